From an optimization exercise on the open Yosys and OpenROAD flow, aimed at small area; shortcuts taken in it are not production practice. Where RTL was checked, it was by simulation tests only, not by an equivalence proof against the original. Runs are listed by start time; runs that overlapped did not see each other's results, and the first one shown may already differ from the original design. Not every run is shown, and edits may drop behaviour that the tests do not exercise. Only the layout flow was run in runs 8, 11 and 13; the RTL was not checked for function there. No activity file was given, so power comes from the tool's default toggle rates.

===== flow/run.sh =====
#!/bin/bash
# synth_recipe.tcl (not shown) runs the flow's synth.tcl, then flattens the netlist and writes it again
# the make line also repeats each setting of config.mk as NAME=value (left out here)
make -C /OpenROAD-flow-scripts/flow DESIGN_CONFIG=/design/flow/config.mk WORK_HOME=/design/flow/orfs CLKGATE_MAP_FILE= SYNTH_SCRIPT=/design/flow/synth_recipe.tcl finish

===== flow/config.mk =====
export PLATFORM = sky130hd
export DESIGN_NAME = ai_accel
export DESIGN_NICKNAME = ai_accel
export VERILOG_FILES = /design/flow/design.v
export SDC_FILE = /design/flow/constraint.sdc
export NUM_CORES = 4
export LEC_CHECK = 0
export CAP_MARGIN = 20
export CORE_MARGIN = 2
export CORE_UTILIZATION = 45
export PLACE_DENSITY = 0.6
export SETUP_SLACK_MARGIN = 1.5
export SLEW_MARGIN = 20

===== flow/design.v =====
`timescale 1ns/1ps
module square(a,avg,outt);
	input [7:0] a;
	input [7:0] avg;
	output [15:0]outt;
	wire[7:0] result=(a>avg)? a-avg : avg-a;  
	wire [15:0] post_square=result*result;
	assign outt={2'b0,post_square[15:2]};  
endmodule
 module average(a,b,c,d,outt);
	input [7:0] a;
	input [7:0] b;
	input [7:0] c;
	input [7:0] d;
	output [7:0]outt;
	wire[15:0] result=a+b+c+d;
	assign outt=result[9:2];
endmodule
module multiplier_24(a,b,c);
	input [23:0] a;
	input [23:0] b;
	output [7:0] c;
	wire[7:0] result1,result2,result3;
	multiplier first(.a(a[7:0]),.b(b[7:0]),.c(result1));
	multiplier sec(.a(a[15:8]),.b(b[15:8]),.c(result2));
	multiplier third(.a(a[23:16]),.b(b[23:16]),.c(result3));
	wire[15:0] ans= result1+ result2+result3;
	assign c= (ans[15:8] == 8'b0) ? ans : 8'b11111111;
endmodule
module multiplier_3x3(a0,a1,a2,b0,b1,b2,c);
	input [23:0] a0;
	input [23:0] a1;
	input [23:0] a2; 
	input [23:0] b0;
	input [23:0] b1;
	input [23:0] b2;
	output [7:0] c;
	wire[7:0] result1,result2,result3;
	multiplier_24 firstrow(.a(a0),.b(b0),.c(result1));
	multiplier_24 secrow(.a(a1),.b(b1),.c(result2));
	multiplier_24 thirdrow(.a(a2),.b(b2),.c(result3));
	wire[15:0] ans= result1+ result2+result3;
	assign c= (ans[15:8] == 8'b0) ? ans : 8'b11111111;
endmodule
module multiplier
(
	a,b, c
);
	input [7:0] a;
	input [7:0] b;
	output [7:0] c;
	wire[15:0] ans= a * b;
	assign c= (ans[15:8] == 8'b0) ? ans : 8'b11111111;
endmodule
module ai_accel
(
        rst_n		,   
        clk,              
        addr		,   
		  wr_en,		 
		  accel_select,
		  data_in,
		  ctr,
        data_out	    
    );
	 input rst_n;
	 input clk;
	 input [31:0] addr;
	 input wr_en;
	 input accel_select;
	 input [31:0] data_in;
	 output [31:0] data_out;
	 output [15:0] ctr;
	 reg [31:0] data_out;
	 reg go_bit;
	 wire go_bit_in;
	 reg done_bit;
	 wire done_bit_in;
	 reg [15:0] counter;
	 reg [31:0] data_A0;
	 reg [31:0] data_A1;
	 reg [31:0] data_A2;
	 reg [31:0] data_B0;
	 reg [31:0] data_B1;
	 reg [31:0] data_B2;
	 reg [31:0] data_B3;
	 reg [31:0] result;
	 wire [7:0] level3_avg;
	 wire [31:0] data_C;
	 wire [31:0] data_C2;
	 reg [7:0] in1, in2;
	 wire[7:0] out;
	 assign ctr = counter;
	 always @(addr[5:2], data_A0,data_A1,data_A2, data_B0,data_B1,data_B2,data_B3, data_C,data_C2, counter, done_bit, go_bit, counter) begin
		case(addr[5:2])
		4'b1000: data_out = {done_bit, 30'b0, go_bit};
		4'b1001: data_out = {16'b0, counter}; 
		4'b1010: data_out = data_A0;
		4'b1011: data_out = data_A1;
		4'b1100: data_out = data_A2;
		4'b1101: data_out = data_B0;
		4'b1110: data_out = data_B1;
		4'b1111: data_out = data_B2;
		4'b0000: data_out = data_B3;
		4'b0001: data_out = data_C;
		4'b0010: data_out = data_C2;
		default: data_out = 32'b0;
		endcase
	 end
	 assign go_bit_in = (wr_en & accel_select & (addr[5:2] == 4'b1000));
	 always @(posedge clk or negedge rst_n)
		if(~rst_n) go_bit <= 1'b0;
		else go_bit <=  go_bit_in ? 1'b1 : 1'b0;
	 always @(posedge clk or negedge rst_n)
		if(~rst_n) begin
			counter <=16'b0;
			data_A0 <= 32'b0;
			data_A1 <= 32'b0;
			data_A2 <= 32'b0;
			data_B0 <= 32'b0;
			data_B1 <= 32'b0;
			data_B2 <= 32'b0;
			data_B3 <= 32'b0;
		end
		else begin
			if (wr_en & accel_select) begin
				data_A0 <= (addr[5:2] == 4'b1010) ? data_in : data_A0;
				data_A1 <= (addr[5:2] == 4'b1011) ? data_in : data_A1;
				data_A2 <= (addr[5:2] == 4'b1100) ? data_in : data_A2;
				data_B0 <= (addr[5:2] == 4'b1101) ? data_in : data_B0;
				data_B1 <= (addr[5:2] == 4'b1110) ? data_in : data_B1;
				data_B2 <= (addr[5:2] == 4'b1111) ? data_in : data_B2;
				data_B3 <= (addr[5:2] == 4'b0000) ? data_in : data_B3;
			end
			else begin
				data_A0 <= data_A0;
				data_A1 <= data_A1;
				data_A2 <= data_A2;
				data_B0 <= data_B0;
				data_B1 <= data_B1;
				data_B2 <= data_B2;
				data_B3 <= data_B3;
			end
			counter <= go_bit_in? 16'h00 : done_bit_in ? counter : counter +16'h01;
		end
	wire[7:0] result1,result2,result3,result4;
	 multiplier_3x3 firstitert(.a0(data_A0),.a1(data_A1),.a2(data_A2),.b0(data_B0[31:8]),.b1(data_B1[31:8]),.b2(data_B2[31:8]),.c(result1));
	 multiplier_3x3 secitert(.a0(data_A0),.a1(data_A1),.a2(data_A2),.b0(data_B0[23:0]),.b1(data_B1[23:0]),.b2(data_B2[23:0]),.c(result2));
	 multiplier_3x3 thirditeret(.a0(data_A0),.a1(data_A1),.a2(data_A2),.b0(data_B1[31:8]),.b1(data_B2[31:8]),.b2(data_B3[31:8]),.c(result3));
	 multiplier_3x3 fourthiteret(.a0(data_A0),.a1(data_A1),.a2(data_A2),.b0(data_B1[23:0]),.b1(data_B2[23:0]),.b2(data_B3[23:0]),.c(result4));
	average step3(.a(result1),.b(result2),.c(result3),.d(result4),.outt(level3_avg));
	wire [31:0] result_in;
	assign result_in[31:24]=(result1>level3_avg) ? result1-level3_avg : 8'b0;
	assign result_in[23:16]=(result2>level3_avg) ? result2-level3_avg : 8'b0;
	assign result_in[15:8]=(result3>level3_avg) ? result3-level3_avg : 8'b0;
	assign result_in[7:0]=(result4>level3_avg) ? result4-level3_avg : 8'b0;
	wire[15:0] resultcov1,resultcov2,resultcov3,resultcov4;
	square firstcov(.a(result1),.avg(level3_avg),.outt(resultcov1));
	square seccov(.a(result2),.avg(level3_avg),.outt(resultcov2));
	square thirdcov(.a(result3),.avg(level3_avg),.outt(resultcov3));
	square fourthcov(.a(result4),.avg(level3_avg),.outt(resultcov4));
	assign data_C2={16'b0, resultcov1} +{16'b0,resultcov2}+{16'b0,resultcov3}+{16'b0,resultcov4};
	 always @(posedge clk or negedge rst_n)
		if(~rst_n) result <=32'h0;
		else result <= result_in;
	 assign data_C = result;
	 assign done_bit_in = (counter == 16'd2);
	 always @(posedge clk or negedge rst_n)
		if(~rst_n) done_bit <= 1'b0;
		else done_bit <= go_bit_in ? 1'b0 : done_bit_in;
endmodule

===== flow/constraint.sdc =====
create_clock -name core_clock -period 32.0 [get_ports {clk}]
set_input_delay 6.4000 -clock core_clock [delete_from_list [all_inputs] [get_ports {clk}]]
set_output_delay 6.4000 -clock core_clock [all_outputs]
set_load 0.01 [all_outputs]

==> results of run 1 <==
## where the power goes
part	leakage, nW	total, mW	switching (mW)	internal, mW
combinational	53.7	5.80	3.36	2.44
sequential	3.44	0.647	0.236	0.411
clock	0.476	0.375	0.177	0.198
total	57.6	6.82	3.77	3.05
## metrics by stage
stage                     instance area [um^2]  power (mW)  utilization, %  hold WS, ps  cells
after floorplan                         105000        4.63               -          481  12069
after global placement                  110000        6.19            47.2          490  14942
after detailed placement                110000        6.32            47.2          497  14943
after CTS                               111000        6.79            47.9          512  15032
after global routing                    112000        7.62            48.3          527  15091
final                                   112000        6.82            48.3          511  15106
## area by class of cell
cell class	instances	area (um^2)	area share (%)
clock buffer	41	853	0.759
antenna	17	42.5	0.0378
sequential	274	7010	6.23
multi-input combinational	8953	88400	78.6
inverter	2362	8870	7.89
clock inverter	14	145	0.129
timing repair buffer	402	3330	2.96
tap	3043	3810	3.39
## worst paths after layout
check	to	slack (ps)	cells after the start	from
hold reg to reg	data_A2[28]$_DFFE_PN0P_	510	1	data_A2[28]$_DFFE_PN0P_
max in group asynchronous	data_A0[5]$_DFFE_PN0P_	22910	4	rst_n
hold / removal	data_A2[28]$_DFFE_PN0P_	510	1	data_A2[28]$_DFFE_PN0P_
setup reg to reg	result[23]$_DFF_PN0_	15960	64	data_B1[2]$_DFFE_PN0P_
min in group asynchronous	data_B2[30]$_DFFE_PN0P_	5840	1	rst_n
setup / recovery	data_out[14]	2470	91	data_B1[2]$_DFFE_PN0P_
## routing by layer
metal / routed length (um) / global-route usage (%) / vias to the layer above / share of wire (%)
li1: - / - / 37701 / -
met1: 134000 / 35.1 / 41666 / 43
met2: 148000 / 44.9 / 1962 / 47
met3: 15100 / 1.89 / 448 / 4.8
met4: 16900 / 12.4 / 6 / 5.4
met5: 46 / 0 / - / 0.015
## synthesized netlist by cell type, types with 26 or more instances
| cell type | number | area [um^2] |
|---|---|---|
| inv_1 | 2360 | 8860 |
| and2_1 | 1718 | 10700 |
| ha_1 | 1610 | 20100 |
| fa_1 | 1585 | 31700 |
| nand2_1 | 821 | 3080 |
| clkbuf_1 | 449 | 1690 |
| nor2_1 | 439 | 1650 |
| a21oi_1 | 314 | 1570 |
| o21ai_0 | 300 | 1500 |
| xnor2_1 | 292 | 2560 |
| dfrtp_1 | 274 | 6860 |
| mux2_2 | 232 | 2610 |
| a21o_1 | 173 | 1300 |
| nand2b_1 | 151 | 945 |
| nor2b_1 | 146 | 913 |
| xor2_1 | 115 | 1010 |
| a22oi_1 | 102 | 766 |
| nor3_1 | 93 | 465 |
| o21bai_1 | 93 | 698 |
| or2_2 | 82 | 513 |
| o21a_1 | 60 | 450 |
| nand3_1 | 53 | 265 |
| or3_1 | 47 | 294 |
| mux2i_1 | 44 | 440 |
| nand4_1 | 42 | 263 |
| a21boi_0 | 41 | 308 |
| a31oi_1 | 32 | 200 |
| nor4_1 | 31 | 194 |
| o211ai_1 | 26 | 195 |
## cell families (layout without fill, tap and decap cells)
kind of cell	Yosys count	count (layout)	synth area share (%)
AND/OR/NAND/NOR	3706	3706	19.0
adder cells (fa/ha/maj)	3198	3198	49.3
XOR/XNOR	416	416	3.55
multiplexers	282	282	3.00
flip-flops	274	274	6.52
other	0	17	0
buffers and inverters	2843	2819	10.2
AO/OA/AOI/OAI	1350	1351	8.43
## worst register-to-register path: cells and delay by family (launching register included)
family,cells,cell delay (ps)
adder cells (fa/ha/maj),16,6180
multiplexers,1,300
buffers and inverters,6,710
XOR/XNOR,1,160
AND/OR/NAND/NOR,14,2800
flip-flops,1,590
AO/OA/AOI/OAI,26,5110
## flip-flops by register name (all words and copies together), names as in the netlist
| register | flops |
|---|---|
| data_A2 | 32 |
| data_A0 | 32 |
| result | 32 |
| done_bit | 1 |
| data_B2 | 32 |
| data_A1 | 32 |
| go_bit | 1 |
| counter | 16 |
| data_B1 | 32 |
| data_B3 | 32 |
| data_B0 | 32 |
## timing repair
item                                    CTS  global route
endpoints found under the setup margin    8             8
resized for setup                       127           127
buffers inserted                         34            56
pin swaps                                 7            32
gates cloned                              0             1
==> flow_summary_export.csv, run 1 <==
group,metric,value,unit
outcome,status,"complete, no violations",
drt,drt-vias-per-instance,5.41,
drt,drt-pass1-iter-count,9,
worst_setup_path,cpMaxStageDelayCell,"fa_1",
logic_synthesis,yosysSeqAreaShare,6.52,%
sta,post-route-min-period,29530,ps
worst_setup_path,cp_max_fo,18,
drt,routed_wl,314000,um
worst_setup_path,crit_top_cell,"fa_1",
drt,vias,81783,
worst_setup_path,start_kind,"flip-flop",
logic_synthesis,yosys_warnings,13,
worst_setup_path,slowest_delay,620,ps
floorplan,initial_utilization,45.2,%
clock_tree,root_buffer,"clkbuf_16",
floorplan,core_area,233000,um^2
placement,io_buffers,87,
clock_tree,clk_latency,650,ps
grt,grt_pass1_vias,86047,
sta,fin_ws,2470,ps
sta,slew_viol_final,0,
clock_tree,clk_pin_slew_worst_paths,70,ps
sta,setup_tns,0,ps
sta,hold_viol,0,
final_layout,final_cell_mix,"2360 x inv_1, 1718 x and2_1, 1597 x ha_1, 1583 x fa_1, 819 x nand2_1",
placement,gp_congestion,0.967,
final_layout,drive_gt1_share,7.55,%
sta,grt_setup_unrepaired,"no",
pwr,power_density,60.7,nW/um^2
worst_setup_path,path_buf_inv,10,
flow_run,maxCapViolCount,0,
logic_synthesis,synth-edff-count,0,
logic_synthesis,ys.flop_type,"dfrtp_1",
grt,grt_use_total,26.7,%
pwr,leakage,57.6,nW
drt,drt_iter0_markers,4835,
sta,finClkSkew,32.4,ps
clock_tree,htreeDepth,1,
min_path,hold_path.class,"flip-flop to flip-flop",
pwr,ir_worst_vdd,0.0534,mV
grt,grt_pass1_wl,495000,um
final_layout,finalNetCount,15287,
worst_setup_path,path_delay_family,"adder cells",
drt,postRouteAntennaNets,0,
clock_tree,cts.sinks,274,
logic_synthesis,syn_inst,12069,
clock_tree,holdBufCountCts,0,
floorplan,dieArea,238000,um^2
sta,finalSetupViolCount,0,
worst_setup_path,worstPathRequired,25600,ps
final_layout,fillers,22177,
floorplan,dieWidth,488,um
sta,min_period_over_period,92.3,%
sta,tightest_slew,1260,ps
floorplan,io_pins,116,
drt,wl_per_cell,20.8,um
grt,grt_max_degree,120,
logic_synthesis,async_flop_share,100,%
placement,dp_hpwl,252000,um
clock_tree,clockBufferDepth,3,
final_layout,syn_to_final_growth,6.87,%
worst_setup_path,endpoint_kind,"output port",
drt,drc_errors,0,
final_layout,final_common_cell,"inv_1",
placement,pre_cts_ws,633,ps
logic_synthesis,avgSynthCellArea,8.72,um^2
sta,fmax,0.0339,GHz
logic_synthesis,yosys_register_bits,274,
sta,max-slew-margin-rel,15.6,%
floorplan,die_h,488,um
logic_synthesis,syn_area,105000,um^2
clock_tree,cts_tree,"built",
floorplan,row_count,177,
grt,antenna_found_initial,19,
clock_tree,cts_buffers,31,
worst_setup_path,criticalPathCategory,"flip-flop to output port",
logic_synthesis,synth.distinct_cells,98,
worst_setup_path,worstPathArrival,23130,ps
grt,gr-total-overflow,0,
==> run 2: changes to the inputs <==
==> flow/design.v (replaced) <==
`timescale 1ns/1ps
module dot9(a, b, w);
	input  [71:0] a;
	input  [71:0] b;
	output [7:0]  w;
	reg [13:0] low;
	reg        hi;
	integer k, i, j;
	always @* begin
		low = 14'd0;
		hi  = 1'b0;
		for (k = 0; k < 9; k = k + 1)
			for (i = 0; i < 8; i = i + 1)
				for (j = 0; j < 8; j = j + 1)
					if (i + j < 8) low = low + ((a[8*k+i] & b[8*k+j]) << (i + j));
					else hi = hi | (a[8*k+i] & b[8*k+j]);
	end
	assign w = (hi | (|low[13:8])) ? 8'hff : low[7:0];
endmodule
module ai_accel
(
	rst_n,
	clk,
	addr,
	wr_en,
	accel_select,
	data_in,
	ctr,
	data_out
);
	input rst_n;
	input clk;
	input [31:0] addr;
	input wr_en;
	input accel_select;
	input [31:0] data_in;
	output [31:0] data_out;
	output [15:0] ctr;
	reg [31:0] data_out;
	reg go_bit;
	reg [1:0] st;           
	reg [31:0] data_A0, data_A1, data_A2;
	reg [31:0] data_B0, data_B1, data_B2, data_B3;
	reg [7:0] res1, res2, res3;
	wire [3:0] fld = addr[5:2];
	wire wr = wr_en & accel_select;
	wire go_bit_in = wr & (fld == 4'b1000);
	wire done_bit = st[1] & st[0];
	wire [1:0] counter = {st[1], st[0] & ~st[1]};
	assign ctr = {14'b0, counter};
	always @(posedge clk or negedge rst_n)
		if (~rst_n) begin
			go_bit <= 1'b0;
			st <= 2'd0;
			data_A0 <= 32'b0;
			data_A1 <= 32'b0;
			data_A2 <= 32'b0;
			data_B0 <= 32'b0;
			data_B1 <= 32'b0;
			data_B2 <= 32'b0;
			data_B3 <= 32'b0;
		end else begin
			go_bit <= go_bit_in;
			st <= go_bit_in ? 2'd0 : (done_bit ? st : st + 2'd1);
			if (wr & (fld == 4'b1010)) data_A0 <= data_in;
			if (wr & (fld == 4'b1011)) data_A1 <= data_in;
			if (wr & (fld == 4'b1100)) data_A2 <= data_in;
			if (wr & (fld == 4'b1101)) data_B0 <= data_in;
			if (wr & (fld == 4'b1110)) data_B1 <= data_in;
			if (wr & (fld == 4'b1111)) data_B2 <= data_in;
			if (wr & (fld == 4'b0000)) data_B3 <= data_in;
		end
	wire [31:0] br0 = st[1] ? data_B1 : data_B0;
	wire [31:0] br1 = st[1] ? data_B2 : data_B1;
	wire [31:0] br2 = st[1] ? data_B3 : data_B2;
	wire [23:0] b0 = st[0] ? br0[23:0] : br0[31:8];
	wire [23:0] b1 = st[0] ? br1[23:0] : br1[31:8];
	wire [23:0] b2 = st[0] ? br2[23:0] : br2[31:8];
	wire [7:0] r;
	dot9 eng(.a({data_A2[23:0], data_A1[23:0], data_A0[23:0]}), .b({b2, b1, b0}), .w(r));
	always @(posedge clk or negedge rst_n)
		if (~rst_n) begin
			res1 <= 8'd0;
			res2 <= 8'd0;
			res3 <= 8'd0;
		end else begin
			if (st == 2'd0) res1 <= r;
		if (st == 2'd1) res2 <= r;
		if (st == 2'd2) res3 <= r;
	end
	wire [9:0] sum = res1 + res2 + res3 + r;
	wire [7:0] avg = sum[9:2];
	wire [8:0] d1 = {1'b0, res1} - {1'b0, avg};
	wire [8:0] d2 = {1'b0, res2} - {1'b0, avg};
	wire [8:0] d3 = {1'b0, res3} - {1'b0, avg};
	wire [8:0] d4 = {1'b0, r} - {1'b0, avg};
	wire [7:0] m1 = d1[8] ? -d1[7:0] : d1[7:0];
	wire [7:0] m2 = d2[8] ? -d2[7:0] : d2[7:0];
	wire [7:0] m3 = d3[8] ? -d3[7:0] : d3[7:0];
	wire [7:0] m4 = d4[8] ? -d4[7:0] : d4[7:0];
	wire [31:0] data_C = {d1[8] ? 8'd0 : d1[7:0], d2[8] ? 8'd0 : d2[7:0],
	                      d3[8] ? 8'd0 : d3[7:0], d4[8] ? 8'd0 : d4[7:0]};
	wire [15:0] q1 = m1 * m1;
	wire [15:0] q2 = m2 * m2;
	wire [15:0] q3 = m3 * m3;
	wire [15:0] q4 = m4 * m4;
	wire [31:0] data_C2 = {16'b0, q1[15:2]} + {16'b0, q2[15:2]} + {16'b0, q3[15:2]} + {16'b0, q4[15:2]};
	always @* begin
		case (fld)
		4'b1000: data_out = {done_bit, 30'b0, go_bit};
		4'b1001: data_out = {30'b0, counter};
		4'b1010: data_out = data_A0;
		4'b1011: data_out = data_A1;
		4'b1100: data_out = data_A2;
		4'b1101: data_out = data_B0;
		4'b1110: data_out = data_B1;
		4'b1111: data_out = data_B2;
		4'b0000: data_out = data_B3;
		4'b0001: data_out = data_C;
		4'b0010: data_out = data_C2;
		default: data_out = 32'b0;
		endcase
	end
endmodule
==> flow_summary_export.csv, run 2 <==
group,metric,value,unit
outcome,status,"complete, no violations",
logic_synthesis,yosys_register_bits,251,
worst_setup_path,worstPathRequired,25600,ps
logic_synthesis,yosysMostFrequentCell,"inv_1",
grt,grt_pass1_wl,171000,um
final_layout,drive_gt1_share,14.1,%
final_layout,finalNetCount,4012,
final_layout,syn_to_final_growth,8.01,%
sta,setup_tns,0,ps
grt,antenna_found_initial,7,
worst_setup_path,rrSetupSlack,21080,ps
min_path,hold_path.class,"flip-flop to flip-flop",
worst_setup_path,criticalPathCategory,"flip-flop to output port",
placement,dp_cells,4198,
sta,post-route-min-period,29370,ps
worst_setup_path,slowest_delay,770,ps
drt,wl_per_cell,27.2,um
sta,finClkSkew,19.3,ps
drt,drt-pass1-iter-count,17,
logic_synthesis,synth-edff-count,0,
placement,gp_congestion,1.05,
sta,tightest_slew,1130,ps
sta,slew_viol_final,0,
logic_synthesis,synth.area.top_cells,"fa_1 27%, dfrtp_1 19%, ha_1 8.4%",
grt,grt_use_total,30.9,%
logic_synthesis,avgSynthCellArea,10.2,um^2
sta,min_period_over_period,91.8,%
clock_tree,cts_tree,"built",
logic_synthesis,yosysSeqAreaShare,18.9,%
floorplan,initial_utilization,45.5,%
worst_setup_path,cpMaxStageDelayCell,"dfrtp_4",
worst_setup_path,crit_top_cell,"fa_1",
floorplan,dieWidth,276,um
logic_synthesis,syn_area,33200,um^2
worst_setup_path,worstPathArrival,22970,ps
drt,vias,25368,
drt,routed_wl,116000,um
logic_synthesis,synth_top_cell_area_share,27.2,%
flow_run,maxCapViolCount,0,
logic_synthesis,syn_inst,3259,
drt,drt-vias-per-instance,5.96,
grt,grt_pass1_vias,25544,
final_layout,final_common_cell,"inv_1",
sta,finalSetupViolCount,0,
drt,drc_errors,0,
logic_synthesis,yosys_warnings,2,
drt,drt_iter0_markers,2504,
logic_synthesis,synth.top_cells.by_count,"576 x inv_1, 452 x fa_1, 287 x nand2_1",
sta,grt_setup_unrepaired,"no",
worst_setup_path,start_kind,"flip-flop",
clock_tree,clk_latency,560,ps
sta,hold_viol,0,
sta,max-slew-margin-rel,23.8,%
clock_tree,cts.sinks,251,
final_layout,final_cell_count_no_fill,4253,
floorplan,die_h,276,um
logic_synthesis,synth_top_area_cell,"fa_1",
drt,postRouteAntennaNets,0,
clock_tree,cts_buffers,27,
placement,io_buffers,73,
final_layout,final_cell_mix,"576 x inv_1, 452 x fa_1, 287 x nand2_1, 249 x dfrtp_1, 243 x mux2_2",
grt,gr-total-overflow,0,
clock_tree,clockBufferDepth,3,
grt,grt_max_degree,111,
sta,fmax,0.0340,GHz
logic_synthesis,async_flop_share,100,%
worst_setup_path,cp_max_fo,26,
worst_setup_path,endpoint_kind,"output port",
placement,dp_hpwl,90300,um
floorplan,dieArea,76000,um^2
clock_tree,htreeDepth,1,
floorplan,row_count,99,
clock_tree,root_buffer,"clkbuf_16",
logic_synthesis,synth.distinct_cells,82,
floorplan,core_area,73100,um^2
clock_tree,clk_pin_slew_worst_paths,60,ps
floorplan,io_pins,116,
clock_tree,holdBufCountCts,0,
logic_synthesis,ys.flop_type,"dfrtp_1",
[run 2: changes by cell type after synthesis, sizes merged, moves of 72 or more]
cell    delta
inv     -1784
and2    -1614
ha      -1388
fa      -1133
nand2    -535
clkbuf   -372
nor2     -328
o21ai    -232
a21oi    -222
xnor2    -201
a21o     -147
nor2b    -142
nand2b   -118
mux4      +72
[run 2: per-layer routing]
layer	vias to the layer above	GRT usage, %	part of all wire [%]
li1	10868	-	-
met1	12967	44.9	43
met2	1281	44.3	42
met3	250	6.95	10
met4	2	13.1	4.9
met5	-	0.940	0.083
[run 2: layout make-up]
cell class | count | area, um^2
clock inverters | 12 | 130
well taps | 959 | 1200
inverters | 578 | 2170
fillers | 6889 | 37200
clock buffers | 37 | 783
diodes | 4 | 10.0
repair buffers | 101 | 971
multi-input cells | 2311 | 24300
flip-flops and latches | 251 | 6290
[run 2: final timing paths]
kind                                         start                       to  cells after the start
min in group asynchronous                    rst_n      res3[7]$_DFFE_PN0N_                      1
max in group asynchronous                    rst_n  data_B3[31]$_DFFE_PN0P_                      2
min                        data_A1[28]$_DFFE_PN0P_  data_A1[28]$_DFFE_PN0P_                      1
max                              st[0]$_DFFE_PN0P_             data_out[15]                     70
max reg2reg                      st[0]$_DFFE_PN0P_      res1[0]$_DFFE_PN0N_                     28
min reg2reg                data_A1[28]$_DFFE_PN0P_  data_A1[28]$_DFFE_PN0P_                      1
[run 2: cell families (layout without fill, tap and decap cells)]
group / after synthesis / in the layout / share of synthesized area, %
XOR/XNOR: 144 / 144 / 4.04
buffers and inverters: 710 / 728 / 8.30
AND/OR/NAND/NOR: 714 / 714 / 10.3
flip-flops: 251 / 251 / 18.9
multiplexers: 324 / 324 / 13.4
AO/OA/AOI/OAI: 435 / 435 / 9.23
adder cells (fa/ha/maj): 680 / 680 / 35.8
other: 1 / 18 / 0.0113
[run 2: metrics by stage]
step | cell area, um^2 | utilization [%] | hold slack (ps) | worst slack (ps)
after floorplan | 33300 | - | 480 | 5450
after global placement | 34900 | 47.7 | 489 | 2600
after detailed placement | 34900 | 47.7 | 497 | 2580
after CTS | 35800 | 49.0 | 511 | 1940
after global routing | 35900 | 49.1 | 520 | 1590
final | 35900 | 49.1 | 507 | 2630
[run 2: repair_timing]
action / in CTS / in global routing
resized for setup: 0 / 4
setup buffers: 0 / 2
setup endpoints to repair: 0 / 7
[run 2: worst max-delay path: cells and delay by family, from the launching register on]
kind | cells | cell delay (ps)
fa+ha+maj | 23 | 10730
compound gates | 14 | 3160
simple gates | 9 | 2410
buf+inv | 18 | 2340
xor+xnor | 4 | 2080
mux | 2 | 860
flops | 1 | 770
Power of run 2 is left out: the tool's default activity adds up to more than one toggle a clock period on the data nets, which glitch-free logic cannot reach.
==> run 3: changes to the inputs <==
==> flow/design.v (replaced) <==
`timescale 1ns/1ps
module ai_accel
(
	rst_n,
	clk,
	addr,
	wr_en,
	accel_select,
	data_in,
	ctr,
	data_out
);
	input rst_n;
	input clk;
	input [31:0] addr;
	input wr_en;
	input accel_select;
	input [31:0] data_in;
	output [31:0] data_out;
	output [15:0] ctr;
	reg go_bit;
	reg [1:0] st;           
	reg [31:0] data_A0, data_A1, data_A2;
	reg [31:0] data_B0, data_B1, data_B2, data_B3;
	reg vA0, vA1, vA2, vB0, vB1, vB2, vB3;
	reg [7:0] res1, res2, res3;
	wire [3:0] fld = addr[5:2];
	wire wr = wr_en & accel_select;
	wire go_bit_in = wr & (fld == 4'b1000);
	wire done_bit = st[1] & st[0];
	wire [1:0] counter = {st[1], st[0] & ~st[1]};
	assign ctr = {14'b0, counter};
	wire wA0 = wr & (fld == 4'b1010);
	wire wA1 = wr & (fld == 4'b1011);
	wire wA2 = wr & (fld == 4'b1100);
	wire wB0 = wr & (fld == 4'b1101);
	wire wB1 = wr & (fld == 4'b1110);
	wire wB2 = wr & (fld == 4'b1111);
	wire wB3 = wr & (fld == 4'b0000);
	always @(posedge clk or negedge rst_n)
		if (~rst_n) begin
			go_bit <= 1'b0;
			st <= 2'd0;
			vA0 <= 1'b0;
			vA1 <= 1'b0;
			vA2 <= 1'b0;
			vB0 <= 1'b0;
			vB1 <= 1'b0;
			vB2 <= 1'b0;
			vB3 <= 1'b0;
		end else begin
			go_bit <= go_bit_in;
			st <= go_bit_in ? 2'd0 : (done_bit ? st : st + 2'd1);
			if (wA0) vA0 <= 1'b1;
			if (wA1) vA1 <= 1'b1;
			if (wA2) vA2 <= 1'b1;
			if (wB0) vB0 <= 1'b1;
			if (wB1) vB1 <= 1'b1;
			if (wB2) vB2 <= 1'b1;
			if (wB3) vB3 <= 1'b1;
		end
	always @(posedge clk) begin
		if (wA0) data_A0 <= data_in;
		if (wA1) data_A1 <= data_in;
		if (wA2) data_A2 <= data_in;
		if (wB0) data_B0 <= data_in;
		if (wB1) data_B1 <= data_in;
		if (wB2) data_B2 <= data_in;
		if (wB3) data_B3 <= data_in;
	end
	wire x = st[1], y = st[0];
	wire [23:0] a0 = data_A0[23:0];
	wire [23:0] a1 = data_A1[23:0];
	wire [23:0] a2 = data_A2[23:0];
	wire [3:0] s0 = {x & y & vB1, x & ~y & vB1, ~x & y & vB0, ~x & ~y & vB0} & {4{vA0}};
	wire [3:0] s1 = {x & y & vB2, x & ~y & vB2, ~x & y & vB1, ~x & ~y & vB1} & {4{vA1}};
	wire [3:0] s2 = {x & y & vB3, x & ~y & vB3, ~x & y & vB2, ~x & ~y & vB2} & {4{vA2}};
	wire [23:0] b0 = ({24{s0[0]}} & data_B0[31:8]) | ({24{s0[1]}} & data_B0[23:0]) |
	                 ({24{s0[2]}} & data_B1[31:8]) | ({24{s0[3]}} & data_B1[23:0]);
	wire [23:0] b1 = ({24{s1[0]}} & data_B1[31:8]) | ({24{s1[1]}} & data_B1[23:0]) |
	                 ({24{s1[2]}} & data_B2[31:8]) | ({24{s1[3]}} & data_B2[23:0]);
	wire [23:0] b2 = ({24{s2[0]}} & data_B2[31:8]) | ({24{s2[1]}} & data_B2[23:0]) |
	                 ({24{s2[2]}} & data_B3[31:8]) | ({24{s2[3]}} & data_B3[23:0]);
	wire [7:0] r;
	wire p1 = a0[0] & b0[0];
	wire p2 = a0[0] & b0[1];
	wire p3 = a0[0] & b0[2];
	wire p4 = a0[0] & b0[3];
	wire p5 = a0[0] & b0[4];
	wire p6 = a0[0] & b0[5];
	wire p7 = a0[0] & b0[6];
	wire p8 = a0[0] & b0[7];
	wire p9 = a0[1] & b0[0];
	wire p10 = a0[1] & b0[1];
	wire p11 = a0[1] & b0[2];
	wire p12 = a0[1] & b0[3];
	wire p13 = a0[1] & b0[4];
	wire p14 = a0[1] & b0[5];
	wire p15 = a0[1] & b0[6];
	wire p16 = a0[2] & b0[0];
	wire p17 = a0[2] & b0[1];
	wire p18 = a0[2] & b0[2];
	wire p19 = a0[2] & b0[3];
	wire p20 = a0[2] & b0[4];
	wire p21 = a0[2] & b0[5];
	wire p22 = a0[3] & b0[0];
	wire p23 = a0[3] & b0[1];
	wire p24 = a0[3] & b0[2];
	wire p25 = a0[3] & b0[3];
	wire p26 = a0[3] & b0[4];
	wire p27 = a0[4] & b0[0];
	wire p28 = a0[4] & b0[1];
	wire p29 = a0[4] & b0[2];
	wire p30 = a0[4] & b0[3];
	wire p31 = a0[5] & b0[0];
	wire p32 = a0[5] & b0[1];
	wire p33 = a0[5] & b0[2];
	wire p34 = a0[6] & b0[0];
	wire p35 = a0[6] & b0[1];
	wire p36 = a0[7] & b0[0];
	wire p37 = a0[8] & b0[8];
	wire p38 = a0[8] & b0[9];
	wire p39 = a0[8] & b0[10];
	wire p40 = a0[8] & b0[11];
	wire p41 = a0[8] & b0[12];
	wire p42 = a0[8] & b0[13];
	wire p43 = a0[8] & b0[14];
	wire p44 = a0[8] & b0[15];
	wire p45 = a0[9] & b0[8];
	wire p46 = a0[9] & b0[9];
	wire p47 = a0[9] & b0[10];
	wire p48 = a0[9] & b0[11];
	wire p49 = a0[9] & b0[12];
	wire p50 = a0[9] & b0[13];
	wire p51 = a0[9] & b0[14];
	wire p52 = a0[10] & b0[8];
	wire p53 = a0[10] & b0[9];
	wire p54 = a0[10] & b0[10];
	wire p55 = a0[10] & b0[11];
	wire p56 = a0[10] & b0[12];
	wire p57 = a0[10] & b0[13];
	wire p58 = a0[11] & b0[8];
	wire p59 = a0[11] & b0[9];
	wire p60 = a0[11] & b0[10];
	wire p61 = a0[11] & b0[11];
	wire p62 = a0[11] & b0[12];
	wire p63 = a0[12] & b0[8];
	wire p64 = a0[12] & b0[9];
	wire p65 = a0[12] & b0[10];
	wire p66 = a0[12] & b0[11];
	wire p67 = a0[13] & b0[8];
	wire p68 = a0[13] & b0[9];
	wire p69 = a0[13] & b0[10];
	wire p70 = a0[14] & b0[8];
	wire p71 = a0[14] & b0[9];
	wire p72 = a0[15] & b0[8];
	wire p73 = a0[16] & b0[16];
	wire p74 = a0[16] & b0[17];
	wire p75 = a0[16] & b0[18];
	wire p76 = a0[16] & b0[19];
	wire p77 = a0[16] & b0[20];
	wire p78 = a0[16] & b0[21];
	wire p79 = a0[16] & b0[22];
	wire p80 = a0[16] & b0[23];
	wire p81 = a0[17] & b0[16];
	wire p82 = a0[17] & b0[17];
	wire p83 = a0[17] & b0[18];
	wire p84 = a0[17] & b0[19];
	wire p85 = a0[17] & b0[20];
	wire p86 = a0[17] & b0[21];
	wire p87 = a0[17] & b0[22];
	wire p88 = a0[18] & b0[16];
	wire p89 = a0[18] & b0[17];
	wire p90 = a0[18] & b0[18];
	wire p91 = a0[18] & b0[19];
	wire p92 = a0[18] & b0[20];
	wire p93 = a0[18] & b0[21];
	wire p94 = a0[19] & b0[16];
	wire p95 = a0[19] & b0[17];
	wire p96 = a0[19] & b0[18];
	wire p97 = a0[19] & b0[19];
	wire p98 = a0[19] & b0[20];
	wire p99 = a0[20] & b0[16];
	wire p100 = a0[20] & b0[17];
	wire p101 = a0[20] & b0[18];
	wire p102 = a0[20] & b0[19];
	wire p103 = a0[21] & b0[16];
	wire p104 = a0[21] & b0[17];
	wire p105 = a0[21] & b0[18];
	wire p106 = a0[22] & b0[16];
	wire p107 = a0[22] & b0[17];
	wire p108 = a0[23] & b0[16];
	wire p109 = a1[0] & b1[0];
	wire p110 = a1[0] & b1[1];
	wire p111 = a1[0] & b1[2];
	wire p112 = a1[0] & b1[3];
	wire p113 = a1[0] & b1[4];
	wire p114 = a1[0] & b1[5];
	wire p115 = a1[0] & b1[6];
	wire p116 = a1[0] & b1[7];
	wire p117 = a1[1] & b1[0];
	wire p118 = a1[1] & b1[1];
	wire p119 = a1[1] & b1[2];
	wire p120 = a1[1] & b1[3];
	wire p121 = a1[1] & b1[4];
	wire p122 = a1[1] & b1[5];
	wire p123 = a1[1] & b1[6];
	wire p124 = a1[2] & b1[0];
	wire p125 = a1[2] & b1[1];
	wire p126 = a1[2] & b1[2];
	wire p127 = a1[2] & b1[3];
	wire p128 = a1[2] & b1[4];
	wire p129 = a1[2] & b1[5];
	wire p130 = a1[3] & b1[0];
	wire p131 = a1[3] & b1[1];
	wire p132 = a1[3] & b1[2];
	wire p133 = a1[3] & b1[3];
	wire p134 = a1[3] & b1[4];
	wire p135 = a1[4] & b1[0];
	wire p136 = a1[4] & b1[1];
	wire p137 = a1[4] & b1[2];
	wire p138 = a1[4] & b1[3];
	wire p139 = a1[5] & b1[0];
	wire p140 = a1[5] & b1[1];
	wire p141 = a1[5] & b1[2];
	wire p142 = a1[6] & b1[0];
	wire p143 = a1[6] & b1[1];
	wire p144 = a1[7] & b1[0];
	wire p145 = a1[8] & b1[8];
	wire p146 = a1[8] & b1[9];
	wire p147 = a1[8] & b1[10];
	wire p148 = a1[8] & b1[11];
	wire p149 = a1[8] & b1[12];
	wire p150 = a1[8] & b1[13];
	wire p151 = a1[8] & b1[14];
	wire p152 = a1[8] & b1[15];
	wire p153 = a1[9] & b1[8];
	wire p154 = a1[9] & b1[9];
	wire p155 = a1[9] & b1[10];
	wire p156 = a1[9] & b1[11];
	wire p157 = a1[9] & b1[12];
	wire p158 = a1[9] & b1[13];
	wire p159 = a1[9] & b1[14];
	wire p160 = a1[10] & b1[8];
	wire p161 = a1[10] & b1[9];
	wire p162 = a1[10] & b1[10];
	wire p163 = a1[10] & b1[11];
	wire p164 = a1[10] & b1[12];
	wire p165 = a1[10] & b1[13];
	wire p166 = a1[11] & b1[8];
	wire p167 = a1[11] & b1[9];
	wire p168 = a1[11] & b1[10];
	wire p169 = a1[11] & b1[11];
	wire p170 = a1[11] & b1[12];
	wire p171 = a1[12] & b1[8];
	wire p172 = a1[12] & b1[9];
	wire p173 = a1[12] & b1[10];
	wire p174 = a1[12] & b1[11];
	wire p175 = a1[13] & b1[8];
	wire p176 = a1[13] & b1[9];
	wire p177 = a1[13] & b1[10];
	wire p178 = a1[14] & b1[8];
	wire p179 = a1[14] & b1[9];
	wire p180 = a1[15] & b1[8];
	wire p181 = a1[16] & b1[16];
	wire p182 = a1[16] & b1[17];
	wire p183 = a1[16] & b1[18];
	wire p184 = a1[16] & b1[19];
	wire p185 = a1[16] & b1[20];
	wire p186 = a1[16] & b1[21];
	wire p187 = a1[16] & b1[22];
	wire p188 = a1[16] & b1[23];
	wire p189 = a1[17] & b1[16];
	wire p190 = a1[17] & b1[17];
	wire p191 = a1[17] & b1[18];
	wire p192 = a1[17] & b1[19];
	wire p193 = a1[17] & b1[20];
	wire p194 = a1[17] & b1[21];
	wire p195 = a1[17] & b1[22];
	wire p196 = a1[18] & b1[16];
	wire p197 = a1[18] & b1[17];
	wire p198 = a1[18] & b1[18];
	wire p199 = a1[18] & b1[19];
	wire p200 = a1[18] & b1[20];
	wire p201 = a1[18] & b1[21];
	wire p202 = a1[19] & b1[16];
	wire p203 = a1[19] & b1[17];
	wire p204 = a1[19] & b1[18];
	wire p205 = a1[19] & b1[19];
	wire p206 = a1[19] & b1[20];
	wire p207 = a1[20] & b1[16];
	wire p208 = a1[20] & b1[17];
	wire p209 = a1[20] & b1[18];
	wire p210 = a1[20] & b1[19];
	wire p211 = a1[21] & b1[16];
	wire p212 = a1[21] & b1[17];
	wire p213 = a1[21] & b1[18];
	wire p214 = a1[22] & b1[16];
	wire p215 = a1[22] & b1[17];
	wire p216 = a1[23] & b1[16];
	wire p217 = a2[0] & b2[0];
	wire p218 = a2[0] & b2[1];
	wire p219 = a2[0] & b2[2];
	wire p220 = a2[0] & b2[3];
	wire p221 = a2[0] & b2[4];
	wire p222 = a2[0] & b2[5];
	wire p223 = a2[0] & b2[6];
	wire p224 = a2[0] & b2[7];
	wire p225 = a2[1] & b2[0];
	wire p226 = a2[1] & b2[1];
	wire p227 = a2[1] & b2[2];
	wire p228 = a2[1] & b2[3];
	wire p229 = a2[1] & b2[4];
	wire p230 = a2[1] & b2[5];
	wire p231 = a2[1] & b2[6];
	wire p232 = a2[2] & b2[0];
	wire p233 = a2[2] & b2[1];
	wire p234 = a2[2] & b2[2];
	wire p235 = a2[2] & b2[3];
	wire p236 = a2[2] & b2[4];
	wire p237 = a2[2] & b2[5];
	wire p238 = a2[3] & b2[0];
	wire p239 = a2[3] & b2[1];
	wire p240 = a2[3] & b2[2];
	wire p241 = a2[3] & b2[3];
	wire p242 = a2[3] & b2[4];
	wire p243 = a2[4] & b2[0];
	wire p244 = a2[4] & b2[1];
	wire p245 = a2[4] & b2[2];
	wire p246 = a2[4] & b2[3];
	wire p247 = a2[5] & b2[0];
	wire p248 = a2[5] & b2[1];
	wire p249 = a2[5] & b2[2];
	wire p250 = a2[6] & b2[0];
	wire p251 = a2[6] & b2[1];
	wire p252 = a2[7] & b2[0];
	wire p253 = a2[8] & b2[8];
	wire p254 = a2[8] & b2[9];
	wire p255 = a2[8] & b2[10];
	wire p256 = a2[8] & b2[11];
	wire p257 = a2[8] & b2[12];
	wire p258 = a2[8] & b2[13];
	wire p259 = a2[8] & b2[14];
	wire p260 = a2[8] & b2[15];
	wire p261 = a2[9] & b2[8];
	wire p262 = a2[9] & b2[9];
	wire p263 = a2[9] & b2[10];
	wire p264 = a2[9] & b2[11];
	wire p265 = a2[9] & b2[12];
	wire p266 = a2[9] & b2[13];
	wire p267 = a2[9] & b2[14];
	wire p268 = a2[10] & b2[8];
	wire p269 = a2[10] & b2[9];
	wire p270 = a2[10] & b2[10];
	wire p271 = a2[10] & b2[11];
	wire p272 = a2[10] & b2[12];
	wire p273 = a2[10] & b2[13];
	wire p274 = a2[11] & b2[8];
	wire p275 = a2[11] & b2[9];
	wire p276 = a2[11] & b2[10];
	wire p277 = a2[11] & b2[11];
	wire p278 = a2[11] & b2[12];
	wire p279 = a2[12] & b2[8];
	wire p280 = a2[12] & b2[9];
	wire p281 = a2[12] & b2[10];
	wire p282 = a2[12] & b2[11];
	wire p283 = a2[13] & b2[8];
	wire p284 = a2[13] & b2[9];
	wire p285 = a2[13] & b2[10];
	wire p286 = a2[14] & b2[8];
	wire p287 = a2[14] & b2[9];
	wire p288 = a2[15] & b2[8];
	wire p289 = a2[16] & b2[16];
	wire p290 = a2[16] & b2[17];
	wire p291 = a2[16] & b2[18];
	wire p292 = a2[16] & b2[19];
	wire p293 = a2[16] & b2[20];
	wire p294 = a2[16] & b2[21];
	wire p295 = a2[16] & b2[22];
	wire p296 = a2[16] & b2[23];
	wire p297 = a2[17] & b2[16];
	wire p298 = a2[17] & b2[17];
	wire p299 = a2[17] & b2[18];
	wire p300 = a2[17] & b2[19];
	wire p301 = a2[17] & b2[20];
	wire p302 = a2[17] & b2[21];
	wire p303 = a2[17] & b2[22];
	wire p304 = a2[18] & b2[16];
	wire p305 = a2[18] & b2[17];
	wire p306 = a2[18] & b2[18];
	wire p307 = a2[18] & b2[19];
	wire p308 = a2[18] & b2[20];
	wire p309 = a2[18] & b2[21];
	wire p310 = a2[19] & b2[16];
	wire p311 = a2[19] & b2[17];
	wire p312 = a2[19] & b2[18];
	wire p313 = a2[19] & b2[19];
	wire p314 = a2[19] & b2[20];
	wire p315 = a2[20] & b2[16];
	wire p316 = a2[20] & b2[17];
	wire p317 = a2[20] & b2[18];
	wire p318 = a2[20] & b2[19];
	wire p319 = a2[21] & b2[16];
	wire p320 = a2[21] & b2[17];
	wire p321 = a2[21] & b2[18];
	wire p322 = a2[22] & b2[16];
	wire p323 = a2[22] & b2[17];
	wire p324 = a2[23] & b2[16];
	wire s325, c325;
	fa u325 (p1, p37, p73, s325, c325);
	wire s326, c326;
	fa u326 (p109, p145, p181, s326, c326);
	wire s327, c327;
	fa u327 (p217, p253, p289, s327, c327);
	wire s328, c328;
	fa u328 (s325, s326, s327, s328, c328);
	wire s329, c329;
	fa u329 (p2, p9, p38, s329, c329);
	wire s330, c330;
	fa u330 (p45, p74, p81, s330, c330);
	wire s331, c331;
	fa u331 (p110, p117, p146, s331, c331);
	wire s332, c332;
	fa u332 (p153, p182, p189, s332, c332);
	wire s333, c333;
	fa u333 (p218, p225, p254, s333, c333);
	wire s334, c334;
	fa u334 (p261, p290, p297, s334, c334);
	wire s335, c335;
	fa u335 (c325, c326, c327, s335, c335);
	wire s336, c336;
	fa u336 (s329, s330, s331, s336, c336);
	wire s337, c337;
	fa u337 (s332, s333, s334, s337, c337);
	wire s338, c338;
	fa u338 (c328, s335, s336, s338, c338);
	wire s339, c339;
	ha u339 (s337, s338, s339, c339);
	wire s340, c340;
	fa u340 (p3, p10, p16, s340, c340);
	wire s341, c341;
	fa u341 (p39, p46, p52, s341, c341);
	wire s342, c342;
	fa u342 (p75, p82, p88, s342, c342);
	wire s343, c343;
	fa u343 (p111, p118, p124, s343, c343);
	wire s344, c344;
	fa u344 (p147, p154, p160, s344, c344);
	wire s345, c345;
	fa u345 (p183, p190, p196, s345, c345);
	wire s346, c346;
	fa u346 (p219, p226, p232, s346, c346);
	wire s347, c347;
	fa u347 (p255, p262, p268, s347, c347);
	wire s348, c348;
	fa u348 (p291, p298, p304, s348, c348);
	wire s349, c349;
	fa u349 (c329, c330, c331, s349, c349);
	wire s350, c350;
	fa u350 (c332, c333, c334, s350, c350);
	wire s351, c351;
	fa u351 (s340, s341, s342, s351, c351);
	wire s352, c352;
	fa u352 (s343, s344, s345, s352, c352);
	wire s353, c353;
	fa u353 (s346, s347, s348, s353, c353);
	wire s354, c354;
	fa u354 (c335, c336, c337, s354, c354);
	wire s355, c355;
	fa u355 (s349, s350, s351, s355, c355);
	wire s356, c356;
	fa u356 (s352, s353, c338, s356, c356);
	wire s357, c357;
	fa u357 (s354, s355, c339, s357, c357);
	wire s358, c358;
	ha u358 (s356, s357, s358, c358);
	wire s359, c359;
	fa u359 (p4, p11, p17, s359, c359);
	wire s360, c360;
	fa u360 (p22, p40, p47, s360, c360);
	wire s361, c361;
	fa u361 (p53, p58, p76, s361, c361);
	wire s362, c362;
	fa u362 (p83, p89, p94, s362, c362);
	wire s363, c363;
	fa u363 (p112, p119, p125, s363, c363);
	wire s364, c364;
	fa u364 (p130, p148, p155, s364, c364);
	wire s365, c365;
	fa u365 (p161, p166, p184, s365, c365);
	wire s366, c366;
	fa u366 (p191, p197, p202, s366, c366);
	wire s367, c367;
	fa u367 (p220, p227, p233, s367, c367);
	wire s368, c368;
	fa u368 (p238, p256, p263, s368, c368);
	wire s369, c369;
	fa u369 (p269, p274, p292, s369, c369);
	wire s370, c370;
	fa u370 (p299, p305, p310, s370, c370);
	wire s371, c371;
	fa u371 (c340, c341, c342, s371, c371);
	wire s372, c372;
	fa u372 (c343, c344, c345, s372, c372);
	wire s373, c373;
	fa u373 (c346, c347, c348, s373, c373);
	wire s374, c374;
	fa u374 (s359, s360, s361, s374, c374);
	wire s375, c375;
	fa u375 (s362, s363, s364, s375, c375);
	wire s376, c376;
	fa u376 (s365, s366, s367, s376, c376);
	wire s377, c377;
	fa u377 (s368, s369, s370, s377, c377);
	wire s378, c378;
	fa u378 (c349, c350, c351, s378, c378);
	wire s379, c379;
	fa u379 (c352, c353, s371, s379, c379);
	wire s380, c380;
	fa u380 (s372, s373, s374, s380, c380);
	wire s381, c381;
	fa u381 (s375, s376, s377, s381, c381);
	wire s382, c382;
	fa u382 (c354, c355, s378, s382, c382);
	wire s383, c383;
	fa u383 (s379, s380, s381, s383, c383);
	wire s384, c384;
	fa u384 (c356, s382, s383, s384, c384);
	wire s385, c385;
	fa u385 (c357, s384, c358, s385, c385);
	wire s386, c386;
	fa u386 (p5, p12, p18, s386, c386);
	wire s387, c387;
	fa u387 (p23, p27, p41, s387, c387);
	wire s388, c388;
	fa u388 (p48, p54, p59, s388, c388);
	wire s389, c389;
	fa u389 (p63, p77, p84, s389, c389);
	wire s390, c390;
	fa u390 (p90, p95, p99, s390, c390);
	wire s391, c391;
	fa u391 (p113, p120, p126, s391, c391);
	wire s392, c392;
	fa u392 (p131, p135, p149, s392, c392);
	wire s393, c393;
	fa u393 (p156, p162, p167, s393, c393);
	wire s394, c394;
	fa u394 (p171, p185, p192, s394, c394);
	wire s395, c395;
	fa u395 (p198, p203, p207, s395, c395);
	wire s396, c396;
	fa u396 (p221, p228, p234, s396, c396);
	wire s397, c397;
	fa u397 (p239, p243, p257, s397, c397);
	wire s398, c398;
	fa u398 (p264, p270, p275, s398, c398);
	wire s399, c399;
	fa u399 (p279, p293, p300, s399, c399);
	wire s400, c400;
	fa u400 (p306, p311, p315, s400, c400);
	wire s401, c401;
	fa u401 (c359, c360, c361, s401, c401);
	wire s402, c402;
	fa u402 (c362, c363, c364, s402, c402);
	wire s403, c403;
	fa u403 (c365, c366, c367, s403, c403);
	wire s404, c404;
	fa u404 (c368, c369, c370, s404, c404);
	wire s405, c405;
	fa u405 (s386, s387, s388, s405, c405);
	wire s406, c406;
	fa u406 (s389, s390, s391, s406, c406);
	wire s407, c407;
	fa u407 (s392, s393, s394, s407, c407);
	wire s408, c408;
	fa u408 (s395, s396, s397, s408, c408);
	wire s409, c409;
	fa u409 (s398, s399, s400, s409, c409);
	wire s410, c410;
	fa u410 (c371, c372, c373, s410, c410);
	wire s411, c411;
	fa u411 (c374, c375, c376, s411, c411);
	wire s412, c412;
	fa u412 (c377, s401, s402, s412, c412);
	wire s413, c413;
	fa u413 (s403, s404, s405, s413, c413);
	wire s414, c414;
	fa u414 (s406, s407, s408, s414, c414);
	wire s415, c415;
	fa u415 (s409, c378, c379, s415, c415);
	wire s416, c416;
	fa u416 (c380, c381, s410, s416, c416);
	wire s417, c417;
	fa u417 (s411, s412, s413, s417, c417);
	wire s418, c418;
	fa u418 (s414, c382, c383, s418, c418);
	wire s419, c419;
	fa u419 (s415, s416, s417, s419, c419);
	wire s420, c420;
	fa u420 (c384, s418, s419, s420, c420);
	wire s421, c421;
	ha u421 (s420, c385, s421, c421);
	wire s422, c422;
	fa u422 (p6, p13, p19, s422, c422);
	wire s423, c423;
	fa u423 (p24, p28, p31, s423, c423);
	wire s424, c424;
	fa u424 (p42, p49, p55, s424, c424);
	wire s425, c425;
	fa u425 (p60, p64, p67, s425, c425);
	wire s426, c426;
	fa u426 (p78, p85, p91, s426, c426);
	wire s427, c427;
	fa u427 (p96, p100, p103, s427, c427);
	wire s428, c428;
	fa u428 (p114, p121, p127, s428, c428);
	wire s429, c429;
	fa u429 (p132, p136, p139, s429, c429);
	wire s430, c430;
	fa u430 (p150, p157, p163, s430, c430);
	wire s431, c431;
	fa u431 (p168, p172, p175, s431, c431);
	wire s432, c432;
	fa u432 (p186, p193, p199, s432, c432);
	wire s433, c433;
	fa u433 (p204, p208, p211, s433, c433);
	wire s434, c434;
	fa u434 (p222, p229, p235, s434, c434);
	wire s435, c435;
	fa u435 (p240, p244, p247, s435, c435);
	wire s436, c436;
	fa u436 (p258, p265, p271, s436, c436);
	wire s437, c437;
	fa u437 (p276, p280, p283, s437, c437);
	wire s438, c438;
	fa u438 (p294, p301, p307, s438, c438);
	wire s439, c439;
	fa u439 (p312, p316, p319, s439, c439);
	wire s440, c440;
	fa u440 (c386, c387, c388, s440, c440);
	wire s441, c441;
	fa u441 (c389, c390, c391, s441, c441);
	wire s442, c442;
	fa u442 (c392, c393, c394, s442, c442);
	wire s443, c443;
	fa u443 (c395, c396, c397, s443, c443);
	wire s444, c444;
	fa u444 (c398, c399, c400, s444, c444);
	wire s445, c445;
	fa u445 (s422, s423, s424, s445, c445);
	wire s446, c446;
	fa u446 (s425, s426, s427, s446, c446);
	wire s447, c447;
	fa u447 (s428, s429, s430, s447, c447);
	wire s448, c448;
	fa u448 (s431, s432, s433, s448, c448);
	wire s449, c449;
	fa u449 (s434, s435, s436, s449, c449);
	wire s450, c450;
	fa u450 (s437, s438, s439, s450, c450);
	wire s451, c451;
	fa u451 (c401, c402, c403, s451, c451);
	wire s452, c452;
	fa u452 (c404, c405, c406, s452, c452);
	wire s453, c453;
	fa u453 (c407, c408, c409, s453, c453);
	wire s454, c454;
	fa u454 (s440, s441, s442, s454, c454);
	wire s455, c455;
	fa u455 (s443, s444, s445, s455, c455);
	wire s456, c456;
	fa u456 (s446, s447, s448, s456, c456);
	wire s457, c457;
	fa u457 (s449, s450, c410, s457, c457);
	wire s458, c458;
	fa u458 (c411, c412, c413, s458, c458);
	wire s459, c459;
	fa u459 (c414, s451, s452, s459, c459);
	wire s460, c460;
	fa u460 (s453, s454, s455, s460, c460);
	wire s461, c461;
	fa u461 (s456, c415, c416, s461, c461);
	wire s462, c462;
	fa u462 (c417, s457, s458, s462, c462);
	wire s463, c463;
	fa u463 (s459, s460, c418, s463, c463);
	wire s464, c464;
	fa u464 (c419, s461, s462, s464, c464);
	wire s465, c465;
	fa u465 (c420, s463, s464, s465, c465);
	wire s466, c466;
	ha u466 (s465, c421, s466, c466);
	wire s467, c467;
	fa u467 (p7, p14, p20, s467, c467);
	wire s468, c468;
	fa u468 (p25, p29, p32, s468, c468);
	wire s469, c469;
	fa u469 (p34, p43, p50, s469, c469);
	wire s470, c470;
	fa u470 (p56, p61, p65, s470, c470);
	wire s471, c471;
	fa u471 (p68, p70, p79, s471, c471);
	wire s472, c472;
	fa u472 (p86, p92, p97, s472, c472);
	wire s473, c473;
	fa u473 (p101, p104, p106, s473, c473);
	wire s474, c474;
	fa u474 (p115, p122, p128, s474, c474);
	wire s475, c475;
	fa u475 (p133, p137, p140, s475, c475);
	wire s476, c476;
	fa u476 (p142, p151, p158, s476, c476);
	wire s477, c477;
	fa u477 (p164, p169, p173, s477, c477);
	wire s478, c478;
	fa u478 (p176, p178, p187, s478, c478);
	wire s479, c479;
	fa u479 (p194, p200, p205, s479, c479);
	wire s480, c480;
	fa u480 (p209, p212, p214, s480, c480);
	wire s481, c481;
	fa u481 (p223, p230, p236, s481, c481);
	wire s482, c482;
	fa u482 (p241, p245, p248, s482, c482);
	wire s483, c483;
	fa u483 (p250, p259, p266, s483, c483);
	wire s484, c484;
	fa u484 (p272, p277, p281, s484, c484);
	wire s485, c485;
	fa u485 (p284, p286, p295, s485, c485);
	wire s486, c486;
	fa u486 (p302, p308, p313, s486, c486);
	wire s487, c487;
	fa u487 (p317, p320, p322, s487, c487);
	wire s488, c488;
	fa u488 (c422, c423, c424, s488, c488);
	wire s489, c489;
	fa u489 (c425, c426, c427, s489, c489);
	wire s490, c490;
	fa u490 (c428, c429, c430, s490, c490);
	wire s491, c491;
	fa u491 (c431, c432, c433, s491, c491);
	wire s492, c492;
	fa u492 (c434, c435, c436, s492, c492);
	wire s493, c493;
	fa u493 (c437, c438, c439, s493, c493);
	wire s494, c494;
	fa u494 (s467, s468, s469, s494, c494);
	wire s495, c495;
	fa u495 (s470, s471, s472, s495, c495);
	wire s496, c496;
	fa u496 (s473, s474, s475, s496, c496);
	wire s497, c497;
	fa u497 (s476, s477, s478, s497, c497);
	wire s498, c498;
	fa u498 (s479, s480, s481, s498, c498);
	wire s499, c499;
	fa u499 (s482, s483, s484, s499, c499);
	wire s500, c500;
	fa u500 (s485, s486, s487, s500, c500);
	wire s501, c501;
	fa u501 (c440, c441, c442, s501, c501);
	wire s502, c502;
	fa u502 (c443, c444, c445, s502, c502);
	wire s503, c503;
	fa u503 (c446, c447, c448, s503, c503);
	wire s504, c504;
	fa u504 (c449, c450, s488, s504, c504);
	wire s505, c505;
	fa u505 (s489, s490, s491, s505, c505);
	wire s506, c506;
	fa u506 (s492, s493, s494, s506, c506);
	wire s507, c507;
	fa u507 (s495, s496, s497, s507, c507);
	wire s508, c508;
	fa u508 (s498, s499, s500, s508, c508);
	wire s509, c509;
	fa u509 (c451, c452, c453, s509, c509);
	wire s510, c510;
	fa u510 (c454, c455, c456, s510, c510);
	wire s511, c511;
	fa u511 (s501, s502, s503, s511, c511);
	wire s512, c512;
	fa u512 (s504, s505, s506, s512, c512);
	wire s513, c513;
	fa u513 (s507, s508, c457, s513, c513);
	wire s514, c514;
	fa u514 (c458, c459, c460, s514, c514);
	wire s515, c515;
	fa u515 (s509, s510, s511, s515, c515);
	wire s516, c516;
	fa u516 (s512, c461, c462, s516, c516);
	wire s517, c517;
	fa u517 (s513, s514, s515, s517, c517);
	wire s518, c518;
	fa u518 (c463, c464, s516, s518, c518);
	wire s519, c519;
	fa u519 (s517, c465, s518, s519, c519);
	wire s520, c520;
	ha u520 (s519, c466, s520, c520);
	wire s521, c521;
	fa u521 (p8, p15, p21, s521, c521);
	wire s522, c522;
	fa u522 (p26, p30, p33, s522, c522);
	wire s523, c523;
	fa u523 (p35, p36, p44, s523, c523);
	wire s524, c524;
	fa u524 (p51, p57, p62, s524, c524);
	wire s525, c525;
	fa u525 (p66, p69, p71, s525, c525);
	wire s526, c526;
	fa u526 (p72, p80, p87, s526, c526);
	wire s527, c527;
	fa u527 (p93, p98, p102, s527, c527);
	wire s528, c528;
	fa u528 (p105, p107, p108, s528, c528);
	wire s529, c529;
	fa u529 (p116, p123, p129, s529, c529);
	wire s530, c530;
	fa u530 (p134, p138, p141, s530, c530);
	wire s531, c531;
	fa u531 (p143, p144, p152, s531, c531);
	wire s532, c532;
	fa u532 (p159, p165, p170, s532, c532);
	wire s533, c533;
	fa u533 (p174, p177, p179, s533, c533);
	wire s534, c534;
	fa u534 (p180, p188, p195, s534, c534);
	wire s535, c535;
	fa u535 (p201, p206, p210, s535, c535);
	wire s536, c536;
	fa u536 (p213, p215, p216, s536, c536);
	wire s537, c537;
	fa u537 (p224, p231, p237, s537, c537);
	wire s538, c538;
	fa u538 (p242, p246, p249, s538, c538);
	wire s539, c539;
	fa u539 (p251, p252, p260, s539, c539);
	wire s540, c540;
	fa u540 (p267, p273, p278, s540, c540);
	wire s541, c541;
	fa u541 (p282, p285, p287, s541, c541);
	wire s542, c542;
	fa u542 (p288, p296, p303, s542, c542);
	wire s543, c543;
	fa u543 (p309, p314, p318, s543, c543);
	wire s544, c544;
	fa u544 (p321, p323, p324, s544, c544);
	wire s545, c545;
	fa u545 (c467, c468, c469, s545, c545);
	wire s546, c546;
	fa u546 (c470, c471, c472, s546, c546);
	wire s547, c547;
	fa u547 (c473, c474, c475, s547, c547);
	wire s548, c548;
	fa u548 (c476, c477, c478, s548, c548);
	wire s549, c549;
	fa u549 (c479, c480, c481, s549, c549);
	wire s550, c550;
	fa u550 (c482, c483, c484, s550, c550);
	wire s551, c551;
	fa u551 (c485, c486, c487, s551, c551);
	wire s552, c552;
	fa u552 (s521, s522, s523, s552, c552);
	wire s553, c553;
	fa u553 (s524, s525, s526, s553, c553);
	wire s554, c554;
	fa u554 (s527, s528, s529, s554, c554);
	wire s555, c555;
	fa u555 (s530, s531, s532, s555, c555);
	wire s556, c556;
	fa u556 (s533, s534, s535, s556, c556);
	wire s557, c557;
	fa u557 (s536, s537, s538, s557, c557);
	wire s558, c558;
	fa u558 (s539, s540, s541, s558, c558);
	wire s559, c559;
	fa u559 (s542, s543, s544, s559, c559);
	wire s560, c560;
	fa u560 (c488, c489, c490, s560, c560);
	wire s561, c561;
	fa u561 (c491, c492, c493, s561, c561);
	wire s562, c562;
	fa u562 (c494, c495, c496, s562, c562);
	wire s563, c563;
	fa u563 (c497, c498, c499, s563, c563);
	wire s564, c564;
	fa u564 (c500, s545, s546, s564, c564);
	wire s565, c565;
	fa u565 (s547, s548, s549, s565, c565);
	wire s566, c566;
	fa u566 (s550, s551, s552, s566, c566);
	wire s567, c567;
	fa u567 (s553, s554, s555, s567, c567);
	wire s568, c568;
	fa u568 (s556, s557, s558, s568, c568);
	wire s569, c569;
	fa u569 (s559, c501, c502, s569, c569);
	wire s570, c570;
	fa u570 (c503, c504, c505, s570, c570);
	wire s571, c571;
	fa u571 (c506, c507, c508, s571, c571);
	wire s572, c572;
	fa u572 (s560, s561, s562, s572, c572);
	wire s573, c573;
	fa u573 (s563, s564, s565, s573, c573);
	wire s574, c574;
	fa u574 (s566, s567, s568, s574, c574);
	wire s575, c575;
	fa u575 (c509, c510, c511, s575, c575);
	wire s576, c576;
	fa u576 (c512, s569, s570, s576, c576);
	wire s577, c577;
	fa u577 (s571, s572, s573, s577, c577);
	wire s578, c578;
	fa u578 (s574, c513, c514, s578, c578);
	wire s579, c579;
	fa u579 (c515, s575, s576, s579, c579);
	wire s580, c580;
	fa u580 (s577, c516, c517, s580, c580);
	wire s581, c581;
	fa u581 (s578, s579, c518, s581, c581);
	wire s582, c582;
	fa u582 (s580, c519, s581, s582, c582);
	wire s583, c583;
	ha u583 (s582, c520, s583, c583);
	wire ovf584 = c521 | c522 | c523 | c524 | c525 | c526 | c527 | c528 | c529 | c530 | c531 | c532 | c533 | c534 | c535 | c536 | c537 | c538 | c539 | c540 | c541 | c542 | c543 | c544 | c545 | c546 | c547 | c548 | c549 | c550 | c551 | c552 | c553 | c554 | c555 | c556 | c557 | c558 | c559 | c560 | c561 | c562 | c563 | c564 | c565 | c566 | c567 | c568 | c569 | c570 | c571 | c572 | c573 | c574 | c575 | c576 | c577 | c578 | c579 | c580 | c581 | c582 | c583 | (a0[1] & (b0[7])) | (a0[2] & (b0[6] | b0[7])) | (a0[3] & (b0[5] | b0[6] | b0[7])) | (a0[4] & (b0[4] | b0[5] | b0[6] | b0[7])) | (a0[5] & (b0[3] | b0[4] | b0[5] | b0[6] | b0[7])) | (a0[6] & (b0[2] | b0[3] | b0[4] | b0[5] | b0[6] | b0[7])) | (a0[7] & (b0[1] | b0[2] | b0[3] | b0[4] | b0[5] | b0[6] | b0[7])) | (a0[9] & (b0[15])) | (a0[10] & (b0[14] | b0[15])) | (a0[11] & (b0[13] | b0[14] | b0[15])) | (a0[12] & (b0[12] | b0[13] | b0[14] | b0[15])) | (a0[13] & (b0[11] | b0[12] | b0[13] | b0[14] | b0[15])) | (a0[14] & (b0[10] | b0[11] | b0[12] | b0[13] | b0[14] | b0[15])) | (a0[15] & (b0[9] | b0[10] | b0[11] | b0[12] | b0[13] | b0[14] | b0[15])) | (a0[17] & (b0[23])) | (a0[18] & (b0[22] | b0[23])) | (a0[19] & (b0[21] | b0[22] | b0[23])) | (a0[20] & (b0[20] | b0[21] | b0[22] | b0[23])) | (a0[21] & (b0[19] | b0[20] | b0[21] | b0[22] | b0[23])) | (a0[22] & (b0[18] | b0[19] | b0[20] | b0[21] | b0[22] | b0[23])) | (a0[23] & (b0[17] | b0[18] | b0[19] | b0[20] | b0[21] | b0[22] | b0[23])) | (a1[1] & (b1[7])) | (a1[2] & (b1[6] | b1[7])) | (a1[3] & (b1[5] | b1[6] | b1[7])) | (a1[4] & (b1[4] | b1[5] | b1[6] | b1[7])) | (a1[5] & (b1[3] | b1[4] | b1[5] | b1[6] | b1[7])) | (a1[6] & (b1[2] | b1[3] | b1[4] | b1[5] | b1[6] | b1[7])) | (a1[7] & (b1[1] | b1[2] | b1[3] | b1[4] | b1[5] | b1[6] | b1[7])) | (a1[9] & (b1[15])) | (a1[10] & (b1[14] | b1[15])) | (a1[11] & (b1[13] | b1[14] | b1[15])) | (a1[12] & (b1[12] | b1[13] | b1[14] | b1[15])) | (a1[13] & (b1[11] | b1[12] | b1[13] | b1[14] | b1[15])) | (a1[14] & (b1[10] | b1[11] | b1[12] | b1[13] | b1[14] | b1[15])) | (a1[15] & (b1[9] | b1[10] | b1[11] | b1[12] | b1[13] | b1[14] | b1[15])) | (a1[17] & (b1[23])) | (a1[18] & (b1[22] | b1[23])) | (a1[19] & (b1[21] | b1[22] | b1[23])) | (a1[20] & (b1[20] | b1[21] | b1[22] | b1[23])) | (a1[21] & (b1[19] | b1[20] | b1[21] | b1[22] | b1[23])) | (a1[22] & (b1[18] | b1[19] | b1[20] | b1[21] | b1[22] | b1[23])) | (a1[23] & (b1[17] | b1[18] | b1[19] | b1[20] | b1[21] | b1[22] | b1[23])) | (a2[1] & (b2[7])) | (a2[2] & (b2[6] | b2[7])) | (a2[3] & (b2[5] | b2[6] | b2[7])) | (a2[4] & (b2[4] | b2[5] | b2[6] | b2[7])) | (a2[5] & (b2[3] | b2[4] | b2[5] | b2[6] | b2[7])) | (a2[6] & (b2[2] | b2[3] | b2[4] | b2[5] | b2[6] | b2[7])) | (a2[7] & (b2[1] | b2[2] | b2[3] | b2[4] | b2[5] | b2[6] | b2[7])) | (a2[9] & (b2[15])) | (a2[10] & (b2[14] | b2[15])) | (a2[11] & (b2[13] | b2[14] | b2[15])) | (a2[12] & (b2[12] | b2[13] | b2[14] | b2[15])) | (a2[13] & (b2[11] | b2[12] | b2[13] | b2[14] | b2[15])) | (a2[14] & (b2[10] | b2[11] | b2[12] | b2[13] | b2[14] | b2[15])) | (a2[15] & (b2[9] | b2[10] | b2[11] | b2[12] | b2[13] | b2[14] | b2[15])) | (a2[17] & (b2[23])) | (a2[18] & (b2[22] | b2[23])) | (a2[19] & (b2[21] | b2[22] | b2[23])) | (a2[20] & (b2[20] | b2[21] | b2[22] | b2[23])) | (a2[21] & (b2[19] | b2[20] | b2[21] | b2[22] | b2[23])) | (a2[22] & (b2[18] | b2[19] | b2[20] | b2[21] | b2[22] | b2[23])) | (a2[23] & (b2[17] | b2[18] | b2[19] | b2[20] | b2[21] | b2[22] | b2[23]));
	wire r585 = ovf584 | s328;
	wire r586 = ovf584 | s339;
	wire r587 = ovf584 | s358;
	wire r588 = ovf584 | s385;
	wire r589 = ovf584 | s421;
	wire r590 = ovf584 | s466;
	wire r591 = ovf584 | s520;
	wire r592 = ovf584 | s583;
	assign r = {r592, r591, r590, r589, r588, r587, r586, r585};
	always @(posedge clk or negedge rst_n)
		if (~rst_n) begin
			res1 <= 8'd0;
			res2 <= 8'd0;
			res3 <= 8'd0;
		end else begin
			if (st == 2'd0) res1 <= r;
			if (st == 2'd1) res2 <= r;
			if (st == 2'd2) res3 <= r;
		end
	wire [31:0] data_C, data_C2;
	wire s593, c593;
	fa u593 (res1[0], res2[0], res3[0], s593, c593);
	wire s594, c594;
	ha u594 (r[0], s593, s594, c594);
	wire s595, c595;
	fa u595 (res1[1], res2[1], res3[1], s595, c595);
	wire s596, c596;
	fa u596 (r[1], c593, s595, s596, c596);
	wire s597, c597;
	ha u597 (c594, s596, s597, c597);
	wire s598, c598;
	fa u598 (res1[2], res2[2], res3[2], s598, c598);
	wire s599, c599;
	fa u599 (r[2], c595, s598, s599, c599);
	wire s600, c600;
	fa u600 (c596, s599, c597, s600, c600);
	wire s601, c601;
	fa u601 (res1[3], res2[3], res3[3], s601, c601);
	wire s602, c602;
	fa u602 (r[3], c598, s601, s602, c602);
	wire s603, c603;
	fa u603 (c599, s602, c600, s603, c603);
	wire s604, c604;
	fa u604 (res1[4], res2[4], res3[4], s604, c604);
	wire s605, c605;
	fa u605 (r[4], c601, s604, s605, c605);
	wire s606, c606;
	fa u606 (c602, s605, c603, s606, c606);
	wire s607, c607;
	fa u607 (res1[5], res2[5], res3[5], s607, c607);
	wire s608, c608;
	fa u608 (r[5], c604, s607, s608, c608);
	wire s609, c609;
	fa u609 (c605, s608, c606, s609, c609);
	wire s610, c610;
	fa u610 (res1[6], res2[6], res3[6], s610, c610);
	wire s611, c611;
	fa u611 (r[6], c607, s610, s611, c611);
	wire s612, c612;
	fa u612 (c608, s611, c609, s612, c612);
	wire s613, c613;
	fa u613 (res1[7], res2[7], res3[7], s613, c613);
	wire s614, c614;
	fa u614 (r[7], c610, s613, s614, c614);
	wire s615, c615;
	fa u615 (c611, s614, c612, s615, c615);
	wire s616, c616;
	fa u616 (c613, c614, c615, s616, c616);
	wire d617 = ~(res1[0] ^ ~s600);
	wire b618 = res1[0] | ~s600;
	wire ny619 = ~s603;
	wire s620, c620;
	fa u620 (res1[1], ny619, b618, s620, c620);
	wire ny621 = ~s606;
	wire s622, c622;
	fa u622 (res1[2], ny621, c620, s622, c622);
	wire ny623 = ~s609;
	wire s624, c624;
	fa u624 (res1[3], ny623, c622, s624, c624);
	wire ny625 = ~s612;
	wire s626, c626;
	fa u626 (res1[4], ny625, c624, s626, c626);
	wire ny627 = ~s615;
	wire s628, c628;
	fa u628 (res1[5], ny627, c626, s628, c628);
	wire ny629 = ~s616;
	wire s630, c630;
	fa u630 (res1[6], ny629, c628, s630, c630);
	wire ny631 = ~c616;
	wire s632, c632;
	fa u632 (res1[7], ny631, c630, s632, c632);
	wire pc633 = d617 & c632;
	wire pc634 = s620 & c632;
	wire pc635 = s622 & c632;
	wire pc636 = s624 & c632;
	wire pc637 = s626 & c632;
	wire pc638 = s628 & c632;
	wire pc639 = s630 & c632;
	wire pc640 = s632 & c632;
	wire x641 = d617 ^ ~c632;
	wire x642 = s620 ^ ~c632;
	wire x643 = s622 ^ ~c632;
	wire x644 = s624 ^ ~c632;
	wire x645 = s626 ^ ~c632;
	wire x646 = s628 ^ ~c632;
	wire x647 = s630 ^ ~c632;
	wire x648 = s632 ^ ~c632;
	wire ng649 = ~c632;
	wire s650, c650;
	ha u650 (x641, ng649, s650, c650);
	wire s651, c651;
	ha u651 (x642, c650, s651, c651);
	wire s652, c652;
	ha u652 (x643, c651, s652, c652);
	wire s653, c653;
	ha u653 (x644, c652, s653, c653);
	wire s654, c654;
	ha u654 (x645, c653, s654, c654);
	wire s655, c655;
	ha u655 (x646, c654, s655, c655);
	wire s656, c656;
	ha u656 (x647, c655, s656, c656);
	wire s657, c657;
	ha u657 (x648, c656, s657, c657);
	wire q658 = s650 & s651;
	wire q659 = s650 & s652;
	wire q660 = s650 & s653;
	wire q661 = s650 & s654;
	wire q662 = s650 & s655;
	wire q663 = s650 & s656;
	wire q664 = s650 & s657;
	wire q665 = s651 & s652;
	wire q666 = s651 & s653;
	wire q667 = s651 & s654;
	wire q668 = s651 & s655;
	wire q669 = s651 & s656;
	wire q670 = s651 & s657;
	wire q671 = s652 & s653;
	wire q672 = s652 & s654;
	wire q673 = s652 & s655;
	wire q674 = s652 & s656;
	wire q675 = s652 & s657;
	wire q676 = s653 & s654;
	wire q677 = s653 & s655;
	wire q678 = s653 & s656;
	wire q679 = s653 & s657;
	wire q680 = s654 & s655;
	wire q681 = s654 & s656;
	wire q682 = s654 & s657;
	wire q683 = s655 & s656;
	wire q684 = s655 & s657;
	wire q685 = s656 & s657;
	wire d686 = ~(res2[0] ^ ~s600);
	wire b687 = res2[0] | ~s600;
	wire ny688 = ~s603;
	wire s689, c689;
	fa u689 (res2[1], ny688, b687, s689, c689);
	wire ny690 = ~s606;
	wire s691, c691;
	fa u691 (res2[2], ny690, c689, s691, c691);
	wire ny692 = ~s609;
	wire s693, c693;
	fa u693 (res2[3], ny692, c691, s693, c693);
	wire ny694 = ~s612;
	wire s695, c695;
	fa u695 (res2[4], ny694, c693, s695, c695);
	wire ny696 = ~s615;
	wire s697, c697;
	fa u697 (res2[5], ny696, c695, s697, c697);
	wire ny698 = ~s616;
	wire s699, c699;
	fa u699 (res2[6], ny698, c697, s699, c699);
	wire ny700 = ~c616;
	wire s701, c701;
	fa u701 (res2[7], ny700, c699, s701, c701);
	wire pc702 = d686 & c701;
	wire pc703 = s689 & c701;
	wire pc704 = s691 & c701;
	wire pc705 = s693 & c701;
	wire pc706 = s695 & c701;
	wire pc707 = s697 & c701;
	wire pc708 = s699 & c701;
	wire pc709 = s701 & c701;
	wire x710 = d686 ^ ~c701;
	wire x711 = s689 ^ ~c701;
	wire x712 = s691 ^ ~c701;
	wire x713 = s693 ^ ~c701;
	wire x714 = s695 ^ ~c701;
	wire x715 = s697 ^ ~c701;
	wire x716 = s699 ^ ~c701;
	wire x717 = s701 ^ ~c701;
	wire ng718 = ~c701;
	wire s719, c719;
	ha u719 (x710, ng718, s719, c719);
	wire s720, c720;
	ha u720 (x711, c719, s720, c720);
	wire s721, c721;
	ha u721 (x712, c720, s721, c721);
	wire s722, c722;
	ha u722 (x713, c721, s722, c722);
	wire s723, c723;
	ha u723 (x714, c722, s723, c723);
	wire s724, c724;
	ha u724 (x715, c723, s724, c724);
	wire s725, c725;
	ha u725 (x716, c724, s725, c725);
	wire s726, c726;
	ha u726 (x717, c725, s726, c726);
	wire q727 = s719 & s720;
	wire q728 = s719 & s721;
	wire q729 = s719 & s722;
	wire q730 = s719 & s723;
	wire q731 = s719 & s724;
	wire q732 = s719 & s725;
	wire q733 = s719 & s726;
	wire q734 = s720 & s721;
	wire q735 = s720 & s722;
	wire q736 = s720 & s723;
	wire q737 = s720 & s724;
	wire q738 = s720 & s725;
	wire q739 = s720 & s726;
	wire q740 = s721 & s722;
	wire q741 = s721 & s723;
	wire q742 = s721 & s724;
	wire q743 = s721 & s725;
	wire q744 = s721 & s726;
	wire q745 = s722 & s723;
	wire q746 = s722 & s724;
	wire q747 = s722 & s725;
	wire q748 = s722 & s726;
	wire q749 = s723 & s724;
	wire q750 = s723 & s725;
	wire q751 = s723 & s726;
	wire q752 = s724 & s725;
	wire q753 = s724 & s726;
	wire q754 = s725 & s726;
	wire d755 = ~(res3[0] ^ ~s600);
	wire b756 = res3[0] | ~s600;
	wire ny757 = ~s603;
	wire s758, c758;
	fa u758 (res3[1], ny757, b756, s758, c758);
	wire ny759 = ~s606;
	wire s760, c760;
	fa u760 (res3[2], ny759, c758, s760, c760);
	wire ny761 = ~s609;
	wire s762, c762;
	fa u762 (res3[3], ny761, c760, s762, c762);
	wire ny763 = ~s612;
	wire s764, c764;
	fa u764 (res3[4], ny763, c762, s764, c764);
	wire ny765 = ~s615;
	wire s766, c766;
	fa u766 (res3[5], ny765, c764, s766, c766);
	wire ny767 = ~s616;
	wire s768, c768;
	fa u768 (res3[6], ny767, c766, s768, c768);
	wire ny769 = ~c616;
	wire s770, c770;
	fa u770 (res3[7], ny769, c768, s770, c770);
	wire pc771 = d755 & c770;
	wire pc772 = s758 & c770;
	wire pc773 = s760 & c770;
	wire pc774 = s762 & c770;
	wire pc775 = s764 & c770;
	wire pc776 = s766 & c770;
	wire pc777 = s768 & c770;
	wire pc778 = s770 & c770;
	wire x779 = d755 ^ ~c770;
	wire x780 = s758 ^ ~c770;
	wire x781 = s760 ^ ~c770;
	wire x782 = s762 ^ ~c770;
	wire x783 = s764 ^ ~c770;
	wire x784 = s766 ^ ~c770;
	wire x785 = s768 ^ ~c770;
	wire x786 = s770 ^ ~c770;
	wire ng787 = ~c770;
	wire s788, c788;
	ha u788 (x779, ng787, s788, c788);
	wire s789, c789;
	ha u789 (x780, c788, s789, c789);
	wire s790, c790;
	ha u790 (x781, c789, s790, c790);
	wire s791, c791;
	ha u791 (x782, c790, s791, c791);
	wire s792, c792;
	ha u792 (x783, c791, s792, c792);
	wire s793, c793;
	ha u793 (x784, c792, s793, c793);
	wire s794, c794;
	ha u794 (x785, c793, s794, c794);
	wire s795, c795;
	ha u795 (x786, c794, s795, c795);
	wire q796 = s788 & s789;
	wire q797 = s788 & s790;
	wire q798 = s788 & s791;
	wire q799 = s788 & s792;
	wire q800 = s788 & s793;
	wire q801 = s788 & s794;
	wire q802 = s788 & s795;
	wire q803 = s789 & s790;
	wire q804 = s789 & s791;
	wire q805 = s789 & s792;
	wire q806 = s789 & s793;
	wire q807 = s789 & s794;
	wire q808 = s789 & s795;
	wire q809 = s790 & s791;
	wire q810 = s790 & s792;
	wire q811 = s790 & s793;
	wire q812 = s790 & s794;
	wire q813 = s790 & s795;
	wire q814 = s791 & s792;
	wire q815 = s791 & s793;
	wire q816 = s791 & s794;
	wire q817 = s791 & s795;
	wire q818 = s792 & s793;
	wire q819 = s792 & s794;
	wire q820 = s792 & s795;
	wire q821 = s793 & s794;
	wire q822 = s793 & s795;
	wire q823 = s794 & s795;
	wire d824 = ~(r[0] ^ ~s600);
	wire b825 = r[0] | ~s600;
	wire ny826 = ~s603;
	wire s827, c827;
	fa u827 (r[1], ny826, b825, s827, c827);
	wire ny828 = ~s606;
	wire s829, c829;
	fa u829 (r[2], ny828, c827, s829, c829);
	wire ny830 = ~s609;
	wire s831, c831;
	fa u831 (r[3], ny830, c829, s831, c831);
	wire ny832 = ~s612;
	wire s833, c833;
	fa u833 (r[4], ny832, c831, s833, c833);
	wire ny834 = ~s615;
	wire s835, c835;
	fa u835 (r[5], ny834, c833, s835, c835);
	wire ny836 = ~s616;
	wire s837, c837;
	fa u837 (r[6], ny836, c835, s837, c837);
	wire ny838 = ~c616;
	wire s839, c839;
	fa u839 (r[7], ny838, c837, s839, c839);
	wire pc840 = d824 & c839;
	wire pc841 = s827 & c839;
	wire pc842 = s829 & c839;
	wire pc843 = s831 & c839;
	wire pc844 = s833 & c839;
	wire pc845 = s835 & c839;
	wire pc846 = s837 & c839;
	wire pc847 = s839 & c839;
	wire x848 = d824 ^ ~c839;
	wire x849 = s827 ^ ~c839;
	wire x850 = s829 ^ ~c839;
	wire x851 = s831 ^ ~c839;
	wire x852 = s833 ^ ~c839;
	wire x853 = s835 ^ ~c839;
	wire x854 = s837 ^ ~c839;
	wire x855 = s839 ^ ~c839;
	wire ng856 = ~c839;
	wire s857, c857;
	ha u857 (x848, ng856, s857, c857);
	wire s858, c858;
	ha u858 (x849, c857, s858, c858);
	wire s859, c859;
	ha u859 (x850, c858, s859, c859);
	wire s860, c860;
	ha u860 (x851, c859, s860, c860);
	wire s861, c861;
	ha u861 (x852, c860, s861, c861);
	wire s862, c862;
	ha u862 (x853, c861, s862, c862);
	wire s863, c863;
	ha u863 (x854, c862, s863, c863);
	wire s864, c864;
	ha u864 (x855, c863, s864, c864);
	wire q865 = s857 & s858;
	wire q866 = s857 & s859;
	wire q867 = s857 & s860;
	wire q868 = s857 & s861;
	wire q869 = s857 & s862;
	wire q870 = s857 & s863;
	wire q871 = s857 & s864;
	wire q872 = s858 & s859;
	wire q873 = s858 & s860;
	wire q874 = s858 & s861;
	wire q875 = s858 & s862;
	wire q876 = s858 & s863;
	wire q877 = s858 & s864;
	wire q878 = s859 & s860;
	wire q879 = s859 & s861;
	wire q880 = s859 & s862;
	wire q881 = s859 & s863;
	wire q882 = s859 & s864;
	wire q883 = s860 & s861;
	wire q884 = s860 & s862;
	wire q885 = s860 & s863;
	wire q886 = s860 & s864;
	wire q887 = s861 & s862;
	wire q888 = s861 & s863;
	wire q889 = s861 & s864;
	wire q890 = s862 & s863;
	wire q891 = s862 & s864;
	wire q892 = s863 & s864;
	wire s893, c893;
	fa u893 (s651, q658, s720, s893, c893);
	wire s894, c894;
	fa u894 (q727, s789, q796, s894, c894);
	wire s895, c895;
	fa u895 (s858, q865, s893, s895, c895);
	wire s896, c896;
	ha u896 (s894, s895, s896, c896);
	wire s897, c897;
	fa u897 (q659, q728, q797, s897, c897);
	wire s898, c898;
	fa u898 (q866, c893, c894, s898, c898);
	wire s899, c899;
	fa u899 (s897, c895, s898, s899, c899);
	wire s900, c900;
	ha u900 (c896, s899, s900, c900);
	wire s901, c901;
	fa u901 (s652, q660, q665, s901, c901);
	wire s902, c902;
	fa u902 (s721, q729, q734, s902, c902);
	wire s903, c903;
	fa u903 (s790, q798, q803, s903, c903);
	wire s904, c904;
	fa u904 (s859, q867, q872, s904, c904);
	wire s905, c905;
	fa u905 (c897, s901, s902, s905, c905);
	wire s906, c906;
	fa u906 (s903, s904, c898, s906, c906);
	wire s907, c907;
	fa u907 (s905, c899, s906, s907, c907);
	wire s908, c908;
	ha u908 (c900, s907, s908, c908);
	wire s909, c909;
	fa u909 (q661, q666, q730, s909, c909);
	wire s910, c910;
	fa u910 (q735, q799, q804, s910, c910);
	wire s911, c911;
	fa u911 (q868, q873, c901, s911, c911);
	wire s912, c912;
	fa u912 (c902, c903, c904, s912, c912);
	wire s913, c913;
	fa u913 (s909, s910, c905, s913, c913);
	wire s914, c914;
	fa u914 (s911, s912, c906, s914, c914);
	wire s915, c915;
	fa u915 (s913, c907, s914, s915, c915);
	wire s916, c916;
	ha u916 (c908, s915, s916, c916);
	wire s917, c917;
	fa u917 (s653, q662, q667, s917, c917);
	wire s918, c918;
	fa u918 (q671, s722, q731, s918, c918);
	wire s919, c919;
	fa u919 (q736, q740, s791, s919, c919);
	wire s920, c920;
	fa u920 (q800, q805, q809, s920, c920);
	wire s921, c921;
	fa u921 (s860, q869, q874, s921, c921);
	wire s922, c922;
	fa u922 (q878, c909, c910, s922, c922);
	wire s923, c923;
	fa u923 (s917, s918, s919, s923, c923);
	wire s924, c924;
	fa u924 (s920, s921, c911, s924, c924);
	wire s925, c925;
	fa u925 (c912, s922, s923, s925, c925);
	wire s926, c926;
	fa u926 (c913, s924, s925, s926, c926);
	wire s927, c927;
	fa u927 (c914, s926, c915, s927, c927);
	wire s928, c928;
	ha u928 (c916, s927, s928, c928);
	wire s929, c929;
	fa u929 (q663, q668, q672, s929, c929);
	wire s930, c930;
	fa u930 (q732, q737, q741, s930, c930);
	wire s931, c931;
	fa u931 (q801, q806, q810, s931, c931);
	wire s932, c932;
	fa u932 (q870, q875, q879, s932, c932);
	wire s933, c933;
	fa u933 (c917, c918, c919, s933, c933);
	wire s934, c934;
	fa u934 (c920, c921, s929, s934, c934);
	wire s935, c935;
	fa u935 (s930, s931, s932, s935, c935);
	wire s936, c936;
	fa u936 (c922, c923, s933, s936, c936);
	wire s937, c937;
	fa u937 (s934, s935, c924, s937, c937);
	wire s938, c938;
	fa u938 (c925, s936, c926, s938, c938);
	wire s939, c939;
	fa u939 (s937, s938, c927, s939, c939);
	wire s940, c940;
	ha u940 (c928, s939, s940, c940);
	wire s941, c941;
	fa u941 (s654, q664, q669, s941, c941);
	wire s942, c942;
	fa u942 (q673, q676, s723, s942, c942);
	wire s943, c943;
	fa u943 (q733, q738, q742, s943, c943);
	wire s944, c944;
	fa u944 (q745, s792, q802, s944, c944);
	wire s945, c945;
	fa u945 (q807, q811, q814, s945, c945);
	wire s946, c946;
	fa u946 (s861, q871, q876, s946, c946);
	wire s947, c947;
	fa u947 (q880, q883, c929, s947, c947);
	wire s948, c948;
	fa u948 (c930, c931, c932, s948, c948);
	wire s949, c949;
	fa u949 (s941, s942, s943, s949, c949);
	wire s950, c950;
	fa u950 (s944, s945, s946, s950, c950);
	wire s951, c951;
	fa u951 (c933, c934, c935, s951, c951);
	wire s952, c952;
	fa u952 (s947, s948, s949, s952, c952);
	wire s953, c953;
	fa u953 (s950, c936, s951, s953, c953);
	wire s954, c954;
	fa u954 (s952, c937, s953, s954, c954);
	wire s955, c955;
	fa u955 (c938, s954, c939, s955, c955);
	wire s956, c956;
	ha u956 (c940, s955, s956, c956);
	wire s957, c957;
	fa u957 (q670, q674, q677, s957, c957);
	wire s958, c958;
	fa u958 (q739, q743, q746, s958, c958);
	wire s959, c959;
	fa u959 (q808, q812, q815, s959, c959);
	wire s960, c960;
	fa u960 (q877, q881, q884, s960, c960);
	wire s961, c961;
	fa u961 (c941, c942, c943, s961, c961);
	wire s962, c962;
	fa u962 (c944, c945, c946, s962, c962);
	wire s963, c963;
	fa u963 (s957, s958, s959, s963, c963);
	wire s964, c964;
	fa u964 (s960, c947, c948, s964, c964);
	wire s965, c965;
	fa u965 (c949, c950, s961, s965, c965);
	wire s966, c966;
	fa u966 (s962, s963, c951, s966, c966);
	wire s967, c967;
	fa u967 (c952, s964, s965, s967, c967);
	wire s968, c968;
	fa u968 (c953, s966, s967, s968, c968);
	wire s969, c969;
	fa u969 (c954, s968, c955, s969, c969);
	wire s970, c970;
	ha u970 (c956, s969, s970, c970);
	wire s971, c971;
	fa u971 (s655, q675, q678, s971, c971);
	wire s972, c972;
	fa u972 (q680, s724, q744, s972, c972);
	wire s973, c973;
	fa u973 (q747, q749, s793, s973, c973);
	wire s974, c974;
	fa u974 (q813, q816, q818, s974, c974);
	wire s975, c975;
	fa u975 (s862, q882, q885, s975, c975);
	wire s976, c976;
	fa u976 (q887, c957, c958, s976, c976);
	wire s977, c977;
	fa u977 (c959, c960, s971, s977, c977);
	wire s978, c978;
	fa u978 (s972, s973, s974, s978, c978);
	wire s979, c979;
	fa u979 (s975, c961, c962, s979, c979);
	wire s980, c980;
	fa u980 (c963, s976, s977, s980, c980);
	wire s981, c981;
	fa u981 (s978, c964, c965, s981, c981);
	wire s982, c982;
	fa u982 (s979, s980, c966, s982, c982);
	wire s983, c983;
	fa u983 (c967, s981, c968, s983, c983);
	wire s984, c984;
	fa u984 (s982, s983, c969, s984, c984);
	wire s985, c985;
	ha u985 (c970, s984, s985, c985);
	wire s986, c986;
	fa u986 (q679, q681, q748, s986, c986);
	wire s987, c987;
	fa u987 (q750, q817, q819, s987, c987);
	wire s988, c988;
	fa u988 (q886, q888, c971, s988, c988);
	wire s989, c989;
	fa u989 (c972, c973, c974, s989, c989);
	wire s990, c990;
	fa u990 (c975, s986, s987, s990, c990);
	wire s991, c991;
	fa u991 (c976, c977, c978, s991, c991);
	wire s992, c992;
	fa u992 (s988, s989, s990, s992, c992);
	wire s993, c993;
	fa u993 (c979, c980, s991, s993, c993);
	wire s994, c994;
	fa u994 (s992, c981, s993, s994, c994);
	wire s995, c995;
	fa u995 (c982, s994, c983, s995, c995);
	wire s996, c996;
	fa u996 (s995, c984, c985, s996, c996);
	wire s997, c997;
	fa u997 (s656, q682, q683, s997, c997);
	wire s998, c998;
	fa u998 (s725, q751, q752, s998, c998);
	wire s999, c999;
	fa u999 (s794, q820, q821, s999, c999);
	wire s1000, c1000;
	fa u1000 (s863, q889, q890, s1000, c1000);
	wire s1001, c1001;
	fa u1001 (c986, c987, s997, s1001, c1001);
	wire s1002, c1002;
	fa u1002 (s998, s999, s1000, s1002, c1002);
	wire s1003, c1003;
	fa u1003 (c988, c989, c990, s1003, c1003);
	wire s1004, c1004;
	fa u1004 (s1001, s1002, c991, s1004, c1004);
	wire s1005, c1005;
	fa u1005 (c992, s1003, c993, s1005, c1005);
	wire s1006, c1006;
	fa u1006 (s1004, c994, s1005, s1006, c1006);
	wire s1007, c1007;
	fa u1007 (s1006, c995, c996, s1007, c1007);
	wire s1008, c1008;
	fa u1008 (q684, q753, q822, s1008, c1008);
	wire s1009, c1009;
	fa u1009 (q891, c997, c998, s1009, c1009);
	wire s1010, c1010;
	fa u1010 (c999, c1000, s1008, s1010, c1010);
	wire s1011, c1011;
	fa u1011 (c1001, c1002, s1009, s1011, c1011);
	wire s1012, c1012;
	fa u1012 (s1010, c1003, s1011, s1012, c1012);
	wire s1013, c1013;
	fa u1013 (c1004, s1012, c1005, s1013, c1013);
	wire s1014, c1014;
	fa u1014 (c1006, s1013, c1007, s1014, c1014);
	wire s1015, c1015;
	fa u1015 (s657, q685, s726, s1015, c1015);
	wire s1016, c1016;
	fa u1016 (q754, s795, q823, s1016, c1016);
	wire s1017, c1017;
	fa u1017 (s864, q892, c1008, s1017, c1017);
	wire s1018, c1018;
	fa u1018 (s1015, s1016, c1009, s1018, c1018);
	wire s1019, c1019;
	fa u1019 (c1010, s1017, c1011, s1019, c1019);
	wire s1020, c1020;
	fa u1020 (s1018, c1012, s1019, s1020, c1020);
	wire s1021, c1021;
	fa u1021 (s1020, c1013, c1014, s1021, c1021);
	wire s1022, c1022;
	fa u1022 (c1015, c1016, c1017, s1022, c1022);
	wire s1023, c1023;
	fa u1023 (c1018, s1022, c1019, s1023, c1023);
	wire s1024, c1024;
	fa u1024 (c1020, s1023, c1021, s1024, c1024);
	wire s1025, c1025;
	fa u1025 (c1022, c1023, c1024, s1025, c1025);
	assign data_C = {pc640, pc639, pc638, pc637, pc636, pc635, pc634, pc633, pc709, pc708, pc707, pc706, pc705, pc704, pc703, pc702, pc778, pc777, pc776, pc775, pc774, pc773, pc772, pc771, pc847, pc846, pc845, pc844, pc843, pc842, pc841, pc840};
	assign data_C2 = {16'b0, c1025, s1025, s1024, s1021, s1014, s1007, s996, s985, s970, s956, s940, s928, s916, s908, s900, s896};
	wire [31:0] rdA0 = vA0 ? data_A0 : 32'b0;
	wire [31:0] rdA1 = vA1 ? data_A1 : 32'b0;
	wire [31:0] rdA2 = vA2 ? data_A2 : 32'b0;
	wire [31:0] rdB0 = vB0 ? data_B0 : 32'b0;
	wire [31:0] rdB1 = vB1 ? data_B1 : 32'b0;
	wire [31:0] rdB2 = vB2 ? data_B2 : 32'b0;
	wire [31:0] rdB3 = vB3 ? data_B3 : 32'b0;
	reg [31:0] data_out;
	always @* begin
		case (fld)
		4'b1000: data_out = {done_bit, 30'b0, go_bit};
		4'b1001: data_out = {30'b0, counter};
		4'b1010: data_out = rdA0;
		4'b1011: data_out = rdA1;
		4'b1100: data_out = rdA2;
		4'b1101: data_out = rdB0;
		4'b1110: data_out = rdB1;
		4'b1111: data_out = rdB2;
		4'b0000: data_out = rdB3;
		4'b0001: data_out = data_C;
		4'b0010: data_out = data_C2;
		default: data_out = 32'b0;
		endcase
	end
endmodule
module fa(x, y, z, s, c);
	input x, y, z;
	output s, c;
	assign s = x ^ y ^ z;
	assign c = (x & y) | (x & z) | (y & z);
endmodule
module ha(x, y, s, c);
	input x, y;
	output s, c;
	assign s = x ^ y;
	assign c = x & y;
endmodule
--- a/flow/config.mk
+++ b/flow/config.mk
@@ -13 +13,3 @@
 export SLEW_MARGIN = 20
+export SYNTH_HIERARCHICAL = 1
+export SYNTH_MINIMUM_KEEP_SIZE = 0
==> flow_summary_export.csv, run 3 <==
group,metric,value,unit
outcome,status,"complete, no violations",
clock_tree,cts_buffers,27,
clock_tree,cts_tree,"built",
floorplan,io_pins,116,
logic_synthesis,synth_top_area_cell,"fa_1",
drt,routed_wl,105000,um
worst_setup_path,path_delay_family,"adder cells",
worst_setup_path,cp_max_fo,19,
final_layout,fillers,4775,
logic_synthesis,muxShareOfSynthArea,0.0801,%
grt,grt_pass1_vias,19775,
min_path,hold_path.class,"flip-flop to flip-flop",
grt,grt_pass1_wl,148000,um
logic_synthesis,yosys_warnings,7,
drt,drt_iter0_markers,2970,
logic_synthesis,synth_compound_area_share,12.8,%
drt,drc_errors,0,
flow_run,maxCapViolCount,0,
grt,grt_use_total,37.1,%
final_layout,drive_gt1_share,11.1,%
logic_synthesis,synth_top_cell_area_share,34.2,%
grt,antenna_found_initial,6,
logic_synthesis,synthXorXnorAreaFrac,0.0350,%
worst_setup_path,startpoint,"st[1]$_DFFE_PN0P_",
logic_synthesis,async_flop_share,13.2,%
floorplan,core_area,55000,um^2
placement,gp_congestion,1.05,
final_layout,finalNetCount,2733,
sta,finClkSkew,34.7,ps
final_layout,syn_to_final_growth,14.1,%
placement,dp_hpwl,79900,um
logic_synthesis,synth.top_cells.by_count,"427 x and2_1, 427 x fa_1, 224 x edfxtp_1",
worst_setup_path,r2r_end,"res1[7]$_DFFE_PN0N_",
sta,tightest_slew,1190,ps
floorplan,dieArea,57400,um^2
worst_setup_path,endpoint_kind,"output port",
worst_setup_path,worstPathArrival,23510,ps
logic_synthesis,syn_inst,2011,
sta,fmax,0.0334,GHz
clock_tree,clk_latency,590,ps
sta,min_period_over_period,93.5,%
worst_setup_path,start_kind,"flip-flop",
worst_setup_path,rrSetupSlack,23130,ps
logic_synthesis,synthAdderAreaFrac,38.7,%
clock_tree,holdBufCountCts,0,
sta,max-slew-margin-rel,20.7,%
drt,drt-vias-per-instance,6.65,
clock_tree,cts.sinks,258,
worst_setup_path,slowest_delay,650,ps
logic_synthesis,avgSynthCellArea,12.4,um^2
logic_synthesis,yosysSeqAreaShare,30.3,%
grt,gr-total-overflow,0,
final_layout,final_cell_mix,"427 x and2_1, 419 x fa_1, 224 x edfxtp_1, 194 x a22oi_1, 112 x buf_4",
clock_tree,htreeDepth,1,
final_layout,final_common_cell,"and2_1",
floorplan,row_count,86,
sta,finalSetupViolCount,0,
worst_setup_path,cpMaxStageDelayCell,"o22ai_1",
min_path,min_from,"vB3$_DFFE_PN0P_",
final_layout,register_area,7580,um^2
floorplan,dieWidth,240,um
worst_setup_path,worstPathRequired,25600,ps
drt,wl_per_cell,35.8,um
floorplan,initial_utilization,45.4,%
worst_setup_path,crit_top_cell,"fa_1",
clock_tree,clk_pin_slew_worst_paths,60,ps
sta,setup_tns,0,ps
logic_synthesis,yosys_register_bits,258,
clock_tree,root_buffer,"clkbuf_16",
logic_synthesis,syn_area,25000,um^2
sta,post-route-min-period,29910,ps
worst_setup_path,r2r_cells,25,
clock_tree,clockBufferDepth,3,
min_path,hold_path_depth,1,
logic_synthesis,synth-edff-count,224,
logic_synthesis,synth.area.top_cells,"fa_1 34%, edfxtp_1 27%, and2_1 11%",
placement,io_buffers,73,
grt,grt_max_degree,38,
drt,postRouteAntennaNets,0,
min_path,hold_end,"vB3$_DFFE_PN0P_",
logic_synthesis,synth.distinct_cells,53,
worst_setup_path,path_buf_inv,6,
drt,drt-pass1-iter-count,10,
logic_synthesis,synthSimpleGateAreaFrac,14.7,%
logic_synthesis,synth_top_family_by_area,"adder cells",
final_layout,multi_input_area,17000,um^2
floorplan,die_h,240,um
logic_synthesis,ys.flop_type,"edfxtp_1",
sta,hold_viol,0,
worst_setup_path,r2r-start,"st[1]$_DFFE_PN0P_",
worst_setup_path,criticalPathCategory,"flip-flop to output port",
sta,grt_setup_unrepaired,"no",
drt,vias,19447,
sta,slew_viol_final,0,
-- run 3: cell types whose count changed after synthesis, sizes merged, moves of 72 or more --
cell    previous run  this run
edfxtp             0       224
inv              578        75
nand2            287        29
mux2             244         0
and2             104       427
mux4              72         0
ha               222        89
dfrtp            251        34
a22oi             40       196
a21oi             94        10
xnor2             98         0
-- run 3: how the worst max path moves through the flow --
stage,end,cells past startpoint
2_1_floorplan,data_out[14],70
3_3_place_gp,data_out[14],64
3_5_place_dp,data_out[14],63
4_1_cts,data_out[14],66
5_1_grt,data_out[14],67
6_report,data_out[14],64
-- run 3: logic make-up after synthesis --
logic type | count (synthesis)
simple gates | 624
buf+inv | 178
xor+xnor | 1
fa+ha+maj | 516
compound gates | 431
mux | 2
other cells | 1
flops | 258
-- run 3: what timing repair did --
item	in CTS	in global routing
hold endpoints to repair	0	0
resized for setup	32	24
setup endpoints to repair	3	3
pin swaps	11	9
buffers inserted	23	5
gates cloned	1	1
-- run 3: metrics by stage --
step	std cells	hold slack [ps]	utilization (%)	cell area, um^2	setup WS (ps)
after detailed placement	2838	483	49.1	27000	1140
after global routing	2918	526	51.8	28500	1480
final	2923	509	51.8	28500	2090
after floorplan	2024	454	-	25000	3480
after global placement	2838	474	49.1	27000	1350
after CTS	2912	497	51.5	28300	1540
-- run 3: cell type report --
class                           count  share of cell area (%)
Multi-Input combinational cell   1588                    59.5
Sequential cell                   258                    26.6
Timing Repair Buffer              199                    6.42
Tap cell                          748                    3.28
Clock buffer                       29                    2.40
Inverter                           75                   0.988
Clock inverter                     21                   0.808
Antenna cell                        5                  0.0439
-- run 3: routing by layer --
metal  GRT usage, %  routed length, um  vias to the layer above  share of wire, %
met1           52.4              41200                    10148                39
met4           15.2               5470                        6               5.2
li1               -                  -                     7533                 -
met5              0                 39                        -             0.037
met3           7.83              12300                      259                12
met2           55.8              45700                     1501                44
-- run 3: modules after synthesis, one instance, submodules excluded --
module | area, um^2 | copies in the design | cells inside
ai_accel | 15800 | 1 | 1535
fa | 20.0 | 427 | 1
ha | 12.5 | 49 | 1
Power of run 3 is not shown: the default activity estimate is doubtful for this run.
--- run 4: outline of the changes from run 3 ---
flow/design.v: 1636 -> 1650 lines; modules unchanged: 2
  ai_accel: edited, 1623 -> 1625 lines, shown in part
  hai: new, 6 lines
  ham: new, 6 lines
==> module ai_accel as of run 4, first 74 of 1625 lines <==
module ai_accel
(
	rst_n,
	clk,
	addr,
	wr_en,
	accel_select,
	data_in,
	ctr,
	data_out
);
	input rst_n;
	input clk;
	input [31:0] addr;
	input wr_en;
	input accel_select;
	input [31:0] data_in;
	output [31:0] data_out;
	output [15:0] ctr;
	reg go_bit;
	reg [1:0] st;           
	reg [31:0] data_A0, data_A1, data_A2;
	reg [31:0] data_B0, data_B1, data_B2, data_B3;
	reg vA0, vA1, vA2, vB0, vB1, vB2, vB3;
	reg [7:0] res1, res2, res3;
	reg go_seen;            
	wire [3:0] fld = addr[5:2];
	wire wr = wr_en & accel_select;
	wire go_bit_in = wr & (fld == 4'b1000);
	wire done_bit = st[1] & st[0];
	wire [1:0] counter = {st[1], st[0] & ~st[1]};
	assign ctr = {14'b0, counter};
	wire wA0 = wr & (fld == 4'b1010);
	wire wA1 = wr & (fld == 4'b1011);
	wire wA2 = wr & (fld == 4'b1100);
	wire wB0 = wr & (fld == 4'b1101);
	wire wB1 = wr & (fld == 4'b1110);
	wire wB2 = wr & (fld == 4'b1111);
	wire wB3 = wr & (fld == 4'b0000);
	always @(posedge clk or negedge rst_n)
		if (~rst_n) begin
			go_bit <= 1'b0;
			go_seen <= 1'b0;
			st <= 2'd0;
			vA0 <= 1'b0;
			vA1 <= 1'b0;
			vA2 <= 1'b0;
			vB0 <= 1'b0;
			vB1 <= 1'b0;
			vB2 <= 1'b0;
			vB3 <= 1'b0;
		end else begin
			go_bit <= go_bit_in;
			if (go_bit_in) go_seen <= 1'b1;
			st <= go_bit_in ? 2'd0 : (done_bit ? st : st + 2'd1);
			if (wA0) vA0 <= 1'b1;
			if (wA1) vA1 <= 1'b1;
			if (wA2) vA2 <= 1'b1;
			if (wB0) vB0 <= 1'b1;
			if (wB1) vB1 <= 1'b1;
			if (wB2) vB2 <= 1'b1;
			if (wB3) vB3 <= 1'b1;
		end
	always @(posedge clk) begin
		if (wA0) data_A0 <= data_in;
		if (wA1) data_A1 <= data_in;
		if (wA2) data_A2 <= data_in;
		if (wB0) data_B0 <= data_in;
		if (wB1) data_B1 <= data_in;
		if (wB2) data_B2 <= data_in;
		if (wB3) data_B3 <= data_in;
	end
	wire x = st[1], y = st[0];
	wire [23:0] a0 = data_A0[23:0];
==> module hai as of run 4 <==
module hai(xn, yn, s, c);
	input xn, yn;
	output s, c;
	assign s = xn ^ yn;
	assign c = ~(xn | yn);
endmodule
==> module ham as of run 4 <==
module ham(x, yn, s, c);
	input x, yn;
	output s, c;
	assign s = ~(x ^ yn);
	assign c = x & ~yn;
endmodule
==> flow_summary_export.csv, run 4 <==
group,metric,value,unit
outcome,status,"complete, no violations",
logic_synthesis,synthSimpleGateAreaFrac,10.9,%
final_layout,final_common_cell,"nand2_1",
placement,dp_hpwl,90000,um
logic_synthesis,synthAdderAreaFrac,40.0,%
worst_setup_path,endpoint_kind,"output port",
floorplan,dieWidth,235,um
final_layout,register_area,7720,um^2
placement,io_buffers,73,
clock_tree,clk_latency,620,ps
worst_setup_path,worstPathRequired,25600,ps
floorplan,dieArea,55200,um^2
clock_tree,root_buffer,"clkbuf_16",
sta,min_period_over_period,99.3,%
placement,gp_congestion,1.07,
floorplan,core_area,52700,um^2
logic_synthesis,synth.distinct_cells,60,
final_layout,drive_gt1_share,29.8,%
final_layout,final_cell_mix,"449 x nand2_1, 336 x buf_4, 304 x fa_1, 248 x edfxtp_1, 188 x a22oi_1",
logic_synthesis,async_flop_share,4.25,%
final_layout,fillers,4390,
grt,antenna_found_initial,6,
floorplan,initial_utilization,45.6,%
logic_synthesis,synth_compound_area_share,12.7,%
logic_synthesis,synth-edff-count,248,
min_path,hold_path.class,"flip-flop to flip-flop",
flow_run,maxCapViolCount,0,
drt,wl_per_cell,36.1,um
logic_synthesis,muxShareOfSynthArea,0.0834,%
sta,post-route-min-period,31760,ps
clock_tree,cts_tree,"built",
clock_tree,cts.sinks,259,
logic_synthesis,ys.flop_type,"edfxtp_1",
final_layout,syn_to_final_growth,27.6,%
drt,routed_wl,112000,um
min_path,min_from,"go_seen$_DFFE_PN0P_",
logic_synthesis,yosysMostFrequentCell,"nand2_1",
drt,postRouteAntennaNets,0,
sta,max-slew-margin-rel,37.6,%
sta,finalSetupViolCount,0,
clock_tree,htreeDepth,1,
clock_tree,holdBufCountCts,0,
floorplan,die_h,235,um
logic_synthesis,synthXorXnorAreaFrac,0.182,%
sta,grt_setup_unrepaired,"yes",
drt,drt-pass1-iter-count,6,
grt,grt_pass1_wl,157000,um
logic_synthesis,syn_inst,2008,
worst_setup_path,r2r_end,"res1[7]$_DFFE_PN_",
grt,grt_max_degree,34,
logic_synthesis,synth.area.top_cells,"fa_1 36%, edfxtp_1 31%, nand2_1 7.1%",
final_layout,final_area,30600,um^2
worst_setup_path,slowest_delay,680,ps
drt,drt-vias-per-instance,6.56,
final_layout,multi_input_area,16500,um^2
grt,grt_pass1_vias,20825,
sta,hold_viol,0,
logic_synthesis,yosysSeqAreaShare,32.2,%
drt,drc_errors,0,
logic_synthesis,yosys_warnings,7,
logic_synthesis,synth.top_cells.by_count,"457 x nand2_1, 427 x fa_1, 248 x edfxtp_1",
sta,fmax,0.0315,GHz
worst_setup_path,criticalPathCategory,"flip-flop to output port",
logic_synthesis,synth_top_cell_area_share,35.6,%
placement,place_area,28300,um^2
logic_synthesis,synth_top_family_by_area,"adder cells",
worst_setup_path,cp_max_fo,9,
worst_setup_path,r2r_cells,29,
floorplan,io_pins,116,
logic_synthesis,syn_area,24000,um^2
floorplan,row_count,84,
logic_synthesis,avgSynthCellArea,12.0,um^2
sta,slew_viol_final,0,
worst_setup_path,cpMaxStageDelayCell,"o22ai_1",
logic_synthesis,yosys_register_bits,259,
worst_setup_path,start_kind,"flip-flop",
drt,drt_iter0_markers,3310,
min_path,hold_end,"go_seen$_DFFE_PN0P_",
grt,gr-total-overflow,0,
clock_tree,cts_buffers,31,
clock_tree,clockBufferDepth,3,
final_layout,finalNetCount,2979,
sta,finClkSkew,16.6,ps
worst_setup_path,rrSetupSlack,22740,ps
clock_tree,clk_pin_slew_worst_paths,60,ps
logic_synthesis,synth_top_area_cell,"fa_1",
min_path,hold_path_depth,1,
drt,vias,20436,
grt,grt_use_total,40.6,%
worst_setup_path,r2r-start,"st[1]$_DFFE_PN0P_",
sta,tightest_slew,936,ps
worst_setup_path,worstPathArrival,25360,ps
[run 4: Yosys stat by module, one instance, submodules excluded]
module / flops+latches / cell area, um^2
ai_accel: 259 / 14800
fa: 0 / 20.0
hai: 0 / 20.0
ham: 0 / 16.3
ha: 0 / 12.5
[run 4: worst max path at each step]
stage / startpoint / to / slack [ps] / cells after the start
finish: st[1]$_DFFE_PN0P_ / data_out[14] / 240 / 78
global route: st[1]$_DFFE_PN0P_ / data_out[14] / -240 / 80
CTS: st[1]$_DFFE_PN0P_ / data_out[14] / 310 / 78
detailed placement: st[0]$_DFFE_PN0P_ / data_out[14] / -680 / 78
global placement: st[1]$_DFFE_PN0P_ / data_out[14] / -460 / 76
floorplan: st[1]$_DFFE_PN0P_ / data_out[14] / 1500 / 78
[run 4: cells by family after synthesis]
| group | after synthesis |
|---|---|
| XOR/XNOR | 5 |
| adder cells (fa/ha/maj) | 512 |
| buffers and inverters | 210 |
| flip-flops | 259 |
| multiplexers | 2 |
| AND/OR/NAND/NOR | 610 |
| AO/OA/AOI/OAI | 409 |
| other | 1 |
[run 4: cell type report]
class | instances | area share [%]
inverter | 90 | 1.15
multi-input combinational | 1552 | 53.8
tap | 688 | 2.81
clock inverter | 26 | 0.887
clock buffer | 32 | 2.55
timing repair buffer | 465 | 13.6
sequential | 259 | 25.2
antenna | 1 | 0.00817
[run 4: timing repair]
item,4_1_cts,5_1_grt
pin swaps,132,60
resized for setup,127,70
setup endpoints to repair,6,5
buffers inserted,42,14
gates cloned,2,3
[run 4: through the flow]
stage                     instances  hold slack (ps)  util (%)  setup WS [ps]  TNS, ps
after floorplan                2021              454         -           1500        0
after global placement         2993              479      53.7           -464     -629
after detailed placement       2993              490      53.7           -684    -1200
after CTS                      3095              505      57.3            309        0
after global routing           3112              517      58.2           -236     -337
final                          3113              509      58.2            236        0
[run 4: routing by layer]
metal	track usage [%]	vias up	part of all wire, %
met4	15.4	10	5.4
met1	58.6	10514	40
met5	0	-	0.055
met2	58.9	1582	42
met3	10.5	322	13
li1	-	8008	-
[run 4: critical path, delay by kind of cell (launching register included)]
kind                       cells  cell delay, ps
buffers and inverters         15            1620
adders and majority gates     50           19420
and+or+nand+nor                9            2080
DFF                            1             450
AOI/OAI and AO/OA              4            1130
Power of run 4 is not shown: the default activity estimate is doubtful for this run.
==> run 5: too many edits to list; what changed since run 4 <==
flow/design.v: 1650 -> 1674 lines; modules unchanged: 4
  ai_accel: edited, 1625 -> 1638 lines, shown in part
  wsel: new, 11 lines
==> module ai_accel, changes in run 5, first 50 of 1921 lines <==
@@ -24,3 +24,3 @@
 	reg vA0, vA1, vA2, vB0, vB1, vB2, vB3;
-	reg [7:0] res1, res2, res3;
+	reg [7:0] res1, res2, res3, res4;
 	reg go_seen;            
@@ -72,3 +72,2 @@
 	end
-	wire x = st[1], y = st[0];
 	wire [23:0] a0 = data_A0[23:0];
@@ -76,5 +75,4 @@
 	wire [23:0] a2 = data_A2[23:0];
-	wire [3:0] s0 = {x & y & vB1, x & ~y & vB1, ~x & y & vB0, ~x & ~y & vB0} & {4{vA0}};
-	wire [3:0] s1 = {x & y & vB2, x & ~y & vB2, ~x & y & vB1, ~x & ~y & vB1} & {4{vA1}};
-	wire [3:0] s2 = {x & y & vB3, x & ~y & vB3, ~x & y & vB2, ~x & ~y & vB2} & {4{vA2}};
+	wire [3:0] s0, s1, s2;
+	wsel ws(go_bit_in, st, vA0, vA1, vA2, vB0, vB1, vB2, vB3, s0, s1, s2);
 	wire [23:0] b0 = ({24{s0[0]}} & data_B0[31:8]) | ({24{s0[1]}} & data_B0[23:0]) |
@@ -474,1086 +472,1077 @@
 	fa u356 (s352, s353, c338, s356, c356);
-	wire s357, c357;
-	fa u357 (s354, s355, s356, s357, c357);
+	wire i357 = ~c339;
 	wire s358, c358;
-	ham u358 (c339, s357, s358, c358);
+	fa u358 (s354, s355, i357, s358, c358);
 	wire s359, c359;
-	fa u359 (p4, p11, p17, s359, c359);
+	hai u359 (s356, s358, s359, c359);
 	wire s360, c360;
-	fa u360 (p22, p40, p47, s360, c360);
+	fa u360 (p4, p11, p17, s360, c360);
 	wire s361, c361;
-	fa u361 (p53, p58, p76, s361, c361);
+	fa u361 (p22, p40, p47, s361, c361);
 	wire s362, c362;
-	fa u362 (p83, p89, p94, s362, c362);
+	fa u362 (p53, p58, p76, s362, c362);
 	wire s363, c363;
-	fa u363 (p112, p119, p125, s363, c363);
+	fa u363 (p83, p89, p94, s363, c363);
 	wire s364, c364;
-	fa u364 (p130, p148, p155, s364, c364);
+	fa u364 (p112, p119, p125, s364, c364);
 	wire s365, c365;
-	fa u365 (p161, p166, p184, s365, c365);
+	fa u365 (p130, p148, p155, s365, c365);
 	wire s366, c366;
-	fa u366 (p191, p197, p202, s366, c366);
+	fa u366 (p161, p166, p184, s366, c366);
 	wire s367, c367;
==> module wsel as of run 5 <==
module wsel(go, st, vA0, vA1, vA2, vB0, vB1, vB2, vB3, s0, s1, s2);
	input go;
	input [1:0] st;
	input vA0, vA1, vA2, vB0, vB1, vB2, vB3;
	output [3:0] s0, s1, s2;
	wire x = ~go & (st != 2'd0);
	wire y = ~go & ~(st == 2'd1);
	assign s0 = {x & y & vB1, x & ~y & vB1, ~x & y & vB0, ~x & ~y & vB0} & {4{vA0}};
	assign s1 = {x & y & vB2, x & ~y & vB2, ~x & y & vB1, ~x & ~y & vB1} & {4{vA1}};
	assign s2 = {x & y & vB3, x & ~y & vB3, ~x & y & vB2, ~x & ~y & vB2} & {4{vA2}};
endmodule
--- a/flow/config.mk
+++ b/flow/config.mk
@@ -11,3 +11,3 @@
 export PLACE_DENSITY = 0.6
-export SETUP_SLACK_MARGIN = 1.5
+export SETUP_SLACK_MARGIN = 0
 export SLEW_MARGIN = 20
==> flow_summary_export.csv, run 5 <==
group,metric,value,unit
drt,drt-vias-per-instance,6.69,
sta,fin_ws,8790,ps
sta,min_period_over_period,72.5,%
clock_tree,clk_pin_slew_worst_paths,60,ps
floorplan,die_h,235,um
sta,setup_tns,0,ps
clock_tree,cts_resized,0,
placement,gp_congestion,1.01,
logic_synthesis,synth.area.top_cells,"fa_1 36%, edfxtp_1 32%, nand2_1 8.0%",
worst_setup_path,r2r-start,"st[1]$_DFFE_PN0P_",
logic_synthesis,synth_top_area_cell,"fa_1",
logic_synthesis,async_flop_share,4.12,%
grt,grt_pass1_wl,140000,um
flow_run,maxCapViolCount,0,
final_layout,final_cell_mix,"511 x nand2_1, 427 x fa_1, 256 x edfxtp_1, 217 x a22oi_1, 98 x inv_1",
worst_setup_path,slowest_delay,640,ps
logic_synthesis,syn_inst,1988,
logic_synthesis,synth_top_cell_area_share,35.6,%
logic_synthesis,syn_area,24000,um^2
logic_synthesis,yosys_warnings,7,
logic_synthesis,synth.top_cells.by_count,"511 x nand2_1, 427 x fa_1, 256 x edfxtp_1",
clock_tree,cts_tree,"built",
placement,io_buffers,73,
logic_synthesis,yosys_register_bits,267,
sta,finalSetupViolCount,0,
floorplan,dieWidth,235,um
final_layout,final_common_cell,"nand2_1",
final_layout,finalNetCount,2612,
final_layout,syn_to_final_growth,10.5,%
sta,finClkSkew,45.9,ps
clock_tree,clockBufferDepth,3,
floorplan,row_count,84,
logic_synthesis,synth-edff-count,256,
worst_setup_path,criticalPathCategory,"flip-flop to output port",
grt,grt_max_degree,34,
worst_setup_path,startpoint,"res2[1]$_DFFE_PN_",
clock_tree,cts_buffers,30,
worst_setup_path,endpoint_kind,"output port",
clock_tree,post_cts_buffers,0,
clock_tree,clk_latency,610,ps
sta,grt_setup_unrepaired,"no",
placement,place_area,25500,um^2
logic_synthesis,yosysSeqAreaShare,33.2,%
clock_tree,htreeDepth,1,
sta,max-slew-margin-rel,21.2,%
floorplan,core_area,52700,um^2
grt,antenna_found_initial,0,
outcome,status,"complete, no violations",
drt,drc_errors,0,
floorplan,initial_utilization,45.6,%
sta,whs,505,ps
final_layout,drive_gt1_share,5.89,%
clock_tree,cts.sinks,267,
logic_synthesis,avgSynthCellArea,12.1,um^2
worst_setup_path,worstPathRequired,25600,ps
min_path,hold_path.class,"flip-flop to flip-flop",
floorplan,dieArea,55200,um^2
grt,grt_pass1_vias,19014,
drt,drt_iter0_markers,2700,
worst_setup_path,start_kind,"flip-flop",
worst_setup_path,cp_max_fo,9,
min_path,hold_path_depth,1,
sta,post-route-min-period,23210,ps
worst_setup_path,path_buf_inv,5,
clock_tree,holdBufCountCts,0,
worst_setup_path,cp_num_cells,42,
sta,hold_viol,0,
drt,drt-pass1-iter-count,7,
worst_setup_path,cpMaxStageDelayCell,"fa_1",
drt,routed_wl,98100,um
final_layout,final_area,26500,um^2
min_path,min_from,"vB3$_DFFE_PN0P_",
placement,dp_hpwl,74000,um
drt,postRouteAntennaNets,0,
sta,fmax,0.0431,GHz
floorplan,io_pins,116,
drt,vias,18358,
clock_tree,root_buffer,"clkbuf_16",
sta,tightest_slew,1180,ps
worst_setup_path,r2r_cells,24,
worst_setup_path,worstPathArrival,16810,ps
drt,wl_per_cell,35.7,um
placement,pre_cts_ws,9300,ps
worst_setup_path,path_delay_family,"adder cells",
logic_synthesis,yosysMostFrequentCell,"nand2_1",
sta,slew_viol_final,0,
grt,gr-total-overflow,0,
worst_setup_path,crit_top_cell,"fa_1",
logic_synthesis,synth.distinct_cells,55,
grt,grt_use_total,35.6,%
logic_synthesis,ys.flop_type,"edfxtp_1",
run 5: cell types whose count changed in the layout (fill, tap and decap cells not counted), sizes merged, moves of 5 or more:
cell / before / now
inv: 95 / 101
nand3: 29 / 24
a21oi: 8 / 2
nand4: 37 / 47
edfxtp: 248 / 256
o31ai: 9 / 16
o41ai: 3 / 8
nand2: 458 / 513
a221oi: 21 / 28
nor3: 8 / 3
clkdlybuf4s50: 68 / 73
o22ai: 68 / 0
buf: 393 / 28
run 5: modules after synthesis, one instance, submodules excluded:
module | flops+latches | copies in the design | area (um^2) | cells inside
ai_accel | 267 | 1 | 14700 | 1474
wsel | 0 | 1 | 111 | 20
fa | 0 | 427 | 20.0 | 1
hai | 0 | 3 | 20.0 | 3
ham | 0 | 16 | 16.3 | 2
ha | 0 | 26 | 12.5 | 1
run 5: cells by family (layout without fill, tap and decap cells):
| group | Yosys count | after routing | synth area share, % |
|---|---|---|---|
| xor+xnor | 5 | 5 | 0.183 |
| mux | 2 | 2 | 0.0834 |
| other cells | 1 | 15 | 0.0156 |
| flops | 267 | 267 | 33.2 |
| simple gates | 674 | 674 | 12.2 |
| compound gates | 327 | 327 | 10.8 |
| buf+inv | 200 | 254 | 3.52 |
| fa+ha+maj | 512 | 512 | 40.1 |
run 5: path summary, 6_finish.rpt:
path,to,slack [ps]
worst max-delay path,data_out[14],8790
worst min-delay path,vB3$_DFFE_PN0P_,510
worst max register to register,res1[7]$_DFFE_PP_,22080
worst min register to register,vB3$_DFFE_PN0P_,510
max in group asynchronous,st[1]$_DFFE_PN0P_,25450
min in group asynchronous,go_seen$_DFFE_PN0P_,6170
run 5: per-layer routing:
metal	up-vias	track usage [%]	wire length, um
met5	-	0	0
met2	1463	52.7	42700
met4	0	16.1	5680
met3	302	8.74	11800
li1	7110	-	-
met1	9483	49.8	37900
run 5: worst register-to-register path, delay by kind of cell, from the launching register on:
family / cells / cell delay (ps)
simple gates: 10 / 3470
compound gates: 2 / 430
fa+ha+maj: 10 / 4680
flops: 1 / 540
buf+inv: 2 / 430
run 5: through the flow:
| stage | util, % | cells |
|---|---|---|
| global placement | 48.3 | 2688 |
| detailed placement | 48.3 | 2688 |
| finish | 50.4 | 2744 |
| CTS | 50.4 | 2743 |
| global route | 50.4 | 2743 |
| floorplan | - | 2001 |
run 5: area by class of cell:
cell class                      instances  area (um^2)
Antenna cell                            1         2.50
Clock buffer                           34          766
Clock inverter                         21          300
Fill cell                            4616        26100
Inverter                               98          368
Multi-Input combinational cell       1534        15300
Sequential cell                       267         7960
Tap cell                              688          861
Timing Repair Buffer                  101          941
Power of run 5 is not shown: the default activity estimate is doubtful for this run.
==> run 6: changes to the inputs <==
--- a/flow/config.mk
+++ b/flow/config.mk
@@ -10,2 +10,5 @@
 export CORE_UTILIZATION = 45
+export CTS_BUF_LIST = sky130_fd_sc_hd__clkbuf_16
+export CTS_CLUSTER_DIAMETER = 100
+export CTS_CLUSTER_SIZE = 25
 export PLACE_DENSITY = 0.6
==> flow_summary_export.csv, run 6 <==
group,metric,value,unit
drt,wl_per_cell,35.9,um
clock_tree,post_cts_buffers,0,
outcome,status,"complete, no violations",
final_layout,antenna_cells,0,
grt,antenna_found_initial,0,
logic_synthesis,synth.distinct_cells,55,
logic_synthesis,synth_top_cell_area_share,35.6,%
clock_tree,htreeDepth,1,
drt,drc_errors,0,
clock_tree,cts_buffers,19,
clock_tree,cts.sinks,267,
floorplan,io_pins,116,
logic_synthesis,yosys_register_bits,267,
floorplan,dieArea,55200,um^2
worst_setup_path,worstPathRequired,25600,ps
logic_synthesis,avgSynthCellArea,12.1,um^2
sta,whs,510,ps
placement,dp_cells,2688,
logic_synthesis,async_flop_share,4.12,%
sta,finalSetupViolCount,0,
grt,grt_pass1_wl,139000,um
logic_synthesis,yosys_warnings,7,
final_layout,drive_gt1_share,4.97,%
placement,place_area,25500,um^2
final_layout,final_area,26100,um^2
drt,routed_wl,97800,um
clock_tree,cts_resized,0,
grt,gr-total-overflow,0,
final_layout,finalNetCount,2601,
placement,dp_hpwl,74000,um
sta,tightest_slew,1200,ps
floorplan,initial_utilization,45.6,%
worst_setup_path,criticalPathCategory,"flip-flop to output port",
drt,drt-pass1-iter-count,7,
drt,drt_iter0_markers,2885,
logic_synthesis,synth.area.top_cells,"fa_1 36%, edfxtp_1 32%, nand2_1 8.0%",
flow_run,maxCapViolCount,0,
logic_synthesis,synth-edff-count,256,
sta,post-route-min-period,23190,ps
final_layout,final_common_cell,"nand2_1",
final_layout,final_cell_mix,"511 x nand2_1, 427 x fa_1, 256 x edfxtp_1, 217 x a22oi_1, 103 x inv_1",
floorplan,die_h,235,um
floorplan,row_count,84,
worst_setup_path,worstPathArrival,16790,ps
drt,postRouteAntennaNets,0,
sta,fmax,0.0431,GHz
min_path,hold_path.class,"flip-flop to flip-flop",
sta,setup_tns,0,ps
sta,finClkSkew,30.5,ps
logic_synthesis,synth.top_cells.by_count,"511 x nand2_1, 427 x fa_1, 256 x edfxtp_1",
clock_tree,cts_tree,"built",
placement,io_buffers,73,
final_layout,final_cell_count_no_fill,2721,
sta,max-slew-margin-rel,20.1,%
logic_synthesis,syn_area,24000,um^2
worst_setup_path,slowest_delay,640,ps
logic_synthesis,yosysMostFrequentCell,"nand2_1",
grt,grt_use_total,35.5,%
final_layout,syn_to_final_growth,8.91,%
logic_synthesis,ys.flop_type,"edfxtp_1",
drt,vias,18340,
clock_tree,clockBufferDepth,3,
clock_tree,holdBufCountCts,0,
floorplan,core_area,52700,um^2
worst_setup_path,cpMaxStageDelayCell,"fa_1",
worst_setup_path,crit_top_cell,"fa_1",
worst_setup_path,start_kind,"flip-flop",
sta,grt_setup_unrepaired,"no",
grt,grt_pass1_vias,18930,
floorplan,dieWidth,235,um
clock_tree,root_buffer,"clkbuf_16",
worst_setup_path,endpoint_kind,"output port",
drt,drt-vias-per-instance,6.74,
sta,hold_viol,0,
logic_synthesis,yosysSeqAreaShare,33.2,%
sta,slew_viol_final,0,
clock_tree,clk_pin_slew_worst_paths,90,ps
clock_tree,clk_latency,560,ps
grt,grt_max_degree,34,
logic_synthesis,synth_top_area_cell,"fa_1",
sta,min_period_over_period,72.5,%
logic_synthesis,syn_inst,1988,
worst_setup_path,cp_max_fo,9,
placement,gp_congestion,1.01,
-- run 6: kinds of logic after synthesis --
group / Yosys count / synth area share [%]
and+or+nand+nor: 674 / 12.2
other: 1 / 0.0156
xor gates and xnor gates: 5 / 0.183
adders and majority gates: 512 / 40.1
buffers and inverters: 200 / 3.52
muxes: 2 / 0.0834
DFF: 267 / 33.2
AOI/OAI and AO/OA: 327 / 10.8
-- run 6: metal layers --
metal / up-vias / share of wire, % / wire length [um] / track usage, %
met2: 1478 / 44 / 42800 / 52.9
met3: 270 / 12 / 11800 / 8.33
met1: 9518 / 39 / 37900 / 49.8
met5: - / 0 / 0 / 0
li1: 7074 / - / - / -
met4: 0 / 5.4 / 5290 / 15.7
-- run 6: final timing paths --
check	startpoint	to	slack, ps	cells after the start
worst max-delay path	res2[1]$_DFFE_PN_	data_out[14]	8810	42
worst min-delay path	vB3$_DFFE_PN0P_	vB3$_DFFE_PN0P_	510	1
worst max register to register	st[1]$_DFFE_PN0P_	res1[0]$_DFFE_PP_	22030	22
worst min register to register	vB3$_DFFE_PN0P_	vB3$_DFFE_PN0P_	510	1
max in group asynchronous	rst_n	vA0$_DFFE_PN0P_	25400	1
min in group asynchronous	rst_n	vB0$_DFFE_PN0P_	6200	1
-- run 6: worst max-delay path: cells and delay by family, from the launching register on --
family,cells,cell delay [ps]
fa+ha+maj,33,14160
buf+inv,5,870
simple gates,3,650
flops,1,440
compound gates,1,90
-- run 6: final cells by class --
class	instances	area, um^2
fillers	4646	26500
multi-input cells	1534	15300
flip-flops and latches	267	7960
repair buffers	101	941
well taps	688	861
clock buffers	19	475
inverters	98	368
clock inverters	14	201
-- run 6: per-stage QoR --
step	setup WS (ps)	utilization [%]
floorplan	11050	-
global placement	9350	48.3
detailed placement	9300	48.3
CTS	8720	49.6
global route	8210	49.6
finish	8810	49.6
-- run 6: per-module statistics from Yosys (local to each module, per instance) --
module,flip-flops and latches,copies in the design,cells
ai_accel,267,1,1474
fa,0,427,1
ha,0,26,1
hai,0,3,3
ham,0,16,2
wsel,0,1,20
Power of run 6 is not shown: the default activity estimate is doubtful for this run.
==> run 7: changes to the inputs <==
==> flow/flow/run.sh (new file) <==
#!/bin/bash
# Standard layout (standard.sh), except: the synthesis buffers are removed at
# floorplan, ports get buf_2 buffers, and CTS inserts no dummy loads.
set -e
cat >> config.mk <<'EOF'
export REMOVE_ABC_BUFFERS = 1
export BUFFER_PORTS_ARGS = -buffer_cell sky130_fd_sc_hd__buf_2
export CTS_ARGS = -sink_clustering_enable -repair_clock_nets -dont_use_dummy_load -sink_clustering_size 25 -sink_clustering_max_diameter 100 -buf_list sky130_fd_sc_hd__clkbuf_16
EOF
bash standard.sh > standard.log 2>&1
==> flow/standard.sh (new file) <==
#!/bin/bash
# synth_recipe.tcl (not shown) runs the flow's synth.tcl, then flattens the netlist and writes it again
# the make line also repeats each setting of config.mk as NAME=value (left out here)
make -C /OpenROAD-flow-scripts/flow DESIGN_CONFIG=/design/flow/config.mk WORK_HOME=/design/flow/orfs CLKGATE_MAP_FILE= SYNTH_SCRIPT=/design/flow/synth_recipe.tcl "${@:-finish}"
--- a/flow/config.mk
+++ b/flow/config.mk
@@ -9,3 +9,3 @@
 export CORE_MARGIN = 2
-export CORE_UTILIZATION = 45
+export CORE_UTILIZATION = 60
 export CTS_BUF_LIST = sky130_fd_sc_hd__clkbuf_16
@@ -13,3 +13,4 @@
 export CTS_CLUSTER_SIZE = 25
-export PLACE_DENSITY = 0.6
+export GPL_TIMING_DRIVEN = 0
+export PLACE_DENSITY = 0.7
 export SETUP_SLACK_MARGIN = 0
@@ -18 +19,4 @@
 export SYNTH_MINIMUM_KEEP_SIZE = 0
+export REMOVE_ABC_BUFFERS = 1
+export BUFFER_PORTS_ARGS = -buffer_cell sky130_fd_sc_hd__buf_2
+export CTS_ARGS = -sink_clustering_enable -repair_clock_nets -dont_use_dummy_load -sink_clustering_size 25 -sink_clustering_max_diameter 100 -buf_list sky130_fd_sc_hd__clkbuf_16
removed: flow/run.sh
==> flow_summary_export.csv, run 7 <==
group,metric,value,unit
worst_setup_path,worstPathArrival,16200,ps
logic_synthesis,synth_top_cell_area_share,35.6,%
logic_synthesis,syn_inst,1988,
final_layout,final_area,25500,um^2
clock_tree,clk_latency,540,ps
clock_tree,cts_buffers,15,
worst_setup_path,path_buf_inv,5,
final_layout,final_common_cell,"nand2_1",
drt,drt-pass1-iter-count,8,
logic_synthesis,synth.top_cells.by_count,"511 x nand2_1, 427 x fa_1, 256 x edfxtp_1",
logic_synthesis,avgSynthCellArea,12.1,um^2
sta,min_period_over_period,70.6,%
worst_setup_path,slowest_delay,610,ps
logic_synthesis,synth.area.top_cells,"fa_1 36%, edfxtp_1 32%, nand2_1 8.0%",
drt,wl_per_cell,39.7,um
grt,grt_pass1_vias,19862,
clock_tree,htreeDepth,1,
drt,drc_errors,0,
sta,max-slew-margin-rel,28.9,%
worst_setup_path,start_kind,"flip-flop",
worst_setup_path,cpMaxStageDelayCell,"fa_1",
final_layout,final_cell_mix,"511 x nand2_1, 427 x fa_1, 256 x edfxtp_1, 217 x a22oi_1, 98 x inv_1",
sta,slew_viol_final,0,
final_layout,finalNetCount,2594,
drt,drt_iter0_markers,3992,
logic_synthesis,synth_top_area_cell,"fa_1",
placement,pre_cts_ws,9880,ps
sta,finClkSkew,98.7,ps
logic_synthesis,yosysSeqAreaShare,33.2,%
logic_synthesis,yosys_register_bits,267,
clock_tree,cts_tree,"built",
logic_synthesis,async_flop_share,4.12,%
worst_setup_path,crit_top_cell,"fa_1",
logic_synthesis,yosysMostFrequentCell,"nand2_1",
floorplan,io_pins,116,
floorplan,row_count,73,
clock_tree,holdBufCountCts,0,
worst_setup_path,criticalPathCategory,"flip-flop to output port",
worst_setup_path,worstPathRequired,25600,ps
placement,dp_hpwl,78000,um
logic_synthesis,ys.flop_type,"edfxtp_1",
drt,routed_wl,101000,um
sta,fin_ws,9400,ps
flow_run,maxCapViolCount,0,
floorplan,dieWidth,204,um
sta,grt_setup_unrepaired,"no",
placement,gp_congestion,1.10,
sta,fmax,0.0443,GHz
grt,gr-total-overflow,0,
sta,tightest_slew,1070,ps
clock_tree,cts.sinks,267,
clock_tree,cts_resized,0,
clock_tree,post_cts_buffers,0,
placement,io_buffers,73,
grt,grt_use_total,49.7,%
min_path,hold_path.class,"flip-flop to flip-flop",
floorplan,dieArea,41600,um^2
worst_setup_path,r2r_cells,23,
sta,finalSetupViolCount,0,
final_layout,syn_to_final_growth,6.26,%
final_layout,drive_gt1_share,8.50,%
floorplan,core_area,39600,um^2
grt,antenna_found_initial,3,
clock_tree,clk_pin_slew_worst_paths,100,ps
grt,grt_pass1_wl,143000,um
logic_synthesis,synth-edff-count,256,
floorplan,die_h,204,um
clock_tree,root_buffer,"clkbuf_16",
drt,vias,19400,
worst_setup_path,path_delay_family,"adder cells",
drt,drt-vias-per-instance,7.64,
sta,hold_viol,0,
clock_tree,clockBufferDepth,3,
worst_setup_path,cp_num_cells,42,
min_path,hold_path_depth,1,
floorplan,initial_utilization,60.5,%
outcome,status,"complete, no violations",
grt,grt_max_degree,30,
final_layout,final_core_util,64.3,%
logic_synthesis,syn_area,24000,um^2
drt,postRouteAntennaNets,0,
placement,place_area,25100,um^2
logic_synthesis,synth.distinct_cells,55,
worst_setup_path,cp_max_fo,9,
sta,post-route-min-period,22600,ps
logic_synthesis,yosys_warnings,7,
worst_setup_path,endpoint_kind,"output port",
sta,setup_tns,0,ps
run 7: cell counts after synthesis:
No cell type changed its count.
run 7: path summary, 6_finish.rpt:
check                             startpoint           endpoint  slack, ps
max                        res2[1]$_DFFE_PN_       data_out[14]       9400
min reg2reg                  vB3$_DFFE_PN0P_    vB3$_DFFE_PN0P_        520
max reg2reg                st[1]$_DFFE_PN0P_  res1[5]$_DFFE_PP_      21000
min in group asynchronous              rst_n    vB1$_DFFE_PN0P_       5710
min                          vB3$_DFFE_PN0P_    vB3$_DFFE_PN0P_        520
max in group asynchronous              rst_n  st[0]$_DFFE_PN0P_      26040
run 7: cells by family (layout without fill, tap and decap cells):
group | after synthesis | count (layout) | share of synthesized area (%)
buffers and inverters | 200 | 211 | 3.52
other | 1 | 15 | 0.0156
xor gates and xnor gates | 5 | 5 | 0.183
adders and majority gates | 512 | 512 | 40.1
and+or+nand+nor | 674 | 674 | 12.2
muxes | 2 | 2 | 0.0834
DFF | 267 | 267 | 33.2
AOI/OAI and AO/OA | 327 | 327 | 10.8
run 7: modules after synthesis, one instance, submodules excluded:
module | flops+latches | area (um^2) | cells inside
fa | 0 | 20.0 | 1
wsel | 0 | 111 | 20
ha | 0 | 12.5 | 1
ham | 0 | 16.3 | 2
hai | 0 | 20.0 | 3
ai_accel | 267 | 14700 | 1474
run 7: layout make-up:
type / instances / area, um^2
timing repair buffer: 98 / 761
fill: 2944 / 14100
clock buffer: 15 / 375
sequential: 267 / 7960
antenna: 1 / 2.50
tap: 525 / 657
inverter: 98 / 368
multi-input combinational: 1534 / 15400
run 7: layer usage:
layer  track usage (%)  up-vias  wire length, um
li1                  -     7046                -
met1              65.4     9549            33100
met2              70.1     2238            41800
met3              20.7      565            18000
met4              27.3        2             7870
met5                 0        -               16
run 7: metrics by stage:
stage          instances  hold slack [ps]
6_report            2538              524
2_1_floorplan       1899              454
3_3_place_gp        2497              480
3_5_place_dp        2522              484
5_1_grt             2537              529
4_1_cts             2537              508
Power of run 7 is not shown: the default activity estimate is doubtful for this run.
==> run 8: changes to the inputs <==
--- a/flow/design.v
+++ b/flow/design.v
@@ -25,3 +25,3 @@
 	reg vA0, vA1, vA2, vB0, vB1, vB2, vB3;
-	reg [7:0] res1, res2, res3, res4;
+	reg [7:0] res1, res2, res3;
 	reg go_seen;            
@@ -77,3 +77,3 @@
 	wire [3:0] s0, s1, s2;
-	wsel ws(go_bit_in, st, vA0, vA1, vA2, vB0, vB1, vB2, vB3, s0, s1, s2);
+	wsel ws(st, vA0, vA1, vA2, vB0, vB1, vB2, vB3, s0, s1, s2);
 	wire [23:0] b0 = ({24{s0[0]}} & data_B0[31:8]) | ({24{s0[1]}} & data_B0[23:0]) |
@@ -940,6 +940,5 @@
 	always @(posedge clk) begin
-		if (go_bit_in) res1 <= r;
-		if (st == 2'd0) res2 <= r;
-		if (st == 2'd1) res3 <= r;
-		if (st == 2'd2) res4 <= r;
+		if (st == 2'd0) res1 <= r;
+		if (st == 2'd1) res2 <= r;
+		if (st == 2'd2) res3 <= r;
 	end
@@ -949,3 +948,3 @@
 	wire s596, c596;
-	ha u596 (res4[0], s595, s596, c596);
+	ha u596 (s595, r[0], s596, c596);
 	wire s597, c597;
@@ -953,3 +952,3 @@
 	wire s598, c598;
-	fa u598 (res4[1], c595, s597, s598, c598);
+	fa u598 (c595, s597, r[1], s598, c598);
 	wire s599, c599;
@@ -959,3 +958,3 @@
 	wire s601, c601;
-	fa u601 (res4[2], c597, s600, s601, c601);
+	fa u601 (c597, s600, r[2], s601, c601);
 	wire s602, c602;
@@ -965,3 +964,3 @@
 	wire s604, c604;
-	fa u604 (res4[3], c600, s603, s604, c604);
+	fa u604 (c600, s603, r[3], s604, c604);
 	wire s605, c605;
@@ -971,3 +970,3 @@
 	wire s607, c607;
-	fa u607 (res4[4], c603, s606, s607, c607);
+	fa u607 (c603, s606, r[4], s607, c607);
 	wire s608, c608;
@@ -977,3 +976,3 @@
 	wire s610, c610;
-	fa u610 (res4[5], c606, s609, s610, c610);
+	fa u610 (c606, s609, r[5], s610, c610);
 	wire s611, c611;
@@ -983,3 +982,3 @@
 	wire s613, c613;
-	fa u613 (res4[6], c609, s612, s613, c613);
+	fa u613 (c609, s612, r[6], s613, c613);
 	wire s614, c614;
@@ -989,3 +988,3 @@
 	wire s616, c616;
-	fa u616 (res4[7], c612, s615, s616, c616);
+	fa u616 (c612, s615, r[7], s616, c616);
 	wire s617, c617;
@@ -1240,25 +1239,25 @@
 	wire p822 = ~(s792 & m794);
-	wire d823 = ~(res4[0] ^ ~s602);
-	wire b824 = res4[0] | ~s602;
+	wire d823 = ~(r[0] ^ ~s602);
+	wire b824 = r[0] | ~s602;
 	wire i825 = ~s605;
 	wire s826, c826;
-	fa u826 (res4[1], i825, b824, s826, c826);
+	fa u826 (r[1], i825, b824, s826, c826);
 	wire i827 = ~s608;
 	wire s828, c828;
-	fa u828 (res4[2], i827, c826, s828, c828);
+	fa u828 (r[2], i827, c826, s828, c828);
 	wire i829 = ~s611;
 	wire s830, c830;
-	fa u830 (res4[3], i829, c828, s830, c830);
+	fa u830 (r[3], i829, c828, s830, c830);
 	wire i831 = ~s614;
 	wire s832, c832;
-	fa u832 (res4[4], i831, c830, s832, c832);
+	fa u832 (r[4], i831, c830, s832, c832);
 	wire i833 = ~s617;
 	wire s834, c834;
-	fa u834 (res4[5], i833, c832, s834, c834);
+	fa u834 (r[5], i833, c832, s834, c834);
 	wire i835 = ~s618;
 	wire s836, c836;
-	fa u836 (res4[6], i835, c834, s836, c836);
+	fa u836 (r[6], i835, c834, s836, c836);
 	wire i837 = ~c618;
 	wire s838, c838;
-	fa u838 (res4[7], i837, c836, s838, c838);
+	fa u838 (r[7], i837, c836, s838, c838);
 	wire pc839 = d823 & c838;
@@ -1538,3 +1537,3 @@
 	wire s1006, c1006;
-	fa u1006 (s1003, s1004, c992, s1006, c1006);
+	fa u1006 (s1003, c992, s1004, s1006, c1006);
 	wire s1007, c1007;
@@ -1565,5 +1564,5 @@
 	wire s1021, c1021;
-	fa u1021 (c1005, s1019, s1020, s1021, c1021);
+	fa u1021 (c1005, s1019, c1006, s1021, c1021);
 	wire s1022, c1022;
-	fa u1022 (c1006, s1021, c1007, s1022, c1022);
+	fa u1022 (s1020, c1007, s1021, s1022, c1022);
 	wire s1023, c1023;
@@ -1584,3 +1583,3 @@
 	wire s1031, c1031;
-	fa u1031 (s1030, c1022, c1023, s1031, c1031);
+	fa u1031 (c1022, s1030, c1023, s1031, c1031);
 	wire s1032, c1032;
@@ -1639,4 +1638,3 @@
 endmodule
-module wsel(go, st, vA0, vA1, vA2, vB0, vB1, vB2, vB3, s0, s1, s2);
-	input go;
+module wsel(st, vA0, vA1, vA2, vB0, vB1, vB2, vB3, s0, s1, s2);
 	input [1:0] st;
@@ -1644,4 +1642,4 @@
 	output [3:0] s0, s1, s2;
-	wire x = ~go & (st != 2'd0);
-	wire y = ~go & ~(st == 2'd1);
+	wire x = st[1];
+	wire y = st[0];
 	assign s0 = {x & y & vB1, x & ~y & vB1, ~x & y & vB0, ~x & ~y & vB0} & {4{vA0}};
==> flow/run.sh (new file) <==
#!/bin/bash
# synth_recipe.tcl (not shown) runs the flow's synth.tcl, then flattens the netlist and writes it again
# the make line also repeats each setting of config.mk as NAME=value (left out here)
make -C /OpenROAD-flow-scripts/flow DESIGN_CONFIG=/design/flow/config.mk WORK_HOME=/design/flow/orfs CLKGATE_MAP_FILE= SYNTH_SCRIPT=/design/flow/synth_recipe.tcl finish
==> flow/config.mk (replaced) <==
export PLATFORM = sky130hd
export DESIGN_NAME = ai_accel
export DESIGN_NICKNAME = ai_accel
export VERILOG_FILES = /design/flow/design.v
export SDC_FILE = /design/flow/constraint.sdc
export NUM_CORES = 4
export LEC_CHECK = 0
export CAP_MARGIN = 20
export CORE_MARGIN = 2
export CORE_UTILIZATION = 45
export CTS_BUF_LIST = sky130_fd_sc_hd__clkbuf_16
export CTS_CLUSTER_DIAMETER = 100
export CTS_CLUSTER_SIZE = 25
export PLACE_DENSITY = 0.6
export SETUP_SLACK_MARGIN = 0
export SLEW_MARGIN = 20
export SYNTH_HIERARCHICAL = 1
export SYNTH_MINIMUM_KEEP_SIZE = 0
removed: flow/flow/run.sh
removed: flow/standard.sh
==> flow_summary_export.csv, run 8 <==
group,metric,value,unit
drt,postRouteAntennaNets,0,
clock_tree,clockBufferDepth,3,
sta,fmax,0.0321,GHz
clock_tree,clk_pin_slew_worst_paths,100,ps
worst_setup_path,crit_top_cell,"fa_1",
clock_tree,cts.sinks,259,
floorplan,die_h,234,um
logic_synthesis,ys.flop_type,"edfxtp_1",
final_layout,syn_to_final_growth,8.90,%
logic_synthesis,yosysSeqAreaShare,32.5,%
drt,routed_wl,101000,um
logic_synthesis,synth_top_area_cell,"fa_1",
worst_setup_path,r2r_end,"res2[7]$_DFFE_PP_",
floorplan,initial_utilization,45.3,%
sta,finalSetupViolCount,0,
floorplan,row_count,84,
worst_setup_path,r2r-start,"st[1]$_DFFE_PN0P_",
floorplan,io_pins,116,
worst_setup_path,rrSetupSlack,21870,ps
min_path,hold_path.class,"flip-flop to flip-flop",
drt,drt-pass1-iter-count,7,
min_path,hold_path_depth,1,
placement,io_buffers,73,
sta,post-route-min-period,31140,ps
placement,dp_hpwl,78100,um
grt,gr-total-overflow,0,
final_layout,final_cell_count_no_fill,2735,
sta,max-slew-margin-rel,18.0,%
drt,drc_errors,0,
flow_run,maxCapViolCount,0,
logic_synthesis,yosysMostFrequentCell,"nand2_1",
logic_synthesis,syn_inst,1977,
worst_setup_path,cpMaxStageDelayCell,"nand2_1",
outcome,status,"complete, no violations",
drt,wl_per_cell,36.8,um
drt,drt-vias-per-instance,6.69,
sta,tightest_slew,1230,ps
clock_tree,clk_latency,530,ps
clock_tree,cts_tree,"built",
clock_tree,root_buffer,"clkbuf_16",
clock_tree,holdBufCountCts,0,
drt,vias,18297,
clock_tree,htreeDepth,1,
worst_setup_path,endpoint_kind,"output port",
worst_setup_path,slowest_delay,660,ps
final_layout,finalNetCount,2617,
worst_setup_path,cp_max_fo,24,
logic_synthesis,synth.area.top_cells,"fa_1 36%, edfxtp_1 31%, nand2_1 8.1%",
final_layout,final_cell_mix,"512 x nand2_1, 427 x fa_1, 248 x edfxtp_1, 218 x a22oi_1, 99 x inv_1",
logic_synthesis,avgSynthCellArea,12.0,um^2
sta,hold_viol,0,
logic_synthesis,async_flop_share,4.25,%
logic_synthesis,yosys_register_bits,259,
sta,slew_viol_final,0,
floorplan,dieArea,54700,um^2
grt,grt_max_degree,34,
min_path,hold_end,"go_seen$_DFFE_PN0P_",
placement,dp_cells,2708,
final_layout,drive_gt1_share,6.02,%
logic_synthesis,synth-edff-count,248,
clock_tree,cts_buffers,15,
sta,min_period_over_period,97.3,%
logic_synthesis,synth.top_cells.by_count,"513 x nand2_1, 427 x fa_1, 248 x edfxtp_1",
grt,grt_use_total,37.7,%
worst_setup_path,criticalPathCategory,"flip-flop to output port",
final_layout,final_common_cell,"nand2_1",
sta,setup_tns,0,ps
logic_synthesis,synth_top_cell_area_share,35.9,%
grt,grt_pass1_vias,18838,
min_path,min_from,"go_seen$_DFFE_PN0P_",
drt,drt_iter0_markers,2514,
grt,antenna_found_initial,4,
logic_synthesis,syn_area,23800,um^2
placement,gp_congestion,0.990,
worst_setup_path,r2r_cells,23,
worst_setup_path,worstPathArrival,24740,ps
grt,grt_pass1_wl,142000,um
logic_synthesis,yosys_warnings,7,
worst_setup_path,worstPathRequired,25600,ps
floorplan,dieWidth,234,um
sta,grt_setup_unrepaired,"no",
floorplan,core_area,52400,um^2
worst_setup_path,start_kind,"flip-flop",
sta,finClkSkew,38.6,ps
logic_synthesis,synth.distinct_cells,54,
==> run 8: metal layers <==
layer  share of wire, %  GRT usage (%)  vias to the layer above
li1                   -              -                     7102
met1                 39           52.7                     9489
met2                 44           57.6                     1430
met3                 12           8.17                      270
met4                5.1           14.9                        6
met5              0.038              0                        -
==> run 8: per-module statistics from Yosys (local to each module, per instance) <==
module	times used	cell area, um^2	cells	flip-flops and latches
fa	427	20.0	1	0
ham	16	16.3	2	0
ha	26	12.5	1	0
ai_accel	1	14400	1469	259
hai	3	20.0	3	0
wsel	1	161	14	0
==> run 8: worst max-delay path: cells and delay by family (launching register included) <==
family                   cells  cell delay, ps
AO/OA/AOI/OAI                2             250
buffers and inverters        8            1510
adder cells (fa/ha/maj)     40           17710
AND/OR/NAND/NOR             12            4050
flip-flops                   1             610
==> run 8: cells by family (layout without fill, tap and decap cells) <==
| family | Yosys count | in the layout | share of synthesized area [%] |
|---|---|---|---|
| simple gates | 669 | 669 | 12.5 |
| other cells | 1 | 17 | 0.0158 |
| xor+xnor | 5 | 5 | 0.184 |
| compound gates | 329 | 329 | 10.7 |
| buf+inv | 200 | 254 | 3.63 |
| mux | 2 | 2 | 0.0842 |
| flops | 259 | 259 | 32.5 |
| fa+ha+maj | 512 | 512 | 40.4 |
==> run 8: worst max path at each step <==
stage	start	to	slack [ps]
floorplan	st[1]$_DFFE_PN0P_	data_out[14]	3860
global placement	st[1]$_DFFE_PN0P_	data_out[14]	1430
detailed placement	st[1]$_DFFE_PN0P_	data_out[14]	1310
CTS	st[1]$_DFFE_PN0P_	data_out[14]	700
global route	st[1]$_DFFE_PN0P_	data_out[14]	20
finish	st[1]$_DFFE_PN0P_	data_out[14]	860
==> run 8: area by class of cell <==
| class | count | area (um^2) |
|---|---|---|
| repair buffers | 135 | 1200 |
| diodes | 3 | 7.51 |
| inverters | 95 | 357 |
| well taps | 688 | 861 |
| clock buffers | 15 | 375 |
| flip-flops and latches | 259 | 7720 |
| clock inverters | 9 | 70.1 |
| multi-input cells | 1531 | 15300 |
| fillers | 4644 | 26500 |
==> run 8: through the flow <==
stage | utilization (%) | setup slack (ps) | instance area, um^2 | hold slack (ps)
floorplan | - | 3860 | 23800 | 462
global route | 49.4 | 16.1 | 25900 | 547
detailed placement | 48.5 | 1310 | 25400 | 488
finish | 49.4 | 864 | 25900 | 517
global placement | 48.5 | 1430 | 25400 | 482
CTS | 49.3 | 696 | 25900 | 512
==> run 8: repair_timing <==
action / 4_1_cts / 5_1_grt
buffers inserted: 0 / 0
gates resized for setup: 0 / 8
endpoints found under the setup margin: 0 / 2
Power of run 8 is not shown: the default activity estimate is doubtful for this run.
==> run 9: changes to the inputs <==
--- a/flow/design.v
+++ b/flow/design.v
@@ -25,3 +25,3 @@
 	reg vA0, vA1, vA2, vB0, vB1, vB2, vB3;
-	reg [7:0] res1, res2, res3;
+	reg [7:0] res1, res2, res3, res4;
 	reg go_seen;            
@@ -77,3 +77,3 @@
 	wire [3:0] s0, s1, s2;
-	wsel ws(st, vA0, vA1, vA2, vB0, vB1, vB2, vB3, s0, s1, s2);
+	wsel ws(go_bit_in, st, vA0, vA1, vA2, vB0, vB1, vB2, vB3, s0, s1, s2);
 	wire [23:0] b0 = ({24{s0[0]}} & data_B0[31:8]) | ({24{s0[1]}} & data_B0[23:0]) |
@@ -940,5 +940,6 @@
 	always @(posedge clk) begin
-		if (st == 2'd0) res1 <= r;
-		if (st == 2'd1) res2 <= r;
-		if (st == 2'd2) res3 <= r;
+		if (go_bit_in) res1 <= r;
+		if (st == 2'd0) res2 <= r;
+		if (st == 2'd1) res3 <= r;
+		if (st == 2'd2) res4 <= r;
 	end
@@ -948,3 +949,3 @@
 	wire s596, c596;
-	ha u596 (s595, r[0], s596, c596);
+	ha u596 (res4[0], s595, s596, c596);
 	wire s597, c597;
@@ -952,3 +953,3 @@
 	wire s598, c598;
-	fa u598 (c595, s597, r[1], s598, c598);
+	fa u598 (res4[1], c595, s597, s598, c598);
 	wire s599, c599;
@@ -958,3 +959,3 @@
 	wire s601, c601;
-	fa u601 (c597, s600, r[2], s601, c601);
+	fa u601 (res4[2], c597, s600, s601, c601);
 	wire s602, c602;
@@ -964,3 +965,3 @@
 	wire s604, c604;
-	fa u604 (c600, s603, r[3], s604, c604);
+	fa u604 (res4[3], c600, s603, s604, c604);
 	wire s605, c605;
@@ -970,3 +971,3 @@
 	wire s607, c607;
-	fa u607 (c603, s606, r[4], s607, c607);
+	fa u607 (res4[4], c603, s606, s607, c607);
 	wire s608, c608;
@@ -976,3 +977,3 @@
 	wire s610, c610;
-	fa u610 (c606, s609, r[5], s610, c610);
+	fa u610 (res4[5], c606, s609, s610, c610);
 	wire s611, c611;
@@ -982,3 +983,3 @@
 	wire s613, c613;
-	fa u613 (c609, s612, r[6], s613, c613);
+	fa u613 (res4[6], c609, s612, s613, c613);
 	wire s614, c614;
@@ -988,3 +989,3 @@
 	wire s616, c616;
-	fa u616 (c612, s615, r[7], s616, c616);
+	fa u616 (res4[7], c612, s615, s616, c616);
 	wire s617, c617;
@@ -1024,591 +1025,555 @@
 	wire pc642 = s634 & c634;
-	wire x643 = d619 ^ ~c634;
-	wire s644, c644;
-	ham u644 (x643, c634, s644, c644);
-	wire x645 = s622 ^ ~c634;
-	wire s646, c646;
-	ha u646 (x645, c644, s646, c646);
-	wire x647 = s624 ^ ~c634;
-	wire s648, c648;
-	ha u648 (x647, c646, s648, c648);
-	wire x649 = s626 ^ ~c634;
-	wire s650, c650;
-	ha u650 (x649, c648, s650, c650);
-	wire x651 = s628 ^ ~c634;
-	wire s652, c652;
-	ha u652 (x651, c650, s652, c652);
-	wire x653 = s630 ^ ~c634;
-	wire s654, c654;
-	ha u654 (x653, c652, s654, c654);
-	wire x655 = s632 ^ ~c634;
-	wire s656, c656;
-	ha u656 (x655, c654, s656, c656);
-	wire x657 = s634 ^ ~c634;
-	wire m658 = x657 ^ c656;
-	wire p659 = ~(s644 & s646);
-	wire p660 = ~(s644 & s648);
-	wire p661 = ~(s644 & s650);
-	wire p662 = ~(s644 & s652);
-	wire p663 = ~(s644 & s654);
-	wire p664 = ~(s644 & s656);
-	wire p665 = ~(s644 & m658);
-	wire p666 = ~(s646 & s648);
-	wire p667 = ~(s646 & s650);
-	wire p668 = ~(s646 & s652);
-	wire p669 = ~(s646 & s654);
-	wire p670 = ~(s646 & s656);
-	wire p671 = ~(s646 & m658);
-	wire p672 = ~(s648 & s650);
-	wire p673 = ~(s648 & s652);
-	wire p674 = ~(s648 & s654);
-	wire p675 = ~(s648 & s656);
-	wire p676 = ~(s648 & m658);
-	wire p677 = ~(s650 & s652);
-	wire p678 = ~(s650 & s654);
-	wire p679 = ~(s650 & s656);
-	wire p680 = ~(s650 & m658);
-	wire p681 = ~(s652 & s654);
-	wire p682 = ~(s652 & s656);
-	wire p683 = ~(s652 & m658);
-	wire p684 = ~(s654 & s656);
-	wire p685 = ~(s654 & m658);
-	wire p686 = ~(s656 & m658);
-	wire d687 = ~(res2[0] ^ ~s602);
-	wire b688 = res2[0] | ~s602;
-	wire i689 = ~s605;
+	wire u643 = ~c634 & d619;
+	wire m644 = s622 ^ u643;
+	wire u645 = u643 | (~c634 & s622);
+	wire m646 = s624 ^ u645;
+	wire u647 = u645 | (~c634 & s624);
+	wire m648 = s626 ^ u647;
+	wire u649 = u647 | (~c634 & s626);
+	wire m650 = s628 ^ u649;
+	wire u651 = u649 | (~c634 & s628);
+	wire m652 = s630 ^ u651;
+	wire u653 = u651 | (~c634 & s630);
+	wire m654 = s632 ^ u653;
+	wire u655 = u653 | (~c634 & s632);
+	wire m656 = s634 ^ u655;
+	wire p657 = ~(d619 & m644);
+	wire p658 = ~(d619 & m646);
+	wire p659 = ~(d619 & m648);
+	wire p660 = ~(d619 & m650);
+	wire p661 = ~(d619 & m652);
+	wire p662 = ~(d619 & m654);
+	wire p663 = ~(d619 & m656);
+	wire p664 = ~(m644 & m646);
+	wire p665 = ~(m644 & m648);
+	wire p666 = ~(m644 & m650);
+	wire p667 = ~(m644 & m652);
+	wire p668 = ~(m644 & m654);
+	wire p669 = ~(m644 & m656);
+	wire p670 = ~(m646 & m648);
+	wire p671 = ~(m646 & m650);
+	wire p672 = ~(m646 & m652);
+	wire p673 = ~(m646 & m654);
+	wire p674 = ~(m646 & m656);
+	wire p675 = ~(m648 & m650);
+	wire p676 = ~(m648 & m652);
+	wire p677 = ~(m648 & m654);
+	wire p678 = ~(m648 & m656);
+	wire p679 = ~(m650 & m652);
+	wire p680 = ~(m650 & m654);
+	wire p681 = ~(m650 & m656);
+	wire p682 = ~(m652 & m654);
+	wire p683 = ~(m652 & m656);
+	wire p684 = ~(m654 & m656);
+	wire d685 = ~(res2[0] ^ ~s602);
+	wire b686 = res2[0] | ~s602;
+	wire i687 = ~s605;
+	wire s688, c688;
+	fa u688 (res2[1], i687, b686, s688, c688);
+	wire i689 = ~s608;
 	wire s690, c690;
-	fa u690 (res2[1], i689, b688, s690, c690);
-	wire i691 = ~s608;
+	fa u690 (res2[2], i689, c688, s690, c690);
+	wire i691 = ~s611;
 	wire s692, c692;
-	fa u692 (res2[2], i691, c690, s692, c692);
-	wire i693 = ~s611;
+	fa u692 (res2[3], i691, c690, s692, c692);
+	wire i693 = ~s614;
 	wire s694, c694;
-	fa u694 (res2[3], i693, c692, s694, c694);
-	wire i695 = ~s614;
+	fa u694 (res2[4], i693, c692, s694, c694);
+	wire i695 = ~s617;
 	wire s696, c696;
-	fa u696 (res2[4], i695, c694, s696, c696);
-	wire i697 = ~s617;
+	fa u696 (res2[5], i695, c694, s696, c696);
+	wire i697 = ~s618;
 	wire s698, c698;
-	fa u698 (res2[5], i697, c696, s698, c698);
-	wire i699 = ~s618;
+	fa u698 (res2[6], i697, c696, s698, c698);
+	wire i699 = ~c618;
 	wire s700, c700;
-	fa u700 (res2[6], i699, c698, s700, c700);
-	wire i701 = ~c618;
-	wire s702, c702;
-	fa u702 (res2[7], i701, c700, s702, c702);
-	wire pc703 = d687 & c702;
-	wire pc704 = s690 & c702;
-	wire pc705 = s692 & c702;
-	wire pc706 = s694 & c702;
-	wire pc707 = s696 & c702;
-	wire pc708 = s698 & c702;
-	wire pc709 = s700 & c702;
-	wire pc710 = s702 & c702;
-	wire x711 = d687 ^ ~c702;
-	wire s712, c712;
-	ham u712 (x711, c702, s712, c712);
-	wire x713 = s690 ^ ~c702;
-	wire s714, c714;
-	ha u714 (x713, c712, s714, c714);
-	wire x715 = s692 ^ ~c702;
-	wire s716, c716;
-	ha u716 (x715, c714, s716, c716);
-	wire x717 = s694 ^ ~c702;
-	wire s718, c718;
-	ha u718 (x717, c716, s718, c718);
-	wire x719 = s696 ^ ~c702;
-	wire s720, c720;
-	ha u720 (x719, c718, s720, c720);
-	wire x721 = s698 ^ ~c702;
-	wire s722, c722;
-	ha u722 (x721, c720, s722, c722);
-	wire x723 = s700 ^ ~c702;
-	wire s724, c724;
-	ha u724 (x723, c722, s724, c724);
-	wire x725 = s702 ^ ~c702;
-	wire m726 = x725 ^ c724;
-	wire p727 = ~(s712 & s714);
-	wire p728 = ~(s712 & s716);
-	wire p729 = ~(s712 & s718);
-	wire p730 = ~(s712 & s720);
-	wire p731 = ~(s712 & s722);
-	wire p732 = ~(s712 & s724);
-	wire p733 = ~(s712 & m726);
-	wire p734 = ~(s714 & s716);
-	wire p735 = ~(s714 & s718);
-	wire p736 = ~(s714 & s720);
-	wire p737 = ~(s714 & s722);
-	wire p738 = ~(s714 & s724);
-	wire p739 = ~(s714 & m726);
-	wire p740 = ~(s716 & s718);
-	wire p741 = ~(s716 & s720);
-	wire p742 = ~(s716 & s722);
-	wire p743 = ~(s716 & s724);
-	wire p744 = ~(s716 & m726);
-	wire p745 = ~(s718 & s720);
-	wire p746 = ~(s718 & s722);
-	wire p747 = ~(s718 & s724);
-	wire p748 = ~(s718 & m726);
-	wire p749 = ~(s720 & s722);
-	wire p750 = ~(s720 & s724);
-	wire p751 = ~(s720 & m726);
-	wire p752 = ~(s722 & s724);
-	wire p753 = ~(s722 & m726);
-	wire p754 = ~(s724 & m726);
-	wire d755 = ~(res3[0] ^ ~s602);
-	wire b756 = res3[0] | ~s602;
-	wire i757 = ~s605;
+	fa u700 (res2[7], i699, c698, s700, c700);
+	wire pc701 = d685 & c700;
+	wire pc702 = s688 & c700;
+	wire pc703 = s690 & c700;
+	wire pc704 = s692 & c700;
+	wire pc705 = s694 & c700;
+	wire pc706 = s696 & c700;
+	wire pc707 = s698 & c700;
+	wire pc708 = s700 & c700;
+	wire u709 = ~c700 & d685;
+	wire m710 = s688 ^ u709;
+	wire u711 = u709 | (~c700 & s688);
+	wire m712 = s690 ^ u711;
+	wire u713 = u711 | (~c700 & s690);
+	wire m714 = s692 ^ u713;
+	wire u715 = u713 | (~c700 & s692);
+	wire m716 = s694 ^ u715;
+	wire u717 = u715 | (~c700 & s694);
+	wire m718 = s696 ^ u717;
+	wire u719 = u717 | (~c700 & s696);
+	wire m720 = s698 ^ u719;
+	wire u721 = u719 | (~c700 & s698);
+	wire m722 = s700 ^ u721;
+	wire p723 = ~(d685 & m710);
+	wire p724 = ~(d685 & m712);
+	wire p725 = ~(d685 & m714);
+	wire p726 = ~(d685 & m716);
+	wire p727 = ~(d685 & m718);
+	wire p728 = ~(d685 & m720);
+	wire p729 = ~(d685 & m722);
+	wire p730 = ~(m710 & m712);
+	wire p731 = ~(m710 & m714);
+	wire p732 = ~(m710 & m716);
+	wire p733 = ~(m710 & m718);
+	wire p734 = ~(m710 & m720);
+	wire p735 = ~(m710 & m722);
+	wire p736 = ~(m712 & m714);
+	wire p737 = ~(m712 & m716);
+	wire p738 = ~(m712 & m718);
+	wire p739 = ~(m712 & m720);
+	wire p740 = ~(m712 & m722);
+	wire p741 = ~(m714 & m716);
+	wire p742 = ~(m714 & m718);
+	wire p743 = ~(m714 & m720);
+	wire p744 = ~(m714 & m722);
+	wire p745 = ~(m716 & m718);
+	wire p746 = ~(m716 & m720);
+	wire p747 = ~(m716 & m722);
+	wire p748 = ~(m718 & m720);
+	wire p749 = ~(m718 & m722);
+	wire p750 = ~(m720 & m722);
+	wire d751 = ~(res3[0] ^ ~s602);
+	wire b752 = res3[0] | ~s602;
+	wire i753 = ~s605;
+	wire s754, c754;
+	fa u754 (res3[1], i753, b752, s754, c754);
+	wire i755 = ~s608;
+	wire s756, c756;
+	fa u756 (res3[2], i755, c754, s756, c756);
+	wire i757 = ~s611;
 	wire s758, c758;
-	fa u758 (res3[1], i757, b756, s758, c758);
-	wire i759 = ~s608;
+	fa u758 (res3[3], i757, c756, s758, c758);
+	wire i759 = ~s614;
 	wire s760, c760;
-	fa u760 (res3[2], i759, c758, s760, c760);
-	wire i761 = ~s611;
+	fa u760 (res3[4], i759, c758, s760, c760);
+	wire i761 = ~s617;
 	wire s762, c762;
-	fa u762 (res3[3], i761, c760, s762, c762);
-	wire i763 = ~s614;
+	fa u762 (res3[5], i761, c760, s762, c762);
+	wire i763 = ~s618;
 	wire s764, c764;
-	fa u764 (res3[4], i763, c762, s764, c764);
-	wire i765 = ~s617;
+	fa u764 (res3[6], i763, c762, s764, c764);
+	wire i765 = ~c618;
 	wire s766, c766;
-	fa u766 (res3[5], i765, c764, s766, c766);
-	wire i767 = ~s618;
-	wire s768, c768;
-	fa u768 (res3[6], i767, c766, s768, c768);
-	wire i769 = ~c618;
-	wire s770, c770;
-	fa u770 (res3[7], i769, c768, s770, c770);
-	wire pc771 = d755 & c770;
-	wire pc772 = s758 & c770;
-	wire pc773 = s760 & c770;
-	wire pc774 = s762 & c770;
-	wire pc775 = s764 & c770;
-	wire pc776 = s766 & c770;
-	wire pc777 = s768 & c770;
-	wire pc778 = s770 & c770;
-	wire x779 = d755 ^ ~c770;
-	wire s780, c780;
-	ham u780 (x779, c770, s780, c780);
-	wire x781 = s758 ^ ~c770;
-	wire s782, c782;
-	ha u782 (x781, c780, s782, c782);
-	wire x783 = s760 ^ ~c770;
-	wire s784, c784;
-	ha u784 (x783, c782, s784, c784);
-	wire x785 = s762 ^ ~c770;
-	wire s786, c786;
-	ha u786 (x785, c784, s786, c786);
-	wire x787 = s764 ^ ~c770;
-	wire s788, c788;
-	ha u788 (x787, c786, s788, c788);
-	wire x789 = s766 ^ ~c770;
-	wire s790, c790;
-	ha u790 (x789, c788, s790, c790);
-	wire x791 = s768 ^ ~c770;
-	wire s792, c792;
-	ha u792 (x791, c790, s792, c792);
-	wire x793 = s770 ^ ~c770;
-	wire m794 = x793 ^ c792;
-	wire p795 = ~(s780 & s782);
-	wire p796 = ~(s780 & s784);
-	wire p797 = ~(s780 & s786);
-	wire p798 = ~(s780 & s788);
-	wire p799 = ~(s780 & s790);
-	wire p800 = ~(s780 & s792);
-	wire p801 = ~(s780 & m794);
-	wire p802 = ~(s782 & s784);
-	wire p803 = ~(s782 & s786);
-	wire p804 = ~(s782 & s788);
-	wire p805 = ~(s782 & s790);
-	wire p806 = ~(s782 & s792);
-	wire p807 = ~(s782 & m794);
-	wire p808 = ~(s784 & s786);
-	wire p809 = ~(s784 & s788);
-	wire p810 = ~(s784 & s790);
-	wire p811 = ~(s784 & s792);
-	wire p812 = ~(s784 & m794);
-	wire p813 = ~(s786 & s788);
-	wire p814 = ~(s786 & s790);
-	wire p815 = ~(s786 & s792);
-	wire p816 = ~(s786 & m794);
-	wire p817 = ~(s788 & s790);
-	wire p818 = ~(s788 & s792);
-	wire p819 = ~(s788 & m794);
-	wire p820 = ~(s790 & s792);
-	wire p821 = ~(s790 & m794);
-	wire p822 = ~(s792 & m794);
-	wire d823 = ~(r[0] ^ ~s602);
-	wire b824 = r[0] | ~s602;
-	wire i825 = ~s605;
+	fa u766 (res3[7], i765, c764, s766, c766);
+	wire pc767 = d751 & c766;
+	wire pc768 = s754 & c766;
+	wire pc769 = s756 & c766;
+	wire pc770 = s758 & c766;
+	wire pc771 = s760 & c766;
+	wire pc772 = s762 & c766;
+	wire pc773 = s764 & c766;
+	wire pc774 = s766 & c766;
+	wire u775 = ~c766 & d751;
+	wire m776 = s754 ^ u775;
+	wire u777 = u775 | (~c766 & s754);
+	wire m778 = s756 ^ u777;
+	wire u779 = u777 | (~c766 & s756);
+	wire m780 = s758 ^ u779;
+	wire u781 = u779 | (~c766 & s758);
+	wire m782 = s760 ^ u781;
+	wire u783 = u781 | (~c766 & s760);
+	wire m784 = s762 ^ u783;
+	wire u785 = u783 | (~c766 & s762);
+	wire m786 = s764 ^ u785;
+	wire u787 = u785 | (~c766 & s764);
+	wire m788 = s766 ^ u787;
+	wire p789 = ~(d751 & m776);
+	wire p790 = ~(d751 & m778);
+	wire p791 = ~(d751 & m780);
+	wire p792 = ~(d751 & m782);
+	wire p793 = ~(d751 & m784);
+	wire p794 = ~(d751 & m786);
+	wire p795 = ~(d751 & m788);
+	wire p796 = ~(m776 & m778);
+	wire p797 = ~(m776 & m780);
+	wire p798 = ~(m776 & m782);
+	wire p799 = ~(m776 & m784);
+	wire p800 = ~(m776 & m786);
+	wire p801 = ~(m776 & m788);
+	wire p802 = ~(m778 & m780);
+	wire p803 = ~(m778 & m782);
+	wire p804 = ~(m778 & m784);
+	wire p805 = ~(m778 & m786);
+	wire p806 = ~(m778 & m788);
+	wire p807 = ~(m780 & m782);
+	wire p808 = ~(m780 & m784);
+	wire p809 = ~(m780 & m786);
+	wire p810 = ~(m780 & m788);
+	wire p811 = ~(m782 & m784);
+	wire p812 = ~(m782 & m786);
+	wire p813 = ~(m782 & m788);
+	wire p814 = ~(m784 & m786);
+	wire p815 = ~(m784 & m788);
+	wire p816 = ~(m786 & m788);
+	wire d817 = ~(res4[0] ^ ~s602);
+	wire b818 = res4[0] | ~s602;
+	wire i819 = ~s605;
+	wire s820, c820;
+	fa u820 (res4[1], i819, b818, s820, c820);
+	wire i821 = ~s608;
+	wire s822, c822;
+	fa u822 (res4[2], i821, c820, s822, c822);
+	wire i823 = ~s611;
+	wire s824, c824;
+	fa u824 (res4[3], i823, c822, s824, c824);
+	wire i825 = ~s614;
 	wire s826, c826;
-	fa u826 (r[1], i825, b824, s826, c826);
-	wire i827 = ~s608;
+	fa u826 (res4[4], i825, c824, s826, c826);
+	wire i827 = ~s617;
 	wire s828, c828;
-	fa u828 (r[2], i827, c826, s828, c828);
-	wire i829 = ~s611;
+	fa u828 (res4[5], i827, c826, s828, c828);
+	wire i829 = ~s618;
 	wire s830, c830;
-	fa u830 (r[3], i829, c828, s830, c830);
-	wire i831 = ~s614;
+	fa u830 (res4[6], i829, c828, s830, c830);
+	wire i831 = ~c618;
 	wire s832, c832;
-	fa u832 (r[4], i831, c830, s832, c832);
-	wire i833 = ~s617;
-	wire s834, c834;
-	fa u834 (r[5], i833, c832, s834, c834);
-	wire i835 = ~s618;
-	wire s836, c836;
-	fa u836 (r[6], i835, c834, s836, c836);
-	wire i837 = ~c618;
-	wire s838, c838;
-	fa u838 (r[7], i837, c836, s838, c838);
-	wire pc839 = d823 & c838;
-	wire pc840 = s826 & c838;
-	wire pc841 = s828 & c838;
-	wire pc842 = s830 & c838;
-	wire pc843 = s832 & c838;
-	wire pc844 = s834 & c838;
-	wire pc845 = s836 & c838;
-	wire pc846 = s838 & c838;
-	wire x847 = d823 ^ ~c838;
-	wire s848, c848;
-	ham u848 (x847, c838, s848, c848);
-	wire x849 = s826 ^ ~c838;
-	wire s850, c850;
-	ha u850 (x849, c848, s850, c850);
-	wire x851 = s828 ^ ~c838;
-	wire s852, c852;
-	ha u852 (x851, c850, s852, c852);
-	wire x853 = s830 ^ ~c838;
-	wire s854, c854;
-	ha u854 (x853, c852, s854, c854);
-	wire x855 = s832 ^ ~c838;
-	wire s856, c856;
-	ha u856 (x855, c854, s856, c856);
-	wire x857 = s834 ^ ~c838;
-	wire s858, c858;
-	ha u858 (x857, c856, s858, c858);
-	wire x859 = s836 ^ ~c838;
-	wire s860, c860;
-	ha u860 (x859, c858, s860, c860);
-	wire x861 = s838 ^ ~c838;
-	wire m862 = x861 ^ c860;
-	wire p863 = ~(s848 & s850);
-	wire p864 = ~(s848 & s852);
-	wire p865 = ~(s848 & s854);
-	wire p866 = ~(s848 & s856);
-	wire p867 = ~(s848 & s858);
-	wire p868 = ~(s848 & s860);
-	wire p869 = ~(s848 & m862);
-	wire p870 = ~(s850 & s852);
-	wire p871 = ~(s850 & s854);
-	wire p872 = ~(s850 & s856);
-	wire p873 = ~(s850 & s858);
-	wire p874 = ~(s850 & s860);
-	wire p875 = ~(s850 & m862);
-	wire p876 = ~(s852 & s854);
-	wire p877 = ~(s852 & s856);
-	wire p878 = ~(s852 & s858);
-	wire p879 = ~(s852 & s860);
-	wire p880 = ~(s852 & m862);
-	wire p881 = ~(s854 & s856);
-	wire p882 = ~(s854 & s858);
-	wire p883 = ~(s854 & s860);
-	wire p884 = ~(s854 & m862);
-	wire p885 = ~(s856 & s858);
-	wire p886 = ~(s856 & s860);
-	wire p887 = ~(s856 & m862);
-	wire p888 = ~(s858 & s860);
-	wire p889 = ~(s858 & m862);
-	wire p890 = ~(s860 & m862);
-	wire s891, c891;
-	fa u891 (s646, s714, s782, s891, c891);
+	fa u832 (res4[7], i831, c830, s832, c832);
+	wire pc833 = d817 & c832;
+	wire pc834 = s820 & c832;
+	wire pc835 = s822 & c832;
+	wire pc836 = s824 & c832;
+	wire pc837 = s826 & c832;
+	wire pc838 = s828 & c832;
+	wire pc839 = s830 & c832;
+	wire pc840 = s832 & c832;
+	wire u841 = ~c832 & d817;
+	wire m842 = s820 ^ u841;
+	wire u843 = u841 | (~c832 & s820);
+	wire m844 = s822 ^ u843;
+	wire u845 = u843 | (~c832 & s822);
+	wire m846 = s824 ^ u845;
+	wire u847 = u845 | (~c832 & s824);
+	wire m848 = s826 ^ u847;
+	wire u849 = u847 | (~c832 & s826);
+	wire m850 = s828 ^ u849;
+	wire u851 = u849 | (~c832 & s828);
+	wire m852 = s830 ^ u851;
+	wire u853 = u851 | (~c832 & s830);
+	wire m854 = s832 ^ u853;
+	wire p855 = ~(d817 & m842);
+	wire p856 = ~(d817 & m844);
+	wire p857 = ~(d817 & m846);
+	wire p858 = ~(d817 & m848);
+	wire p859 = ~(d817 & m850);
+	wire p860 = ~(d817 & m852);
+	wire p861 = ~(d817 & m854);
+	wire p862 = ~(m842 & m844);
+	wire p863 = ~(m842 & m846);
+	wire p864 = ~(m842 & m848);
+	wire p865 = ~(m842 & m850);
+	wire p866 = ~(m842 & m852);
+	wire p867 = ~(m842 & m854);
+	wire p868 = ~(m844 & m846);
+	wire p869 = ~(m844 & m848);
+	wire p870 = ~(m844 & m850);
+	wire p871 = ~(m844 & m852);
+	wire p872 = ~(m844 & m854);
+	wire p873 = ~(m846 & m848);
+	wire p874 = ~(m846 & m850);
+	wire p875 = ~(m846 & m852);
+	wire p876 = ~(m846 & m854);
+	wire p877 = ~(m848 & m850);
+	wire p878 = ~(m848 & m852);
+	wire p879 = ~(m848 & m854);
+	wire p880 = ~(m850 & m852);
+	wire p881 = ~(m850 & m854);
+	wire p882 = ~(m852 & m854);
+	wire s883, c883;
+	fa u883 (m644, m710, m776, s883, c883);
+	wire s884, c884;
+	fa u884 (p657, p723, p789, s884, c884);
+	wire i885 = ~p855;
+	wire s886, c886;
+	fa u886 (m842, i885, s883, s886, c886);
+	wire s887, c887;
+	ham u887 (s886, s884, s887, c887);
+	wire s888, c888;
+	fa u888 (p658, p724, p790, s888, c888);
+	wire i889 = ~c883;
+	wire s890, c890;
+	fa u890 (p856, i889, c884, s890, c890);
+	wire i891 = ~c886;
 	wire s892, c892;
-	fa u892 (p659, p727, p795, s892, c892);
-	wire i893 = ~p863;
+	fa u892 (s888, i891, s890, s892, c892);
+	wire s893, c893;
+	ham u893 (c887, s892, s893, c893);
 	wire s894, c894;
-	fa u894 (s850, i893, s891, s894, c894);
+	fa u894 (m646, m712, m778, s894, c894);
 	wire s895, c895;
-	ham u895 (s894, s892, s895, c895);
+	fa u895 (p664, p730, p796, s895, c895);
 	wire s896, c896;
-	fa u896 (p660, p728, p796, s896, c896);
-	wire i897 = ~c891;
+	fa u896 (p862, p659, p725, s896, c896);
+	wire i897 = ~m844;
 	wire s898, c898;
-	fa u898 (p864, i897, c892, s898, c898);
-	wire i899 = ~c894;
+	fa u898 (i897, p791, p857, s898, c898);
+	wire i899 = ~s894;
 	wire s900, c900;
-	fa u900 (i899, s896, s898, s900, c900);
+	fa u900 (i899, c888, s895, s900, c900);
 	wire s901, c901;
-	ham u901 (c895, s900, s901, c901);
+	fa u901 (c890, s896, s898, s901, c901);
 	wire s902, c902;
-	fa u902 (s648, s716, s784, s902, c902);
+	fa u902 (s900, c892, s901, s902, c902);
 	wire s903, c903;
-	fa u903 (p666, p734, p802, s903, c903);
+	ham u903 (c893, s902, s903, c903);
 	wire s904, c904;
-	fa u904 (p870, p661, p729, s904, c904);
-	wire i905 = ~s852;
+	fa u904 (p665, p731, p797, s904, c904);
+	wire s905, c905;
+	fa u905 (p863, p660, p726, s905, c905);
 	wire s906, c906;
-	fa u906 (i905, p797, p865, s906, c906);
-	wire i907 = ~s902;
+	fa u906 (p792, p858, c895, s906, c906);
+	wire i907 = ~c894;
 	wire s908, c908;
-	fa u908 (i907, c896, s903, s908, c908);
+	fa u908 (i907, c896, c898, s908, c908);
 	wire s909, c909;
-	fa u909 (c898, s904, s906, s909, c909);
+	fa u909 (s904, c900, s905, s909, c909);
 	wire s910, c910;
-	fa u910 (s908, c900, s909, s910, c910);
+	fa u910 (s906, c901, s908, s910, c910);
 	wire s911, c911;
-	ham u911 (c901, s910, s911, c911);
+	fa u911 (s909, c902, s910, s911, c911);
 	wire s912, c912;
-	fa u912 (p667, p735, p803, s912, c912);
-	wire i913 = ~c902;
+	ham u912 (c903, s911, s912, c912);
+	wire s913, c913;
+	fa u913 (m648, m714, m780, s913, c913);
 	wire s914, c914;
-	fa u914 (p871, i913, c903, s914, c914);
+	fa u914 (p670, p736, p802, s914, c914);
 	wire s915, c915;
-	fa u915 (p662, p730, p798, s915, c915);
-	wire s916, c916;
-	fa u916 (p866, c904, c906, s916, c916);
+	fa u915 (p868, p666, p732, s915, c915);
+	wire i916 = ~m846;
 	wire s917, c917;
-	fa u917 (s912, c908, s914, s917, c917);
+	fa u917 (i916, p798, p864, s917, c917);
 	wire s918, c918;
-	fa u918 (s915, c909, s916, s918, c918);
-	wire s919, c919;
-	fa u919 (s917, c910, s918, s919, c919);
+	fa u918 (p661, p727, p793, s918, c918);
+	wire i919 = ~s913;
 	wire s920, c920;
-	ham u920 (c911, s919, s920, c920);
+	fa u920 (i919, p859, c904, s920, c920);
 	wire s921, c921;
-	fa u921 (s650, s718, s786, s921, c921);
+	fa u921 (s914, c905, c906, s921, c921);
 	wire s922, c922;
-	fa u922 (p672, p740, p808, s922, c922);
+	fa u922 (s915, s917, c908, s922, c922);
 	wire s923, c923;
-	fa u923 (p876, p668, p736, s923, c923);
-	wire i924 = ~s854;
+	fa u923 (s918, s920, c909, s923, c923);
+	wire s924, c924;
+	fa u924 (s921, c910, s922, s924, c924);
 	wire s925, c925;
-	fa u925 (i924, p804, p872, s925, c925);
+	fa u925 (s923, c911, s924, s925, c925);
 	wire s926, c926;
-	fa u926 (c912, p663, p731, s926, c926);
+	ham u926 (c912, s925, s926, c926);
 	wire s927, c927;
-	fa u927 (p799, p867, s922, s927, c927);
-	wire i928 = ~s921;
+	fa u927 (p671, p737, p803, s927, c927);
+	wire s928, c928;
+	fa u928 (p869, p667, p733, s928, c928);
 	wire s929, c929;
-	fa u929 (i928, c914, c915, s929, c929);
+	fa u929 (p799, p865, c914, s929, c929);
 	wire s930, c930;
-	fa u930 (s923, s925, c916, s930, c930);
+	fa u930 (p662, p728, p794, s930, c930);
 	wire s931, c931;
-	fa u931 (s926, s927, c917, s931, c931);
-	wire s932, c932;
-	fa u932 (s929, c918, s930, s932, c932);
+	fa u931 (p860, c915, c917, s931, c931);
+	wire i932 = ~c913;
 	wire s933, c933;
-	fa u933 (s931, c919, s932, s933, c933);
+	fa u933 (i932, s927, c918, s933, c933);
 	wire s934, c934;
-	ham u934 (c920, s933, s934, c934);
+	fa u934 (c920, s928, s929, s934, c934);
 	wire s935, c935;
-	fa u935 (p673, p741, p809, s935, c935);
-	wire i936 = ~c921;
+	fa u935 (c921, s930, s931, s935, c935);
+	wire s936, c936;
+	fa u936 (c922, s933, s934, s936, c936);
 	wire s937, c937;
-	fa u937 (p877, i936, c922, s937, c937);
+	fa u937 (c923, s935, c924, s937, c937);
 	wire s938, c938;
-	fa u938 (p669, p737, p805, s938, c938);
+	fa u938 (s936, c925, s937, s938, c938);
 	wire s939, c939;
-	fa u939 (p873, c923, c925, s939, c939);
+	ham u939 (c926, s938, s939, c939);
 	wire s940, c940;
-	fa u940 (p664, p732, p800, s940, c940);
+	fa u940 (m650, m716, m782, s940, c940);
 	wire s941, c941;
-	fa u941 (p868, s935, c926, s941, c941);
+	fa u941 (p675, p741, p807, s941, c941);
 	wire s942, c942;
-	fa u942 (c927, s937, s938, s942, c942);
-	wire s943, c943;
-	fa u943 (c929, s939, c930, s943, c943);
+	fa u942 (p873, p672, p738, s942, c942);
+	wire i943 = ~m848;
 	wire s944, c944;
-	fa u944 (s940, s941, c931, s944, c944);
+	fa u944 (i943, p804, p870, s944, c944);
 	wire s945, c945;
-	fa u945 (s942, c932, s943, s945, c945);
-	wire s946, c946;
-	fa u946 (s944, c933, s945, s946, c946);
+	fa u945 (p668, p734, p800, s945, c945);
+	wire i946 = ~s940;
 	wire s947, c947;
-	ham u947 (c934, s946, s947, c947);
+	fa u947 (i946, p866, c927, s947, c947);
 	wire s948, c948;
-	fa u948 (s652, s720, s788, s948, c948);
+	fa u948 (s941, p663, p729, s948, c948);
 	wire s949, c949;
-	fa u949 (p677, p745, p813, s949, c949);
+	fa u949 (p795, p861, c928, s949, c949);
 	wire s950, c950;
-	fa u950 (p881, p674, p742, s950, c950);
-	wire i951 = ~s856;
+	fa u950 (c929, s942, s944, s950, c950);
+	wire s951, c951;
+	fa u951 (c930, c931, s945, s951, c951);
 	wire s952, c952;
-	fa u952 (i951, p810, p878, s952, c952);
+	fa u952 (s947, c933, c934, s952, c952);
 	wire s953, c953;
-	fa u953 (c935, p670, p738, s953, c953);
+	fa u953 (s948, s949, s950, s953, c953);
 	wire s954, c954;
-	fa u954 (p806, p874, s949, s954, c954);
+	fa u954 (c935, s951, c936, s954, c954);
 	wire s955, c955;
-	fa u955 (c937, p665, p733, s955, c955);
+	fa u955 (s952, s953, c937, s955, c955);
 	wire s956, c956;
-	fa u956 (p801, p869, c938, s956, c956);
-	wire i957 = ~s948;
+	fa u956 (s954, c938, s955, s956, c956);
+	wire s957, c957;
+	ham u957 (c939, s956, s957, c957);
 	wire s958, c958;
-	fa u958 (i957, s950, s952, s958, c958);
+	fa u958 (p676, p742, p808, s958, c958);
 	wire s959, c959;
-	fa u959 (c939, c940, s953, s959, c959);
+	fa u959 (p874, p673, p739, s959, c959);
 	wire s960, c960;
-	fa u960 (s954, c941, c942, s960, c960);
+	fa u960 (p805, p871, c941, s960, c960);
 	wire s961, c961;
-	fa u961 (s955, s956, s958, s961, c961);
+	fa u961 (p669, p735, p801, s961, c961);
 	wire s962, c962;
-	fa u962 (c943, s959, c944, s962, c962);
-	wire s963, c963;
-	fa u963 (s960, s961, c945, s963, c963);
+	fa u962 (p867, c942, c944, s962, c962);
+	wire i963 = ~c940;
 	wire s964, c964;
-	fa u964 (s962, c946, s963, s964, c964);
+	fa u964 (i963, s958, c945, s964, c964);
 	wire s965, c965;
-	ham u965 (c947, s964, s965, c965);
+	fa u965 (c947, s959, s960, s965, c965);
 	wire s966, c966;
-	fa u966 (p678, p746, p814, s966, c966);
-	wire i967 = ~c948;
+	fa u966 (c948, c949, c950, s966, c966);
+	wire s967, c967;
+	fa u967 (s961, s962, c951, s967, c967);
 	wire s968, c968;
-	fa u968 (p882, i967, c949, s968, c968);
+	fa u968 (s964, s965, c952, s968, c968);
 	wire s969, c969;
-	fa u969 (p675, p743, p811, s969, c969);
+	fa u969 (c953, s966, s967, s969, c969);
 	wire s970, c970;
-	fa u970 (p879, p671, p739, s970, c970);
+	fa u970 (c954, s968, c955, s970, c970);
 	wire s971, c971;
-	fa u971 (p807, p875, c950, s971, c971);
+	fa u971 (s969, c956, s970, s971, c971);
 	wire s972, c972;
-	fa u972 (c952, s966, c953, s972, c972);
+	ham u972 (c957, s971, s972, c972);
 	wire s973, c973;
-	fa u973 (c954, s968, s969, s973, c973);
+	fa u973 (m652, m718, m784, s973, c973);
 	wire s974, c974;
-	fa u974 (c955, c956, c958, s974, c974);
+	fa u974 (p679, p745, p811, s974, c974);
 	wire s975, c975;
-	fa u975 (s970, s971, c959, s975, c975);
-	wire s976, c976;
-	fa u976 (s972, s973, c960, s976, c976);
+	fa u975 (p877, p677, p743, s975, c975);
+	wire i976 = ~m850;
 	wire s977, c977;
-	fa u977 (c961, s974, s975, s977, c977);
+	fa u977 (i976, p809, p875, s977, c977);
 	wire s978, c978;
-	fa u978 (c962, s976, c963, s978, c978);
-	wire s979, c979;
-	fa u979 (s977, c964, s978, s979, c979);
+	fa u978 (p674, p740, p806, s978, c978);
+	wire i979 = ~s973;
 	wire s980, c980;
-	ham u980 (c965, s979, s980, c980);
+	fa u980 (i979, p872, c958, s980, c980);
 	wire s981, c981;
-	fa u981 (s654, s722, s790, s981, c981);
+	fa u981 (s974, c959, c960, s981, c981);
 	wire s982, c982;
-	fa u982 (p681, p749, p817, s982, c982);
+	fa u982 (s975, s977, c961, s982, c982);
 	wire s983, c983;
-	fa u983 (p885, p679, p747, s983, c983);
-	wire i984 = ~s858;
+	fa u983 (c962, s978, s980, s983, c983);
+	wire s984, c984;
+	fa u984 (c964, c965, s981, s984, c984);
 	wire s985, c985;
-	fa u985 (i984, p815, p883, s985, c985);
+	fa u985 (c966, s982, s983, s985, c985);
 	wire s986, c986;
-	fa u986 (p676, p744, p812, s986, c986);
-	wire i987 = ~s981;
+	fa u986 (c967, s984, c968, s986, c986);
+	wire s987, c987;
+	fa u987 (s985, c969, s986, s987, c987);
 	wire s988, c988;
-	fa u988 (i987, p880, c966, s988, c988);
+	fa u988 (c970, s987, c971, s988, c988);
 	wire s989, c989;
-	fa u989 (s982, c968, c969, s989, c989);
+	ham u989 (c972, s988, s989, c989);
 	wire s990, c990;
-	fa u990 (s983, s985, c970, s990, c990);
+	fa u990 (p680, p746, p812, s990, c990);
 	wire s991, c991;
-	fa u991 (c971, s986, s988, s991, c991);
+	fa u991 (p878, p678, p744, s991, c991);
 	wire s992, c992;
-	fa u992 (c972, c973, s989, s992, c992);
-	wire s993, c993;
-	fa u993 (c974, s990, s991, s993, c993);
+	fa u992 (p810, p876, c974, s992, c992);
+	wire i993 = ~c973;
 	wire s994, c994;
-	fa u994 (c975, s992, c976, s994, c994);
+	fa u994 (i993, c975, c977, s994, c994);
 	wire s995, c995;
-	fa u995 (s993, c977, s994, s995, c995);
+	fa u995 (s990, c978, c980, s995, c995);
 	wire s996, c996;
-	fa u996 (c978, s995, c979, s996, c996);
+	fa u996 (s991, s992, c981, s996, c996);
 	wire s997, c997;
-	ham u997 (c980, s996, s997, c997);
+	fa u997 (s994, c982, c983, s997, c997);
 	wire s998, c998;
-	fa u998 (p682, p750, p818, s998, c998);
+	fa u998 (s995, c984, s996, s998, c998);
 	wire s999, c999;
-	fa u999 (p886, p680, p748, s999, c999);
+	fa u999 (c985, s997, s998, s999, c999);
 	wire s1000, c1000;
-	fa u1000 (p816, p884, c982, s1000, c1000);
-	wire i1001 = ~c981;
+	fa u1000 (c986, s999, c987, s1000, c1000);
+	wire i1001 = ~c989;
 	wire s1002, c1002;
-	fa u1002 (i1001, c983, c985, s1002, c1002);
+	fa u1002 (s1000, c988, i1001, s1002, c1002);
 	wire s1003, c1003;
-	fa u1003 (s998, c986, c988, s1003, c1003);
+	fa u1003 (m654, m720, m786, s1003, c1003);
 	wire s1004, c1004;
-	fa u1004 (s999, s1000, c989, s1004, c1004);
+	fa u1004 (p682, p748, p814, s1004, c1004);
 	wire s1005, c1005;
-	fa u1005 (s1002, c990, c991, s1005, c1005);
-	wire s1006, c1006;
-	fa u1006 (s1003, c992, s1004, s1006, c1006);
+	fa u1005 (p880, p681, p747, s1005, c1005);
+	wire i1006 = ~m852;
 	wire s1007, c1007;
-	fa u1007 (c993, s1005, s1006, s1007, c1007);
-	wire s1008, c1008;
-	fa u1008 (c994, s1007, c995, s1008, c1008);
-	wire i1009 = ~c997;
+	fa u1007 (i1006, p813, p879, s1007, c1007);
+	wire i1008 = ~s1003;
+	wire s1009, c1009;
+	fa u1009 (i1008, c990, s1004, s1009, c1009);
 	wire s1010, c1010;
-	fa u1010 (s1008, c996, i1009, s1010, c1010);
+	fa u1010 (c991, c992, s1005, s1010, c1010);
 	wire s1011, c1011;
-	fa u1011 (s656, s724, s792, s1011, c1011);
+	fa u1011 (s1007, c994, s1009, s1011, c1011);
 	wire s1012, c1012;
-	fa u1012 (p684, p752, p820, s1012, c1012);
+	fa u1012 (c995, s1010, c996, s1012, c1012);
 	wire s1013, c1013;
-	fa u1013 (p888, p683, p751, s1013, c1013);
-	wire i1014 = ~s860;
+	fa u1013 (s1011, c997, c998, s1013, c1013);
+	wire s1014, c1014;
+	fa u1014 (s1012, c999, s1013, s1014, c1014);
 	wire s1015, c1015;
-	fa u1015 (i1014, p819, p887, s1015, c1015);
-	wire i1016 = ~s1011;
-	wire s1017, c1017;
-	fa u1017 (i1016, c998, s1012, s1017, c1017);
+	fa u1015 (s1014, c1000, c1002, s1015, c1015);
+	wire s1016, c1016;
+	fa u1016 (p683, p749, p815, s1016, c1016);
+	wire i1017 = ~c1003;
 	wire s1018, c1018;
-	fa u1018 (c999, c1000, s1013, s1018, c1018);
+	fa u1018 (p881, i1017, c1004, s1018, c1018);
 	wire s1019, c1019;
-	fa u1019 (s1015, c1002, c1003, s1019, c1019);
+	fa u1019 (c1005, c1007, s1016, s1019, c1019);
 	wire s1020, c1020;
-	fa u1020 (s1017, s1018, c1004, s1020, c1020);
+	fa u1020 (c1009, s1018, c1010, s1020, c1020);
 	wire s1021, c1021;
-	fa u1021 (c1005, s1019, c1006, s1021, c1021);
+	fa u1021 (s1019, c1011, c1012, s1021, c1021);
 	wire s1022, c1022;
-	fa u1022 (s1020, c1007, s1021, s1022, c1022);
+	fa u1022 (s1020, c1013, s1021, s1022, c1022);
 	wire s1023, c1023;
-	fa u1023 (s1022, c1008, c1010, s1023, c1023);
+	fa u1023 (c1014, s1022, c1015, s1023, c1023);
 	wire s1024, c1024;
-	fa u1024 (p685, p753, p821, s1024, c1024);
-	wire i1025 = ~c1011;
-	wire s1026, c1026;
-	fa u1026 (p889, i1025, c1012, s1026, c1026);
+	fa u1024 (m656, m722, m788, s1024, c1024);
+	wire s1025, c1025;
+	fa u1025 (p684, p750, p816, s1025, c1025);
+	wire i1026 = ~p882;
 	wire s1027, c1027;
-	fa u1027 (c1013, c1015, s1024, s1027, c1027);
+	fa u1027 (m854, i1026, s1024, s1027, c1027);
 	wire s1028, c1028;
-	fa u1028 (c1017, s1026, c1018, s1028, c1028);
-	wire s1029, c1029;
-	fa u1029 (s1027, c1019, s1028, s1029, c1029);
+	fa u1028 (c1016, s1025, c1018, s1028, c1028);
+	wire i1029 = ~s1027;
 	wire s1030, c1030;
-	fa u1030 (c1020, s1029, c1021, s1030, c1030);
+	fa u1030 (i1029, c1019, s1028, s1030, c1030);
 	wire s1031, c1031;
-	fa u1031 (c1022, s1030, c1023, s1031, c1031);
+	fa u1031 (c1020, s1030, c1021, s1031, c1031);
 	wire s1032, c1032;
-	fa u1032 (m658, m726, m794, s1032, c1032);
-	wire s1033, c1033;
-	fa u1033 (p686, p754, p822, s1033, c1033);
-	wire i1034 = ~p890;
-	wire s1035, c1035;
-	fa u1035 (m862, i1034, s1032, s1035, c1035);
+	fa u1032 (c1022, s1031, c1023, s1032, c1032);
+	wire i1033 = ~c1025;
+	wire s1034, c1034;
+	fa u1034 (c1024, i1033, c1027, s1034, c1034);
+	wire i1035 = ~s1034;
 	wire s1036, c1036;
-	fa u1036 (c1024, s1033, c1026, s1036, c1036);
-	wire i1037 = ~s1035;
-	wire s1038, c1038;
-	fa u1038 (i1037, c1027, s1036, s1038, c1038);
+	fa u1036 (c1028, i1035, c1030, s1036, c1036);
+	wire s1037, c1037;
+	fa u1037 (s1036, c1031, c1032, s1037, c1037);
+	wire i1038 = ~c1034;
 	wire s1039, c1039;
-	fa u1039 (c1028, s1038, c1029, s1039, c1039);
-	wire s1040, c1040;
-	fa u1040 (s1039, c1030, c1031, s1040, c1040);
-	wire i1041 = ~c1033;
-	wire s1042, c1042;
-	fa u1042 (c1032, i1041, c1035, s1042, c1042);
-	wire i1043 = ~s1042;
-	wire s1044, c1044;
-	fa u1044 (c1036, i1043, c1038, s1044, c1044);
-	wire s1045, c1045;
-	fa u1045 (s1044, c1039, c1040, s1045, c1045);
-	wire i1046 = ~c1042;
-	wire s1047, c1047;
-	fa u1047 (i1046, c1044, c1045, s1047, c1047);
-	assign data_C = {pc642, pc641, pc640, pc639, pc638, pc637, pc636, pc635, pc710, pc709, pc708, pc707, pc706, pc705, pc704, pc703, pc778, pc777, pc776, pc775, pc774, pc773, pc772, pc771, pc846, pc845, pc844, pc843, pc842, pc841, pc840, pc839};
-	assign data_C2 = {16'b0, ~c1047, ~s1047, ~s1045, ~s1040, ~s1031, ~s1023, ~s1010, s997, s980, s965, s947, s934, s920, s911, s901, s895};
+	fa u1039 (i1038, c1036, c1037, s1039, c1039);
+	assign data_C = {pc642, pc641, pc640, pc639, pc638, pc637, pc636, pc635, pc708, pc707, pc706, pc705, pc704, pc703, pc702, pc701, pc774, pc773, pc772, pc771, pc770, pc769, pc768, pc767, pc840, pc839, pc838, pc837, pc836, pc835, pc834, pc833};
+	assign data_C2 = {16'b0, ~c1039, ~s1039, ~s1037, ~s1032, ~s1023, ~s1015, ~s1002, s989, s972, s957, s939, s926, s912, s903, s893, s887};
 	wire [31:0] rdA0 = vA0 ? data_A0 : 32'b0;
@@ -1638,3 +1603,4 @@
 endmodule
-module wsel(st, vA0, vA1, vA2, vB0, vB1, vB2, vB3, s0, s1, s2);
+module wsel(go, st, vA0, vA1, vA2, vB0, vB1, vB2, vB3, s0, s1, s2);
+	input go;
 	input [1:0] st;
@@ -1642,4 +1608,4 @@
 	output [3:0] s0, s1, s2;
-	wire x = st[1];
-	wire y = st[0];
+	wire x = ~go & (st != 2'd0);
+	wire y = ~go & ~(st == 2'd1);
 	assign s0 = {x & y & vB1, x & ~y & vB1, ~x & y & vB0, ~x & ~y & vB0} & {4{vA0}};
==> flow/flow/run.sh (new file) <==
#!/bin/bash
# Standard layout (standard.sh), except: the synthesis buffers are removed at
# floorplan, ports get buf_2 buffers, and CTS inserts no dummy loads.
set -e
cat >> config.mk <<'EOF'
export REMOVE_ABC_BUFFERS = 1
export BUFFER_PORTS_ARGS = -buffer_cell sky130_fd_sc_hd__buf_2
export CTS_ARGS = -sink_clustering_enable -repair_clock_nets -dont_use_dummy_load -sink_clustering_size 25 -sink_clustering_max_diameter 100 -buf_list sky130_fd_sc_hd__clkbuf_16
EOF
bash standard.sh > standard.log 2>&1
==> flow/standard.sh (new file) <==
#!/bin/bash
# synth_recipe.tcl (not shown) runs the flow's synth.tcl, then flattens the netlist and writes it again
# the make line also repeats each setting of config.mk as NAME=value (left out here)
make -C /OpenROAD-flow-scripts/flow DESIGN_CONFIG=/design/flow/config.mk WORK_HOME=/design/flow/orfs CLKGATE_MAP_FILE= SYNTH_SCRIPT=/design/flow/synth_recipe.tcl "${@:-finish}"
--- a/flow/config.mk
+++ b/flow/config.mk
@@ -9,3 +9,3 @@
 export CORE_MARGIN = 2
-export CORE_UTILIZATION = 45
+export CORE_UTILIZATION = 60
 export CTS_BUF_LIST = sky130_fd_sc_hd__clkbuf_16
@@ -13,3 +13,4 @@
 export CTS_CLUSTER_SIZE = 25
-export PLACE_DENSITY = 0.6
+export GPL_TIMING_DRIVEN = 0
+export PLACE_DENSITY = 0.7
 export SETUP_SLACK_MARGIN = 0
@@ -18 +19,4 @@
 export SYNTH_MINIMUM_KEEP_SIZE = 0
+export REMOVE_ABC_BUFFERS = 1
+export BUFFER_PORTS_ARGS = -buffer_cell sky130_fd_sc_hd__buf_2
+export CTS_ARGS = -sink_clustering_enable -repair_clock_nets -dont_use_dummy_load -sink_clustering_size 25 -sink_clustering_max_diameter 100 -buf_list sky130_fd_sc_hd__clkbuf_16
removed: flow/run.sh
==> flow_summary_export.csv, run 9 <==
group,metric,value,unit
sta,tightest_slew,1270,ps
floorplan,initial_utilization,60.9,%
worst_setup_path,worstPathArrival,16090,ps
logic_synthesis,synth_top_family_by_area,"adder cells",
floorplan,row_count,72,
clock_tree,root_buffer,"clkbuf_16",
grt,grt_pass1_wl,133000,um
logic_synthesis,syn_area,23600,um^2
logic_synthesis,synth.distinct_cells,57,
final_layout,final_common_cell,"nand2_1",
grt,grt_max_degree,26,
grt,antenna_found_initial,5,
final_layout,syn_to_final_growth,6.68,%
clock_tree,cts_tree,"built",
logic_synthesis,synth_top_area_cell,"fa_1",
drt,vias,18893,
floorplan,die_h,202,um
sta,setup_tns,0,ps
drt,drt-pass1-iter-count,10,
placement,pre_cts_ws,9890,ps
sta,fmax,0.0445,GHz
worst_setup_path,crit_top_cell,"fa_1",
logic_synthesis,synthXorXnorAreaFrac,1.08,%
sta,fin_ws,9510,ps
placement,gp_congestion,1.06,
final_layout,fillers,2988,
final_layout,final_cell_mix,"520 x nand2_1, 427 x fa_1, 256 x edfxtp_1, 226 x a22oi_1, 81 x buf_2",
logic_synthesis,async_flop_share,4.12,%
floorplan,io_pins,116,
logic_synthesis,synthAdderAreaFrac,37.6,%
drt,routed_wl,91600,um
worst_setup_path,start_kind,"flip-flop",
drt,postRouteAntennaNets,0,
worst_setup_path,cp_max_fo,8,
logic_synthesis,synth.top_cells.by_count,"520 x nand2_1, 427 x fa_1, 256 x edfxtp_1",
sta,min_period_over_period,70.3,%
logic_synthesis,synth.area.top_cells,"fa_1 36%, edfxtp_1 33%, nand2_1 8.3%",
drt,drt_iter0_markers,3482,
clock_tree,holdBufCountCts,0,
floorplan,dieWidth,202,um
flow_run,maxCapViolCount,0,
grt,grt_use_total,45.9,%
sta,hold_viol,0,
logic_synthesis,yosysMostFrequentCell,"nand2_1",
logic_synthesis,muxShareOfSynthArea,0.0901,%
placement,io_buffers,73,
final_layout,multi_input_area,15100,um^2
logic_synthesis,yosysSeqAreaShare,33.7,%
clock_tree,clk_pin_slew_worst_paths,90,ps
outcome,status,"complete, no violations",
placement,dp_hpwl,70900,um
clock_tree,cts_resized,0,
worst_setup_path,endpoint_kind,"output port",
floorplan,core_area,38700,um^2
sta,finClkSkew,27.5,ps
sta,slew_viol_final,0,
grt,grt_pass1_vias,19381,
sta,grt_setup_unrepaired,"no",
clock_tree,htreeDepth,1,
final_layout,finalNetCount,2544,
logic_synthesis,syn_inst,1991,
clock_tree,post_cts_buffers,0,
logic_synthesis,synth_compound_area_share,10.9,%
final_layout,register_area,7960,um^2
clock_tree,clk_latency,520,ps
logic_synthesis,avgSynthCellArea,11.9,um^2
logic_synthesis,synth_top_cell_area_share,36.2,%
drt,wl_per_cell,36.0,um
min_path,hold_path.class,"flip-flop to flip-flop",
logic_synthesis,synthSimpleGateAreaFrac,13.6,%
logic_synthesis,ys.flop_type,"edfxtp_1",
worst_setup_path,worstPathRequired,25600,ps
worst_setup_path,slowest_delay,1000,ps
sta,post-route-min-period,22490,ps
grt,gr-total-overflow,0,
clock_tree,cts.sinks,267,
logic_synthesis,synth-edff-count,256,
floorplan,dieArea,40900,um^2
final_layout,drive_gt1_share,8.56,%
clock_tree,cts_buffers,14,
worst_setup_path,cpMaxStageDelayCell,"xnor2_1",
sta,finalSetupViolCount,0,
sta,max-slew-margin-rel,14.6,%
drt,drc_errors,0,
clock_tree,clockBufferDepth,3,
worst_setup_path,criticalPathCategory,"flip-flop to output port",
logic_synthesis,yosys_warnings,7,
drt,drt-vias-per-instance,7.42,
logic_synthesis,yosys_register_bits,267,
==> run 9: cell types whose count changed in the layout (fill, tap and decap cells not counted), moves of 15 or more <==
cell	previous run	this run
a221oi_1	26	9
buf_2	0	81
buf_4	62	10
clkdlybuf4s50_1	73	0
ha_1	85	25
inv_1	99	72
nand2b_1	2	24
nand3_1	27	12
nand4_1	42	59
==> run 9: modules after synthesis, one instance, submodules excluded <==
module | flip-flops and latches | times used | area (um^2)
fa | 0 | 427 | 20.0
ai_accel | 267 | 1 | 14700
ham | 0 | 12 | 16.3
hai | 0 | 3 | 20.0
ha | 0 | 2 | 12.5
wsel | 0 | 1 | 111
==> run 9: logic make-up (layout without fill, tap and decap cells) <==
group | after synthesis | count (layout)
flip-flops | 267 | 267
AND/OR/NAND/NOR | 726 | 726
adder cells (fa/ha/maj) | 452 | 452
buffers and inverters | 175 | 193
multiplexers | 2 | 2
AO/OA/AOI/OAI | 339 | 339
XOR/XNOR | 29 | 29
other | 1 | 20
==> run 9: cell type report <==
type	instances	share of cell area, %
flip-flops and latches	267	31.6
clock buffers	14	1.39
diodes	6	0.0596
multi-input cells	1562	60.1
repair buffers	107	3.17
well taps	518	2.57
inverters	72	1.07
==> run 9: path summary, 6_finish.rpt <==
check                                       start                end  slack, ps  cells past startpoint
worst max-delay path            res2[1]$_DFFE_PN_       data_out[14]       9510                     39
worst min-delay path              vB3$_DFFE_PN0P_    vB3$_DFFE_PN0P_        540                      1
worst max register to register  st[0]$_DFFE_PN0P_  res3[6]$_DFFE_PP_      20970                     23
worst min register to register    vB3$_DFFE_PN0P_    vB3$_DFFE_PN0P_        540                      1
max in group asynchronous                   rst_n    vB0$_DFFE_PN0P_      26010                      1
min in group asynchronous                   rst_n    vB1$_DFFE_PN0P_       5770                      1
==> run 9: routing by layer <==
layer | wire, um | global-route usage, % | vias to the layer above
li1 | - | - | 7067
met1 | 32500 | 64.0 | 9546
met2 | 38200 | 64.8 | 1918
met3 | 14700 | 15.5 | 362
met4 | 6200 | 22.9 | 0
met5 | 0 | 0 | -
==> run 9: critical path: cells and delay by family (launching register included) <==
| kind | cells | cell delay, ps |
|---|---|---|
| AOI/OAI and AO/OA | 2 | 410 |
| adders and majority gates | 28 | 12480 |
| xor gates and xnor gates | 1 | 1000 |
| DFF | 1 | 450 |
| buffers and inverters | 5 | 570 |
| and+or+nand+nor | 3 | 680 |
==> run 9: metrics by stage <==
stage	hold slack (ps)	utilization (%)	std cells	instance area [um^2]
6_report	541	65.0	2546	25200
5_1_grt	560	65.0	2543	25200
4_1_cts	518	64.9	2539	25100
3_5_place_dp	495	64.0	2525	24800
3_3_place_gp	496	62.5	2492	24200
2_1_floorplan	454	-	1901	23200
Power of run 9 is not shown: the default activity estimate is doubtful for this run.
==> run 10: changes to the inputs <==
--- a/flow/design.v
+++ b/flow/design.v
@@ -25,3 +25,3 @@
 	reg vA0, vA1, vA2, vB0, vB1, vB2, vB3;
-	reg [7:0] res1, res2, res3, res4;
+	reg [7:0] res1, res2, res3;
 	reg go_seen;            
@@ -77,3 +77,3 @@
 	wire [3:0] s0, s1, s2;
-	wsel ws(go_bit_in, st, vA0, vA1, vA2, vB0, vB1, vB2, vB3, s0, s1, s2);
+	wsel ws(st, vA0, vA1, vA2, vB0, vB1, vB2, vB3, s0, s1, s2);
 	wire [23:0] b0 = ({24{s0[0]}} & data_B0[31:8]) | ({24{s0[1]}} & data_B0[23:0]) |
@@ -940,6 +940,5 @@
 	always @(posedge clk) begin
-		if (go_bit_in) res1 <= r;
-		if (st == 2'd0) res2 <= r;
-		if (st == 2'd1) res3 <= r;
-		if (st == 2'd2) res4 <= r;
+		if (st == 2'd0) res1 <= r;
+		if (st == 2'd1) res2 <= r;
+		if (st == 2'd2) res3 <= r;
 	end
@@ -949,3 +948,3 @@
 	wire s596, c596;
-	ha u596 (res4[0], s595, s596, c596);
+	ha u596 (s595, r[0], s596, c596);
 	wire s597, c597;
@@ -953,3 +952,3 @@
 	wire s598, c598;
-	fa u598 (res4[1], c595, s597, s598, c598);
+	fa u598 (c595, s597, r[1], s598, c598);
 	wire s599, c599;
@@ -959,3 +958,3 @@
 	wire s601, c601;
-	fa u601 (res4[2], c597, s600, s601, c601);
+	fa u601 (c597, s600, r[2], s601, c601);
 	wire s602, c602;
@@ -965,3 +964,3 @@
 	wire s604, c604;
-	fa u604 (res4[3], c600, s603, s604, c604);
+	fa u604 (c600, s603, r[3], s604, c604);
 	wire s605, c605;
@@ -971,3 +970,3 @@
 	wire s607, c607;
-	fa u607 (res4[4], c603, s606, s607, c607);
+	fa u607 (c603, s606, r[4], s607, c607);
 	wire s608, c608;
@@ -977,3 +976,3 @@
 	wire s610, c610;
-	fa u610 (res4[5], c606, s609, s610, c610);
+	fa u610 (c606, s609, r[5], s610, c610);
 	wire s611, c611;
@@ -983,3 +982,3 @@
 	wire s613, c613;
-	fa u613 (res4[6], c609, s612, s613, c613);
+	fa u613 (c609, s612, r[6], s613, c613);
 	wire s614, c614;
@@ -989,3 +988,3 @@
 	wire s616, c616;
-	fa u616 (res4[7], c612, s615, s616, c616);
+	fa u616 (c612, s615, r[7], s616, c616);
 	wire s617, c617;
@@ -1026,43 +1025,50 @@
 	wire u643 = ~c634 & d619;
-	wire m644 = s622 ^ u643;
+	wire x644;
+	xo2 u644 (s622, u643, x644);
 	wire u645 = u643 | (~c634 & s622);
-	wire m646 = s624 ^ u645;
+	wire x646;
+	xo2 u646 (s624, u645, x646);
 	wire u647 = u645 | (~c634 & s624);
-	wire m648 = s626 ^ u647;
+	wire x648;
+	xo2 u648 (s626, u647, x648);
 	wire u649 = u647 | (~c634 & s626);
-	wire m650 = s628 ^ u649;
+	wire x650;
+	xo2 u650 (s628, u649, x650);
 	wire u651 = u649 | (~c634 & s628);
-	wire m652 = s630 ^ u651;
+	wire x652;
+	xo2 u652 (s630, u651, x652);
 	wire u653 = u651 | (~c634 & s630);
-	wire m654 = s632 ^ u653;
+	wire x654;
+	xo2 u654 (s632, u653, x654);
 	wire u655 = u653 | (~c634 & s632);
-	wire m656 = s634 ^ u655;
-	wire p657 = ~(d619 & m644);
-	wire p658 = ~(d619 & m646);
-	wire p659 = ~(d619 & m648);
-	wire p660 = ~(d619 & m650);
-	wire p661 = ~(d619 & m652);
-	wire p662 = ~(d619 & m654);
-	wire p663 = ~(d619 & m656);
-	wire p664 = ~(m644 & m646);
-	wire p665 = ~(m644 & m648);
-	wire p666 = ~(m644 & m650);
-	wire p667 = ~(m644 & m652);
-	wire p668 = ~(m644 & m654);
-	wire p669 = ~(m644 & m656);
-	wire p670 = ~(m646 & m648);
-	wire p671 = ~(m646 & m650);
-	wire p672 = ~(m646 & m652);
-	wire p673 = ~(m646 & m654);
-	wire p674 = ~(m646 & m656);
-	wire p675 = ~(m648 & m650);
-	wire p676 = ~(m648 & m652);
-	wire p677 = ~(m648 & m654);
-	wire p678 = ~(m648 & m656);
-	wire p679 = ~(m650 & m652);
-	wire p680 = ~(m650 & m654);
-	wire p681 = ~(m650 & m656);
-	wire p682 = ~(m652 & m654);
-	wire p683 = ~(m652 & m656);
-	wire p684 = ~(m654 & m656);
+	wire x656;
+	xo2 u656 (s634, u655, x656);
+	wire p657 = ~(d619 & x644);
+	wire p658 = ~(d619 & x646);
+	wire p659 = ~(d619 & x648);
+	wire p660 = ~(d619 & x650);
+	wire p661 = ~(d619 & x652);
+	wire p662 = ~(d619 & x654);
+	wire p663 = ~(d619 & x656);
+	wire p664 = ~(x644 & x646);
+	wire p665 = ~(x644 & x648);
+	wire p666 = ~(x644 & x650);
+	wire p667 = ~(x644 & x652);
+	wire p668 = ~(x644 & x654);
+	wire p669 = ~(x644 & x656);
+	wire p670 = ~(x646 & x648);
+	wire p671 = ~(x646 & x650);
+	wire p672 = ~(x646 & x652);
+	wire p673 = ~(x646 & x654);
+	wire p674 = ~(x646 & x656);
+	wire p675 = ~(x648 & x650);
+	wire p676 = ~(x648 & x652);
+	wire p677 = ~(x648 & x654);
+	wire p678 = ~(x648 & x656);
+	wire p679 = ~(x650 & x652);
+	wire p680 = ~(x650 & x654);
+	wire p681 = ~(x650 & x656);
+	wire p682 = ~(x652 & x654);
+	wire p683 = ~(x652 & x656);
+	wire p684 = ~(x654 & x656);
 	wire d685 = ~(res2[0] ^ ~s602);
@@ -1099,43 +1105,50 @@
 	wire u709 = ~c700 & d685;
-	wire m710 = s688 ^ u709;
+	wire x710;
+	xo2 u710 (s688, u709, x710);
 	wire u711 = u709 | (~c700 & s688);
-	wire m712 = s690 ^ u711;
+	wire x712;
+	xo2 u712 (s690, u711, x712);
 	wire u713 = u711 | (~c700 & s690);
-	wire m714 = s692 ^ u713;
+	wire x714;
+	xo2 u714 (s692, u713, x714);
 	wire u715 = u713 | (~c700 & s692);
-	wire m716 = s694 ^ u715;
+	wire x716;
+	xo2 u716 (s694, u715, x716);
 	wire u717 = u715 | (~c700 & s694);
-	wire m718 = s696 ^ u717;
+	wire x718;
+	xo2 u718 (s696, u717, x718);
 	wire u719 = u717 | (~c700 & s696);
-	wire m720 = s698 ^ u719;
+	wire x720;
+	xo2 u720 (s698, u719, x720);
 	wire u721 = u719 | (~c700 & s698);
-	wire m722 = s700 ^ u721;
-	wire p723 = ~(d685 & m710);
-	wire p724 = ~(d685 & m712);
-	wire p725 = ~(d685 & m714);
-	wire p726 = ~(d685 & m716);
-	wire p727 = ~(d685 & m718);
-	wire p728 = ~(d685 & m720);
-	wire p729 = ~(d685 & m722);
-	wire p730 = ~(m710 & m712);
-	wire p731 = ~(m710 & m714);
-	wire p732 = ~(m710 & m716);
-	wire p733 = ~(m710 & m718);
-	wire p734 = ~(m710 & m720);
-	wire p735 = ~(m710 & m722);
-	wire p736 = ~(m712 & m714);
-	wire p737 = ~(m712 & m716);
-	wire p738 = ~(m712 & m718);
-	wire p739 = ~(m712 & m720);
-	wire p740 = ~(m712 & m722);
-	wire p741 = ~(m714 & m716);
-	wire p742 = ~(m714 & m718);
-	wire p743 = ~(m714 & m720);
-	wire p744 = ~(m714 & m722);
-	wire p745 = ~(m716 & m718);
-	wire p746 = ~(m716 & m720);
-	wire p747 = ~(m716 & m722);
-	wire p748 = ~(m718 & m720);
-	wire p749 = ~(m718 & m722);
-	wire p750 = ~(m720 & m722);
+	wire x722;
+	xo2 u722 (s700, u721, x722);
+	wire p723 = ~(d685 & x710);
+	wire p724 = ~(d685 & x712);
+	wire p725 = ~(d685 & x714);
+	wire p726 = ~(d685 & x716);
+	wire p727 = ~(d685 & x718);
+	wire p728 = ~(d685 & x720);
+	wire p729 = ~(d685 & x722);
+	wire p730 = ~(x710 & x712);
+	wire p731 = ~(x710 & x714);
+	wire p732 = ~(x710 & x716);
+	wire p733 = ~(x710 & x718);
+	wire p734 = ~(x710 & x720);
+	wire p735 = ~(x710 & x722);
+	wire p736 = ~(x712 & x714);
+	wire p737 = ~(x712 & x716);
+	wire p738 = ~(x712 & x718);
+	wire p739 = ~(x712 & x720);
+	wire p740 = ~(x712 & x722);
+	wire p741 = ~(x714 & x716);
+	wire p742 = ~(x714 & x718);
+	wire p743 = ~(x714 & x720);
+	wire p744 = ~(x714 & x722);
+	wire p745 = ~(x716 & x718);
+	wire p746 = ~(x716 & x720);
+	wire p747 = ~(x716 & x722);
+	wire p748 = ~(x718 & x720);
+	wire p749 = ~(x718 & x722);
+	wire p750 = ~(x720 & x722);
 	wire d751 = ~(res3[0] ^ ~s602);
@@ -1172,66 +1185,73 @@
 	wire u775 = ~c766 & d751;
-	wire m776 = s754 ^ u775;
+	wire x776;
+	xo2 u776 (s754, u775, x776);
 	wire u777 = u775 | (~c766 & s754);
-	wire m778 = s756 ^ u777;
+	wire x778;
+	xo2 u778 (s756, u777, x778);
 	wire u779 = u777 | (~c766 & s756);
-	wire m780 = s758 ^ u779;
+	wire x780;
+	xo2 u780 (s758, u779, x780);
 	wire u781 = u779 | (~c766 & s758);
-	wire m782 = s760 ^ u781;
+	wire x782;
+	xo2 u782 (s760, u781, x782);
 	wire u783 = u781 | (~c766 & s760);
-	wire m784 = s762 ^ u783;
+	wire x784;
+	xo2 u784 (s762, u783, x784);
 	wire u785 = u783 | (~c766 & s762);
-	wire m786 = s764 ^ u785;
+	wire x786;
+	xo2 u786 (s764, u785, x786);
 	wire u787 = u785 | (~c766 & s764);
-	wire m788 = s766 ^ u787;
-	wire p789 = ~(d751 & m776);
-	wire p790 = ~(d751 & m778);
-	wire p791 = ~(d751 & m780);
-	wire p792 = ~(d751 & m782);
-	wire p793 = ~(d751 & m784);
-	wire p794 = ~(d751 & m786);
-	wire p795 = ~(d751 & m788);
-	wire p796 = ~(m776 & m778);
-	wire p797 = ~(m776 & m780);
-	wire p798 = ~(m776 & m782);
-	wire p799 = ~(m776 & m784);
-	wire p800 = ~(m776 & m786);
-	wire p801 = ~(m776 & m788);
-	wire p802 = ~(m778 & m780);
-	wire p803 = ~(m778 & m782);
-	wire p804 = ~(m778 & m784);
-	wire p805 = ~(m778 & m786);
-	wire p806 = ~(m778 & m788);
-	wire p807 = ~(m780 & m782);
-	wire p808 = ~(m780 & m784);
-	wire p809 = ~(m780 & m786);
-	wire p810 = ~(m780 & m788);
-	wire p811 = ~(m782 & m784);
-	wire p812 = ~(m782 & m786);
-	wire p813 = ~(m782 & m788);
-	wire p814 = ~(m784 & m786);
-	wire p815 = ~(m784 & m788);
-	wire p816 = ~(m786 & m788);
-	wire d817 = ~(res4[0] ^ ~s602);
-	wire b818 = res4[0] | ~s602;
+	wire x788;
+	xo2 u788 (s766, u787, x788);
+	wire p789 = ~(d751 & x776);
+	wire p790 = ~(d751 & x778);
+	wire p791 = ~(d751 & x780);
+	wire p792 = ~(d751 & x782);
+	wire p793 = ~(d751 & x784);
+	wire p794 = ~(d751 & x786);
+	wire p795 = ~(d751 & x788);
+	wire p796 = ~(x776 & x778);
+	wire p797 = ~(x776 & x780);
+	wire p798 = ~(x776 & x782);
+	wire p799 = ~(x776 & x784);
+	wire p800 = ~(x776 & x786);
+	wire p801 = ~(x776 & x788);
+	wire p802 = ~(x778 & x780);
+	wire p803 = ~(x778 & x782);
+	wire p804 = ~(x778 & x784);
+	wire p805 = ~(x778 & x786);
+	wire p806 = ~(x778 & x788);
+	wire p807 = ~(x780 & x782);
+	wire p808 = ~(x780 & x784);
+	wire p809 = ~(x780 & x786);
+	wire p810 = ~(x780 & x788);
+	wire p811 = ~(x782 & x784);
+	wire p812 = ~(x782 & x786);
+	wire p813 = ~(x782 & x788);
+	wire p814 = ~(x784 & x786);
+	wire p815 = ~(x784 & x788);
+	wire p816 = ~(x786 & x788);
+	wire d817 = ~(r[0] ^ ~s602);
+	wire b818 = r[0] | ~s602;
 	wire i819 = ~s605;
 	wire s820, c820;
-	fa u820 (res4[1], i819, b818, s820, c820);
+	fa u820 (r[1], i819, b818, s820, c820);
 	wire i821 = ~s608;
 	wire s822, c822;
-	fa u822 (res4[2], i821, c820, s822, c822);
+	fa u822 (r[2], i821, c820, s822, c822);
 	wire i823 = ~s611;
 	wire s824, c824;
-	fa u824 (res4[3], i823, c822, s824, c824);
+	fa u824 (r[3], i823, c822, s824, c824);
 	wire i825 = ~s614;
 	wire s826, c826;
-	fa u826 (res4[4], i825, c824, s826, c826);
+	fa u826 (r[4], i825, c824, s826, c826);
 	wire i827 = ~s617;
 	wire s828, c828;
-	fa u828 (res4[5], i827, c826, s828, c828);
+	fa u828 (r[5], i827, c826, s828, c828);
 	wire i829 = ~s618;
 	wire s830, c830;
-	fa u830 (res4[6], i829, c828, s830, c830);
+	fa u830 (r[6], i829, c828, s830, c830);
 	wire i831 = ~c618;
 	wire s832, c832;
-	fa u832 (res4[7], i831, c830, s832, c832);
+	fa u832 (r[7], i831, c830, s832, c832);
 	wire pc833 = d817 & c832;
@@ -1245,45 +1265,52 @@
 	wire u841 = ~c832 & d817;
-	wire m842 = s820 ^ u841;
+	wire x842;
+	xo2 u842 (s820, u841, x842);
 	wire u843 = u841 | (~c832 & s820);
-	wire m844 = s822 ^ u843;
+	wire x844;
+	xo2 u844 (s822, u843, x844);
 	wire u845 = u843 | (~c832 & s822);
-	wire m846 = s824 ^ u845;
+	wire x846;
+	xo2 u846 (s824, u845, x846);
 	wire u847 = u845 | (~c832 & s824);
-	wire m848 = s826 ^ u847;
+	wire x848;
+	xo2 u848 (s826, u847, x848);
 	wire u849 = u847 | (~c832 & s826);
-	wire m850 = s828 ^ u849;
+	wire x850;
+	xo2 u850 (s828, u849, x850);
 	wire u851 = u849 | (~c832 & s828);
-	wire m852 = s830 ^ u851;
+	wire x852;
+	xo2 u852 (s830, u851, x852);
 	wire u853 = u851 | (~c832 & s830);
-	wire m854 = s832 ^ u853;
-	wire p855 = ~(d817 & m842);
-	wire p856 = ~(d817 & m844);
-	wire p857 = ~(d817 & m846);
-	wire p858 = ~(d817 & m848);
-	wire p859 = ~(d817 & m850);
-	wire p860 = ~(d817 & m852);
-	wire p861 = ~(d817 & m854);
-	wire p862 = ~(m842 & m844);
-	wire p863 = ~(m842 & m846);
-	wire p864 = ~(m842 & m848);
-	wire p865 = ~(m842 & m850);
-	wire p866 = ~(m842 & m852);
-	wire p867 = ~(m842 & m854);
-	wire p868 = ~(m844 & m846);
-	wire p869 = ~(m844 & m848);
-	wire p870 = ~(m844 & m850);
-	wire p871 = ~(m844 & m852);
-	wire p872 = ~(m844 & m854);
-	wire p873 = ~(m846 & m848);
-	wire p874 = ~(m846 & m850);
-	wire p875 = ~(m846 & m852);
-	wire p876 = ~(m846 & m854);
-	wire p877 = ~(m848 & m850);
-	wire p878 = ~(m848 & m852);
-	wire p879 = ~(m848 & m854);
-	wire p880 = ~(m850 & m852);
-	wire p881 = ~(m850 & m854);
-	wire p882 = ~(m852 & m854);
+	wire x854;
+	xo2 u854 (s832, u853, x854);
+	wire p855 = ~(d817 & x842);
+	wire p856 = ~(d817 & x844);
+	wire p857 = ~(d817 & x846);
+	wire p858 = ~(d817 & x848);
+	wire p859 = ~(d817 & x850);
+	wire p860 = ~(d817 & x852);
+	wire p861 = ~(d817 & x854);
+	wire p862 = ~(x842 & x844);
+	wire p863 = ~(x842 & x846);
+	wire p864 = ~(x842 & x848);
+	wire p865 = ~(x842 & x850);
+	wire p866 = ~(x842 & x852);
+	wire p867 = ~(x842 & x854);
+	wire p868 = ~(x844 & x846);
+	wire p869 = ~(x844 & x848);
+	wire p870 = ~(x844 & x850);
+	wire p871 = ~(x844 & x852);
+	wire p872 = ~(x844 & x854);
+	wire p873 = ~(x846 & x848);
+	wire p874 = ~(x846 & x850);
+	wire p875 = ~(x846 & x852);
+	wire p876 = ~(x846 & x854);
+	wire p877 = ~(x848 & x850);
+	wire p878 = ~(x848 & x852);
+	wire p879 = ~(x848 & x854);
+	wire p880 = ~(x850 & x852);
+	wire p881 = ~(x850 & x854);
+	wire p882 = ~(x852 & x854);
 	wire s883, c883;
-	fa u883 (m644, m710, m776, s883, c883);
+	fa u883 (x644, x710, x776, s883, c883);
 	wire s884, c884;
@@ -1292,3 +1319,3 @@
 	wire s886, c886;
-	fa u886 (m842, i885, s883, s886, c886);
+	fa u886 (x842, i885, s883, s886, c886);
 	wire s887, c887;
@@ -1306,3 +1333,3 @@
 	wire s894, c894;
-	fa u894 (m646, m712, m778, s894, c894);
+	fa u894 (x646, x712, x778, s894, c894);
 	wire s895, c895;
@@ -1311,3 +1338,3 @@
 	fa u896 (p862, p659, p725, s896, c896);
-	wire i897 = ~m844;
+	wire i897 = ~x844;
 	wire s898, c898;
@@ -1333,3 +1360,3 @@
 	wire s909, c909;
-	fa u909 (s904, c900, s905, s909, c909);
+	fa u909 (s904, s905, c900, s909, c909);
 	wire s910, c910;
@@ -1341,3 +1368,3 @@
 	wire s913, c913;
-	fa u913 (m648, m714, m780, s913, c913);
+	fa u913 (x648, x714, x780, s913, c913);
 	wire s914, c914;
@@ -1346,3 +1373,3 @@
 	fa u915 (p868, p666, p732, s915, c915);
-	wire i916 = ~m846;
+	wire i916 = ~x846;
 	wire s917, c917;
@@ -1392,3 +1419,3 @@
 	wire s940, c940;
-	fa u940 (m650, m716, m782, s940, c940);
+	fa u940 (x650, x716, x782, s940, c940);
 	wire s941, c941;
@@ -1397,3 +1424,3 @@
 	fa u942 (p873, p672, p738, s942, c942);
-	wire i943 = ~m848;
+	wire i943 = ~x848;
 	wire s944, c944;
@@ -1414,9 +1441,9 @@
 	wire s952, c952;
-	fa u952 (s947, c933, c934, s952, c952);
+	fa u952 (s947, c933, s948, s952, c952);
 	wire s953, c953;
-	fa u953 (s948, s949, s950, s953, c953);
+	fa u953 (s949, c934, s950, s953, c953);
 	wire s954, c954;
-	fa u954 (c935, s951, c936, s954, c954);
+	fa u954 (c935, s951, s952, s954, c954);
 	wire s955, c955;
-	fa u955 (s952, s953, c937, s955, c955);
+	fa u955 (c936, s953, c937, s955, c955);
 	wire s956, c956;
@@ -1441,5 +1468,5 @@
 	wire s966, c966;
-	fa u966 (c948, c949, c950, s966, c966);
+	fa u966 (c948, c949, s961, s966, c966);
 	wire s967, c967;
-	fa u967 (s961, s962, c951, s967, c967);
+	fa u967 (c950, s962, c951, s967, c967);
 	wire s968, c968;
@@ -1447,3 +1474,3 @@
 	wire s969, c969;
-	fa u969 (c953, s966, s967, s969, c969);
+	fa u969 (s966, c953, s967, s969, c969);
 	wire s970, c970;
@@ -1455,3 +1482,3 @@
 	wire s973, c973;
-	fa u973 (m652, m718, m784, s973, c973);
+	fa u973 (x652, x718, x784, s973, c973);
 	wire s974, c974;
@@ -1460,3 +1487,3 @@
 	fa u975 (p877, p677, p743, s975, c975);
-	wire i976 = ~m850;
+	wire i976 = ~x850;
 	wire s977, c977;
@@ -1511,3 +1538,3 @@
 	wire s1003, c1003;
-	fa u1003 (m654, m720, m786, s1003, c1003);
+	fa u1003 (x654, x720, x786, s1003, c1003);
 	wire s1004, c1004;
@@ -1516,3 +1543,3 @@
 	fa u1005 (p880, p681, p747, s1005, c1005);
-	wire i1006 = ~m852;
+	wire i1006 = ~x852;
 	wire s1007, c1007;
@@ -1550,3 +1577,3 @@
 	wire s1024, c1024;
-	fa u1024 (m656, m722, m788, s1024, c1024);
+	fa u1024 (x656, x722, x788, s1024, c1024);
 	wire s1025, c1025;
@@ -1555,3 +1582,3 @@
 	wire s1027, c1027;
-	fa u1027 (m854, i1026, s1024, s1027, c1027);
+	fa u1027 (x854, i1026, s1024, s1027, c1027);
 	wire s1028, c1028;
@@ -1603,4 +1630,3 @@
 endmodule
-module wsel(go, st, vA0, vA1, vA2, vB0, vB1, vB2, vB3, s0, s1, s2);
-	input go;
+module wsel(st, vA0, vA1, vA2, vB0, vB1, vB2, vB3, s0, s1, s2);
 	input [1:0] st;
@@ -1608,4 +1634,4 @@
 	output [3:0] s0, s1, s2;
-	wire x = ~go & (st != 2'd0);
-	wire y = ~go & ~(st == 2'd1);
+	wire x = st[1];
+	wire y = st[0];
 	assign s0 = {x & y & vB1, x & ~y & vB1, ~x & y & vB0, ~x & ~y & vB0} & {4{vA0}};
@@ -1614,2 +1640,7 @@
 endmodule
+module xo2(x, y, s);
+	input x, y;
+	output s;
+	assign s = x ^ y;
+endmodule
 module fa(x, y, z, s, c);
==> flow_summary_export.csv, run 10 <==
group,metric,value,unit
floorplan,dieArea,40600,um^2
sta,slew_viol_final,0,
worst_setup_path,start_kind,"flip-flop",
placement,io_buffers,73,
floorplan,row_count,72,
final_layout,final_cell_mix,"539 x nand2_1, 427 x fa_1, 248 x edfxtp_1, 205 x a22oi_1, 73 x buf_2",
sta,max-slew-margin-rel,18.5,%
final_layout,drive_gt1_share,8.16,%
final_layout,fillers,2998,
sta,hold_viol,0,
logic_synthesis,synth-edff-count,248,
min_path,hold_path.class,"flip-flop to flip-flop",
logic_synthesis,avgSynthCellArea,11.8,um^2
drt,drt-pass1-iter-count,8,
grt,grt_max_degree,27,
floorplan,dieWidth,201,um
sta,finalSetupViolCount,0,
logic_synthesis,synth.distinct_cells,52,
grt,grt_use_total,45.8,%
clock_tree,cts_tree,"built",
worst_setup_path,cpMaxStageDelayCell,"fa_1",
sta,post-route-min-period,31260,ps
logic_synthesis,synth_top_cell_area_share,36.5,%
drt,wl_per_cell,36.5,um
final_layout,finalNetCount,2520,
placement,dp_cells,2499,
grt,antenna_found_initial,3,
sta,tightest_slew,1210,ps
clock_tree,clockBufferDepth,3,
drt,routed_wl,91900,um
clock_tree,cts.sinks,259,
floorplan,io_pins,116,
worst_setup_path,crit_top_cell,"fa_1",
logic_synthesis,yosysSeqAreaShare,33.0,%
logic_synthesis,synth_top_area_cell,"fa_1",
drt,vias,18521,
clock_tree,cts_buffers,14,
drt,drt_iter0_markers,3627,
clock_tree,clk_latency,530,ps
worst_setup_path,path_delay_family,"adder cells",
logic_synthesis,synth.top_cells.by_count,"545 x nand2_1, 427 x fa_1, 248 x edfxtp_1",
floorplan,initial_utilization,60.7,%
sta,finClkSkew,68.3,ps
floorplan,core_area,38600,um^2
final_layout,final_common_cell,"nand2_1",
floorplan,die_h,201,um
clock_tree,htreeDepth,1,
logic_synthesis,syn_area,23400,um^2
placement,gp_congestion,1.06,
worst_setup_path,worstPathArrival,24860,ps
final_layout,register_area,7720,um^2
logic_synthesis,syn_inst,1985,
worst_setup_path,worstPathRequired,25600,ps
worst_setup_path,slowest_delay,610,ps
worst_setup_path,criticalPathCategory,"flip-flop to output port",
logic_synthesis,yosysMostFrequentCell,"nand2_1",
logic_synthesis,synth.area.top_cells,"fa_1 37%, edfxtp_1 32%, nand2_1 8.7%",
logic_synthesis,ys.flop_type,"edfxtp_1",
final_layout,multi_input_area,15100,um^2
clock_tree,root_buffer,"clkbuf_16",
grt,grt_pass1_vias,18856,
grt,grt_pass1_wl,131000,um
grt,gr-total-overflow,0,
clock_tree,clk_pin_slew_worst_paths,100,ps
logic_synthesis,yosys_register_bits,259,
sta,grt_setup_unrepaired,"no",
placement,dp_hpwl,70000,um
logic_synthesis,yosys_warnings,7,
worst_setup_path,path_buf_inv,6,
sta,setup_tns,0,ps
drt,drc_errors,0,
clock_tree,holdBufCountCts,0,
final_layout,syn_to_final_growth,6.32,%
outcome,status,"complete, no violations",
drt,drt-vias-per-instance,7.35,
sta,min_period_over_period,97.7,%
logic_synthesis,async_flop_share,4.25,%
drt,postRouteAntennaNets,0,
final_layout,final_cell_count_no_fill,2519,
sta,fmax,0.0320,GHz
flow_run,maxCapViolCount,0,
worst_setup_path,cp_max_fo,20,
worst_setup_path,endpoint_kind,"output port",
==> run 10: cell count changes after synthesis, sizes merged, moves of 6 or more <==
cell / delta
nor2b: +8
xor2: +13
clkbuf: +9
o31a: +6
a222oi: +15
nor3: -7
a22o: -6
a221oi: -6
xnor2: -13
a22oi: -21
edfxtp: -8
and4b: +7
nand2: +25
==> run 10: worst paths after layout <==
| path | endpoint | from | slack (ps) | depth (start not counted) |
|---|---|---|---|---|
| worst max-delay path | data_out[15] | st[1]$_DFFE_PN0P_ | 740 | 61 |
| worst min-delay path | vB3$_DFFE_PN0P_ | vB3$_DFFE_PN0P_ | 550 | 1 |
| worst max register to register | res3[5]$_DFFE_PN_ | st[1]$_DFFE_PN0P_ | 21830 | 23 |
| worst min register to register | vB3$_DFFE_PN0P_ | vB3$_DFFE_PN0P_ | 550 | 1 |
| max in group asynchronous | st[1]$_DFFE_PN0P_ | rst_n | 26070 | 1 |
| min in group asynchronous | vB0$_DFFE_PN0P_ | rst_n | 5720 | 1 |
==> run 10: per-module statistics from Yosys (local to each module, per instance) <==
module	area, um^2	times used	cells
xo2	8.76	28	1
ha	12.5	2	1
wsel	161	1	14
ai_accel	14200	1	1481
fa	20.0	427	1
ham	16.3	12	2
hai	20.0	3	3
==> run 10: metal layers <==
layer  global-route usage (%)  part of all wire (%)
met1                     62.6                    35
met2                     66.9                    42
met3                     15.1                    16
met4                     21.7                   7.6
met5                        0                 0.012
==> run 10: repair_timing <==
action / CTS / global route
buffers inserted: 0 / 0
resized for setup: 0 / 22
setup endpoints to repair: 0 / 3
==> run 10: logic make-up after synthesis <==
kind of cell	count (synthesis)	share of synthesized area (%)
AND/OR/NAND/NOR	744	14.3
AO/OA/AOI/OAI	318	10.4
adder cells (fa/ha/maj)	452	37.9
XOR/XNOR	29	1.09
other	1	0.0160
multiplexers	2	0.0856
flip-flops	259	33.0
buffers and inverters	180	3.25
==> run 10: area by class of cell <==
cell class	instances	share of cell area, %
sequential	259	31.1
timing repair buffer	94	3.03
tap	518	2.61
antenna	3	0.0302
inverter	69	1.04
clock buffer	14	1.41
multi-input combinational	1562	60.8
==> run 10: metrics by stage <==
stage          area, um^2  hold WS, ps  util, %  worst slack [ps]
3_5_place_dp        24400          497     63.3               879
2_1_floorplan       22900          462        -              4100
4_1_cts             24800          521     64.2               292
6_report            24900          553     64.5               741
5_1_grt             24900          575     64.5              19.7
3_3_place_gp        24000          493     62.1               626
Power of run 10 is not shown: the default activity estimate is doubtful for this run.
==> run 11: changes to the inputs <==
--- a/flow/design.v
+++ b/flow/design.v
@@ -19,2 +19,3 @@
 	output [31:0] data_out;
+	wire [31:0] data_out;
 	output [15:0] ctr;
@@ -944,3 +945,13 @@
 	end
-	wire [31:0] data_C, data_C2;
+	wire sA0 = vA0 & (fld == 4'b1010);
+	wire sA1 = vA1 & (fld == 4'b1011);
+	wire sA2 = vA2 & (fld == 4'b1100);
+	wire sB0 = vB0 & (fld == 4'b1101);
+	wire sB1 = vB1 & (fld == 4'b1110);
+	wire sB2 = vB2 & (fld == 4'b1111);
+	wire sB3 = vB3 & (fld == 4'b0000);
+	wire sC = go_seen & (fld == 4'b0001);
+	wire sC2 = go_seen & (fld == 4'b0010);
+	wire s8 = (fld == 4'b1000);
+	wire s9 = (fld == 4'b1001);
 	wire s595, c595;
@@ -1016,615 +1027,796 @@
 	fa u634 (res1[7], i633, c632, s634, c634);
-	wire pc635 = d619 & c634;
-	wire pc636 = s622 & c634;
-	wire pc637 = s624 & c634;
-	wire pc638 = s626 & c634;
-	wire pc639 = s628 & c634;
-	wire pc640 = s630 & c634;
-	wire pc641 = s632 & c634;
-	wire pc642 = s634 & c634;
-	wire u643 = ~c634 & d619;
+	wire u635 = ~c634 & d619;
+	wire x636;
+	xo2 u636 (s622, u635, x636);
+	wire u637 = u635 | (~c634 & s622);
+	wire x638;
+	xo2 u638 (s624, u637, x638);
+	wire u639 = u637 | (~c634 & s624);
+	wire x640;
+	xo2 u640 (s626, u639, x640);
+	wire u641 = u639 | (~c634 & s626);
+	wire x642;
+	xo2 u642 (s628, u641, x642);
+	wire u643 = u641 | (~c634 & s628);
 	wire x644;
-	xo2 u644 (s622, u643, x644);
-	wire u645 = u643 | (~c634 & s622);
+	xo2 u644 (s630, u643, x644);
+	wire u645 = u643 | (~c634 & s630);
 	wire x646;
-	xo2 u646 (s624, u645, x646);
-	wire u647 = u645 | (~c634 & s624);
+	xo2 u646 (s632, u645, x646);
+	wire u647 = u645 | (~c634 & s632);
 	wire x648;
-	xo2 u648 (s626, u647, x648);
-	wire u649 = u647 | (~c634 & s626);
-	wire x650;
-	xo2 u650 (s628, u649, x650);
-	wire u651 = u649 | (~c634 & s628);
-	wire x652;
-	xo2 u652 (s630, u651, x652);
-	wire u653 = u651 | (~c634 & s630);
-	wire x654;
-	xo2 u654 (s632, u653, x654);
-	wire u655 = u653 | (~c634 & s632);
-	wire x656;
-	xo2 u656 (s634, u655, x656);
-	wire p657 = ~(d619 & x644);
-	wire p658 = ~(d619 & x646);
-	wire p659 = ~(d619 & x648);
-	wire p660 = ~(d619 & x650);
-	wire p661 = ~(d619 & x652);
-	wire p662 = ~(d619 & x654);
-	wire p663 = ~(d619 & x656);
-	wire p664 = ~(x644 & x646);
-	wire p665 = ~(x644 & x648);
-	wire p666 = ~(x644 & x650);
-	wire p667 = ~(x644 & x652);
-	wire p668 = ~(x644 & x654);
-	wire p669 = ~(x644 & x656);
-	wire p670 = ~(x646 & x648);
-	wire p671 = ~(x646 & x650);
-	wire p672 = ~(x646 & x652);
-	wire p673 = ~(x646 & x654);
-	wire p674 = ~(x646 & x656);
-	wire p675 = ~(x648 & x650);
-	wire p676 = ~(x648 & x652);
-	wire p677 = ~(x648 & x654);
-	wire p678 = ~(x648 & x656);
-	wire p679 = ~(x650 & x652);
-	wire p680 = ~(x650 & x654);
-	wire p681 = ~(x650 & x656);
-	wire p682 = ~(x652 & x654);
-	wire p683 = ~(x652 & x656);
-	wire p684 = ~(x654 & x656);
-	wire d685 = ~(res2[0] ^ ~s602);
-	wire b686 = res2[0] | ~s602;
-	wire i687 = ~s605;
+	xo2 u648 (s634, u647, x648);
+	wire p649 = ~(d619 & x636);
+	wire p650 = ~(d619 & x638);
+	wire p651 = ~(d619 & x640);
+	wire p652 = ~(d619 & x642);
+	wire p653 = ~(d619 & x644);
+	wire p654 = ~(d619 & x646);
+	wire p655 = ~(d619 & x648);
+	wire p656 = ~(x636 & x638);
+	wire p657 = ~(x636 & x640);
+	wire p658 = ~(x636 & x642);
+	wire p659 = ~(x636 & x644);
+	wire p660 = ~(x636 & x646);
+	wire p661 = ~(x636 & x648);
+	wire p662 = ~(x638 & x640);
+	wire p663 = ~(x638 & x642);
+	wire p664 = ~(x638 & x644);
+	wire p665 = ~(x638 & x646);
+	wire p666 = ~(x638 & x648);
+	wire p667 = ~(x640 & x642);
+	wire p668 = ~(x640 & x644);
+	wire p669 = ~(x640 & x646);
+	wire p670 = ~(x640 & x648);
+	wire p671 = ~(x642 & x644);
+	wire p672 = ~(x642 & x646);
+	wire p673 = ~(x642 & x648);
+	wire p674 = ~(x644 & x646);
+	wire p675 = ~(x644 & x648);
+	wire p676 = ~(x646 & x648);
+	wire d677 = ~(res2[0] ^ ~s602);
+	wire b678 = res2[0] | ~s602;
+	wire i679 = ~s605;
+	wire s680, c680;
+	fa u680 (res2[1], i679, b678, s680, c680);
+	wire i681 = ~s608;
+	wire s682, c682;
+	fa u682 (res2[2], i681, c680, s682, c682);
+	wire i683 = ~s611;
+	wire s684, c684;
+	fa u684 (res2[3], i683, c682, s684, c684);
+	wire i685 = ~s614;
+	wire s686, c686;
+	fa u686 (res2[4], i685, c684, s686, c686);
+	wire i687 = ~s617;
 	wire s688, c688;
-	fa u688 (res2[1], i687, b686, s688, c688);
-	wire i689 = ~s608;
+	fa u688 (res2[5], i687, c686, s688, c688);
+	wire i689 = ~s618;
 	wire s690, c690;
-	fa u690 (res2[2], i689, c688, s690, c690);
-	wire i691 = ~s611;
+	fa u690 (res2[6], i689, c688, s690, c690);
+	wire i691 = ~c618;
 	wire s692, c692;
-	fa u692 (res2[3], i691, c690, s692, c692);
-	wire i693 = ~s614;
-	wire s694, c694;
-	fa u694 (res2[4], i693, c692, s694, c694);
-	wire i695 = ~s617;
-	wire s696, c696;
-	fa u696 (res2[5], i695, c694, s696, c696);
-	wire i697 = ~s618;
-	wire s698, c698;
-	fa u698 (res2[6], i697, c696, s698, c698);
-	wire i699 = ~c618;
-	wire s700, c700;
-	fa u700 (res2[7], i699, c698, s700, c700);
-	wire pc701 = d685 & c700;
-	wire pc702 = s688 & c700;
-	wire pc703 = s690 & c700;
-	wire pc704 = s692 & c700;
-	wire pc705 = s694 & c700;
-	wire pc706 = s696 & c700;
-	wire pc707 = s698 & c700;
-	wire pc708 = s700 & c700;
-	wire u709 = ~c700 & d685;
-	wire x710;
-	xo2 u710 (s688, u709, x710);
-	wire u711 = u709 | (~c700 & s688);
-	wire x712;
-	xo2 u712 (s690, u711, x712);
-	wire u713 = u711 | (~c700 & s690);
-	wire x714;
-	xo2 u714 (s692, u713, x714);
-	wire u715 = u713 | (~c700 & s692);
-	wire x716;
-	xo2 u716 (s694, u715, x716);
-	wire u717 = u715 | (~c700 & s694);
-	wire x718;
-	xo2 u718 (s696, u717, x718);
-	wire u719 = u717 | (~c700 & s696);
-	wire x720;
-	xo2 u720 (s698, u719, x720);
-	wire u721 = u719 | (~c700 & s698);
-	wire x722;
-	xo2 u722 (s700, u721, x722);
-	wire p723 = ~(d685 & x710);
-	wire p724 = ~(d685 & x712);
-	wire p725 = ~(d685 & x714);
-	wire p726 = ~(d685 & x716);
-	wire p727 = ~(d685 & x718);
-	wire p728 = ~(d685 & x720);
-	wire p729 = ~(d685 & x722);
-	wire p730 = ~(x710 & x712);
-	wire p731 = ~(x710 & x714);
-	wire p732 = ~(x710 & x716);
-	wire p733 = ~(x710 & x718);
-	wire p734 = ~(x710 & x720);
-	wire p735 = ~(x710 & x722);
-	wire p736 = ~(x712 & x714);
-	wire p737 = ~(x712 & x716);
-	wire p738 = ~(x712 & x718);
-	wire p739 = ~(x712 & x720);
-	wire p740 = ~(x712 & x722);
-	wire p741 = ~(x714 & x716);
-	wire p742 = ~(x714 & x718);
-	wire p743 = ~(x714 & x720);
-	wire p744 = ~(x714 & x722);
-	wire p745 = ~(x716 & x718);
-	wire p746 = ~(x716 & x720);
-	wire p747 = ~(x716 & x722);
-	wire p748 = ~(x718 & x720);
-	wire p749 = ~(x718 & x722);
-	wire p750 = ~(x720 & x722);
-	wire d751 = ~(res3[0] ^ ~s602);
-	wire b752 = res3[0] | ~s602;
-	wire i753 = ~s605;
-	wire s754, c754;
-	fa u754 (res3[1], i753, b752, s754, c754);
-	wire i755 = ~s608;
-	wire s756, c756;
-	fa u756 (res3[2], i755, c754, s756, c756);
-	wire i757 = ~s611;
-	wire s758, c758;
-	fa u758 (res3[3], i757, c756, s758, c758);
-	wire i759 = ~s614;
-	wire s760, c760;
-	fa u760 (res3[4], i759, c758, s760, c760);
-	wire i761 = ~s617;
-	wire s762, c762;
-	fa u762 (res3[5], i761, c760, s762, c762);
-	wire i763 = ~s618;
-	wire s764, c764;
-	fa u764 (res3[6], i763, c762, s764, c764);
-	wire i765 = ~c618;
-	wire s766, c766;
-	fa u766 (res3[7], i765, c764, s766, c766);
-	wire pc767 = d751 & c766;
-	wire pc768 = s754 & c766;
-	wire pc769 = s756 & c766;
-	wire pc770 = s758 & c766;
-	wire pc771 = s760 & c766;
-	wire pc772 = s762 & c766;
-	wire pc773 = s764 & c766;
-	wire pc774 = s766 & c766;
-	wire u775 = ~c766 & d751;
-	wire x776;
-	xo2 u776 (s754, u775, x776);
-	wire u777 = u775 | (~c766 & s754);
-	wire x778;
-	xo2 u778 (s756, u777, x778);
-	wire u779 = u777 | (~c766 & s756);
-	wire x780;
-	xo2 u780 (s758, u779, x780);
-	wire u781 = u779 | (~c766 & s758);
-	wire x782;
-	xo2 u782 (s760, u781, x782);
-	wire u783 = u781 | (~c766 & s760);
-	wire x784;
-	xo2 u784 (s762, u783, x784);
-	wire u785 = u783 | (~c766 & s762);
-	wire x786;
-	xo2 u786 (s764, u785, x786);
-	wire u787 = u785 | (~c766 & s764);
-	wire x788;
-	xo2 u788 (s766, u787, x788);
-	wire p789 = ~(d751 & x776);
-	wire p790 = ~(d751 & x778);
-	wire p791 = ~(d751 & x780);
-	wire p792 = ~(d751 & x782);
-	wire p793 = ~(d751 & x784);
-	wire p794 = ~(d751 & x786);
-	wire p795 = ~(d751 & x788);
-	wire p796 = ~(x776 & x778);
-	wire p797 = ~(x776 & x780);
-	wire p798 = ~(x776 & x782);
-	wire p799 = ~(x776 & x784);
-	wire p800 = ~(x776 & x786);
-	wire p801 = ~(x776 & x788);
-	wire p802 = ~(x778 & x780);
-	wire p803 = ~(x778 & x782);
-	wire p804 = ~(x778 & x784);
-	wire p805 = ~(x778 & x786);
-	wire p806 = ~(x778 & x788);
-	wire p807 = ~(x780 & x782);
-	wire p808 = ~(x780 & x784);
-	wire p809 = ~(x780 & x786);
-	wire p810 = ~(x780 & x788);
-	wire p811 = ~(x782 & x784);
-	wire p812 = ~(x782 & x786);
-	wire p813 = ~(x782 & x788);
-	wire p814 = ~(x784 & x786);
-	wire p815 = ~(x784 & x788);
-	wire p816 = ~(x786 & x788);
-	wire d817 = ~(r[0] ^ ~s602);
-	wire b818 = r[0] | ~s602;
-	wire i819 = ~s605;
-	wire s820, c820;
-	fa u820 (r[1], i819, b818, s820, c820);
-	wire i821 = ~s608;
-	wire s822, c822;
-	fa u822 (r[2], i821, c820, s822, c822);
-	wire i823 = ~s611;
-	wire s824, c824;
-	fa u824 (r[3], i823, c822, s824, c824);
-	wire i825 = ~s614;
-	wire s826, c826;
-	fa u826 (r[4], i825, c824, s826, c826);
-	wire i827 = ~s617;
-	wire s828, c828;
-	fa u828 (r[5], i827, c826, s828, c828);
-	wire i829 = ~s618;
-	wire s830, c830;
-	fa u830 (r[6], i829, c828, s830, c830);
-	wire i831 = ~c618;
-	wire s832, c832;
-	fa u832 (r[7], i831, c830, s832, c832);
-	wire pc833 = d817 & c832;
-	wire pc834 = s820 & c832;
-	wire pc835 = s822 & c832;
-	wire pc836 = s824 & c832;
-	wire pc837 = s826 & c832;
-	wire pc838 = s828 & c832;
-	wire pc839 = s830 & c832;
-	wire pc840 = s832 & c832;
-	wire u841 = ~c832 & d817;
-	wire x842;
-	xo2 u842 (s820, u841, x842);
-	wire u843 = u841 | (~c832 & s820);
-	wire x844;
-	xo2 u844 (s822, u843, x844);
-	wire u845 = u843 | (~c832 & s822);
-	wire x846;
-	xo2 u846 (s824, u845, x846);
-	wire u847 = u845 | (~c832 & s824);
-	wire x848;
-	xo2 u848 (s826, u847, x848);
-	wire u849 = u847 | (~c832 & s826);
-	wire x850;
-	xo2 u850 (s828, u849, x850);
-	wire u851 = u849 | (~c832 & s828);
-	wire x852;
-	xo2 u852 (s830, u851, x852);
-	wire u853 = u851 | (~c832 & s830);
-	wire x854;
-	xo2 u854 (s832, u853, x854);
-	wire p855 = ~(d817 & x842);
-	wire p856 = ~(d817 & x844);
-	wire p857 = ~(d817 & x846);
-	wire p858 = ~(d817 & x848);
-	wire p859 = ~(d817 & x850);
-	wire p860 = ~(d817 & x852);
-	wire p861 = ~(d817 & x854);
-	wire p862 = ~(x842 & x844);
-	wire p863 = ~(x842 & x846);
-	wire p864 = ~(x842 & x848);
-	wire p865 = ~(x842 & x850);
-	wire p866 = ~(x842 & x852);
-	wire p867 = ~(x842 & x854);
-	wire p868 = ~(x844 & x846);
-	wire p869 = ~(x844 & x848);
-	wire p870 = ~(x844 & x850);
-	wire p871 = ~(x844 & x852);
-	wire p872 = ~(x844 & x854);
-	wire p873 = ~(x846 & x848);
-	wire p874 = ~(x846 & x850);
-	wire p875 = ~(x846 & x852);
-	wire p876 = ~(x846 & x854);
-	wire p877 = ~(x848 & x850);
-	wire p878 = ~(x848 & x852);
-	wire p879 = ~(x848 & x854);
-	wire p880 = ~(x850 & x852);
-	wire p881 = ~(x850 & x854);
-	wire p882 = ~(x852 & x854);
+	fa u692 (res2[7], i691, c690, s692, c692);
+	wire u693 = ~c692 & d677;
+	wire x694;
+	xo2 u694 (s680, u693, x694);
+	wire u695 = u693 | (~c692 & s680);
+	wire x696;
+	xo2 u696 (s682, u695, x696);
+	wire u697 = u695 | (~c692 & s682);
+	wire x698;
+	xo2 u698 (s684, u697, x698);
+	wire u699 = u697 | (~c692 & s684);
+	wire x700;
+	xo2 u700 (s686, u699, x700);
+	wire u701 = u699 | (~c692 & s686);
+	wire x702;
+	xo2 u702 (s688, u701, x702);
+	wire u703 = u701 | (~c692 & s688);
+	wire x704;
+	xo2 u704 (s690, u703, x704);
+	wire u705 = u703 | (~c692 & s690);
+	wire x706;
+	xo2 u706 (s692, u705, x706);
+	wire p707 = ~(d677 & x694);
+	wire p708 = ~(d677 & x696);
+	wire p709 = ~(d677 & x698);
+	wire p710 = ~(d677 & x700);
+	wire p711 = ~(d677 & x702);
+	wire p712 = ~(d677 & x704);
+	wire p713 = ~(d677 & x706);
+	wire p714 = ~(x694 & x696);
+	wire p715 = ~(x694 & x698);
+	wire p716 = ~(x694 & x700);
+	wire p717 = ~(x694 & x702);
+	wire p718 = ~(x694 & x704);
+	wire p719 = ~(x694 & x706);
+	wire p720 = ~(x696 & x698);
+	wire p721 = ~(x696 & x700);
+	wire p722 = ~(x696 & x702);
+	wire p723 = ~(x696 & x704);
+	wire p724 = ~(x696 & x706);
+	wire p725 = ~(x698 & x700);
+	wire p726 = ~(x698 & x702);
+	wire p727 = ~(x698 & x704);
+	wire p728 = ~(x698 & x706);
+	wire p729 = ~(x700 & x702);
+	wire p730 = ~(x700 & x704);
+	wire p731 = ~(x700 & x706);
+	wire p732 = ~(x702 & x704);
+	wire p733 = ~(x702 & x706);
+	wire p734 = ~(x704 & x706);
+	wire d735 = ~(res3[0] ^ ~s602);
+	wire b736 = res3[0] | ~s602;
+	wire i737 = ~s605;
+	wire s738, c738;
+	fa u738 (res3[1], i737, b736, s738, c738);
+	wire i739 = ~s608;
+	wire s740, c740;
+	fa u740 (res3[2], i739, c738, s740, c740);
+	wire i741 = ~s611;
+	wire s742, c742;
+	fa u742 (res3[3], i741, c740, s742, c742);
+	wire i743 = ~s614;
+	wire s744, c744;
+	fa u744 (res3[4], i743, c742, s744, c744);
+	wire i745 = ~s617;
+	wire s746, c746;
+	fa u746 (res3[5], i745, c744, s746, c746);
+	wire i747 = ~s618;
+	wire s748, c748;
+	fa u748 (res3[6], i747, c746, s748, c748);
+	wire i749 = ~c618;
+	wire s750, c750;
+	fa u750 (res3[7], i749, c748, s750, c750);
+	wire u751 = ~c750 & d735;
+	wire x752;
+	xo2 u752 (s738, u751, x752);
+	wire u753 = u751 | (~c750 & s738);
+	wire x754;
+	xo2 u754 (s740, u753, x754);
+	wire u755 = u753 | (~c750 & s740);
+	wire x756;
+	xo2 u756 (s742, u755, x756);
+	wire u757 = u755 | (~c750 & s742);
+	wire x758;
+	xo2 u758 (s744, u757, x758);
+	wire u759 = u757 | (~c750 & s744);
+	wire x760;
+	xo2 u760 (s746, u759, x760);
+	wire u761 = u759 | (~c750 & s746);
+	wire x762;
+	xo2 u762 (s748, u761, x762);
+	wire u763 = u761 | (~c750 & s748);
+	wire x764;
+	xo2 u764 (s750, u763, x764);
+	wire p765 = ~(d735 & x752);
+	wire p766 = ~(d735 & x754);
+	wire p767 = ~(d735 & x756);
+	wire p768 = ~(d735 & x758);
+	wire p769 = ~(d735 & x760);
+	wire p770 = ~(d735 & x762);
+	wire p771 = ~(d735 & x764);
+	wire p772 = ~(x752 & x754);
+	wire p773 = ~(x752 & x756);
+	wire p774 = ~(x752 & x758);
+	wire p775 = ~(x752 & x760);
+	wire p776 = ~(x752 & x762);
+	wire p777 = ~(x752 & x764);
+	wire p778 = ~(x754 & x756);
+	wire p779 = ~(x754 & x758);
+	wire p780 = ~(x754 & x760);
+	wire p781 = ~(x754 & x762);
+	wire p782 = ~(x754 & x764);
+	wire p783 = ~(x756 & x758);
+	wire p784 = ~(x756 & x760);
+	wire p785 = ~(x756 & x762);
+	wire p786 = ~(x756 & x764);
+	wire p787 = ~(x758 & x760);
+	wire p788 = ~(x758 & x762);
+	wire p789 = ~(x758 & x764);
+	wire p790 = ~(x760 & x762);
+	wire p791 = ~(x760 & x764);
+	wire p792 = ~(x762 & x764);
+	wire d793 = ~(r[0] ^ ~s602);
+	wire b794 = r[0] | ~s602;
+	wire i795 = ~s605;
+	wire s796, c796;
+	fa u796 (r[1], i795, b794, s796, c796);
+	wire i797 = ~s608;
+	wire s798, c798;
+	fa u798 (r[2], i797, c796, s798, c798);
+	wire i799 = ~s611;
+	wire s800, c800;
+	fa u800 (r[3], i799, c798, s800, c800);
+	wire i801 = ~s614;
+	wire s802, c802;
+	fa u802 (r[4], i801, c800, s802, c802);
+	wire i803 = ~s617;
+	wire s804, c804;
+	fa u804 (r[5], i803, c802, s804, c804);
+	wire i805 = ~s618;
+	wire s806, c806;
+	fa u806 (r[6], i805, c804, s806, c806);
+	wire i807 = ~c618;
+	wire s808, c808;
+	fa u808 (r[7], i807, c806, s808, c808);
+	wire u809 = ~c808 & d793;
+	wire x810;
+	xo2 u810 (s796, u809, x810);
+	wire u811 = u809 | (~c808 & s796);
+	wire x812;
+	xo2 u812 (s798, u811, x812);
+	wire u813 = u811 | (~c808 & s798);
+	wire x814;
+	xo2 u814 (s800, u813, x814);
+	wire u815 = u813 | (~c808 & s800);
+	wire x816;
+	xo2 u816 (s802, u815, x816);
+	wire u817 = u815 | (~c808 & s802);
+	wire x818;
+	xo2 u818 (s804, u817, x818);
+	wire u819 = u817 | (~c808 & s804);
+	wire x820;
+	xo2 u820 (s806, u819, x820);
+	wire u821 = u819 | (~c808 & s806);
+	wire x822;
+	xo2 u822 (s808, u821, x822);
+	wire p823 = ~(d793 & x810);
+	wire p824 = ~(d793 & x812);
+	wire p825 = ~(d793 & x814);
+	wire p826 = ~(d793 & x816);
+	wire p827 = ~(d793 & x818);
+	wire p828 = ~(d793 & x820);
+	wire p829 = ~(d793 & x822);
+	wire p830 = ~(x810 & x812);
+	wire p831 = ~(x810 & x814);
+	wire p832 = ~(x810 & x816);
+	wire p833 = ~(x810 & x818);
+	wire p834 = ~(x810 & x820);
+	wire p835 = ~(x810 & x822);
+	wire p836 = ~(x812 & x814);
+	wire p837 = ~(x812 & x816);
+	wire p838 = ~(x812 & x818);
+	wire p839 = ~(x812 & x820);
+	wire p840 = ~(x812 & x822);
+	wire p841 = ~(x814 & x816);
+	wire p842 = ~(x814 & x818);
+	wire p843 = ~(x814 & x820);
+	wire p844 = ~(x814 & x822);
+	wire p845 = ~(x816 & x818);
+	wire p846 = ~(x816 & x820);
+	wire p847 = ~(x816 & x822);
+	wire p848 = ~(x818 & x820);
+	wire p849 = ~(x818 & x822);
+	wire p850 = ~(x820 & x822);
+	wire s851, c851;
+	fa u851 (x636, x694, x752, s851, c851);
+	wire s852, c852;
+	fa u852 (p649, p707, p765, s852, c852);
+	wire i853 = ~p823;
+	wire s854, c854;
+	fa u854 (x810, i853, s851, s854, c854);
+	wire s855, c855;
+	ham u855 (s854, s852, s855, c855);
+	wire s856, c856;
+	fa u856 (p650, p708, p766, s856, c856);
+	wire i857 = ~c851;
+	wire s858, c858;
+	fa u858 (p824, i857, c852, s858, c858);
+	wire i859 = ~c854;
+	wire s860, c860;
+	fa u860 (s856, i859, s858, s860, c860);
+	wire s861, c861;
+	ham u861 (c855, s860, s861, c861);
+	wire s862, c862;
+	fa u862 (x638, x696, x754, s862, c862);
+	wire s863, c863;
+	fa u863 (p656, p714, p772, s863, c863);
+	wire s864, c864;
+	fa u864 (p830, p651, p709, s864, c864);
+	wire i865 = ~x812;
+	wire s866, c866;
+	fa u866 (i865, p767, p825, s866, c866);
+	wire i867 = ~s862;
+	wire s868, c868;
+	fa u868 (i867, c856, s863, s868, c868);
+	wire s869, c869;
+	fa u869 (c858, s864, s866, s869, c869);
+	wire s870, c870;
+	fa u870 (s868, c860, s869, s870, c870);
+	wire s871, c871;
+	ham u871 (c861, s870, s871, c871);
+	wire s872, c872;
+	fa u872 (p657, p715, p773, s872, c872);
+	wire s873, c873;
+	fa u873 (p831, p652, p710, s873, c873);
+	wire s874, c874;
+	fa u874 (p768, p826, c863, s874, c874);
+	wire i875 = ~c862;
+	wire s876, c876;
+	fa u876 (i875, c864, c866, s876, c876);
+	wire s877, c877;
+	fa u877 (s872, s873, c868, s877, c877);
+	wire s878, c878;
+	fa u878 (s874, c869, s876, s878, c878);
+	wire s879, c879;
+	fa u879 (s877, c870, s878, s879, c879);
+	wire s880, c880;
+	ham u880 (c871, s879, s880, c880);
+	wire s881, c881;
+	fa u881 (x640, x698, x756, s881, c881);
+	wire s882, c882;
+	fa u882 (p662, p720, p778, s882, c882);
 	wire s883, c883;
-	fa u883 (x644, x710, x776, s883, c883);
-	wire s884, c884;
-	fa u884 (p657, p723, p789, s884, c884);
-	wire i885 = ~p855;
+	fa u883 (p836, p658, p716, s883, c883);
+	wire i884 = ~x814;
+	wire s885, c885;
+	fa u885 (i884, p774, p832, s885, c885);
 	wire s886, c886;
-	fa u886 (x842, i885, s883, s886, c886);
-	wire s887, c887;
-	ham u887 (s886, s884, s887, c887);
+	fa u886 (p653, p711, p769, s886, c886);
+	wire i887 = ~s881;
 	wire s888, c888;
-	fa u888 (p658, p724, p790, s888, c888);
-	wire i889 = ~c883;
+	fa u888 (i887, p827, c872, s888, c888);
+	wire s889, c889;
+	fa u889 (s882, c873, c874, s889, c889);
 	wire s890, c890;
-	fa u890 (p856, i889, c884, s890, c890);
-	wire i891 = ~c886;
+	fa u890 (s883, s885, c876, s890, c890);
+	wire s891, c891;
+	fa u891 (s886, s888, c877, s891, c891);
 	wire s892, c892;
-	fa u892 (s888, i891, s890, s892, c892);
+	fa u892 (s889, c878, s890, s892, c892);
 	wire s893, c893;
-	ham u893 (c887, s892, s893, c893);
+	fa u893 (s891, c879, s892, s893, c893);
 	wire s894, c894;
-	fa u894 (x646, x712, x778, s894, c894);
+	ham u894 (c880, s893, s894, c894);
 	wire s895, c895;
-	fa u895 (p664, p730, p796, s895, c895);
+	fa u895 (p663, p721, p779, s895, c895);
 	wire s896, c896;
-	fa u896 (p862, p659, p725, s896, c896);
-	wire i897 = ~x844;
+	fa u896 (p837, p659, p717, s896, c896);
+	wire s897, c897;
+	fa u897 (p775, p833, c882, s897, c897);
 	wire s898, c898;
-	fa u898 (i897, p791, p857, s898, c898);
-	wire i899 = ~s894;
-	wire s900, c900;
-	fa u900 (i899, c888, s895, s900, c900);
+	fa u898 (p654, p712, p770, s898, c898);
+	wire s899, c899;
+	fa u899 (p828, c883, c885, s899, c899);
+	wire i900 = ~c881;
 	wire s901, c901;
-	fa u901 (c890, s896, s898, s901, c901);
+	fa u901 (i900, s895, c886, s901, c901);
 	wire s902, c902;
-	fa u902 (s900, c892, s901, s902, c902);
+	fa u902 (c888, s896, s897, s902, c902);
 	wire s903, c903;
-	ham u903 (c893, s902, s903, c903);
+	fa u903 (c889, s898, s899, s903, c903);
 	wire s904, c904;
-	fa u904 (p665, p731, p797, s904, c904);
+	fa u904 (c890, s901, s902, s904, c904);
 	wire s905, c905;
-	fa u905 (p863, p660, p726, s905, c905);
+	fa u905 (c891, s903, c892, s905, c905);
 	wire s906, c906;
-	fa u906 (p792, p858, c895, s906, c906);
-	wire i907 = ~c894;
+	fa u906 (s904, c893, s905, s906, c906);
+	wire s907, c907;
+	ham u907 (c894, s906, s907, c907);
 	wire s908, c908;
-	fa u908 (i907, c896, c898, s908, c908);
+	fa u908 (x642, x700, x758, s908, c908);
 	wire s909, c909;
-	fa u909 (s904, s905, c900, s909, c909);
+	fa u909 (p667, p725, p783, s909, c909);
 	wire s910, c910;
-	fa u910 (s906, c901, s908, s910, c910);
-	wire s911, c911;
-	fa u911 (s909, c902, s910, s911, c911);
+	fa u910 (p841, p664, p722, s910, c910);
+	wire i911 = ~x816;
 	wire s912, c912;
-	ham u912 (c903, s911, s912, c912);
+	fa u912 (i911, p780, p838, s912, c912);
 	wire s913, c913;
-	fa u913 (x648, x714, x780, s913, c913);
-	wire s914, c914;
-	fa u914 (p670, p736, p802, s914, c914);
+	fa u913 (p660, p718, p776, s913, c913);
+	wire i914 = ~s908;
 	wire s915, c915;
-	fa u915 (p868, p666, p732, s915, c915);
-	wire i916 = ~x846;
+	fa u915 (i914, p834, c895, s915, c915);
+	wire s916, c916;
+	fa u916 (s909, p655, p713, s916, c916);
 	wire s917, c917;
-	fa u917 (i916, p798, p864, s917, c917);
+	fa u917 (p771, p829, c896, s917, c917);
 	wire s918, c918;
-	fa u918 (p661, p727, p793, s918, c918);
-	wire i919 = ~s913;
+	fa u918 (c897, s910, s912, s918, c918);
+	wire s919, c919;
+	fa u919 (c898, c899, s913, s919, c919);
 	wire s920, c920;
-	fa u920 (i919, p859, c904, s920, c920);
+	fa u920 (s915, c901, s916, s920, c920);
 	wire s921, c921;
-	fa u921 (s914, c905, c906, s921, c921);
+	fa u921 (s917, c902, s918, s921, c921);
 	wire s922, c922;
-	fa u922 (s915, s917, c908, s922, c922);
+	fa u922 (c903, s919, s920, s922, c922);
 	wire s923, c923;
-	fa u923 (s918, s920, c909, s923, c923);
+	fa u923 (c904, s921, c905, s923, c923);
 	wire s924, c924;
-	fa u924 (s921, c910, s922, s924, c924);
+	fa u924 (s922, c906, s923, s924, c924);
 	wire s925, c925;
-	fa u925 (s923, c911, s924, s925, c925);
+	ham u925 (c907, s924, s925, c925);
 	wire s926, c926;
-	ham u926 (c912, s925, s926, c926);
+	fa u926 (p668, p726, p784, s926, c926);
 	wire s927, c927;
-	fa u927 (p671, p737, p803, s927, c927);
+	fa u927 (p842, p665, p723, s927, c927);
 	wire s928, c928;
-	fa u928 (p869, p667, p733, s928, c928);
+	fa u928 (p781, p839, c909, s928, c928);
 	wire s929, c929;
-	fa u929 (p799, p865, c914, s929, c929);
+	fa u929 (p661, p719, p777, s929, c929);
 	wire s930, c930;
-	fa u930 (p662, p728, p794, s930, c930);
-	wire s931, c931;
-	fa u931 (p860, c915, c917, s931, c931);
-	wire i932 = ~c913;
+	fa u930 (p835, c910, c912, s930, c930);
+	wire i931 = ~c908;
+	wire s932, c932;
+	fa u932 (i931, s926, c913, s932, c932);
 	wire s933, c933;
-	fa u933 (i932, s927, c918, s933, c933);
+	fa u933 (c915, s927, s928, s933, c933);
 	wire s934, c934;
-	fa u934 (c920, s928, s929, s934, c934);
+	fa u934 (c916, c917, s929, s934, c934);
 	wire s935, c935;
-	fa u935 (c921, s930, s931, s935, c935);
+	fa u935 (c918, s930, c919, s935, c935);
 	wire s936, c936;
-	fa u936 (c922, s933, s934, s936, c936);
+	fa u936 (s932, s933, c920, s936, c936);
 	wire s937, c937;
-	fa u937 (c923, s935, c924, s937, c937);
+	fa u937 (s934, c921, s935, s937, c937);
 	wire s938, c938;
-	fa u938 (s936, c925, s937, s938, c938);
+	fa u938 (c922, s936, c923, s938, c938);
 	wire s939, c939;
-	ham u939 (c926, s938, s939, c939);
+	fa u939 (s937, c924, s938, s939, c939);
 	wire s940, c940;
-	fa u940 (x650, x716, x782, s940, c940);
+	ham u940 (c925, s939, s940, c940);
 	wire s941, c941;
-	fa u941 (p675, p741, p807, s941, c941);
+	fa u941 (x644, x702, x760, s941, c941);
 	wire s942, c942;
-	fa u942 (p873, p672, p738, s942, c942);
-	wire i943 = ~x848;
-	wire s944, c944;
-	fa u944 (i943, p804, p870, s944, c944);
+	fa u942 (p671, p729, p787, s942, c942);
+	wire s943, c943;
+	fa u943 (p845, p669, p727, s943, c943);
+	wire i944 = ~x818;
 	wire s945, c945;
-	fa u945 (p668, p734, p800, s945, c945);
-	wire i946 = ~s940;
-	wire s947, c947;
-	fa u947 (i946, p866, c927, s947, c947);
+	fa u945 (i944, p785, p843, s945, c945);
+	wire s946, c946;
+	fa u946 (p666, p724, p782, s946, c946);
+	wire i947 = ~s941;
 	wire s948, c948;
-	fa u948 (s941, p663, p729, s948, c948);
+	fa u948 (i947, p840, c926, s948, c948);
 	wire s949, c949;
-	fa u949 (p795, p861, c928, s949, c949);
+	fa u949 (s942, c927, c928, s949, c949);
 	wire s950, c950;
-	fa u950 (c929, s942, s944, s950, c950);
+	fa u950 (s943, s945, c929, s950, c950);
 	wire s951, c951;
-	fa u951 (c930, c931, s945, s951, c951);
+	fa u951 (c930, s946, s948, s951, c951);
 	wire s952, c952;
-	fa u952 (s947, c933, s948, s952, c952);
+	fa u952 (c932, c933, s949, s952, c952);
 	wire s953, c953;
-	fa u953 (s949, c934, s950, s953, c953);
+	fa u953 (c934, s950, s951, s953, c953);
 	wire s954, c954;
-	fa u954 (c935, s951, s952, s954, c954);
+	fa u954 (c935, s952, c936, s954, c954);
 	wire s955, c955;
-	fa u955 (c936, s953, c937, s955, c955);
+	fa u955 (s953, c937, s954, s955, c955);
 	wire s956, c956;
-	fa u956 (s954, c938, s955, s956, c956);
+	fa u956 (c938, s955, c939, s956, c956);
 	wire s957, c957;
-	ham u957 (c939, s956, s957, c957);
+	ham u957 (c940, s956, s957, c957);
 	wire s958, c958;
-	fa u958 (p676, p742, p808, s958, c958);
+	fa u958 (p672, p730, p788, s958, c958);
 	wire s959, c959;
-	fa u959 (p874, p673, p739, s959, c959);
+	fa u959 (p846, p670, p728, s959, c959);
 	wire s960, c960;
-	fa u960 (p805, p871, c941, s960, c960);
-	wire s961, c961;
-	fa u961 (p669, p735, p801, s961, c961);
+	fa u960 (p786, p844, c942, s960, c960);
+	wire i961 = ~c941;
 	wire s962, c962;
-	fa u962 (p867, c942, c944, s962, c962);
-	wire i963 = ~c940;
+	fa u962 (i961, c943, c945, s962, c962);
+	wire s963, c963;
+	fa u963 (s958, c946, c948, s963, c963);
 	wire s964, c964;
-	fa u964 (i963, s958, c945, s964, c964);
+	fa u964 (s959, s960, c949, s964, c964);
 	wire s965, c965;
-	fa u965 (c947, s959, s960, s965, c965);
+	fa u965 (s962, c950, c951, s965, c965);
 	wire s966, c966;
-	fa u966 (c948, c949, s961, s966, c966);
+	fa u966 (s963, c952, s964, s966, c966);
 	wire s967, c967;
-	fa u967 (c950, s962, c951, s967, c967);
+	fa u967 (c953, s965, s966, s967, c967);
 	wire s968, c968;
-	fa u968 (s964, s965, c952, s968, c968);
-	wire s969, c969;
-	fa u969 (s966, c953, s967, s969, c969);
+	fa u968 (c954, s967, c955, s968, c968);
+	wire i969 = ~c957;
 	wire s970, c970;
-	fa u970 (c954, s968, c955, s970, c970);
+	fa u970 (s968, c956, i969, s970, c970);
 	wire s971, c971;
-	fa u971 (s969, c956, s970, s971, c971);
+	fa u971 (x646, x704, x762, s971, c971);
 	wire s972, c972;
-	ham u972 (c957, s971, s972, c972);
+	fa u972 (p674, p732, p790, s972, c972);
 	wire s973, c973;
-	fa u973 (x652, x718, x784, s973, c973);
-	wire s974, c974;
-	fa u974 (p679, p745, p811, s974, c974);
+	fa u973 (p848, p673, p731, s973, c973);
+	wire i974 = ~x820;
 	wire s975, c975;
-	fa u975 (p877, p677, p743, s975, c975);
-	wire i976 = ~x850;
+	fa u975 (i974, p789, p847, s975, c975);
+	wire i976 = ~s971;
 	wire s977, c977;
-	fa u977 (i976, p809, p875, s977, c977);
+	fa u977 (i976, c958, s972, s977, c977);
 	wire s978, c978;
-	fa u978 (p674, p740, p806, s978, c978);
-	wire i979 = ~s973;
+	fa u978 (c959, c960, s973, s978, c978);
+	wire s979, c979;
+	fa u979 (s975, c962, s977, s979, c979);
 	wire s980, c980;
-	fa u980 (i979, p872, c958, s980, c980);
+	fa u980 (c963, s978, c964, s980, c980);
 	wire s981, c981;
-	fa u981 (s974, c959, c960, s981, c981);
+	fa u981 (s979, c965, c966, s981, c981);
 	wire s982, c982;
-	fa u982 (s975, s977, c961, s982, c982);
+	fa u982 (s980, c967, s981, s982, c982);
 	wire s983, c983;
-	fa u983 (c962, s978, s980, s983, c983);
+	fa u983 (s982, c968, c970, s983, c983);
 	wire s984, c984;
-	fa u984 (c964, c965, s981, s984, c984);
-	wire s985, c985;
-	fa u985 (c966, s982, s983, s985, c985);
+	fa u984 (p675, p733, p791, s984, c984);
+	wire i985 = ~c971;
 	wire s986, c986;
-	fa u986 (c967, s984, c968, s986, c986);
+	fa u986 (p849, i985, c972, s986, c986);
 	wire s987, c987;
-	fa u987 (s985, c969, s986, s987, c987);
+	fa u987 (c973, c975, s984, s987, c987);
 	wire s988, c988;
-	fa u988 (c970, s987, c971, s988, c988);
+	fa u988 (c977, s986, c978, s988, c988);
 	wire s989, c989;
-	ham u989 (c972, s988, s989, c989);
+	fa u989 (s987, c979, c980, s989, c989);
 	wire s990, c990;
-	fa u990 (p680, p746, p812, s990, c990);
+	fa u990 (s988, c981, s989, s990, c990);
 	wire s991, c991;
-	fa u991 (p878, p678, p744, s991, c991);
+	fa u991 (c982, s990, c983, s991, c991);
 	wire s992, c992;
-	fa u992 (p810, p876, c974, s992, c992);
-	wire i993 = ~c973;
-	wire s994, c994;
-	fa u994 (i993, c975, c977, s994, c994);
+	fa u992 (x648, x706, x764, s992, c992);
+	wire s993, c993;
+	fa u993 (p676, p734, p792, s993, c993);
+	wire i994 = ~p850;
 	wire s995, c995;
-	fa u995 (s990, c978, c980, s995, c995);
+	fa u995 (x822, i994, s992, s995, c995);
 	wire s996, c996;
-	fa u996 (s991, s992, c981, s996, c996);
-	wire s997, c997;
-	fa u997 (s994, c982, c983, s997, c997);
+	fa u996 (c984, s993, c986, s996, c996);
+	wire i997 = ~s995;
 	wire s998, c998;
-	fa u998 (s995, c984, s996, s998, c998);
+	fa u998 (i997, c987, s996, s998, c998);
 	wire s999, c999;
-	fa u999 (c985, s997, s998, s999, c999);
+	fa u999 (c988, s998, c989, s999, c999);
 	wire s1000, c1000;
-	fa u1000 (c986, s999, c987, s1000, c1000);
-	wire i1001 = ~c989;
+	fa u1000 (c990, s999, c991, s1000, c1000);
+	wire i1001 = ~c993;
 	wire s1002, c1002;
-	fa u1002 (s1000, c988, i1001, s1002, c1002);
-	wire s1003, c1003;
-	fa u1003 (x654, x720, x786, s1003, c1003);
+	fa u1002 (c992, i1001, c995, s1002, c1002);
+	wire i1003 = ~s1002;
 	wire s1004, c1004;
-	fa u1004 (p682, p748, p814, s1004, c1004);
+	fa u1004 (c996, i1003, c998, s1004, c1004);
 	wire s1005, c1005;
-	fa u1005 (p880, p681, p747, s1005, c1005);
-	wire i1006 = ~x852;
+	fa u1005 (s1004, c999, c1000, s1005, c1005);
+	wire i1006 = ~c1002;
 	wire s1007, c1007;
-	fa u1007 (i1006, p813, p879, s1007, c1007);
-	wire i1008 = ~s1003;
-	wire s1009, c1009;
-	fa u1009 (i1008, c990, s1004, s1009, c1009);
-	wire s1010, c1010;
-	fa u1010 (c991, c992, s1005, s1010, c1010);
-	wire s1011, c1011;
-	fa u1011 (s1007, c994, s1009, s1011, c1011);
-	wire s1012, c1012;
-	fa u1012 (c995, s1010, c996, s1012, c1012);
-	wire s1013, c1013;
-	fa u1013 (s1011, c997, c998, s1013, c1013);
-	wire s1014, c1014;
-	fa u1014 (s1012, c999, s1013, s1014, c1014);
-	wire s1015, c1015;
-	fa u1015 (s1014, c1000, c1002, s1015, c1015);
-	wire s1016, c1016;
-	fa u1016 (p683, p749, p815, s1016, c1016);
-	wire i1017 = ~c1003;
-	wire s1018, c1018;
-	fa u1018 (p881, i1017, c1004, s1018, c1018);
-	wire s1019, c1019;
-	fa u1019 (c1005, c1007, s1016, s1019, c1019);
-	wire s1020, c1020;
-	fa u1020 (c1009, s1018, c1010, s1020, c1020);
-	wire s1021, c1021;
-	fa u1021 (s1019, c1011, c1012, s1021, c1021);
-	wire s1022, c1022;
-	fa u1022 (s1020, c1013, s1021, s1022, c1022);
-	wire s1023, c1023;
-	fa u1023 (c1014, s1022, c1015, s1023, c1023);
-	wire s1024, c1024;
-	fa u1024 (x656, x722, x788, s1024, c1024);
-	wire s1025, c1025;
-	fa u1025 (p684, p750, p816, s1025, c1025);
-	wire i1026 = ~p882;
-	wire s1027, c1027;
-	fa u1027 (x854, i1026, s1024, s1027, c1027);
-	wire s1028, c1028;
-	fa u1028 (c1016, s1025, c1018, s1028, c1028);
-	wire i1029 = ~s1027;
-	wire s1030, c1030;
-	fa u1030 (i1029, c1019, s1028, s1030, c1030);
-	wire s1031, c1031;
-	fa u1031 (c1020, s1030, c1021, s1031, c1031);
-	wire s1032, c1032;
-	fa u1032 (c1022, s1031, c1023, s1032, c1032);
-	wire i1033 = ~c1025;
-	wire s1034, c1034;
-	fa u1034 (c1024, i1033, c1027, s1034, c1034);
-	wire i1035 = ~s1034;
-	wire s1036, c1036;
-	fa u1036 (c1028, i1035, c1030, s1036, c1036);
-	wire s1037, c1037;
-	fa u1037 (s1036, c1031, c1032, s1037, c1037);
-	wire i1038 = ~c1034;
-	wire s1039, c1039;
-	fa u1039 (i1038, c1036, c1037, s1039, c1039);
-	assign data_C = {pc642, pc641, pc640, pc639, pc638, pc637, pc636, pc635, pc708, pc707, pc706, pc705, pc704, pc703, pc702, pc701, pc774, pc773, pc772, pc771, pc770, pc769, pc768, pc767, pc840, pc839, pc838, pc837, pc836, pc835, pc834, pc833};
-	assign data_C2 = {16'b0, ~c1039, ~s1039, ~s1037, ~s1032, ~s1023, ~s1015, ~s1002, s989, s972, s957, s939, s926, s912, s903, s893, s887};
-	wire [31:0] rdA0 = vA0 ? data_A0 : 32'b0;
-	wire [31:0] rdA1 = vA1 ? data_A1 : 32'b0;
-	wire [31:0] rdA2 = vA2 ? data_A2 : 32'b0;
-	wire [31:0] rdB0 = vB0 ? data_B0 : 32'b0;
-	wire [31:0] rdB1 = vB1 ? data_B1 : 32'b0;
-	wire [31:0] rdB2 = vB2 ? data_B2 : 32'b0;
-	wire [31:0] rdB3 = vB3 ? data_B3 : 32'b0;
-	reg [31:0] data_out;
-	always @* begin
-		case (fld)
-		4'b1000: data_out = {done_bit, 30'b0, go_bit};
-		4'b1001: data_out = {30'b0, counter};
-		4'b1010: data_out = rdA0;
-		4'b1011: data_out = rdA1;
-		4'b1100: data_out = rdA2;
-		4'b1101: data_out = rdB0;
-		4'b1110: data_out = rdB1;
-		4'b1111: data_out = rdB2;
-		4'b0000: data_out = rdB3;
-		4'b0001: data_out = go_seen ? data_C : 32'b0;
-		4'b0010: data_out = go_seen ? data_C2 : 32'b0;
-		default: data_out = 32'b0;
-		endcase
-	end
+	fa u1007 (i1006, c1004, c1005, s1007, c1007);
+	wire sc1008 = sC & c634;
+	wire sc1009 = sC & c692;
+	wire sc1010 = sC & c750;
+	wire sc1011 = sC & c808;
+	wire o1012;
+	aoi222 u1012 (sA0, data_A0[0], sA1, data_A1[0], sA2, data_A2[0], o1012);
+	wire o1013;
+	aoi222 u1013 (sB0, data_B0[0], sB1, data_B1[0], sB2, data_B2[0], o1013);
+	wire o1014;
+	aoi222 u1014 (sB3, data_B3[0], sc1011, d793, sC2, s855, o1014);
+	wire o1015;
+	aoi22 u1015 (s8, go_bit, s9, counter[0], o1015);
+	nd4 u1016 (o1012, o1013, o1014, o1015, data_out[0]);
+	wire o1017;
+	aoi222 u1017 (sA0, data_A0[1], sA1, data_A1[1], sA2, data_A2[1], o1017);
+	wire o1018;
+	aoi222 u1018 (sB0, data_B0[1], sB1, data_B1[1], sB2, data_B2[1], o1018);
+	wire o1019;
+	aoi222 u1019 (sB3, data_B3[1], sc1011, s796, sC2, s861, o1019);
+	wire o1020;
+	nd2 u1020 (s9, counter[1], o1020);
+	nd4 u1021 (o1017, o1018, o1019, o1020, data_out[1]);
+	wire o1022;
+	aoi222 u1022 (sA0, data_A0[2], sA1, data_A1[2], sA2, data_A2[2], o1022);
+	wire o1023;
+	aoi222 u1023 (sB0, data_B0[2], sB1, data_B1[2], sB2, data_B2[2], o1023);
+	wire o1024;
+	aoi222 u1024 (sB3, data_B3[2], sc1011, s798, sC2, s871, o1024);
+	nd3 u1025 (o1022, o1023, o1024, data_out[2]);
+	wire o1026;
+	aoi222 u1026 (sA0, data_A0[3], sA1, data_A1[3], sA2, data_A2[3], o1026);
+	wire o1027;
+	aoi222 u1027 (sB0, data_B0[3], sB1, data_B1[3], sB2, data_B2[3], o1027);
+	wire o1028;
+	aoi222 u1028 (sB3, data_B3[3], sc1011, s800, sC2, s880, o1028);
+	nd3 u1029 (o1026, o1027, o1028, data_out[3]);
+	wire o1030;
+	aoi222 u1030 (sA0, data_A0[4], sA1, data_A1[4], sA2, data_A2[4], o1030);
+	wire o1031;
+	aoi222 u1031 (sB0, data_B0[4], sB1, data_B1[4], sB2, data_B2[4], o1031);
+	wire o1032;
+	aoi222 u1032 (sB3, data_B3[4], sc1011, s802, sC2, s894, o1032);
+	nd3 u1033 (o1030, o1031, o1032, data_out[4]);
+	wire o1034;
+	aoi222 u1034 (sA0, data_A0[5], sA1, data_A1[5], sA2, data_A2[5], o1034);
+	wire o1035;
+	aoi222 u1035 (sB0, data_B0[5], sB1, data_B1[5], sB2, data_B2[5], o1035);
+	wire o1036;
+	aoi222 u1036 (sB3, data_B3[5], sc1011, s804, sC2, s907, o1036);
+	nd3 u1037 (o1034, o1035, o1036, data_out[5]);
+	wire o1038;
+	aoi222 u1038 (sA0, data_A0[6], sA1, data_A1[6], sA2, data_A2[6], o1038);
+	wire o1039;
+	aoi222 u1039 (sB0, data_B0[6], sB1, data_B1[6], sB2, data_B2[6], o1039);
+	wire o1040;
+	aoi222 u1040 (sB3, data_B3[6], sc1011, s806, sC2, s925, o1040);
+	nd3 u1041 (o1038, o1039, o1040, data_out[6]);
+	wire o1042;
+	aoi222 u1042 (sA0, data_A0[7], sA1, data_A1[7], sA2, data_A2[7], o1042);
+	wire o1043;
+	aoi222 u1043 (sB0, data_B0[7], sB1, data_B1[7], sB2, data_B2[7], o1043);
+	wire o1044;
+	aoi222 u1044 (sB3, data_B3[7], sc1011, s808, sC2, s940, o1044);
+	nd3 u1045 (o1042, o1043, o1044, data_out[7]);
+	wire o1046;
+	aoi222 u1046 (sA0, data_A0[8], sA1, data_A1[8], sA2, data_A2[8], o1046);
+	wire o1047;
+	aoi222 u1047 (sB0, data_B0[8], sB1, data_B1[8], sB2, data_B2[8], o1047);
+	wire o1048;
+	aoi222 u1048 (sB3, data_B3[8], sc1010, d735, sC2, s957, o1048);
+	nd3 u1049 (o1046, o1047, o1048, data_out[8]);
+	wire i1050 = ~s970;
+	wire o1051;
+	aoi222 u1051 (sA0, data_A0[9], sA1, data_A1[9], sA2, data_A2[9], o1051);
+	wire o1052;
+	aoi222 u1052 (sB0, data_B0[9], sB1, data_B1[9], sB2, data_B2[9], o1052);
+	wire o1053;
+	aoi222 u1053 (sB3, data_B3[9], sc1010, s738, sC2, i1050, o1053);
+	nd3 u1054 (o1051, o1052, o1053, data_out[9]);
+	wire i1055 = ~s983;
+	wire o1056;
+	aoi222 u1056 (sA0, data_A0[10], sA1, data_A1[10], sA2, data_A2[10], o1056);
+	wire o1057;
+	aoi222 u1057 (sB0, data_B0[10], sB1, data_B1[10], sB2, data_B2[10], o1057);
+	wire o1058;
+	aoi222 u1058 (sB3, data_B3[10], sc1010, s740, sC2, i1055, o1058);
+	nd3 u1059 (o1056, o1057, o1058, data_out[10]);
+	wire i1060 = ~s991;
+	wire o1061;
+	aoi222 u1061 (sA0, data_A0[11], sA1, data_A1[11], sA2, data_A2[11], o1061);
+	wire o1062;
+	aoi222 u1062 (sB0, data_B0[11], sB1, data_B1[11], sB2, data_B2[11], o1062);
+	wire o1063;
+	aoi222 u1063 (sB3, data_B3[11], sc1010, s742, sC2, i1060, o1063);
+	nd3 u1064 (o1061, o1062, o1063, data_out[11]);
+	wire i1065 = ~s1000;
+	wire o1066;
+	aoi222 u1066 (sA0, data_A0[12], sA1, data_A1[12], sA2, data_A2[12], o1066);
+	wire o1067;
+	aoi222 u1067 (sB0, data_B0[12], sB1, data_B1[12], sB2, data_B2[12], o1067);
+	wire o1068;
+	aoi222 u1068 (sB3, data_B3[12], sc1010, s744, sC2, i1065, o1068);
+	nd3 u1069 (o1066, o1067, o1068, data_out[12]);
+	wire i1070 = ~s1005;
+	wire o1071;
+	aoi222 u1071 (sA0, data_A0[13], sA1, data_A1[13], sA2, data_A2[13], o1071);
+	wire o1072;
+	aoi222 u1072 (sB0, data_B0[13], sB1, data_B1[13], sB2, data_B2[13], o1072);
+	wire o1073;
+	aoi222 u1073 (sB3, data_B3[13], sc1010, s746, sC2, i1070, o1073);
+	nd3 u1074 (o1071, o1072, o1073, data_out[13]);
+	wire i1075 = ~s1007;
+	wire o1076;
+	aoi222 u1076 (sA0, data_A0[14], sA1, data_A1[14], sA2, data_A2[14], o1076);
+	wire o1077;
+	aoi222 u1077 (sB0, data_B0[14], sB1, data_B1[14], sB2, data_B2[14], o1077);
+	wire o1078;
+	aoi222 u1078 (sB3, data_B3[14], sc1010, s748, sC2, i1075, o1078);
+	nd3 u1079 (o1076, o1077, o1078, data_out[14]);
+	wire i1080 = ~c1007;
+	wire o1081;
+	aoi222 u1081 (sA0, data_A0[15], sA1, data_A1[15], sA2, data_A2[15], o1081);
+	wire o1082;
+	aoi222 u1082 (sB0, data_B0[15], sB1, data_B1[15], sB2, data_B2[15], o1082);
+	wire o1083;
+	aoi222 u1083 (sB3, data_B3[15], sc1010, s750, sC2, i1080, o1083);
+	nd3 u1084 (o1081, o1082, o1083, data_out[15]);
+	wire o1085;
+	aoi222 u1085 (sA0, data_A0[16], sA1, data_A1[16], sA2, data_A2[16], o1085);
+	wire o1086;
+	aoi222 u1086 (sB0, data_B0[16], sB1, data_B1[16], sB2, data_B2[16], o1086);
+	wire o1087;
+	aoi22 u1087 (sB3, data_B3[16], sc1009, d677, o1087);
+	nd3 u1088 (o1085, o1086, o1087, data_out[16]);
+	wire o1089;
+	aoi222 u1089 (sA0, data_A0[17], sA1, data_A1[17], sA2, data_A2[17], o1089);
+	wire o1090;
+	aoi222 u1090 (sB0, data_B0[17], sB1, data_B1[17], sB2, data_B2[17], o1090);
+	wire o1091;
+	aoi22 u1091 (sB3, data_B3[17], sc1009, s680, o1091);
+	nd3 u1092 (o1089, o1090, o1091, data_out[17]);
+	wire o1093;
+	aoi222 u1093 (sA0, data_A0[18], sA1, data_A1[18], sA2, data_A2[18], o1093);
+	wire o1094;
+	aoi222 u1094 (sB0, data_B0[18], sB1, data_B1[18], sB2, data_B2[18], o1094);
+	wire o1095;
+	aoi22 u1095 (sB3, data_B3[18], sc1009, s682, o1095);
+	nd3 u1096 (o1093, o1094, o1095, data_out[18]);
+	wire o1097;
+	aoi222 u1097 (sA0, data_A0[19], sA1, data_A1[19], sA2, data_A2[19], o1097);
+	wire o1098;
+	aoi222 u1098 (sB0, data_B0[19], sB1, data_B1[19], sB2, data_B2[19], o1098);
+	wire o1099;
+	aoi22 u1099 (sB3, data_B3[19], sc1009, s684, o1099);
+	nd3 u1100 (o1097, o1098, o1099, data_out[19]);
+	wire o1101;
+	aoi222 u1101 (sA0, data_A0[20], sA1, data_A1[20], sA2, data_A2[20], o1101);
+	wire o1102;
+	aoi222 u1102 (sB0, data_B0[20], sB1, data_B1[20], sB2, data_B2[20], o1102);
+	wire o1103;
+	aoi22 u1103 (sB3, data_B3[20], sc1009, s686, o1103);
+	nd3 u1104 (o1101, o1102, o1103, data_out[20]);
+	wire o1105;
+	aoi222 u1105 (sA0, data_A0[21], sA1, data_A1[21], sA2, data_A2[21], o1105);
+	wire o1106;
+	aoi222 u1106 (sB0, data_B0[21], sB1, data_B1[21], sB2, data_B2[21], o1106);
+	wire o1107;
+	aoi22 u1107 (sB3, data_B3[21], sc1009, s688, o1107);
+	nd3 u1108 (o1105, o1106, o1107, data_out[21]);
+	wire o1109;
+	aoi222 u1109 (sA0, data_A0[22], sA1, data_A1[22], sA2, data_A2[22], o1109);
+	wire o1110;
+	aoi222 u1110 (sB0, data_B0[22], sB1, data_B1[22], sB2, data_B2[22], o1110);
+	wire o1111;
+	aoi22 u1111 (sB3, data_B3[22], sc1009, s690, o1111);
+	nd3 u1112 (o1109, o1110, o1111, data_out[22]);
+	wire o1113;
+	aoi222 u1113 (sA0, data_A0[23], sA1, data_A1[23], sA2, data_A2[23], o1113);
+	wire o1114;
+	aoi222 u1114 (sB0, data_B0[23], sB1, data_B1[23], sB2, data_B2[23], o1114);
+	wire o1115;
+	aoi22 u1115 (sB3, data_B3[23], sc1009, s692, o1115);
+	nd3 u1116 (o1113, o1114, o1115, data_out[23]);
+	wire o1117;
+	aoi222 u1117 (sA0, data_A0[24], sA1, data_A1[24], sA2, data_A2[24], o1117);
+	wire o1118;
+	aoi222 u1118 (sB0, data_B0[24], sB1, data_B1[24], sB2, data_B2[24], o1118);
+	wire o1119;
+	aoi22 u1119 (sB3, data_B3[24], sc1008, d619, o1119);
+	nd3 u1120 (o1117, o1118, o1119, data_out[24]);
+	wire o1121;
+	aoi222 u1121 (sA0, data_A0[25], sA1, data_A1[25], sA2, data_A2[25], o1121);
+	wire o1122;
+	aoi222 u1122 (sB0, data_B0[25], sB1, data_B1[25], sB2, data_B2[25], o1122);
+	wire o1123;
+	aoi22 u1123 (sB3, data_B3[25], sc1008, s622, o1123);
+	nd3 u1124 (o1121, o1122, o1123, data_out[25]);
+	wire o1125;
+	aoi222 u1125 (sA0, data_A0[26], sA1, data_A1[26], sA2, data_A2[26], o1125);
+	wire o1126;
+	aoi222 u1126 (sB0, data_B0[26], sB1, data_B1[26], sB2, data_B2[26], o1126);
+	wire o1127;
+	aoi22 u1127 (sB3, data_B3[26], sc1008, s624, o1127);
+	nd3 u1128 (o1125, o1126, o1127, data_out[26]);
+	wire o1129;
+	aoi222 u1129 (sA0, data_A0[27], sA1, data_A1[27], sA2, data_A2[27], o1129);
+	wire o1130;
+	aoi222 u1130 (sB0, data_B0[27], sB1, data_B1[27], sB2, data_B2[27], o1130);
+	wire o1131;
+	aoi22 u1131 (sB3, data_B3[27], sc1008, s626, o1131);
+	nd3 u1132 (o1129, o1130, o1131, data_out[27]);
+	wire o1133;
+	aoi222 u1133 (sA0, data_A0[28], sA1, data_A1[28], sA2, data_A2[28], o1133);
+	wire o1134;
+	aoi222 u1134 (sB0, data_B0[28], sB1, data_B1[28], sB2, data_B2[28], o1134);
+	wire o1135;
+	aoi22 u1135 (sB3, data_B3[28], sc1008, s628, o1135);
+	nd3 u1136 (o1133, o1134, o1135, data_out[28]);
+	wire o1137;
+	aoi222 u1137 (sA0, data_A0[29], sA1, data_A1[29], sA2, data_A2[29], o1137);
+	wire o1138;
+	aoi222 u1138 (sB0, data_B0[29], sB1, data_B1[29], sB2, data_B2[29], o1138);
+	wire o1139;
+	aoi22 u1139 (sB3, data_B3[29], sc1008, s630, o1139);
+	nd3 u1140 (o1137, o1138, o1139, data_out[29]);
+	wire o1141;
+	aoi222 u1141 (sA0, data_A0[30], sA1, data_A1[30], sA2, data_A2[30], o1141);
+	wire o1142;
+	aoi222 u1142 (sB0, data_B0[30], sB1, data_B1[30], sB2, data_B2[30], o1142);
+	wire o1143;
+	aoi22 u1143 (sB3, data_B3[30], sc1008, s632, o1143);
+	nd3 u1144 (o1141, o1142, o1143, data_out[30]);
+	wire o1145;
+	aoi222 u1145 (sA0, data_A0[31], sA1, data_A1[31], sA2, data_A2[31], o1145);
+	wire o1146;
+	aoi222 u1146 (sB0, data_B0[31], sB1, data_B1[31], sB2, data_B2[31], o1146);
+	wire o1147;
+	aoi222 u1147 (sB3, data_B3[31], sc1008, s634, s8, done_bit, o1147);
+	nd3 u1148 (o1145, o1146, o1147, data_out[31]);
 endmodule
@@ -1640,2 +1832,27 @@
 endmodule
+module aoi222(a1, b1, a2, b2, a3, b3, y);
+	input a1, b1, a2, b2, a3, b3;
+	output y;
+	assign y = ~((a1 & b1) | (a2 & b2) | (a3 & b3));
+endmodule
+module aoi22(a1, b1, a2, b2, y);
+	input a1, b1, a2, b2;
+	output y;
+	assign y = ~((a1 & b1) | (a2 & b2));
+endmodule
+module nd2(a, b, y);
+	input a, b;
+	output y;
+	assign y = ~(a & b);
+endmodule
+module nd3(a, b, c, y);
+	input a, b, c;
+	output y;
+	assign y = ~(a & b & c);
+endmodule
+module nd4(a, b, c, d, y);
+	input a, b, c, d;
+	output y;
+	assign y = ~(a & b & c & d);
+endmodule
 module xo2(x, y, s);
==> flow_summary_export.csv, run 11 <==
group,metric,value,unit
sta,tightest_slew,1160,ps
logic_synthesis,syn_area,23200,um^2
clock_tree,cts_buffers,14,
floorplan,row_count,71,
grt,antenna_found_initial,1,
min_path,min_from,"go_seen$_DFFE_PN0P_",
worst_setup_path,crit_top_cell,"fa_1",
drt,drc_errors,0,
drt,vias,18188,
worst_setup_path,r2r_end,"res1[5]$_DFFE_PN_",
worst_setup_path,cp_max_fo,24,
placement,dp_hpwl,69000,um
grt,grt_max_degree,32,
worst_setup_path,r2r_cells,22,
sta,setup_tns,0,ps
sta,post-route-min-period,31320,ps
logic_synthesis,syn_inst,1909,
sta,max-slew-margin-rel,22.5,%
grt,grt_use_total,44.8,%
logic_synthesis,synth_top_area_cell,"fa_1",
final_layout,final_cell_mix,"505 x nand2_1, 427 x fa_1, 248 x edfxtp_1, 146 x a22oi_1, 84 x inv_1",
logic_synthesis,synth_top_cell_area_share,36.9,%
worst_setup_path,endpoint_kind,"output port",
worst_setup_path,rrSetupSlack,22200,ps
min_path,hold_path_depth,1,
floorplan,dieWidth,200,um
placement,dp_cells,2458,
sta,finClkSkew,33.6,ps
clock_tree,root_buffer,"clkbuf_16",
grt,grt_pass1_vias,18931,
min_path,hold_end,"go_seen$_DFFE_PN0P_",
final_layout,final_common_cell,"nand2_1",
drt,drt-pass1-iter-count,10,
final_layout,fillers,2897,
worst_setup_path,r2r-start,"st[0]$_DFFE_PN0P_",
floorplan,dieArea,40200,um^2
drt,drt_iter0_markers,3664,
drt,drt-vias-per-instance,7.35,
final_layout,multi_input_area,15000,um^2
logic_synthesis,synth.distinct_cells,56,
final_layout,syn_to_final_growth,7.07,%
floorplan,initial_utilization,61.2,%
min_path,hold_path.class,"flip-flop to flip-flop",
grt,grt_pass1_wl,129000,um
logic_synthesis,synth-edff-count,248,
clock_tree,htreeDepth,1,
sta,grt_setup_unrepaired,"no",
final_layout,register_area,7720,um^2
flow_run,maxCapViolCount,0,
clock_tree,cts.sinks,259,
sta,finalSetupViolCount,0,
logic_synthesis,avgSynthCellArea,12.1,um^2
placement,io_buffers,73,
logic_synthesis,ys.flop_type,"edfxtp_1",
logic_synthesis,yosysSeqAreaShare,33.4,%
clock_tree,clk_pin_slew_worst_paths,70,ps
floorplan,io_pins,116,
drt,routed_wl,88500,um
worst_setup_path,worstPathArrival,24920,ps
sta,fmax,0.0319,GHz
logic_synthesis,synth.top_cells.by_count,"516 x nand2_1, 427 x fa_1, 248 x edfxtp_1",
placement,gp_congestion,1.06,
logic_synthesis,synth.area.top_cells,"fa_1 37%, edfxtp_1 32%, nand2_1 8.4%",
sta,slew_viol_final,0,
clock_tree,clockBufferDepth,3,
logic_synthesis,yosys_register_bits,259,
clock_tree,post_cts_buffers,0,
logic_synthesis,async_flop_share,4.25,%
drt,wl_per_cell,35.7,um
clock_tree,cts_tree,"built",
logic_synthesis,yosys_warnings,7,
worst_setup_path,worstPathRequired,25600,ps
worst_setup_path,start_kind,"flip-flop",
final_layout,final_cell_count_no_fill,2475,
worst_setup_path,cpMaxStageDelayCell,"a222oi_1",
final_layout,finalNetCount,2485,
drt,postRouteAntennaNets,0,
worst_setup_path,slowest_delay,790,ps
floorplan,core_area,37800,um^2
floorplan,die_h,200,um
logic_synthesis,yosysMostFrequentCell,"nand2_1",
final_layout,drive_gt1_share,9.48,%
outcome,status,"complete, no violations",
worst_setup_path,criticalPathCategory,"flip-flop to output port",
sta,min_period_over_period,97.9,%
clock_tree,clk_latency,510,ps
sta,hold_viol,0,
grt,gr-total-overflow,0,
## run 11: changes by cell type after synthesis, sizes merged, moves of 6 or more
cell    before  now
a222oi      32   82
a22o        10    1
a22oi      205  162
clkbuf      64   25
inv         69   84
nand2      545  516
nand2b      19    7
nand3        8   41
nand4       54   29
nand4b       7    1
nor4         3   17
o21ai       23   12
or4         12    6
## run 11: per-layer routing
| layer | global-route usage, % | up-vias | share of wire, % |
|---|---|---|---|
| li1 | - | 6903 | - |
| met1 | 63.3 | 9204 | 35 |
| met2 | 63.1 | 1784 | 41 |
| met3 | 14.0 | 297 | 16 |
| met4 | 23.0 | 0 | 7.0 |
| met5 | 0 | - | 0 |
## run 11: cells by family after synthesis
group                      Yosys count  synth area share (%)
and+or+nand+nor                    709                  13.4
adders and majority gates          452                  38.3
DFF                                259                  33.4
AOI/OAI and AO/OA                  302                  10.9
muxes                                1                0.0432
xor gates and xnor gates            29                  1.10
buffers and inverters              156                  2.90
other                                1                0.0162
## run 11: Yosys stat by module (local to each module, per instance)
module    cells inside  cell area [um^2]
ha                   1              12.5
xo2                  1              8.76
ham                  2              16.3
hai                  3              20.0
fa                   1              20.0
nd4                  1              6.26
aoi222               1              10.0
nd3                  1              5.00
aoi22                1              12.5
ai_accel          1275             12700
nd2                  1              3.75
wsel                14               161
## run 11: worst max path at each step
| stage | to | slack (ps) | cells past startpoint | from |
|---|---|---|---|---|
| 2_1_floorplan | data_out[14] | 4290 | 59 | st[1]$_DFFE_PN0P_ |
| 6_report | data_out[14] | 680 | 60 | st[0]$_DFFE_PN0P_ |
| 3_3_place_gp | data_out[14] | 750 | 60 | st[1]$_DFFE_PN0P_ |
| 5_1_grt | data_out[14] | 70 | 60 | st[1]$_DFFE_PN0P_ |
| 4_1_cts | data_out[14] | 50 | 60 | st[1]$_DFFE_PN0P_ |
| 3_5_place_dp | data_out[14] | 410 | 60 | st[1]$_DFFE_PN0P_ |
## run 11: critical path, delay by kind of cell (launching register included)
family          cells  cell delay (ps)
simple gates       12             4310
compound gates      3             1110
fa+ha+maj          38            17220
flops               1              530
xor+xnor            1              580
buf+inv             6              620
## run 11: stage by stage
stage / cell area, um^2 / utilization (%) / hold WS, ps / setup WS (ps)
2_1_floorplan: 22900 / - / 439 / 4290
3_3_place_gp: 23900 / 63.1 / 453 / 748
3_5_place_dp: 24300 / 64.2 / 455 / 405
4_1_cts: 24600 / 65.1 / 474 / 53.5
5_1_grt: 24800 / 65.5 / 497 / 72.8
6_report: 24800 / 65.5 / 472 / 684
## run 11: final cells by class
cell class              count  area share, %
diodes                      1         0.0101
clock buffers              14           1.41
inverters                  87           1.32
multi-input cells        1507           60.6
flip-flops and latches    259           31.2
well taps                 511           2.58
repair buffers             96           2.96
## run 11: timing repair
| action | 4_1_cts | 5_1_grt |
|---|---|---|
| gates resized for setup | 2 | 31 |
| pin swaps | 0 | 2 |
| setup endpoints to repair | 1 | 3 |
| hold buffers | 0 | 0 |
Power of run 11 is left out: the tool's default activity adds up to more than one toggle a clock period on the data nets, which glitch-free logic cannot reach.
==> run 12: changes to the inputs <==
--- a/flow/design.v
+++ b/flow/design.v
@@ -1579,146 +1579,149 @@
 	fa u1005 (s1004, c999, c1000, s1005, c1005);
-	wire i1006 = ~c1002;
-	wire s1007, c1007;
-	fa u1007 (i1006, c1004, c1005, s1007, c1007);
-	wire sc1008 = sC & c634;
-	wire sc1009 = sC & c692;
-	wire sc1010 = sC & c750;
-	wire sc1011 = sC & c808;
+	wire sc1006 = sC & c634;
+	wire sc1007 = sC & c692;
+	wire sc1008 = sC & c750;
+	wire sc1009 = sC & c808;
+	wire o1010;
+	aoi222 u1010 (sA0, data_A0[0], sA1, data_A1[0], sA2, data_A2[0], o1010);
+	wire o1011;
+	aoi222 u1011 (sB0, data_B0[0], sB1, data_B1[0], sB2, data_B2[0], o1011);
 	wire o1012;
-	aoi222 u1012 (sA0, data_A0[0], sA1, data_A1[0], sA2, data_A2[0], o1012);
+	aoi222 u1012 (sB3, data_B3[0], sc1009, d793, sC2, s855, o1012);
 	wire o1013;
-	aoi222 u1013 (sB0, data_B0[0], sB1, data_B1[0], sB2, data_B2[0], o1013);
-	wire o1014;
-	aoi222 u1014 (sB3, data_B3[0], sc1011, d793, sC2, s855, o1014);
+	aoi22 u1013 (s8, go_bit, s9, counter[0], o1013);
+	nd4 u1014 (o1010, o1011, o1012, o1013, data_out[0]);
 	wire o1015;
-	aoi22 u1015 (s8, go_bit, s9, counter[0], o1015);
-	nd4 u1016 (o1012, o1013, o1014, o1015, data_out[0]);
+	aoi222 u1015 (sA0, data_A0[1], sA1, data_A1[1], sA2, data_A2[1], o1015);
+	wire o1016;
+	aoi222 u1016 (sB0, data_B0[1], sB1, data_B1[1], sB2, data_B2[1], o1016);
 	wire o1017;
-	aoi222 u1017 (sA0, data_A0[1], sA1, data_A1[1], sA2, data_A2[1], o1017);
+	aoi222 u1017 (sB3, data_B3[1], sc1009, s796, sC2, s861, o1017);
 	wire o1018;
-	aoi222 u1018 (sB0, data_B0[1], sB1, data_B1[1], sB2, data_B2[1], o1018);
-	wire o1019;
-	aoi222 u1019 (sB3, data_B3[1], sc1011, s796, sC2, s861, o1019);
+	nd2 u1018 (s9, counter[1], o1018);
+	nd4 u1019 (o1015, o1016, o1017, o1018, data_out[1]);
 	wire o1020;
-	nd2 u1020 (s9, counter[1], o1020);
-	nd4 u1021 (o1017, o1018, o1019, o1020, data_out[1]);
+	aoi222 u1020 (sA0, data_A0[2], sA1, data_A1[2], sA2, data_A2[2], o1020);
+	wire o1021;
+	aoi222 u1021 (sB0, data_B0[2], sB1, data_B1[2], sB2, data_B2[2], o1021);
 	wire o1022;
-	aoi222 u1022 (sA0, data_A0[2], sA1, data_A1[2], sA2, data_A2[2], o1022);
-	wire o1023;
-	aoi222 u1023 (sB0, data_B0[2], sB1, data_B1[2], sB2, data_B2[2], o1023);
+	aoi222 u1022 (sB3, data_B3[2], sc1009, s798, sC2, s871, o1022);
+	nd3 u1023 (o1020, o1021, o1022, data_out[2]);
 	wire o1024;
-	aoi222 u1024 (sB3, data_B3[2], sc1011, s798, sC2, s871, o1024);
-	nd3 u1025 (o1022, o1023, o1024, data_out[2]);
+	aoi222 u1024 (sA0, data_A0[3], sA1, data_A1[3], sA2, data_A2[3], o1024);
+	wire o1025;
+	aoi222 u1025 (sB0, data_B0[3], sB1, data_B1[3], sB2, data_B2[3], o1025);
 	wire o1026;
-	aoi222 u1026 (sA0, data_A0[3], sA1, data_A1[3], sA2, data_A2[3], o1026);
-	wire o1027;
-	aoi222 u1027 (sB0, data_B0[3], sB1, data_B1[3], sB2, data_B2[3], o1027);
+	aoi222 u1026 (sB3, data_B3[3], sc1009, s800, sC2, s880, o1026);
+	nd3 u1027 (o1024, o1025, o1026, data_out[3]);
 	wire o1028;
-	aoi222 u1028 (sB3, data_B3[3], sc1011, s800, sC2, s880, o1028);
-	nd3 u1029 (o1026, o1027, o1028, data_out[3]);
+	aoi222 u1028 (sA0, data_A0[4], sA1, data_A1[4], sA2, data_A2[4], o1028);
+	wire o1029;
+	aoi222 u1029 (sB0, data_B0[4], sB1, data_B1[4], sB2, data_B2[4], o1029);
 	wire o1030;
-	aoi222 u1030 (sA0, data_A0[4], sA1, data_A1[4], sA2, data_A2[4], o1030);
-	wire o1031;
-	aoi222 u1031 (sB0, data_B0[4], sB1, data_B1[4], sB2, data_B2[4], o1031);
+	aoi222 u1030 (sB3, data_B3[4], sc1009, s802, sC2, s894, o1030);
+	nd3 u1031 (o1028, o1029, o1030, data_out[4]);
 	wire o1032;
-	aoi222 u1032 (sB3, data_B3[4], sc1011, s802, sC2, s894, o1032);
-	nd3 u1033 (o1030, o1031, o1032, data_out[4]);
+	aoi222 u1032 (sA0, data_A0[5], sA1, data_A1[5], sA2, data_A2[5], o1032);
+	wire o1033;
+	aoi222 u1033 (sB0, data_B0[5], sB1, data_B1[5], sB2, data_B2[5], o1033);
 	wire o1034;
-	aoi222 u1034 (sA0, data_A0[5], sA1, data_A1[5], sA2, data_A2[5], o1034);
-	wire o1035;
-	aoi222 u1035 (sB0, data_B0[5], sB1, data_B1[5], sB2, data_B2[5], o1035);
+	aoi222 u1034 (sB3, data_B3[5], sc1009, s804, sC2, s907, o1034);
+	nd3 u1035 (o1032, o1033, o1034, data_out[5]);
 	wire o1036;
-	aoi222 u1036 (sB3, data_B3[5], sc1011, s804, sC2, s907, o1036);
-	nd3 u1037 (o1034, o1035, o1036, data_out[5]);
+	aoi222 u1036 (sA0, data_A0[6], sA1, data_A1[6], sA2, data_A2[6], o1036);
+	wire o1037;
+	aoi222 u1037 (sB0, data_B0[6], sB1, data_B1[6], sB2, data_B2[6], o1037);
 	wire o1038;
-	aoi222 u1038 (sA0, data_A0[6], sA1, data_A1[6], sA2, data_A2[6], o1038);
-	wire o1039;
-	aoi222 u1039 (sB0, data_B0[6], sB1, data_B1[6], sB2, data_B2[6], o1039);
+	aoi222 u1038 (sB3, data_B3[6], sc1009, s806, sC2, s925, o1038);
+	nd3 u1039 (o1036, o1037, o1038, data_out[6]);
 	wire o1040;
-	aoi222 u1040 (sB3, data_B3[6], sc1011, s806, sC2, s925, o1040);
-	nd3 u1041 (o1038, o1039, o1040, data_out[6]);
+	aoi222 u1040 (sA0, data_A0[7], sA1, data_A1[7], sA2, data_A2[7], o1040);
+	wire o1041;
+	aoi222 u1041 (sB0, data_B0[7], sB1, data_B1[7], sB2, data_B2[7], o1041);
 	wire o1042;
-	aoi222 u1042 (sA0, data_A0[7], sA1, data_A1[7], sA2, data_A2[7], o1042);
-	wire o1043;
-	aoi222 u1043 (sB0, data_B0[7], sB1, data_B1[7], sB2, data_B2[7], o1043);
+	aoi222 u1042 (sB3, data_B3[7], sc1009, s808, sC2, s940, o1042);
+	nd3 u1043 (o1040, o1041, o1042, data_out[7]);
 	wire o1044;
-	aoi222 u1044 (sB3, data_B3[7], sc1011, s808, sC2, s940, o1044);
-	nd3 u1045 (o1042, o1043, o1044, data_out[7]);
+	aoi222 u1044 (sA0, data_A0[8], sA1, data_A1[8], sA2, data_A2[8], o1044);
+	wire o1045;
+	aoi222 u1045 (sB0, data_B0[8], sB1, data_B1[8], sB2, data_B2[8], o1045);
 	wire o1046;
-	aoi222 u1046 (sA0, data_A0[8], sA1, data_A1[8], sA2, data_A2[8], o1046);
-	wire o1047;
-	aoi222 u1047 (sB0, data_B0[8], sB1, data_B1[8], sB2, data_B2[8], o1047);
-	wire o1048;
-	aoi222 u1048 (sB3, data_B3[8], sc1010, d735, sC2, s957, o1048);
-	nd3 u1049 (o1046, o1047, o1048, data_out[8]);
-	wire i1050 = ~s970;
+	aoi222 u1046 (sB3, data_B3[8], sc1008, d735, sC2, s957, o1046);
+	nd3 u1047 (o1044, o1045, o1046, data_out[8]);
+	wire i1048 = ~s970;
+	wire o1049;
+	aoi222 u1049 (sA0, data_A0[9], sA1, data_A1[9], sA2, data_A2[9], o1049);
+	wire o1050;
+	aoi222 u1050 (sB0, data_B0[9], sB1, data_B1[9], sB2, data_B2[9], o1050);
 	wire o1051;
-	aoi222 u1051 (sA0, data_A0[9], sA1, data_A1[9], sA2, data_A2[9], o1051);
-	wire o1052;
-	aoi222 u1052 (sB0, data_B0[9], sB1, data_B1[9], sB2, data_B2[9], o1052);
-	wire o1053;
-	aoi222 u1053 (sB3, data_B3[9], sc1010, s738, sC2, i1050, o1053);
-	nd3 u1054 (o1051, o1052, o1053, data_out[9]);
-	wire i1055 = ~s983;
+	aoi222 u1051 (sB3, data_B3[9], sc1008, s738, sC2, i1048, o1051);
+	nd3 u1052 (o1049, o1050, o1051, data_out[9]);
+	wire i1053 = ~s983;
+	wire o1054;
+	aoi222 u1054 (sA0, data_A0[10], sA1, data_A1[10], sA2, data_A2[10], o1054);
+	wire o1055;
+	aoi222 u1055 (sB0, data_B0[10], sB1, data_B1[10], sB2, data_B2[10], o1055);
 	wire o1056;
-	aoi222 u1056 (sA0, data_A0[10], sA1, data_A1[10], sA2, data_A2[10], o1056);
-	wire o1057;
-	aoi222 u1057 (sB0, data_B0[10], sB1, data_B1[10], sB2, data_B2[10], o1057);
-	wire o1058;
-	aoi222 u1058 (sB3, data_B3[10], sc1010, s740, sC2, i1055, o1058);
-	nd3 u1059 (o1056, o1057, o1058, data_out[10]);
-	wire i1060 = ~s991;
+	aoi222 u1056 (sB3, data_B3[10], sc1008, s740, sC2, i1053, o1056);
+	nd3 u1057 (o1054, o1055, o1056, data_out[10]);
+	wire i1058 = ~s991;
+	wire o1059;
+	aoi222 u1059 (sA0, data_A0[11], sA1, data_A1[11], sA2, data_A2[11], o1059);
+	wire o1060;
+	aoi222 u1060 (sB0, data_B0[11], sB1, data_B1[11], sB2, data_B2[11], o1060);
 	wire o1061;
-	aoi222 u1061 (sA0, data_A0[11], sA1, data_A1[11], sA2, data_A2[11], o1061);
-	wire o1062;
-	aoi222 u1062 (sB0, data_B0[11], sB1, data_B1[11], sB2, data_B2[11], o1062);
-	wire o1063;
-	aoi222 u1063 (sB3, data_B3[11], sc1010, s742, sC2, i1060, o1063);
-	nd3 u1064 (o1061, o1062, o1063, data_out[11]);
-	wire i1065 = ~s1000;
+	aoi222 u1061 (sB3, data_B3[11], sc1008, s742, sC2, i1058, o1061);
+	nd3 u1062 (o1059, o1060, o1061, data_out[11]);
+	wire i1063 = ~s1000;
+	wire o1064;
+	aoi222 u1064 (sA0, data_A0[12], sA1, data_A1[12], sA2, data_A2[12], o1064);
+	wire o1065;
+	aoi222 u1065 (sB0, data_B0[12], sB1, data_B1[12], sB2, data_B2[12], o1065);
 	wire o1066;
-	aoi222 u1066 (sA0, data_A0[12], sA1, data_A1[12], sA2, data_A2[12], o1066);
-	wire o1067;
-	aoi222 u1067 (sB0, data_B0[12], sB1, data_B1[12], sB2, data_B2[12], o1067);
-	wire o1068;
-	aoi222 u1068 (sB3, data_B3[12], sc1010, s744, sC2, i1065, o1068);
-	nd3 u1069 (o1066, o1067, o1068, data_out[12]);
-	wire i1070 = ~s1005;
+	aoi222 u1066 (sB3, data_B3[12], sc1008, s744, sC2, i1063, o1066);
+	nd3 u1067 (o1064, o1065, o1066, data_out[12]);
+	wire i1068 = ~s1005;
+	wire o1069;
+	aoi222 u1069 (sA0, data_A0[13], sA1, data_A1[13], sA2, data_A2[13], o1069);
+	wire o1070;
+	aoi222 u1070 (sB0, data_B0[13], sB1, data_B1[13], sB2, data_B2[13], o1070);
 	wire o1071;
-	aoi222 u1071 (sA0, data_A0[13], sA1, data_A1[13], sA2, data_A2[13], o1071);
-	wire o1072;
-	aoi222 u1072 (sB0, data_B0[13], sB1, data_B1[13], sB2, data_B2[13], o1072);
+	aoi222 u1071 (sB3, data_B3[13], sc1008, s746, sC2, i1068, o1071);
+	nd3 u1072 (o1069, o1070, o1071, data_out[13]);
 	wire o1073;
-	aoi222 u1073 (sB3, data_B3[13], sc1010, s746, sC2, i1070, o1073);
-	nd3 u1074 (o1071, o1072, o1073, data_out[13]);
-	wire i1075 = ~s1007;
+	aoi222 u1073 (sA0, data_A0[14], sA1, data_A1[14], sA2, data_A2[14], o1073);
+	wire o1074;
+	aoi222 u1074 (sB0, data_B0[14], sB1, data_B1[14], sB2, data_B2[14], o1074);
+	wire o1075;
+	nd2 u1075 (sB3, data_B3[14], o1075);
 	wire o1076;
-	aoi222 u1076 (sA0, data_A0[14], sA1, data_A1[14], sA2, data_A2[14], o1076);
-	wire o1077;
-	aoi222 u1077 (sB0, data_B0[14], sB1, data_B1[14], sB2, data_B2[14], o1077);
+	nd2 u1076 (sc1008, s748, o1076);
+	nd4 u1077 (o1073, o1074, o1075, o1076, data_out[14]);
 	wire o1078;
-	aoi222 u1078 (sB3, data_B3[14], sc1010, s748, sC2, i1075, o1078);
-	nd3 u1079 (o1076, o1077, o1078, data_out[14]);
-	wire i1080 = ~c1007;
+	aoi222 u1078 (sA0, data_A0[15], sA1, data_A1[15], sA2, data_A2[15], o1078);
+	wire o1079;
+	aoi222 u1079 (sB0, data_B0[15], sB1, data_B1[15], sB2, data_B2[15], o1079);
+	wire o1080;
+	nd2 u1080 (sB3, data_B3[15], o1080);
 	wire o1081;
-	aoi222 u1081 (sA0, data_A0[15], sA1, data_A1[15], sA2, data_A2[15], o1081);
-	wire o1082;
-	aoi222 u1082 (sB0, data_B0[15], sB1, data_B1[15], sB2, data_B2[15], o1082);
+	nd2 u1081 (sc1008, s750, o1081);
+	nd4 u1082 (o1078, o1079, o1080, o1081, data_out[15]);
 	wire o1083;
-	aoi222 u1083 (sB3, data_B3[15], sc1010, s750, sC2, i1080, o1083);
-	nd3 u1084 (o1081, o1082, o1083, data_out[15]);
+	aoi222 u1083 (sA0, data_A0[16], sA1, data_A1[16], sA2, data_A2[16], o1083);
+	wire o1084;
+	aoi222 u1084 (sB0, data_B0[16], sB1, data_B1[16], sB2, data_B2[16], o1084);
 	wire o1085;
-	aoi222 u1085 (sA0, data_A0[16], sA1, data_A1[16], sA2, data_A2[16], o1085);
+	nd2 u1085 (sB3, data_B3[16], o1085);
 	wire o1086;
-	aoi222 u1086 (sB0, data_B0[16], sB1, data_B1[16], sB2, data_B2[16], o1086);
-	wire o1087;
-	aoi22 u1087 (sB3, data_B3[16], sc1009, d677, o1087);
-	nd3 u1088 (o1085, o1086, o1087, data_out[16]);
+	nd2 u1086 (sc1007, d677, o1086);
+	nd4 u1087 (o1083, o1084, o1085, o1086, data_out[16]);
+	wire o1088;
+	aoi222 u1088 (sA0, data_A0[17], sA1, data_A1[17], sA2, data_A2[17], o1088);
 	wire o1089;
-	aoi222 u1089 (sA0, data_A0[17], sA1, data_A1[17], sA2, data_A2[17], o1089);
+	aoi222 u1089 (sB0, data_B0[17], sB1, data_B1[17], sB2, data_B2[17], o1089);
 	wire o1090;
-	aoi222 u1090 (sB0, data_B0[17], sB1, data_B1[17], sB2, data_B2[17], o1090);
+	nd2 u1090 (sB3, data_B3[17], o1090);
 	wire o1091;
-	aoi22 u1091 (sB3, data_B3[17], sc1009, s680, o1091);
-	nd3 u1092 (o1089, o1090, o1091, data_out[17]);
+	nd2 u1091 (sc1007, s680, o1091);
+	nd4 u1092 (o1088, o1089, o1090, o1091, data_out[17]);
 	wire o1093;
@@ -1728,95 +1731,121 @@
 	wire o1095;
-	aoi22 u1095 (sB3, data_B3[18], sc1009, s682, o1095);
-	nd3 u1096 (o1093, o1094, o1095, data_out[18]);
-	wire o1097;
-	aoi222 u1097 (sA0, data_A0[19], sA1, data_A1[19], sA2, data_A2[19], o1097);
+	nd2 u1095 (sB3, data_B3[18], o1095);
+	wire o1096;
+	nd2 u1096 (sc1007, s682, o1096);
+	nd4 u1097 (o1093, o1094, o1095, o1096, data_out[18]);
 	wire o1098;
-	aoi222 u1098 (sB0, data_B0[19], sB1, data_B1[19], sB2, data_B2[19], o1098);
+	aoi222 u1098 (sA0, data_A0[19], sA1, data_A1[19], sA2, data_A2[19], o1098);
 	wire o1099;
-	aoi22 u1099 (sB3, data_B3[19], sc1009, s684, o1099);
-	nd3 u1100 (o1097, o1098, o1099, data_out[19]);
+	aoi222 u1099 (sB0, data_B0[19], sB1, data_B1[19], sB2, data_B2[19], o1099);
+	wire o1100;
+	nd2 u1100 (sB3, data_B3[19], o1100);
 	wire o1101;
-	aoi222 u1101 (sA0, data_A0[20], sA1, data_A1[20], sA2, data_A2[20], o1101);
-	wire o1102;
-	aoi222 u1102 (sB0, data_B0[20], sB1, data_B1[20], sB2, data_B2[20], o1102);
+	nd2 u1101 (sc1007, s684, o1101);
+	nd4 u1102 (o1098, o1099, o1100, o1101, data_out[19]);
 	wire o1103;
-	aoi22 u1103 (sB3, data_B3[20], sc1009, s686, o1103);
-	nd3 u1104 (o1101, o1102, o1103, data_out[20]);
+	aoi222 u1103 (sA0, data_A0[20], sA1, data_A1[20], sA2, data_A2[20], o1103);
+	wire o1104;
+	aoi222 u1104 (sB0, data_B0[20], sB1, data_B1[20], sB2, data_B2[20], o1104);
 	wire o1105;
-	aoi222 u1105 (sA0, data_A0[21], sA1, data_A1[21], sA2, data_A2[21], o1105);
+	nd2 u1105 (sB3, data_B3[20], o1105);
 	wire o1106;
-	aoi222 u1106 (sB0, data_B0[21], sB1, data_B1[21], sB2, data_B2[21], o1106);
-	wire o1107;
-	aoi22 u1107 (sB3, data_B3[21], sc1009, s688, o1107);
-	nd3 u1108 (o1105, o1106, o1107, data_out[21]);
+	nd2 u1106 (sc1007, s686, o1106);
+	nd4 u1107 (o1103, o1104, o1105, o1106, data_out[20]);
+	wire o1108;
+	aoi222 u1108 (sA0, data_A0[21], sA1, data_A1[21], sA2, data_A2[21], o1108);
 	wire o1109;
-	aoi222 u1109 (sA0, data_A0[22], sA1, data_A1[22], sA2, data_A2[22], o1109);
+	aoi222 u1109 (sB0, data_B0[21], sB1, data_B1[21], sB2, data_B2[21], o1109);
 	wire o1110;
-	aoi222 u1110 (sB0, data_B0[22], sB1, data_B1[22], sB2, data_B2[22], o1110);
+	nd2 u1110 (sB3, data_B3[21], o1110);
 	wire o1111;
-	aoi22 u1111 (sB3, data_B3[22], sc1009, s690, o1111);
-	nd3 u1112 (o1109, o1110, o1111, data_out[22]);
+	nd2 u1111 (sc1007, s688, o1111);
+	nd4 u1112 (o1108, o1109, o1110, o1111, data_out[21]);
 	wire o1113;
-	aoi222 u1113 (sA0, data_A0[23], sA1, data_A1[23], sA2, data_A2[23], o1113);
+	aoi222 u1113 (sA0, data_A0[22], sA1, data_A1[22], sA2, data_A2[22], o1113);
 	wire o1114;
-	aoi222 u1114 (sB0, data_B0[23], sB1, data_B1[23], sB2, data_B2[23], o1114);
+	aoi222 u1114 (sB0, data_B0[22], sB1, data_B1[22], sB2, data_B2[22], o1114);
 	wire o1115;
-	aoi22 u1115 (sB3, data_B3[23], sc1009, s692, o1115);
-	nd3 u1116 (o1113, o1114, o1115, data_out[23]);
-	wire o1117;
-	aoi222 u1117 (sA0, data_A0[24], sA1, data_A1[24], sA2, data_A2[24], o1117);
+	nd2 u1115 (sB3, data_B3[22], o1115);
+	wire o1116;
+	nd2 u1116 (sc1007, s690, o1116);
+	nd4 u1117 (o1113, o1114, o1115, o1116, data_out[22]);
 	wire o1118;
-	aoi222 u1118 (sB0, data_B0[24], sB1, data_B1[24], sB2, data_B2[24], o1118);
+	aoi222 u1118 (sA0, data_A0[23], sA1, data_A1[23], sA2, data_A2[23], o1118);
 	wire o1119;
-	aoi22 u1119 (sB3, data_B3[24], sc1008, d619, o1119);
-	nd3 u1120 (o1117, o1118, o1119, data_out[24]);
+	aoi222 u1119 (sB0, data_B0[23], sB1, data_B1[23], sB2, data_B2[23], o1119);
+	wire o1120;
+	nd2 u1120 (sB3, data_B3[23], o1120);
 	wire o1121;
-	aoi222 u1121 (sA0, data_A0[25], sA1, data_A1[25], sA2, data_A2[25], o1121);
-	wire o1122;
-	aoi222 u1122 (sB0, data_B0[25], sB1, data_B1[25], sB2, data_B2[25], o1122);
+	nd2 u1121 (sc1007, s692, o1121);
+	nd4 u1122 (o1118, o1119, o1120, o1121, data_out[23]);
 	wire o1123;
-	aoi22 u1123 (sB3, data_B3[25], sc1008, s622, o1123);
-	nd3 u1124 (o1121, o1122, o1123, data_out[25]);
+	aoi222 u1123 (sA0, data_A0[24], sA1, data_A1[24], sA2, data_A2[24], o1123);
+	wire o1124;
+	aoi222 u1124 (sB0, data_B0[24], sB1, data_B1[24], sB2, data_B2[24], o1124);
 	wire o1125;
-	aoi222 u1125 (sA0, data_A0[26], sA1, data_A1[26], sA2, data_A2[26], o1125);
+	nd2 u1125 (sB3, data_B3[24], o1125);
 	wire o1126;
-	aoi222 u1126 (sB0, data_B0[26], sB1, data_B1[26], sB2, data_B2[26], o1126);
-	wire o1127;
-	aoi22 u1127 (sB3, data_B3[26], sc1008, s624, o1127);
-	nd3 u1128 (o1125, o1126, o1127, data_out[26]);
+	nd2 u1126 (sc1006, d619, o1126);
+	nd4 u1127 (o1123, o1124, o1125, o1126, data_out[24]);
+	wire o1128;
+	aoi222 u1128 (sA0, data_A0[25], sA1, data_A1[25], sA2, data_A2[25], o1128);
 	wire o1129;
-	aoi222 u1129 (sA0, data_A0[27], sA1, data_A1[27], sA2, data_A2[27], o1129);
+	aoi222 u1129 (sB0, data_B0[25], sB1, data_B1[25], sB2, data_B2[25], o1129);
 	wire o1130;
-	aoi222 u1130 (sB0, data_B0[27], sB1, data_B1[27], sB2, data_B2[27], o1130);
+	nd2 u1130 (sB3, data_B3[25], o1130);
 	wire o1131;
-	aoi22 u1131 (sB3, data_B3[27], sc1008, s626, o1131);
-	nd3 u1132 (o1129, o1130, o1131, data_out[27]);
+	nd2 u1131 (sc1006, s622, o1131);
+	nd4 u1132 (o1128, o1129, o1130, o1131, data_out[25]);
 	wire o1133;
-	aoi222 u1133 (sA0, data_A0[28], sA1, data_A1[28], sA2, data_A2[28], o1133);
+	aoi222 u1133 (sA0, data_A0[26], sA1, data_A1[26], sA2, data_A2[26], o1133);
 	wire o1134;
-	aoi222 u1134 (sB0, data_B0[28], sB1, data_B1[28], sB2, data_B2[28], o1134);
+	aoi222 u1134 (sB0, data_B0[26], sB1, data_B1[26], sB2, data_B2[26], o1134);
 	wire o1135;
-	aoi22 u1135 (sB3, data_B3[28], sc1008, s628, o1135);
-	nd3 u1136 (o1133, o1134, o1135, data_out[28]);
-	wire o1137;
-	aoi222 u1137 (sA0, data_A0[29], sA1, data_A1[29], sA2, data_A2[29], o1137);
+	nd2 u1135 (sB3, data_B3[26], o1135);
+	wire o1136;
+	nd2 u1136 (sc1006, s624, o1136);
+	nd4 u1137 (o1133, o1134, o1135, o1136, data_out[26]);
 	wire o1138;
-	aoi222 u1138 (sB0, data_B0[29], sB1, data_B1[29], sB2, data_B2[29], o1138);
+	aoi222 u1138 (sA0, data_A0[27], sA1, data_A1[27], sA2, data_A2[27], o1138);
 	wire o1139;
-	aoi22 u1139 (sB3, data_B3[29], sc1008, s630, o1139);
-	nd3 u1140 (o1137, o1138, o1139, data_out[29]);
+	aoi222 u1139 (sB0, data_B0[27], sB1, data_B1[27], sB2, data_B2[27], o1139);
+	wire o1140;
+	nd2 u1140 (sB3, data_B3[27], o1140);
 	wire o1141;
-	aoi222 u1141 (sA0, data_A0[30], sA1, data_A1[30], sA2, data_A2[30], o1141);
-	wire o1142;
-	aoi222 u1142 (sB0, data_B0[30], sB1, data_B1[30], sB2, data_B2[30], o1142);
+	nd2 u1141 (sc1006, s626, o1141);
+	nd4 u1142 (o1138, o1139, o1140, o1141, data_out[27]);
 	wire o1143;
-	aoi22 u1143 (sB3, data_B3[30], sc1008, s632, o1143);
-	nd3 u1144 (o1141, o1142, o1143, data_out[30]);
+	aoi222 u1143 (sA0, data_A0[28], sA1, data_A1[28], sA2, data_A2[28], o1143);
+	wire o1144;
+	aoi222 u1144 (sB0, data_B0[28], sB1, data_B1[28], sB2, data_B2[28], o1144);
 	wire o1145;
-	aoi222 u1145 (sA0, data_A0[31], sA1, data_A1[31], sA2, data_A2[31], o1145);
+	nd2 u1145 (sB3, data_B3[28], o1145);
 	wire o1146;
-	aoi222 u1146 (sB0, data_B0[31], sB1, data_B1[31], sB2, data_B2[31], o1146);
-	wire o1147;
-	aoi222 u1147 (sB3, data_B3[31], sc1008, s634, s8, done_bit, o1147);
-	nd3 u1148 (o1145, o1146, o1147, data_out[31]);
+	nd2 u1146 (sc1006, s628, o1146);
+	nd4 u1147 (o1143, o1144, o1145, o1146, data_out[28]);
+	wire o1148;
+	aoi222 u1148 (sA0, data_A0[29], sA1, data_A1[29], sA2, data_A2[29], o1148);
+	wire o1149;
+	aoi222 u1149 (sB0, data_B0[29], sB1, data_B1[29], sB2, data_B2[29], o1149);
+	wire o1150;
+	nd2 u1150 (sB3, data_B3[29], o1150);
+	wire o1151;
+	nd2 u1151 (sc1006, s630, o1151);
+	nd4 u1152 (o1148, o1149, o1150, o1151, data_out[29]);
+	wire o1153;
+	aoi222 u1153 (sA0, data_A0[30], sA1, data_A1[30], sA2, data_A2[30], o1153);
+	wire o1154;
+	aoi222 u1154 (sB0, data_B0[30], sB1, data_B1[30], sB2, data_B2[30], o1154);
+	wire o1155;
+	nd2 u1155 (sB3, data_B3[30], o1155);
+	wire o1156;
+	nd2 u1156 (sc1006, s632, o1156);
+	nd4 u1157 (o1153, o1154, o1155, o1156, data_out[30]);
+	wire o1158;
+	aoi222 u1158 (sA0, data_A0[31], sA1, data_A1[31], sA2, data_A2[31], o1158);
+	wire o1159;
+	aoi222 u1159 (sB0, data_B0[31], sB1, data_B1[31], sB2, data_B2[31], o1159);
+	wire o1160;
+	aoi222 u1160 (sB3, data_B3[31], sc1006, s634, s8, done_bit, o1160);
+	nd3 u1161 (o1158, o1159, o1160, data_out[31]);
 endmodule
==> flow_summary_export.csv, run 12 <==
group,metric,value,unit
placement,gp_congestion,1.06,
worst_setup_path,slowest_delay,890,ps
logic_synthesis,async_flop_share,4.25,%
sta,hold_viol,0,
drt,drc_errors,0,
sta,tightest_slew,1220,ps
logic_synthesis,ys.flop_type,"edfxtp_1",
drt,routed_wl,90300,um
sta,slew_viol_final,0,
clock_tree,htreeDepth,1,
logic_synthesis,synth_top_area_cell,"fa_1",
logic_synthesis,synth_top_cell_area_share,37.0,%
logic_synthesis,yosys_warnings,7,
clock_tree,clk_pin_slew_worst_paths,70,ps
floorplan,dieArea,40000,um^2
drt,drt-pass1-iter-count,10,
logic_synthesis,yosys_register_bits,259,
logic_synthesis,yosysSeqAreaShare,33.5,%
worst_setup_path,endpoint_kind,"output port",
drt,wl_per_cell,36.3,um
clock_tree,root_buffer,"clkbuf_16",
placement,io_buffers,73,
logic_synthesis,syn_inst,1919,
logic_synthesis,avgSynthCellArea,12.0,um^2
final_layout,drive_gt1_share,7.90,%
floorplan,initial_utilization,61.1,%
final_layout,syn_to_final_growth,6.94,%
logic_synthesis,synth.distinct_cells,57,
final_layout,final_cell_mix,"554 x nand2_1, 426 x fa_1, 248 x edfxtp_1, 146 x a22oi_1, 81 x a222oi_1",
drt,drt-vias-per-instance,7.38,
clock_tree,clockBufferDepth,3,
logic_synthesis,synth-edff-count,248,
worst_setup_path,criticalPathCategory,"flip-flop to output port",
floorplan,row_count,71,
clock_tree,clk_latency,500,ps
logic_synthesis,synth.top_cells.by_count,"555 x nand2_1, 426 x fa_1, 248 x edfxtp_1",
grt,antenna_found_initial,6,
grt,grt_use_total,46.9,%
floorplan,core_area,37800,um^2
worst_setup_path,cp_max_fo,24,
worst_setup_path,crit_top_cell,"fa_1",
clock_tree,cts_tree,"built",
clock_tree,cts_buffers,14,
logic_synthesis,yosysMostFrequentCell,"nand2_1",
min_path,hold_path.class,"flip-flop to flip-flop",
worst_setup_path,start_kind,"flip-flop",
final_layout,fillers,2884,
sta,finClkSkew,44.5,ps
clock_tree,holdBufCountCts,0,
sta,setup_tns,0,ps
flow_run,maxCapViolCount,0,
placement,dp_hpwl,69100,um
logic_synthesis,synth.area.top_cells,"fa_1 37%, edfxtp_1 32%, nand2_1 9.0%",
final_layout,finalNetCount,2496,
grt,grt_pass1_vias,18919,
sta,post-route-min-period,31480,ps
drt,postRouteAntennaNets,0,
worst_setup_path,worstPathArrival,25080,ps
logic_synthesis,syn_area,23100,um^2
drt,vias,18365,
worst_setup_path,worstPathRequired,25600,ps
grt,gr-total-overflow,0,
sta,fmax,0.0318,GHz
sta,finalSetupViolCount,0,
worst_setup_path,cpMaxStageDelayCell,"a222oi_1",
grt,grt_pass1_wl,130000,um
grt,grt_max_degree,33,
sta,grt_setup_unrepaired,"no",
final_layout,multi_input_area,14900,um^2
final_layout,final_common_cell,"nand2_1",
outcome,status,"complete, no violations",
drt,drt_iter0_markers,3499,
floorplan,dieWidth,200,um
worst_setup_path,rrSetupSlack,21390,ps
floorplan,die_h,200,um
sta,max-slew-margin-rel,18.5,%
sta,min_period_over_period,98.4,%
floorplan,io_pins,116,
final_layout,register_area,7720,um^2
clock_tree,cts.sinks,259,
==> run 12: cell count changes after synthesis, moves of 4 or more <==
cell,before,now
inv_1,84,74
clkbuf_1,25,29
nand3_1,41,19
nor4_1,16,12
a22oi_2,16,1
or3_1,4,9
nand2_1,516,555
nand4_1,29,48
a2111oi_0,4,0
==> run 12: final cells by class <==
type | count | area share (%)
flip-flops and latches | 259 | 31.3
well taps | 511 | 2.59
repair buffers | 96 | 3.03
diodes | 4 | 0.0406
inverters | 77 | 1.17
multi-input cells | 1529 | 60.4
clock buffers | 14 | 1.42
==> run 12: final timing paths <==
path	start	to	depth (start not counted)
worst max-delay path	st[0]$_DFFE_PN0P_	data_out[13]	58
worst min-delay path	go_seen$_DFFE_PN0P_	go_seen$_DFFE_PN0P_	1
worst max register to register	st[0]$_DFFE_PN0P_	res1[7]$_DFFE_PN_	21
worst min register to register	go_seen$_DFFE_PN0P_	go_seen$_DFFE_PN0P_	1
max in group asynchronous	rst_n	vB3$_DFFE_PN0P_	1
min in group asynchronous	rst_n	vB1$_DFFE_PN0P_	1
==> run 12: critical path, delay by kind of cell (launching register included) <==
family          cells  cell delay, ps
flops               1             680
simple gates       11            4290
xor+xnor            1             520
compound gates      3            1390
fa+ha+maj          37           17040
buf+inv             6             630
==> run 12: what timing repair did <==
| action | 4_1_cts | 5_1_grt |
|---|---|---|
| setup buffers | 0 | 0 |
| gates resized for setup | 0 | 7 |
| endpoints found under the setup margin | 0 | 1 |
==> run 12: metal layers <==
metal,up-vias,wire (um),track usage [%]
li1,6928,-,-
met1,9167,31200,64.7
met2,1915,37300,65.1
met3,349,15700,17.3
met4,6,6020,25.2
met5,-,34,1.60
==> run 12: Yosys stat by module, one instance, submodules excluded, excerpt <==
module,cells,flops+latches
aoi22,1,0
ham,2,0
nd2,1,0
nd3,1,0
nd4,1,0
wsel,14,0
==> run 12: kinds of logic (layout without fill, tap and decap cells) <==
logic type               count (synthesis)  count (layout)  share of synthesized area, %
flip-flops                             259             259                          33.5
AO/OA/AOI/OAI                          283             283                          10.0
adder cells (fa/ha/maj)                451             451                          38.4
other                                    1              18                        0.0163
XOR/XNOR                                29              29                          1.10
AND/OR/NAND/NOR                        751             751                          14.3
buffers and inverters                  144             187                          2.65
multiplexers                             1               1                        0.0434
==> run 12: through the flow <==
stage / worst slack [ps] / instance area (um^2) / utilization (%) / hold WS (ps) / instances
global placement: 1190 / 23800 / 63.0 / 453 / 2449
detailed placement: 1410 / 24200 / 64.2 / 456 / 2472
finish: 519 / 24700 / 65.3 / 475 / 2490
floorplan: 4730 / 22800 / - / 439 / 1865
CTS: 878 / 24600 / 65.1 / 473 / 2486
global route: 0.162 / 24600 / 65.3 / 504 / 2488
Power of run 12 is left out for the same reason.
==> run 13: changes to the inputs <==
--- a/flow/design.v
+++ b/flow/design.v
@@ -34,9 +34,8 @@
 	assign ctr = {14'b0, counter};
-	wire wA0 = wr & (fld == 4'b1010);
-	wire wA1 = wr & (fld == 4'b1011);
-	wire wA2 = wr & (fld == 4'b1100);
-	wire wB0 = wr & (fld == 4'b1101);
-	wire wB1 = wr & (fld == 4'b1110);
-	wire wB2 = wr & (fld == 4'b1111);
-	wire wB3 = wr & (fld == 4'b0000);
+	wire [6:0] we0, we1, we2, we3;
+	wdec wd0(wr, fld, we0);
+	wdec wd1(wr, fld, we1);
+	wdec wd2(wr, fld, we2);
+	wdec wd3(wr, fld, we3);
+	wire wA0 = we0[0], wA1 = we0[1], wA2 = we0[2], wB0 = we0[3], wB1 = we0[4], wB2 = we0[5], wB3 = we0[6];
 	always @(posedge clk or negedge rst_n)
@@ -66,9 +65,30 @@
 	always @(posedge clk) begin
-		if (wA0) data_A0 <= data_in;
-		if (wA1) data_A1 <= data_in;
-		if (wA2) data_A2 <= data_in;
-		if (wB0) data_B0 <= data_in;
-		if (wB1) data_B1 <= data_in;
-		if (wB2) data_B2 <= data_in;
-		if (wB3) data_B3 <= data_in;
+		if (we0[0]) data_A0[7:0] <= data_in[7:0];
+		if (we1[0]) data_A0[15:8] <= data_in[15:8];
+		if (we2[0]) data_A0[23:16] <= data_in[23:16];
+		if (we3[0]) data_A0[31:24] <= data_in[31:24];
+		if (we0[1]) data_A1[7:0] <= data_in[7:0];
+		if (we1[1]) data_A1[15:8] <= data_in[15:8];
+		if (we2[1]) data_A1[23:16] <= data_in[23:16];
+		if (we3[1]) data_A1[31:24] <= data_in[31:24];
+		if (we0[2]) data_A2[7:0] <= data_in[7:0];
+		if (we1[2]) data_A2[15:8] <= data_in[15:8];
+		if (we2[2]) data_A2[23:16] <= data_in[23:16];
+		if (we3[2]) data_A2[31:24] <= data_in[31:24];
+		if (we0[3]) data_B0[7:0] <= data_in[7:0];
+		if (we1[3]) data_B0[15:8] <= data_in[15:8];
+		if (we2[3]) data_B0[23:16] <= data_in[23:16];
+		if (we3[3]) data_B0[31:24] <= data_in[31:24];
+		if (we0[4]) data_B1[7:0] <= data_in[7:0];
+		if (we1[4]) data_B1[15:8] <= data_in[15:8];
+		if (we2[4]) data_B1[23:16] <= data_in[23:16];
+		if (we3[4]) data_B1[31:24] <= data_in[31:24];
+		if (we0[5]) data_B2[7:0] <= data_in[7:0];
+		if (we1[5]) data_B2[15:8] <= data_in[15:8];
+		if (we2[5]) data_B2[23:16] <= data_in[23:16];
+		if (we3[5]) data_B2[31:24] <= data_in[31:24];
+		if (we0[6]) data_B3[7:0] <= data_in[7:0];
+		if (we1[6]) data_B3[15:8] <= data_in[15:8];
+		if (we2[6]) data_B3[23:16] <= data_in[23:16];
+		if (we3[6]) data_B3[31:24] <= data_in[31:24];
 	end
@@ -945,13 +965,7 @@
 	end
-	wire sA0 = vA0 & (fld == 4'b1010);
-	wire sA1 = vA1 & (fld == 4'b1011);
-	wire sA2 = vA2 & (fld == 4'b1100);
-	wire sB0 = vB0 & (fld == 4'b1101);
-	wire sB1 = vB1 & (fld == 4'b1110);
-	wire sB2 = vB2 & (fld == 4'b1111);
-	wire sB3 = vB3 & (fld == 4'b0000);
-	wire sC = go_seen & (fld == 4'b0001);
-	wire sC2 = go_seen & (fld == 4'b0010);
-	wire s8 = (fld == 4'b1000);
-	wire s9 = (fld == 4'b1001);
+	wire [10:0] rs0, rs1, rs2, rs3;
+	rdec rd0(fld, {go_seen, vB3, vB2, vB1, vB0, vA2, vA1, vA0}, rs0);
+	rdec rd1(fld, {go_seen, vB3, vB2, vB1, vB0, vA2, vA1, vA0}, rs1);
+	rdec rd2(fld, {go_seen, vB3, vB2, vB1, vB0, vA2, vA1, vA0}, rs2);
+	rdec rd3(fld, {go_seen, vB3, vB2, vB1, vB0, vA2, vA1, vA0}, rs3);
 	wire s595, c595;
@@ -1579,72 +1593,72 @@
 	fa u1005 (s1004, c999, c1000, s1005, c1005);
-	wire sc1006 = sC & c634;
-	wire sc1007 = sC & c692;
-	wire sc1008 = sC & c750;
-	wire sc1009 = sC & c808;
+	wire sc1006 = rs3[7] & c634;
+	wire sc1007 = rs2[7] & c692;
+	wire sc1008 = rs1[7] & c750;
+	wire sc1009 = rs0[7] & c808;
 	wire o1010;
-	aoi222 u1010 (sA0, data_A0[0], sA1, data_A1[0], sA2, data_A2[0], o1010);
+	aoi222 u1010 (rs0[0], data_A0[0], rs0[1], data_A1[0], rs0[2], data_A2[0], o1010);
 	wire o1011;
-	aoi222 u1011 (sB0, data_B0[0], sB1, data_B1[0], sB2, data_B2[0], o1011);
+	aoi222 u1011 (rs0[3], data_B0[0], rs0[4], data_B1[0], rs0[5], data_B2[0], o1011);
 	wire o1012;
-	aoi222 u1012 (sB3, data_B3[0], sc1009, d793, sC2, s855, o1012);
+	aoi222 u1012 (rs0[6], data_B3[0], sc1009, d793, rs0[8], s855, o1012);
 	wire o1013;
-	aoi22 u1013 (s8, go_bit, s9, counter[0], o1013);
+	aoi22 u1013 (rs0[9], go_bit, rs0[10], counter[0], o1013);
 	nd4 u1014 (o1010, o1011, o1012, o1013, data_out[0]);
 	wire o1015;
-	aoi222 u1015 (sA0, data_A0[1], sA1, data_A1[1], sA2, data_A2[1], o1015);
+	aoi222 u1015 (rs0[0], data_A0[1], rs0[1], data_A1[1], rs0[2], data_A2[1], o1015);
 	wire o1016;
-	aoi222 u1016 (sB0, data_B0[1], sB1, data_B1[1], sB2, data_B2[1], o1016);
+	aoi222 u1016 (rs0[3], data_B0[1], rs0[4], data_B1[1], rs0[5], data_B2[1], o1016);
 	wire o1017;
-	aoi222 u1017 (sB3, data_B3[1], sc1009, s796, sC2, s861, o1017);
+	aoi222 u1017 (rs0[6], data_B3[1], sc1009, s796, rs0[8], s861, o1017);
 	wire o1018;
-	nd2 u1018 (s9, counter[1], o1018);
+	nd2 u1018 (rs0[10], counter[1], o1018);
 	nd4 u1019 (o1015, o1016, o1017, o1018, data_out[1]);
 	wire o1020;
-	aoi222 u1020 (sA0, data_A0[2], sA1, data_A1[2], sA2, data_A2[2], o1020);
+	aoi222 u1020 (rs0[0], data_A0[2], rs0[1], data_A1[2], rs0[2], data_A2[2], o1020);
 	wire o1021;
-	aoi222 u1021 (sB0, data_B0[2], sB1, data_B1[2], sB2, data_B2[2], o1021);
+	aoi222 u1021 (rs0[3], data_B0[2], rs0[4], data_B1[2], rs0[5], data_B2[2], o1021);
 	wire o1022;
-	aoi222 u1022 (sB3, data_B3[2], sc1009, s798, sC2, s871, o1022);
+	aoi222 u1022 (rs0[6], data_B3[2], sc1009, s798, rs0[8], s871, o1022);
 	nd3 u1023 (o1020, o1021, o1022, data_out[2]);
 	wire o1024;
-	aoi222 u1024 (sA0, data_A0[3], sA1, data_A1[3], sA2, data_A2[3], o1024);
+	aoi222 u1024 (rs0[0], data_A0[3], rs0[1], data_A1[3], rs0[2], data_A2[3], o1024);
 	wire o1025;
-	aoi222 u1025 (sB0, data_B0[3], sB1, data_B1[3], sB2, data_B2[3], o1025);
+	aoi222 u1025 (rs0[3], data_B0[3], rs0[4], data_B1[3], rs0[5], data_B2[3], o1025);
 	wire o1026;
-	aoi222 u1026 (sB3, data_B3[3], sc1009, s800, sC2, s880, o1026);
+	aoi222 u1026 (rs0[6], data_B3[3], sc1009, s800, rs0[8], s880, o1026);
 	nd3 u1027 (o1024, o1025, o1026, data_out[3]);
 	wire o1028;
-	aoi222 u1028 (sA0, data_A0[4], sA1, data_A1[4], sA2, data_A2[4], o1028);
+	aoi222 u1028 (rs0[0], data_A0[4], rs0[1], data_A1[4], rs0[2], data_A2[4], o1028);
 	wire o1029;
-	aoi222 u1029 (sB0, data_B0[4], sB1, data_B1[4], sB2, data_B2[4], o1029);
+	aoi222 u1029 (rs0[3], data_B0[4], rs0[4], data_B1[4], rs0[5], data_B2[4], o1029);
 	wire o1030;
-	aoi222 u1030 (sB3, data_B3[4], sc1009, s802, sC2, s894, o1030);
+	aoi222 u1030 (rs0[6], data_B3[4], sc1009, s802, rs0[8], s894, o1030);
 	nd3 u1031 (o1028, o1029, o1030, data_out[4]);
 	wire o1032;
-	aoi222 u1032 (sA0, data_A0[5], sA1, data_A1[5], sA2, data_A2[5], o1032);
+	aoi222 u1032 (rs0[0], data_A0[5], rs0[1], data_A1[5], rs0[2], data_A2[5], o1032);
 	wire o1033;
-	aoi222 u1033 (sB0, data_B0[5], sB1, data_B1[5], sB2, data_B2[5], o1033);
+	aoi222 u1033 (rs0[3], data_B0[5], rs0[4], data_B1[5], rs0[5], data_B2[5], o1033);
 	wire o1034;
-	aoi222 u1034 (sB3, data_B3[5], sc1009, s804, sC2, s907, o1034);
+	aoi222 u1034 (rs0[6], data_B3[5], sc1009, s804, rs0[8], s907, o1034);
 	nd3 u1035 (o1032, o1033, o1034, data_out[5]);
 	wire o1036;
-	aoi222 u1036 (sA0, data_A0[6], sA1, data_A1[6], sA2, data_A2[6], o1036);
+	aoi222 u1036 (rs0[0], data_A0[6], rs0[1], data_A1[6], rs0[2], data_A2[6], o1036);
 	wire o1037;
-	aoi222 u1037 (sB0, data_B0[6], sB1, data_B1[6], sB2, data_B2[6], o1037);
+	aoi222 u1037 (rs0[3], data_B0[6], rs0[4], data_B1[6], rs0[5], data_B2[6], o1037);
 	wire o1038;
-	aoi222 u1038 (sB3, data_B3[6], sc1009, s806, sC2, s925, o1038);
+	aoi222 u1038 (rs0[6], data_B3[6], sc1009, s806, rs0[8], s925, o1038);
 	nd3 u1039 (o1036, o1037, o1038, data_out[6]);
 	wire o1040;
-	aoi222 u1040 (sA0, data_A0[7], sA1, data_A1[7], sA2, data_A2[7], o1040);
+	aoi222 u1040 (rs0[0], data_A0[7], rs0[1], data_A1[7], rs0[2], data_A2[7], o1040);
 	wire o1041;
-	aoi222 u1041 (sB0, data_B0[7], sB1, data_B1[7], sB2, data_B2[7], o1041);
+	aoi222 u1041 (rs0[3], data_B0[7], rs0[4], data_B1[7], rs0[5], data_B2[7], o1041);
 	wire o1042;
-	aoi222 u1042 (sB3, data_B3[7], sc1009, s808, sC2, s940, o1042);
+	aoi222 u1042 (rs0[6], data_B3[7], sc1009, s808, rs0[8], s940, o1042);
 	nd3 u1043 (o1040, o1041, o1042, data_out[7]);
 	wire o1044;
-	aoi222 u1044 (sA0, data_A0[8], sA1, data_A1[8], sA2, data_A2[8], o1044);
+	aoi222 u1044 (rs1[0], data_A0[8], rs1[1], data_A1[8], rs1[2], data_A2[8], o1044);
 	wire o1045;
-	aoi222 u1045 (sB0, data_B0[8], sB1, data_B1[8], sB2, data_B2[8], o1045);
+	aoi222 u1045 (rs1[3], data_B0[8], rs1[4], data_B1[8], rs1[5], data_B2[8], o1045);
 	wire o1046;
-	aoi222 u1046 (sB3, data_B3[8], sc1008, d735, sC2, s957, o1046);
+	aoi222 u1046 (rs1[6], data_B3[8], sc1008, d735, rs1[8], s957, o1046);
 	nd3 u1047 (o1044, o1045, o1046, data_out[8]);
@@ -1652,7 +1666,7 @@
 	wire o1049;
-	aoi222 u1049 (sA0, data_A0[9], sA1, data_A1[9], sA2, data_A2[9], o1049);
+	aoi222 u1049 (rs1[0], data_A0[9], rs1[1], data_A1[9], rs1[2], data_A2[9], o1049);
 	wire o1050;
-	aoi222 u1050 (sB0, data_B0[9], sB1, data_B1[9], sB2, data_B2[9], o1050);
+	aoi222 u1050 (rs1[3], data_B0[9], rs1[4], data_B1[9], rs1[5], data_B2[9], o1050);
 	wire o1051;
-	aoi222 u1051 (sB3, data_B3[9], sc1008, s738, sC2, i1048, o1051);
+	aoi222 u1051 (rs1[6], data_B3[9], sc1008, s738, rs1[8], i1048, o1051);
 	nd3 u1052 (o1049, o1050, o1051, data_out[9]);
@@ -1660,7 +1674,7 @@
 	wire o1054;
-	aoi222 u1054 (sA0, data_A0[10], sA1, data_A1[10], sA2, data_A2[10], o1054);
+	aoi222 u1054 (rs1[0], data_A0[10], rs1[1], data_A1[10], rs1[2], data_A2[10], o1054);
 	wire o1055;
-	aoi222 u1055 (sB0, data_B0[10], sB1, data_B1[10], sB2, data_B2[10], o1055);
+	aoi222 u1055 (rs1[3], data_B0[10], rs1[4], data_B1[10], rs1[5], data_B2[10], o1055);
 	wire o1056;
-	aoi222 u1056 (sB3, data_B3[10], sc1008, s740, sC2, i1053, o1056);
+	aoi222 u1056 (rs1[6], data_B3[10], sc1008, s740, rs1[8], i1053, o1056);
 	nd3 u1057 (o1054, o1055, o1056, data_out[10]);
@@ -1668,7 +1682,7 @@
 	wire o1059;
-	aoi222 u1059 (sA0, data_A0[11], sA1, data_A1[11], sA2, data_A2[11], o1059);
+	aoi222 u1059 (rs1[0], data_A0[11], rs1[1], data_A1[11], rs1[2], data_A2[11], o1059);
 	wire o1060;
-	aoi222 u1060 (sB0, data_B0[11], sB1, data_B1[11], sB2, data_B2[11], o1060);
+	aoi222 u1060 (rs1[3], data_B0[11], rs1[4], data_B1[11], rs1[5], data_B2[11], o1060);
 	wire o1061;
-	aoi222 u1061 (sB3, data_B3[11], sc1008, s742, sC2, i1058, o1061);
+	aoi222 u1061 (rs1[6], data_B3[11], sc1008, s742, rs1[8], i1058, o1061);
 	nd3 u1062 (o1059, o1060, o1061, data_out[11]);
@@ -1676,7 +1690,7 @@
 	wire o1064;
-	aoi222 u1064 (sA0, data_A0[12], sA1, data_A1[12], sA2, data_A2[12], o1064);
+	aoi222 u1064 (rs1[0], data_A0[12], rs1[1], data_A1[12], rs1[2], data_A2[12], o1064);
 	wire o1065;
-	aoi222 u1065 (sB0, data_B0[12], sB1, data_B1[12], sB2, data_B2[12], o1065);
+	aoi222 u1065 (rs1[3], data_B0[12], rs1[4], data_B1[12], rs1[5], data_B2[12], o1065);
 	wire o1066;
-	aoi222 u1066 (sB3, data_B3[12], sc1008, s744, sC2, i1063, o1066);
+	aoi222 u1066 (rs1[6], data_B3[12], sc1008, s744, rs1[8], i1063, o1066);
 	nd3 u1067 (o1064, o1065, o1066, data_out[12]);
@@ -1684,14 +1698,14 @@
 	wire o1069;
-	aoi222 u1069 (sA0, data_A0[13], sA1, data_A1[13], sA2, data_A2[13], o1069);
+	aoi222 u1069 (rs1[0], data_A0[13], rs1[1], data_A1[13], rs1[2], data_A2[13], o1069);
 	wire o1070;
-	aoi222 u1070 (sB0, data_B0[13], sB1, data_B1[13], sB2, data_B2[13], o1070);
+	aoi222 u1070 (rs1[3], data_B0[13], rs1[4], data_B1[13], rs1[5], data_B2[13], o1070);
 	wire o1071;
-	aoi222 u1071 (sB3, data_B3[13], sc1008, s746, sC2, i1068, o1071);
+	aoi222 u1071 (rs1[6], data_B3[13], sc1008, s746, rs1[8], i1068, o1071);
 	nd3 u1072 (o1069, o1070, o1071, data_out[13]);
 	wire o1073;
-	aoi222 u1073 (sA0, data_A0[14], sA1, data_A1[14], sA2, data_A2[14], o1073);
+	aoi222 u1073 (rs1[0], data_A0[14], rs1[1], data_A1[14], rs1[2], data_A2[14], o1073);
 	wire o1074;
-	aoi222 u1074 (sB0, data_B0[14], sB1, data_B1[14], sB2, data_B2[14], o1074);
+	aoi222 u1074 (rs1[3], data_B0[14], rs1[4], data_B1[14], rs1[5], data_B2[14], o1074);
 	wire o1075;
-	nd2 u1075 (sB3, data_B3[14], o1075);
+	nd2 u1075 (rs1[6], data_B3[14], o1075);
 	wire o1076;
@@ -1700,7 +1714,7 @@
 	wire o1078;
-	aoi222 u1078 (sA0, data_A0[15], sA1, data_A1[15], sA2, data_A2[15], o1078);
+	aoi222 u1078 (rs1[0], data_A0[15], rs1[1], data_A1[15], rs1[2], data_A2[15], o1078);
 	wire o1079;
-	aoi222 u1079 (sB0, data_B0[15], sB1, data_B1[15], sB2, data_B2[15], o1079);
+	aoi222 u1079 (rs1[3], data_B0[15], rs1[4], data_B1[15], rs1[5], data_B2[15], o1079);
 	wire o1080;
-	nd2 u1080 (sB3, data_B3[15], o1080);
+	nd2 u1080 (rs1[6], data_B3[15], o1080);
 	wire o1081;
@@ -1709,7 +1723,7 @@
 	wire o1083;
-	aoi222 u1083 (sA0, data_A0[16], sA1, data_A1[16], sA2, data_A2[16], o1083);
+	aoi222 u1083 (rs2[0], data_A0[16], rs2[1], data_A1[16], rs2[2], data_A2[16], o1083);
 	wire o1084;
-	aoi222 u1084 (sB0, data_B0[16], sB1, data_B1[16], sB2, data_B2[16], o1084);
+	aoi222 u1084 (rs2[3], data_B0[16], rs2[4], data_B1[16], rs2[5], data_B2[16], o1084);
 	wire o1085;
-	nd2 u1085 (sB3, data_B3[16], o1085);
+	nd2 u1085 (rs2[6], data_B3[16], o1085);
 	wire o1086;
@@ -1718,7 +1732,7 @@
 	wire o1088;
-	aoi222 u1088 (sA0, data_A0[17], sA1, data_A1[17], sA2, data_A2[17], o1088);
+	aoi222 u1088 (rs2[0], data_A0[17], rs2[1], data_A1[17], rs2[2], data_A2[17], o1088);
 	wire o1089;
-	aoi222 u1089 (sB0, data_B0[17], sB1, data_B1[17], sB2, data_B2[17], o1089);
+	aoi222 u1089 (rs2[3], data_B0[17], rs2[4], data_B1[17], rs2[5], data_B2[17], o1089);
 	wire o1090;
-	nd2 u1090 (sB3, data_B3[17], o1090);
+	nd2 u1090 (rs2[6], data_B3[17], o1090);
 	wire o1091;
@@ -1727,7 +1741,7 @@
 	wire o1093;
-	aoi222 u1093 (sA0, data_A0[18], sA1, data_A1[18], sA2, data_A2[18], o1093);
+	aoi222 u1093 (rs2[0], data_A0[18], rs2[1], data_A1[18], rs2[2], data_A2[18], o1093);
 	wire o1094;
-	aoi222 u1094 (sB0, data_B0[18], sB1, data_B1[18], sB2, data_B2[18], o1094);
+	aoi222 u1094 (rs2[3], data_B0[18], rs2[4], data_B1[18], rs2[5], data_B2[18], o1094);
 	wire o1095;
-	nd2 u1095 (sB3, data_B3[18], o1095);
+	nd2 u1095 (rs2[6], data_B3[18], o1095);
 	wire o1096;
@@ -1736,7 +1750,7 @@
 	wire o1098;
-	aoi222 u1098 (sA0, data_A0[19], sA1, data_A1[19], sA2, data_A2[19], o1098);
+	aoi222 u1098 (rs2[0], data_A0[19], rs2[1], data_A1[19], rs2[2], data_A2[19], o1098);
 	wire o1099;
-	aoi222 u1099 (sB0, data_B0[19], sB1, data_B1[19], sB2, data_B2[19], o1099);
+	aoi222 u1099 (rs2[3], data_B0[19], rs2[4], data_B1[19], rs2[5], data_B2[19], o1099);
 	wire o1100;
-	nd2 u1100 (sB3, data_B3[19], o1100);
+	nd2 u1100 (rs2[6], data_B3[19], o1100);
 	wire o1101;
@@ -1745,7 +1759,7 @@
 	wire o1103;
-	aoi222 u1103 (sA0, data_A0[20], sA1, data_A1[20], sA2, data_A2[20], o1103);
+	aoi222 u1103 (rs2[0], data_A0[20], rs2[1], data_A1[20], rs2[2], data_A2[20], o1103);
 	wire o1104;
-	aoi222 u1104 (sB0, data_B0[20], sB1, data_B1[20], sB2, data_B2[20], o1104);
+	aoi222 u1104 (rs2[3], data_B0[20], rs2[4], data_B1[20], rs2[5], data_B2[20], o1104);
 	wire o1105;
-	nd2 u1105 (sB3, data_B3[20], o1105);
+	nd2 u1105 (rs2[6], data_B3[20], o1105);
 	wire o1106;
@@ -1754,7 +1768,7 @@
 	wire o1108;
-	aoi222 u1108 (sA0, data_A0[21], sA1, data_A1[21], sA2, data_A2[21], o1108);
+	aoi222 u1108 (rs2[0], data_A0[21], rs2[1], data_A1[21], rs2[2], data_A2[21], o1108);
 	wire o1109;
-	aoi222 u1109 (sB0, data_B0[21], sB1, data_B1[21], sB2, data_B2[21], o1109);
+	aoi222 u1109 (rs2[3], data_B0[21], rs2[4], data_B1[21], rs2[5], data_B2[21], o1109);
 	wire o1110;
-	nd2 u1110 (sB3, data_B3[21], o1110);
+	nd2 u1110 (rs2[6], data_B3[21], o1110);
 	wire o1111;
@@ -1763,7 +1777,7 @@
 	wire o1113;
-	aoi222 u1113 (sA0, data_A0[22], sA1, data_A1[22], sA2, data_A2[22], o1113);
+	aoi222 u1113 (rs2[0], data_A0[22], rs2[1], data_A1[22], rs2[2], data_A2[22], o1113);
 	wire o1114;
-	aoi222 u1114 (sB0, data_B0[22], sB1, data_B1[22], sB2, data_B2[22], o1114);
+	aoi222 u1114 (rs2[3], data_B0[22], rs2[4], data_B1[22], rs2[5], data_B2[22], o1114);
 	wire o1115;
-	nd2 u1115 (sB3, data_B3[22], o1115);
+	nd2 u1115 (rs2[6], data_B3[22], o1115);
 	wire o1116;
@@ -1772,7 +1786,7 @@
 	wire o1118;
-	aoi222 u1118 (sA0, data_A0[23], sA1, data_A1[23], sA2, data_A2[23], o1118);
+	aoi222 u1118 (rs2[0], data_A0[23], rs2[1], data_A1[23], rs2[2], data_A2[23], o1118);
 	wire o1119;
-	aoi222 u1119 (sB0, data_B0[23], sB1, data_B1[23], sB2, data_B2[23], o1119);
+	aoi222 u1119 (rs2[3], data_B0[23], rs2[4], data_B1[23], rs2[5], data_B2[23], o1119);
 	wire o1120;
-	nd2 u1120 (sB3, data_B3[23], o1120);
+	nd2 u1120 (rs2[6], data_B3[23], o1120);
 	wire o1121;
@@ -1781,7 +1795,7 @@
 	wire o1123;
-	aoi222 u1123 (sA0, data_A0[24], sA1, data_A1[24], sA2, data_A2[24], o1123);
+	aoi222 u1123 (rs3[0], data_A0[24], rs3[1], data_A1[24], rs3[2], data_A2[24], o1123);
 	wire o1124;
-	aoi222 u1124 (sB0, data_B0[24], sB1, data_B1[24], sB2, data_B2[24], o1124);
+	aoi222 u1124 (rs3[3], data_B0[24], rs3[4], data_B1[24], rs3[5], data_B2[24], o1124);
 	wire o1125;
-	nd2 u1125 (sB3, data_B3[24], o1125);
+	nd2 u1125 (rs3[6], data_B3[24], o1125);
 	wire o1126;
@@ -1790,7 +1804,7 @@
 	wire o1128;
-	aoi222 u1128 (sA0, data_A0[25], sA1, data_A1[25], sA2, data_A2[25], o1128);
+	aoi222 u1128 (rs3[0], data_A0[25], rs3[1], data_A1[25], rs3[2], data_A2[25], o1128);
 	wire o1129;
-	aoi222 u1129 (sB0, data_B0[25], sB1, data_B1[25], sB2, data_B2[25], o1129);
+	aoi222 u1129 (rs3[3], data_B0[25], rs3[4], data_B1[25], rs3[5], data_B2[25], o1129);
 	wire o1130;
-	nd2 u1130 (sB3, data_B3[25], o1130);
+	nd2 u1130 (rs3[6], data_B3[25], o1130);
 	wire o1131;
@@ -1799,7 +1813,7 @@
 	wire o1133;
-	aoi222 u1133 (sA0, data_A0[26], sA1, data_A1[26], sA2, data_A2[26], o1133);
+	aoi222 u1133 (rs3[0], data_A0[26], rs3[1], data_A1[26], rs3[2], data_A2[26], o1133);
 	wire o1134;
-	aoi222 u1134 (sB0, data_B0[26], sB1, data_B1[26], sB2, data_B2[26], o1134);
+	aoi222 u1134 (rs3[3], data_B0[26], rs3[4], data_B1[26], rs3[5], data_B2[26], o1134);
 	wire o1135;
-	nd2 u1135 (sB3, data_B3[26], o1135);
+	nd2 u1135 (rs3[6], data_B3[26], o1135);
 	wire o1136;
@@ -1808,7 +1822,7 @@
 	wire o1138;
-	aoi222 u1138 (sA0, data_A0[27], sA1, data_A1[27], sA2, data_A2[27], o1138);
+	aoi222 u1138 (rs3[0], data_A0[27], rs3[1], data_A1[27], rs3[2], data_A2[27], o1138);
 	wire o1139;
-	aoi222 u1139 (sB0, data_B0[27], sB1, data_B1[27], sB2, data_B2[27], o1139);
+	aoi222 u1139 (rs3[3], data_B0[27], rs3[4], data_B1[27], rs3[5], data_B2[27], o1139);
 	wire o1140;
-	nd2 u1140 (sB3, data_B3[27], o1140);
+	nd2 u1140 (rs3[6], data_B3[27], o1140);
 	wire o1141;
@@ -1817,7 +1831,7 @@
 	wire o1143;
-	aoi222 u1143 (sA0, data_A0[28], sA1, data_A1[28], sA2, data_A2[28], o1143);
+	aoi222 u1143 (rs3[0], data_A0[28], rs3[1], data_A1[28], rs3[2], data_A2[28], o1143);
 	wire o1144;
-	aoi222 u1144 (sB0, data_B0[28], sB1, data_B1[28], sB2, data_B2[28], o1144);
+	aoi222 u1144 (rs3[3], data_B0[28], rs3[4], data_B1[28], rs3[5], data_B2[28], o1144);
 	wire o1145;
-	nd2 u1145 (sB3, data_B3[28], o1145);
+	nd2 u1145 (rs3[6], data_B3[28], o1145);
 	wire o1146;
@@ -1826,7 +1840,7 @@
 	wire o1148;
-	aoi222 u1148 (sA0, data_A0[29], sA1, data_A1[29], sA2, data_A2[29], o1148);
+	aoi222 u1148 (rs3[0], data_A0[29], rs3[1], data_A1[29], rs3[2], data_A2[29], o1148);
 	wire o1149;
-	aoi222 u1149 (sB0, data_B0[29], sB1, data_B1[29], sB2, data_B2[29], o1149);
+	aoi222 u1149 (rs3[3], data_B0[29], rs3[4], data_B1[29], rs3[5], data_B2[29], o1149);
 	wire o1150;
-	nd2 u1150 (sB3, data_B3[29], o1150);
+	nd2 u1150 (rs3[6], data_B3[29], o1150);
 	wire o1151;
@@ -1835,7 +1849,7 @@
 	wire o1153;
-	aoi222 u1153 (sA0, data_A0[30], sA1, data_A1[30], sA2, data_A2[30], o1153);
+	aoi222 u1153 (rs3[0], data_A0[30], rs3[1], data_A1[30], rs3[2], data_A2[30], o1153);
 	wire o1154;
-	aoi222 u1154 (sB0, data_B0[30], sB1, data_B1[30], sB2, data_B2[30], o1154);
+	aoi222 u1154 (rs3[3], data_B0[30], rs3[4], data_B1[30], rs3[5], data_B2[30], o1154);
 	wire o1155;
-	nd2 u1155 (sB3, data_B3[30], o1155);
+	nd2 u1155 (rs3[6], data_B3[30], o1155);
 	wire o1156;
@@ -1844,9 +1858,26 @@
 	wire o1158;
-	aoi222 u1158 (sA0, data_A0[31], sA1, data_A1[31], sA2, data_A2[31], o1158);
+	aoi222 u1158 (rs3[0], data_A0[31], rs3[1], data_A1[31], rs3[2], data_A2[31], o1158);
 	wire o1159;
-	aoi222 u1159 (sB0, data_B0[31], sB1, data_B1[31], sB2, data_B2[31], o1159);
+	aoi222 u1159 (rs3[3], data_B0[31], rs3[4], data_B1[31], rs3[5], data_B2[31], o1159);
 	wire o1160;
-	aoi222 u1160 (sB3, data_B3[31], sc1006, s634, s8, done_bit, o1160);
+	aoi222 u1160 (rs3[6], data_B3[31], sc1006, s634, rs3[9], done_bit, o1160);
 	nd3 u1161 (o1158, o1159, o1160, data_out[31]);
 endmodule
+module wdec(wr, fld, we);
+	input wr;
+	input [3:0] fld;
+	output [6:0] we;
+	assign we = {wr & (fld == 4'b0000), wr & (fld == 4'b1111), wr & (fld == 4'b1110),
+	             wr & (fld == 4'b1101), wr & (fld == 4'b1100), wr & (fld == 4'b1011),
+	             wr & (fld == 4'b1010)};
+endmodule
+module rdec(fld, v, s);
+	input [3:0] fld;
+	input [7:0] v;       
+	output [10:0] s;
+	assign s = {fld == 4'b1001, fld == 4'b1000, v[7] & (fld == 4'b0010), v[7] & (fld == 4'b0001),
+	            v[6] & (fld == 4'b0000), v[5] & (fld == 4'b1111), v[4] & (fld == 4'b1110),
+	            v[3] & (fld == 4'b1101), v[2] & (fld == 4'b1100), v[1] & (fld == 4'b1011),
+	            v[0] & (fld == 4'b1010)};
+endmodule
 module wsel(st, vA0, vA1, vA2, vB0, vB1, vB2, vB3, s0, s1, s2);
--- a/flow/config.mk
+++ b/flow/config.mk
@@ -7,3 +7,3 @@
 export LEC_CHECK = 0
-export CAP_MARGIN = 20
+export CAP_MARGIN = 5
 export CORE_MARGIN = 2
@@ -16,3 +16,3 @@
 export SETUP_SLACK_MARGIN = 0
-export SLEW_MARGIN = 20
+export SLEW_MARGIN = 5
 export SYNTH_HIERARCHICAL = 1
==> flow_summary_export.csv, run 13 <==
group,metric,value,unit
drt,drc_errors,0,
final_layout,final_area,24900,um^2
worst_setup_path,slowest_delay,940,ps
placement,place_area,24400,um^2
logic_synthesis,avgSynthCellArea,11.8,um^2
clock_tree,cts_buffers,15,
sta,whs,628,ps
worst_setup_path,start_kind,"flip-flop",
drt,drt_iter0_markers,3847,
worst_setup_path,worstPathArrival,24880,ps
drt,vias,19207,
logic_synthesis,yosys_warnings,7,
worst_setup_path,worstPathRequired,25600,ps
final_layout,drive_gt1_share,7.91,%
final_layout,final_cell_mix,"538 x nand2_1, 426 x fa_1, 248 x edfxtp_1, 147 x a22oi_1, 80 x a222oi_1",
worst_setup_path,r2r-start,"st[1]$_DFFE_PN0P_",
min_path,min_from,"go_seen$_DFFE_PN0P_",
logic_synthesis,syn_area,23600,um^2
sta,hold_viol,0,
placement,io_buffers,73,
placement,gp_congestion,1.09,
floorplan,core_area,38700,um^2
clock_tree,clk_pin_slew_worst_paths,100,ps
sta,max-slew-margin-rel,19.2,%
final_layout,final_common_cell,"nand2_1",
floorplan,io_pins,116,
worst_setup_path,cpMaxStageDelayCell,"a222oi_1",
clock_tree,root_buffer,"clkbuf_16",
grt,grt_pass1_vias,19253,
sta,finClkSkew,101,ps
drt,wl_per_cell,37.6,um
final_layout,syn_to_final_growth,5.59,%
worst_setup_path,endpoint_kind,"output port",
outcome,status,"complete, no violations",
floorplan,row_count,72,
clock_tree,cts.sinks,259,
logic_synthesis,syn_inst,1992,
worst_setup_path,criticalPathCategory,"flip-flop to output port",
grt,gr-total-overflow,0,
grt,grt_pass1_wl,137000,um
drt,routed_wl,96100,um
min_path,hold_path.class,"flip-flop to flip-flop",
worst_setup_path,crit_top_cell,"fa_1",
grt,antenna_found_initial,2,
floorplan,initial_utilization,60.8,%
worst_setup_path,path_buf_inv,6,
drt,drt-pass1-iter-count,10,
final_layout,fillers,3001,
clock_tree,cts_tree,"built",
sta,min_period_over_period,97.7,%
floorplan,dieArea,40900,um^2
floorplan,dieWidth,202,um
final_layout,final_core_util,64.2,%
sta,finalSetupViolCount,0,
worst_setup_path,path_delay_family,"adder cells",
placement,dp_hpwl,72700,um
worst_setup_path,cp_max_fo,24,
sta,fmax,0.0320,GHz
drt,drt-vias-per-instance,7.51,
clock_tree,clockBufferDepth,3,
final_layout,finalNetCount,2557,
sta,tightest_slew,1210,ps
flow_run,maxCapViolCount,0,
clock_tree,holdBufCountCts,0,
floorplan,die_h,202,um
worst_setup_path,startpoint,"st[1]$_DFFE_PN0P_",
clock_tree,htreeDepth,1,
sta,slew_viol_final,0,
sta,post-route-min-period,31280,ps
drt,postRouteAntennaNets,0,
grt,grt_max_degree,45,
clock_tree,clk_latency,530,ps
grt,grt_use_total,48.1,%
## run 13: cell count changes in the layout (fill, tap and decap cells not counted), moves of 6 or more
cell / delta
o21ai_0: +9
buf_16: -6
nand2_1: -16
nor4_1: -9
nand2b_1: +9
nor2_1: +21
and3_1: +17
nor2_4: -8
and4b_4: +6
nor3_1: +9
nand2_2: +8
## run 13: layout make-up
cell class | count | area, um^2 | share of cell area [%]
clock buffers | 15 | 375 | 1.51
inverters | 79 | 297 | 1.19
well taps | 518 | 648 | 2.61
multi-input cells | 1602 | 15400 | 61.9
repair buffers | 81 | 433 | 1.74
diodes | 2 | 5.00 | 0.0201
flip-flops and latches | 259 | 7720 | 31.0
## run 13: per-layer routing
layer | up-vias | GRT usage (%) | routed length [um]
met3 | 437 | 19.4 | 16200
met2 | 1988 | 68.5 | 40000
met4 | 4 | 26.7 | 7170
li1 | 7179 | - | -
met1 | 9599 | 63.2 | 32600
met5 | - | 1.90 | 114
## run 13: final timing paths
check / end / slack, ps / cells after the start
min in group asynchronous: st[1]$_DFFE_PN0P_ / 5720 / 1
max in group asynchronous: go_bit$_DFF_PN0_ / 26070 / 1
min reg2reg: go_seen$_DFFE_PN0P_ / 630 / 1
min: go_seen$_DFFE_PN0P_ / 630 / 1
max reg2reg: res1[6]$_DFFE_PN_ / 21950 / 21
max: data_out[13] / 720 / 57
## run 13: metrics by stage
step                worst slack (ps)  instances  setup TNS [ps]
floorplan                       4760       1940               0
global placement                1220       2531               0
detailed placement              1000       2535               0
CTS                              367       2550               0
global route                   -35.7       2554           -35.7
finish                           723       2556               0
## run 13: what timing repair did
action,CTS,global route
buffers inserted,0,3
resized for setup,0,28
endpoints found under the setup margin,0,2
## run 13: worst reg2reg max path, cell delays in order (launching register included)
cell	delay, ps
dfrtp_1	760
and4b_4	700
a22oi_1	170
nand2_1	520
nand2_1	200
fa_1	490
fa_1	470
fa_1	490
fa_1	550
fa_1	660
fa_1	460
fa_1	460
fa_1	470
fa_1	550
inv_1	50
ha_1	180
nand4b_1	340
nor4_1	350
nand3_1	110
or3_1	410
nor4_4	580
nand4_1	600
Power of run 13 is left out for the same reason.
==> run 14: changes to the inputs <==
==> flow/design.v: back to that of run 12 <==
--- a/flow/config.mk
+++ b/flow/config.mk
@@ -7,3 +7,3 @@
 export LEC_CHECK = 0
-export CAP_MARGIN = 5
+export CAP_MARGIN = 0
 export CORE_MARGIN = 2
@@ -16,3 +16,3 @@
 export SETUP_SLACK_MARGIN = 0
-export SLEW_MARGIN = 5
+export SLEW_MARGIN = 0
 export SYNTH_HIERARCHICAL = 1
==> flow_summary_export.csv, run 14 <==
group,metric,value,unit
outcome,status,"complete, no violations",
grt,grt_pass1_vias,18971,
logic_synthesis,synth_top_cell_area_share,37.0,%
final_layout,fillers,2881,
floorplan,core_area,37800,um^2
drt,vias,18237,
drt,drt_iter0_markers,3316,
logic_synthesis,synth.top_cells.by_count,"555 x nand2_1, 426 x fa_1, 248 x edfxtp_1",
logic_synthesis,syn_inst,1919,
sta,finalSetupViolCount,0,
sta,grt_setup_unrepaired,"no",
flow_run,maxCapViolCount,0,
sta,hold_viol,0,
drt,drt-pass1-iter-count,11,
floorplan,io_pins,116,
logic_synthesis,synth-edff-count,248,
clock_tree,htreeDepth,1,
logic_synthesis,async_flop_share,4.25,%
drt,drc_errors,0,
clock_tree,holdBufCountCts,0,
drt,wl_per_cell,36.4,um
logic_synthesis,synth_top_area_cell,"fa_1",
worst_setup_path,crit_top_cell,"fa_1",
clock_tree,cts_buffers,14,
sta,max-slew-margin-rel,18.7,%
floorplan,row_count,71,
clock_tree,clk_latency,520,ps
sta,post-route-min-period,31270,ps
final_layout,syn_to_final_growth,6.25,%
grt,antenna_found_initial,7,
logic_synthesis,syn_area,23100,um^2
final_layout,final_common_cell,"nand2_1",
clock_tree,post_cts_buffers,0,
min_path,hold_path.class,"flip-flop to flip-flop",
worst_setup_path,worstPathArrival,24870,ps
logic_synthesis,yosys_register_bits,259,
floorplan,die_h,200,um
worst_setup_path,start_kind,"flip-flop",
clock_tree,clockBufferDepth,3,
worst_setup_path,criticalPathCategory,"flip-flop to output port",
logic_synthesis,yosysSeqAreaShare,33.5,%
worst_setup_path,slowest_delay,810,ps
floorplan,dieArea,40000,um^2
grt,grt_pass1_wl,130000,um
clock_tree,root_buffer,"clkbuf_16",
sta,slew_viol_final,0,
grt,gr-total-overflow,0,
logic_synthesis,yosysMostFrequentCell,"nand2_1",
logic_synthesis,ys.flop_type,"edfxtp_1",
sta,setup_tns,0,ps
logic_synthesis,avgSynthCellArea,12.0,um^2
logic_synthesis,synth.distinct_cells,57,
sta,tightest_slew,1220,ps
final_layout,final_cell_mix,"554 x nand2_1, 426 x fa_1, 248 x edfxtp_1, 146 x a22oi_1, 81 x a222oi_1",
grt,grt_use_total,46.9,%
final_layout,finalNetCount,2487,
worst_setup_path,cpMaxStageDelayCell,"and4b_2",
drt,drt-vias-per-instance,7.35,
placement,dp_hpwl,68500,um
drt,postRouteAntennaNets,0,
clock_tree,cts.sinks,259,
final_layout,drive_gt1_share,7.43,%
logic_synthesis,yosys_warnings,7,
placement,gp_congestion,1.06,
sta,fmax,0.0320,GHz
clock_tree,cts_tree,"built",
placement,io_buffers,73,
logic_synthesis,synth.area.top_cells,"fa_1 37%, edfxtp_1 32%, nand2_1 9.0%",
clock_tree,clk_pin_slew_worst_paths,70,ps
drt,routed_wl,90200,um
sta,min_period_over_period,97.7,%
worst_setup_path,endpoint_kind,"output port",
floorplan,initial_utilization,61.1,%
worst_setup_path,worstPathRequired,25600,ps
grt,grt_max_degree,33,
sta,finClkSkew,37.9,ps
worst_setup_path,cp_max_fo,24,
floorplan,dieWidth,200,um
==> run 14: worst paths after layout <==
kind / start / end / cells past startpoint / slack [ps]
max: st[1]$_DFFE_PN0P_ / data_out[13] / 58 / 730
min: go_seen$_DFFE_PN0P_ / go_seen$_DFFE_PN0P_ / 1 / 480
max reg2reg: st[1]$_DFFE_PN0P_ / res3[7]$_DFFE_PN_ / 21 / 21560
min reg2reg: go_seen$_DFFE_PN0P_ / go_seen$_DFFE_PN0P_ / 1 / 480
max in group asynchronous: rst_n / st[1]$_DFFE_PN0P_ / 1 / 26010
min in group asynchronous: rst_n / vA1$_DFFE_PN0P_ / 1 / 5750
==> run 14: layout make-up <==
| type | instances | area, um^2 | area share (%) |
|---|---|---|---|
| Timing Repair Buffer | 87 | 603 | 2.46 |
| Inverter | 77 | 289 | 1.18 |
| Clock buffer | 14 | 350 | 1.43 |
| Antenna cell | 3 | 7.51 | 0.0306 |
| Tap cell | 511 | 639 | 2.61 |
| Multi-Input combinational cell | 1529 | 14900 | 60.8 |
| Sequential cell | 259 | 7720 | 31.5 |
==> run 14: stage by stage <==
| stage | hold slack, ps | area, um^2 | instances | utilization, % | worst slack, ps |
|---|---|---|---|---|---|
| 2_1_floorplan | 439 | 22800 | 1865 | - | 4730 |
| 3_3_place_gp | 453 | 23800 | 2449 | 63.0 | 1190 |
| 3_5_place_dp | 461 | 24100 | 2463 | 63.8 | 1130 |
| 4_1_cts | 478 | 24400 | 2477 | 64.8 | 532 |
| 5_1_grt | 502 | 24500 | 2480 | 64.9 | 31.2 |
| 6_report | 476 | 24500 | 2480 | 64.9 | 728 |
==> run 14: critical path: cells and delay by family, from the launching register on <==
family	cells	cell delay (ps)
buffers and inverters	6	610
AO/OA/AOI/OAI	3	1250
flip-flops	1	700
XOR/XNOR	1	520
adder cells (fa/ha/maj)	37	17040
AND/OR/NAND/NOR	11	4200
==> run 14: cell families after synthesis <==
| group | count (synthesis) | synth area share (%) |
|---|---|---|
| muxes | 1 | 0.0434 |
| and+or+nand+nor | 751 | 14.3 |
| other | 1 | 0.0163 |
| adders and majority gates | 451 | 38.4 |
| xor gates and xnor gates | 29 | 1.10 |
| AOI/OAI and AO/OA | 283 | 10.0 |
| DFF | 259 | 33.5 |
| buffers and inverters | 144 | 2.65 |
==> run 14: per-module statistics from Yosys, one instance, submodules excluded <==
module    area, um^2  cells  flip-flops and latches  copies in the design
wsel             161     14                       0                     1
ai_accel       12700   1269                     259                     1
ham             16.3      2                       0                    12
nd2             3.75      1                       0                    35
nd3             5.00      1                       0                    13
aoi222          10.0      1                       0                    79
fa              20.0      1                       0                   426
xo2             8.76      1                       0                    28
hai             20.0      3                       0                     3
aoi22           12.5      1                       0                     1
ha              12.5      1                       0                     2
nd4             6.26      1                       0                    19
==> run 14: what timing repair did <==
action,4_1_cts,5_1_grt
gates resized for setup,0,11
endpoints found under the hold margin,0,0
setup endpoints to repair,0,2
==> run 14: routing by layer <==
layer	global-route usage, %	vias to the layer above	part of all wire [%]
met2	64.5	1792	41
met4	26.5	10	7.0
met5	1.73	-	0.15
li1	-	6908	-
met3	17.7	361	18
met1	64.5	9166	35
Power of run 14 is left out for the same reason.
==> run 15: changes to the inputs <==
--- a/flow/config.mk
+++ b/flow/config.mk
@@ -7,3 +7,3 @@
 export LEC_CHECK = 0
-export CAP_MARGIN = 0
+export CAP_MARGIN = 5
 export CORE_MARGIN = 2
@@ -16,3 +16,3 @@
 export SETUP_SLACK_MARGIN = 0
-export SLEW_MARGIN = 0
+export SLEW_MARGIN = 5
 export SYNTH_HIERARCHICAL = 1
==> flow_summary_export.csv, run 15 <==
group,metric,value,unit
final_layout,final_common_cell,"nand2_1",
floorplan,io_pins,116,
worst_setup_path,r2r_cells,21,
logic_synthesis,synthXorXnorAreaFrac,1.10,%
worst_setup_path,cp_max_fo,24,
worst_setup_path,endpoint_kind,"output port",
worst_setup_path,r2r-start,"st[1]$_DFFE_PN0P_",
floorplan,core_area,37800,um^2
clock_tree,root_buffer,"clkbuf_16",
grt,grt_pass1_wl,129000,um
drt,routed_wl,89600,um
worst_setup_path,critPathCapture,"data_out[13]",
logic_synthesis,synth.area.top_cells,"fa_1 37%, edfxtp_1 32%, nand2_1 9.0%",
logic_synthesis,syn_inst,1919,
drt,drt-pass1-iter-count,12,
final_layout,fillers,2866,
sta,finalSetupViolCount,0,
logic_synthesis,synth_top_cell_area_share,37.0,%
logic_synthesis,synth_top_area_cell,"fa_1",
grt,grt_pass1_vias,19001,
logic_synthesis,avgSynthCellArea,12.0,um^2
logic_synthesis,syn_area,23100,um^2
placement,pre_cts_ws,1090,ps
drt,drt_iter0_markers,3429,
worst_setup_path,crit_top_cell,"fa_1",
outcome,status,"complete, no violations",
logic_synthesis,synthAdderAreaFrac,38.4,%
logic_synthesis,muxShareOfSynthArea,0.0434,%
floorplan,initial_utilization,61.1,%
grt,antenna_found_initial,6,
clock_tree,cts.sinks,259,
clock_tree,cts_tree,"built",
logic_synthesis,synth_compound_area_share,10.0,%
floorplan,row_count,71,
final_layout,syn_to_final_growth,6.33,%
clock_tree,clockBufferDepth,3,
worst_setup_path,path_delay_family,"adder cells",
flow_run,maxCapViolCount,0,
clock_tree,clk_latency,510,ps
final_layout,final_cell_mix,"555 x nand2_1, 426 x fa_1, 248 x edfxtp_1, 146 x a22oi_1, 81 x a222oi_1",
worst_setup_path,slowest_delay,990,ps
logic_synthesis,async_flop_share,4.25,%
final_layout,drive_gt1_share,7.47,%
sta,slew_viol_final,0,
grt,grt_max_degree,33,
sta,tightest_slew,1260,ps
sta,hold_viol,0,
placement,io_buffers,73,
worst_setup_path,startpoint,"st[1]$_DFFE_PN0P_",
logic_synthesis,synthSimpleGateAreaFrac,14.3,%
floorplan,die_h,200,um
worst_setup_path,worstPathArrival,24920,ps
worst_setup_path,cpMaxStageDelayCell,"xor2_1",
sta,min_period_over_period,97.9,%
drt,wl_per_cell,36.1,um
sta,fin_ws,683,ps
logic_synthesis,yosys_register_bits,259,
clock_tree,post_cts_buffers,0,
min_path,hold_path.class,"flip-flop to flip-flop",
clock_tree,htreeDepth,1,
worst_setup_path,worstPathRequired,25600,ps
worst_setup_path,r2r_end,"res2[6]$_DFFE_PP_",
logic_synthesis,synth.top_cells.by_count,"555 x nand2_1, 426 x fa_1, 248 x edfxtp_1",
logic_synthesis,yosysMostFrequentCell,"nand2_1",
sta,finClkSkew,30.6,ps
logic_synthesis,yosys_warnings,7,
clock_tree,clk_pin_slew_worst_paths,60,ps
floorplan,dieArea,40000,um^2
worst_setup_path,cp_num_cells,57,
worst_setup_path,rrSetupSlack,21720,ps
floorplan,dieWidth,200,um
worst_setup_path,start_kind,"flip-flop",
drt,postRouteAntennaNets,0,
placement,dp_hpwl,68500,um
worst_setup_path,criticalPathCategory,"flip-flop to output port",
sta,setup_tns,0,ps
clock_tree,cts_buffers,14,
worst_setup_path,path_buf_inv,6,
logic_synthesis,synth_top_family_by_area,"adder cells",
sta,grt_setup_unrepaired,"no",
logic_synthesis,synth-edff-count,248,
grt,gr-total-overflow,0,
sta,post-route-min-period,31320,ps
logic_synthesis,ys.flop_type,"edfxtp_1",
sta,fmax,0.0319,GHz
logic_synthesis,synth.distinct_cells,57,
logic_synthesis,yosysSeqAreaShare,33.5,%
placement,gp_congestion,1.06,
drt,drc_errors,0,
final_layout,finalNetCount,2489,
drt,drt-vias-per-instance,7.31,
sta,max-slew-margin-rel,15.4,%
drt,vias,18165,
grt,grt_use_total,46.9,%
final_layout,final_core_util,64.9,%
==> run 15: layout make-up <==
| type | instances | area [um^2] | share of cell area (%) |
|---|---|---|---|
| Multi-Input combinational cell | 1529 | 14900 | 60.7 |
| Sequential cell | 259 | 7720 | 31.5 |
| Tap cell | 511 | 639 | 2.61 |
| Timing Repair Buffer | 89 | 627 | 2.56 |
| Clock buffer | 14 | 350 | 1.43 |
| Inverter | 77 | 289 | 1.18 |
| Antenna cell | 5 | 12.5 | 0.0510 |
==> run 15: worst min-delay path by stage <==
stage / startpoint / slack [ps] / end / cells past startpoint
global route: go_seen$_DFFE_PN0P_ / 500 / go_seen$_DFFE_PN0P_ / 1
CTS: go_seen$_DFFE_PN0P_ / 480 / go_seen$_DFFE_PN0P_ / 1
detailed placement: go_seen$_DFFE_PN0P_ / 460 / go_seen$_DFFE_PN0P_ / 1
floorplan: go_seen$_DFFE_PN0P_ / 440 / go_seen$_DFFE_PN0P_ / 1
global placement: go_seen$_DFFE_PN0P_ / 450 / go_seen$_DFFE_PN0P_ / 1
finish: go_seen$_DFFE_PN0P_ / 480 / go_seen$_DFFE_PN0P_ / 1
==> run 15: repair_timing <==
action	in CTS	in global routing
hold buffers	0	0
endpoints found under the setup margin	0	2
gates resized for setup	0	7
==> run 15: metrics by stage <==
stage          hold WS [ps]  instances  area (um^2)
6_report                475       2484        24500
5_1_grt                 501       2482        24500
4_1_cts                 477       2479        24500
3_5_place_dp            461       2465        24100
3_3_place_gp            453       2449        23800
2_1_floorplan           439       1865        22800
==> run 15: logic make-up after synthesis <==
group           Yosys count
flops                   259
other cells               1
fa+ha+maj               451
xor+xnor                 29
compound gates          283
buf+inv                 144
simple gates            751
mux                       1
==> run 15: metal layers <==
| metal | routed length [um] | GRT usage [%] |
|---|---|---|
| met1 | 31100 | 64.2 |
| met2 | 36700 | 64.9 |
| met3 | 15400 | 17.5 |
| met4 | 6340 | 25.7 |
| met5 | 113 | 1.98 |
==> run 15: Yosys stat by module, one instance, submodules excluded <==
module / area, um^2 / cells / flip-flops and latches
nd3: 5.00 / 1 / 0
ham: 16.3 / 2 / 0
ai_accel: 12700 / 1269 / 259
aoi22: 12.5 / 1 / 0
aoi222: 10.0 / 1 / 0
hai: 20.0 / 3 / 0
wsel: 161 / 14 / 0
ha: 12.5 / 1 / 0
fa: 20.0 / 1 / 0
nd2: 3.75 / 1 / 0
xo2: 8.76 / 1 / 0
nd4: 6.26 / 1 / 0
==> run 15: worst reg2reg max path, cell delays in order, from the launching register on <==
cell      delay (ps)
dfrtp_1          700
and4_2           810
a22oi_1          210
nand2_1          680
nand2_1          200
fa_1             550
fa_1             440
fa_1             460
fa_1             600
fa_1             640
fa_1             460
fa_1             460
fa_1             470
fa_1             630
inv_1             60
ha_1             210
nand3b_1         170
or4_1            510
a221oi_1         290
nand4_1          230
nor4_4           590
nand4_1          480
Power of run 15 is left out for the same reason.
==> run 16: changes to the inputs <==
--- a/flow/design.v
+++ b/flow/design.v
@@ -26,3 +26,3 @@
 	reg vA0, vA1, vA2, vB0, vB1, vB2, vB3;
-	reg [7:0] res1, res2, res3;
+	reg [7:0] res1, res2, res3, res4;
 	reg go_seen;            
@@ -78,3 +78,3 @@
 	wire [3:0] s0, s1, s2;
-	wsel ws(st, vA0, vA1, vA2, vB0, vB1, vB2, vB3, s0, s1, s2);
+	wsel ws(go_bit_in, st, vA0, vA1, vA2, vB0, vB1, vB2, vB3, s0, s1, s2);
 	wire [23:0] b0 = ({24{s0[0]}} & data_B0[31:8]) | ({24{s0[1]}} & data_B0[23:0]) |
@@ -941,5 +941,6 @@
 	always @(posedge clk) begin
-		if (st == 2'd0) res1 <= r;
-		if (st == 2'd1) res2 <= r;
-		if (st == 2'd2) res3 <= r;
+		if (go_bit_in) res1 <= r;
+		if (st == 2'd0) res2 <= r;
+		if (st == 2'd1) res3 <= r;
+		if (st == 2'd2) res4 <= r;
 	end
@@ -959,3 +960,3 @@
 	wire s596, c596;
-	ha u596 (s595, r[0], s596, c596);
+	ha u596 (res4[0], s595, s596, c596);
 	wire s597, c597;
@@ -963,3 +964,3 @@
 	wire s598, c598;
-	fa u598 (c595, s597, r[1], s598, c598);
+	fa u598 (res4[1], c595, s597, s598, c598);
 	wire s599, c599;
@@ -969,3 +970,3 @@
 	wire s601, c601;
-	fa u601 (c597, s600, r[2], s601, c601);
+	fa u601 (res4[2], c597, s600, s601, c601);
 	wire s602, c602;
@@ -975,3 +976,3 @@
 	wire s604, c604;
-	fa u604 (c600, s603, r[3], s604, c604);
+	fa u604 (res4[3], c600, s603, s604, c604);
 	wire s605, c605;
@@ -981,3 +982,3 @@
 	wire s607, c607;
-	fa u607 (c603, s606, r[4], s607, c607);
+	fa u607 (res4[4], c603, s606, s607, c607);
 	wire s608, c608;
@@ -987,3 +988,3 @@
 	wire s610, c610;
-	fa u610 (c606, s609, r[5], s610, c610);
+	fa u610 (res4[5], c606, s609, s610, c610);
 	wire s611, c611;
@@ -993,3 +994,3 @@
 	wire s613, c613;
-	fa u613 (c609, s612, r[6], s613, c613);
+	fa u613 (res4[6], c609, s612, s613, c613);
 	wire s614, c614;
@@ -999,3 +1000,3 @@
 	wire s616, c616;
-	fa u616 (c612, s615, r[7], s616, c616);
+	fa u616 (res4[7], c612, s615, s616, c616);
 	wire s617, c617;
@@ -1220,25 +1221,25 @@
 	wire p792 = ~(x762 & x764);
-	wire d793 = ~(r[0] ^ ~s602);
-	wire b794 = r[0] | ~s602;
+	wire d793 = ~(res4[0] ^ ~s602);
+	wire b794 = res4[0] | ~s602;
 	wire i795 = ~s605;
 	wire s796, c796;
-	fa u796 (r[1], i795, b794, s796, c796);
+	fa u796 (res4[1], i795, b794, s796, c796);
 	wire i797 = ~s608;
 	wire s798, c798;
-	fa u798 (r[2], i797, c796, s798, c798);
+	fa u798 (res4[2], i797, c796, s798, c798);
 	wire i799 = ~s611;
 	wire s800, c800;
-	fa u800 (r[3], i799, c798, s800, c800);
+	fa u800 (res4[3], i799, c798, s800, c800);
 	wire i801 = ~s614;
 	wire s802, c802;
-	fa u802 (r[4], i801, c800, s802, c802);
+	fa u802 (res4[4], i801, c800, s802, c802);
 	wire i803 = ~s617;
 	wire s804, c804;
-	fa u804 (r[5], i803, c802, s804, c804);
+	fa u804 (res4[5], i803, c802, s804, c804);
 	wire i805 = ~s618;
 	wire s806, c806;
-	fa u806 (r[6], i805, c804, s806, c806);
+	fa u806 (res4[6], i805, c804, s806, c806);
 	wire i807 = ~c618;
 	wire s808, c808;
-	fa u808 (r[7], i807, c806, s808, c808);
+	fa u808 (res4[7], i807, c806, s808, c808);
 	wire u809 = ~c808 & d793;
@@ -1339,3 +1340,3 @@
 	wire s877, c877;
-	fa u877 (s872, s873, c868, s877, c877);
+	fa u877 (s872, c868, s873, s877, c877);
 	wire s878, c878;
@@ -1420,9 +1421,9 @@
 	wire s920, c920;
-	fa u920 (s915, c901, s916, s920, c920);
+	fa u920 (s915, c901, c902, s920, c920);
 	wire s921, c921;
-	fa u921 (s917, c902, s918, s921, c921);
+	fa u921 (s916, s917, s918, s921, c921);
 	wire s922, c922;
-	fa u922 (c903, s919, s920, s922, c922);
+	fa u922 (c903, s919, c904, s922, c922);
 	wire s923, c923;
-	fa u923 (c904, s921, c905, s923, c923);
+	fa u923 (s920, s921, c905, s923, c923);
 	wire s924, c924;
@@ -1447,5 +1448,5 @@
 	wire s934, c934;
-	fa u934 (c916, c917, s929, s934, c934);
+	fa u934 (c916, c917, c918, s934, c934);
 	wire s935, c935;
-	fa u935 (c918, s930, c919, s935, c935);
+	fa u935 (s929, s930, c919, s935, c935);
 	wire s936, c936;
@@ -1453,3 +1454,3 @@
 	wire s937, c937;
-	fa u937 (s934, c921, s935, s937, c937);
+	fa u937 (c921, s934, s935, s937, c937);
 	wire s938, c938;
@@ -1851,3 +1852,4 @@
 endmodule
-module wsel(st, vA0, vA1, vA2, vB0, vB1, vB2, vB3, s0, s1, s2);
+module wsel(go, st, vA0, vA1, vA2, vB0, vB1, vB2, vB3, s0, s1, s2);
+	input go;
 	input [1:0] st;
@@ -1855,4 +1857,4 @@
 	output [3:0] s0, s1, s2;
-	wire x = st[1];
-	wire y = st[0];
+	wire x = ~go & (st != 2'd0);
+	wire y = ~go & ~(st == 2'd1);
 	assign s0 = {x & y & vB1, x & ~y & vB1, ~x & y & vB0, ~x & ~y & vB0} & {4{vA0}};
==> flow_summary_export.csv, run 16 <==
group,metric,value,unit
sta,setup_tns,0,ps
floorplan,die_h,201,um
grt,antenna_found_initial,0,
logic_synthesis,synth-edff-count,256,
final_layout,antenna_cells,0,
sta,hold_viol,0,
sta,post-route-min-period,22630,ps
clock_tree,post_cts_buffers,0,
clock_tree,cts_tree,"built",
floorplan,initial_utilization,60.5,%
worst_setup_path,crit_top_cell,"fa_1",
outcome,status,"complete, no violations",
min_path,min_from,"go_seen$_DFFE_PN0P_",
flow_run,maxCapViolCount,0,
sta,max-slew-margin-rel,8.26,%
worst_setup_path,cpMaxStageDelayCell,"xor2_1",
sta,finalSetupViolCount,0,
placement,io_buffers,73,
worst_setup_path,worstPathArrival,16230,ps
clock_tree,clk_pin_slew_worst_paths,100,ps
min_path,hold_path.class,"flip-flop to flip-flop",
worst_setup_path,start_kind,"flip-flop",
logic_synthesis,ys.flop_type,"edfxtp_1",
logic_synthesis,yosys_warnings,7,
drt,drc_errors,0,
clock_tree,root_buffer,"clkbuf_16",
grt,grt_pass1_wl,128000,um
worst_setup_path,slowest_delay,860,ps
drt,routed_wl,87800,um
final_layout,syn_to_final_growth,6.76,%
floorplan,dieWidth,201,um
grt,gr-total-overflow,0,
logic_synthesis,synth_top_area_cell,"fa_1",
min_path,hold_path_depth,1,
logic_synthesis,yosysSeqAreaShare,34.3,%
logic_synthesis,yosys_register_bits,267,
sta,tightest_slew,1380,ps
floorplan,row_count,72,
final_layout,finalNetCount,2509,
final_layout,drive_gt1_share,7.44,%
final_layout,final_common_cell,"nand2_1",
sta,min_period_over_period,70.7,%
logic_synthesis,synth.distinct_cells,53,
grt,grt_pass1_vias,18646,
sta,fmax,0.0442,GHz
clock_tree,cts.sinks,267,
floorplan,dieArea,40300,um^2
sta,finClkSkew,24.3,ps
logic_synthesis,synth.area.top_cells,"fa_1 37%, edfxtp_1 33%, nand2_1 9.0%",
floorplan,io_pins,116,
clock_tree,htreeDepth,1,
logic_synthesis,synth_top_cell_area_share,36.7,%
drt,wl_per_cell,35.0,um
clock_tree,clockBufferDepth,3,
worst_setup_path,endpoint_kind,"output port",
logic_synthesis,syn_area,23200,um^2
drt,drt-vias-per-instance,7.26,
logic_synthesis,syn_inst,1927,
logic_synthesis,yosysMostFrequentCell,"nand2_1",
worst_setup_path,criticalPathCategory,"flip-flop to output port",
worst_setup_path,cp_max_fo,8,
worst_setup_path,r2r-start,"st[1]$_DFFE_PN0P_",
sta,slew_viol_final,0,
worst_setup_path,r2r_cells,22,
min_path,hold_end,"go_seen$_DFFE_PN0P_",
placement,dp_hpwl,68100,um
logic_synthesis,avgSynthCellArea,12.0,um^2
clock_tree,clk_latency,510,ps
placement,gp_congestion,1.06,
drt,drt_iter0_markers,3468,
clock_tree,cts_resized,0,
drt,postRouteAntennaNets,0,
drt,vias,18195,
logic_synthesis,async_flop_share,4.12,%
grt,grt_max_degree,33,
logic_synthesis,synth.top_cells.by_count,"554 x nand2_1, 426 x fa_1, 256 x edfxtp_1",
worst_setup_path,worstPathRequired,25600,ps
drt,drt-pass1-iter-count,12,
clock_tree,cts_buffers,14,
sta,grt_setup_unrepaired,"no",
worst_setup_path,rrSetupSlack,21170,ps
floorplan,core_area,38400,um^2
clock_tree,holdBufCountCts,0,
worst_setup_path,r2r_end,"res2[6]$_DFFE_PN_",
final_layout,final_cell_mix,"554 x nand2_1, 426 x fa_1, 256 x edfxtp_1, 146 x a22oi_1, 81 x a222oi_1",
grt,grt_use_total,44.6,%
==> run 16: cell types whose count changed in the layout (fill, tap and decap cells not counted), moves of 5 or more <==
cell      before  now
and4b_2        6    1
nor4_1        12    4
or3_1          9    4
and3_1         0    5
o31ai_1       10   15
buf_4          3    9
diode_2        5    0
edfxtp_1     248  256
==> run 16: kinds of logic (layout without fill, tap and decap cells) <==
family	Yosys count	in the layout	share of synthesized area, %
and+or+nand+nor	749	749	13.9
adders and majority gates	451	451	38.1
AOI/OAI and AO/OA	286	286	9.99
DFF	267	267	34.3
buffers and inverters	143	191	2.58
xor gates and xnor gates	29	29	1.09
other	1	14	0.0162
muxes	1	1	0.0431
==> run 16: Yosys stat by module (local to each module, per instance), a selection <==
| module | cell area, um^2 | flops+latches |
|---|---|---|
| wsel | 111 | 0 |
| fa | 20.0 | 0 |
| hai | 20.0 | 0 |
| aoi22 | 12.5 | 0 |
| aoi222 | 10.0 | 0 |
| nd4 | 6.26 | 0 |
==> run 16: layer usage <==
layer	part of all wire, %	global-route usage, %
met4	6.9	23.3
met2	41	61.7
met1	35	62.8
met5	0	0
met3	17	15.8
==> run 16: area by class of cell <==
cell class | count | area (um^2)
Multi-Input combinational cell | 1530 | 14800
Tap cell | 518 | 648
Sequential cell | 267 | 7960
Fill cell | 3001 | 13600
Inverter | 79 | 297
Timing Repair Buffer | 98 | 719
Clock buffer | 14 | 350
==> run 16: per-stage QoR <==
stage | instance area (um^2) | utilization (%) | setup slack (ps) | hold slack (ps) | instances
final | 24800 | 64.6 | 9370 | 472 | 2506
after global routing | 24800 | 64.6 | 8860 | 487 | 2506
after CTS | 24800 | 64.6 | 9360 | 476 | 2506
after detailed placement | 24400 | 63.6 | 9890 | 454 | 2492
after global placement | 24000 | 62.5 | 10130 | 453 | 2467
after floorplan | 23000 | - | 11820 | 439 | 1876
==> run 16: worst max-delay path: cells and delay by family, from the launching register on <==
kind,cells,cell delay [ps]
flip-flops,1,460
XOR/XNOR,1,860
buffers and inverters,5,530
AND/OR/NAND/NOR,3,590
adder cells (fa/ha/maj),28,12560
AO/OA/AOI/OAI,1,720
==> run 16: how the worst max path moves through the flow <==
stage	from	to	slack, ps	cells past startpoint
2_1_floorplan	res2[1]$_DFFE_PN_	data_out[13]	11820	37
3_3_place_gp	res2[1]$_DFFE_PN_	data_out[13]	10130	38
3_5_place_dp	res2[1]$_DFFE_PN_	data_out[13]	9890	38
4_1_cts	res2[1]$_DFFE_PN_	data_out[13]	9360	38
5_1_grt	res2[1]$_DFFE_PN_	data_out[13]	8860	38
6_report	res2[1]$_DFFE_PN_	data_out[13]	9370	38
Power of run 16 is not shown: the default activity estimate is doubtful for this run.
==> run 17: changes to the inputs <==
==> flow/design.v: back to that of run 12 <==
==> flow/flow/run.sh (replaced) <==
#!/bin/bash
# Standard layout (standard.sh), except: the synthesis buffers are removed at
# floorplan, ports get buf_1 buffers, and CTS inserts no dummy loads.
set -e
cat >> config.mk <<'EOF'
export REMOVE_ABC_BUFFERS = 1
export BUFFER_PORTS_ARGS = -buffer_cell sky130_fd_sc_hd__buf_1
export CTS_ARGS = -sink_clustering_enable -repair_clock_nets -dont_use_dummy_load -sink_clustering_size 16 -sink_clustering_max_diameter 80 -buf_list sky130_fd_sc_hd__clkbuf_8
EOF
bash standard.sh > standard.log 2>&1
==> flow/config.mk (replaced) <==
export PLATFORM = sky130hd
export DESIGN_NAME = ai_accel
export DESIGN_NICKNAME = ai_accel
export VERILOG_FILES = /design/flow/design.v
export SDC_FILE = /design/flow/constraint.sdc
export NUM_CORES = 4
export LEC_CHECK = 0
export CAP_MARGIN = 5
export CORE_MARGIN = 2
export CORE_UTILIZATION = 60
export CTS_BUF_LIST = sky130_fd_sc_hd__clkbuf_8
export CTS_CLUSTER_DIAMETER = 80
export CTS_CLUSTER_SIZE = 16
export GPL_TIMING_DRIVEN = 0
export PLACE_DENSITY = 0.7
export SETUP_SLACK_MARGIN = 0
export SLEW_MARGIN = 5
export SYNTH_HIERARCHICAL = 1
export SYNTH_MINIMUM_KEEP_SIZE = 0
export REMOVE_ABC_BUFFERS = 1
export BUFFER_PORTS_ARGS = -buffer_cell sky130_fd_sc_hd__buf_1
export CTS_ARGS = -sink_clustering_enable -repair_clock_nets -dont_use_dummy_load -sink_clustering_size 16 -sink_clustering_max_diameter 80 -buf_list sky130_fd_sc_hd__clkbuf_8
==> flow_summary_export.csv, run 17 <==
group,metric,value,unit
outcome,status,"complete, no violations",
clock_tree,root_buffer,"clkbuf_8",
placement,dp_hpwl,68800,um
logic_synthesis,syn_area,23100,um^2
logic_synthesis,synth_top_area_cell,"fa_1",
min_path,hold_path.class,"flip-flop to flip-flop",
sta,grt_setup_unrepaired,"no",
final_layout,finalNetCount,2496,
logic_synthesis,yosys_register_bits,259,
worst_setup_path,path_delay_family,"adder cells",
placement,io_buffers,73,
sta,finClkSkew,94.8,ps
clock_tree,clk_pin_slew_worst_paths,90,ps
drt,drt-pass1-iter-count,10,
sta,slew_viol_final,0,
logic_synthesis,yosysSeqAreaShare,33.5,%
logic_synthesis,synth_top_cell_area_share,37.0,%
logic_synthesis,yosys_warnings,7,
flow_run,maxCapViolCount,0,
logic_synthesis,synth.top_cells.by_count,"555 x nand2_1, 426 x fa_1, 248 x edfxtp_1",
clock_tree,cts_resized,0,
floorplan,core_area,37800,um^2
worst_setup_path,path_buf_inv,6,
clock_tree,clockBufferDepth,3,
logic_synthesis,avgSynthCellArea,12.0,um^2
sta,post-route-min-period,31400,ps
clock_tree,cts_buffers,21,
sta,hold_viol,0,
floorplan,io_pins,116,
worst_setup_path,start_kind,"flip-flop",
drt,vias,18299,
drt,postRouteAntennaNets,0,
worst_setup_path,criticalPathCategory,"flip-flop to output port",
sta,max-slew-margin-rel,20.7,%
grt,grt_pass1_vias,18734,
worst_setup_path,cp_max_fo,24,
sta,setup_tns,0,ps
floorplan,initial_utilization,61.1,%
floorplan,row_count,71,
worst_setup_path,crit_top_cell,"fa_1",
placement,dp_cells,2465,
final_layout,drive_gt1_share,4.15,%
grt,grt_use_total,47.1,%
sta,min_period_over_period,98.1,%
clock_tree,cts_tree,"built",
drt,wl_per_cell,36.3,um
drt,routed_wl,90200,um
final_layout,final_cell_mix,"554 x nand2_1, 426 x fa_1, 248 x edfxtp_1, 146 x a22oi_1, 81 x a222oi_1",
drt,drt_iter0_markers,3652,
worst_setup_path,worstPathArrival,25000,ps
sta,finalSetupViolCount,0,
min_path,min_from,"go_seen$_DFFE_PN0P_",
grt,gr-total-overflow,0,
clock_tree,post_cts_buffers,0,
logic_synthesis,ys.flop_type,"edfxtp_1",
worst_setup_path,worstPathRequired,25600,ps
final_layout,final_cell_count_no_fill,2487,
clock_tree,cts.sinks,259,
grt,grt_pass1_wl,130000,um
logic_synthesis,syn_inst,1919,
final_layout,final_area,24400,um^2
floorplan,die_h,200,um
floorplan,dieWidth,200,um
final_layout,syn_to_final_growth,5.67,%
final_layout,fillers,2898,
sta,fmax,0.0318,GHz
logic_synthesis,synth.distinct_cells,57,
placement,place_area,24000,um^2
logic_synthesis,synth-edff-count,248,
placement,gp_congestion,1.05,
final_layout,final_common_cell,"nand2_1",
grt,grt_max_degree,33,
drt,drt-vias-per-instance,7.36,
logic_synthesis,synth.area.top_cells,"fa_1 37%, edfxtp_1 32%, nand2_1 9.0%",
drt,drc_errors,0,
clock_tree,clk_latency,600,ps
worst_setup_path,endpoint_kind,"output port",
logic_synthesis,async_flop_share,4.25,%
worst_setup_path,slowest_delay,960,ps
worst_setup_path,cpMaxStageDelayCell,"and4bb_2",
clock_tree,holdBufCountCts,0,
grt,antenna_found_initial,2,
worst_setup_path,r2r-start,"st[1]$_DFFE_PN0P_",
logic_synthesis,yosysMostFrequentCell,"nand2_1",
clock_tree,htreeDepth,1,
sta,tightest_slew,1190,ps
worst_setup_path,startpoint,"st[1]$_DFFE_PN0P_",
floorplan,dieArea,40000,um^2
-- run 17: cell count changes after synthesis, moves of 4 or more --
cell,delta
buf_1,+4
o31ai_1,-5
nor3_1,-5
edfxtp_1,-8
or3_1,+5
and3_1,-5
nor4_1,+6
nor2_1,-4
-- run 17: Yosys stat by module (local to each module, per instance) --
module,times used,cells,flip-flops and latches
ai_accel,1,1269,259
wsel,1,14,0
fa,426,1,0
hai,3,3,0
ham,12,2,0
aoi22,1,1,0
ha,2,1,0
aoi222,79,1,0
xo2,28,1,0
nd4,19,1,0
nd3,13,1,0
nd2,35,1,0
-- run 17: metal layers --
layer | GRT usage, % | share of wire (%) | vias to the layer above
li1 | - | - | 6923
met1 | 65.9 | 35 | 9141
met2 | 64.7 | 40 | 1858
met3 | 17.3 | 17 | 375
met4 | 25.1 | 7.4 | 2
met5 | 0 | 0.014 | -
-- run 17: kinds of logic (layout without fill, tap and decap cells) --
logic type	after synthesis	count (layout)	share of synthesized area [%]
compound gates	283	283	10.0
xor+xnor	29	29	1.10
fa+ha+maj	451	451	38.4
buf+inv	144	187	2.65
flops	259	259	33.5
mux	1	1	0.0434
other cells	1	15	0.0163
simple gates	751	751	14.3
-- run 17: cell type report --
type	count	area, um^2	share of cell area, %
Antenna cell	1	2.50	0.0103
Clock buffer	21	289	1.19
Inverter	77	289	1.19
Multi-Input combinational cell	1529	14900	61.1
Sequential cell	259	7720	31.7
Tap cell	511	639	2.62
Timing Repair Buffer	89	544	2.23
-- run 17: final timing paths --
| check | slack [ps] | end | depth (start not counted) |
|---|---|---|---|
| worst max-delay path | 600 | data_out[13] | 58 |
| worst min-delay path | 480 | go_seen$_DFFE_PN0P_ | 1 |
| worst max register to register | 21500 | res2[6]$_DFFE_PP_ | 21 |
| worst min register to register | 480 | go_seen$_DFFE_PN0P_ | 1 |
| max in group asynchronous | 25780 | vB3$_DFFE_PN0P_ | 1 |
| min in group asynchronous | 5790 | vB1$_DFFE_PN0P_ | 1 |
-- run 17: stage by stage --
stage	setup slack, ps	util [%]	hold slack (ps)
finish	600	64.5	478
global route	44.0	64.5	494
global placement	1200	62.8	453
detailed placement	1130	63.7	459
CTS	487	64.4	477
floorplan	4730	-	439
Power of run 17 is left out: the tool's default activity adds up to more than one toggle a clock period on the data nets, which glitch-free logic cannot reach.

what the ideal ports hide:
The flow's constraints put no driver on any port. The routed layouts listed below were extracted and timed again, unchanged, in two steps.
Step 1 sets driving cells, clkbuf_16 on the clock port and buf_2 on the other inputs (assumed; they add their load-dependent delay and slew).
Step 2 times the ports against the registers' clock, not the clock port: input delays grow and output delays shrink by t, the midpoint of the rising clock arrivals with the driver on.
Three values: ideal ports, drivers, drivers and shift; two values: the first two.
run | t, ns | setup slack, ns | hold WS [ns]
run 1 | 0.712 | 2.469 / 2.392 / 3.103 | 0.511 / 0.511 / 0.511
run 2 | 0.613 | 2.631 / 2.572 / 3.185 | 0.507 / 0.507 / 0.507
run 3 | 0.632 | 2.092 / 2.035 / 2.667 | 0.509 / 0.509 / 0.509
run 4 | 0.669 | 0.236 / 0.178 / 0.848 | 0.509 / 0.509 / 0.509
run 5 | 0.646 | 8.786 / 8.730 / 9.376 | 0.505 / 0.505 / 0.505
run 6 | 0.609 | 8.808 / 8.748 / 9.358 | 0.510 / 0.510 / 0.510
run 7 | 0.545 | 9.402 / 9.344 / 9.889 | 0.524 / 0.524 / 0.524
run 8 | 0.570 | 0.864 / 0.809 / 1.379 | 0.517 / 0.517 / 0.517
run 9 | 0.555 | 9.506 / 9.454 / 10.009 | 0.541 / 0.541 / 0.541
run 10 | 0.551 | 0.741 / 0.688 / 1.239 | 0.553 / 0.553 / 0.553
run 11 | 0.546 | 0.684 / 0.633 / 1.179 | 0.472 / 0.472 / 0.472
run 12 | 0.530 | 0.519 / 0.472 / 1.001 | 0.475 / 0.475 / 0.475
run 13 | 0.543 | 0.723 / 0.663 / 1.207 | 0.628 / 0.628 / 0.628
run 14 | 0.547 | 0.728 / 0.675 / 1.222 | 0.476 / 0.476 / 0.476
run 15 | 0.544 | 0.683 / 0.628 / 1.173 | 0.475 / 0.475 / 0.475
run 16 | 0.547 | 9.370 / 9.318 / 9.865 | 0.472 / 0.472 / 0.472
run 17 | 0.603 | 0.600 / 0.553 / 1.156 | 0.478 / 0.478 / 0.478
After both steps every run listed still meets setup and hold.
